Context: an optimization exercise on an open-source flow, tuned for small area. The choices shown serve that exercise and are no tape-out recipe.
At most, simulation tests tie the RTL to the original design; equivalence was not proved.
Runs are listed by start time; runs that overlapped did not see each other's results, and the first one shown may already differ from the original design.
Not every run is shown, and edits may drop behaviour that the tests do not exercise.
No functional check of the RTL was part of runs 2 to 5, 9, 11 to 13, 15, 19, 20, 23, 24, 26, 28, 29, 31 and 34.
Power figures rest on the tool's default switching activity, not on a simulated workload.

==> flow/design.v <==
module dff(clk, reset, d, q);
input clk;
input reset;
input  [15:0] d;
output [15:0] q; 
reg    [15:0] q_r;
always @(posedge clk)
begin
    if(reset)
        q_r <= 0;
    else
        q_r <= d;
end
assign q = q_r; 
endmodule
module fir(clk, din, reset, dout);
input clk; 
input signed [7:0] din; 
input reset; 
output signed [15:0] dout; 
reg    signed [15:0] dout_reg;
wire  signed [7:0]  h0,h1,h2,h3,h4,h5,h6,h7,h8,h9,h10,h11,h12;
wire  signed [15:0] m0,m1,m2,m3,m4,m5,m6,m7,m8,m9,m10,m11,m12; 
wire  signed [15:0] q1,q2,q3,q4,q5,q6,q7,q8,q9,q10,q11,q12; 
wire  signed [15:0] a1,a2,a3,a4,a5,a6,a7,a8,a9,a10,a11,a12;
assign h0  = -1;
assign h1  = 2;
assign h2  = 2;
assign h3  = -9;
assign h4  = -3;
assign h5  = 38;
assign h6  = 67;
assign h7  = 38;
assign h8  = -3;
assign h9  = -9;
assign h10 = 2;
assign h11 = 2;
assign h12 = -1;
assign m12 = h12 * din; 
assign m11 = h11 * din; 
assign m10 = h10 * din; 
assign m9  = h9  * din; 
assign m8  = h8  * din; 
assign m7  = h7  * din; 
assign m6  = h6  * din; 
assign m5  = h5  * din; 
assign m4  = h4  * din; 
assign m3  = h3  * din; 
assign m2  = h2  * din; 
assign m1  = h1  * din; 
assign m0  = h0  * din; 
assign a1  = q1  + m11;
assign a2  = q2  + m10; 
assign a3  = q3  + m9;
assign a4  = q4  + m8; 
assign a5  = q5  + m7;
assign a6  = q6  + m6; 
assign a7  = q7  + m5;
assign a8  = q8  + m4; 
assign a9  = q9  + m3;
assign a10 = q10 + m2; 
assign a11 = q11 + m1;
assign a12 = q12 + m0; 
dff dff1( .clk(clk), .reset(reset),.d(m12), .q(q1)); 
dff dff2( .clk(clk), .reset(reset),.d(a1),  .q(q2)); 
dff dff3( .clk(clk), .reset(reset),.d(a2),  .q(q3)); 
dff dff4( .clk(clk), .reset(reset),.d(a3),  .q(q4)); 
dff dff5( .clk(clk), .reset(reset),.d(a4),  .q(q5)); 
dff dff6( .clk(clk), .reset(reset),.d(a5),  .q(q6)); 
dff dff7( .clk(clk), .reset(reset),.d(a6),  .q(q7)); 
dff dff8( .clk(clk), .reset(reset),.d(a7),  .q(q8)); 
dff dff9( .clk(clk), .reset(reset),.d(a8),  .q(q9)); 
dff dff10(.clk(clk), .reset(reset),.d(a9),  .q(q10)); 
dff dff11(.clk(clk), .reset(reset),.d(a10), .q(q11)); 
dff dff12(.clk(clk), .reset(reset),.d(a11), .q(q12)); 
always @(posedge clk)
begin
  if(reset)
    dout_reg <= 0;
  else
    dout_reg <= a12;
end
assign dout = dout_reg;
endmodule
==> flow/constraint.sdc <==
create_clock -name core_clock -period 6.5 [get_ports {clk}]
set_input_delay 1.3000 -clock core_clock [delete_from_list [all_inputs] [get_ports {clk}]]
set_output_delay 1.3000 -clock core_clock [all_outputs]
set_load 0.01 [all_outputs]
==> flow/config.mk <==
export PLATFORM = sky130hd
export DESIGN_NAME = fir
export DESIGN_NICKNAME = fir
export VERILOG_FILES = /design/flow/design.v
export SDC_FILE = /design/flow/constraint.sdc
export NUM_CORES = 4
export LEC_CHECK = 0
export CAP_MARGIN = 20
export CORE_MARGIN = 2
export CORE_UTILIZATION = 40
export SLEW_MARGIN = 20
==> flow/run.sh <==
#!/bin/bash
# synth_recipe.tcl (not shown) runs the flow's synth.tcl, then flattens the netlist and writes it again
# the make line also repeats each setting of config.mk as NAME=value (left out here)
make -C /OpenROAD-flow-scripts/flow DESIGN_CONFIG=/design/flow/config.mk WORK_HOME=/design/flow/orfs CLKGATE_MAP_FILE= SYNTH_SCRIPT=/design/flow/synth_recipe.tcl finish
==> results of run 1 <==
routing by layer:
metal | GRT usage (%) | vias to the layer above
met3 | 2.392 | 78
li1 | - | 6412
met5 | 0 | -
met1 | 24.18 | 5787
met4 | 6.315 | 0
met2 | 33.21 | 228
worst register-to-register path: cells and delay by family, from the launching register on:
kind | cells | cell delay [ns]
xor+xnor | 1 | 0.17
buf+inv | 2 | 0.09
simple gates | 1 | 0.05
compound gates | 5 | 1.27
flops | 1 | 0.30
fa+ha+maj | 7 | 2.08
area by class of cell:
class	instances	share of cell area, %
Antenna cell	1	0.01381
Clock inverter	11	1.056
Inverter	129	2.672
Timing Repair Buffer	79	3.598
Multi-Input combinational cell	1411	62.02
Clock buffer	34	4.033
Sequential cell	208	22.98
Tap cell	525	3.625
worst max-delay path by stage:
stage / endpoint / slack, ns / cells after the start
final: dff4.q_r[15] / 0.46 / 23
after global routing: dff10.q_r[15] / 0.13 / 23
after CTS: dff10.q_r[15] / 0.55 / 23
after detailed placement: dff10.q_r[15] / -0.03 / 23
after global placement: dff10.q_r[15] / 0.03 / 23
after floorplan: dff10.q_r[15] / 0.39 / 18
cells in the mapped netlist, drive strengths merged, types with 10 or more instances:
library cell	instances	area share, %
ha	278	22
dfxtp	208	26
nor2	201	4.7
inv	129	3.0
a21oi	104	3.2
xnor2	81	4.4
a21o	69	3.2
xor2	69	3.8
o21ai	68	2.1
nand2	63	1.5
nor2b	61	2.4
nor3	53	1.7
fa	47	5.9
clkbuf	34	0.93
o21a	32	1.5
nand3	22	0.69
a31oi	20	0.78
and2	19	0.74
o21bai	17	0.79
nand2b	16	0.62
a211oi	15	0.70
and3	14	0.55
nand4	13	0.51
or3	11	0.43
a2111oi	10	1.0
mux2	10	0.70
o31a	10	0.54
metrics by stage:
stage | std cells | hold slack [ns]
2_1_floorplan | 1789 | 0.4138
3_3_place_gp | 2352 | 0.4182
3_5_place_dp | 2352 | 0.4220
4_1_cts | 2397 | 0.4351
5_1_grt | 2397 | 0.4496
6_report | 2398 | 0.4331
logic make-up (layout without fill, tap and decap cells):
group / after synthesis / count (layout)
buf+inv: 170 / 253
mux: 13 / 13
fa+ha+maj: 325 / 325
other cells: 0 / 1
simple gates: 512 / 512
xor+xnor: 153 / 153
flops: 208 / 208
compound gates: 408 / 408
report_power, final:
| part | switching (mW) | total, mW | internal, mW |
|---|---|---|---|
| sequential | 0.174 | 1.88 | 1.71 |
| clock | 0.579 | 1.56 | 0.983 |
| combinational | 2.78 | 5.09 | 2.31 |
| total | 3.53 | 8.54 | 5.00 |
==> results.cfg, run 1 <==
[status]
outcome = no timing/DRC/antenna violations

[synth]
synth_top_flop_cell = dfxtp_1
synth-adder-area-share_pct = 27.50
synth_edf_count = 0
synth_cell_type_count = 72
syn_avg_cell_area_um2 = 8.983
synth-async-reset-ratio_pct = 0
yosys_warnings = 2
netlist_area_mm2 = 0.01607
synth-xor-area-share_pct = 8.603
muxShareOfSynthArea_pct = 0.8876
synth_top_family_by_area = adder cells
synth_compound_area_share_pct = 17.31
synth-seq-cells = 208
ys_seq_area_share_pct = 25.91
syn_inst = 1789
synth-simple-area-share_pct = 15.63

[place]
dp_hpwl_mm = 29.93
portBuffers = 25
placed_area_mm2 = 0.01720
globalplace.congestion = 0.8984
dp_slack_ns = -0.02544

[global_route]
grt-ovfl-total = 0
antenna_found_initial = 0
grt_pass1_wl_mm = 63.97
track_usage_pct = 19.02
grt_max_degree = 112
grt_pass1_vias = 12658

[setup_path]
cp_top_family = adder cells
criticalPathCategory = input pin to register
path_buf_inv = 7
cp_data_required_time_ns = 6.98
cpMostUsedCell = inv_1
crit_chain = clkdlybuf4s50_1 -> inv_1 -> fa_1 -> inv_1 -> ha_1 -> inv_1 -> fa_1 -> inv_1 -> buf_4 -> ha_1 -> a21oi_1 -> nor2b_1 -> nor2_1 -> xnor2_1 -> ha_1 -> a2111oi_0 -> o21ai_0 -> a41oi_1 -> buf_4 -> o21ai_0 -> a31oi_1 -> xor3_1 -> nor2_1
worst_setup_path_end_kind = register
rr_worst_depth = 16
worst-path-max-fanout = 3
critPathLaunchType = input pin
worstPathArrival_ns = 6.53
r2r_start = dff6.q_r[1]
cp_slowest_cell = fa_1
worst_path_largest_cell_delay_ns = 0.55
worstSetupStartpoint = din[2]
r2r_end = dff7.q_r[14]
rrSetupSlack_ns = 2.39

[pwr]
p_per_area_mw_per_mm2 = 471.1
power_mw = 8.536
ir_worst_vdd_uv = 305.2
leakage_nw = 8.626

[hold_path]
hold-path-cell-count = 1
min_to = dff3.q_r[0]
hold_class = register to register
min-delay-start = dff2.q_r[0]

[sta]
slew_viol_final = 0
hold_viol = 0
timing.final.ws_setup_ns = 0.4587
fmax_mhz = 165.5
tightest_slew_ns = 0.8588
setup_tns_ns = 0
finClkSkew_ns = 0.01339
min_period_over_period_pct = 92.94
min_period_ns = 6.041
relSlewSlack_pct = 42.74
finalSetupViolations = 0
rsz0062_at_grt = no

[floorplan]
num_rows = 73
num_io_pins = 26
dieArea_mm2 = 0.04180
core_area_mm2 = 0.03973
die_h_um = 204.4
dieWidth_um = 204.4
start_util_pct = 40.45

[finish]
n_fill_cell = 3868
mostFrequentLayoutCell = ha_1
multi_input_area_mm2 = 0.01124
layout_common_cells = ha_1, dfxtp_1, nor2_1
syn_to_final_growth_pct = 12.75
postLayoutCoreUtil_pct = 45.61
design_area_mm2 = 0.01812
layout-drive-gt1-share_pct = 6.784
nNetsFinal = 2190
regArea_mm2 = 0.004164

[drt]
first_pass_iters = 5
vias = 12505
routed.top_layer = met4
drt_iter0_markers = 718
wl_met1_mm = 18.06
wirelength_mm = 38.77
met3_wirelength_mm = 1.201
wl_per_cell_um = 16.17
route.met2.wl_mm = 18.22
final_antenna_net_count = 0
drc = 0
viasPerCell = 5.215

[clock_network]
cts_setup_buffers = 0
ctsResizeCount = 0
numCtsBuffers = 26
cts_buffer_depth = 3
cts.htree.levels = 1
clockRootBuffer = clkbuf_16
clkTransAtPathRegs_ns = 0.06
hold_buffers = 0
tritoncts = done
cts_sinks = 208
clock_latency_ns = 0.56

[flow_run]
drv_cap = 0
==> run 2: changes to the inputs <==
==> flow/design.v (replaced) <==
module dff(clk, reset, d, q);
input clk;
input reset;
input  [15:0] d;
output [15:0] q; 
reg    [15:0] q_r;
always @(posedge clk)
begin
    if(reset)
        q_r <= 0;
    else
        q_r <= d;
end
assign q = q_r; 
endmodule
module fir(clk, din, reset, dout);
input clk;
input signed [7:0] din;
input reset;
output signed [15:0] dout;
reg [7:0] x0;
reg [7:0] x1;
reg [7:0] x2;
reg [7:0] x3;
reg [7:0] x4;
reg [7:0] x5;
reg [7:0] x6;
reg [7:0] x7;
reg [7:0] x8;
reg [7:0] x9;
reg [7:0] x10;
reg [7:0] x11;
reg [7:0] x12;
always @(posedge clk) begin
  x0 <= reset ? 8'hff : ~din;
  x1 <= reset ? 8'h00 : ~x0;
  x2 <= reset ? 8'hff : ~x1;
  x3 <= reset ? 8'h00 : ~x2;
  x4 <= reset ? 8'hff : ~x3;
  x5 <= reset ? 8'h00 : ~x4;
  x6 <= reset ? 8'hff : ~x5;
  x7 <= reset ? 8'h00 : ~x6;
  x8 <= reset ? 8'hff : ~x7;
  x9 <= reset ? 8'h00 : ~x8;
  x10 <= reset ? 8'hff : ~x9;
  x11 <= reset ? 8'h00 : ~x10;
  x12 <= reset ? 8'hff : ~x11;
end
wire s1;
wire c2;
wire n3;
wire s4;
wire c5;
wire s6;
wire c7;
wire s8;
wire c9;
wire s10;
wire c11;
wire s12;
wire c13;
wire s14;
wire c15;
wire n16;
wire s17;
wire c18;
wire s19;
wire c20;
wire n21;
wire s22;
wire c23;
wire s24;
wire c25;
wire s26;
wire c27;
wire s28;
wire c29;
wire s30;
wire c31;
wire s32;
wire c33;
wire n34;
wire s35;
wire c36;
wire s37;
wire c38;
wire n39;
wire s40;
wire c41;
wire s42;
wire c43;
wire s44;
wire c45;
wire s46;
wire c47;
wire s48;
wire c49;
wire s50;
wire c51;
wire n52;
wire s53;
wire c54;
wire s55;
wire c56;
wire n57;
wire s58;
wire c59;
wire s60;
wire c61;
wire s62;
wire c63;
wire n64;
wire s65;
wire c66;
wire s67;
wire c68;
wire n69;
wire s70;
wire c71;
wire n72;
wire s73;
wire c74;
wire s75;
wire c76;
wire n77;
wire s78;
wire c79;
wire s80;
wire c81;
wire n82;
wire s83;
wire c84;
wire s85;
wire c86;
wire n87;
wire s88;
wire c89;
wire n90;
wire s91;
wire c92;
wire n93;
wire s94;
wire c95;
wire n96;
wire s97;
wire c98;
wire s99;
wire c100;
wire s101;
wire c102;
wire s103;
wire c104;
wire s105;
wire c106;
wire n107;
wire s108;
wire c109;
wire s110;
wire c111;
wire s112;
wire c113;
wire n114;
wire s115;
wire c116;
wire n117;
wire s118;
wire c119;
wire n120;
wire s121;
wire c122;
wire n123;
wire s124;
wire c125;
wire s126;
wire c127;
wire s128;
wire c129;
wire n130;
wire s131;
wire c132;
wire s133;
wire c134;
wire s135;
wire c136;
wire n137;
wire s138;
wire c139;
wire s140;
wire c141;
wire n142;
wire s143;
wire c144;
wire s145;
wire c146;
wire n147;
wire s148;
wire c149;
wire n150;
wire s151;
wire c152;
wire n153;
wire s154;
wire c155;
wire s156;
wire c157;
wire s158;
wire c159;
wire n160;
wire s161;
wire c162;
wire s163;
wire c164;
wire s165;
wire c166;
wire s167;
wire c168;
wire n169;
wire s170;
wire c171;
wire n172;
wire s173;
wire c174;
wire n175;
wire s176;
wire c177;
wire s178;
wire c179;
wire n180;
wire s181;
wire c182;
wire n183;
wire s184;
wire c185;
wire s186;
wire c187;
wire n188;
wire s189;
wire c190;
wire n191;
wire s192;
wire c193;
wire s194;
wire c195;
wire n196;
wire s197;
wire c198;
wire n199;
wire s200;
wire c201;
wire s202;
wire c203;
wire s204;
wire c205;
wire n206;
wire s207;
wire c208;
wire s209;
wire c210;
wire n211;
wire s212;
wire c213;
wire s214;
wire c215;
wire s216;
wire c217;
wire n218;
wire s219;
wire c220;
wire n221;
wire s222;
wire c223;
wire n224;
wire s225;
wire c226;
wire n227;
wire s228;
wire c229;
wire s230;
wire c231;
wire s232;
wire c233;
wire s234;
wire c235;
wire n236;
wire s237;
wire c238;
wire s239;
wire c240;
wire s241;
wire c242;
wire n243;
wire s244;
wire c245;
wire s246;
wire c247;
wire n248;
wire s249;
wire c250;
wire n251;
wire s252;
wire c253;
wire n254;
wire s255;
wire c256;
wire n257;
wire s258;
wire c259;
wire n260;
wire s261;
wire c262;
wire n263;
wire s264;
wire c265;
wire n266;
wire s267;
wire c268;
wire n269;
wire s270;
wire c271;
wire s272;
wire c273;
wire n274;
wire s275;
wire c276;
wire s277;
wire c278;
wire n279;
wire s280;
wire c281;
wire s282;
wire c283;
wire s284;
wire c285;
wire n286;
wire s287;
wire c288;
wire n289;
wire s290;
wire c291;
wire n292;
wire s293;
wire c294;
wire n295;
wire s296;
wire c297;
wire s298;
wire c299;
wire n300;
wire s301;
wire c302;
wire n303;
wire s304;
wire c305;
wire n306;
wire s307;
wire c308;
wire s309;
wire c310;
wire n311;
wire s312;
wire c313;
wire s314;
wire c315;
wire s316;
wire c317;
wire s318;
wire c319;
wire s320;
wire c321;
wire n322;
wire s323;
wire c324;
wire s325;
wire c326;
wire s327;
wire c328;
wire s329;
wire c330;
wire n331;
wire s332;
wire c333;
wire s334;
wire c335;
wire s336;
wire c337;
wire n338;
wire s339;
wire c340;
wire s341;
wire c342;
wire s343;
wire c344;
wire s345;
wire c346;
wire s347;
wire c348;
wire s349;
wire c350;
wire n351;
wire s352;
wire c353;
wire n354;
wire s355;
wire c356;
wire n357;
wire s358;
wire c359;
wire s360;
wire c361;
wire s362;
wire c363;
wire n364;
wire s365;
wire c366;
wire s367;
wire c368;
wire n369;
wire s370;
wire c371;
wire s372;
wire c373;
wire n374;
wire s375;
wire c376;
wire n377;
wire s378;
wire c379;
wire n380;
wire s381;
wire c382;
wire s383;
wire c384;
wire s385;
wire c386;
wire n387;
wire s388;
wire c389;
wire s390;
wire c391;
wire n392;
wire s393;
wire c394;
assign s1 = x3[0] ^ x9[0];
assign c2 = ~(x3[0] & x9[0]);
assign n3 = ~c2;
assign s4 = x3[1] ^ x9[1] ^ n3;
assign c5 = (x3[1] & x9[1]) | (x3[1] & n3) | (x9[1] & n3);
assign s6 = x3[2] ^ x9[2] ^ c5;
assign c7 = (x3[2] & x9[2]) | (x3[2] & c5) | (x9[2] & c5);
assign s8 = x3[3] ^ x9[3] ^ c7;
assign c9 = (x3[3] & x9[3]) | (x3[3] & c7) | (x9[3] & c7);
assign s10 = x3[4] ^ x9[4] ^ c9;
assign c11 = (x3[4] & x9[4]) | (x3[4] & c9) | (x9[4] & c9);
assign s12 = x3[5] ^ x9[5] ^ c11;
assign c13 = (x3[5] & x9[5]) | (x3[5] & c11) | (x9[5] & c11);
assign s14 = x3[6] ^ x9[6] ^ c13;
assign c15 = (x3[6] & x9[6]) | (x3[6] & c13) | (x9[6] & c13);
assign n16 = ~c15;
assign s17 = x3[7] ^ x9[7] ^ n16;
assign c18 = (x3[7] & x9[7]) | (x3[7] & n16) | (x9[7] & n16);
assign s19 = x4[0] ^ x8[0];
assign c20 = ~(x4[0] | x8[0]);
assign n21 = ~c20;
assign s22 = x4[1] ^ x8[1] ^ n21;
assign c23 = (x4[1] & x8[1]) | (x4[1] & n21) | (x8[1] & n21);
assign s24 = x4[2] ^ x8[2] ^ c23;
assign c25 = (x4[2] & x8[2]) | (x4[2] & c23) | (x8[2] & c23);
assign s26 = x4[3] ^ x8[3] ^ c25;
assign c27 = (x4[3] & x8[3]) | (x4[3] & c25) | (x8[3] & c25);
assign s28 = x4[4] ^ x8[4] ^ c27;
assign c29 = (x4[4] & x8[4]) | (x4[4] & c27) | (x8[4] & c27);
assign s30 = x4[5] ^ x8[5] ^ c29;
assign c31 = (x4[5] & x8[5]) | (x4[5] & c29) | (x8[5] & c29);
assign s32 = x4[6] ^ x8[6] ^ c31;
assign c33 = (x4[6] & x8[6]) | (x4[6] & c31) | (x8[6] & c31);
assign n34 = ~c33;
assign s35 = x4[7] ^ x8[7] ^ n34;
assign c36 = (x4[7] & x8[7]) | (x4[7] & n34) | (x8[7] & n34);
assign s37 = x5[0] ^ x7[0];
assign c38 = ~(x5[0] & x7[0]);
assign n39 = ~c38;
assign s40 = x5[1] ^ x7[1] ^ n39;
assign c41 = (x5[1] & x7[1]) | (x5[1] & n39) | (x7[1] & n39);
assign s42 = x5[2] ^ x7[2] ^ c41;
assign c43 = (x5[2] & x7[2]) | (x5[2] & c41) | (x7[2] & c41);
assign s44 = x5[3] ^ x7[3] ^ c43;
assign c45 = (x5[3] & x7[3]) | (x5[3] & c43) | (x7[3] & c43);
assign s46 = x5[4] ^ x7[4] ^ c45;
assign c47 = (x5[4] & x7[4]) | (x5[4] & c45) | (x7[4] & c45);
assign s48 = x5[5] ^ x7[5] ^ c47;
assign c49 = (x5[5] & x7[5]) | (x5[5] & c47) | (x7[5] & c47);
assign s50 = x5[6] ^ x7[6] ^ c49;
assign c51 = (x5[6] & x7[6]) | (x5[6] & c49) | (x7[6] & c49);
assign n52 = ~c51;
assign s53 = x5[7] ^ x7[7] ^ n52;
assign c54 = (x5[7] & x7[7]) | (x5[7] & n52) | (x7[7] & n52);
assign s55 = x0[0] ^ x12[0];
assign c56 = ~(x0[0] | x12[0]);
assign n57 = ~s19;
assign s58 = x6[0] ^ s1 ^ n57;
assign c59 = (x6[0] & s1) | (x6[0] & n57) | (s1 & n57);
assign s60 = s55 ^ s58;
assign c61 = ~(s55 | s58);
assign s62 = x0[1] ^ x12[1];
assign c63 = ~(x0[1] | x12[1]);
assign n64 = ~x2[0];
assign s65 = x1[0] ^ x11[0] ^ n64;
assign c66 = (x1[0] & x11[0]) | (x1[0] & n64) | (x11[0] & n64);
assign s67 = x10[0] ^ x6[0] ^ x6[1];
assign c68 = (x10[0] & x6[0]) | (x10[0] & x6[1]) | (x6[0] & x6[1]);
assign n69 = ~s37;
assign s70 = c56 ^ s62 ^ n69;
assign c71 = (c56 & s62) | (c56 & n69) | (s62 & n69);
assign n72 = ~s65;
assign s73 = s67 ^ n72 ^ c59;
assign c74 = (s67 & n72) | (s67 & c59) | (n72 & c59);
assign s75 = s4 ^ s22 ^ s70;
assign c76 = (s4 & s22) | (s4 & s70) | (s22 & s70);
assign n77 = ~c61;
assign s78 = s73 ^ n77 ^ s75;
assign c79 = (s73 & n77) | (s73 & s75) | (n77 & s75);
assign s80 = x0[2] ^ x12[2];
assign c81 = ~(x0[2] | x12[2]);
assign n82 = ~x2[1];
assign s83 = x1[1] ^ x11[1] ^ n82;
assign c84 = (x1[1] & x11[1]) | (x1[1] & n82) | (x11[1] & n82);
assign s85 = x10[1] ^ x6[1] ^ x6[2];
assign c86 = (x10[1] & x6[1]) | (x10[1] & x6[2]) | (x6[1] & x6[2]);
assign n87 = ~s37;
assign s88 = c63 ^ s19 ^ n87;
assign c89 = (c63 & s19) | (c63 & n87) | (s19 & n87);
assign n90 = ~c66;
assign s91 = s80 ^ c68 ^ n90;
assign c92 = (s80 & c68) | (s80 & n90) | (c68 & n90);
assign n93 = ~s83;
assign s94 = s85 ^ n93 ^ c71;
assign c95 = (s85 & n93) | (s85 & c71) | (n93 & c71);
assign n96 = ~s40;
assign s97 = s88 ^ n96 ^ s91;
assign c98 = (s88 & n96) | (s88 & s91) | (n96 & s91);
assign s99 = c74 ^ s6 ^ s24;
assign c100 = (c74 & s6) | (c74 & s24) | (s6 & s24);
assign s101 = s94 ^ c76 ^ s97;
assign c102 = (s94 & c76) | (s94 & s97) | (c76 & s97);
assign s103 = c79 ^ s99 ^ s101;
assign c104 = (c79 & s99) | (c79 & s101) | (s99 & s101);
assign s105 = x0[3] ^ x12[3];
assign c106 = ~(x0[3] | x12[3]);
assign n107 = ~x2[2];
assign s108 = x1[2] ^ x11[2] ^ n107;
assign c109 = (x1[2] & x11[2]) | (x1[2] & n107) | (x11[2] & n107);
assign s110 = x10[2] ^ x6[2] ^ x6[3];
assign c111 = (x10[2] & x6[2]) | (x10[2] & x6[3]) | (x6[2] & x6[3]);
assign s112 = c81 ^ s1 ^ s105;
assign c113 = (c81 & s1) | (c81 & s105) | (s1 & s105);
assign n114 = ~c86;
assign s115 = c84 ^ s108 ^ n114;
assign c116 = (c84 & s108) | (c84 & n114) | (s108 & n114);
assign n117 = ~s22;
assign s118 = s110 ^ c89 ^ n117;
assign c119 = (s110 & c89) | (s110 & n117) | (c89 & n117);
assign n120 = ~s40;
assign s121 = s112 ^ n120 ^ c92;
assign c122 = (s112 & n120) | (s112 & c92) | (n120 & c92);
assign n123 = ~c95;
assign s124 = s115 ^ s42 ^ n123;
assign c125 = (s115 & s42) | (s115 & n123) | (s42 & n123);
assign s126 = s118 ^ c98 ^ s121;
assign c127 = (s118 & c98) | (s118 & s121) | (c98 & s121);
assign s128 = s8 ^ s26 ^ c100;
assign c129 = (s8 & s26) | (s8 & c100) | (s26 & c100);
assign n130 = ~s124;
assign s131 = n130 ^ c102 ^ s126;
assign c132 = (n130 & c102) | (n130 & s126) | (c102 & s126);
assign s133 = s128 ^ c104 ^ s131;
assign c134 = (s128 & c104) | (s128 & s131) | (c104 & s131);
assign s135 = x0[4] ^ x12[4] ^ x1[3];
assign c136 = (x0[4] & x12[4]) | (x0[4] & x1[3]) | (x12[4] & x1[3]);
assign n137 = ~x11[3];
assign s138 = x2[3] ^ x10[3] ^ n137;
assign c139 = (x2[3] & x10[3]) | (x2[3] & n137) | (x10[3] & n137);
assign s140 = x6[3] ^ x6[4] ^ c106;
assign c141 = (x6[3] & x6[4]) | (x6[3] & c106) | (x6[4] & c106);
assign n142 = ~c111;
assign s143 = c109 ^ s135 ^ n142;
assign c144 = (c109 & s135) | (c109 & n142) | (s135 & n142);
assign s145 = s138 ^ s140 ^ c113;
assign c146 = (s138 & s140) | (s138 & c113) | (s140 & c113);
assign n147 = ~s4;
assign s148 = n147 ^ c116 ^ s143;
assign c149 = (n147 & c116) | (n147 & s143) | (c116 & s143);
assign n150 = ~s145;
assign s151 = s24 ^ s42 ^ n150;
assign c152 = (s24 & s42) | (s24 & n150) | (s42 & n150);
assign n153 = ~s148;
assign s154 = c119 ^ c122 ^ n153;
assign c155 = (c119 & c122) | (c119 & n153) | (c122 & n153);
assign s156 = s44 ^ c125 ^ s151;
assign c157 = (s44 & c125) | (s44 & s151) | (c125 & s151);
assign s158 = c127 ^ s10 ^ s28;
assign c159 = (c127 & s10) | (c127 & s28) | (s10 & s28);
assign n160 = ~s156;
assign s161 = s154 ^ c129 ^ n160;
assign c162 = (s154 & c129) | (s154 & n160) | (c129 & n160);
assign s163 = c132 ^ s158 ^ c134;
assign c164 = (c132 & s158) | (c132 & c134) | (s158 & c134);
assign s165 = s161 ^ s163;
assign c166 = ~(s161 | s163);
assign s167 = x0[5] ^ x12[5] ^ x1[4];
assign c168 = (x0[5] & x12[5]) | (x0[5] & x1[4]) | (x12[5] & x1[4]);
assign n169 = ~x11[4];
assign s170 = x2[4] ^ x10[4] ^ n169;
assign c171 = (x2[4] & x10[4]) | (x2[4] & n169) | (x10[4] & n169);
assign n172 = ~s37;
assign s173 = x6[4] ^ x6[5] ^ n172;
assign c174 = (x6[4] & x6[5]) | (x6[4] & n172) | (x6[5] & n172);
assign n175 = ~c139;
assign s176 = c136 ^ s167 ^ n175;
assign c177 = (c136 & s167) | (c136 & n175) | (s167 & n175);
assign s178 = s170 ^ c141 ^ s173;
assign c179 = (s170 & c141) | (s170 & s173) | (c141 & s173);
assign n180 = ~c146;
assign s181 = c144 ^ s176 ^ n180;
assign c182 = (c144 & s176) | (c144 & n180) | (s176 & n180);
assign n183 = ~c149;
assign s184 = s6 ^ s178 ^ n183;
assign c185 = (s6 & s178) | (s6 & n183) | (s178 & n183);
assign s186 = s26 ^ s44 ^ c152;
assign c187 = (s26 & s44) | (s26 & c152) | (s44 & c152);
assign n188 = ~c155;
assign s189 = s181 ^ s46 ^ n188;
assign c190 = (s181 & s46) | (s181 & n188) | (s46 & n188);
assign n191 = ~s184;
assign s192 = n191 ^ s186 ^ c157;
assign c193 = (n191 & s186) | (n191 & c157) | (s186 & c157);
assign s194 = s12 ^ s30 ^ c159;
assign c195 = (s12 & s30) | (s12 & c159) | (s30 & c159);
assign n196 = ~c162;
assign s197 = s189 ^ s192 ^ n196;
assign c198 = (s189 & s192) | (s189 & n196) | (s192 & n196);
assign n199 = ~s197;
assign s200 = s194 ^ c164 ^ n199;
assign c201 = (s194 & c164) | (s194 & n199) | (c164 & n199);
assign s202 = c166 ^ s200;
assign c203 = c166 & ~s200;
assign s204 = x0[6] ^ x12[6] ^ x1[5];
assign c205 = (x0[6] & x12[6]) | (x0[6] & x1[5]) | (x12[6] & x1[5]);
assign n206 = ~x11[5];
assign s207 = x2[5] ^ x10[5] ^ n206;
assign c208 = (x2[5] & x10[5]) | (x2[5] & n206) | (x10[5] & n206);
assign s209 = x6[0] ^ x6[5] ^ x6[6];
assign c210 = (x6[0] & x6[5]) | (x6[0] & x6[6]) | (x6[5] & x6[6]);
assign n211 = ~c171;
assign s212 = c168 ^ s204 ^ n211;
assign c213 = (c168 & s204) | (c168 & n211) | (s204 & n211);
assign s214 = s207 ^ s209 ^ c174;
assign c215 = (s207 & s209) | (s207 & c174) | (s209 & c174);
assign s216 = s40 ^ c177 ^ s212;
assign c217 = (s40 & c177) | (s40 & s212) | (c177 & s212);
assign n218 = ~s216;
assign s219 = c179 ^ s214 ^ n218;
assign c220 = (c179 & s214) | (c179 & n218) | (s214 & n218);
assign n221 = ~c182;
assign s222 = s8 ^ n221 ^ c185;
assign c223 = (s8 & n221) | (s8 & c185) | (n221 & c185);
assign n224 = ~s219;
assign s225 = s28 ^ s46 ^ n224;
assign c226 = (s28 & s46) | (s28 & n224) | (s46 & n224);
assign n227 = ~s222;
assign s228 = c187 ^ s48 ^ n227;
assign c229 = (c187 & s48) | (c187 & n227) | (s48 & n227);
assign s230 = c190 ^ s225 ^ c193;
assign c231 = (c190 & s225) | (c190 & c193) | (s225 & c193);
assign s232 = s14 ^ s32 ^ c195;
assign c233 = (s14 & s32) | (s14 & c195) | (s32 & c195);
assign s234 = s228 ^ s230 ^ c198;
assign c235 = (s228 & s230) | (s228 & c198) | (s230 & c198);
assign n236 = ~s234;
assign s237 = s232 ^ c201 ^ n236;
assign c238 = (s232 & c201) | (s232 & n236) | (c201 & n236);
assign s239 = c203 ^ s237;
assign c240 = c203 & ~s237;
assign s241 = x0[7] ^ x12[7];
assign c242 = ~(x0[7] & x12[7]);
assign n243 = ~x2[6];
assign s244 = x1[6] ^ x11[6] ^ n243;
assign c245 = (x1[6] & x11[6]) | (x1[6] & n243) | (x11[6] & n243);
assign s246 = x10[6] ^ x6[1] ^ x6[6];
assign c247 = (x10[6] & x6[1]) | (x10[6] & x6[6]) | (x6[1] & x6[6]);
assign n248 = ~s241;
assign s249 = x6[7] ^ n248 ^ c205;
assign c250 = (x6[7] & n248) | (x6[7] & c205) | (n248 & c205);
assign n251 = ~s244;
assign s252 = c208 ^ c210 ^ n251;
assign c253 = (c208 & c210) | (c208 & n251) | (c210 & n251);
assign n254 = ~s246;
assign s255 = n254 ^ s249 ^ c213;
assign c256 = (n254 & s249) | (n254 & c213) | (s249 & c213);
assign n257 = ~s42;
assign s258 = s252 ^ c215 ^ n257;
assign c259 = (s252 & c215) | (s252 & n257) | (c215 & n257);
assign n260 = ~s258;
assign s261 = s255 ^ c217 ^ n260;
assign c262 = (s255 & c217) | (s255 & n260) | (c217 & n260);
assign n263 = ~s261;
assign s264 = s10 ^ c220 ^ n263;
assign c265 = (s10 & c220) | (s10 & n263) | (c220 & n263);
assign n266 = ~c223;
assign s267 = s30 ^ s48 ^ n266;
assign c268 = (s30 & s48) | (s30 & n266) | (s48 & n266);
assign n269 = ~s264;
assign s270 = c226 ^ s50 ^ n269;
assign c271 = (c226 & s50) | (c226 & n269) | (s50 & n269);
assign s272 = c229 ^ s267 ^ c231;
assign c273 = (c229 & s267) | (c229 & c231) | (s267 & c231);
assign n274 = ~c233;
assign s275 = s17 ^ s35 ^ n274;
assign c276 = (s17 & s35) | (s17 & n274) | (s35 & n274);
assign s277 = s270 ^ s272 ^ c235;
assign c278 = (s270 & s272) | (s270 & c235) | (s272 & c235);
assign n279 = ~c238;
assign s280 = s275 ^ s277 ^ n279;
assign c281 = (s275 & s277) | (s275 & n279) | (s277 & n279);
assign s282 = c240 ^ s280;
assign c283 = ~(c240 & s280);
assign s284 = x1[7] ^ x11[7];
assign c285 = ~(x1[7] & x11[7]);
assign n286 = ~x6[2];
assign s287 = x2[7] ^ x10[7] ^ n286;
assign c288 = (x2[7] & x10[7]) | (x2[7] & n286) | (x10[7] & n286);
assign n289 = ~s284;
assign s290 = x6[7] ^ c242 ^ n289;
assign c291 = (x6[7] & c242) | (x6[7] & n289) | (c242 & n289);
assign n292 = ~c247;
assign s293 = c245 ^ s287 ^ n292;
assign c294 = (c245 & s287) | (c245 & n292) | (s287 & n292);
assign n295 = ~c253;
assign s296 = s290 ^ c250 ^ n295;
assign c297 = (s290 & c250) | (s290 & n295) | (c250 & n295);
assign s298 = s293 ^ c256 ^ s296;
assign c299 = (s293 & c256) | (s293 & s296) | (c256 & s296);
assign n300 = ~c259;
assign s301 = s44 ^ n300 ^ s298;
assign c302 = (s44 & n300) | (s44 & s298) | (n300 & s298);
assign n303 = ~s12;
assign s304 = c262 ^ s301 ^ n303;
assign c305 = (c262 & s301) | (c262 & n303) | (s301 & n303);
assign n306 = ~c265;
assign s307 = s32 ^ s50 ^ n306;
assign c308 = (s32 & s50) | (s32 & n306) | (s50 & n306);
assign s309 = c268 ^ s304 ^ c18;
assign c310 = (c268 & s304) | (c268 & c18) | (s304 & c18);
assign n311 = ~s53;
assign s312 = c36 ^ c271 ^ n311;
assign c313 = (c36 & c271) | (c36 & n311) | (c271 & n311);
assign s314 = s307 ^ c273 ^ s309;
assign c315 = (s307 & c273) | (s307 & s309) | (c273 & s309);
assign s316 = c276 ^ s312 ^ c278;
assign c317 = (c276 & s312) | (c276 & c278) | (s312 & c278);
assign s318 = s314 ^ s316 ^ c281;
assign c319 = (s314 & s316) | (s314 & c281) | (s316 & c281);
assign s320 = s318 ^ c283;
assign c321 = s318 & ~c283;
assign n322 = ~x6[3];
assign s323 = n322 ^ c285 ^ c288;
assign c324 = (n322 & c285) | (n322 & c288) | (c285 & c288);
assign s325 = c291 ^ s323 ^ c294;
assign c326 = (c291 & s323) | (c291 & c294) | (s323 & c294);
assign s327 = s325 ^ c297 ^ c299;
assign c328 = (s325 & c297) | (s325 & c299) | (c297 & c299);
assign s329 = s46 ^ c302 ^ s327;
assign c330 = (s46 & c302) | (s46 & s327) | (c302 & s327);
assign n331 = ~s14;
assign s332 = n331 ^ c305 ^ s329;
assign c333 = (n331 & c305) | (n331 & s329) | (c305 & s329);
assign s334 = c54 ^ s35 ^ s53;
assign c335 = (c54 & s35) | (c54 & s53) | (s35 & s53);
assign s336 = c308 ^ s332 ^ c310;
assign c337 = (c308 & s332) | (c308 & c310) | (s332 & c310);
assign n338 = ~s334;
assign s339 = c313 ^ n338 ^ c315;
assign c340 = (c313 & n338) | (c313 & c315) | (n338 & c315);
assign s341 = s336 ^ c317 ^ s339;
assign c342 = (s336 & c317) | (s336 & s339) | (c317 & s339);
assign s343 = s341 ^ c319 ^ c321;
assign c344 = (s341 & c319) | (s341 & c321) | (c319 & c321);
assign s345 = c324 ^ x6[4];
assign c346 = c324 | ~x6[4];
assign s347 = s345 ^ c326 ^ c328;
assign c348 = (s345 & c326) | (s345 & c328) | (c326 & c328);
assign s349 = s48 ^ s347 ^ c330;
assign c350 = (s48 & s347) | (s48 & c330) | (s347 & c330);
assign n351 = ~s17;
assign s352 = c36 ^ c54 ^ n351;
assign c353 = (c36 & c54) | (c36 & n351) | (c54 & n351);
assign n354 = ~c335;
assign s355 = s349 ^ c333 ^ n354;
assign c356 = (s349 & c333) | (s349 & n354) | (c333 & n354);
assign n357 = ~s352;
assign s358 = n357 ^ c337 ^ s355;
assign c359 = (n357 & c337) | (n357 & s355) | (c337 & s355);
assign s360 = c340 ^ s358 ^ c342;
assign c361 = (c340 & s358) | (c340 & c342) | (s358 & c342);
assign s362 = s360 ^ c344;
assign c363 = ~(s360 & c344);
assign n364 = ~x6[5];
assign s365 = n364 ^ c346 ^ c348;
assign c366 = (n364 & c346) | (n364 & c348) | (c346 & c348);
assign s367 = s50 ^ s365 ^ c18;
assign c368 = (s50 & s365) | (s50 & c18) | (s365 & c18);
assign n369 = ~c353;
assign s370 = c350 ^ s367 ^ n369;
assign c371 = (c350 & s367) | (c350 & n369) | (s367 & n369);
assign s372 = c356 ^ s370 ^ c359;
assign c373 = (c356 & s370) | (c356 & c359) | (s370 & c359);
assign n374 = ~c363;
assign s375 = s372 ^ c361 ^ n374;
assign c376 = (s372 & c361) | (s372 & n374) | (c361 & n374);
assign n377 = ~c366;
assign s378 = x6[6] ^ n377 ^ s53;
assign c379 = (x6[6] & n377) | (x6[6] & s53) | (n377 & s53);
assign n380 = ~s378;
assign s381 = c368 ^ n380 ^ c371;
assign c382 = (c368 & n380) | (c368 & c371) | (n380 & c371);
assign s383 = s381 ^ c373 ^ c376;
assign c384 = (s381 & c373) | (s381 & c376) | (c373 & c376);
assign s385 = x6[7] ^ c54;
assign c386 = x6[7] | ~c54;
assign n387 = ~c379;
assign s388 = s385 ^ n387 ^ c382;
assign c389 = (s385 & n387) | (s385 & c382) | (n387 & c382);
assign s390 = s388 ^ c384;
assign c391 = ~(s388 & c384);
assign n392 = ~c391;
assign s393 = c386 ^ c389 ^ n392;
assign c394 = (c386 & c389) | (c386 & n392) | (c389 & n392);
assign dout[0] = s60;
assign dout[1] = ~s78;
assign dout[2] = ~s103;
assign dout[3] = ~s133;
assign dout[4] = s165;
assign dout[5] = ~s202;
assign dout[6] = ~s239;
assign dout[7] = s282;
assign dout[8] = ~s320;
assign dout[9] = s343;
assign dout[10] = s362;
assign dout[11] = s375;
assign dout[12] = s383;
assign dout[13] = s390;
assign dout[14] = s393;
assign dout[15] = ~c394;
endmodule
==> run 2 against run 1 <==
Compared with the run above:
- the layout now fails its checks (negative setup slack)
- highest routed layer unchanged
- cell area decreased by 56%
- register-to-register slack improved by 3.3 ns
- critical endpoint is now dout[14]
- clock-buffer cell count decreased by 25
- non-clock buffer count increased by 19
- clock skew decreased by 0.0052 ns
- sequential share of layout area increased by 3.4 points
- routed wire length decreased by 71%
- worst setup slack got worse by 3.1 ns
- critical path type is now register to primary output
- synthesized cell count decreased by 67%
==> results.cfg, run 2 <==
[sta]
slew_viol_final = 0
min_period_over_period_pct = 140.8
tightest_slew_ns = 0.8929
finClkSkew_ns = 0.008180
fmax_mhz = 109.2
holdWs_ns = 0.3978
timing.final.ws_setup_ns = -2.655
rsz0062_at_grt = yes
finalSetupViolations = 9
relSlewSlack_pct = 40.47
hold_viol = 0
min_period_ns = 9.155

[hold_path]
min-delay-start = x3[3]
hold-path-cell-count = 1
min_to = x4[3]
hold_class = register to register

[setup_path]
critPathLaunchType = register
worst_setup_path_end_kind = primary output
criticalPathCategory = register to primary output
worst-path-max-fanout = 1
rr_worst_depth = 2
r2r_start = x6[3]
rrSetupSlack_ns = 5.72
cp_data_required_time_ns = 5.20
r2r_end = x7[3]
worstPathArrival_ns = 7.85

[floorplan]
num_rows = 46
core_area_mm2 = 0.01600
dieArea_mm2 = 0.01751
start_util_pct = 41.17
die_h_um = 132.3
dieWidth_um = 132.3
num_io_pins = 26

[drt]
drc = 0
wl_per_cell_um = 12.54
wirelength_mm = 11.40
viasPerCell = 3.986
first_pass_iters = 4
drt_iter0_markers = 167
final_antenna_net_count = 0
vias = 3623

[synth]
yosys_warnings = 1
syn_inst = 599
synth-seq-cells = 104
synth-async-reset-ratio_pct = 0
yosys.area.top_type = fa_1
ys_seq_area_share_pct = 31.60
syn_avg_cell_area_um2 = 11.00
synth_cell_type_count = 15
synth.most_common_cell = inv_1
synthTopCellsByCount = inv_1, fa_1, dfxtp_1, nand2b_1, nor2_1
synth.area.top_cells = fa_1, dfxtp_1, inv_1, nand2b_1, ha_1
netlist_area_mm2 = 0.006588
synth_edf_count = 0
synth_top_area_share_pct = 41.94
synth_top_flop_cell = dfxtp_1

[global_route]
grt_pass1_vias = 4176
track_usage_pct = 14.63
grt-ovfl-total = 0
grt_max_degree = 105
antenna_found_initial = 0
grt_pass1_wl_mm = 20.04

[status]
outcome = finished with violations
failed_layout_checks = negative setup slack

[finish]
layout.cells.non_filler = 909
insertedDiodeCount = 0
mostFrequentLayoutCell = inv_1
syn_to_final_growth_pct = 20.32
nNetsFinal = 856
layout-drive-gt1-share_pct = 21.07
layout_common_cells = inv_1, fa_1, dfxtp_1

[pwr]
ir_worst_vdd_uv = 343.6
p_per_area_mw_per_mm2 = 332.9
leakage_nw = 3.847

[place]
globalplace.congestion = 0.8266
portBuffers = 25
dp.cells = 891
dp_hpwl_mm = 9.528

[clock_network]
numCtsBuffers = 9
cts_sinks = 104
clock_latency_ns = 0.35
clkTransAtPathRegs_ns = 0.07
clockRootBuffer = clkbuf_16
tritoncts = done
cts_buffer_depth = 2
cts.htree.levels = 3

[flow_run]
drv_cap = 0
## run 2: cell count changes after synthesis, sizes merged, moves of 77 or more
| cell | before | now |
|---|---|---|
| ha | 278 | 20 |
| inv | 129 | 206 |
| a21oi | 104 | 1 |
| nor2 | 201 | 48 |
| dfxtp | 208 | 104 |
| fa | 47 | 138 |
| xnor2 | 81 | 2 |
## run 2: what timing repair did
| item | 4_1_cts | 5_1_grt |
|---|---|---|
| gates cloned | 0 | 0 |
| pin swaps | 9 | 2 |
| setup buffers | 2 | 0 |
| gates resized for setup | 31 | 38 |
| hold buffers | 0 | 0 |
| setup endpoints to repair | 11 | 10 |
## run 2: area by class of cell
class                           instances  area (µm²)
Sequential cell                       104        2090
Fill cell                            1471        8074
Timing Repair Buffer                   98       779.5
Tap cell                              216       270.3
Inverter                              206       773.2
Clock inverter                          7       87.58
Clock buffer                            9       225.2
Multi-Input combinational cell        269        3701
## run 2: worst max-delay path, stage by stage (launching register included)
cell      delay (ns)
dfxtp_2         0.33
fa_1            0.49
fa_1            0.52
inv_2           0.06
fa_1            0.54
inv_2           0.04
fa_1            0.50
fa_1            0.43
fa_1            0.42
fa_1            0.58
fa_1            0.44
fa_2            0.36
fa_1            0.51
ha_2            0.17
inv_2           0.04
fa_2            0.32
inv_2           0.07
ha_4            0.12
inv_2           0.03
fa_2            0.32
fa_2            0.34
inv_2           0.07
ha_4            0.12
inv_1           0.04
fa_1            0.47
inv_1           0.04
clkbuf_2        0.12
## run 2: worst max-delay path by stage
stage	slack (ns)	depth (start not counted)	endpoint	start
floorplan	-2.07	28	dout[14]	x12[6]
global placement	-2.72	28	dout[14]	x0[4]
detailed placement	-2.75	26	dout[14]	x0[4]
CTS	-2.84	26	dout[14]	x12[6]
global route	-2.87	28	dout[14]	x12[6]
finish	-2.65	26	dout[14]	x12[6]
## run 2: cells by family (layout without fill, tap and decap cells)
kind of cell	Yosys count	count (layout)	share of synthesized area, %
xor gates and xnor gates	3	3	0.3989
DFF	104	104	31.60
and+or+nand+nor	105	105	8.148
AOI/OAI and AO/OA	3	3	0.2658
buffers and inverters	226	320	13.85
adders and majority gates	158	158	45.74
## run 2: routing by layer
layer  GRT usage, %  wire [µm]
met5              0          0
met4          4.122        136
met3          2.499        210
met2          23.55       5269
met1          20.55       5786
## run 2: power breakdown
| group | switching (mW) | total, mW | internal (mW) |
|---|---|---|---|
| clock network | 0.255 | 0.562 | 0.307 |
| registers | 0.00493 | 0.650 | 0.645 |
| logic | 0.678 | 1.43 | 0.749 |
## run 2: metrics by stage
| step | power (mW) | utilization [%] | instance area, µm² | setup slack, ns | TNS [ns] |
|---|---|---|---|---|---|
| 2_1_floorplan | 1.703 | - | 6633 | -2.067 | -9.932 |
| 3_3_place_gp | 2.005 | 47.09 | 7535 | -2.720 | -15.41 |
| 3_5_place_dp | 2.002 | 47.09 | 7535 | -2.750 | -15.78 |
| 4_1_cts | 2.499 | 49.27 | 7884 | -2.839 | -16.96 |
| 5_1_grt | 2.884 | 49.54 | 7926 | -2.865 | -16.82 |
| 6_report | 2.639 | 49.54 | 7926 | -2.655 | -14.93 |
==> run 3: changes to the inputs <==
==> flow/design.v (replaced) <==
module dff(clk, reset, d, q);
input clk;
input reset;
input  [15:0] d;
output [15:0] q; 
reg    [15:0] q_r;
always @(posedge clk)
begin
    if(reset)
        q_r <= 0;
    else
        q_r <= d;
end
assign q = q_r; 
endmodule
module fir(clk, din, reset, dout);
input clk;
input signed [7:0] din;
input reset;
output signed [15:0] dout;
reg [7:0] x1;
reg [7:0] x2;
reg [7:0] x3;
reg [7:0] x4;
reg [7:0] x5;
reg [7:0] x6;
reg [7:0] x7;
reg [7:0] x8;
reg [7:0] x9;
reg [7:0] x10;
reg [7:0] x11;
reg [7:0] x12;
always @(posedge clk) begin
  x1 <= reset ? 8'hff : (din ^ 8'hff);
  x2 <= reset ? 8'h00 : (x1 ^ 8'hff);
  x3 <= reset ? 8'hff : (x2 ^ 8'hff);
  x4 <= reset ? 8'h00 : (x3 ^ 8'hff);
  x5 <= reset ? 8'hff : (x4 ^ 8'hff);
  x6 <= reset ? 8'h00 : (x5 ^ 8'hff);
  x7 <= reset ? 8'hff : (x6 ^ 8'hff);
  x8 <= reset ? 8'h00 : (x7 ^ 8'hff);
  x9 <= reset ? 8'hff : (x8 ^ 8'hff);
  x10 <= reset ? 8'h00 : (x9 ^ 8'hff);
  x11 <= reset ? 8'hff : (x10 ^ 8'hff);
  x12 <= reset ? 8'h00 : (x11 ^ 8'hff);
end
wire n1;
wire n2;
wire s3;
wire c4;
wire n5;
wire s6;
wire c7;
wire s8;
wire c9;
wire s10;
wire c11;
wire s12;
wire c13;
wire s14;
wire c15;
wire s16;
wire c17;
wire n18;
wire s19;
wire c20;
wire s21;
wire c22;
wire s23;
wire c24;
wire s25;
wire c26;
wire s27;
wire c28;
wire s29;
wire c30;
wire s31;
wire c32;
wire s33;
wire c34;
wire n35;
wire s36;
wire c37;
wire n38;
wire n39;
wire s40;
wire c41;
wire n42;
wire s43;
wire c44;
wire s45;
wire c46;
wire s47;
wire c48;
wire s49;
wire c50;
wire s51;
wire c52;
wire s53;
wire c54;
wire n55;
wire s56;
wire c57;
wire n58;
wire s59;
wire c60;
wire n61;
wire s62;
wire c63;
wire s64;
wire c65;
wire s66;
wire c67;
wire n68;
wire s69;
wire c70;
wire s71;
wire c72;
wire n73;
wire s74;
wire c75;
wire n76;
wire s77;
wire c78;
wire n79;
wire s80;
wire c81;
wire s82;
wire c83;
wire s84;
wire c85;
wire n86;
wire s87;
wire c88;
wire n89;
wire s90;
wire c91;
wire n92;
wire s93;
wire c94;
wire s95;
wire c96;
wire s97;
wire c98;
wire n99;
wire s100;
wire c101;
wire n102;
wire s103;
wire c104;
wire n105;
wire s106;
wire c107;
wire s108;
wire c109;
wire s110;
wire c111;
wire n112;
wire s113;
wire c114;
wire n115;
wire s116;
wire c117;
wire s118;
wire c119;
wire n120;
wire s121;
wire c122;
wire n123;
wire s124;
wire c125;
wire s126;
wire c127;
wire s128;
wire c129;
wire n130;
wire s131;
wire c132;
wire s133;
wire c134;
wire n135;
wire s136;
wire c137;
wire s138;
wire c139;
wire s140;
wire c141;
wire n142;
wire s143;
wire c144;
wire n145;
wire s146;
wire c147;
wire n148;
wire s149;
wire c150;
wire s151;
wire c152;
wire n153;
wire s154;
wire c155;
wire s156;
wire c157;
wire n158;
wire s159;
wire c160;
wire s161;
wire c162;
wire n163;
wire s164;
wire c165;
wire n166;
wire s167;
wire c168;
wire s169;
wire c170;
wire s171;
wire c172;
wire s173;
wire c174;
wire s175;
wire c176;
wire n177;
wire s178;
wire c179;
wire n180;
wire s181;
wire c182;
wire n183;
wire s184;
wire c185;
wire n186;
wire s187;
wire c188;
wire s189;
wire c190;
wire s191;
wire c192;
wire s193;
wire c194;
wire s195;
wire c196;
wire s197;
wire c198;
wire n199;
wire s200;
wire c201;
wire s202;
wire c203;
wire s204;
wire c205;
wire s206;
wire c207;
wire s208;
wire c209;
wire n210;
wire s211;
wire c212;
wire n213;
wire s214;
wire c215;
wire n216;
wire s217;
wire c218;
wire n219;
wire s220;
wire c221;
wire s222;
wire c223;
wire s224;
wire c225;
wire s226;
wire c227;
wire n228;
wire s229;
wire c230;
wire s231;
wire c232;
wire s233;
wire c234;
wire n235;
wire s236;
wire c237;
wire s238;
wire c239;
wire n240;
wire s241;
wire c242;
wire s243;
wire c244;
wire n245;
wire s246;
wire c247;
wire n248;
wire s249;
wire c250;
wire n251;
wire s252;
wire c253;
wire s254;
wire c255;
wire n256;
wire s257;
wire c258;
wire n259;
wire s260;
wire c261;
wire s262;
wire c263;
wire n264;
wire s265;
wire c266;
wire s267;
wire c268;
wire s269;
wire c270;
wire n271;
wire s272;
wire c273;
wire s274;
wire c275;
wire n276;
wire s277;
wire c278;
wire n279;
wire s280;
wire c281;
wire n282;
wire s283;
wire c284;
wire n285;
wire s286;
wire c287;
wire n288;
wire s289;
wire c290;
wire n291;
wire s292;
wire c293;
wire n294;
wire s295;
wire c296;
wire n297;
wire s298;
wire c299;
wire s300;
wire c301;
wire s302;
wire c303;
wire n304;
wire s305;
wire c306;
wire s307;
wire c308;
wire n309;
wire s310;
wire c311;
wire s312;
wire c313;
wire n314;
wire s315;
wire c316;
wire n317;
wire s318;
wire c319;
wire n320;
wire s321;
wire c322;
wire n323;
wire s324;
wire c325;
wire n326;
wire s327;
wire c328;
wire s329;
wire c330;
wire n331;
wire s332;
wire c333;
wire n334;
wire s335;
wire c336;
wire n337;
wire s338;
wire c339;
wire n340;
wire s341;
wire c342;
wire n343;
wire s344;
wire c345;
wire s346;
wire c347;
wire n348;
wire s349;
wire c350;
wire s351;
wire c352;
wire s353;
wire c354;
wire s355;
wire c356;
wire n357;
wire s358;
wire c359;
wire n360;
wire s361;
wire c362;
wire n363;
wire s364;
wire c365;
wire n366;
wire s367;
wire c368;
wire s369;
wire c370;
wire s371;
wire c372;
wire s373;
wire c374;
wire s375;
wire c376;
wire s377;
wire c378;
wire s379;
wire c380;
wire n381;
wire s382;
wire c383;
wire s384;
wire c385;
wire s386;
wire c387;
assign n1 = ~x3[0];
assign n2 = ~x9[0];
ha u4 (.a(n1), .b(n2), .s(s3), .co(c4));
assign n5 = ~c4;
fa u7 (.a(x3[1]), .b(x9[1]), .ci(n5), .s(s6), .co(c7));
fa u9 (.a(x3[2]), .b(x9[2]), .ci(c7), .s(s8), .co(c9));
fa u11 (.a(x3[3]), .b(x9[3]), .ci(c9), .s(s10), .co(c11));
fa u13 (.a(x3[4]), .b(x9[4]), .ci(c11), .s(s12), .co(c13));
fa u15 (.a(x3[5]), .b(x9[5]), .ci(c13), .s(s14), .co(c15));
fa u17 (.a(x3[6]), .b(x9[6]), .ci(c15), .s(s16), .co(c17));
assign n18 = ~c17;
fa u20 (.a(x3[7]), .b(x9[7]), .ci(n18), .s(s19), .co(c20));
ha u22 (.a(x4[0]), .b(x8[0]), .s(s21), .co(c22));
fa u24 (.a(x4[1]), .b(x8[1]), .ci(c22), .s(s23), .co(c24));
fa u26 (.a(x4[2]), .b(x8[2]), .ci(c24), .s(s25), .co(c26));
fa u28 (.a(x4[3]), .b(x8[3]), .ci(c26), .s(s27), .co(c28));
fa u30 (.a(x4[4]), .b(x8[4]), .ci(c28), .s(s29), .co(c30));
fa u32 (.a(x4[5]), .b(x8[5]), .ci(c30), .s(s31), .co(c32));
fa u34 (.a(x4[6]), .b(x8[6]), .ci(c32), .s(s33), .co(c34));
assign n35 = ~c34;
fa u37 (.a(x4[7]), .b(x8[7]), .ci(n35), .s(s36), .co(c37));
assign n38 = ~x5[0];
assign n39 = ~x7[0];
ha u41 (.a(n38), .b(n39), .s(s40), .co(c41));
assign n42 = ~c41;
fa u44 (.a(x5[1]), .b(x7[1]), .ci(n42), .s(s43), .co(c44));
fa u46 (.a(x5[2]), .b(x7[2]), .ci(c44), .s(s45), .co(c46));
fa u48 (.a(x5[3]), .b(x7[3]), .ci(c46), .s(s47), .co(c48));
fa u50 (.a(x5[4]), .b(x7[4]), .ci(c48), .s(s49), .co(c50));
fa u52 (.a(x5[5]), .b(x7[5]), .ci(c50), .s(s51), .co(c52));
fa u54 (.a(x5[6]), .b(x7[6]), .ci(c52), .s(s53), .co(c54));
assign n55 = ~c54;
fa u57 (.a(x5[7]), .b(x7[7]), .ci(n55), .s(s56), .co(c57));
assign n58 = ~x12[0];
fa u60 (.a(x6[0]), .b(n58), .ci(s21), .s(s59), .co(c60));
assign n61 = ~s59;
fa u63 (.a(s3), .b(n61), .ci(din[0]), .s(s62), .co(c63));
fa u65 (.a(1'b0), .b(x12[1]), .ci(x1[0]), .s(s64), .co(c65));
fa u67 (.a(x2[0]), .b(x10[0]), .ci(x6[0]), .s(s66), .co(c67));
assign n68 = ~x11[0];
fa u70 (.a(x6[1]), .b(n68), .ci(s40), .s(s69), .co(c70));
fa u72 (.a(s66), .b(c60), .ci(s23), .s(s71), .co(c72));
assign n73 = ~s69;
fa u75 (.a(s64), .b(din[1]), .ci(n73), .s(s74), .co(c75));
assign n76 = ~c63;
fa u78 (.a(s6), .b(s71), .ci(n76), .s(s77), .co(c78));
assign n79 = ~s77;
fa u81 (.a(s62), .b(s74), .ci(n79), .s(s80), .co(c81));
fa u83 (.a(1'b0), .b(x12[2]), .ci(x1[1]), .s(s82), .co(c83));
fa u85 (.a(x2[1]), .b(x10[1]), .ci(x6[1]), .s(s84), .co(c85));
assign n86 = ~x6[2];
fa u88 (.a(x11[1]), .b(n86), .ci(s21), .s(s87), .co(c88));
assign n89 = ~c65;
fa u91 (.a(s40), .b(c67), .ci(n89), .s(s90), .co(c91));
assign n92 = ~s82;
fa u94 (.a(s84), .b(n92), .ci(c70), .s(s93), .co(c94));
fa u96 (.a(s87), .b(din[2]), .ci(s43), .s(s95), .co(c96));
fa u98 (.a(s90), .b(c72), .ci(s25), .s(s97), .co(c98));
assign n99 = ~c75;
fa u101 (.a(s93), .b(s8), .ci(n99), .s(s100), .co(c101));
assign n102 = ~s95;
fa u104 (.a(n102), .b(s97), .ci(c78), .s(s103), .co(c104));
assign n105 = ~c81;
fa u107 (.a(s100), .b(s103), .ci(n105), .s(s106), .co(c107));
fa u109 (.a(1'b0), .b(x12[3]), .ci(x1[2]), .s(s108), .co(c109));
fa u111 (.a(x2[2]), .b(x10[2]), .ci(x6[2]), .s(s110), .co(c111));
assign n112 = ~x6[3];
fa u114 (.a(x11[2]), .b(n112), .ci(s3), .s(s113), .co(c114));
assign n115 = ~c85;
fa u117 (.a(c83), .b(n115), .ci(s108), .s(s116), .co(c117));
fa u119 (.a(c88), .b(s23), .ci(s113), .s(s118), .co(c119));
assign n120 = ~s110;
fa u122 (.a(n120), .b(din[3]), .ci(s43), .s(s121), .co(c122));
assign n123 = ~s116;
fa u125 (.a(c91), .b(c94), .ci(n123), .s(s124), .co(c125));
fa u127 (.a(s45), .b(s118), .ci(c96), .s(s126), .co(c127));
fa u129 (.a(s27), .b(c98), .ci(s10), .s(s128), .co(c129));
assign n130 = ~s121;
fa u132 (.a(n130), .b(s124), .ci(c101), .s(s131), .co(c132));
fa u134 (.a(c104), .b(s128), .ci(s131), .s(s133), .co(c134));
assign n135 = ~s126;
fa u137 (.a(n135), .b(s133), .ci(c107), .s(s136), .co(c137));
fa u139 (.a(x12[4]), .b(x1[3]), .ci(x11[3]), .s(s138), .co(c139));
fa u141 (.a(x2[3]), .b(x10[3]), .ci(x6[3]), .s(s140), .co(c141));
assign n142 = ~c109;
fa u144 (.a(x6[4]), .b(c111), .ci(n142), .s(s143), .co(c144));
assign n145 = ~s140;
fa u147 (.a(s138), .b(n145), .ci(c114), .s(s146), .co(c147));
assign n148 = ~s6;
fa u150 (.a(din[4]), .b(n148), .ci(c117), .s(s149), .co(c150));
fa u152 (.a(s25), .b(s146), .ci(c119), .s(s151), .co(c152));
assign n153 = ~s143;
fa u155 (.a(n153), .b(s45), .ci(c122), .s(s154), .co(c155));
fa u157 (.a(s149), .b(s47), .ci(s151), .s(s156), .co(c157));
assign n158 = ~c125;
fa u160 (.a(n158), .b(c127), .ci(s154), .s(s159), .co(c160));
fa u162 (.a(s29), .b(s12), .ci(c129), .s(s161), .co(c162));
assign n163 = ~c132;
fa u165 (.a(n163), .b(s156), .ci(s159), .s(s164), .co(c165));
assign n166 = ~s164;
fa u168 (.a(s161), .b(c134), .ci(n166), .s(s167), .co(c168));
ha u170 (.a(c137), .b(s167), .s(s169), .co(c170));
fa u172 (.a(x12[5]), .b(x1[4]), .ci(x11[4]), .s(s171), .co(c172));
fa u174 (.a(x2[4]), .b(x10[4]), .ci(x6[4]), .s(s173), .co(c174));
fa u176 (.a(x6[5]), .b(s40), .ci(c141), .s(s175), .co(c176));
assign n177 = ~s173;
fa u179 (.a(c139), .b(s171), .ci(n177), .s(s178), .co(c179));
assign n180 = ~din[5];
fa u182 (.a(n180), .b(c144), .ci(s175), .s(s181), .co(c182));
assign n183 = ~s8;
fa u185 (.a(c147), .b(s178), .ci(n183), .s(s184), .co(c185));
assign n186 = ~s181;
fa u188 (.a(c150), .b(s27), .ci(n186), .s(s187), .co(c188));
fa u190 (.a(s47), .b(c152), .ci(c155), .s(s189), .co(c190));
fa u192 (.a(s184), .b(s49), .ci(s187), .s(s191), .co(c192));
fa u194 (.a(c157), .b(s189), .ci(c160), .s(s193), .co(c194));
fa u196 (.a(s31), .b(s14), .ci(c162), .s(s195), .co(c196));
fa u198 (.a(s191), .b(c165), .ci(s193), .s(s197), .co(c198));
assign n199 = ~s197;
fa u201 (.a(s195), .b(c168), .ci(n199), .s(s200), .co(c201));
ha u203 (.a(c170), .b(s200), .s(s202), .co(c203));
fa u205 (.a(x12[6]), .b(x1[5]), .ci(x11[5]), .s(s204), .co(c205));
fa u207 (.a(x2[5]), .b(x10[5]), .ci(x6[0]), .s(s206), .co(c207));
fa u209 (.a(x6[5]), .b(x6[6]), .ci(c174), .s(s208), .co(c209));
assign n210 = ~s206;
fa u212 (.a(c172), .b(s204), .ci(n210), .s(s211), .co(c212));
assign n213 = ~c176;
fa u215 (.a(din[6]), .b(s43), .ci(n213), .s(s214), .co(c215));
assign n216 = ~s208;
fa u218 (.a(n216), .b(c179), .ci(s211), .s(s217), .co(c218));
assign n219 = ~c182;
fa u221 (.a(s214), .b(n219), .ci(s217), .s(s220), .co(c221));
fa u223 (.a(c185), .b(s29), .ci(c188), .s(s222), .co(c223));
fa u225 (.a(s49), .b(s220), .ci(c190), .s(s224), .co(c225));
fa u227 (.a(s51), .b(s222), .ci(c192), .s(s226), .co(c227));
assign n228 = ~s10;
fa u230 (.a(n228), .b(s224), .ci(c194), .s(s229), .co(c230));
fa u232 (.a(s33), .b(s16), .ci(c196), .s(s231), .co(c232));
fa u234 (.a(s226), .b(c198), .ci(s229), .s(s233), .co(c234));
assign n235 = ~s233;
fa u237 (.a(s231), .b(c201), .ci(n235), .s(s236), .co(c237));
ha u239 (.a(c203), .b(s236), .s(s238), .co(c239));
assign n240 = ~x12[7];
fa u242 (.a(x1[6]), .b(x11[6]), .ci(n240), .s(s241), .co(c242));
fa u244 (.a(x2[6]), .b(x10[6]), .ci(x6[1]), .s(s243), .co(c244));
assign n245 = ~x6[6];
fa u247 (.a(x6[7]), .b(n245), .ci(c205), .s(s246), .co(c247));
assign n248 = ~s241;
fa u250 (.a(c207), .b(s243), .ci(n248), .s(s249), .co(c250));
assign n251 = ~s246;
fa u253 (.a(din[7]), .b(c209), .ci(n251), .s(s252), .co(c253));
fa u255 (.a(c212), .b(s45), .ci(c215), .s(s254), .co(c255));
assign n256 = ~c218;
fa u258 (.a(s249), .b(s252), .ci(n256), .s(s257), .co(c258));
assign n259 = ~s12;
fa u261 (.a(s254), .b(c221), .ci(n259), .s(s260), .co(c261));
fa u263 (.a(s31), .b(c223), .ci(s51), .s(s262), .co(c263));
assign n264 = ~s257;
fa u266 (.a(n264), .b(c225), .ci(s260), .s(s265), .co(c266));
fa u268 (.a(s53), .b(s262), .ci(c227), .s(s267), .co(c268));
fa u270 (.a(c230), .b(s265), .ci(s36), .s(s269), .co(c270));
assign n271 = ~c232;
fa u273 (.a(s19), .b(n271), .ci(s267), .s(s272), .co(c273));
fa u275 (.a(c234), .b(s269), .ci(s272), .s(s274), .co(c275));
assign n276 = ~s274;
fa u278 (.a(c237), .b(c239), .ci(n276), .s(s277), .co(c278));
assign n279 = ~x2[7];
fa u281 (.a(x1[7]), .b(x11[7]), .ci(n279), .s(s280), .co(c281));
assign n282 = ~x6[2];
fa u284 (.a(x10[7]), .b(x6[7]), .ci(n282), .s(s283), .co(c284));
assign n285 = ~c242;
fa u287 (.a(c244), .b(n285), .ci(s280), .s(s286), .co(c287));
assign n288 = ~c250;
fa u290 (.a(s283), .b(c247), .ci(n288), .s(s289), .co(c290));
assign n291 = ~s289;
fa u293 (.a(s286), .b(c253), .ci(n291), .s(s292), .co(c293));
assign n294 = ~c258;
fa u296 (.a(s47), .b(c255), .ci(n294), .s(s295), .co(c296));
assign n297 = ~c261;
fa u299 (.a(s292), .b(s14), .ci(n297), .s(s298), .co(c299));
fa u301 (.a(s295), .b(s33), .ci(s53), .s(s300), .co(c301));
fa u303 (.a(c263), .b(c266), .ci(c37), .s(s302), .co(c303));
assign n304 = ~c20;
fa u306 (.a(s298), .b(n304), .ci(s56), .s(s305), .co(c306));
fa u308 (.a(s300), .b(c268), .ci(c270), .s(s307), .co(c308));
assign n309 = ~s305;
fa u311 (.a(s302), .b(n309), .ci(c273), .s(s310), .co(c311));
fa u313 (.a(s307), .b(c275), .ci(s310), .s(s312), .co(c313));
assign n314 = ~s312;
fa u316 (.a(c278), .b(n314), .ci(s277), .s(s315), .co(c316));
assign n317 = ~c284;
fa u319 (.a(x6[3]), .b(c281), .ci(n317), .s(s318), .co(c319));
assign n320 = ~c290;
fa u322 (.a(c287), .b(s318), .ci(n320), .s(s321), .co(c322));
assign n323 = ~s49;
fa u325 (.a(c293), .b(s321), .ci(n323), .s(s324), .co(c325));
assign n326 = ~c296;
fa u328 (.a(n326), .b(s324), .ci(s16), .s(s327), .co(c328));
fa u330 (.a(c299), .b(s36), .ci(c57), .s(s329), .co(c330));
assign n331 = ~c301;
fa u333 (.a(s56), .b(n331), .ci(s327), .s(s332), .co(c333));
assign n334 = ~c303;
fa u336 (.a(n334), .b(s329), .ci(c306), .s(s335), .co(c336));
assign n337 = ~c308;
fa u339 (.a(s332), .b(n337), .ci(s335), .s(s338), .co(c339));
assign n340 = ~s338;
fa u342 (.a(c311), .b(n340), .ci(c313), .s(s341), .co(c342));
assign n343 = ~s341;
fa u345 (.a(n343), .b(c316), .ci(s315), .s(s344), .co(c345));
fa u347 (.a(x6[4]), .b(c319), .ci(c322), .s(s346), .co(c347));
assign n348 = ~s51;
fa u350 (.a(s346), .b(n348), .ci(c325), .s(s349), .co(c350));
fa u352 (.a(s349), .b(c37), .ci(c57), .s(s351), .co(c352));
fa u354 (.a(c328), .b(c330), .ci(s351), .s(s353), .co(c354));
fa u356 (.a(c333), .b(c336), .ci(s353), .s(s355), .co(c356));
assign n357 = ~s19;
fa u359 (.a(n357), .b(c339), .ci(s355), .s(s358), .co(c359));
assign n360 = ~c342;
fa u362 (.a(s358), .b(n360), .ci(c345), .s(s361), .co(c362));
assign n363 = ~s53;
fa u365 (.a(x6[5]), .b(c347), .ci(n363), .s(s364), .co(c365));
assign n366 = ~c20;
fa u368 (.a(c350), .b(n366), .ci(s364), .s(s367), .co(c368));
fa u370 (.a(c352), .b(s367), .ci(c354), .s(s369), .co(c370));
fa u372 (.a(s369), .b(c356), .ci(c359), .s(s371), .co(c372));
fa u374 (.a(s371), .b(c362), .ci(s361), .s(s373), .co(c374));
fa u376 (.a(x6[6]), .b(s56), .ci(c365), .s(s375), .co(c376));
fa u378 (.a(c368), .b(s375), .ci(c370), .s(s377), .co(c378));
fa u380 (.a(s377), .b(c372), .ci(c374), .s(s379), .co(c380));
assign n381 = ~x6[7];
fa u383 (.a(n381), .b(c57), .ci(c376), .s(s382), .co(c383));
fa u385 (.a(s382), .b(c378), .ci(c380), .s(s384), .co(c385));
fa u387 (.a(c383), .b(c385), .ci(s384), .s(s386), .co(c387));
reg [15:0] y;
always @(posedge clk) begin
  y <= reset ? 16'h0000 : {~c387, s386, ~s384, s379, s373, ~s361, s344, ~s315, ~s277, s238, s202, s169, s136, s106, ~s80, s62};
end
assign dout = y;
endmodule
module fa(a, b, ci, s, co);
input a, b, ci;
output s, co;
assign s = a ^ b ^ ci;
assign co = (a & b) | (a & ci) | (b & ci);
endmodule
module ha(a, b, s, co);
input a, b;
output s, co;
assign s = a ^ b;
assign co = a & b;
endmodule
--- a/flow/config.mk
+++ b/flow/config.mk
@@ -9,3 +9,5 @@
 export CORE_MARGIN = 2
 export CORE_UTILIZATION = 40
 export SLEW_MARGIN = 20
+export SYNTH_HIERARCHICAL = 1
+export SYNTH_MINIMUM_KEEP_SIZE = 0
==> run 3 against run 2 <==
Compared with the run above:
- still fails the layout checks on negative setup slack
- critical endpoint is now y[14]
- synthesized cell count decreased by 22%
- clock skew grew 0.0064 ns
- first-iteration DRC count shrank 40%
- critical path type is now register to register
- non-clock buffer count decreased by 19
- clock power increased by 4.4%
- worst setup slack better by 0.93 ns
- total power grew 13%
==> results.cfg, run 3 <==
[finish]
syn_to_final_growth_pct = 20.73
postLayoutCoreUtil_pct = 49.42
design_area_mm2 = 0.007485
layout_common_cells = fa_1, dfxtp_1, inv_1
insertedDiodeCount = 0
layout-drive-gt1-share_pct = 22.06
nNetsFinal = 712
n_fill_cell = 1281
mostFrequentLayoutCell = fa_1
largest_register = y
largest_reg_flops = 16

[floorplan]
start_util_pct = 40.93
num_io_pins = 26
dieWidth_um = 128.5
core_area_mm2 = 0.01515
dieArea_mm2 = 0.01651
die_h_um = 128.5
num_rows = 45

[place]
dp_hpwl_mm = 9.070
globalplace.congestion = 0.8136
portBuffers = 25
dp_slack_ns = -2.541
placed_area_mm2 = 0.007077

[drt]
met3_wirelength_um = 196
wirelength_mm = 11.29
first_pass_iters = 4
wl_met1_mm = 5.432
vias = 3207
drt_iter0_markers = 100
route.met2.wl_mm = 5.501
final_antenna_net_count = 0
viasPerCell = 4.328
drc = 0
routed.top_layer = met4
wl_per_cell_um = 15.23

[sta]
slew_viol_final = 0
relSlewSlack_pct = 34.56
hold_viol = 0
rsz0062_at_grt = yes
min_period_ns = 8.224
finClkSkew_ns = 0.01456
finalSetupViolations = 6
timing.final.ws_setup_ns = -1.724
min_period_over_period_pct = 126.5
fmax_mhz = 121.6
tightest_slew_ns = 0.9816
setup_tns_ns = -6.129

[setup_path]
worstPathArrival_ns = 8.43
r2r_end = y[14]
cp_slowest_cell = fa_1
worst_setup_path_end_kind = register
crit_chain = fa_1 -> inv_2 -> fa_1 -> fa_1 -> fa_1 -> fa_1 -> fa_1 -> fa_1 -> inv_1 -> fa_1 -> ha_2 -> fa_1 -> fa_1 -> fa_2 -> fa_1 -> fa_2 -> fa_2 -> fa_1 -> fa_1 -> nor2b_1
worst_path_largest_cell_delay_ns = 0.55
cpMostUsedCell = fa_1
r2r_start = x2[5]
rrSetupSlack_ns = -1.72
critPathLaunchType = register
rr_worst_depth = 20
cp_data_required_time_ns = 6.71
worst-path-max-fanout = 2
criticalPathCategory = register to register

[synth]
synth_edf_count = 0
synth_cell_type_count = 11
syn_inst = 468
synth-async-reset-ratio_pct = 0
synth.area.top_cells = fa_1, dfxtp_1, nand2b_1, inv_1, nor2_1
yosys.area.top_type = fa_1
synth_top_area_share_pct = 47.79
synthTopCellsByCount = fa_1, dfxtp_1, inv_1, nor2_1, nand2b_1
syn_avg_cell_area_um2 = 13.25
synth_top_flop_cell = dfxtp_1
synth-seq-cells = 112
netlist_area_mm2 = 0.006200
yosys_warnings = 7
synth.most_common_cell = fa_1
ys_seq_area_share_pct = 36.17

[global_route]
grt_max_degree = 113
grt_pass1_wl_mm = 18.85
grt_pass1_vias = 3703
track_usage_pct = 15.31
grt-ovfl-total = 0
antenna_found_initial = 0

[status]
failed_layout_checks = negative setup slack
outcome = finished with violations

[flow_run]
drv_cap = 0

[pwr]
leakage_nw = 3.107
ir_worst_vdd_uv = 366.5
power_mw = 2.971
p_per_area_mw_per_mm2 = 397.0

[clock_network]
clockRootBuffer = clkbuf_16
hold_buffers = 0
clkTransAtPathRegs_ns = 0.08
cts.htree.levels = 3
numCtsBuffers = 9
clock_latency_ns = 0.36
cts_sinks = 112
tritoncts = done
cts_buffer_depth = 2

[hold_path]
min_to = x10[0]
hold-path-cell-count = 1
min-delay-start = x9[0]
hold_class = register to register
run 3: critical path: cells and delay by family, from the launching register on:
kind	cells	cell delay, ns
and+or+nand+nor	1	0.13
buffers and inverters	2	0.09
DFF	1	0.34
adders and majority gates	17	7.50
run 3: stage by stage:
stage	hold slack [ns]	instances
global route	0.4185	741
CTS	0.4060	741
global placement	0.3767	724
floorplan	0.3698	470
detailed placement	0.3877	724
finish	0.4004	741
run 3: cell type report:
cell class	count	area [µm²]	area share (%)
clock inverter	7	85.08	1.137
multi-input combinational	269	3742	50.00
inverter	77	296.5	3.962
timing repair buffer	79	649.4	8.676
tap	188	235.2	3.143
clock buffer	9	225.2	3.009
sequential	112	2251	30.07
run 3: metal layers:
| metal | track usage [%] | up-vias |
|---|---|---|
| li1 | - | 1487 |
| met2 | 24.84 | 22 |
| met4 | 4.604 | 0 |
| met5 | 0 | - |
| met3 | 2.495 | 11 |
| met1 | 21.50 | 1687 |
run 3: power breakdown:
part	switching (mW)	leakage, nW	internal (mW)
logic	0.731	2.04	0.875
clock network	0.279	0.153	0.308
registers	0.0159	0.915	0.763
total	1.03	3.11	1.95
run 3: Yosys stat by module (local to each module, per instance):
module | flops+latches | times used | area (µm²) | cells
fir | 112 | 1 | 3162 | 314
ha | 0 | 6 | 12.51 | 1
fa | 0 | 148 | 20.02 | 1
run 3: worst max-delay path by stage:
| stage | from | to | slack (ns) | depth (start not counted) |
|---|---|---|---|---|
| 3_3_place_gp | din[5] | y[14] | -2.51 | 20 |
| 6_report | x2[5] | y[14] | -1.72 | 20 |
| 5_1_grt | x2[5] | y[14] | -2.01 | 20 |
| 2_1_floorplan | din[5] | y[14] | -1.70 | 19 |
| 4_1_cts | x2[5] | y[14] | -1.76 | 20 |
| 3_5_place_dp | din[5] | y[14] | -2.54 | 20 |
run 3: cell families after synthesis:
kind of cell / count (synthesis) / synth area share (%)
other cells: 1 / 0.06049
buf+inv: 89 / 5.651
flops: 112 / 36.17
fa+ha+maj: 154 / 49.00
simple gates: 112 / 9.122
run 3: what timing repair did:
action                                  4_1_cts  5_1_grt
resized for setup                            37        4
endpoints found under the setup margin        7        6
cloned                                        0        0
endpoints found under the hold margin         0        0
pin swaps                                     9        0
buffers inserted                              1        0
==> run 4: changes to the inputs <==
==> flow/design.v (replaced) <==
module dff(clk, reset, d, q);
input clk;
input reset;
input  [15:0] d;
output [15:0] q; 
reg    [15:0] q_r;
always @(posedge clk)
begin
    if(reset)
        q_r <= 0;
    else
        q_r <= d;
end
assign q = q_r; 
endmodule
module fir(clk, din, reset, dout);
input clk;
input signed [7:0] din;
input reset;
output signed [15:0] dout;
reg [7:0] x1;
reg [7:0] x2;
reg [7:0] x3;
reg [7:0] x4;
reg [7:0] x5;
reg [7:0] x6;
reg [7:0] x7;
reg [7:0] x8;
reg [7:0] x9;
reg [7:0] x10;
reg [7:0] x11;
reg [7:0] x12;
always @(posedge clk) begin
  x1 <= reset ? 8'h00 : din;
  x2 <= reset ? 8'hff : (x1 ^ 8'hff);
  x3 <= reset ? 8'h00 : (x2 ^ 8'hff);
  x4 <= reset ? 8'hff : (x3 ^ 8'hff);
  x5 <= reset ? 8'h00 : (x4 ^ 8'hff);
  x6 <= reset ? 8'hff : (x5 ^ 8'hff);
  x7 <= reset ? 8'h00 : (x6 ^ 8'hff);
  x8 <= reset ? 8'hff : (x7 ^ 8'hff);
  x9 <= reset ? 8'h00 : (x8 ^ 8'hff);
  x10 <= reset ? 8'hff : (x9 ^ 8'hff);
  x11 <= reset ? 8'h00 : (x10 ^ 8'hff);
  x12 <= reset ? 8'hff : (x11 ^ 8'hff);
end
wire s1;
wire c2;
wire s3;
wire c4;
wire s5;
wire c6;
wire s7;
wire c8;
wire s9;
wire c10;
wire s11;
wire c12;
wire s13;
wire c14;
wire n15;
wire s16;
wire c17;
wire n18;
wire n19;
wire s20;
wire c21;
wire n22;
wire s23;
wire c24;
wire s25;
wire c26;
wire s27;
wire c28;
wire s29;
wire c30;
wire s31;
wire c32;
wire s33;
wire c34;
wire n35;
wire s36;
wire c37;
wire s38;
wire c39;
wire s40;
wire c41;
wire s42;
wire c43;
wire s44;
wire c45;
wire s46;
wire c47;
wire s48;
wire c49;
wire s50;
wire c51;
wire n52;
wire s53;
wire c54;
wire n55;
wire s56;
wire c57;
wire n58;
wire s59;
wire c60;
wire s61;
wire c62;
wire s63;
wire c64;
wire n65;
wire s66;
wire c67;
wire s68;
wire c69;
wire n70;
wire s71;
wire c72;
wire s73;
wire c74;
wire n75;
wire s76;
wire c77;
wire s78;
wire c79;
wire s80;
wire c81;
wire n82;
wire s83;
wire c84;
wire n85;
wire s86;
wire c87;
wire s88;
wire c89;
wire n90;
wire s91;
wire c92;
wire s93;
wire c94;
wire n95;
wire s96;
wire c97;
wire s98;
wire c99;
wire n100;
wire s101;
wire c102;
wire s103;
wire c104;
wire s105;
wire c106;
wire n107;
wire s108;
wire c109;
wire n110;
wire s111;
wire c112;
wire n113;
wire s114;
wire c115;
wire n116;
wire s117;
wire c118;
wire s119;
wire c120;
wire s121;
wire c122;
wire s123;
wire c124;
wire s125;
wire c126;
wire s127;
wire c128;
wire n129;
wire s130;
wire c131;
wire s132;
wire c133;
wire s134;
wire c135;
wire n136;
wire s137;
wire c138;
wire s139;
wire c140;
wire n141;
wire s142;
wire c143;
wire s144;
wire c145;
wire s146;
wire c147;
wire s148;
wire c149;
wire s150;
wire c151;
wire n152;
wire s153;
wire c154;
wire n155;
wire s156;
wire c157;
wire n158;
wire s159;
wire c160;
wire n161;
wire n162;
wire s163;
wire c164;
wire s165;
wire c166;
wire s167;
wire c168;
wire n169;
wire s170;
wire c171;
wire n172;
wire s173;
wire c174;
wire n175;
wire s176;
wire c177;
wire s178;
wire c179;
wire s180;
wire c181;
wire s182;
wire c183;
wire s184;
wire c185;
wire s186;
wire c187;
wire n188;
wire s189;
wire c190;
wire n191;
wire s192;
wire c193;
wire n194;
wire s195;
wire c196;
wire n197;
wire s198;
wire c199;
wire s200;
wire c201;
wire s202;
wire c203;
wire s204;
wire c205;
wire n206;
wire s207;
wire c208;
wire n209;
wire s210;
wire c211;
wire n212;
wire s213;
wire c214;
wire n215;
wire s216;
wire c217;
wire n218;
wire s219;
wire c220;
wire n221;
wire s222;
wire c223;
wire n224;
wire s225;
wire c226;
wire s227;
wire c228;
wire s229;
wire c230;
wire s231;
wire c232;
wire n233;
wire s234;
wire c235;
wire n236;
wire s237;
wire c238;
wire s239;
wire c240;
wire n241;
wire s242;
wire c243;
wire n244;
wire s245;
wire c246;
wire n247;
wire s248;
wire c249;
wire s250;
wire c251;
wire n252;
wire s253;
wire c254;
wire n255;
wire s256;
wire c257;
wire s258;
wire c259;
wire s260;
wire c261;
wire s262;
wire c263;
wire n264;
wire s265;
wire c266;
wire s267;
wire c268;
wire n269;
wire s270;
wire c271;
wire n272;
wire s273;
wire c274;
wire s275;
wire c276;
wire s277;
wire c278;
wire n279;
wire s280;
wire c281;
wire n282;
wire s283;
wire c284;
wire s285;
wire c286;
wire n287;
wire s288;
wire c289;
wire s290;
wire c291;
wire n292;
wire s293;
wire c294;
wire s295;
wire c296;
wire n297;
wire s298;
wire c299;
wire n300;
wire s301;
wire c302;
wire s303;
wire c304;
wire s305;
wire c306;
wire n307;
wire s308;
wire c309;
wire n310;
wire s311;
wire c312;
wire n313;
wire s314;
wire c315;
wire s316;
wire c317;
wire n318;
wire s319;
wire c320;
wire n321;
wire s322;
wire c323;
wire s324;
wire c325;
wire s326;
wire c327;
wire s328;
wire c329;
wire n330;
wire s331;
wire c332;
wire s333;
wire c334;
wire n335;
wire s336;
wire c337;
wire n338;
wire s339;
wire c340;
wire n341;
wire s342;
wire c343;
wire n344;
wire s345;
wire c346;
wire n347;
wire s348;
wire c349;
wire s350;
wire c351;
wire s352;
wire c353;
wire n354;
wire s355;
wire c356;
wire n357;
wire s358;
wire c359;
wire s360;
wire c361;
wire s362;
wire c363;
wire n364;
wire s365;
wire c366;
wire n367;
wire s368;
wire c369;
wire n370;
wire s371;
wire c372;
wire n373;
wire s374;
wire c375;
wire n376;
wire s377;
wire c378;
wire s379;
wire c380;
wire s381;
wire c382;
wire s383;
wire c384;
wire g385;
wire p386;
wire p387;
wire g388;
wire p389;
wire g390;
wire g391;
wire g392;
wire p393;
wire g394;
wire p395;
wire g396;
wire g397;
wire g398;
wire g399;
wire g400;
wire g401;
wire s402;
wire s403;
wire s404;
wire s405;
wire s406;
wire s407;
wire s408;
wire s409;
ha u2 (.a(x3[0]), .b(x9[0]), .s(s1), .co(c2));
fa u4 (.a(x3[1]), .b(x9[1]), .ci(c2), .s(s3), .co(c4));
fa u6 (.a(x3[2]), .b(x9[2]), .ci(c4), .s(s5), .co(c6));
fa u8 (.a(x3[3]), .b(x9[3]), .ci(c6), .s(s7), .co(c8));
fa u10 (.a(x3[4]), .b(x9[4]), .ci(c8), .s(s9), .co(c10));
fa u12 (.a(x3[5]), .b(x9[5]), .ci(c10), .s(s11), .co(c12));
fa u14 (.a(x3[6]), .b(x9[6]), .ci(c12), .s(s13), .co(c14));
assign n15 = ~c14;
fa u17 (.a(x3[7]), .b(x9[7]), .ci(n15), .s(s16), .co(c17));
assign n18 = ~x4[0];
assign n19 = ~x8[0];
ha u21 (.a(n18), .b(n19), .s(s20), .co(c21));
assign n22 = ~c21;
fa u24 (.a(x4[1]), .b(x8[1]), .ci(n22), .s(s23), .co(c24));
fa u26 (.a(x4[2]), .b(x8[2]), .ci(c24), .s(s25), .co(c26));
fa u28 (.a(x4[3]), .b(x8[3]), .ci(c26), .s(s27), .co(c28));
fa u30 (.a(x4[4]), .b(x8[4]), .ci(c28), .s(s29), .co(c30));
fa u32 (.a(x4[5]), .b(x8[5]), .ci(c30), .s(s31), .co(c32));
fa u34 (.a(x4[6]), .b(x8[6]), .ci(c32), .s(s33), .co(c34));
assign n35 = ~c34;
fa u37 (.a(x4[7]), .b(x8[7]), .ci(n35), .s(s36), .co(c37));
ha u39 (.a(x5[0]), .b(x7[0]), .s(s38), .co(c39));
fa u41 (.a(x5[1]), .b(x7[1]), .ci(c39), .s(s40), .co(c41));
fa u43 (.a(x5[2]), .b(x7[2]), .ci(c41), .s(s42), .co(c43));
fa u45 (.a(x5[3]), .b(x7[3]), .ci(c43), .s(s44), .co(c45));
fa u47 (.a(x5[4]), .b(x7[4]), .ci(c45), .s(s46), .co(c47));
fa u49 (.a(x5[5]), .b(x7[5]), .ci(c47), .s(s48), .co(c49));
fa u51 (.a(x5[6]), .b(x7[6]), .ci(c49), .s(s50), .co(c51));
assign n52 = ~c51;
fa u54 (.a(x5[7]), .b(x7[7]), .ci(n52), .s(s53), .co(c54));
assign n55 = ~x12[0];
fa u57 (.a(x6[0]), .b(n55), .ci(s1), .s(s56), .co(c57));
assign n58 = ~s20;
fa u60 (.a(n58), .b(s56), .ci(din[0]), .s(s59), .co(c60));
fa u62 (.a(1'b1), .b(x12[1]), .ci(x1[0]), .s(s61), .co(c62));
fa u64 (.a(x2[0]), .b(x10[0]), .ci(x6[0]), .s(s63), .co(c64));
assign n65 = ~x6[1];
fa u67 (.a(x11[0]), .b(n65), .ci(s38), .s(s66), .co(c67));
fa u69 (.a(s63), .b(c57), .ci(s3), .s(s68), .co(c69));
assign n70 = ~din[1];
fa u72 (.a(s61), .b(s66), .ci(n70), .s(s71), .co(c72));
fa u74 (.a(s23), .b(s68), .ci(c60), .s(s73), .co(c74));
assign n75 = ~s71;
fa u77 (.a(s59), .b(n75), .ci(s73), .s(s76), .co(c77));
fa u79 (.a(1'b1), .b(x12[2]), .ci(x1[1]), .s(s78), .co(c79));
fa u81 (.a(x2[1]), .b(x10[1]), .ci(x6[1]), .s(s80), .co(c81));
assign n82 = ~x6[2];
fa u84 (.a(x11[1]), .b(n82), .ci(s38), .s(s83), .co(c84));
assign n85 = ~c62;
fa u87 (.a(s20), .b(c64), .ci(n85), .s(s86), .co(c87));
fa u89 (.a(s78), .b(c67), .ci(s40), .s(s88), .co(c89));
assign n90 = ~s83;
fa u92 (.a(s80), .b(din[2]), .ci(n90), .s(s91), .co(c92));
fa u94 (.a(s86), .b(s5), .ci(c69), .s(s93), .co(c94));
assign n95 = ~s25;
fa u97 (.a(s88), .b(c72), .ci(n95), .s(s96), .co(c97));
fa u99 (.a(s91), .b(s93), .ci(c74), .s(s98), .co(c99));
assign n100 = ~s96;
fa u102 (.a(n100), .b(c77), .ci(s98), .s(s101), .co(c102));
fa u104 (.a(1'b1), .b(x12[3]), .ci(x1[2]), .s(s103), .co(c104));
fa u106 (.a(x2[2]), .b(x10[2]), .ci(x6[2]), .s(s105), .co(c106));
assign n107 = ~x11[2];
fa u109 (.a(x6[3]), .b(n107), .ci(s1), .s(s108), .co(c109));
assign n110 = ~c81;
fa u112 (.a(c79), .b(n110), .ci(s103), .s(s111), .co(c112));
assign n113 = ~s105;
fa u115 (.a(n113), .b(c84), .ci(s40), .s(s114), .co(c115));
assign n116 = ~s23;
fa u118 (.a(s108), .b(din[3]), .ci(n116), .s(s117), .co(c118));
fa u120 (.a(s42), .b(s111), .ci(c89), .s(s119), .co(c120));
fa u122 (.a(c87), .b(c92), .ci(s117), .s(s121), .co(c122));
fa u124 (.a(s7), .b(c94), .ci(s27), .s(s123), .co(c124));
fa u126 (.a(s114), .b(s119), .ci(c97), .s(s125), .co(c126));
fa u128 (.a(s121), .b(c99), .ci(s123), .s(s127), .co(c128));
assign n129 = ~s125;
fa u131 (.a(n129), .b(c102), .ci(s127), .s(s130), .co(c131));
fa u133 (.a(x12[4]), .b(x1[3]), .ci(x11[3]), .s(s132), .co(c133));
fa u135 (.a(x2[3]), .b(x10[3]), .ci(x6[3]), .s(s134), .co(c135));
assign n136 = ~c104;
fa u138 (.a(x6[4]), .b(c106), .ci(n136), .s(s137), .co(c138));
fa u140 (.a(s134), .b(c109), .ci(s3), .s(s139), .co(c140));
assign n141 = ~din[4];
fa u143 (.a(s132), .b(n141), .ci(c112), .s(s142), .co(c143));
fa u145 (.a(s42), .b(c115), .ci(s25), .s(s144), .co(c145));
fa u147 (.a(s137), .b(s139), .ci(c118), .s(s146), .co(c147));
fa u149 (.a(s44), .b(s142), .ci(c120), .s(s148), .co(c149));
fa u151 (.a(c122), .b(s146), .ci(s9), .s(s150), .co(c151));
assign n152 = ~s144;
fa u154 (.a(n152), .b(s29), .ci(c124), .s(s153), .co(c154));
assign n155 = ~s150;
fa u157 (.a(s148), .b(c126), .ci(n155), .s(s156), .co(c157));
assign n158 = ~s156;
fa u160 (.a(s153), .b(c128), .ci(n158), .s(s159), .co(c160));
assign n161 = ~c131;
assign n162 = ~s159;
ha u164 (.a(n161), .b(n162), .s(s163), .co(c164));
fa u166 (.a(x12[5]), .b(x1[4]), .ci(x11[4]), .s(s165), .co(c166));
fa u168 (.a(x2[4]), .b(x10[4]), .ci(x6[4]), .s(s167), .co(c168));
assign n169 = ~x6[5];
fa u171 (.a(n169), .b(s38), .ci(c133), .s(s170), .co(c171));
assign n172 = ~s165;
fa u174 (.a(c135), .b(s167), .ci(n172), .s(s173), .co(c174));
assign n175 = ~s170;
fa u177 (.a(din[5]), .b(c138), .ci(n175), .s(s176), .co(c177));
fa u179 (.a(s5), .b(s173), .ci(c140), .s(s178), .co(c179));
fa u181 (.a(c143), .b(s44), .ci(s27), .s(s180), .co(c181));
fa u183 (.a(s176), .b(s178), .ci(c147), .s(s182), .co(c183));
fa u185 (.a(c145), .b(s46), .ci(c149), .s(s184), .co(c185));
fa u187 (.a(s182), .b(s11), .ci(c151), .s(s186), .co(c187));
assign n188 = ~s31;
fa u190 (.a(s180), .b(n188), .ci(s184), .s(s189), .co(c190));
assign n191 = ~c157;
fa u193 (.a(c154), .b(s186), .ci(n191), .s(s192), .co(c193));
assign n194 = ~s189;
fa u196 (.a(n194), .b(c160), .ci(s192), .s(s195), .co(c196));
assign n197 = ~s195;
ha u199 (.a(c164), .b(n197), .s(s198), .co(c199));
fa u201 (.a(x12[6]), .b(x1[5]), .ci(x11[5]), .s(s200), .co(c201));
fa u203 (.a(x2[5]), .b(x10[5]), .ci(x6[0]), .s(s202), .co(c203));
fa u205 (.a(x6[5]), .b(x6[6]), .ci(c168), .s(s204), .co(c205));
assign n206 = ~s202;
fa u208 (.a(c166), .b(s200), .ci(n206), .s(s207), .co(c208));
assign n209 = ~din[6];
fa u211 (.a(s40), .b(n209), .ci(c171), .s(s210), .co(c211));
assign n212 = ~s207;
fa u214 (.a(s204), .b(c174), .ci(n212), .s(s213), .co(c214));
assign n215 = ~s210;
fa u217 (.a(c177), .b(s7), .ci(n215), .s(s216), .co(c217));
assign n218 = ~s46;
fa u220 (.a(c179), .b(s213), .ci(n218), .s(s219), .co(c220));
assign n221 = ~s216;
fa u223 (.a(s29), .b(c181), .ci(n221), .s(s222), .co(c223));
assign n224 = ~c183;
fa u226 (.a(n224), .b(s48), .ci(c185), .s(s225), .co(c226));
fa u228 (.a(s219), .b(s13), .ci(c187), .s(s227), .co(c228));
fa u230 (.a(s222), .b(s225), .ci(c190), .s(s229), .co(c230));
fa u232 (.a(s33), .b(s227), .ci(c193), .s(s231), .co(c232));
assign n233 = ~s229;
fa u235 (.a(n233), .b(s231), .ci(c196), .s(s234), .co(c235));
assign n236 = ~x12[7];
fa u238 (.a(1'b1), .b(x1[6]), .ci(n236), .s(s237), .co(c238));
fa u240 (.a(x2[6]), .b(x10[6]), .ci(x6[1]), .s(s239), .co(c240));
assign n241 = ~x6[6];
fa u243 (.a(x11[6]), .b(x6[7]), .ci(n241), .s(s242), .co(c243));
assign n244 = ~c203;
fa u246 (.a(c201), .b(n244), .ci(s237), .s(s245), .co(c246));
assign n247 = ~s239;
fa u249 (.a(s242), .b(n247), .ci(din[7]), .s(s248), .co(c249));
fa u251 (.a(c208), .b(s42), .ci(s245), .s(s250), .co(c251));
assign n252 = ~c205;
fa u254 (.a(n252), .b(s248), .ci(c211), .s(s253), .co(c254));
assign n255 = ~c214;
fa u257 (.a(n255), .b(s250), .ci(s253), .s(s256), .co(c257));
fa u259 (.a(s9), .b(c217), .ci(c220), .s(s258), .co(c259));
fa u261 (.a(s48), .b(s256), .ci(s31), .s(s260), .co(c261));
fa u263 (.a(c223), .b(s50), .ci(c226), .s(s262), .co(c263));
assign n264 = ~s258;
fa u266 (.a(n264), .b(s260), .ci(s16), .s(s265), .co(c266));
fa u268 (.a(s36), .b(s262), .ci(c230), .s(s267), .co(c268));
assign n269 = ~s265;
fa u271 (.a(c228), .b(n269), .ci(c232), .s(s270), .co(c271));
assign n272 = ~s267;
fa u274 (.a(n272), .b(s270), .ci(c235), .s(s273), .co(c274));
fa u276 (.a(1'b0), .b(x1[7]), .ci(x11[7]), .s(s275), .co(c276));
fa u278 (.a(x2[7]), .b(x10[7]), .ci(x6[7]), .s(s277), .co(c278));
assign n279 = ~c238;
fa u281 (.a(x6[2]), .b(c240), .ci(n279), .s(s280), .co(c281));
assign n282 = ~s275;
fa u284 (.a(c243), .b(s277), .ci(n282), .s(s283), .co(c284));
fa u286 (.a(c246), .b(s283), .ci(c249), .s(s285), .co(c286));
assign n287 = ~s280;
fa u289 (.a(n287), .b(s44), .ci(c251), .s(s288), .co(c289));
fa u291 (.a(s285), .b(c254), .ci(s288), .s(s290), .co(c291));
assign n292 = ~s11;
fa u294 (.a(c257), .b(n292), .ci(s290), .s(s293), .co(c294));
fa u296 (.a(s50), .b(s33), .ci(c261), .s(s295), .co(c296));
assign n297 = ~c259;
fa u299 (.a(n297), .b(s293), .ci(c17), .s(s298), .co(c299));
assign n300 = ~s53;
fa u302 (.a(c37), .b(c263), .ci(n300), .s(s301), .co(c302));
fa u304 (.a(s295), .b(c266), .ci(s298), .s(s303), .co(c304));
fa u306 (.a(s301), .b(c268), .ci(s303), .s(s305), .co(c306));
assign n307 = ~s305;
fa u309 (.a(c271), .b(n307), .ci(c274), .s(s308), .co(c309));
assign n310 = ~c278;
fa u312 (.a(x6[3]), .b(c276), .ci(n310), .s(s311), .co(c312));
assign n313 = ~c284;
fa u315 (.a(c281), .b(s311), .ci(n313), .s(s314), .co(c315));
fa u317 (.a(c286), .b(s46), .ci(c289), .s(s316), .co(c317));
assign n318 = ~s314;
fa u320 (.a(n318), .b(c291), .ci(s316), .s(s319), .co(c320));
assign n321 = ~s13;
fa u323 (.a(n321), .b(c294), .ci(s319), .s(s322), .co(c323));
fa u325 (.a(c54), .b(s53), .ci(s36), .s(s324), .co(c325));
fa u327 (.a(c296), .b(s322), .ci(c299), .s(s326), .co(c327));
fa u329 (.a(c302), .b(c304), .ci(s326), .s(s328), .co(c329));
assign n330 = ~s324;
fa u332 (.a(n330), .b(c306), .ci(s328), .s(s331), .co(c332));
fa u334 (.a(1'b0), .b(x6[4]), .ci(c312), .s(s333), .co(c334));
assign n335 = ~s48;
fa u337 (.a(s333), .b(c315), .ci(n335), .s(s336), .co(c337));
assign n338 = ~s336;
fa u340 (.a(c317), .b(n338), .ci(c320), .s(s339), .co(c340));
assign n341 = ~s16;
fa u343 (.a(c54), .b(c37), .ci(n341), .s(s342), .co(c343));
assign n344 = ~c325;
fa u346 (.a(c323), .b(s339), .ci(n344), .s(s345), .co(c346));
assign n347 = ~s342;
fa u349 (.a(n347), .b(c327), .ci(s345), .s(s348), .co(c349));
fa u351 (.a(c329), .b(s348), .ci(c332), .s(s350), .co(c351));
fa u353 (.a(x6[5]), .b(c334), .ci(c337), .s(s352), .co(c353));
assign n354 = ~s352;
fa u356 (.a(s50), .b(c17), .ci(n354), .s(s355), .co(c356));
assign n357 = ~c343;
fa u359 (.a(c340), .b(n357), .ci(s355), .s(s358), .co(c359));
fa u361 (.a(c346), .b(s358), .ci(c349), .s(s360), .co(c361));
fa u363 (.a(x6[6]), .b(c353), .ci(s53), .s(s362), .co(c363));
assign n364 = ~s362;
fa u366 (.a(c356), .b(n364), .ci(c359), .s(s365), .co(c366));
assign n367 = ~c54;
fa u369 (.a(1'b1), .b(x6[7]), .ci(n367), .s(s368), .co(c369));
assign n370 = ~c363;
fa u372 (.a(s368), .b(n370), .ci(c366), .s(s371), .co(c372));
assign n373 = ~s234;
ha u375 (.a(c199), .b(n373), .s(s374), .co(c375));
assign n376 = ~c309;
ha u378 (.a(n376), .b(s331), .s(s377), .co(c378));
ha u380 (.a(c351), .b(s360), .s(s379), .co(c380));
ha u382 (.a(c361), .b(s365), .s(s381), .co(c382));
ha u384 (.a(c369), .b(c372), .s(s383), .co(c384));
assign g385 = 1'b0 | (~s273 & c375);
assign p386 = s377 & ~s308;
assign p387 = s379 & s350;
assign g388 = 1'b0 | (s371 & c382);
assign p389 = s371 & s381;
assign g390 = 1'b0 | (~s308 & g385);
assign g391 = c378 | (p386 & g385);
assign g392 = c382 | (s381 & c380);
assign p393 = s381 & p387;
assign g394 = g388 | (p389 & c380);
assign p395 = p389 & p387;
assign g396 = 1'b0 | (s350 & g391);
assign g397 = c380 | (p387 & g391);
assign g398 = g392 | (p393 & g391);
assign g399 = g394 | (p395 & g391);
assign g400 = c384 | (s383 & g399);
assign g401 = c384 | (s383 & g399);
assign s402 = s273 ^ c375;
assign s403 = s308 ^ g385;
assign s404 = s377 ^ g390;
assign s405 = s350 ^ g391;
assign s406 = s379 ^ g396;
assign s407 = s381 ^ g397;
assign s408 = s371 ^ g398;
assign s409 = s383 ^ g399;
reg [15:0] y;
always @(posedge clk) begin
  y <= reset ? 16'h0000 : {~g400, s409, s408, s407, s406, s405, s404, ~s403, ~s402, s374, s198, s163, ~s130, ~s101, ~s76, s59};
end
assign dout = y;
endmodule
module fa(a, b, ci, s, co);
input a, b, ci;
output s, co;
assign s = a ^ b ^ ci;
assign co = (a & b) | (a & ci) | (b & ci);
endmodule
module ha(a, b, s, co);
input a, b;
output s, co;
assign s = a ^ b;
assign co = a & b;
endmodule
==> run 4 against run 3 <==
Compared with the run above:
- still fails the layout checks on negative setup slack
- clock skew decreased by 0.0030 ns
- global-route usage decreased by 0.41 points
- hold slack improved by 0.0052 ns
- synthesized cell count increased by 4.3%
- clock power decreased by 9.0%
- via count increased by 2.1%
- combinational power increased by 9%
- routed wire length decreased by 1.8%
- final cell count increased by 4.6%
- first-iteration DRC count decreased by 1.0%
- clock-buffer cell count increased by 1
==> results.cfg, run 4 <==
[flow_run]
drv_cap = 0

[setup_path]
cp_data_required_time_ns = 6.72
worstPathArrival_ns = 6.75
crit_chain = ha_4 -> fa_2 -> fa_2 -> fa_2 -> fa_2 -> fa_2 -> fa_1 -> fa_2 -> fa_2 -> fa_2 -> fa_2 -> fa_2 -> ha_4 -> a21o_1 -> a21oi_2 -> a21oi_2 -> and2_1 -> ha_1 -> nor2b_1
critPathLaunchType = register
rrSetupSlack_ns = -0.03
cp_slowest_cell = fa_2
r2r_end = y[14]
worst_path_largest_cell_delay_ns = 0.58
criticalPathCategory = register to register
path_buf_inv = 0
worst_setup_path_end_kind = register
cp_top_family = adder cells
rr_worst_depth = 19
r2r_start = x7[0]
cpMostUsedCell = fa_2
worst-path-max-fanout = 2

[sta]
timing.final.ws_setup_ns = -0.02944
hold_viol = 0
finClkSkew_ns = 0.01156
tightest_slew_ns = 0.6709
min_period_ns = 6.529
relSlewSlack_pct = 55.27
finalSetupViolations = 1
holdWs_ns = 0.4056
fmax_mhz = 153.2
min_period_over_period_pct = 100.5
rsz0062_at_grt = yes
setup_tns_ns = -0.02944
slew_viol_final = 0

[finish]
layout_common_cells = fa_1, dfxtp_1, inv_1
insertedDiodeCount = 0
syn_to_final_growth_pct = 18.79
postLayoutCoreUtil_pct = 47.93
design_area_mm2 = 0.007531
layout-drive-gt1-share_pct = 19.14
largest_reg_flops = 16
n_fill_cell = 1403
largest_register = y
nNetsFinal = 722

[synth]
yosys_warnings = 7
synth.area.top_cells = fa_1, dfxtp_1, nand2b_1, inv_1, nor2_1
syn_avg_cell_area_um2 = 12.99
syn_inst = 488
ys_seq_area_share_pct = 35.37
synth_top_area_share_pct = 45.47
netlist_area_mm2 = 0.006340
yosys.area.top_type = fa_1
synth_cell_type_count = 18
synth-async-reset-ratio_pct = 0
synth_top_flop_cell = dfxtp_1
synth_edf_count = 0
synth.most_common_cell = fa_1
synthTopCellsByCount = fa_1, dfxtp_1, inv_1, nor2_1, nand2b_1
synth-seq-cells = 112

[drt]
vias = 3273
wl_per_cell_um = 14.30
first_pass_iters = 4
drt_iter0_markers = 99
wirelength_mm = 11.08
final_antenna_net_count = 0
viasPerCell = 4.223
drc = 0

[floorplan]
num_io_pins = 26
core_area_mm2 = 0.01571
start_util_pct = 40.35
dieArea_mm2 = 0.01687
die_h_um = 129.9
dieWidth_um = 129.9
num_rows = 46

[clock_network]
tritoncts = done
cts_buffer_depth = 2
numCtsBuffers = 9
cts.htree.levels = 3
cts_sinks = 112
clockRootBuffer = clkbuf_16
clock_latency_ns = 0.36
clkTransAtPathRegs_ns = 0.08

[place]
dp_slack_ns = -0.6502
globalplace.congestion = 0.7766
dp_hpwl_mm = 9.402
portBuffers = 25
placed_area_mm2 = 0.007137

[global_route]
track_usage_pct = 14.91
antenna_found_initial = 0
grt_pass1_wl_mm = 18.49
grt_max_degree = 78
grt-ovfl-total = 0
grt_pass1_vias = 3758

[hold_path]
min-delay-start = x8[0]
hold_class = register to register
min_to = x9[0]
hold-path-cell-count = 1

[status]
outcome = finished with violations
failed_layout_checks = negative setup slack

[pwr]
p_per_area_mw_per_mm2 = 405.6
ir_worst_vdd_uv = 396.9
leakage_nw = 3.186
-- run 4: stage by stage --
step	total power, mW	std cells
floorplan	1.959	493
global route	3.378	775
global placement	2.434	757
finish	3.054	775
CTS	3.036	775
detailed placement	2.486	757
-- run 4: what timing repair did --
| item | CTS | global route |
|---|---|---|
| resized for setup | 21 | 18 |
| gates cloned | 0 | 0 |
| endpoints found under the setup margin | 6 | 6 |
| hold buffers | 0 | 0 |
| pin swaps | 22 | 4 |
| setup buffers | 2 | 0 |
-- run 4: worst max-delay path by stage --
stage                     depth (start not counted)    end  startpoint
final                                            19  y[14]       x7[0]
after global routing                             19  y[14]       x7[0]
after CTS                                        19  y[14]       x7[0]
after detailed placement                         17  y[14]      din[7]
after global placement                           17  y[14]      din[7]
after floorplan                                  19  y[14]       x7[0]
-- run 4: final cells by class --
type / count / area [µm²] / area share (%)
Tap cell: 216 / 270.3 / 3.589
Timing Repair Buffer: 62 / 523.0 / 6.945
Multi-Input combinational cell: 291 / 3919 / 52.04
Clock inverter: 6 / 48.80 / 0.6479
Inverter: 78 / 292.8 / 3.888
Sequential cell: 112 / 2248 / 29.86
Clock buffer: 10 / 229.0 / 3.040
-- run 4: routing by layer --
metal	up-vias	routed length (µm)	global-route usage [%]
met5	-	0	0
met4	0	144	4.491
met3	10	249	3.444
met2	30	5755	25.81
met1	1702	4933	18.72
li1	1531	-	-
-- run 4: power by group --
| group | total [mW] | internal, mW | switching (mW) |
|---|---|---|---|
| Clock | 0.534 | 0.266 | 0.268 |
| Sequential | 0.763 | 0.747 | 0.0162 |
| Combinational | 1.76 | 1.01 | 0.743 |
-- run 4: logic make-up (layout without fill, tap and decap cells) --
group | Yosys count | count (layout) | share of synthesized area (%)
xor+xnor | 3 | 3 | 0.4145
buf+inv | 90 | 156 | 5.447
other cells | 2 | 7 | 0.1185
flops | 112 | 112 | 35.37
mux | 1 | 1 | 0.2368
compound gates | 4 | 4 | 0.5724
fa+ha+maj | 158 | 158 | 48.23
simple gates | 118 | 118 | 9.611
-- run 4: Yosys stat by module, one instance, submodules excluded --
module | flops+latches | cells | times used
fa | 0 | 1 | 144
fir | 112 | 334 | 1
ha | 0 | 1 | 10
## Run 5: large edit since run 4, in outline
flow/design.v: 728 -> 734 lines; modules unchanged: 3
  fir: edited, 701 -> 707 lines, shown in part
==> module fir, changes in run 5, first 116 of 1055 lines <==
@@ -46,28 +46,28 @@
 wire n15;
 wire s16;
 wire c17;
-wire n18;
+wire p18;
 wire n19;
-wire s20;
-wire c21;
-wire n22;
-wire s23;
-wire c24;
-wire s25;
-wire c26;
-wire s27;
-wire c28;
-wire s29;
-wire c30;
-wire s31;
-wire c32;
-wire s33;
-wire c34;
-wire n35;
-wire s36;
-wire c37;
-wire s38;
-wire c39;
+wire n20;
+wire s21;
+wire c22;
+wire n23;
+wire s24;
+wire c25;
+wire s26;
+wire c27;
+wire s28;
+wire c29;
+wire s30;
+wire c31;
+wire s32;
+wire c33;
+wire s34;
+wire c35;
+wire n36;
+wire s37;
+wire c38;
+wire p39;
 wire s40;
 wire c41;
 wire s42;
@@ -80,62 +80,62 @@
 wire c49;
 wire s50;
 wire c51;
-wire n52;
-wire s53;
-wire c54;
-wire n55;
-wire s56;
-wire c57;
+wire s52;
+wire c53;
+wire n54;
+wire s55;
+wire c56;
+wire p57;
 wire n58;
 wire s59;
 wire c60;
-wire s61;
-wire c62;
-wire s63;
-wire c64;
-wire n65;
+wire n61;
+wire s62;
+wire c63;
+wire s64;
+wire c65;
 wire s66;
 wire c67;
-wire s68;
-wire c69;
-wire n70;
+wire n68;
+wire s69;
+wire c70;
 wire s71;
 wire c72;
-wire s73;
-wire c74;
-wire n75;
+wire n73;
+wire s74;
+wire c75;
 wire s76;
 wire c77;
-wire s78;
-wire c79;
-wire s80;
-wire c81;
-wire n82;
+wire n78;
+wire s79;
+wire c80;
+wire s81;
+wire c82;
 wire s83;
 wire c84;
 wire n85;
 wire s86;
 wire c87;
-wire s88;
-wire c89;
-wire n90;
+wire n88;
==> run 5 against run 4 <==
Compared with the run above:
- the layout still fails its checks (negative setup slack)
- area after synthesis did not move
- sequential cell count did not move
- largest cell class unchanged
- non-clock buffer count rose by 2
- critical path type is now input pin to register
==> results.cfg, run 5 <==
[hold_path]
min_to = x10[0]
hold_class = register to register
min-delay-start = x9[0]
hold-path-cell-count = 1

[sta]
hold_viol = 0
relSlewSlack_pct = 45.80
rsz0062_at_grt = yes
min_period_ns = 6.510
holdWs_ns = 0.4050
min_period_over_period_pct = 100.1
slew_viol_final = 0
timing.final.ws_setup_ns = -0.009517
fmax_mhz = 153.6
setup_tns_ns = -0.009517
finalSetupViolations = 1
finClkSkew_ns = 0.01236
tightest_slew_ns = 0.8131

[pwr]
ir_worst_vdd_uv = 475.8
p_per_area_mw_per_mm2 = 429.6
leakage_nw = 3.215

[drt]
first_pass_iters = 4
wirelength_mm = 11.55
wl_per_cell_um = 14.87
drc = 0
final_antenna_net_count = 0
viasPerCell = 4.230
drt_iter0_markers = 117
vias = 3287

[clock_network]
cts_buffer_depth = 2
numCtsBuffers = 9
clockRootBuffer = clkbuf_16
clkTransAtPathRegs_ns = 0.08
clock_latency_ns = 0.36
cts_sinks = 112
tritoncts = done
cts.htree.levels = 3

[finish]
layout_common_cells = fa_1, dfxtp_1, inv_1
design_area_mm2 = 0.007579
largest_register = y
postLayoutCoreUtil_pct = 48.23
syn_to_final_growth_pct = 19.54
nNetsFinal = 724
layout-drive-gt1-share_pct = 18.54
insertedDiodeCount = 0
largest_reg_flops = 16
n_fill_cell = 1381

[synth]
synth_top_area_share_pct = 45.47
ys_seq_area_share_pct = 35.37
yosys_warnings = 7
muxShareOfSynthArea_pct = 0.2368
synth-simple-area-share_pct = 9.611
netlist_area_mm2 = 0.006340
syn_inst = 488
synth-adder-area-share_pct = 48.23
synth-async-reset-ratio_pct = 0
synth_compound_area_share_pct = 0.5723
synth_top_family_by_area = adder cells
syn_avg_cell_area_um2 = 12.99
synth-seq-cells = 112
synth.area.top_cells = fa_1, dfxtp_1, nand2b_1, inv_1, nor2_1
synth_top_flop_cell = dfxtp_1
synth_edf_count = 0
synth-xor-area-share_pct = 0.4144
synth_cell_type_count = 18
yosys.area.top_type = fa_1
synthTopCellsByCount = fa_1, dfxtp_1, inv_1, nor2_1, nand2b_1
synth.most_common_cell = fa_1

[floorplan]
num_io_pins = 26
die_h_um = 129.9
start_util_pct = 40.35
core_area_mm2 = 0.01571
num_rows = 46
dieArea_mm2 = 0.01687
dieWidth_um = 129.9

[setup_path]
critPathLaunchType = input pin
criticalPathCategory = input pin to register
worst_setup_path_end_kind = register
worstPathArrival_ns = 6.73
rr_worst_depth = 19
rrSetupSlack_ns = 0
r2r_start = x7[0]
cp_data_required_time_ns = 6.72
worst-path-max-fanout = 2
r2r_end = y[14]

[global_route]
antenna_found_initial = 0
grt_pass1_wl_mm = 19.40
grt-ovfl-total = 0
grt_pass1_vias = 3869
track_usage_pct = 15.58
grt_max_degree = 92

[place]
globalplace.congestion = 0.7912
dp_slack_ns = -0.7152
placed_area_mm2 = 0.007144
portBuffers = 25
dp_hpwl_mm = 9.570

[flow_run]
drv_cap = 0

[status]
failed_layout_checks = negative setup slack
outcome = finished with violations
run 5: cell counts after synthesis:
Identical to the previous run, type by type.
run 5: stage by stage:
| stage | power, mW | std cells |
|---|---|---|
| 2_1_floorplan | 1.959 | 493 |
| 3_3_place_gp | 2.442 | 758 |
| 3_5_place_dp | 2.507 | 758 |
| 4_1_cts | 3.103 | 776 |
| 5_1_grt | 3.584 | 777 |
| 6_report | 3.256 | 777 |
run 5: cells by family after synthesis:
| family | Yosys count |
|---|---|
| adder cells (fa/ha/maj) | 158 |
| AND/OR/NAND/NOR | 118 |
| flip-flops | 112 |
| buffers and inverters | 90 |
| AO/OA/AOI/OAI | 4 |
| XOR/XNOR | 3 |
| other | 2 |
| multiplexers | 1 |
run 5: repair_timing:
item                                    in CTS  in global routing
hold buffers                                 0                  0
hold endpoints to repair                     0                  0
endpoints found under the setup margin       6                  6
pin swaps                                   20                 10
setup buffers                                2                  2
gates resized for setup                     18                 16
run 5: metal layers:
| metal | track usage, % | part of all wire (%) |
|---|---|---|
| met4 | 3.985 | 0.81 |
| met5 | 0 | 0 |
| met2 | 26.82 | 52 |
| met1 | 20.04 | 45 |
| met3 | 3.526 | 2.5 |
run 5: Yosys stat by module, one instance, submodules excluded:
module | copies in the design | area [µm²] | cells
fir | 1 | 3332 | 334
fa | 144 | 20.02 | 1
ha | 10 | 12.51 | 1
run 5: final cells by class:
cell class	count	area [µm²]	share of cell area, %
Inverter	78	292.8	3.863
Clock buffer	10	229.0	3.021
Tap cell	216	270.3	3.566
Sequential cell	112	2245	29.62
Multi-Input combinational cell	291	3924	51.77
Clock inverter	6	82.58	1.090
Timing Repair Buffer	64	535.5	7.066
run 5: worst max-delay path, cell delays in order:
cell             delay, ns
clkdlybuf4s50_1       0.45
inv_1                 0.08
fa_2                  0.36
fa_2                  0.56
fa_2                  0.44
fa_2                  0.36
fa_2                  0.38
fa_1                  0.57
fa_1                  0.44
fa_2                  0.35
fa_2                  0.36
ha_4                  0.28
a21o_1                0.13
a21oi_2               0.06
a21oi_2               0.13
and2_4                0.16
ha_4                  0.18
nor2b_1               0.12
run 5: how the worst max path moves through the flow:
stage               cells after the start     to  startpoint
global route                           19  y[14]       x7[0]
global placement                       17  y[14]      din[7]
finish                                 18  y[14]      din[6]
detailed placement                     17  y[14]      din[7]
CTS                                    19  y[14]       x7[0]
floorplan                              19  y[14]       x7[0]
run 5: power breakdown:
| part | internal, mW | total, mW | switching [mW] | leakage, nW |
|---|---|---|---|---|
| Clock | 0.311 | 0.586 | 0.276 | 0.151 |
| Combinational | 1.10 | 1.91 | 0.802 | 2.15 |
| Sequential | 0.747 | 0.763 | 0.0158 | 0.914 |
## Run 6: large edit since run 5, in outline
flow/design.v: 734 -> 741 lines; modules unchanged: 3
  fir: edited, 707 -> 714 lines, shown in part
==> module fir, changes in run 6, first 116 of 1072 lines <==
@@ -46,28 +46,28 @@
 wire n15;
 wire s16;
 wire c17;
-wire p18;
+wire n18;
 wire n19;
-wire n20;
-wire s21;
-wire c22;
-wire n23;
-wire s24;
-wire c25;
-wire s26;
-wire c27;
-wire s28;
-wire c29;
-wire s30;
-wire c31;
-wire s32;
-wire c33;
-wire s34;
-wire c35;
-wire n36;
-wire s37;
-wire c38;
-wire p39;
+wire s20;
+wire c21;
+wire n22;
+wire s23;
+wire c24;
+wire s25;
+wire c26;
+wire s27;
+wire c28;
+wire s29;
+wire c30;
+wire s31;
+wire c32;
+wire s33;
+wire c34;
+wire n35;
+wire s36;
+wire c37;
+wire s38;
+wire c39;
 wire s40;
 wire c41;
 wire s42;
@@ -80,62 +80,62 @@
 wire c49;
 wire s50;
 wire c51;
-wire s52;
-wire c53;
-wire n54;
-wire s55;
-wire c56;
-wire p57;
+wire n52;
+wire s53;
+wire c54;
+wire n55;
+wire s56;
+wire c57;
 wire n58;
 wire s59;
 wire c60;
-wire n61;
-wire s62;
-wire c63;
-wire s64;
-wire c65;
+wire s61;
+wire c62;
+wire s63;
+wire c64;
+wire n65;
 wire s66;
 wire c67;
-wire n68;
-wire s69;
-wire c70;
+wire s68;
+wire c69;
+wire n70;
 wire s71;
 wire c72;
-wire n73;
-wire s74;
-wire c75;
+wire s73;
+wire c74;
+wire n75;
 wire s76;
 wire c77;
-wire n78;
-wire s79;
-wire c80;
-wire s81;
-wire c82;
+wire s78;
+wire c79;
+wire s80;
+wire c81;
+wire n82;
 wire s83;
 wire c84;
 wire n85;
 wire s86;
 wire c87;
-wire n88;
-wire s89;
-wire c90;
+wire s88;
==> run 6 against run 5 <==
Compared with the run above:
- now clean on timing, DRC and antenna
- critical path depth decreased by 2
- sequential power is essentially flat
- sequential cell count did not move
- register-to-register slack better by 0.11 ns
- die area increased by 0.80%
- worst setup slack better by 0.090 ns
- critical path type unchanged
- largest power group unchanged
==> results.cfg, run 6 <==
[pwr]
leakage_nw = 3.234
p_sw_share_pct = 34.53
seq_power_share_pct = 22.1
clkPwrFrac_pct = 15.8
p_per_area_mw_per_mm2 = 455.4
p_switching_mw = 1.192
p_int_mw = 2.260
pwr-share-comb_pct = 62.1
ir_worst_vdd_uv = 485.3

[global_route]
track_usage_pct = 14.97
grt_pass1_vias = 3780
antenna_found_initial = 0
grt_pass1_wl_mm = 18.79
grt_max_degree = 116
grt-ovfl-total = 0

[clock_network]
cts_buffer_depth = 2
clock_latency_ns = 0.35
cts.htree.levels = 3
tritoncts = done
clockRootBuffer = clkbuf_16
numCtsBuffers = 9
clkTransAtPathRegs_ns = 0.08
hold_buffers = 0
cts_sinks = 112

[sta]
timing.final.ws_setup_ns = 0.08086
tightest_slew_ns = 1.021
finalSetupViolations = 0
slew_viol_final = 0
finClkSkew_ns = 0.01235
holdWs_ns = 0.4039
relSlewSlack_pct = 31.95
min_period_over_period_pct = 98.76
rsz0062_at_grt = yes
fmax_mhz = 155.8
min_period_ns = 6.419
hold_viol = 0

[setup_path]
cp_slowest_cell = fa_2
criticalPathCategory = input pin to register
critPathLaunchType = input pin
worst_path_largest_cell_delay_ns = 0.57
worstPathArrival_ns = 6.64
worst-path-max-fanout = 2
worst_setup_path_end_kind = register
cpMostUsedCell = fa_2
path_buf_inv = 2
cp_top_family = adder cells
cp_data_required_time_ns = 6.72
crit_chain = clkdlybuf4s50_1 -> inv_1 -> fa_2 -> fa_1 -> fa_2 -> fa_2 -> fa_2 -> fa_2 -> fa_2 -> fa_1 -> ha_4 -> o211ai_2 -> o21a_1 -> o21ai_1 -> ha_1 -> nor2b_4

[finish]
insertedDiodeCount = 0
layout-drive-gt1-share_pct = 16.67
mostFrequentLayoutCell = fa_1
layout_common_cells = fa_1, dfxtp_1, inv_1
largest_reg_flops = 16
syn_to_final_growth_pct = 18.59
nNetsFinal = 730
largest_register = y

[synth]
syn_avg_cell_area_um2 = 12.89
synth_edf_count = 0
syn_inst = 496
synth_cell_type_count = 25
ys_seq_area_share_pct = 35.08
synth_top_area_share_pct = 44.16
yosys.area.top_type = fa_1
synth.area.top_cells = fa_1, dfxtp_1, nand2b_1, inv_1, ha_1
synth-seq-cells = 112
synth_top_flop_cell = dfxtp_1
yosys_warnings = 7
synth-async-reset-ratio_pct = 0
synth.most_common_cell = fa_1
netlist_area_mm2 = 0.006392
synthTopCellsByCount = fa_1, dfxtp_1, inv_1, nor2_1, nand2b_1

[drt]
drc = 0
viasPerCell = 4.287
first_pass_iters = 4
final_antenna_net_count = 0
wirelength_mm = 11.30
drt_iter0_markers = 121
vias = 3344
wl_per_cell_um = 14.48

[floorplan]
start_util_pct = 40.53
die_h_um = 130.4
core_area_mm2 = 0.01577
dieWidth_um = 130.4
dieArea_mm2 = 0.01701
num_rows = 46
num_io_pins = 26

[place]
dp_slack_ns = -0.4810
dp_hpwl_mm = 9.393
globalplace.congestion = 0.8101
portBuffers = 25

[status]
outcome = no timing/DRC/antenna violations

[hold_path]
hold_class = register to register

[flow_run]
drv_cap = 0
run 6: changes by cell type in the layout (fill, tap and decap cells not counted), sizes merged, moves of 2 or more:
cell / before / now
o211ai: 0 / 2
xor2: 0 / 2
xnor2: 3 / 0
fa: 144 / 141
nor3b: 0 / 2
ha: 14 / 20
buf: 40 / 35
run 6: cell type report:
type	instances	area (µm²)
fill	1467	8189
multi-input combinational	300	3983
sequential	112	2245
timing repair buffer	59	505.5
inverter	77	289.0
tap	216	270.3
clock buffer	11	242.7
clock inverter	5	46.29
run 6: layer usage:
| layer | share of wire, % | GRT usage [%] | wire (µm) |
|---|---|---|---|
| met1 | 46 | 19.94 | 5190 |
| met4 | 0.91 | 3.191 | 103 |
| met3 | 3.1 | 3.664 | 348 |
| met2 | 50 | 25.22 | 5653 |
| met5 | 0 | 0 | 0 |
run 6: cell families after synthesis:
group | count (synthesis) | share of synthesized area, %
AO/OA/AOI/OAI | 10 | 1.272
XOR/XNOR | 2 | 0.2741
adder cells (fa/ha/maj) | 161 | 48.07
buffers and inverters | 89 | 5.363
flip-flops | 112 | 35.08
multiplexers | 1 | 0.1566
other | 2 | 0.1175
AND/OR/NAND/NOR | 119 | 9.669
run 6: power groups by stage:
stage          logic, mW  registers [mW]  clock network (mW)
5_1_grt             2.43           0.770               0.595
3_3_place_gp        1.72           0.780                   0
6_report            2.14           0.764               0.544
2_1_floorplan       1.07           0.799                   0
4_1_cts             1.92           0.766               0.562
3_5_place_dp        1.77           0.781                   0
run 6: repair_timing:
| item | in CTS | in global routing |
|---|---|---|
| endpoints found under the setup margin | 4 | 5 |
| pin swaps | 4 | 19 |
| resized for setup | 16 | 30 |
| buffers inserted | 2 | 2 |
run 6: per-module statistics from Yosys (local to each module, per instance):
module  cells  cell area [µm²]  flip-flops and latches  copies in the design
ha          1            12.51                       0                    16
fir       339             3369                     112                     1
fa          1            20.02                       0                   141
run 6: worst register-to-register path: stages (launching register included):
cell      delay [ns]
dfxtp_2         0.34
ha_4            0.15
fa_2            0.35
fa_2            0.40
fa_2            0.58
fa_1            0.44
fa_2            0.55
fa_2            0.44
fa_2            0.57
fa_2            0.46
fa_2            0.39
fa_1            0.49
ha_4            0.30
o211ai_2        0.08
o21a_1          0.22
o21ai_1         0.13
ha_1            0.24
nor2b_4         0.12
run 6: stage by stage:
step	utilization (%)	power, mW	cell area [µm²]	std cells	TNS (ns)
after floorplan	-	1.871	6411	501	0
after global placement	45.01	2.504	7098	760	-1.505
after detailed placement	45.01	2.548	7098	760	-1.901
after CTS	47.24	3.251	7450	778	0
after global routing	48.07	3.794	7581	780	-0.08865
final	48.07	3.452	7581	780	0
run 6: path summary, 6_finish.rpt:
path / to / slack, ns / startpoint / cells past startpoint
worst max-delay path: y[14] / 0.08 / din[6] / 16
worst min-delay path: x10[0] / 0.40 / x9[0] / 1
worst max register to register: y[14] / 0.11 / x5[0] / 17
worst min register to register: x10[0] / 0.40 / x9[0] / 1
==> run 7: changes to the inputs <==
--- a/flow/config.mk
+++ b/flow/config.mk
@@ -5,9 +5,11 @@
 export SDC_FILE = /design/flow/constraint.sdc
 export NUM_CORES = 4
 export LEC_CHECK = 0
+export ABC_AREA = 1
 export CAP_MARGIN = 20
 export CORE_MARGIN = 2
 export CORE_UTILIZATION = 40
+export CTS_BUF_LIST = sky130_fd_sc_hd__clkbuf_4 sky130_fd_sc_hd__clkbuf_8
 export SLEW_MARGIN = 20
 export SYNTH_HIERARCHICAL = 1
 export SYNTH_MINIMUM_KEEP_SIZE = 0
==> run 7 against run 6 <==
Compared with the run above:
- first-iteration DRC count down 16%
- die area down 1.2%
- cell area down 3.7%
- combinational power is 14% lower
==> results.cfg, run 7 <==
[status]
outcome = no timing/DRC/antenna violations

[synth]
syn_inst = 515
yosys.area.top_type = fa_1
synth_top_flop_cell = dfxtp_1
ys_seq_area_share_pct = 35.52
yosys_warnings = 7
synth-seq-cells = 112
synthTopCellsByCount = fa_1, dfxtp_1, inv_1, nor2_1, nand2_1
synth.most_common_cell = fa_1
synth_edf_count = 0
synth_cell_type_count = 23
synth-async-reset-ratio_pct = 0
syn_avg_cell_area_um2 = 12.26
netlist_area_mm2 = 0.006312
synth_top_area_share_pct = 44.72
synth.area.top_cells = fa_1, dfxtp_1, inv_1, ha_1, nor2_1

[sta]
tightest_slew_ns = 0.8839
finClkSkew_ns = 0.009469
finalSetupViolations = 0
slew_viol_final = 0
relSlewSlack_pct = 41.07
hold_viol = 0
min_period_over_period_pct = 97.48
fmax_mhz = 157.8
min_period_ns = 6.337
timing.final.ws_setup_ns = 0.1635
setup_tns_ns = 0
rsz0062_at_grt = yes

[floorplan]
start_util_pct = 41.22
core_area_mm2 = 0.01531
dieArea_mm2 = 0.01680
num_io_pins = 26
dieWidth_um = 129.6
num_rows = 45
die_h_um = 129.6

[drt]
wl_per_cell_um = 14.40
first_pass_iters = 4
drt_iter0_markers = 102
wirelength_mm = 11.37
final_antenna_net_count = 0
vias = 3417
viasPerCell = 4.325
drc = 0

[setup_path]
worst-path-max-fanout = 3
worst_setup_path_end_kind = register
rrSetupSlack_ns = 0.17
criticalPathCategory = input pin to register
worstSetupStartpoint = din[6]
cp_data_required_time_ns = 6.83
worstPathArrival_ns = 6.66
cp-endpoint = y[14]
critPathLaunchType = input pin
r2r_start = x5[0]
r2r_end = y[14]
rr_worst_depth = 20

[global_route]
grt_pass1_vias = 3907
grt_max_degree = 65
track_usage_pct = 15.66
grt-ovfl-total = 0
antenna_found_initial = 0
grt_pass1_wl_mm = 19.47

[pwr]
ir_worst_vdd_uv = 375.3
power_mw = 3.015
leakage_nw = 3.245
p_per_area_mw_per_mm2 = 413.2

[clock_network]
cts.htree.levels = 3
hold_buffers = 0
tritoncts = done
clkTransAtPathRegs_ns = 0.11
numCtsBuffers = 9
cts_buffer_depth = 2
cts_sinks = 112
clockRootBuffer = clkbuf_8
clock_latency_ns = 0.39

[place]
globalplace.congestion = 0.8077
dp.cells = 773
dp_slack_ns = -0.4135
dp_hpwl_mm = 9.569
portBuffers = 25

[finish]
insertedDiodeCount = 0
layout.cells.non_filler = 790
largest_reg_flops = 16
regArea_mm2 = 0.002246
postLayoutCoreUtil_pct = 47.65
largest_register = y
syn_to_final_growth_pct = 15.60
layout-drive-gt1-share_pct = 15.54
layout_common_cells = fa_1, dfxtp_1, inv_1
multi_input_area_mm2 = 0.003771
nNetsFinal = 745
mostFrequentLayoutCell = fa_1
n_fill_cell = 1427

[flow_run]
drv_cap = 0

[hold_path]
hold_class = register to register
[run 7: cell types whose count changed after synthesis, sizes merged, moves of 2 or more]
cell	before	now
nand2	1	56
nand2b	49	0
inv	77	95
nor2b	13	0
nor2	51	61
buf	7	12
clkbuf	5	0
a21oi	2	6
nand3	0	2
nor3	1	3
o211ai	2	0
xor2	2	0
[run 7: kinds of logic after synthesis]
group / after synthesis / share of synthesized area [%]
buf+inv: 107 / 6.898
flops: 112 / 35.52
other cells: 2 / 0.1190
compound gates: 9 / 0.8723
fa+ha+maj: 161 / 48.68
simple gates: 124 / 7.909
[run 7: per-layer routing]
| layer | track usage [%] | vias up | wire length [µm] |
|---|---|---|---|
| met2 | 27.07 | 35 | 6163 |
| met3 | 3.179 | 17 | 364 |
| met1 | 19.31 | 1766 | 4568 |
| met4 | 6.199 | 0 | 277 |
| li1 | - | 1599 | - |
| met5 | 0 | - | 0 |
[run 7: through the flow]
stage / hold slack (ns) / cell area [µm²]
after global placement: 0.3760 / 6979
after detailed placement: 0.3840 / 6979
final: 0.4079 / 7297
after global routing: 0.4237 / 7297
after floorplan: 0.3660 / 6331
after CTS: 0.4105 / 7196
[run 7: report_power, final]
group | leakage, nW | internal, mW | total [mW] | switching (mW)
combinational | 2.23 | 0.989 | 1.85 | 0.860
sequential | 0.914 | 0.746 | 0.762 | 0.0160
clock | 0.0985 | 0.156 | 0.404 | 0.247
[run 7: worst max-delay path: stages]
cell	delay, ns
clkdlybuf4s50_1	0.46
inv_1	0.08
fa_1	0.42
fa_1	0.53
fa_2	0.45
fa_1	0.42
fa_2	0.36
fa_1	0.57
fa_1	0.44
fa_1	0.57
ha_4	0.22
a21oi_2	0.13
nand2_2	0.09
nand2_4	0.06
nand2_2	0.04
a21o_1	0.17
ha_4	0.26
inv_1	0.03
nor2_1	0.07
[run 7: Yosys stat by module, one instance, submodules excluded]
module	cells	flip-flops and latches	area (µm²)
fa	1	0	20.02
ha	1	0	12.51
fir	358	112	3289
[run 7: worst min-delay path by stage]
stage	cells past startpoint	endpoint	from	slack (ns)
floorplan	1	x12[2]	x11[2]	0.37
global placement	1	x10[0]	x9[0]	0.38
detailed placement	1	x12[2]	x11[2]	0.38
CTS	1	x12[2]	x11[2]	0.41
global route	1	x12[5]	x11[5]	0.42
finish	1	x12[2]	x11[2]	0.41
[run 7: repair_timing]
action | CTS | global route
buffers inserted | 1 | 0
endpoints found under the setup margin | 4 | 4
pin swaps | 3 | 18
gates resized for setup | 9 | 28
[run 7: area by class of cell]
| type | count | area share [%] |
|---|---|---|
| clock buffer | 10 | 1.886 |
| clock inverter | 6 | 0.6687 |
| inverter | 95 | 4.887 |
| multi-input combinational | 301 | 51.68 |
| sequential | 112 | 30.78 |
| tap | 211 | 3.618 |
| timing repair buffer | 55 | 6.481 |
==> run 8: changes to the inputs <==
--- a/flow/config.mk
+++ b/flow/config.mk
@@ -8,8 +8,11 @@
 export ABC_AREA = 1
 export CAP_MARGIN = 20
 export CORE_MARGIN = 2
-export CORE_UTILIZATION = 40
+export CORE_UTILIZATION = 70
 export CTS_BUF_LIST = sky130_fd_sc_hd__clkbuf_4 sky130_fd_sc_hd__clkbuf_8
+export GPL_ROUTABILITY_DRIVEN = 0
+export GPL_TIMING_DRIVEN = 0
+export PLACE_DENSITY = 0.8
 export SLEW_MARGIN = 20
 export SYNTH_HIERARCHICAL = 1
 export SYNTH_MINIMUM_KEEP_SIZE = 0
==> run 8 against run 7 <==
Compared with the run above:
- still clean
- synthesized cell count stayed put
- via count is 4.5% higher
- clock skew fell by 0.0026 ns
- hold slack lost 0.0016 ns
- area after synthesis unchanged
- routed wire length up 9.9%
- cell area down 2.9%
- worst setup slack worse by 0.052 ns
- non-clock buffer count fell by 13
- combinational power is 12% lower
- critical path depth unchanged
- critical endpoint unchanged
- largest power group unchanged
==> results.cfg, run 8 <==
[synth]
synth_top_area_share_pct = 44.72
synth-seq-cells = 112
syn_avg_cell_area_um2 = 12.26
yosys.area.top_type = fa_1
synth_edf_count = 0
synthTopCellsByCount = fa_1, dfxtp_1, inv_1, nor2_1, nand2_1
synth_cell_type_count = 23
synth-async-reset-ratio_pct = 0
syn_inst = 515
synth_top_flop_cell = dfxtp_1
netlist_area_mm2 = 0.006312
synth.most_common_cell = fa_1
ys_seq_area_share_pct = 35.52
synth.area.top_cells = fa_1, dfxtp_1, inv_1, ha_1, nor2_1
yosys_warnings = 7

[clock_network]
cts_sinks = 112
cts_buffer_depth = 2
hold_buffers = 0
clockRootBuffer = clkbuf_8
numCtsBuffers = 9
tritoncts = done
clock_latency_ns = 0.37
clkTransAtPathRegs_ns = 0.11
cts.htree.levels = 3

[finish]
layout_common_cells = dfxtp_1, fa_1, inv_1
largest_register = y
nNetsFinal = 732
layout-drive-gt1-share_pct = 14.66
layout.cells.non_filler = 674
syn_to_final_growth_pct = 12.21
design_area_mm2 = 0.007083
mostFrequentLayoutCell = dfxtp_1
postLayoutCoreUtil_pct = 81.22
insertedDiodeCount = 0
largest_reg_flops = 16

[pwr]
p_per_area_mw_per_mm2 = 400.6
leakage_nw = 3.170
power_mw = 2.838
ir_worst_vdd_uv = 439.8

[drt]
drc = 0
viasPerCell = 5.297
first_pass_iters = 4
final_antenna_net_count = 0
wirelength_mm = 12.50
vias = 3570
drt_iter0_markers = 149
wl_per_cell_um = 18.55

[setup_path]
crit_chain = clkdlybuf4s50_1 -> inv_1 -> fa_2 -> fa_2 -> fa_1 -> fa_2 -> fa_1 -> fa_1 -> fa_1 -> fa_1 -> ha_4 -> a21oi_2 -> nand2_2 -> nand2_4 -> nand2_1 -> a21o_1 -> ha_1 -> inv_1 -> nor2_1
cp_data_required_time_ns = 6.77
worst-path-max-fanout = 4
cp_slowest_cell = fa_1
criticalPathCategory = input pin to register
cp.depth = 19
cp_top_family = adder cells
path_buf_inv = 3
rrSetupSlack_ns = 0.12
cpMostUsedCell = fa_1
rr_worst_depth = 20
worst_path_largest_cell_delay_ns = 0.56
worstPathArrival_ns = 6.66
critPathLaunchType = input pin
worst_setup_path_end_kind = register

[global_route]
antenna_found_initial = 0
grt_max_degree = 21
grt_pass1_wl_mm = 19.95
track_usage_pct = 28.14
grt_pass1_vias = 4114
grt-ovfl-total = 0

[sta]
finClkSkew_ns = 0.006845
rsz0062_at_grt = yes
slew_viol_final = 0
finalSetupViolations = 0
fmax_mhz = 156.5
hold_viol = 0
min_period_over_period_pct = 98.29
min_period_ns = 6.389

[floorplan]
die_h_um = 98.96
num_io_pins = 26
start_util_pct = 72.38
num_rows = 34
dieWidth_um = 98.96
dieArea_mm2 = 0.009793
core_area_mm2 = 0.008721

[place]
dp.cells = 652
portBuffers = 24
dp_hpwl_mm = 10.23
placed_area_mm2 = 0.006706

[flow_run]
drv_cap = 0

[status]
outcome = no timing/DRC/antenna violations

[hold_path]
hold_class = register to register
hold-path-cell-count = 1
run 8: cell counts after synthesis:
Identical to the previous run, type by type.
run 8: cells by family after synthesis:
family                   synth area share [%]
AO/OA/AOI/OAI                          0.8723
buffers and inverters                   6.898
other                                  0.1190
AND/OR/NAND/NOR                         7.909
adder cells (fa/ha/maj)                 48.68
flip-flops                              35.52
run 8: worst reg2reg max path: cells and delay by family (launching register included):
kind                       cells  cell delay, ns
AOI/OAI and AO/OA              2            0.30
adders and majority gates     13            5.33
buffers and inverters          1            0.05
DFF                            1            0.33
and+or+nand+nor                4            0.27
run 8: metrics by stage:
step                setup TNS [ns]  hold slack [ns]  worst slack (ns)
global placement           -0.9869           0.3723           -0.3757
detailed placement          -1.255           0.3813           -0.4429
CTS                              0           0.4067          0.004301
floorplan                        0           0.3660            0.2054
finish                           0           0.4064            0.1111
global route              -0.04050           0.4324          -0.04050
run 8: worst paths after layout:
kind	startpoint	to
worst min-delay path	x7[0]	x8[0]
worst max register to register	x5[0]	y[14]
worst min register to register	x7[0]	x8[0]
worst max-delay path	din[6]	y[14]
run 8: timing repair:
action | in CTS | in global routing
cloned | 0 | 0
endpoints found under the setup margin | 3 | 3
buffers inserted | 2 | 4
gates resized for setup | 19 | 22
pin swaps | 5 | 16
run 8: report_power, final:
group	internal [mW]	switching, mW
sequential	0.746	0.0179
combinational	0.775	0.860
clock	0.187	0.252
run 8: per-module statistics from Yosys (local to each module, per instance):
module  cells inside  flops+latches
fir              358            112
ha                 1              0
fa                 1              0
run 8: metal layers:
metal	vias to the layer above	GRT usage [%]	routed length [µm]
met3	39	6.241	657
li1	1576	-	-
met5	-	0	0
met2	112	48.75	6718
met4	0	13.80	531
met1	1843	33.38	4593
run 8: final cells by class:
cell class,count,area [µm²]
repair buffers,30,287.8
multi-input cells,301,3766
plain buffers,12,78.83
fillers,472,1638
well taps,108,135.1
clock buffers,9,123.9
clock inverters,7,90.09
inverters,95,356.6
flip-flops and latches,112,2245
==> run 9: changes to the inputs <==
==> flow/design.v (replaced) <==
module dff(clk, reset, d, q);
input clk;
input reset;
input  [15:0] d;
output [15:0] q; 
reg    [15:0] q_r;
always @(posedge clk)
begin
    if(reset)
        q_r <= 0;
    else
        q_r <= d;
end
assign q = q_r; 
endmodule
module fir(clk, din, reset, dout);
input clk;
input signed [7:0] din;
input reset;
output signed [15:0] dout;
reg [7:0] x1;
reg [7:0] x2;
reg [7:0] x3;
reg [7:0] x4;
reg [7:0] x5;
reg [7:0] x6;
reg [7:0] x7;
reg [7:0] x8;
reg [7:0] x9;
reg [7:0] x10;
reg [7:0] x11;
reg [7:0] x12;
always @(posedge clk) begin
  x1 <= reset ? 8'h85 : (din ^ 8'h85);
  x2 <= reset ? 8'hfa : (x1 ^ 8'h7f);
  x3 <= reset ? 8'h01 : (x2 ^ 8'hfb);
  x4 <= reset ? 8'hfe : (x3 ^ 8'hff);
  x5 <= reset ? 8'h00 : (x4 ^ 8'hfe);
  x6 <= reset ? 8'heb : (x5 ^ 8'heb);
  x7 <= reset ? 8'h80 : (x6 ^ 8'h6b);
  x8 <= reset ? 8'h7e : (x7 ^ 8'hfe);
  x9 <= reset ? 8'h01 : (x8 ^ 8'h7f);
  x10 <= reset ? 8'hfe : (x9 ^ 8'hff);
  x11 <= reset ? 8'h80 : (x10 ^ 8'h7e);
  x12 <= reset ? 8'h7f : (x11 ^ 8'hff);
end
wire n1;
wire n2;
wire s3;
wire c4;
wire s5;
wire c6;
wire s7;
wire c8;
wire s9;
wire c10;
wire s11;
wire c12;
wire s13;
wire c14;
wire s15;
wire c16;
wire n17;
wire s18;
wire c19;
wire s20;
wire c21;
wire n22;
wire s23;
wire c24;
wire s25;
wire c26;
wire s27;
wire c28;
wire s29;
wire c30;
wire s31;
wire c32;
wire s33;
wire c34;
wire n35;
wire s36;
wire c37;
wire s38;
wire c39;
wire s40;
wire c41;
wire s42;
wire c43;
wire s44;
wire c45;
wire s46;
wire c47;
wire s48;
wire c49;
wire s50;
wire c51;
wire n52;
wire s53;
wire c54;
wire n55;
wire s56;
wire c57;
wire n58;
wire s59;
wire c60;
wire n61;
wire s62;
wire c63;
wire s64;
wire c65;
wire n66;
wire s67;
wire c68;
wire s69;
wire c70;
wire s71;
wire c72;
wire s73;
wire c74;
wire n75;
wire s76;
wire c77;
wire s78;
wire c79;
wire s80;
wire c81;
wire s82;
wire c83;
wire s84;
wire c85;
wire s86;
wire c87;
wire n88;
wire s89;
wire c90;
wire n91;
wire s92;
wire c93;
wire s94;
wire c95;
wire n96;
wire s97;
wire c98;
wire n99;
wire s100;
wire c101;
wire n102;
wire s103;
wire c104;
wire s105;
wire c106;
wire s107;
wire c108;
wire s109;
wire c110;
wire s111;
wire c112;
wire s113;
wire c114;
wire s115;
wire c116;
wire n117;
wire s118;
wire c119;
wire s120;
wire c121;
wire n122;
wire s123;
wire c124;
wire s125;
wire c126;
wire n127;
wire s128;
wire c129;
wire s130;
wire c131;
wire s132;
wire c133;
wire s134;
wire c135;
wire s136;
wire c137;
wire s138;
wire c139;
wire s140;
wire c141;
wire s142;
wire c143;
wire s144;
wire c145;
wire n146;
wire s147;
wire c148;
wire s149;
wire c150;
wire s151;
wire c152;
wire n153;
wire s154;
wire c155;
wire n156;
wire s157;
wire c158;
wire s159;
wire c160;
wire s161;
wire c162;
wire s163;
wire c164;
wire n165;
wire s166;
wire c167;
wire n168;
wire s169;
wire c170;
wire s171;
wire c172;
wire s173;
wire c174;
wire n175;
wire s176;
wire c177;
wire s178;
wire c179;
wire n180;
wire s181;
wire c182;
wire s183;
wire c184;
wire s185;
wire c186;
wire n187;
wire s188;
wire c189;
wire s190;
wire c191;
wire s192;
wire c193;
wire s194;
wire c195;
wire s196;
wire c197;
wire n198;
wire s199;
wire c200;
wire n201;
wire s202;
wire c203;
wire n204;
wire s205;
wire c206;
wire n207;
wire s208;
wire c209;
wire n210;
wire s211;
wire c212;
wire s213;
wire c214;
wire s215;
wire c216;
wire n217;
wire s218;
wire c219;
wire s220;
wire c221;
wire s222;
wire c223;
wire n224;
wire s225;
wire c226;
wire s227;
wire c228;
wire s229;
wire c230;
wire n231;
wire s232;
wire c233;
wire n234;
wire s235;
wire c236;
wire n237;
wire s238;
wire c239;
wire s240;
wire c241;
wire n242;
wire s243;
wire c244;
wire n245;
wire s246;
wire c247;
wire n248;
wire s249;
wire c250;
wire n251;
wire s252;
wire c253;
wire s254;
wire c255;
wire s256;
wire c257;
wire n258;
wire s259;
wire c260;
wire s261;
wire c262;
wire n263;
wire s264;
wire c265;
wire s266;
wire c267;
wire s268;
wire c269;
wire s270;
wire c271;
wire n272;
wire s273;
wire c274;
wire s275;
wire c276;
wire s277;
wire c278;
wire s279;
wire c280;
wire n281;
wire s282;
wire c283;
wire s284;
wire c285;
wire s286;
wire c287;
wire s288;
wire c289;
wire n290;
wire s291;
wire c292;
wire s293;
wire c294;
wire n295;
wire s296;
wire c297;
wire n298;
wire s299;
wire c300;
wire s301;
wire c302;
wire s303;
wire c304;
wire s305;
wire c306;
wire s307;
wire c308;
wire s309;
wire c310;
wire n311;
wire s312;
wire c313;
wire s314;
wire c315;
wire s316;
wire c317;
wire s318;
wire c319;
wire s320;
wire c321;
wire s322;
wire c323;
wire s324;
wire c325;
wire s326;
wire c327;
wire s328;
wire c329;
wire s330;
wire c331;
wire s332;
wire c333;
wire s334;
wire c335;
wire n336;
wire s337;
wire c338;
wire s339;
wire c340;
wire n341;
wire s342;
wire c343;
wire s344;
wire c345;
wire s346;
wire c347;
wire s348;
wire c349;
wire s350;
wire c351;
wire s352;
wire c353;
wire s354;
wire c355;
wire s356;
wire c357;
wire s358;
wire c359;
wire s360;
wire c361;
wire s362;
wire c363;
wire g364;
wire p365;
wire g366;
wire p367;
wire g368;
wire p369;
wire g370;
wire g371;
wire g372;
wire p373;
wire g374;
wire p375;
wire g376;
wire g377;
wire g378;
wire g379;
wire g380;
wire g381;
wire s382;
wire s383;
wire s384;
wire s385;
wire s386;
wire s387;
wire s388;
wire s389;
assign n1 = ~x3[0];
assign n2 = ~x9[0];
ha u4 (.a(n1), .b(n2), .s(s3), .co(c4));
fa u6 (.a(x3[1]), .b(x9[1]), .ci(c4), .s(s5), .co(c6));
fa u8 (.a(x3[2]), .b(x9[2]), .ci(c6), .s(s7), .co(c8));
fa u10 (.a(x3[3]), .b(x9[3]), .ci(c8), .s(s9), .co(c10));
fa u12 (.a(x3[4]), .b(x9[4]), .ci(c10), .s(s11), .co(c12));
fa u14 (.a(x3[5]), .b(x9[5]), .ci(c12), .s(s13), .co(c14));
fa u16 (.a(x3[6]), .b(x9[6]), .ci(c14), .s(s15), .co(c16));
assign n17 = ~c16;
fa u19 (.a(x3[7]), .b(x9[7]), .ci(n17), .s(s18), .co(c19));
ha u21 (.a(x4[0]), .b(x8[0]), .s(s20), .co(c21));
assign n22 = ~c21;
fa u24 (.a(x4[1]), .b(x8[1]), .ci(n22), .s(s23), .co(c24));
fa u26 (.a(x4[2]), .b(x8[2]), .ci(c24), .s(s25), .co(c26));
fa u28 (.a(x4[3]), .b(x8[3]), .ci(c26), .s(s27), .co(c28));
fa u30 (.a(x4[4]), .b(x8[4]), .ci(c28), .s(s29), .co(c30));
fa u32 (.a(x4[5]), .b(x8[5]), .ci(c30), .s(s31), .co(c32));
fa u34 (.a(x4[6]), .b(x8[6]), .ci(c32), .s(s33), .co(c34));
assign n35 = ~x4[7];
fa u37 (.a(x8[7]), .b(n35), .ci(c34), .s(s36), .co(c37));
ha u39 (.a(x5[0]), .b(x7[0]), .s(s38), .co(c39));
fa u41 (.a(x5[1]), .b(x7[1]), .ci(c39), .s(s40), .co(c41));
fa u43 (.a(x5[2]), .b(x7[2]), .ci(c41), .s(s42), .co(c43));
fa u45 (.a(x5[3]), .b(x7[3]), .ci(c43), .s(s44), .co(c45));
fa u47 (.a(x5[4]), .b(x7[4]), .ci(c45), .s(s46), .co(c47));
fa u49 (.a(x5[5]), .b(x7[5]), .ci(c47), .s(s48), .co(c49));
fa u51 (.a(x5[6]), .b(x7[6]), .ci(c49), .s(s50), .co(c51));
assign n52 = ~x5[7];
fa u54 (.a(x7[7]), .b(n52), .ci(c51), .s(s53), .co(c54));
assign n55 = ~x6[0];
fa u57 (.a(x12[0]), .b(n55), .ci(s20), .s(s56), .co(c57));
assign n58 = ~s56;
fa u60 (.a(s3), .b(din[0]), .ci(n58), .s(s59), .co(c60));
assign n61 = ~x1[0];
fa u63 (.a(1'b1), .b(x12[1]), .ci(n61), .s(s62), .co(c63));
fa u65 (.a(x11[0]), .b(x2[0]), .ci(x10[0]), .s(s64), .co(c65));
assign n66 = ~s38;
fa u68 (.a(x6[0]), .b(x6[1]), .ci(n66), .s(s67), .co(c68));
fa u70 (.a(s62), .b(s64), .ci(c57), .s(s69), .co(c70));
fa u72 (.a(s5), .b(s23), .ci(din[1]), .s(s71), .co(c72));
fa u74 (.a(s67), .b(c60), .ci(s71), .s(s73), .co(c74));
assign n75 = ~s69;
fa u77 (.a(n75), .b(s59), .ci(s73), .s(s76), .co(c77));
fa u79 (.a(1'b1), .b(x12[2]), .ci(x1[1]), .s(s78), .co(c79));
fa u81 (.a(x2[1]), .b(x10[1]), .ci(x6[1]), .s(s80), .co(c81));
fa u83 (.a(x11[1]), .b(x6[2]), .ci(s38), .s(s82), .co(c83));
fa u85 (.a(c63), .b(c65), .ci(s78), .s(s84), .co(c85));
fa u87 (.a(s20), .b(s80), .ci(c68), .s(s86), .co(c87));
assign n88 = ~din[2];
fa u90 (.a(s40), .b(s82), .ci(n88), .s(s89), .co(c90));
assign n91 = ~s7;
fa u93 (.a(s84), .b(c70), .ci(n91), .s(s92), .co(c93));
fa u95 (.a(s25), .b(c72), .ci(s86), .s(s94), .co(c95));
assign n96 = ~c74;
fa u98 (.a(s89), .b(s92), .ci(n96), .s(s97), .co(c98));
assign n99 = ~s97;
fa u101 (.a(s94), .b(c77), .ci(n99), .s(s100), .co(c101));
assign n102 = ~x1[2];
fa u104 (.a(1'b1), .b(x12[3]), .ci(n102), .s(s103), .co(c104));
fa u106 (.a(x11[2]), .b(x2[2]), .ci(x6[2]), .s(s105), .co(c106));
fa u108 (.a(x10[2]), .b(x6[3]), .ci(s3), .s(s107), .co(c108));
fa u110 (.a(c79), .b(s103), .ci(s105), .s(s109), .co(c110));
fa u112 (.a(c83), .b(s40), .ci(s23), .s(s111), .co(c112));
fa u114 (.a(c81), .b(din[3]), .ci(s107), .s(s113), .co(c114));
fa u116 (.a(c85), .b(s42), .ci(s109), .s(s115), .co(c116));
assign n117 = ~c87;
fa u119 (.a(n117), .b(s111), .ci(c90), .s(s118), .co(c119));
fa u121 (.a(s113), .b(s9), .ci(s27), .s(s120), .co(c121));
assign n122 = ~c95;
fa u124 (.a(c93), .b(s115), .ci(n122), .s(s123), .co(c124));
fa u126 (.a(s118), .b(c98), .ci(s123), .s(s125), .co(c126));
assign n127 = ~s125;
fa u129 (.a(s120), .b(c101), .ci(n127), .s(s128), .co(c129));
fa u131 (.a(x12[4]), .b(x1[3]), .ci(x11[3]), .s(s130), .co(c131));
fa u133 (.a(x2[3]), .b(x10[3]), .ci(x6[3]), .s(s132), .co(c133));
fa u135 (.a(x6[4]), .b(c104), .ci(c106), .s(s134), .co(c135));
fa u137 (.a(s132), .b(c108), .ci(s5), .s(s136), .co(c137));
fa u139 (.a(s130), .b(c110), .ci(s134), .s(s138), .co(c139));
fa u141 (.a(s42), .b(s25), .ci(c112), .s(s140), .co(c141));
fa u143 (.a(din[4]), .b(c114), .ci(s136), .s(s142), .co(c143));
fa u145 (.a(s44), .b(c116), .ci(s138), .s(s144), .co(c145));
assign n146 = ~s142;
fa u148 (.a(s140), .b(c119), .ci(n146), .s(s147), .co(c148));
fa u150 (.a(s11), .b(s29), .ci(c121), .s(s149), .co(c150));
fa u152 (.a(s144), .b(c124), .ci(s147), .s(s151), .co(c152));
assign n153 = ~s149;
fa u155 (.a(n153), .b(c126), .ci(s151), .s(s154), .co(c155));
assign n156 = ~c129;
ha u158 (.a(n156), .b(s154), .s(s157), .co(c158));
fa u160 (.a(x12[5]), .b(x1[4]), .ci(x11[4]), .s(s159), .co(c160));
fa u162 (.a(x2[4]), .b(x10[4]), .ci(x6[5]), .s(s161), .co(c162));
fa u164 (.a(x6[4]), .b(s38), .ci(c131), .s(s163), .co(c164));
assign n165 = ~s159;
fa u167 (.a(c133), .b(s161), .ci(n165), .s(s166), .co(c167));
assign n168 = ~din[5];
fa u170 (.a(n168), .b(c135), .ci(s163), .s(s169), .co(c170));
fa u172 (.a(s166), .b(s7), .ci(c137), .s(s171), .co(c172));
fa u174 (.a(s44), .b(c139), .ci(s169), .s(s173), .co(c174));
assign n175 = ~s171;
fa u177 (.a(s27), .b(c141), .ci(n175), .s(s176), .co(c177));
fa u179 (.a(s46), .b(c145), .ci(s173), .s(s178), .co(c179));
assign n180 = ~c143;
fa u182 (.a(n180), .b(s176), .ci(c148), .s(s181), .co(c182));
fa u184 (.a(s13), .b(s31), .ci(c150), .s(s183), .co(c184));
fa u186 (.a(s178), .b(c152), .ci(s181), .s(s185), .co(c186));
assign n187 = ~s183;
fa u189 (.a(n187), .b(c155), .ci(s185), .s(s188), .co(c189));
ha u191 (.a(c158), .b(s188), .s(s190), .co(c191));
fa u193 (.a(x12[6]), .b(x1[5]), .ci(x11[5]), .s(s192), .co(c193));
fa u195 (.a(x2[5]), .b(x10[5]), .ci(x6[0]), .s(s194), .co(c195));
fa u197 (.a(x6[5]), .b(x6[6]), .ci(c162), .s(s196), .co(c197));
assign n198 = ~s194;
fa u200 (.a(c160), .b(s192), .ci(n198), .s(s199), .co(c200));
assign n201 = ~din[6];
fa u203 (.a(s40), .b(n201), .ci(c164), .s(s202), .co(c203));
assign n204 = ~s199;
fa u206 (.a(s196), .b(c167), .ci(n204), .s(s205), .co(c206));
assign n207 = ~s9;
fa u209 (.a(c170), .b(s202), .ci(n207), .s(s208), .co(c209));
assign n210 = ~s46;
fa u212 (.a(c172), .b(s205), .ci(n210), .s(s211), .co(c212));
fa u214 (.a(s29), .b(c174), .ci(s208), .s(s213), .co(c214));
fa u216 (.a(c177), .b(s48), .ci(c179), .s(s215), .co(c216));
assign n217 = ~s211;
fa u219 (.a(n217), .b(s213), .ci(c182), .s(s218), .co(c219));
fa u221 (.a(s15), .b(s33), .ci(c184), .s(s220), .co(c221));
fa u223 (.a(s215), .b(s218), .ci(c186), .s(s222), .co(c223));
assign n224 = ~s220;
fa u226 (.a(n224), .b(c189), .ci(s222), .s(s225), .co(c226));
fa u228 (.a(1'b1), .b(x12[7]), .ci(x1[6]), .s(s227), .co(c228));
fa u230 (.a(x2[6]), .b(x10[6]), .ci(x6[1]), .s(s229), .co(c230));
assign n231 = ~x6[6];
fa u233 (.a(x11[6]), .b(x6[7]), .ci(n231), .s(s232), .co(c233));
assign n234 = ~c195;
fa u236 (.a(c193), .b(n234), .ci(s227), .s(s235), .co(c236));
assign n237 = ~s229;
fa u239 (.a(s232), .b(n237), .ci(din[7]), .s(s238), .co(c239));
fa u241 (.a(c200), .b(s42), .ci(s235), .s(s240), .co(c241));
assign n242 = ~c197;
fa u244 (.a(n242), .b(s238), .ci(c203), .s(s243), .co(c244));
assign n245 = ~c206;
fa u247 (.a(n245), .b(s240), .ci(s243), .s(s246), .co(c247));
assign n248 = ~s11;
fa u250 (.a(n248), .b(c209), .ci(s48), .s(s249), .co(c250));
assign n251 = ~c212;
fa u253 (.a(s31), .b(s246), .ci(n251), .s(s252), .co(c253));
fa u255 (.a(c214), .b(s50), .ci(s249), .s(s254), .co(c255));
fa u257 (.a(c216), .b(s252), .ci(c219), .s(s256), .co(c257));
assign n258 = ~s18;
fa u260 (.a(s36), .b(c221), .ci(n258), .s(s259), .co(c260));
fa u262 (.a(s254), .b(s256), .ci(c223), .s(s261), .co(c262));
assign n263 = ~s259;
fa u265 (.a(n263), .b(s261), .ci(c226), .s(s264), .co(c265));
fa u267 (.a(1'b1), .b(x1[7]), .ci(x11[7]), .s(s266), .co(c267));
fa u269 (.a(x2[7]), .b(x10[7]), .ci(x6[2]), .s(s268), .co(c269));
fa u271 (.a(x6[7]), .b(c228), .ci(c233), .s(s270), .co(c271));
assign n272 = ~c230;
fa u274 (.a(n272), .b(s266), .ci(s268), .s(s273), .co(c274));
fa u276 (.a(c236), .b(s270), .ci(s273), .s(s275), .co(c276));
fa u278 (.a(c239), .b(s44), .ci(c241), .s(s277), .co(c278));
fa u280 (.a(s275), .b(c244), .ci(s277), .s(s279), .co(c280));
assign n281 = ~s13;
fa u283 (.a(c247), .b(n281), .ci(s279), .s(s282), .co(c283));
fa u285 (.a(s50), .b(c250), .ci(s33), .s(s284), .co(c285));
fa u287 (.a(c253), .b(s282), .ci(s53), .s(s286), .co(c287));
fa u289 (.a(c19), .b(c255), .ci(s284), .s(s288), .co(c289));
assign n290 = ~c37;
fa u292 (.a(n290), .b(c257), .ci(s286), .s(s291), .co(c292));
fa u294 (.a(s288), .b(s291), .ci(c262), .s(s293), .co(c294));
assign n295 = ~c260;
fa u297 (.a(n295), .b(s293), .ci(c265), .s(s296), .co(c297));
assign n298 = ~x6[3];
fa u300 (.a(n298), .b(c267), .ci(c269), .s(s299), .co(c300));
fa u302 (.a(c271), .b(c274), .ci(s299), .s(s301), .co(c302));
fa u304 (.a(c276), .b(s301), .ci(s46), .s(s303), .co(c304));
fa u306 (.a(c278), .b(s303), .ci(c280), .s(s305), .co(c306));
fa u308 (.a(c283), .b(s305), .ci(c54), .s(s307), .co(c308));
fa u310 (.a(s53), .b(s36), .ci(c285), .s(s309), .co(c310));
assign n311 = ~s15;
fa u313 (.a(n311), .b(s307), .ci(c287), .s(s312), .co(c313));
fa u315 (.a(c289), .b(s309), .ci(c292), .s(s314), .co(c315));
fa u317 (.a(s312), .b(s314), .ci(c294), .s(s316), .co(c317));
fa u319 (.a(1'b1), .b(x6[4]), .ci(c300), .s(s318), .co(c319));
fa u321 (.a(s318), .b(c302), .ci(s48), .s(s320), .co(c321));
fa u323 (.a(c304), .b(s320), .ci(c306), .s(s322), .co(c323));
fa u325 (.a(c54), .b(c37), .ci(s18), .s(s324), .co(c325));
fa u327 (.a(s322), .b(c308), .ci(c310), .s(s326), .co(c327));
fa u329 (.a(s324), .b(c313), .ci(s326), .s(s328), .co(c329));
ha u331 (.a(c315), .b(s328), .s(s330), .co(c331));
fa u333 (.a(c319), .b(s50), .ci(c321), .s(s332), .co(c333));
fa u335 (.a(c19), .b(s332), .ci(c323), .s(s334), .co(c335));
assign n336 = ~x6[5];
fa u338 (.a(n336), .b(c325), .ci(s334), .s(s337), .co(c338));
fa u340 (.a(c327), .b(s337), .ci(c329), .s(s339), .co(c340));
assign n341 = ~x6[6];
fa u343 (.a(n341), .b(s53), .ci(c333), .s(s342), .co(c343));
fa u345 (.a(s342), .b(c335), .ci(c338), .s(s344), .co(c345));
fa u347 (.a(1'b1), .b(x6[7]), .ci(c54), .s(s346), .co(c347));
ha u349 (.a(s346), .b(c343), .s(s348), .co(c349));
ha u351 (.a(c191), .b(s225), .s(s350), .co(c351));
ha u353 (.a(c297), .b(s316), .s(s352), .co(c353));
ha u355 (.a(s330), .b(c317), .s(s354), .co(c355));
ha u357 (.a(c331), .b(s339), .s(s356), .co(c357));
ha u359 (.a(c340), .b(s344), .s(s358), .co(c359));
ha u361 (.a(s348), .b(c345), .s(s360), .co(c361));
ha u363 (.a(c347), .b(c349), .s(s362), .co(c363));
assign g364 = 1'b0 | (s264 & c351);
assign p365 = s352 & s296;
assign g366 = c357 | (s356 & c355);
assign p367 = s356 & s354;
assign g368 = c361 | (s360 & c359);
assign p369 = s360 & s358;
assign g370 = 1'b0 | (s296 & g364);
assign g371 = c353 | (p365 & g364);
assign g372 = c359 | (s358 & g366);
assign p373 = s358 & p367;
assign g374 = g368 | (p369 & g366);
assign p375 = p369 & p367;
assign g376 = c355 | (s354 & g371);
assign g377 = g366 | (p367 & g371);
assign g378 = g372 | (p373 & g371);
assign g379 = g374 | (p375 & g371);
assign g380 = c363 | (s362 & g379);
assign g381 = c363 | (s362 & g379);
assign s382 = s264 ^ c351;
assign s383 = s296 ^ g364;
assign s384 = s352 ^ g370;
assign s385 = s354 ^ g371;
assign s386 = s356 ^ g376;
assign s387 = s358 ^ g377;
assign s388 = s360 ^ g378;
assign s389 = s362 ^ g379;
reg [15:0] y;
always @(posedge clk) begin
  y <= reset ? 16'h0000 : {~g380, s389, s388, s387, s386, s385, s384, s383, s382, s350, s190, s157, ~s128, ~s100, ~s76, s59};
end
assign dout = y;
endmodule
module fa(a, b, ci, s, co);
input a, b, ci;
output s, co;
assign s = a ^ b ^ ci;
assign co = (a & b) | (a & ci) | (b & ci);
endmodule
module ha(a, b, s, co);
input a, b;
output s, co;
assign s = a ^ b;
assign co = a & b;
endmodule
==> run 9 against run 8 <==
Compared with the run above:
- die area decreased by 0.69%
- cell area increased by 0.18%
- sequential cell count unchanged
- critical path depth increased by 2
- core utilization increased by 0.14 points
- still clean on timing, DRC and antenna
- global-route usage increased by 0.29 points
- fmax decreased by 0.27%
- area after synthesis decreased by 0.71%
- critical path type is now register to register
- total power increased by 15%
- final cell count decreased by 2.5%
- highest routed layer unchanged
- hold slack improved by 0.0036 ns
- sequential power about the same
==> results.cfg, run 9 <==
[status]
outcome = no timing/DRC/antenna violations

[synth]
synth-seq-cells = 112
yosys_warnings = 7
syn_avg_cell_area_um2 = 12.69
ys_seq_area_share_pct = 35.78
syn_inst = 494
netlist_area_mm2 = 0.006267
synthTopCellsByCount = fa_1, dfxtp_1, inv_1, nor2_1, nand2_1
synth.area.top_cells = fa_1, dfxtp_1, inv_1, ha_1, nor2_1
synth_edf_count = 0
synth.most_common_cell = fa_1
yosys.area.top_type = fa_1
synth_top_area_share_pct = 45.36
synth_top_flop_cell = dfxtp_1
synth_cell_type_count = 24
synth-async-reset-ratio_pct = 0

[finish]
mostFrequentLayoutCell = fa_1
largest_register = y
insertedDiodeCount = 0
multi_input_area_mm2 = 0.003819
regArea_mm2 = 0.002247
layout.cells.non_filler = 657
design_area_mm2 = 0.007096
postLayoutCoreUtil_pct = 81.36
largest_reg_flops = 16
layout-drive-gt1-share_pct = 17.49
syn_to_final_growth_pct = 13.22
layout_common_cells = fa_1, dfxtp_1, inv_1
n_fill_cell = 479
nNetsFinal = 714

[global_route]
grt-ovfl-total = 0
grt_pass1_wl_mm = 20.04
grt_pass1_vias = 3913
track_usage_pct = 28.43
grt_max_degree = 21
antenna_found_initial = 0

[floorplan]
num_io_pins = 26
num_rows = 34
die_h_um = 98.62
core_area_mm2 = 0.008721
start_util_pct = 71.87
dieWidth_um = 98.62
dieArea_mm2 = 0.009726

[sta]
fmax_mhz = 156.1
setup_tns_ns = 0
slew_viol_final = 0
hold_viol = 0
min_period_ns = 6.406
finalSetupViolations = 0
finClkSkew_ns = 0.01363
timing.final.ws_setup_ns = 0.09413
min_period_over_period_pct = 98.55
rsz0062_at_grt = yes

[place]
dp_hpwl_mm = 10.15
portBuffers = 24
placed_area_mm2 = 0.006665
dp.cells = 632
dp_slack_ns = -0.5375

[clock_network]
cts_buffer_depth = 2
numCtsBuffers = 9
clock_latency_ns = 0.39
clockRootBuffer = clkbuf_8
cts_sinks = 112
cts.htree.levels = 3
tritoncts = done
clkTransAtPathRegs_ns = 0.11

[flow_run]
drv_cap = 0

[drt]
viasPerCell = 5.374
drt_iter0_markers = 142
final_antenna_net_count = 0
wl_per_cell_um = 20.64
vias = 3531
wirelength_mm = 13.56
first_pass_iters = 4
drc = 0

[hold_path]
hold_class = register to register

[pwr]
pwr-share-comb_pct = 62.8
leakage_nw = 3.050
p_per_area_mw_per_mm2 = 461.5
p_sw_share_pct = 40.79
clkPwrFrac_pct = 13.8
p_int_mw = 1.939
seq_power_share_pct = 23.4
ir_worst_vdd_uv = 713.3
p_switching_mw = 1.336

[setup_path]
critPathLaunchType = register
cp_data_required_time_ns = 6.78
worst_setup_path_end_kind = register
criticalPathCategory = register to register
worstPathArrival_ns = 6.68
worst-path-max-fanout = 3
==> run 9: cell types whose count changed after synthesis, sizes merged, moves of 2 or more <==
cell | before | now
inv | 95 | 76
nand2 | 56 | 53
or2 | 0 | 3
a21oi | 6 | 3
nor2 | 61 | 64
ha | 20 | 18
==> run 9: metrics by stage <==
step / hold WS [ns] / power (mW)
CTS: 0.4151 / 3.008
detailed placement: 0.3905 / 2.476
floorplan: 0.3660 / 2.087
global placement: 0.3749 / 2.388
global route: 0.4342 / 3.551
finish: 0.4100 / 3.274
==> run 9: worst max-delay path, cell delays in order, from the launching register on <==
cell,delay (ns)
dfxtp_2,0.36
ha_4,0.16
fa_2,0.36
fa_2,0.39
fa_2,0.37
fa_2,0.41
fa_2,0.38
fa_2,0.40
fa_2,0.61
fa_1,0.43
fa_2,0.55
fa_2,0.45
fa_2,0.37
ha_4,0.27
nand3_4,0.08
nand2_4,0.07
nand2_4,0.06
nand2_1,0.05
a21o_1,0.16
ha_1,0.26
inv_1,0.06
nor2_1,0.03
==> run 9: path summary, 6_finish.rpt <==
kind	depth (start not counted)	startpoint	end	slack, ns
setup / recovery	21	x5[0]	y[14]	0.09
hold / removal	1	x5[7]	x6[7]	0.41
setup reg to reg	21	x5[0]	y[14]	0.09
hold reg to reg	1	x5[7]	x6[7]	0.41
==> run 9: timing repair <==
item,CTS,global route
endpoints found under the setup margin,3,3
pin swaps,5,18
hold buffers,0,0
buffers inserted,2,7
endpoints found under the hold margin,0,0
gates resized for setup,19,24
==> run 9: logic make-up after synthesis <==
group / after synthesis / synth area share [%]
xor gates and xnor gates: 1 / 0.1398
adders and majority gates: 160 / 48.95
other: 1 / 0.05983
and+or+nand+nor: 126 / 8.625
AOI/OAI and AO/OA: 5 / 0.5589
DFF: 112 / 35.78
buffers and inverters: 89 / 5.889
==> run 9: power groups by stage <==
stage / combinational (mW) / sequential [mW] / clock, mW
5_1_grt: 2.31 / 0.771 / 0.475
3_5_place_dp: 1.69 / 0.782 / 0
4_1_cts: 1.79 / 0.767 / 0.454
2_1_floorplan: 1.29 / 0.801 / 0
3_3_place_gp: 1.61 / 0.779 / 0
6_report: 2.06 / 0.766 / 0.453
==> run 9: metal layers <==
layer  up-vias  share of wire [%]  track usage, %
li1       1534                  -               -
met1      1831                 37           36.26
met2       123                 54           50.55
met3        43                5.4           4.468
met4         0                3.6           9.273
met5         -                  0               0
==> run 9: layout make-up <==
cell class                      instances  share of cell area (%)
Inverter                               77                   4.091
Tap cell                              108                   1.904
Clock buffer                           10                   1.940
Clock inverter                          6                   1.146
Sequential cell                       112                   31.67
Timing Repair Buffer                   33                   4.320
Multi-Input combinational cell        299                   53.82
Buffer                                 12                   1.111
==> run 9: per-module statistics from Yosys (local to each module, per instance) <==
module  flops+latches  cell area, µm²  times used
ha                  0           12.51          14
fir               112            3249           1
fa                  0           20.02         142
==> run 10: changes to the inputs <==
==> flow/design.v: back to that of run 6 <==
==> flow/flow/run.sh (new file) <==
#!/bin/bash
# Layout flow: the standard flow (standard.sh, unchanged synthesis), with
# the ports buffered by the smallest buffer and no dummy loads on the clock tree.
set -euo pipefail
bash standard.sh \
  BUFFER_PORTS_ARGS="-buffer_cell sky130_fd_sc_hd__buf_1" \
  CTS_ARGS="-sink_clustering_enable -repair_clock_nets -buf_list {sky130_fd_sc_hd__clkbuf_4 sky130_fd_sc_hd__clkbuf_8} -dont_use_dummy_load" \
  finish > flow.log 2>&1
==> flow/standard.sh (new file) <==
#!/bin/bash
# synth_recipe.tcl (not shown) runs the flow's synth.tcl, then flattens the netlist and writes it again
# the make line also repeats each setting of config.mk as NAME=value (left out here)
make -C /OpenROAD-flow-scripts/flow DESIGN_CONFIG=/design/flow/config.mk WORK_HOME=/design/flow/orfs CLKGATE_MAP_FILE= SYNTH_SCRIPT=/design/flow/synth_recipe.tcl "${@:-finish}"
removed: flow/run.sh
==> run 10 against run 9 <==
Compared with the run above:
- cell area fell by 3.1%
- core utilization fell by 2.5 points
- final cell count rose by 1.8%
- die area rose by 0.69%
- routed wire length fell by 7.2%
- largest power group unchanged
- global-route usage rose by 0.58 points
- sequential share of layout area rose by 0.99 points
- fmax rose by 0.12%
- combinational power fell by 17%
- first-iteration DRC count fell by 1.4%
- highest routed layer unchanged
==> results.cfg, run 10 <==
[status]
outcome = no timing/DRC/antenna violations

[place]
portBuffers = 24
placed_area_mm2 = 0.006556
dp.cells = 652
dp_slack_ns = -0.1968
dp_hpwl_mm = 9.958

[floorplan]
die_h_um = 98.96
dieWidth_um = 98.96
num_rows = 34
num_io_pins = 26
start_util_pct = 72.38
core_area_mm2 = 0.008721
dieArea_mm2 = 0.009793

[setup_path]
criticalPathCategory = register to register
cp_top_family = adder cells
worst_path_largest_cell_delay_ns = 0.62
cp-endpoint = y[14]
worst-path-max-fanout = 4
path_buf_inv = 1
cpMostUsedCell = fa_2
worstSetupStartpoint = x5[0]
critPathLaunchType = register
worst_setup_path_end_kind = register
worstPathArrival_ns = 6.70
cp_data_required_time_ns = 6.81
r2r_end = y[14]
r2r_start = x5[0]
crit_chain = ha_4 -> fa_2 -> fa_2 -> fa_2 -> fa_1 -> fa_2 -> fa_2 -> fa_2 -> fa_1 -> fa_1 -> fa_1 -> ha_4 -> a21oi_4 -> nand2_4 -> nand2_4 -> nand2_2 -> a21o_1 -> ha_4 -> inv_2 -> nor2_1
cp.depth = 20
rrSetupSlack_ns = 0.10
rr_worst_depth = 20
cp_slowest_cell = fa_2

[global_route]
grt_max_degree = 22
grt-ovfl-total = 0
grt_pass1_vias = 4126
antenna_found_initial = 0
track_usage_pct = 29.02
grt_pass1_wl_mm = 20.62

[synth]
synth-async-reset-ratio_pct = 0
synth_top_flop_cell = dfxtp_1
ys_seq_area_share_pct = 35.52
syn_avg_cell_area_um2 = 12.26
syn_inst = 515
yosys_warnings = 7
synth_edf_count = 0
synth-seq-cells = 112
synthTopCellsByCount = fa_1, dfxtp_1, inv_1, nor2_1, nand2_1
synth.area.top_cells = fa_1, dfxtp_1, inv_1, ha_1, nor2_1
synth_cell_type_count = 23
synth_top_area_share_pct = 44.72
netlist_area_mm2 = 0.006312
synth.most_common_cell = fa_1
yosys.area.top_type = fa_1

[hold_path]
hold_class = register to register

[finish]
layout-drive-gt1-share_pct = 12.83
design_area_mm2 = 0.006877
nNetsFinal = 734
postLayoutCoreUtil_pct = 78.85
largest_reg_flops = 16
layout.cells.non_filler = 669
syn_to_final_growth_pct = 8.940
largest_register = y
layout_common_cells = fa_1, dfxtp_1, inv_1
mostFrequentLayoutCell = fa_1
insertedDiodeCount = 0

[sta]
rsz0062_at_grt = yes
timing.final.ws_setup_ns = 0.1019
min_period_over_period_pct = 98.43
finalSetupViolations = 0
slew_viol_final = 0
setup_tns_ns = 0
holdWs_ns = 0.3936
hold_viol = 0
finClkSkew_ns = 0.03114
fmax_mhz = 156.3
min_period_ns = 6.398

[drt]
wirelength_mm = 12.59
viasPerCell = 5.312
wl_per_cell_um = 18.82
drc = 0
final_antenna_net_count = 0
drt_iter0_markers = 140
vias = 3554
first_pass_iters = 4

[pwr]
ir_worst_vdd_uv = 501.3
power_mw = 2.792
leakage_nw = 3.087
p_per_area_mw_per_mm2 = 406.0

[clock_network]
clock_latency_ns = 0.39
tritoncts = done
cts_sinks = 112
numCtsBuffers = 9
clkTransAtPathRegs_ns = 0.11
cts_buffer_depth = 2
clockRootBuffer = clkbuf_8
cts.htree.levels = 3

[flow_run]
drv_cap = 0
-- run 10: cell type report --
cell class | instances | area (µm²)
plain buffers | 12 | 78.83
multi-input cells | 301 | 3786
flip-flops and latches | 112 | 2246
inverters | 95 | 356.6
fillers | 522 | 1844
well taps | 108 | 135.1
clock buffers | 9 | 123.9
repair buffers | 32 | 150.1
-- run 10: how the worst min path moves through the flow --
| stage | start | to | slack, ns | depth (start not counted) |
|---|---|---|---|---|
| floorplan | x11[2] | x12[2] | 0.37 | 1 |
| global placement | x11[2] | x12[2] | 0.37 | 1 |
| detailed placement | x9[0] | x10[0] | 0.38 | 1 |
| CTS | x1[0] | x2[0] | 0.40 | 1 |
| global route | x1[0] | x2[0] | 0.41 | 1 |
| finish | x1[0] | x2[0] | 0.39 | 1 |
-- run 10: worst reg2reg max path, stage by stage (launching register included) --
cell and delay [ns]:
dfxtp_2 0.36, ha_4 0.16, fa_2 0.33, fa_2 0.36, fa_2 0.62, fa_1 0.45, fa_2 0.54, fa_2 0.44
fa_2 0.37, fa_1 0.53, fa_1 0.45, fa_1 0.56, ha_4 0.23, a21oi_4 0.17, nand2_4 0.08, nand2_4 0.08
nand2_2 0.04, a21o_1 0.17, ha_4 0.26, inv_2 0.02, nor2_1 0.07
-- run 10: cell families after synthesis --
logic type               after synthesis  synth area share, %
AO/OA/AOI/OAI                          9               0.8723
adder cells (fa/ha/maj)              161                48.68
other                                  2               0.1190
AND/OR/NAND/NOR                      124                7.909
buffers and inverters                107                6.898
flip-flops                           112                35.52
-- run 10: repair_timing --
action	in CTS	in global routing
hold buffers	0	0
endpoints found under the setup margin	3	3
gates resized for setup	20	18
setup buffers	5	3
pin swaps	12	6
-- run 10: power by group --
part	leakage (nW)	total, mW	internal (mW)	switching [mW]
logic	2.11	1.70	0.779	0.920
clock network	0.0647	0.331	0.125	0.206
registers	0.914	0.762	0.746	0.0161
total	3.09	2.79	1.65	1.14
-- run 10: routing by layer --
| metal | routed length (µm) | global-route usage, % | up-vias |
|---|---|---|---|
| li1 | - | - | 1572 |
| met1 | 4791 | 36.61 | 1849 |
| met2 | 6611 | 47.66 | 86 |
| met3 | 460 | 4.965 | 47 |
| met4 | 724 | 17.28 | 0 |
| met5 | 0 | 0 | - |
-- run 10: per-module statistics from Yosys (local to each module, per instance) --
| module | flip-flops and latches | cell area (µm²) | copies in the design |
|---|---|---|---|
| fir | 112 | 3289 | 1 |
| fa | 0 | 20.02 | 141 |
| ha | 0 | 12.51 | 16 |
==> run 11: too many edits to list; what changed since run 10 <==
flow/design.v: 741 -> 704 lines; modules unchanged: 3
  fir: edited, 714 -> 662 lines, not shown
  xr: new, 5 lines
  nr: new, 5 lines
  nd: new, 5 lines
==> module xr as of run 11 <==
module xr(a, b, y);
input a, b;
output y;
assign y = a ^ b;
endmodule
==> module nr as of run 11 <==
module nr(a, b, y);
input a, b;
output y;
assign y = ~(a | b);
endmodule
==> module nd as of run 11 <==
module nd(a, b, y);
input a, b;
output y;
assign y = ~(a & b);
endmodule
==> flow/config.mk (replaced) <==
export PLATFORM = sky130hd
export DESIGN_NAME = fir
export DESIGN_NICKNAME = fir
export VERILOG_FILES = /design/flow/design.v
export SDC_FILE = /design/flow/constraint.sdc
export NUM_CORES = 4
export LEC_CHECK = 0
export ABC_AREA = 1
export CAP_MARGIN = 5
export CORE_MARGIN = 2
export CORE_UTILIZATION = 80
export CTS_BUF_LIST = sky130_fd_sc_hd__clkbuf_4 sky130_fd_sc_hd__clkbuf_8
export GPL_ROUTABILITY_DRIVEN = 0
export GPL_TIMING_DRIVEN = 0
export PLACE_DENSITY = 0.85
export SLEW_MARGIN = 5
export SYNTH_HIERARCHICAL = 1
export SYNTH_MINIMUM_KEEP_SIZE = 0
==> run 11 against run 10 <==
Compared with the run above:
- the layout now fails its checks (negative setup slack)
- cell area decreased by 0.84%
- sequential share of layout area increased by 0.48 points
- clock skew decreased by 0.0043 ns
- clock power increased by 2%
- sequential power about the same
- final cell count increased by 3.0%
- worst setup slack got worse by 0.20 ns
- combinational power about the same
- highest routed layer unchanged
- first-iteration DRC count increased by 79%
==> results.cfg, run 11 <==
[floorplan]
die_h_um = 92.43
num_rows = 32
dieWidth_um = 92.43
num_io_pins = 26
core_area_mm2 = 0.007647
dieArea_mm2 = 0.008543
start_util_pct = 81.81

[hold_path]
min-delay-start = x9[4]
hold_class = register to register

[finish]
layout.cells.non_filler = 689
mostFrequentLayoutCell = fa_1
largest_reg_flops = 16
syn_to_final_growth_pct = 9.000
largest_register = y
layout-drive-gt1-share_pct = 15.67
layout_common_cells = fa_1, dfxtp_1, inv_1, nand2_1, nor2_1
postLayoutCoreUtil_pct = 89.17
nNetsFinal = 746
insertedDiodeCount = 0

[flow_run]
drv_cap = 0

[drt]
first_pass_iters = 5
drc = 0
viasPerCell = 5.884
wirelength_mm = 16.03
drt_iter0_markers = 250
final_antenna_net_count = 0
vias = 4054
wl_per_cell_um = 23.26

[sta]
min_period_ns = 6.601
slew_viol_final = 0
fmax_mhz = 151.5
relSlewSlack_pct = 75.70
holdWs_ns = 0.4037
setup_tns_ns = -0.1011
hold_viol = 0
tightest_slew_ns = 0.3640
finClkSkew_ns = 0.02687
timing.final.ws_setup_ns = -0.1011
rsz0062_at_grt = yes
finalSetupViolations = 1
min_period_over_period_pct = 101.6

[global_route]
antenna_found_initial = 0
grt_pass1_wl_mm = 23.40
grt_pass1_vias = 4632
grt-ovfl-total = 0
grt_max_degree = 20
track_usage_pct = 39.37

[synth]
ys_seq_area_share_pct = 35.84
syn_inst = 548
synthTopCellsByCount = fa_1, dfxtp_1, inv_1, nand2_1, nor2_1
synth.area.top_cells = fa_1, dfxtp_1, inv_1, nand2_1, nor2_1
syn_avg_cell_area_um2 = 11.42
synth_edf_count = 0
synth.most_common_cell = fa_1
yosys_warnings = 7
synth-seq-cells = 112
synth_top_flop_cell = dfxtp_1
yosys.area.top_type = fa_1
synth_top_area_share_pct = 43.20
synth_cell_type_count = 20
netlist_area_mm2 = 0.006256
synth-async-reset-ratio_pct = 0

[setup_path]
r2r_start = x5[0]
cp_data_required_time_ns = 6.75
worstPathArrival_ns = 6.85
critPathLaunchType = register
criticalPathCategory = register to register
worstSetupStartpoint = x5[0]
worst_setup_path_end_kind = register
worst-path-max-fanout = 4

[clock_network]
tritoncts = done
clockRootBuffer = clkbuf_8
cts_sinks = 112
cts_buffer_depth = 2
clkTransAtPathRegs_ns = 0.11
numCtsBuffers = 9
hold_buffers = 0
clock_latency_ns = 0.38
cts.htree.levels = 3

[pwr]
p_per_area_mw_per_mm2 = 409.5
ir_worst_vdd_uv = 468.0
leakage_nw = 2.876

[place]
dp_hpwl_mm = 11.14
portBuffers = 24
dp.cells = 674

[status]
failed_layout_checks = negative setup slack
outcome = finished with violations
run 11: cell count changes after synthesis, sizes merged, moves of 2 or more:
| cell | previous run | this run |
|---|---|---|
| fa | 141 | 135 |
| nand2 | 56 | 92 |
| ha | 20 | 12 |
| nor2 | 61 | 73 |
| or2 | 0 | 5 |
| conb | 2 | 0 |
run 11: area by class of cell:
cell class / count / area [µm²]
fill: 301 / 828.3
timing repair buffer: 30 / 135.1
sequential: 112 / 2260
buffer: 12 / 72.57
clock buffer: 9 / 123.9
multi-input combinational: 330 / 3747
tap: 102 / 127.6
inverter: 94 / 352.8
run 11: kinds of logic after synthesis:
family / count (synthesis) / synth area share [%]
adder cells (fa/ha/maj): 147 / 45.60
AO/OA/AOI/OAI: 7 / 0.6600
XOR/XNOR: 1 / 0.1400
buffers and inverters: 106 / 6.800
AND/OR/NAND/NOR: 175 / 10.96
flip-flops: 112 / 35.84
run 11: metrics by stage:
step                      area, µm²  worst slack (ns)  total power, mW
after floorplan                6256            0.1495            1.802
after global placement         6474           -0.2402            2.006
after detailed placement       6474           -0.4406            2.153
after CTS                      6728          -0.04547            2.590
after global routing           6819           -0.2286            2.974
final                          6819           -0.1011            2.793
run 11: path summary, 6_finish.rpt:
kind | to | slack [ns] | cells past startpoint
min | x10[4] | 0.40 | 1
max | y[14] | -0.10 | 23
min reg2reg | x10[4] | 0.40 | 1
max reg2reg | y[14] | -0.10 | 23
run 11: what timing repair did:
item                                    in CTS  in global routing
pin swaps                                   16                 12
setup buffers                                5                  1
resized for setup                           33                 30
endpoints found under the setup margin       4                  3
run 11: report_power, final:
group,internal [mW],total [mW],switching [mW]
clock network,0.125,0.337,0.211
registers,0.742,0.759,0.0176
logic,0.700,1.70,0.996
total,1.57,2.79,1.23
run 11: routing by layer:
metal / wire length [µm] / track usage [%] / part of all wire (%) / vias up
met5: 0 / 0 / 0 / -
met4: 1136 / 24.75 / 7.1 / 0
met3: 1165 / 10.98 / 7.3 / 99
met2: 8491 / 68.43 / 53 / 256
met1: 5235 / 42.40 / 33 / 2044
li1: - / - / - / 1655
run 11: Yosys stat by module (local to each module, per instance):
module,cells inside,flip-flops and latches,area [µm²]
nd,1,0,3.754
fa,1,0,20.02
fir,327,112,3161
ha,1,0,12.51
nr,1,0,3.754
xr,5,0,18.77
run 11: critical path: stages (launching register included):
cell and delay (ns):
dfxtp_4 0.38, ha_4 0.16, fa_2 0.37, fa_2 0.36, fa_2 0.38, fa_2 0.38, fa_2 0.36, fa_1 0.38
inv_2 0.08, fa_2 0.48, fa_2 0.40, fa_1 0.48, fa_2 0.38, fa_1 0.53, inv_2 0.06, ha_4 0.29
nand2_1 0.09, nor2_2 0.17, nand2_4 0.09, nand2_1 0.10, a21o_1 0.20, ha_4 0.23, inv_2 0.07, nor2_1 0.04
==> run 12: changes to the inputs <==
==> flow/config.mk (replaced) <==
export PLATFORM = sky130hd
export DESIGN_NAME = fir
export DESIGN_NICKNAME = fir
export VERILOG_FILES = /design/flow/design.v
export SDC_FILE = /design/flow/constraint.sdc
export NUM_CORES = 4
export LEC_CHECK = 0
export ABC_AREA = 1
export CAP_MARGIN = 20
export CORE_MARGIN = 2
export CORE_UTILIZATION = 70
export CTS_BUF_LIST = sky130_fd_sc_hd__clkbuf_4 sky130_fd_sc_hd__clkbuf_8
export GPL_ROUTABILITY_DRIVEN = 0
export GPL_TIMING_DRIVEN = 0
export PLACE_DENSITY = 0.8
export SLEW_MARGIN = 20
export SYNTH_HIERARCHICAL = 1
export SYNTH_MINIMUM_KEEP_SIZE = 0
==> run 12 against run 11 <==
Compared with the run above:
- the run now finishes clean
- first-iteration DRC count decreased by 21%
- core utilization decreased by 11 points
- sequential share of layout area about the same
- die area grew 14%
- largest power group unchanged
- routed wire length down 19%
- non-clock buffer count down 1
- combinational power is 12% lower
- register-to-register slack improved by 0.21 ns
- fmax rose by 3.4%
- synthesized cell count is the same
- total power is 7.4% lower
- clock skew is 0.0019 ns higher
- critical endpoint unchanged
==> results.cfg, run 12 <==
[synth]
ys_seq_area_share_pct = 35.84
synth.most_common_cell = fa_1
synth_top_flop_cell = dfxtp_1
synth-async-reset-ratio_pct = 0
synth_edf_count = 0
yosys.area.top_type = fa_1
netlist_area_mm2 = 0.006256
yosys_warnings = 7
syn_inst = 548
synth-seq-cells = 112
syn_avg_cell_area_um2 = 11.42
synth.area.top_cells = fa_1, dfxtp_1, inv_1, nand2_1, nor2_1
synthTopCellsByCount = fa_1, dfxtp_1, inv_1, nand2_1, nor2_1
synth_top_area_share_pct = 43.20
synth_cell_type_count = 20

[finish]
regArea_mm2 = 0.002256
syn_to_final_growth_pct = 8.760
multi_input_area_mm2 = 0.003736
layout.cells.non_filler = 694
largest_register = y
postLayoutCoreUtil_pct = 78.40
largest_reg_flops = 16
layout_common_cells = dfxtp_1, fa_1, inv_1
layout-drive-gt1-share_pct = 14.51
mostFrequentLayoutCell = dfxtp_1
insertedDiodeCount = 0
nNetsFinal = 745
n_fill_cell = 535

[clock_network]
cts.htree.levels = 3
numCtsBuffers = 9
clockRootBuffer = clkbuf_8
cts_sinks = 112
clkTransAtPathRegs_ns = 0.11
cts_buffer_depth = 2
tritoncts = done
clock_latency_ns = 0.36

[setup_path]
worstSetupStartpoint = x3[0]
critPathLaunchType = register
r2r_start = x3[0]
crit_chain = ha_1 -> fa_2 -> fa_2 -> fa_2 -> fa_1 -> fa_2 -> fa_2 -> fa_2 -> fa_1 -> fa_1 -> fa_1 -> fa_2 -> inv_1 -> nand3_2 -> nand2_4 -> nand2_4 -> nand2_1 -> a21o_1 -> ha_4 -> inv_2 -> nor2_1
worst_setup_path_end_kind = register
cp_slowest_cell = fa_2
cp_data_required_time_ns = 6.79
worst-path-max-fanout = 4
criticalPathCategory = register to register
cpMostUsedCell = fa_2
worst_path_largest_cell_delay_ns = 0.58
cp_top_family = adder cells
worstPathArrival_ns = 6.67
path_buf_inv = 2

[drt]
viasPerCell = 5.340
drc = 0
first_pass_iters = 5
wl_per_cell_um = 18.70
wirelength_mm = 12.98
drt_iter0_markers = 197
vias = 3706
final_antenna_net_count = 0

[global_route]
grt_pass1_vias = 4119
grt_max_degree = 20
antenna_found_initial = 1
grt_pass1_wl_mm = 20.79
track_usage_pct = 29.38
grt-ovfl-total = 0

[floorplan]
dieWidth_um = 98.54
num_io_pins = 26
num_rows = 34
start_util_pct = 72.09
core_area_mm2 = 0.008678
dieArea_mm2 = 0.009709
die_h_um = 98.54

[place]
portBuffers = 24
dp.cells = 680
dp_hpwl_mm = 10.39

[hold_path]
min-delay-start = x11[1]
hold_class = register to register

[sta]
fmax_mhz = 156.6
min_period_over_period_pct = 98.25
rsz0062_at_grt = yes
finalSetupViolations = 0
slew_viol_final = 0
tightest_slew_ns = 0.3427
relSlewSlack_pct = 77.16
min_period_ns = 6.387
hold_viol = 0
finClkSkew_ns = 0.02879

[pwr]
p_per_area_mw_per_mm2 = 379.9
leakage_nw = 2.881
ir_worst_vdd_uv = 379.0

[flow_run]
drv_cap = 0

[status]
outcome = no timing/DRC/antenna violations
[run 12: per-module statistics from Yosys, one instance, submodules excluded]
module  flip-flops and latches  times used  cell area, µm²
fa                           0         135           20.02
nr                           0          11           3.754
ha                           0           8           12.51
xr                           0          13           18.77
fir                        112           1            3161
nd                           0           2           3.754
[run 12: area by class of cell]
type	count	area share [%]
flip-flops and latches	112	33.16
clock buffers	9	1.821
repair buffers	29	1.876
plain buffers	12	1.067
multi-input cells	330	54.91
well taps	108	1.986
inverters	94	5.186
[run 12: per-layer routing]
| metal | global-route usage [%] | wire, µm | vias to the layer above |
|---|---|---|---|
| met2 | 50.92 | 6854 | 122 |
| met5 | 0 | 0 | - |
| met1 | 36.67 | 4985 | 1906 |
| li1 | - | - | 1644 |
| met4 | 11.06 | 407 | 0 |
| met3 | 6.383 | 730 | 34 |
[run 12: metrics by stage]
step / hold WS [ns] / setup TNS [ns] / cell area (µm²) / setup slack, ns / total power, mW
2_1_floorplan: 0.3660 / 0 / 6256 / 0.1495 / 1.802
3_3_place_gp: 0.3725 / -0.3193 / 6481 / -0.2240 / 2.009
3_5_place_dp: 0.3781 / -0.7091 / 6481 / -0.3840 / 2.103
4_1_cts: 0.4030 / 0 / 6729 / 0.002285 / 2.496
5_1_grt: 0.4131 / -0.08775 / 6804 / -0.08775 / 2.851
6_report: 0.4046 / 0 / 6804 / 0.1134 / 2.585
[run 12: final timing paths]
kind                            endpoint  slack (ns)  cells after the start
worst max-delay path               y[14]        0.11                     21
worst min-delay path              x12[1]        0.40                      1
worst max register to register     y[14]        0.11                     21
worst min register to register    x12[1]        0.40                      1
[run 12: power by group]
part / leakage, nW / total [mW] / internal [mW] / switching (mW)
Clock: 0.0647 / 0.332 / 0.125 / 0.206
Combinational: 1.91 / 1.49 / 0.652 / 0.843
Sequential: 0.912 / 0.759 / 0.742 / 0.0167
[run 12: logic make-up (layout without fill, tap and decap cells)]
family | after synthesis | in the layout | synth area share [%]
buffers and inverters | 106 | 144 | 6.800
adder cells (fa/ha/maj) | 147 | 147 | 45.60
AND/OR/NAND/NOR | 175 | 175 | 10.96
AO/OA/AOI/OAI | 7 | 7 | 0.6600
flip-flops | 112 | 112 | 35.84
XOR/XNOR | 1 | 1 | 0.1400
[run 12: what timing repair did]
item / CTS / global route
hold buffers: 0 / 0
buffers inserted: 5 / 0
resized for setup: 34 / 20
endpoints found under the setup margin: 3 / 3
pin swaps: 12 / 11
==> run 13: changes to the inputs <==
--- a/flow/design.v
+++ b/flow/design.v
@@ -30,19 +30,128 @@
 reg [7:0] x10;
 reg [7:0] x11;
 reg [7:0] x12;
+wire rst_n = ~reset;
+wire [7:0] d1;
+an r1 (.a(rst_n), .b(din[0]), .y(d1[0]));
+an r2 (.a(rst_n), .b(din[1]), .y(d1[1]));
+an r3 (.a(rst_n), .b(din[2]), .y(d1[2]));
+an r4 (.a(rst_n), .b(din[3]), .y(d1[3]));
+nd r5 (.a(rst_n), .b(din[4]), .y(d1[4]));
+an r6 (.a(rst_n), .b(din[5]), .y(d1[5]));
+an r7 (.a(rst_n), .b(din[6]), .y(d1[6]));
+nd r8 (.a(rst_n), .b(din[7]), .y(d1[7]));
+wire [7:0] d2;
+nd r9 (.a(rst_n), .b(x1[0]), .y(d2[0]));
+nd r10 (.a(rst_n), .b(x1[1]), .y(d2[1]));
+nd r11 (.a(rst_n), .b(x1[2]), .y(d2[2]));
+nd r12 (.a(rst_n), .b(x1[3]), .y(d2[3]));
+og r13 (.a(reset), .b(x1[4]), .y(d2[4]));
+nd r14 (.a(rst_n), .b(x1[5]), .y(d2[5]));
+nd r15 (.a(rst_n), .b(x1[6]), .y(d2[6]));
+nr r16 (.a(reset), .b(x1[7]), .y(d2[7]));
+wire [7:0] d3;
+nr r17 (.a(reset), .b(x2[0]), .y(d3[0]));
+nr r18 (.a(reset), .b(x2[1]), .y(d3[1]));
+nr r19 (.a(reset), .b(x2[2]), .y(d3[2]));
+nr r20 (.a(reset), .b(x2[3]), .y(d3[3]));
+nr r21 (.a(reset), .b(x2[4]), .y(d3[4]));
+nr r22 (.a(reset), .b(x2[5]), .y(d3[5]));
+nr r23 (.a(reset), .b(x2[6]), .y(d3[6]));
+nd r24 (.a(rst_n), .b(x2[7]), .y(d3[7]));
+wire [7:0] d4;
+nd r25 (.a(rst_n), .b(x3[0]), .y(d4[0]));
+nd r26 (.a(rst_n), .b(x3[1]), .y(d4[1]));
+nd r27 (.a(rst_n), .b(x3[2]), .y(d4[2]));
+nd r28 (.a(rst_n), .b(x3[3]), .y(d4[3]));
+nd r29 (.a(rst_n), .b(x3[4]), .y(d4[4]));
+nd r30 (.a(rst_n), .b(x3[5]), .y(d4[5]));
+nd r31 (.a(rst_n), .b(x3[6]), .y(d4[6]));
+og r32 (.a(reset), .b(x3[7]), .y(d4[7]));
+wire [7:0] d5;
+nr r33 (.a(reset), .b(x4[0]), .y(d5[0]));
+nr r34 (.a(reset), .b(x4[1]), .y(d5[1]));
+nr r35 (.a(reset), .b(x4[2]), .y(d5[2]));
+nr r36 (.a(reset), .b(x4[3]), .y(d5[3]));
+nr r37 (.a(reset), .b(x4[4]), .y(d5[4]));
+nr r38 (.a(reset), .b(x4[5]), .y(d5[5]));
+nr r39 (.a(reset), .b(x4[6]), .y(d5[6]));
+nr r40 (.a(reset), .b(x4[7]), .y(d5[7]));
+wire [7:0] d6;
+nd r41 (.a(rst_n), .b(x5[0]), .y(d6[0]));
+nd r42 (.a(rst_n), .b(x5[1]), .y(d6[1]));
+nd r43 (.a(rst_n), .b(x5[2]), .y(d6[2]));
+nd r44 (.a(rst_n), .b(x5[3]), .y(d6[3]));
+nd r45 (.a(rst_n), .b(x5[4]), .y(d6[4]));
+nd r46 (.a(rst_n), .b(x5[5]), .y(d6[5]));
+nd r47 (.a(rst_n), .b(x5[6]), .y(d6[6]));
+an r48 (.a(rst_n), .b(x5[7]), .y(d6[7]));
+wire [7:0] d7;
+nr r49 (.a(reset), .b(x6[0]), .y(d7[0]));
+nr r50 (.a(reset), .b(x6[1]), .y(d7[1]));
+nr r51 (.a(reset), .b(x6[2]), .y(d7[2]));
+nr r52 (.a(reset), .b(x6[3]), .y(d7[3]));
+nr r53 (.a(reset), .b(x6[4]), .y(d7[4]));
+nr r54 (.a(reset), .b(x6[5]), .y(d7[5]));
+nr r55 (.a(reset), .b(x6[6]), .y(d7[6]));
+an r56 (.a(rst_n), .b(x6[7]), .y(d7[7]));
+wire [7:0] d8;
+nd r57 (.a(rst_n), .b(x7[0]), .y(d8[0]));
+nd r58 (.a(rst_n), .b(x7[1]), .y(d8[1]));
+nd r59 (.a(rst_n), .b(x7[2]), .y(d8[2]));
+nd r60 (.a(rst_n), .b(x7[3]), .y(d8[3]));
+nd r61 (.a(rst_n), .b(x7[4]), .y(d8[4]));
+nd r62 (.a(rst_n), .b(x7[5]), .y(d8[5]));
+nd r63 (.a(rst_n), .b(x7[6]), .y(d8[6]));
+nd r64 (.a(rst_n), .b(x7[7]), .y(d8[7]));
+wire [7:0] d9;
+nr r65 (.a(reset), .b(x8[0]), .y(d9[0]));
+nr r66 (.a(reset), .b(x8[1]), .y(d9[1]));
+nr r67 (.a(reset), .b(x8[2]), .y(d9[2]));
+nr r68 (.a(reset), .b(x8[3]), .y(d9[3]));
+nr r69 (.a(reset), .b(x8[4]), .y(d9[4]));
+nr r70 (.a(reset), .b(x8[5]), .y(d9[5]));
+nr r71 (.a(reset), .b(x8[6]), .y(d9[6]));
+og r72 (.a(reset), .b(x8[7]), .y(d9[7]));
+wire [7:0] d10;
+nd r73 (.a(rst_n), .b(x9[0]), .y(d10[0]));
+nd r74 (.a(rst_n), .b(x9[1]), .y(d10[1]));
+nd r75 (.a(rst_n), .b(x9[2]), .y(d10[2]));
+nd r76 (.a(rst_n), .b(x9[3]), .y(d10[3]));
+nd r77 (.a(rst_n), .b(x9[4]), .y(d10[4]));
+nd r78 (.a(rst_n), .b(x9[5]), .y(d10[5]));
+nd r79 (.a(rst_n), .b(x9[6]), .y(d10[6]));
+nr r80 (.a(reset), .b(x9[7]), .y(d10[7]));
+wire [7:0] d11;
+og r81 (.a(reset), .b(x10[0]), .y(d11[0]));
+nr r82 (.a(reset), .b(x10[1]), .y(d11[1]));
+og r83 (.a(reset), .b(x10[2]), .y(d11[2]));
+nr r84 (.a(reset), .b(x10[3]), .y(d11[3]));
+nr r85 (.a(reset), .b(x10[4]), .y(d11[4]));
+nr r86 (.a(reset), .b(x10[5]), .y(d11[5]));
+nr r87 (.a(reset), .b(x10[6]), .y(d11[6]));
+nd r88 (.a(rst_n), .b(x10[7]), .y(d11[7]));
+wire [7:0] d12;
+nr r89 (.a(reset), .b(x11[0]), .y(d12[0]));
+nd r90 (.a(rst_n), .b(x11[1]), .y(d12[1]));
+nr r91 (.a(reset), .b(x11[2]), .y(d12[2]));
+nd r92 (.a(rst_n), .b(x11[3]), .y(d12[3]));
+nd r93 (.a(rst_n), .b(x11[4]), .y(d12[4]));
+an r94 (.a(rst_n), .b(x11[5]), .y(d12[5]));
+nd r95 (.a(rst_n), .b(x11[6]), .y(d12[6]));
+nr r96 (.a(reset), .b(x11[7]), .y(d12[7]));
 always @(posedge clk) begin
-  x1 <= reset ? 8'h90 : (din ^ 8'h90);
-  x2 <= reset ? 8'h7f : (x1 ^ 8'hef);
-  x3 <= reset ? 8'h80 : (x2 ^ 8'hff);
-  x4 <= reset ? 8'hff : (x3 ^ 8'h7f);
-  x5 <= reset ? 8'h00 : (x4 ^ 8'hff);
-  x6 <= reset ? 8'h7f : (x5 ^ 8'h7f);
-  x7 <= reset ? 8'h00 : (x6 ^ 8'h7f);
-  x8 <= reset ? 8'hff : (x7 ^ 8'hff);
-  x9 <= reset ? 8'h80 : (x8 ^ 8'h7f);
-  x10 <= reset ? 8'h7f : (x9 ^ 8'hff);
-  x11 <= reset ? 8'h85 : (x10 ^ 8'hfa);
-  x12 <= reset ? 8'h5a : (x11 ^ 8'hdf);
+  x1 <= d1;
+  x2 <= d2;
+  x3 <= d3;
+  x4 <= d4;
+  x5 <= d5;
+  x6 <= d6;
+  x7 <= d7;
+  x8 <= d8;
+  x9 <= d9;
+  x10 <= d10;
+  x11 <= d11;
+  x12 <= d12;
 end
 wire s1;
 wire c2;
@@ -661,17 +770,34 @@
 assign g374 = g369 | (p370 & g366);
 assign g375 = c358 | (s357 & g374);
 assign g376 = c358 | (s357 & g374);
-assign s377 = s248 ^ c343;
-assign s378 = s280 ^ g359;
-assign s379 = ~(s344 ^ g365);
-assign s380 = ~(s347 ^ g366);
-assign s381 = ~(s350 ^ g371);
-assign s382 = ~(s352 ^ g372);
-assign s383 = ~(s355 ^ g373);
-assign s384 = ~(s357 ^ g374);
+xr w377 (.a(s248), .b(c343), .y(s377));
+xr w378 (.a(s280), .b(g359), .y(s378));
+xn w379 (.a(s344), .b(g365), .y(s379));
+xn w380 (.a(s347), .b(g366), .y(s380));
+xn w381 (.a(s350), .b(g371), .y(s381));
+xn w382 (.a(s352), .b(g372), .y(s382));
+xn w383 (.a(s355), .b(g373), .y(s383));
+xn w384 (.a(s357), .b(g374), .y(s384));
 reg [15:0] y;
+wire [15:0] dy;
+an r97 (.a(rst_n), .b(s55), .y(dy[0]));
+nr r98 (.a(reset), .b(s70), .y(dy[1]));
+nr r99 (.a(reset), .b(s94), .y(dy[2]));
+nr r100 (.a(reset), .b(s121), .y(dy[3]));
+an r101 (.a(rst_n), .b(s149), .y(dy[4]));
+an r102 (.a(rst_n), .b(s181), .y(dy[5]));
+an r103 (.a(rst_n), .b(s342), .y(dy[6]));
+nr r104 (.a(reset), .b(s377), .y(dy[7]));
+nr r105 (.a(reset), .b(s378), .y(dy[8]));
+nr r106 (.a(reset), .b(s379), .y(dy[9]));
+nr r107 (.a(reset), .b(s380), .y(dy[10]));
+nr r108 (.a(reset), .b(s381), .y(dy[11]));
+nr r109 (.a(reset), .b(s382), .y(dy[12]));
+nr r110 (.a(reset), .b(s383), .y(dy[13]));
+nr r111 (.a(reset), .b(s384), .y(dy[14]));
+nr r112 (.a(reset), .b(g375), .y(dy[15]));
 always @(posedge clk) begin
-  y <= reset ? 16'h0000 : {~g375, ~s384, ~s383, ~s382, ~s381, ~s380, ~s379, ~s378, ~s377, s342, s181, s149, ~s121, ~s94, ~s70, s55};
+  y <= dy;
 end
 assign dout = y;
 endmodule
@@ -686,6 +812,11 @@
 output y;
 assign y = a ^ b;
 endmodule
+module xn(a, b, y);
+input a, b;
+output y;
+assign y = ~(a ^ b);
+endmodule
 module nr(a, b, y);
 input a, b;
 output y;
@@ -696,6 +827,16 @@
 output y;
 assign y = ~(a & b);
 endmodule
+module an(a, b, y);
+input a, b;
+output y;
+assign y = a & b;
+endmodule
+module og(a, b, y);
+input a, b;
+output y;
+assign y = a | b;
+endmodule
 module ha(a, b, s, co);
 input a, b;
 output s, co;
--- a/flow/config.mk
+++ b/flow/config.mk
@@ -5,13 +5,12 @@
 export SDC_FILE = /design/flow/constraint.sdc
 export NUM_CORES = 4
 export LEC_CHECK = 0
-export ABC_AREA = 1
 export CAP_MARGIN = 20
 export CORE_MARGIN = 2
 export CORE_UTILIZATION = 70
 export CTS_BUF_LIST = sky130_fd_sc_hd__clkbuf_4 sky130_fd_sc_hd__clkbuf_8
 export GPL_ROUTABILITY_DRIVEN = 0
-export GPL_TIMING_DRIVEN = 0
+export GPL_TIMING_DRIVEN = 1
 export PLACE_DENSITY = 0.8
 export SLEW_MARGIN = 20
 export SYNTH_HIERARCHICAL = 1
==> run 13 against run 12 <==
Compared with the run above:
- the layout now fails its checks (negative setup slack)
- cell area fell by 1.1%
- sequential share of layout area rose by 0.23 points
- register-to-register slack got worse by 0.13 ns
- fmax fell by 2.1%
- combinational power rose by 28%
- sequential cell count did not move
- clock skew rose by 0.0078 ns
- critical endpoint is now y[14]
==> results.cfg, run 13 <==
[setup_path]
cp_slowest_cell = fa_2
critPathLaunchType = register
criticalPathCategory = register to register
worst_setup_path_end_kind = register
crit_chain = ha_1 -> fa_2 -> fa_2 -> fa_2 -> buf_4 -> fa_1 -> fa_1 -> fa_2 -> fa_1 -> fa_1 -> fa_2 -> fa_1 -> xor2_1 -> and4bb_1 -> or2_4 -> a31o_4 -> xnor2_2 -> nor2_1
worstPathArrival_ns = 6.76
cp_data_required_time_ns = 6.74
worst-path-max-fanout = 4
worst_path_largest_cell_delay_ns = 0.64

[floorplan]
die_h_um = 96.90
start_util_pct = 72.79
core_area_mm2 = 0.008299
dieWidth_um = 96.90
num_rows = 33
dieArea_mm2 = 0.009389
num_io_pins = 26

[sta]
slew_viol_final = 0
min_period_ns = 6.521
fmax_mhz = 153.3
finClkSkew_ns = 0.03658
hold_viol = 0
holdWs_ns = 0.3972
setup_tns_ns = -0.02149
finalSetupViolations = 1
relSlewSlack_pct = 58.71
timing.final.ws_setup_ns = -0.02149
min_period_over_period_pct = 100.3
rsz0062_at_grt = yes
tightest_slew_ns = 0.6193

[status]
failed_layout_checks = negative setup slack
outcome = finished with violations

[synth]
synth_edf_count = 0
synthTopCellsByCount = fa_1, dfxtp_1, nor2_1, inv_1, nand2_1
syn_avg_cell_area_um2 = 12.99
synth_cell_type_count = 23
ys_seq_area_share_pct = 37.12
synth.area.top_cells = fa_1, dfxtp_1, nor2_1, inv_1, nand2_1
netlist_area_mm2 = 0.006041
synth-seq-cells = 112
yosys_warnings = 7
synth.most_common_cell = fa_1
syn_inst = 465
synth_top_flop_cell = dfxtp_1
synth_top_area_share_pct = 44.74
yosys.area.top_type = fa_1
synth-async-reset-ratio_pct = 0

[clock_network]
cts_buffer_depth = 2
tritoncts = done
cts.htree.levels = 3
numCtsBuffers = 9
clkTransAtPathRegs_ns = 0.10
cts_sinks = 112
clockRootBuffer = clkbuf_8
hold_buffers = 0
clock_latency_ns = 0.37

[finish]
largest_reg_flops = 16
syn_to_final_growth_pct = 11.35
insertedDiodeCount = 0
largest_register = y
layout-drive-gt1-share_pct = 14.45
nNetsFinal = 681
mostFrequentLayoutCell = dfxtp_1
layout_common_cells = dfxtp_1, fa_1, nor2_1

[pwr]
power_mw = 2.998
p_int_mw = 1.873
leakage_nw = 2.645
p_switching_mw = 1.125
p_per_area_mw_per_mm2 = 445.7
clkPwrFrac_pct = 11.2
ir_worst_vdd_uv = 606.9
p_sw_share_pct = 37.54
seq_power_share_pct = 25.4
pwr-share-comb_pct = 63.5

[drt]
drt_iter0_markers = 143
vias = 3492
first_pass_iters = 4
wirelength_mm = 12.83
final_antenna_net_count = 0
wl_per_cell_um = 20.34
viasPerCell = 5.534
drc = 0

[global_route]
grt_max_degree = 58
antenna_found_initial = 0
grt-ovfl-total = 0
track_usage_pct = 26.90
grt_pass1_wl_mm = 19.11
grt_pass1_vias = 3906

[flow_run]
drv_cap = 0

[hold_path]
hold_class = register to register

[place]
dp_hpwl_mm = 9.411
portBuffers = 25
==> run 13: cell count changes after synthesis, sizes merged, moves of 4 or more <==
| cell | previous run | this run |
|---|---|---|
| nor2 | 73 | 62 |
| and2 | 0 | 13 |
| nand2 | 92 | 46 |
| xor2 | 0 | 15 |
| inv | 94 | 46 |
| ha | 12 | 8 |
| buf | 12 | 0 |
| xnor2 | 1 | 6 |
==> run 13: path summary, 6_finish.rpt <==
check	start	to	slack, ns	depth (start not counted)
setup / recovery	x3[0]	y[14]	-0.02	18
hold / removal	x11[6]	x12[6]	0.40	1
setup reg to reg	x3[0]	y[14]	-0.02	18
hold reg to reg	x11[6]	x12[6]	0.40	1
==> run 13: timing repair <==
item,in CTS,in global routing
buffers inserted,1,3
cloned,0,0
pin swaps,8,13
setup endpoints to repair,6,6
gates resized for setup,18,21
==> run 13: metrics by stage <==
| step | util (%) | instance area, µm² | instances | setup WS (ns) |
|---|---|---|---|---|
| finish | 81.05 | 6726 | 631 | -0.02149 |
| global route | 81.05 | 6726 | 631 | -0.2369 |
| CTS | 79.71 | 6615 | 628 | 0.01509 |
| detailed placement | 77.60 | 6440 | 618 | -0.1383 |
| global placement | 77.60 | 6440 | 618 | -0.0008664 |
| floorplan | - | 6041 | 465 | 0.1960 |
==> run 13: kinds of logic (layout without fill, tap and decap cells) <==
logic type                 count (synthesis)  count (layout)  share of synthesized area [%]
xor gates and xnor gates                  21              21                          3.045
adders and majority gates                143             143                          46.40
and+or+nand+nor                          133             133                          9.466
DFF                                      112             112                          37.12
AOI/OAI and AO/OA                         10              10                          1.119
buffers and inverters                     46             107                          2.858
==> run 13: power by group through the flow <==
stage | Combinational [mW] | Sequential, mW | Clock (mW)
floorplan | 1.14 | 0.796 | 0
global placement | 1.51 | 0.776 | 0
detailed placement | 1.60 | 0.778 | 0
CTS | 1.62 | 0.762 | 0.335
global route | 2.10 | 0.765 | 0.356
finish | 1.90 | 0.761 | 0.334
==> run 13: Yosys stat by module, one instance, submodules excluded <==
module	cells inside	times used	flip-flops and latches
fir	176	1	112
an	1	13	0
nd	1	45	0
nr	1	62	0
fa	1	135	0
ha	1	8	0
xr	1	15	0
xn	1	6	0
og	1	5	0
==> run 13: layout make-up <==
| cell class | count | area [µm²] |
|---|---|---|
| well taps | 105 | 131.4 |
| flip-flops and latches | 112 | 2246 |
| inverters | 46 | 172.7 |
| fillers | 468 | 1573 |
| multi-input cells | 307 | 3751 |
| repair buffers | 52 | 301.5 |
| clock buffers | 9 | 123.9 |
==> run 13: critical path: cells and delay by family, from the launching register on <==
kind / cells / cell delay [ns]
and+or+nand+nor: 3 / 0.58
AOI/OAI and AO/OA: 1 / 0.24
buffers and inverters: 1 / 0.13
adders and majority gates: 11 / 4.75
xor gates and xnor gates: 2 / 0.34
DFF: 1 / 0.35
==> run 13: per-layer routing <==
layer	part of all wire, %	routed length [µm]	global-route usage [%]	vias up
met1	37	4805	32.73	1840
met3	4.7	597	5.780	37
li1	-	-	-	1505
met4	3.2	409	7.909	0
met5	0	0	0	-
met2	55	7020	48.50	110
==> run 14: too many edits to list; what changed since run 13 <==
flow/design.v: 845 -> 846 lines; modules unchanged: 9
  fir: edited, 788 -> 789 lines, not shown
--- a/flow/config.mk
+++ b/flow/config.mk
@@ -10,7 +10,7 @@
 export CORE_UTILIZATION = 70
 export CTS_BUF_LIST = sky130_fd_sc_hd__clkbuf_4 sky130_fd_sc_hd__clkbuf_8
 export GPL_ROUTABILITY_DRIVEN = 0
-export GPL_TIMING_DRIVEN = 1
+export GPL_TIMING_DRIVEN = 0
 export PLACE_DENSITY = 0.8
 export SLEW_MARGIN = 20
 export SYNTH_HIERARCHICAL = 1
==> run 14 against run 13 <==
Compared with the run above:
- combinational power decreased by 18%
- clock skew decreased by 0.0040 ns
- hold slack worse by 0.0036 ns
- now clean on timing, DRC and antenna
- routed wire length shrank 9.8%
- fmax rose by 1.8%
- final cell count fell by 2.9%
==> results.cfg, run 14 <==
[sta]
relSlewSlack_pct = 66.45
slew_viol_final = 0
hold_viol = 0
tightest_slew_ns = 0.5026
rsz0062_at_grt = yes
finalSetupViolations = 0
holdWs_ns = 0.3936
finClkSkew_ns = 0.03261
fmax_mhz = 156.1
min_period_over_period_pct = 98.55
min_period_ns = 6.406
timing.final.ws_setup_ns = 0.09416

[drt]
final_antenna_net_count = 0
vias = 3331
drt_iter0_markers = 159
drc = 0
viasPerCell = 5.434
first_pass_iters = 4
wl_per_cell_um = 18.87
wirelength_mm = 11.57

[synth]
synth_top_area_share_pct = 44.68
synth_edf_count = 0
synthTopCellsByCount = fa_1, dfxtp_1, nor2_1, inv_1, nand2_1
yosys.area.top_type = fa_1
syn_avg_cell_area_um2 = 13.04
synth-seq-cells = 112
yosys_warnings = 7
synth.area.top_cells = fa_1, dfxtp_1, nor2_1, inv_1, nand2_1
synth_top_flop_cell = dfxtp_1
netlist_area_mm2 = 0.006048
synth_cell_type_count = 23
ys_seq_area_share_pct = 37.07
synth.most_common_cell = fa_1
syn_inst = 464
synth-async-reset-ratio_pct = 0

[setup_path]
rr_worst_depth = 18
crit_chain = nor2_4 -> fa_2 -> fa_2 -> fa_2 -> fa_1 -> inv_1 -> fa_1 -> fa_1 -> fa_1 -> fa_2 -> fa_2 -> fa_1 -> xor2_2 -> and4bb_1 -> or2_4 -> a21o_2 -> xnor2_1 -> nor2_1
path_buf_inv = 1
cp_top_family = adder cells
cp_data_required_time_ns = 6.75
cp.depth = 18
r2r_start = x5[0]
rrSetupSlack_ns = 0.09
worst_setup_path_end_kind = register
worst-path-max-fanout = 4
critPathLaunchType = register
worst_path_largest_cell_delay_ns = 0.61
cp_slowest_cell = fa_2
worstPathArrival_ns = 6.65
r2r_end = y[11]
criticalPathCategory = register to register

[clock_network]
cts.htree.levels = 3
clock_latency_ns = 0.37
tritoncts = done
cts_buffer_depth = 2
numCtsBuffers = 9
clockRootBuffer = clkbuf_8
cts_sinks = 112
clkTransAtPathRegs_ns = 0.10
hold_buffers = 0

[hold_path]
min-delay-start = x3[2]
min_to = x4[2]
hold_class = register to register
hold-path-cell-count = 1

[pwr]
power_mw = 2.642
p_sw_share_pct = 37.31
p_per_area_mw_per_mm2 = 400.0
p_int_mw = 1.656
pwr-share-comb_pct = 58.8
clkPwrFrac_pct = 12.5
seq_power_share_pct = 28.7
leakage_nw = 2.540
ir_worst_vdd_uv = 451.7
p_switching_uw = 985.8

[finish]
layout_common_cells = fa_1, dfxtp_1, nor2_1
nNetsFinal = 662
n_fill_cell = 459
layout.cells.non_filler = 613
largest_register = y
insertedDiodeCount = 0
mostFrequentLayoutCell = fa_1
layout-drive-gt1-share_pct = 10.63
largest_reg_flops = 16
syn_to_final_growth_pct = 9.206

[floorplan]
dieWidth_um = 96.96
num_io_pins = 26
die_h_um = 96.96
dieArea_mm2 = 0.009400
core_area_mm2 = 0.008299
start_util_pct = 72.88
num_rows = 33

[place]
portBuffers = 25
dp_slack_ns = -0.1400
dp.cells = 596
dp_hpwl_mm = 9.155

[global_route]
track_usage_pct = 26.18
grt_pass1_wl_mm = 18.40
grt_max_degree = 45
grt-ovfl-total = 0
antenna_found_initial = 0
grt_pass1_vias = 3684

[flow_run]
drv_cap = 0

[status]
outcome = no timing/DRC/antenna violations
run 14: cell count changes in the layout (fill, tap and decap cells not counted), sizes merged, moves of 2 or more:
cell / change
buf: -16
or2: +5
nor2: -3
inv: -2
nand2: -2
run 14: through the flow:
step / TNS, ns / utilization [%] / instance area (µm²)
after floorplan: 0 / - / 6048
after global placement: -0.3662 / 75.59 / 6274
after detailed placement: -0.4595 / 76.18 / 6322
after CTS: 0 / 78.03 / 6476
after global routing: -0.08920 / 79.59 / 6605
final: 0 / 79.59 / 6605
run 14: timing repair:
item                                   4_1_cts  5_1_grt
setup buffers                                1        7
gates cloned                                 0        0
pin swaps                                    3        8
endpoints found under the hold margin        0        0
resized for setup                            7       24
setup endpoints to repair                    5        5
run 14: kinds of logic after synthesis:
kind of cell | after synthesis | share of synthesized area, %
buffers and inverters | 44 | 2.731
adder cells (fa/ha/maj) | 142 | 46.13
XOR/XNOR | 22 | 3.186
flip-flops | 112 | 37.07
AO/OA/AOI/OAI | 10 | 1.117
AND/OR/NAND/NOR | 134 | 9.764
run 14: how the worst max path moves through the flow:
stage,endpoint,from
global placement,y[14],x3[0]
detailed placement,y[14],x3[0]
finish,y[11],x5[0]
global route,y[11],x7[0]
CTS,y[14],x6[3]
floorplan,y[14],din[3]
run 14: power groups by stage:
stage               sequential, mW  clock [mW]  combinational, mW
finish                       0.760       0.329               1.55
detailed placement           0.776           0               1.32
CTS                          0.760       0.339               1.33
global placement             0.774           0               1.24
global route                 0.764       0.360               1.72
floorplan                    0.795           0               1.03
run 14: modules after synthesis (local to each module, per instance):
module  cell area, µm²  flops+latches  times used  cells inside
an               6.256              0          14             1
xn               8.758              0           6             1
nr               3.754              0          59             1
fir               2532            112           1           174
fa               20.02              0         135             1
nd               3.754              0          43             1
og               6.256              0          10             1
ha               12.51              0           7             1
xr               8.758              0          16             1
run 14: area by class of cell:
cell class | instances | area, µm² | share of cell area, %
multi-input combinational | 308 | 3734 | 56.53
inverter | 44 | 165.2 | 2.500
sequential | 112 | 2248 | 34.04
tap | 105 | 131.4 | 1.989
clock buffer | 9 | 123.9 | 1.875
timing repair buffer | 35 | 202.7 | 3.069
run 14: per-layer routing:
| layer | vias up | wire (µm) | GRT usage [%] |
|---|---|---|---|
| li1 | 1469 | - | - |
| met1 | 1748 | 4461 | 33.51 |
| met2 | 93 | 6398 | 46.47 |
| met3 | 21 | 455 | 4.046 |
| met4 | 0 | 253 | 8.126 |
| met5 | - | 0 | 0 |
==> run 15: too many edits to list; what changed since run 14 <==
flow/design.v: 846 -> 828 lines; modules unchanged: 9
  fir: edited, 789 -> 771 lines, not shown
==> run 15 against run 14 <==
Compared with the run above:
- via count up 1.1%
- sequential share of layout area up 0.060 points
- critical path depth down 2
- register-to-register slack about the same
- clock skew about the same
- still clean
- synthesized cell count down 1.3%
- hold slack worse by 0.020 ns
- global-route usage up 0.92 points
- area after synthesis down 0.41%
- fmax about the same
==> results.cfg, run 15 <==
[status]
outcome = no timing/DRC/antenna violations

[finish]
largest_register = y
layout-drive-gt1-share_pct = 14.68
insertedDiodeCount = 0
largest_reg_flops = 16
layout_common_cells = fa_1, dfxtp_1, nor2_1
nNetsFinal = 658
syn_to_final_growth_pct = 10.07
postLayoutCoreUtil_pct = 79.89
layout.cells.non_filler = 609

[global_route]
grt-ovfl-total = 0
antenna_found_initial = 0
track_usage_pct = 27.10
grt_max_degree = 48
grt_pass1_wl_mm = 19.00
grt_pass1_vias = 3777

[place]
dp_slack_ns = -0.2346
portBuffers = 25
dp.cells = 590
dp_hpwl_mm = 9.233

[drt]
vias = 3369
drt_iter0_markers = 135
wl_met1_mm = 4.479
route.met2.wl_mm = 6.409
wl_per_cell_um = 19.54
routed.top_layer = met4
met3_wirelength_um = 630
wirelength_mm = 11.90
final_antenna_net_count = 0
drc = 0
viasPerCell = 5.532
first_pass_iters = 4

[clock_network]
tritoncts = done
clockRootBuffer = clkbuf_8
clock_latency_ns = 0.38
cts_sinks = 112
cts_buffer_depth = 2
cts.htree.levels = 3
numCtsBuffers = 9
clkTransAtPathRegs_ns = 0.12

[synth]
synth_cell_type_count = 23
netlist_area_mm2 = 0.006023
yosys.area.top_type = fa_1
synth.area.top_cells = fa_1, dfxtp_1, nor2_1, nand2_1, inv_1
synth_top_flop_cell = dfxtp_1
yosys_warnings = 7
synth-seq-cells = 112
synth.most_common_cell = fa_1
synth_top_area_share_pct = 44.87
synth-async-reset-ratio_pct = 0
syn_avg_cell_area_um2 = 13.15
synthTopCellsByCount = fa_1, dfxtp_1, nor2_1, nand2_1, inv_1
ys_seq_area_share_pct = 37.22
synth_edf_count = 0
syn_inst = 458

[hold_path]
hold-path-cell-count = 1
min-delay-start = x11[6]
hold_class = register to register
min_to = x12[6]

[pwr]
p_per_area_mw_per_mm2 = 419.3
p_switching_mw = 1.039
pwr-share-comb_pct = 60.9
leakage_nw = 2.511
p_int_mw = 1.741
clkPwrFrac_pct = 11.8
ir_worst_vdd_uv = 498.5
p_sw_share_pct = 37.37
seq_power_share_pct = 27.3

[floorplan]
start_util_pct = 72.58
num_rows = 33
num_io_pins = 26
die_h_um = 96.76
dieWidth_um = 96.76
dieArea_mm2 = 0.009363
core_area_mm2 = 0.008299

[setup_path]
cp_data_required_time_ns = 6.74
rrSetupSlack_ns = 0.1
rr_worst_depth = 16
criticalPathCategory = register to register
worst-path-max-fanout = 4
worst_path_largest_cell_delay_ns = 0.56
cp_slowest_cell = fa_1
r2r_end = y[14]
worstPathArrival_ns = 6.64
crit_chain = fa_1 -> fa_1 -> fa_1 -> fa_1 -> fa_2 -> fa_1 -> fa_2 -> fa_2 -> fa_2 -> fa_1 -> xor2_1 -> and4bb_1 -> or2_4 -> a31o_4 -> xnor2_2 -> nor2_1
worst_setup_path_end_kind = register
path_buf_inv = 0
critPathLaunchType = register
cpMostUsedCell = fa_1
r2r_start = x2[7]
worstSetupStartpoint = x2[7]
cp_top_family = adder cells

[sta]
hold_viol = 0
tightest_slew_ns = 0.5267
relSlewSlack_pct = 64.76
rsz0062_at_grt = yes
min_period_over_period_pct = 98.50
fmax_mhz = 156.2
min_period_ns = 6.403
finalSetupViolations = 0
timing.final.ws_setup_ns = 0.09733
finClkSkew_ns = 0.03268
slew_viol_final = 0

[flow_run]
drv_cap = 0
## run 15: cell families after synthesis
logic type | Yosys count | synth area share [%]
simple gates | 134 | 9.763
fa+ha+maj | 142 | 46.32
xor+xnor | 22 | 3.199
flops | 112 | 37.22
compound gates | 10 | 1.122
buf+inv | 38 | 2.368
## run 15: power groups by stage
stage               sequential [mW]  combinational [mW]  clock (mW)
floorplan                     0.795                1.07           0
global placement              0.775                1.29           0
detailed placement            0.776                1.37           0
CTS                           0.759                1.44       0.335
global route                  0.763                1.89       0.366
finish                        0.758                1.69       0.328
## run 15: modules after synthesis, one instance, submodules excluded
module | cells inside | times used | cell area (µm²)
og | 1 | 10 | 6.256
an | 1 | 13 | 6.256
fa | 1 | 135 | 20.02
fir | 168 | 1 | 2510
ha | 1 | 7 | 12.51
nr | 1 | 60 | 3.754
nd | 1 | 43 | 3.754
xr | 1 | 16 | 8.758
xn | 1 | 6 | 8.758
## run 15: final cells by class
type                       count  area [µm²]
multi-input combinational    308        3761
sequential                   112        2261
fill                         458        1669
timing repair buffer          37       210.2
inverter                      38       142.6
tap                          105       131.4
clock buffer                   9       123.9
## run 15: layer usage
metal	up-vias	GRT usage, %
li1	1463	-
met5	-	0
met1	1761	34.81
met4	0	7.909
met2	106	47.22
met3	39	5.564
## run 15: through the flow
step           setup TNS (ns)  total power [mW]  hold slack [ns]  cell area (µm²)
3_3_place_gp          -0.4663             2.063           0.3679             6248
3_5_place_dp          -0.6776             2.149           0.3772             6290
5_1_grt               -0.1116             3.019           0.3909             6630
2_1_floorplan               0             1.867           0.3579             6023
6_report                    0             2.780           0.3734             6630
4_1_cts                     0             2.531           0.3712             6482
## run 15: worst max-delay path by stage
stage	endpoint	cells past startpoint
6_report	y[14]	16
5_1_grt	y[11]	16
4_1_cts	y[13]	17
3_5_place_dp	y[13]	18
3_3_place_gp	y[14]	16
2_1_floorplan	y[14]	15
## run 15: worst register-to-register path, stage by stage (launching register included)
cell and delay, ns:
dfxtp_2 0.34, fa_1 0.56, fa_1 0.44, fa_1 0.52, fa_1 0.45, fa_2 0.56, fa_1 0.45, fa_2 0.56
fa_2 0.45, fa_2 0.35, fa_1 0.49, xor2_1 0.19, and4bb_1 0.24, or2_4 0.26, a31o_4 0.24, xnor2_2 0.13
nor2_1 0.06
## run 15: what timing repair did
action	CTS	global route
hold endpoints to repair	0	0
buffers inserted	2	8
endpoints found under the setup margin	6	5
gates resized for setup	24	29
hold buffers	0	0
pin swaps	6	11
==> run 16: changes to the inputs <==
==> flow/design.v: back to that of run 14 <==
==> flow/flow/run.sh (replaced) <==
#!/bin/bash
# Layout flow: the standard flow (standard.sh, unchanged synthesis), with
# the ports buffered by the smallest buffer and no dummy loads on the clock tree.
set -euo pipefail
bash standard.sh \
  BUFFER_PORTS_ARGS="-buffer_cell sky130_fd_sc_hd__buf_1" \
  CTS_ARGS="-sink_clustering_enable -repair_clock_nets -buf_list {sky130_fd_sc_hd__clkbuf_8} -sink_clustering_size 28 -sink_clustering_max_diameter 100 -dont_use_dummy_load" \
  finish > flow.log 2>&1
==> run 16 against run 15 <==
Compared with the run above:
- total power down 5.0%
- clock power about the same
- clock skew about the same
- fmax about the same
- still clean on timing, DRC and antenna
- die area up 0.40%
- register-to-register slack about the same
- hold slack better by 0.020 ns
- global-route usage down 0.92 points
- critical path type unchanged
- final cell count up 0.66%
==> results.cfg, run 16 <==
[status]
outcome = no timing/DRC/antenna violations

[place]
dp_hpwl_mm = 9.155
portBuffers = 25
dp.cells = 596
placed_area_mm2 = 0.006322

[floorplan]
num_rows = 33
start_util_pct = 72.88
core_area_mm2 = 0.008299
num_io_pins = 26
dieWidth_um = 96.96
dieArea_mm2 = 0.009400
die_h_um = 96.96

[finish]
insertedDiodeCount = 0
layout.cells.non_filler = 613
mostFrequentLayoutCell = fa_1
largest_reg_flops = 16
layout-drive-gt1-share_pct = 10.63
nNetsFinal = 662
design_area_mm2 = 0.006605
largest_register = y
layout_common_cells = fa_1, dfxtp_1, nor2_1
syn_to_final_growth_pct = 9.206
postLayoutCoreUtil_pct = 79.59

[sta]
relSlewSlack_pct = 66.45
tightest_slew_ns = 0.5026
slew_viol_final = 0
fmax_mhz = 156.1
finClkSkew_ns = 0.03261
holdWs_ns = 0.3936
min_period_over_period_pct = 98.55
finalSetupViolations = 0
hold_viol = 0
rsz0062_at_grt = yes
min_period_ns = 6.406

[clock_network]
hold_buffers = 0
cts_buffer_depth = 2
numCtsBuffers = 9
cts.htree.levels = 3
cts_sinks = 112
clock_latency_ns = 0.37
clockRootBuffer = clkbuf_8
tritoncts = done
clkTransAtPathRegs_ns = 0.10

[synth]
yosys.area.top_type = fa_1
synth.area.top_cells = fa_1, dfxtp_1, nor2_1, inv_1, nand2_1
synth-async-reset-ratio_pct = 0
syn_avg_cell_area_um2 = 13.04
synth.most_common_cell = fa_1
netlist_area_mm2 = 0.006048
synth_top_flop_cell = dfxtp_1
ys_seq_area_share_pct = 37.07
synth_top_area_share_pct = 44.68
yosys_warnings = 7
synth_edf_count = 0
synth_cell_type_count = 23
synth-seq-cells = 112
synthTopCellsByCount = fa_1, dfxtp_1, nor2_1, inv_1, nand2_1
syn_inst = 464

[setup_path]
cp_data_required_time_ns = 6.75
worst-path-max-fanout = 4
worst_setup_path_end_kind = register
worstPathArrival_ns = 6.65
critPathLaunchType = register
criticalPathCategory = register to register

[drt]
vias = 3331
drc = 0
wirelength_mm = 11.57
wl_per_cell_um = 18.87
first_pass_iters = 4
drt_iter0_markers = 159
final_antenna_net_count = 0
viasPerCell = 5.434

[pwr]
ir_worst_vdd_uv = 451.7
power_mw = 2.642
leakage_nw = 2.540
p_per_area_mw_per_mm2 = 400.0

[global_route]
grt_pass1_wl_mm = 18.40
track_usage_pct = 26.18
antenna_found_initial = 0
grt_max_degree = 45
grt_pass1_vias = 3684
grt-ovfl-total = 0

[flow_run]
drv_cap = 0

[hold_path]
hold_class = register to register
[run 16: cell count changes in the layout (fill, tap and decap cells not counted), sizes merged]
cell,delta
nor2,-1
and2,+1
buf,-2
inv,+6
[run 16: final cells by class]
cell class,count,area (µm²)
inverters,44,165.2
clock buffers,9,123.9
flip-flops and latches,112,2248
fillers,459,1694
repair buffers,35,202.7
well taps,105,131.4
multi-input cells,308,3734
[run 16: metrics by stage]
stage	worst slack, ns	setup TNS, ns
2_1_floorplan	0.2779	0
3_3_place_gp	-0.1388	-0.3662
3_5_place_dp	-0.1400	-0.4595
4_1_cts	0.004904	0
5_1_grt	-0.04576	-0.08920
6_report	0.09416	0
[run 16: final timing paths]
kind,startpoint,endpoint,slack (ns),cells past startpoint
max,x5[0],y[11],0.09,18
min,x3[2],x4[2],0.39,1
max reg2reg,x5[0],y[11],0.09,18
min reg2reg,x3[2],x4[2],0.39,1
[run 16: cells by family (layout without fill, tap and decap cells)]
logic type / count (synthesis) / after routing / share of synthesized area, %
flip-flops: 112 / 112 / 37.07
AND/OR/NAND/NOR: 134 / 134 / 9.764
adder cells (fa/ha/maj): 142 / 142 / 46.13
XOR/XNOR: 22 / 22 / 3.186
buffers and inverters: 44 / 88 / 2.731
AO/OA/AOI/OAI: 10 / 10 / 1.117
[run 16: per-module statistics from Yosys, one instance, submodules excluded]
module / cells inside / flops+latches
nd: 1 / 0
an: 1 / 0
xn: 1 / 0
xr: 1 / 0
nr: 1 / 0
fa: 1 / 0
og: 1 / 0
fir: 174 / 112
ha: 1 / 0
[run 16: report_power, final]
part	switching, mW	internal [mW]
sequential	0.0163	0.743
clock	0.204	0.125
combinational	0.765	0.788
total	0.986	1.66
[run 16: metal layers]
layer	track usage, %	up-vias	wire (µm)
li1	-	1469	-
met1	33.51	1748	4461
met2	46.47	93	6398
met3	4.046	21	455
met4	8.126	0	253
met5	0	-	0
[run 16: worst max-delay path, cell delays in order (launching register included)]
cell	delay (ns)
dfxtp_4	0.39
nor2_4	0.04
fa_2	0.39
fa_2	0.43
fa_2	0.61
fa_1	0.43
inv_1	0.08
fa_1	0.43
fa_1	0.50
fa_1	0.52
fa_2	0.45
fa_2	0.35
fa_1	0.52
xor2_2	0.20
and4bb_1	0.23
or2_4	0.25
a21o_2	0.22
xnor2_1	0.17
nor2_1	0.08
[run 16: what timing repair did]
item	4_1_cts	5_1_grt
buffers inserted	1	7
endpoints found under the setup margin	5	5
gates resized for setup	7	24
pin swaps	3	8
==> run 17: changes to the inputs <==
==> flow/flow/run.sh (replaced) <==
#!/bin/bash
# Layout flow: the standard flow (standard.sh, unchanged synthesis), with
# the ports buffered by the smallest buffer and no dummy loads on the clock tree.
set -euo pipefail
bash standard.sh \
  BUFFER_PORTS_ARGS="-buffer_cell sky130_fd_sc_hd__buf_1" \
  CTS_ARGS="-sink_clustering_enable -repair_clock_nets -buf_list {sky130_fd_sc_hd__clkbuf_4 sky130_fd_sc_hd__clkbuf_8 sky130_fd_sc_hd__clkbuf_16} -sink_clustering_size 40 -sink_clustering_max_diameter 150 -dont_use_dummy_load" \
  finish > flow.log 2>&1
==> run 17 against run 16 <==
Compared with the run above:
- sequential power about the same
- sequential cell count unchanged
- first-iteration DRC count is the same
- register-to-register slack barely moved
- worst setup slack stayed put
- fmax stayed put
- area after synthesis is the same
- total power stayed put
- final cell count unchanged
- via count unchanged
- critical endpoint unchanged
- routed wire length is the same
==> results.cfg, run 17 <==
[synth]
synth_edf_count = 0
yosys_warnings = 7
synth.most_common_cell = fa_1
syn_inst = 464
synth-seq-cells = 112
synth.area.top_cells = fa_1, dfxtp_1, nor2_1, inv_1, nand2_1
synth_top_area_share_pct = 44.68
syn_avg_cell_area_um2 = 13.04
synthTopCellsByCount = fa_1, dfxtp_1, nor2_1, inv_1, nand2_1
netlist_area_mm2 = 0.006048
synth_cell_type_count = 23
synth-async-reset-ratio_pct = 0
synth_top_flop_cell = dfxtp_1
ys_seq_area_share_pct = 37.07
yosys.area.top_type = fa_1

[sta]
tightest_slew_ns = 0.5026
hold_viol = 0
min_period_over_period_pct = 98.55
timing.final.ws_setup_ns = 0.09416
min_period_ns = 6.406
fmax_mhz = 156.1
slew_viol_final = 0
rsz0062_at_grt = yes
finalSetupViolations = 0
setup_tns_ns = 0
relSlewSlack_pct = 66.45
finClkSkew_ns = 0.03261

[setup_path]
cp_top_family = adder cells
r2r_start = x5[0]
criticalPathCategory = register to register
path_buf_inv = 1
cp-endpoint = y[11]
worst-path-max-fanout = 4
critPathLaunchType = register
crit_chain = nor2_4 -> fa_2 -> fa_2 -> fa_2 -> fa_1 -> inv_1 -> fa_1 -> fa_1 -> fa_1 -> fa_2 -> fa_2 -> fa_1 -> xor2_2 -> and4bb_1 -> or2_4 -> a21o_2 -> xnor2_1 -> nor2_1
worstSetupStartpoint = x5[0]
worstPathArrival_ns = 6.65
rr_worst_depth = 18
cp.depth = 18
cp_slowest_cell = fa_2
worst_setup_path_end_kind = register
worst_path_largest_cell_delay_ns = 0.61
rrSetupSlack_ns = 0.09
r2r_end = y[11]
cp_data_required_time_ns = 6.75

[finish]
design_area_mm2 = 0.006605
n_fill_cell = 459
layout-drive-gt1-share_pct = 10.63
layout.cells.non_filler = 613
insertedDiodeCount = 0
largest_register = y
nNetsFinal = 662
layout_common_cells = fa_1, dfxtp_1, nor2_1
largest_reg_flops = 16
mostFrequentLayoutCell = fa_1
syn_to_final_growth_pct = 9.206

[floorplan]
num_io_pins = 26
num_rows = 33
die_h_um = 96.96
start_util_pct = 72.88
dieArea_mm2 = 0.009400
core_area_mm2 = 0.008299
dieWidth_um = 96.96

[pwr]
clkPwrFrac_pct = 12.5
seq_power_share_pct = 28.7
p_per_area_mw_per_mm2 = 400.0
p_sw_share_pct = 37.31
power_mw = 2.642
p_switching_uw = 985.8
p_int_mw = 1.656
pwr-share-comb_pct = 58.8
ir_worst_vdd_uv = 451.7
leakage_nw = 2.540

[drt]
vias = 3331
drt_iter0_markers = 159
final_antenna_net_count = 0
first_pass_iters = 4
drc = 0
wirelength_mm = 11.57
viasPerCell = 5.434
wl_per_cell_um = 18.87

[clock_network]
clockRootBuffer = clkbuf_8
clock_latency_ns = 0.37
clkTransAtPathRegs_ns = 0.10
cts_sinks = 112
tritoncts = done
cts.htree.levels = 3
numCtsBuffers = 9
cts_buffer_depth = 2
hold_buffers = 0

[hold_path]
min-delay-start = x3[2]
hold_class = register to register

[global_route]
track_usage_pct = 26.18
grt_pass1_wl_mm = 18.40
antenna_found_initial = 0
grt_max_degree = 45
grt_pass1_vias = 3684
grt-ovfl-total = 0

[place]
dp_hpwl_mm = 9.155
dp_slack_ns = -0.1400
placed_area_mm2 = 0.006322
portBuffers = 25
dp.cells = 596

[flow_run]
drv_cap = 0

[status]
outcome = no timing/DRC/antenna violations
==> run 17: worst reg2reg max path, cell delays in order, from the launching register on <==
cell,delay [ns]
dfxtp_4,0.39
nor2_4,0.04
fa_2,0.39
fa_2,0.43
fa_2,0.61
fa_1,0.43
inv_1,0.08
fa_1,0.43
fa_1,0.50
fa_1,0.52
fa_2,0.45
fa_2,0.35
fa_1,0.52
xor2_2,0.20
and4bb_1,0.23
or2_4,0.25
a21o_2,0.23
xnor2_1,0.17
nor2_1,0.08
==> run 17: how the worst min path moves through the flow <==
stage	depth (start not counted)	to
after floorplan	1	x12[1]
after global placement	1	x12[1]
after detailed placement	1	x12[1]
after CTS	1	x10[1]
after global routing	1	x10[1]
final	1	x4[2]
==> run 17: power by group through the flow <==
| stage | clock [mW] | sequential (mW) | combinational [mW] |
|---|---|---|---|
| floorplan | 0 | 0.795 | 1.03 |
| global placement | 0 | 0.774 | 1.24 |
| detailed placement | 0 | 0.776 | 1.32 |
| CTS | 0.339 | 0.760 | 1.33 |
| global route | 0.360 | 0.764 | 1.72 |
| finish | 0.329 | 0.760 | 1.55 |
==> run 17: kinds of logic after synthesis <==
group | share of synthesized area [%]
flops | 37.07
compound gates | 1.117
simple gates | 9.764
fa+ha+maj | 46.13
buf+inv | 2.731
xor+xnor | 3.186
==> run 17: routing by layer <==
| metal | vias up | global-route usage (%) | part of all wire (%) |
|---|---|---|---|
| met5 | - | 0 | 0 |
| met4 | 0 | 8.126 | 2.2 |
| met3 | 21 | 4.046 | 3.9 |
| met2 | 93 | 46.47 | 55 |
| met1 | 1748 | 33.51 | 39 |
| li1 | 1469 | - | - |
==> run 17: modules after synthesis, one instance, submodules excluded <==
| module | copies in the design | area, µm² | flops+latches |
|---|---|---|---|
| xn | 6 | 8.758 | 0 |
| nr | 59 | 3.754 | 0 |
| xr | 16 | 8.758 | 0 |
| ha | 7 | 12.51 | 0 |
| nd | 43 | 3.754 | 0 |
| og | 10 | 6.256 | 0 |
| fa | 135 | 20.02 | 0 |
| fir | 1 | 2532 | 112 |
| an | 14 | 6.256 | 0 |
==> run 17: timing repair <==
item | in CTS | in global routing
gates resized for setup | 7 | 24
endpoints found under the setup margin | 5 | 5
pin swaps | 3 | 8
setup buffers | 1 | 7
cloned | 0 | 0
==> run 17: per-stage QoR <==
step	utilization [%]	hold slack (ns)
after floorplan	-	0.3579
after global placement	75.59	0.3660
after detailed placement	76.18	0.3678
after CTS	78.03	0.3918
after global routing	79.59	0.4099
final	79.59	0.3936
==> run 17: cell type report <==
cell class	count	area, µm²	area share, %
multi-input cells	308	3734	56.53
inverters	44	165.2	2.500
clock buffers	9	123.9	1.875
repair buffers	35	202.7	3.069
flip-flops and latches	112	2248	34.04
well taps	105	131.4	1.989
==> run 18: too many edits to list; what changed since run 17 <==
flow/design.v: 846 -> 802 lines; modules unchanged: 9
  fir: edited, 789 -> 745 lines, not shown
==> flow/flow/run.sh (replaced) <==
#!/bin/bash
# Layout flow: the standard flow (standard.sh, unchanged synthesis), with
# the ports buffered by the smallest buffer and no dummy loads on the clock tree.
set -euo pipefail
bash standard.sh \
  BUFFER_PORTS_ARGS="-buffer_cell sky130_fd_sc_hd__buf_1" \
  CTS_ARGS="-sink_clustering_enable -repair_clock_nets -buf_list {sky130_fd_sc_hd__clkbuf_4 sky130_fd_sc_hd__clkbuf_8} -dont_use_dummy_load" \
  finish > flow.log 2>&1
==> run 18 against run 17 <==
Compared with the run above:
- via count decreased by 1.5%
- largest power group unchanged
- clock power increased by 2%
- highest routed layer unchanged
- die area decreased by 2.0%
- register-to-register slack improved by 0.07 ns
- global-route usage increased by 2.1 points
- hold slack got worse by 0.020 ns
- final cell count decreased by 3.4%
- still clean on timing, DRC and antenna
- clock-buffer cell count unchanged
- synthesized cell count decreased by 3.4%
==> results.cfg, run 18 <==
[clock_network]
numCtsBuffers = 9
tritoncts = done
clkTransAtPathRegs_ns = 0.12
cts_buffer_depth = 2
cts_sinks = 112
clock_latency_ns = 0.38
clockRootBuffer = clkbuf_8
cts.htree.levels = 3
hold_buffers = 0

[finish]
postLayoutCoreUtil_pct = 78.68
insertedDiodeCount = 0
n_fill_cell = 467
syn_to_final_growth_pct = 9.101
mostFrequentLayoutCell = dfxtp_1
largest_register = y
nNetsFinal = 639
layout_common_cells = dfxtp_1, fa_1, nor2_1
largest_reg_flops = 16
layout-drive-gt1-share_pct = 11.50
design_area_mm2 = 0.006465

[floorplan]
start_util_pct = 72.12
num_io_pins = 26
die_h_um = 96.01
num_rows = 33
dieWidth_um = 96.01
core_area_mm2 = 0.008217
dieArea_mm2 = 0.009217

[drt]
drc = 0
wirelength_mm = 11.40
first_pass_iters = 4
final_antenna_net_count = 0
vias = 3282
drt_iter0_markers = 164
wl_per_cell_um = 19.26
viasPerCell = 5.544

[setup_path]
worstPathArrival_ns = 6.58
critPathLaunchType = register
rr_worst_depth = 18
r2r_end = y[14]
criticalPathCategory = register to register
r2r_start = x5[0]
rrSetupSlack_ns = 0.16
worst-path-max-fanout = 4
cp_data_required_time_ns = 6.74
worst_setup_path_end_kind = register

[hold_path]
hold-path-cell-count = 1
hold_class = register to register
min-delay-start = x5[6]
min_to = x6[6]

[synth]
synth-async-reset-ratio_pct = 0
muxShareOfSynthArea_pct = 0
synth_top_area_share_pct = 45.27
synthTopCellsByCount = fa_1, dfxtp_1, nor2_1, nand2_1, inv_1
synth-seq-cells = 112
synth_top_family_by_area = adder cells
synth-simple-area-share_pct = 9.396
ys_seq_area_share_pct = 37.84
syn_inst = 448
synth_compound_area_share_pct = 1.267
synth-adder-area-share_pct = 46.54
yosys.area.top_type = fa_1
synth-xor-area-share_pct = 2.808
netlist_area_mm2 = 0.005926
synth.area.top_cells = fa_1, dfxtp_1, nor2_1, nand2_1, inv_1
synth_edf_count = 0
synth.most_common_cell = fa_1
yosys_warnings = 7
synth_top_flop_cell = dfxtp_1
synth_cell_type_count = 25
syn_avg_cell_area_um2 = 13.23

[sta]
fmax_mhz = 157.7
min_period_ns = 6.340
slew_viol_final = 0
finClkSkew_ns = 0.03830
min_period_over_period_pct = 97.53
tightest_slew_ns = 0.5501
setup_tns_ns = 0
hold_viol = 0
relSlewSlack_pct = 63.32
finalSetupViolations = 0

[global_route]
track_usage_pct = 28.23
grt_pass1_vias = 3735
grt-ovfl-total = 0
grt_max_degree = 50
antenna_found_initial = 0
grt_pass1_wl_mm = 18.49

[pwr]
ir_worst_vdd_uv = 369.0
power_mw = 2.620
leakage_nw = 2.491
p_per_area_mw_per_mm2 = 405.3

[place]
portBuffers = 25
dp_hpwl_mm = 8.933
placed_area_mm2 = 0.006200

[flow_run]
drv_cap = 0

[status]
outcome = no timing/DRC/antenna violations
## run 18: cell types whose count changed after synthesis, sizes merged, moves of 2 or more
| cell | previous run | this run |
|---|---|---|
| or2 | 11 | 1 |
| nand2 | 44 | 47 |
| nor2 | 59 | 64 |
| xor2 | 16 | 12 |
| and3 | 2 | 0 |
| inv | 44 | 34 |
## run 18: final cells by class
cell class,instances,area [µm²],area share (%)
multi-input combinational,302,3672,56.80
clock buffer,9,123.9,1.916
tap,105,131.4,2.032
sequential,112,2245,34.72
inverter,34,127.6,1.974
timing repair buffer,30,165.2,2.555
## run 18: routing by layer
metal	GRT usage [%]	wire length [µm]	vias up
met5	0	0	-
met4	6.905	266	0
met3	7.283	539	22
met2	48.90	6001	96
met1	35.94	4595	1739
li1	-	-	1425
## run 18: stage by stage
step / hold slack (ns) / worst slack [ns] / std cells
floorplan: 0.3579 / 0.2677 / 448
global placement: 0.3672 / -0.1471 / 578
detailed placement: 0.3691 / -0.2278 / 580
CTS: 0.3861 / 0.003742 / 590
global route: 0.3971 / -0.02309 / 592
finish: 0.3740 / 0.1603 / 592
## run 18: worst max-delay path, cell delays in order, from the launching register on
cell and delay (ns):
dfxtp_1 0.33, ha_2 0.19, fa_2 0.56, fa_1 0.46
fa_2 0.36, fa_1 0.38, fa_2 0.35, fa_1 0.40
fa_2 0.37, fa_2 0.35, fa_2 0.35, fa_1 0.54
fa_2 0.50, xor2_4 0.19, a21oi_2 0.21, a21oi_2 0.10
or3_1 0.37, xnor2_1 0.16, nor2_1 0.06
## run 18: per-module statistics from Yosys, one instance, submodules excluded, a selection
module  copies in the design  cells
an                        14      1
fir                        1    166
ha                         6      1
fa                       134      1
xr                        12      1
xn                         7      1
## run 18: logic make-up (layout without fill, tap and decap cells)
kind of cell | count (synthesis) | in the layout
buf+inv | 34 | 73
xor+xnor | 19 | 19
compound gates | 10 | 10
simple gates | 133 | 133
flops | 112 | 112
fa+ha+maj | 140 | 140
## run 18: report_power, final
group	total, mW	internal [mW]	switching [mW]
clock	0.335	0.125	0.210
combinational	1.52	0.730	0.793
sequential	0.762	0.746	0.0163
## run 18: how the worst max path moves through the flow
stage | slack, ns | start | to
after floorplan | 0.27 | x5[0] | y[13]
after global placement | -0.15 | x5[0] | y[13]
after detailed placement | -0.23 | x5[0] | y[13]
after CTS | 0.004 | x5[0] | y[14]
after global routing | -0.02 | x1[4] | y[14]
final | 0.16 | x5[0] | y[14]
## run 18: what timing repair did
action | CTS | global route
gates resized for setup | 15 | 22
pin swaps | 7 | 8
setup endpoints to repair | 5 | 5
setup buffers | 1 | 2
## Run 19: large edit since run 18, in outline
flow/design.v: 802 -> 797 lines; modules unchanged: 9
  fir: edited, 745 -> 740 lines, not shown
==> run 19 against run 18 <==
Compared with the run above:
- clock power about the same
- sequential power about the same
- area after synthesis shrank 0.13%
- register-to-register slack about the same
- cell area increased by 0.81%
- largest power group unchanged
- core utilization rose by 0.64 points
- final cell count is 0.68% higher
- critical path depth stayed put
- critical path type unchanged
- first-iteration DRC count shrank 24%
- non-clock buffer count grew 7
- total power increased by 1.0%
- hold slack better by 0.021 ns
==> results.cfg, run 19 <==
[setup_path]
rr_worst_depth = 18
worstPathArrival_ns = 6.57
criticalPathCategory = register to register
worst_setup_path_end_kind = register
critPathLaunchType = register
cp_slowest_cell = fa_2
cpMostUsedCell = fa_1
cp_data_required_time_ns = 6.72
r2r_end = y[14]
r2r_start = x5[0]
crit_chain = ha_2 -> fa_2 -> fa_2 -> buf_4 -> fa_1 -> fa_1 -> fa_1 -> fa_1 -> fa_1 -> fa_1 -> fa_1 -> fa_1 -> xor2_2 -> nand4b_1 -> a21oi_2 -> or3_1 -> xnor2_1 -> nor2_1
worst_path_largest_cell_delay_ns = 0.61
cp-endpoint = y[14]
worst-path-max-fanout = 3
rrSetupSlack_ns = 0.15
worstSetupStartpoint = x5[0]

[clock_network]
cts_sinks = 112
clockRootBuffer = clkbuf_8
numCtsBuffers = 9
clock_latency_ns = 0.37
cts.htree.levels = 3
cts_buffer_depth = 2
clkTransAtPathRegs_ns = 0.10
tritoncts = done
hold_buffers = 0

[finish]
postLayoutCoreUtil_pct = 79.32
largest_register = y
insertedDiodeCount = 0
nNetsFinal = 644
mostFrequentLayoutCell = dfxtp_1
largest_reg_flops = 16
layout_common_cells = dfxtp_1, fa_1, nor2_1
layout-drive-gt1-share_pct = 14.26
syn_to_final_growth_pct = 10.13

[sta]
min_period_ns = 6.349
rsz0062_at_grt = yes
slew_viol_final = 0
tightest_slew_ns = 0.4902
finalSetupViolations = 0
finClkSkew_ns = 0.02889
hold_viol = 0
min_period_over_period_pct = 97.68
relSlewSlack_pct = 67.32
setup_tns_ns = 0
fmax_mhz = 157.5

[floorplan]
dieArea_mm2 = 0.009206
num_io_pins = 26
start_util_pct = 72.03
die_h_um = 95.95
num_rows = 33
core_area_mm2 = 0.008217
dieWidth_um = 95.95

[pwr]
clkPwrFrac_pct = 12.6
p_sw_share_pct = 38.53
p_per_area_mw_per_mm2 = 406.1
p_switching_mw = 1.020
ir_worst_vdd_uv = 424.9
p_int_mw = 1.627
seq_power_share_pct = 28.8
leakage_nw = 2.580
pwr-share-comb_pct = 58.6

[status]
outcome = no timing/DRC/antenna violations

[hold_path]
hold_class = register to register

[synth]
syn_inst = 445
synth.most_common_cell = fa_1
synth_edf_count = 0
synth_top_area_share_pct = 45.33
synth-seq-cells = 112
ys_seq_area_share_pct = 37.89
yosys_warnings = 7
synthTopCellsByCount = fa_1, dfxtp_1, nor2_1, nand2_1, inv_1
synth.area.top_cells = fa_1, dfxtp_1, nor2_1, nand2_1, inv_1
synth_cell_type_count = 25
netlist_area_mm2 = 0.005918
yosys.area.top_type = fa_1
syn_avg_cell_area_um2 = 13.30
synth_top_flop_cell = dfxtp_1
synth-async-reset-ratio_pct = 0

[drt]
wirelength_mm = 12.02
viasPerCell = 5.497
first_pass_iters = 4
vias = 3276
drc = 0
wl_per_cell_um = 20.16
final_antenna_net_count = 0
drt_iter0_markers = 125

[global_route]
grt_pass1_vias = 3650
track_usage_pct = 28.89
grt-ovfl-total = 0
antenna_found_initial = 0
grt_max_degree = 50
grt_pass1_wl_mm = 18.51

[flow_run]
drv_cap = 0

[place]
dp_hpwl_mm = 9.332
portBuffers = 25
-- run 19: worst min-delay path by stage --
stage           start      to  slack [ns]  cells after the start
3_5_place_dp   x11[0]  x12[0]        0.37                      1
5_1_grt         x9[6]  x10[6]        0.41                      1
4_1_cts        x10[7]  x11[7]        0.40                      1
6_report       x10[7]  x11[7]        0.39                      1
3_3_place_gp    x7[0]   x8[0]        0.37                      1
2_1_floorplan  x11[0]  x12[0]        0.36                      1
-- run 19: routing by layer --
metal  share of wire, %  GRT usage [%]  vias to the layer above
li1                   -              -                     1432
met1                 38          35.76                     1745
met2                 56          51.86                       82
met3                3.8          3.994                       17
met4                1.9          11.07                        0
met5                  0              0                        -
-- run 19: what timing repair did --
action                                  CTS  global route
endpoints found under the setup margin    5             5
pin swaps                                 2            14
setup buffers                             2             8
gates cloned                              0             0
resized for setup                        20            24
-- run 19: modules after synthesis, one instance, submodules excluded --
module  copies in the design  flip-flops and latches  area [µm²]  cells inside
fa                       134                       0       20.02             1
nr                        62                       0       3.754             1
ha                         7                       0       12.51             1
xn                         7                       0       8.758             1
an                        14                       0       6.256             1
xr                        11                       0       8.758             1
nd                        46                       0       3.754             1
fir                        1                     112        2497           164
-- run 19: worst max-delay path, delay by kind of cell (launching register included) --
| family | cells | cell delay [ns] |
|---|---|---|
| simple gates | 3 | 0.57 |
| buf+inv | 1 | 0.14 |
| flops | 1 | 0.34 |
| fa+ha+maj | 11 | 4.73 |
| compound gates | 1 | 0.09 |
| xor+xnor | 2 | 0.33 |
-- run 19: cells by family (layout without fill, tap and decap cells) --
| group | after synthesis | count (layout) | synth area share [%] |
|---|---|---|---|
| flops | 112 | 112 | 37.89 |
| xor+xnor | 18 | 18 | 2.664 |
| buf+inv | 32 | 78 | 2.030 |
| fa+ha+maj | 141 | 141 | 46.81 |
| compound gates | 10 | 10 | 1.269 |
| simple gates | 132 | 132 | 9.345 |
-- run 19: per-stage QoR --
step                      setup slack (ns)  area [µm²]  total power, mW  std cells  hold WS [ns]
final                               0.1509        6518            2.647        596        0.3946
after detailed placement           -0.3371        6185            2.162        577        0.3730
after global routing              -0.04367        6518            2.842        596        0.4091
after floorplan                     0.2643        5918            1.898        445        0.3579
after CTS                          0.01239        6391            2.533        588        0.3964
after global placement             -0.2295        6143            2.098        575        0.3668
-- run 19: area by class of cell --
cell class	instances	area [µm²]
inverter	32	120.1
timing repair buffer	37	210.2
sequential	112	2247
multi-input combinational	301	3685
fill	471	1699
tap	105	131.4
clock buffer	9	123.9
-- run 19: power by group through the flow --
stage               Sequential [mW]  Clock (mW)  Combinational, mW
floorplan                     0.797           0               1.10
global placement              0.777           0               1.32
detailed placement            0.779           0               1.38
CTS                           0.763       0.336               1.43
global route                  0.768       0.361               1.71
finish                        0.763       0.333               1.55
## Run 20: large edit since run 19, in outline
flow/design.v: 797 -> 802 lines; modules unchanged: 9
  fir: edited, 740 -> 745 lines, not shown
==> run 20 against run 19 <==
Compared with the run above:
- non-clock buffer count is 4 lower
- die area is 0.20% higher
- final cell count fell by 0.17%
- clock power barely moved
- sequential cell count is the same
- still clean
- clock-buffer cell count stayed put
- clock skew shrank 0.0037 ns
- fmax up 0.24%
- largest cell class unchanged
==> results.cfg, run 20 <==
[setup_path]
worstPathArrival_ns = 6.59
worst_setup_path_end_kind = register
worst-path-max-fanout = 3
critPathLaunchType = register
criticalPathCategory = register to register
cp_data_required_time_ns = 6.76

[drt]
first_pass_iters = 5
drc = 0
wirelength_mm = 12.15
vias = 3272
wl_per_cell_um = 20.43
drt_iter0_markers = 154
final_antenna_net_count = 0
viasPerCell = 5.499

[clock_network]
tritoncts = done
hold_buffers = 0
numCtsBuffers = 9
cts_sinks = 112
clock_latency_ns = 0.37
cts.htree.levels = 3
cts_buffer_depth = 2
clockRootBuffer = clkbuf_8
clkTransAtPathRegs_ns = 0.10

[sta]
timing.final.ws_setup_ns = 0.1660
relSlewSlack_pct = 68.85
min_period_over_period_pct = 97.45
slew_viol_final = 0
hold_viol = 0
fmax_mhz = 157.9
tightest_slew_ns = 0.4656
finClkSkew_ns = 0.02521
finalSetupViolations = 0
holdWs_ns = 0.3847
min_period_ns = 6.334

[finish]
insertedDiodeCount = 0
largest_reg_flops = 16
n_fill_cell = 467
syn_to_final_growth_pct = 9.388
design_area_mm2 = 0.006487
nNetsFinal = 642
layout-drive-gt1-share_pct = 11.02
largest_register = y
mostFrequentLayoutCell = fa_1
layout.cells.non_filler = 595
layout_common_cells = fa_1, dfxtp_1, nor2_1

[synth]
synthTopCellsByCount = fa_1, dfxtp_1, nor2_1, nand2_1, inv_1
synth.most_common_cell = fa_1
synth-async-reset-ratio_pct = 0
syn_avg_cell_area_um2 = 13.24
synth_cell_type_count = 26
yosys_warnings = 7
ys_seq_area_share_pct = 37.81
synth_top_area_share_pct = 45.23
synth_top_flop_cell = dfxtp_1
yosys.area.top_type = fa_1
synth_edf_count = 0
syn_inst = 448
synth.area.top_cells = fa_1, dfxtp_1, nor2_1, nand2_1, inv_1
synth-seq-cells = 112
netlist_area_mm2 = 0.005931

[status]
outcome = no timing/DRC/antenna violations

[floorplan]
core_area_mm2 = 0.008217
die_h_um = 96.05
start_util_pct = 72.18
dieWidth_um = 96.05
num_rows = 33
num_io_pins = 26
dieArea_mm2 = 0.009225

[place]
placed_area_mm2 = 0.006197
dp.cells = 580
dp_hpwl_mm = 8.933
portBuffers = 25
dp_slack_ns = -0.06734

[pwr]
ir_worst_vdd_uv = 338.8
leakage_nw = 2.546
power_mw = 2.758
p_per_area_mw_per_mm2 = 425.1

[global_route]
grt-ovfl-total = 0
grt_pass1_wl_mm = 18.37
antenna_found_initial = 0
track_usage_pct = 28.39
grt_max_degree = 49
grt_pass1_vias = 3720

[flow_run]
drv_cap = 0

[hold_path]
hold_class = register to register
==> run 20: cell types whose count changed after synthesis <==
cell | before | now
nand2_1 | 47 | 46
and2_1 | 14 | 15
ha_1 | 7 | 6
or2_1 | 0 | 1
xor2_1 | 11 | 12
inv_1 | 32 | 34
==> run 20: worst paths after layout <==
kind / start / end / slack [ns] / cells past startpoint
worst max-delay path: x5[0] / y[14] / 0.17 / 18
worst min-delay path: x10[7] / x11[7] / 0.38 / 1
worst max register to register: x5[0] / y[14] / 0.17 / 18
worst min register to register: x10[7] / x11[7] / 0.38 / 1
==> run 20: power breakdown <==
group	total [mW]	switching, mW	internal, mW
clock	0.330	0.205	0.125
sequential	0.763	0.0164	0.747
combinational	1.66	0.881	0.784
total	2.76	1.10	1.66
==> run 20: cell type report <==
type / instances / area, µm² / area share (%)
Clock buffer: 9 / 123.9 / 1.909
Sequential cell: 112 / 2243 / 34.58
Inverter: 34 / 127.6 / 1.967
Tap cell: 105 / 131.4 / 2.025
Timing Repair Buffer: 33 / 192.7 / 2.970
Multi-Input combinational cell: 302 / 3669 / 56.55
==> run 20: Yosys stat by module (local to each module, per instance) <==
module,copies in the design,cells inside,flops+latches,area [µm²]
fir,1,166,112,2505
og,1,1,0,6.256
ha,6,1,0,12.51
nd,45,1,0,3.754
xn,7,1,0,8.758
fa,134,1,0,20.02
an,15,1,0,6.256
nr,62,1,0,3.754
xr,12,1,0,8.758
==> run 20: worst max-delay path, stage by stage (launching register included) <==
cell and delay [ns]:
dfxtp_1 0.33, ha_1 0.23, fa_2 0.36, fa_2 0.50, buf_12 0.16, fa_1 0.46
fa_1 0.42, fa_1 0.48, fa_1 0.42, fa_1 0.47, fa_1 0.42, fa_1 0.41
fa_2 0.59, nor2_1 0.11, a21oi_2 0.18, a21oi_2 0.09, or3_1 0.36, xnor2_1 0.16
nor2_1 0.06
==> run 20: through the flow <==
step                TNS, ns  util [%]
floorplan                 0         -
global placement    -0.2123     74.92
detailed placement  -0.1230     75.42
CTS                       0     77.36
global route        -0.1397     78.96
finish                    0     78.96
==> run 20: repair_timing <==
action | 4_1_cts | 5_1_grt
resized for setup | 7 | 25
pin swaps | 0 | 9
endpoints found under the setup margin | 2 | 5
setup buffers | 0 | 6
==> run 20: kinds of logic after synthesis <==
kind of cell	after synthesis	share of synthesized area (%)
simple gates	133	9.473
fa+ha+maj	140	46.50
buf+inv	34	2.152
xor+xnor	19	2.806
flops	112	37.81
compound gates	10	1.266
==> run 20: layer usage <==
layer / vias up / global-route usage (%) / wire (µm) / part of all wire, %
met4: 0 / 12.62 / 474 / 3.9
met5: - / 0 / 0 / 0
li1: 1431 / - / - / -
met3: 44 / 6.108 / 483 / 4.0
met2: 99 / 50.58 / 6604 / 54
met1: 1698 / 32.98 / 4591 / 38
==> run 21: changes to the inputs <==
==> flow/design.v: back to that of run 18 <==
--- a/flow/config.mk
+++ b/flow/config.mk
@@ -7,11 +7,11 @@
 export LEC_CHECK = 0
 export CAP_MARGIN = 20
 export CORE_MARGIN = 2
-export CORE_UTILIZATION = 70
+export CORE_UTILIZATION = 75
 export CTS_BUF_LIST = sky130_fd_sc_hd__clkbuf_4 sky130_fd_sc_hd__clkbuf_8
 export GPL_ROUTABILITY_DRIVEN = 0
 export GPL_TIMING_DRIVEN = 0
-export PLACE_DENSITY = 0.8
+export PLACE_DENSITY = 0.85
 export SLEW_MARGIN = 20
 export SYNTH_HIERARCHICAL = 1
 export SYNTH_MINIMUM_KEEP_SIZE = 0
==> run 21 against run 20 <==
Compared with the run above:
- the layout now fails its checks (negative setup slack)
- register-to-register slack worse by 0.41 ns
- critical path depth down 1
- clock power about the same
- sequential share of layout area down 0.60 points
- sequential power about the same
- worst setup slack worse by 0.41 ns
- routed wire length up 33%
- core utilization up 7.1 points
- hold slack better by 0.0033 ns
- via count up 15%
- clock skew up 0.016 ns
- area after synthesis about the same
==> results.cfg, run 21 <==
[pwr]
ir_worst_vdd_uv = 373.7
p_per_area_mw_per_mm2 = 460.0
leakage_nw = 2.544

[drt]
first_pass_iters = 5
viasPerCell = 6.295
drc = 0
wirelength_mm = 16.22
wl_per_cell_um = 27.03
drt_iter0_markers = 286
final_antenna_net_count = 0
vias = 3777

[setup_path]
path_buf_inv = 0
worstPathArrival_ns = 6.96
worst_path_largest_cell_delay_ns = 0.61
critPathLaunchType = register
crit_chain = xor2_1 -> fa_1 -> fa_1 -> fa_1 -> fa_1 -> fa_2 -> fa_1 -> fa_1 -> fa_1 -> fa_1 -> fa_2 -> xor2_2 -> nand3b_1 -> a22oi_2 -> a31o_2 -> xnor2_1 -> nor2_1
r2r_start = x8[0]
criticalPathCategory = register to register
cp_top_family = adder cells
cp_data_required_time_ns = 6.72
worstSetupStartpoint = x8[0]
cp_slowest_cell = fa_1
worst-path-max-fanout = 3
cpMostUsedCell = fa_1
worst_setup_path_end_kind = register

[sta]
finClkSkew_ns = 0.04140
rsz0062_at_grt = yes
slew_viol_final = 0
finalSetupViolations = 6
holdWs_ns = 0.3880
timing.final.ws_setup_ns = -0.2411
hold_viol = 0
fmax_mhz = 148.3
min_period_ns = 6.741
tightest_slew_ns = 0.5567
min_period_over_period_pct = 103.7
relSlewSlack_pct = 62.76

[synth]
yosys.area.top_type = fa_1
synth_cell_type_count = 25
synth-async-reset-ratio_pct = 0
yosys_warnings = 7
synth_edf_count = 0
synth-adder-area-share_pct = 46.54
synthTopCellsByCount = fa_1, dfxtp_1, nor2_1, nand2_1, inv_1
syn_inst = 448
muxShareOfSynthArea_pct = 0
synth_compound_area_share_pct = 1.267
synth_top_area_share_pct = 45.27
ys_seq_area_share_pct = 37.84
synth-seq-cells = 112
synth_top_flop_cell = dfxtp_1
netlist_area_mm2 = 0.005926
synth-simple-area-share_pct = 9.396
syn_avg_cell_area_um2 = 13.23
synth.most_common_cell = fa_1
synth_top_family_by_area = adder cells
synth-xor-area-share_pct = 2.808
synth.area.top_cells = fa_1, dfxtp_1, nor2_1, nand2_1, inv_1

[clock_network]
cts.htree.levels = 3
tritoncts = done
cts_buffer_depth = 2
clock_latency_ns = 0.37
clkTransAtPathRegs_ns = 0.12
numCtsBuffers = 9
clockRootBuffer = clkbuf_8
cts_sinks = 112

[finish]
largest_reg_flops = 16
mostFrequentLayoutCell = dfxtp_1
layout-drive-gt1-share_pct = 17.47
syn_to_final_growth_pct = 11.61
insertedDiodeCount = 0
layout_common_cells = dfxtp_1, fa_1, nor2_1
nNetsFinal = 650
largest_register = y
design_area_mm2 = 0.006614

[status]
outcome = finished with violations
failed_layout_checks = negative setup slack

[floorplan]
core_area_mm2 = 0.007687
num_io_pins = 26
num_rows = 32
die_h_um = 92.89
dieWidth_um = 92.89
start_util_pct = 77.08
dieArea_mm2 = 0.008628

[flow_run]
drv_cap = 0

[place]
placed_area_mm2 = 0.006188
dp_hpwl_mm = 10.10
dp_slack_ns = -0.3819
portBuffers = 25

[global_route]
antenna_found_initial = 0
track_usage_pct = 35.73
grt_max_degree = 45
grt_pass1_wl_mm = 21.65
grt_pass1_vias = 4125
grt-ovfl-total = 0

[hold_path]
hold_class = register to register
min-delay-start = x5[6]
[run 21: cell types whose count changed after synthesis, sizes merged]
| cell | before | now |
|---|---|---|
| and2 | 15 | 14 |
| or2 | 2 | 1 |
| nand2 | 46 | 47 |
| nor2 | 63 | 64 |
[run 21: layer usage]
metal	up-vias	part of all wire [%]	track usage (%)
li1	1442	-	-
met4	0	7.8	20.10
met1	1887	33	40.65
met5	-	0	0
met3	122	9.0	7.404
met2	326	50	62.86
[run 21: area by class of cell]
| type | count | area [µm²] |
|---|---|---|
| Sequential cell | 112 | 2247 |
| Multi-Input combinational cell | 302 | 3747 |
| Timing Repair Buffer | 41 | 240.2 |
| Clock buffer | 9 | 123.9 |
| Fill cell | 320 | 1074 |
| Inverter | 34 | 127.6 |
| Tap cell | 102 | 127.6 |
[run 21: per-module statistics from Yosys (local to each module, per instance)]
module  area (µm²)  times used  flops+latches
an           6.256          14              0
fa           20.02         134              0
fir           2505           1            112
ha           12.51           6              0
nd           3.754          46              0
nr           3.754          63              0
xn           8.758           7              0
xr           8.758          12              0
[run 21: cell families (layout without fill, tap and decap cells)]
| logic type | after synthesis | after routing |
|---|---|---|
| flops | 112 | 112 |
| fa+ha+maj | 140 | 140 |
| buf+inv | 34 | 84 |
| xor+xnor | 19 | 19 |
| simple gates | 133 | 133 |
| compound gates | 10 | 10 |
[run 21: report_power, final]
| part | total, mW | switching, mW | internal (mW) | leakage, nW |
|---|---|---|---|---|
| Sequential | 0.763 | 0.0169 | 0.746 | 0.913 |
| Combinational | 1.95 | 1.06 | 0.886 | 1.57 |
| Clock | 0.333 | 0.207 | 0.125 | 0.0647 |
| Total | 3.04 | 1.28 | 1.76 | 2.54 |
[run 21: worst paths after layout]
| check | slack [ns] | cells past startpoint | endpoint |
|---|---|---|---|
| worst max-delay path | -0.24 | 17 | y[13] |
| worst min-delay path | 0.39 | 1 | x6[6] |
| worst max register to register | -0.24 | 17 | y[13] |
| worst min register to register | 0.39 | 1 | x6[6] |
[run 21: per-stage QoR]
| step | power, mW | setup TNS (ns) | std cells | utilization (%) |
|---|---|---|---|---|
| floorplan | 1.832 | 0 | 448 | - |
| global placement | 2.003 | -0.4012 | 575 | 79.96 |
| detailed placement | 2.161 | -1.437 | 577 | 80.50 |
| CTS | 2.644 | 0 | 590 | 83.54 |
| global route | 3.195 | -1.539 | 600 | 86.04 |
| finish | 3.042 | -0.8601 | 600 | 86.04 |
[run 21: worst register-to-register path: stages (launching register included)]
cell	delay, ns
dfxtp_1	0.36
xor2_1	0.23
fa_1	0.42
fa_1	0.48
fa_1	0.61
fa_1	0.53
fa_2	0.42
fa_1	0.50
fa_1	0.43
fa_1	0.45
fa_1	0.42
fa_2	0.59
xor2_2	0.25
nand3b_1	0.16
a22oi_2	0.26
a31o_2	0.24
xnor2_1	0.16
nor2_1	0.08
[run 21: timing repair]
action / 4_1_cts / 5_1_grt
cloned: 0 / 0
pin swaps: 8 / 22
setup endpoints to repair: 6 / 6
hold buffers: 0 / 0
gates resized for setup: 24 / 36
buffers inserted: 4 / 10
==> run 22: changes to the inputs <==
--- a/flow/config.mk
+++ b/flow/config.mk
@@ -7,11 +7,11 @@
 export LEC_CHECK = 0
 export CAP_MARGIN = 20
 export CORE_MARGIN = 2
-export CORE_UTILIZATION = 75
+export CORE_UTILIZATION = 60
 export CTS_BUF_LIST = sky130_fd_sc_hd__clkbuf_4 sky130_fd_sc_hd__clkbuf_8
 export GPL_ROUTABILITY_DRIVEN = 0
 export GPL_TIMING_DRIVEN = 0
-export PLACE_DENSITY = 0.85
+export PLACE_DENSITY = 0.7
 export SLEW_MARGIN = 20
 export SYNTH_HIERARCHICAL = 1
 export SYNTH_MINIMUM_KEEP_SIZE = 0
==> run 22 against run 21 <==
Compared with the run above:
- the run now finishes clean
- clock skew decreased by 0.023 ns
- total power decreased by 18%
- critical endpoint is now y[14]
- highest routed layer unchanged
- sequential cell count unchanged
- fmax increased by 6.7%
- critical path type unchanged
- non-clock buffer count decreased by 9
==> results.cfg, run 22 <==
[clock_network]
cts.htree.levels = 3
clock_latency_ns = 0.38
clockRootBuffer = clkbuf_8
cts_sinks = 112
cts_buffer_depth = 2
numCtsBuffers = 9
tritoncts = done
hold_buffers = 0
clkTransAtPathRegs_ns = 0.09

[finish]
largest_reg_flops = 16
mostFrequentLayoutCell = dfxtp_1
nNetsFinal = 641
largest_register = y
design_area_mm2 = 0.006494
layout_common_cells = dfxtp_1, fa_1, nor2_1
layout-drive-gt1-share_pct = 11.66
insertedDiodeCount = 0
syn_to_final_growth_pct = 9.586

[drt]
wl_met1_mm = 4.201
drt_iter0_markers = 116
wl_per_cell_um = 16.61
route.met2.wl_mm = 5.644
met3_wirelength_um = 242
viasPerCell = 5.003
final_antenna_net_count = 0
drc = 0
first_pass_iters = 4
vias = 3112
wirelength_mm = 10.33
routed.top_layer = met4

[sta]
setup_tns_ns = 0
min_period_ns = 6.316
hold_viol = 0
finalSetupViolations = 0
rsz0062_at_grt = no
relSlewSlack_pct = 67.67
finClkSkew_ns = 0.01792
min_period_over_period_pct = 97.16
fmax_mhz = 158.3
timing.final.ws_setup_ns = 0.1843
tightest_slew_ns = 0.4850
slew_viol_final = 0

[synth]
synth.most_common_cell = fa_1
synthTopCellsByCount = fa_1, dfxtp_1, nor2_1, nand2_1, inv_1
synth_top_flop_cell = dfxtp_1
synth_cell_type_count = 25
synth-adder-area-share_pct = 46.54
synth-xor-area-share_pct = 2.808
muxShareOfSynthArea_pct = 0
ys_seq_area_share_pct = 37.84
synth_top_family_by_area = adder cells
yosys_warnings = 7
netlist_area_mm2 = 0.005926
synth-async-reset-ratio_pct = 0
synth_edf_count = 0
synth.area.top_cells = fa_1, dfxtp_1, nor2_1, nand2_1, inv_1
syn_avg_cell_area_um2 = 13.23
syn_inst = 448
synth-simple-area-share_pct = 9.396
synth-seq-cells = 112
synth_compound_area_share_pct = 1.267
yosys.area.top_type = fa_1
synth_top_area_share_pct = 45.27

[pwr]
p_int_mw = 1.566
p_per_area_mw_per_mm2 = 383.5
p_sw_share_pct = 37.09
clkPwrFrac_pct = 13.2
leakage_nw = 2.500
power_mw = 2.490
pwr-share-comb_pct = 56.3
ir_worst_vdd_uv = 231.2
p_switching_uw = 923.6
seq_power_share_pct = 30.6

[global_route]
grt-ovfl-total = 0
grt_pass1_wl_mm = 17.52
grt_max_degree = 38
antenna_found_initial = 0
track_usage_pct = 23.19
grt_pass1_vias = 3474

[floorplan]
dieWidth_um = 103.4
dieArea_mm2 = 0.01069
num_io_pins = 26
num_rows = 36
core_area_mm2 = 0.009684
die_h_um = 103.4
start_util_pct = 61.19

[setup_path]
criticalPathCategory = register to register
worstPathArrival_ns = 6.58
worst_setup_path_end_kind = register
worst-path-max-fanout = 4
critPathLaunchType = register
cp_data_required_time_ns = 6.76

[place]
placed_area_mm2 = 0.006227
portBuffers = 25
dp_hpwl_mm = 8.770
dp_slack_ns = -0.2195

[flow_run]
drv_cap = 0

[hold_path]
hold_class = register to register

[status]
outcome = no timing/DRC/antenna violations
-- run 22: cell counts after synthesis --
Identical to the previous run, type by type.
-- run 22: power groups by stage --
stage	logic, mW	clock network, mW	registers, mW
after floorplan	1.04	0	0.797
after global placement	1.28	0	0.777
after detailed placement	1.30	0	0.778
after CTS	1.35	0.343	0.762
after global routing	1.62	0.366	0.767
final	1.40	0.328	0.761
-- run 22: cells by family (layout without fill, tap and decap cells) --
logic type / Yosys count / count (layout)
adder cells (fa/ha/maj): 140 / 140
AND/OR/NAND/NOR: 133 / 133
flip-flops: 112 / 112
buffers and inverters: 34 / 75
XOR/XNOR: 19 / 19
AO/OA/AOI/OAI: 10 / 10
-- run 22: per-layer routing --
layer | track usage (%) | vias to the layer above
met3 | 5.040 | 17
met5 | 0 | -
met4 | 8.502 | 0
met1 | 28.99 | 1627
li1 | - | 1433
met2 | 40.05 | 35
-- run 22: area by class of cell --
class                      instances  area [µm²]
clock buffer                       9       123.9
tap                              133       166.4
timing repair buffer              32       172.7
inverter                          34       127.6
fill                             741        3191
multi-input combinational        302        3659
sequential                       112        2245
-- run 22: critical path: stages, from the launching register on --
cell and delay, ns:
dfxtp_1 0.33, ha_2 0.19, fa_2 0.56, fa_1 0.45, fa_2 0.37, fa_2 0.34, fa_2 0.36, fa_1 0.39
fa_2 0.36, fa_1 0.40, fa_2 0.35, fa_1 0.50, fa_1 0.46, xor2_2 0.23, a21oi_2 0.22, a21oi_2 0.10
or3_1 0.36, xnor2_1 0.17, nor2_1 0.06
-- run 22: worst paths after layout --
| check | slack [ns] | startpoint | cells after the start | to |
|---|---|---|---|---|
| max | 0.18 | x5[0] | 18 | y[14] |
| min | 0.38 | x11[5] | 1 | x12[5] |
| max reg2reg | 0.18 | x5[0] | 18 | y[14] |
| min reg2reg | 0.38 | x11[5] | 1 | x12[5] |
-- run 22: what timing repair did --
| item | 4_1_cts | 5_1_grt |
|---|---|---|
| setup endpoints to repair | 5 | 5 |
| resized for setup | 18 | 17 |
| pin swaps | 2 | 5 |
| buffers inserted | 1 | 4 |
-- run 22: per-module statistics from Yosys, one instance, submodules excluded --
module  copies in the design  cells
fir                        1    166
fa                       134      1
ha                         6      1
xn                         7      1
xr                        12      1
an                        14      1
nd                        46      1
nr                        63      1
-- run 22: through the flow --
stage	hold WS [ns]	cells	utilization, %
finish	0.3797	622	67.05
floorplan	0.3579	448	-
global placement	0.3644	606	63.88
detailed placement	0.3795	608	64.30
CTS	0.3840	618	66.20
global route	0.3907	622	67.05
## Run 23: large edit since run 22, in outline
flow/design.v: 802 -> 796 lines; modules unchanged: 9
  fir: edited, 745 -> 739 lines, not shown
==> run 23 against run 22 <==
Compared with the run above:
- combinational power increased by 11%
- routed wire length increased by 0.74%
- sequential power about the same
- register-to-register slack got worse by 0.12 ns
- synthesized cell count decreased by 0.67%
- critical path depth unchanged
- worst setup slack got worse by 0.12 ns
- total power increased by 6.1%
- cell area increased by 0.19%
- final cell count decreased by 0.48%
==> results.cfg, run 23 <==
[finish]
nNetsFinal = 638
postLayoutCoreUtil_pct = 67.18
design_area_mm2 = 0.006506
layout_common_cells = fa_1, dfxtp_1, nor2_1
mostFrequentLayoutCell = fa_1
syn_to_final_growth_pct = 10.05
largest_register = y
layout-drive-gt1-share_pct = 9.671
insertedDiodeCount = 0
largest_reg_flops = 16

[synth]
netlist_area_mm2 = 0.005912
synth-async-reset-ratio_pct = 0
synth_cell_type_count = 26
syn_avg_cell_area_um2 = 13.29
synthTopCellsByCount = fa_1, dfxtp_1, nor2_1, nand2_1, inv_1
synth.most_common_cell = fa_1
yosys_warnings = 7
synth_edf_count = 0
synth.area.top_cells = fa_1, dfxtp_1, nor2_1, nand2_1, inv_1
syn_inst = 445
synth-seq-cells = 112
synth_top_area_share_pct = 45.38
yosys.area.top_type = fa_1
synth_top_flop_cell = dfxtp_1
ys_seq_area_share_pct = 37.93

[setup_path]
cp_data_required_time_ns = 6.76
worst_path_largest_cell_delay_ns = 0.58
crit_chain = ha_4 -> fa_2 -> fa_2 -> fa_1 -> fa_1 -> fa_2 -> fa_2 -> fa_1 -> fa_1 -> inv_2 -> fa_1 -> fa_2 -> xor2_4 -> a21oi_4 -> a21oi_2 -> or3_1 -> xnor2_1 -> nor2_1
worst-path-max-fanout = 4
path_buf_inv = 1
cp_top_family = adder cells
worstPathArrival_ns = 6.70
critPathLaunchType = register
cp_slowest_cell = fa_2
criticalPathCategory = register to register
worst_setup_path_end_kind = register

[sta]
slew_viol_final = 0
fmax_mhz = 155.3
finalSetupViolations = 0
min_period_ns = 6.437
rsz0062_at_grt = yes
min_period_over_period_pct = 99.03
tightest_slew_ns = 0.5348
relSlewSlack_pct = 64.30
timing.final.ws_setup_ns = 0.06276
finClkSkew_ns = 0.02662
holdWs_ns = 0.3859
hold_viol = 0

[global_route]
track_usage_pct = 23.23
grt-ovfl-total = 0
grt_pass1_vias = 3512
antenna_found_initial = 0
grt_pass1_wl_mm = 17.44
grt_max_degree = 41

[clock_network]
clockRootBuffer = clkbuf_8
numCtsBuffers = 9
tritoncts = done
cts_buffer_depth = 2
clkTransAtPathRegs_ns = 0.11
cts_sinks = 112
clock_latency_ns = 0.40
cts.htree.levels = 3

[drt]
viasPerCell = 4.981
wirelength_mm = 10.41
first_pass_iters = 4
wl_per_cell_um = 16.82
drt_iter0_markers = 125
drc = 0
final_antenna_net_count = 0
vias = 3083

[floorplan]
dieWidth_um = 103.3
dieArea_mm2 = 0.01066
num_io_pins = 26
start_util_pct = 61.05
die_h_um = 103.3
core_area_mm2 = 0.009684
num_rows = 36

[pwr]
p_switching_mw = 1.023
ir_worst_vdd_uv = 338.1
p_per_area_mw_per_mm2 = 406.1
p_sw_share_pct = 38.70
pwr-share-comb_pct = 58.7
p_int_mw = 1.620
leakage_nw = 2.512
clkPwrFrac_pct = 12.6
seq_power_share_pct = 28.7

[place]
placed_area_mm2 = 0.006221
portBuffers = 25
dp_hpwl_mm = 8.619
dp_slack_ns = -0.1194

[hold_path]
hold_class = register to register

[status]
outcome = no timing/DRC/antenna violations

[flow_run]
drv_cap = 0
[run 23: stage by stage]
step | TNS [ns] | instances | power (mW)
floorplan | 0 | 445 | 1.837
global placement | -0.4374 | 603 | 2.021
detailed placement | -0.3155 | 605 | 2.070
CTS | 0 | 615 | 2.461
global route | -0.2771 | 619 | 2.888
finish | 0 | 619 | 2.642
[run 23: repair_timing]
item / in CTS / in global routing
pin swaps: 1 / 8
buffers inserted: 1 / 4
hold buffers: 0 / 0
gates resized for setup: 5 / 24
endpoints found under the setup margin: 3 / 5
[run 23: routing by layer]
metal / routed length (µm) / share of wire [%] / track usage [%]
met3: 444 / 4.3 / 5.175
met4: 206 / 2.0 / 6.883
met5: 0 / 0 / 0
met2: 5154 / 50 / 38.91
met1: 4604 / 44 / 30.88
[run 23: worst paths after layout]
path	startpoint	to	slack, ns	cells past startpoint
max reg2reg	x5[0]	y[14]	0.06	18
min reg2reg	x7[2]	x8[2]	0.39	1
min	x7[2]	x8[2]	0.39	1
max	x5[0]	y[14]	0.06	18
[run 23: power by group through the flow]
stage,Combinational (mW),Sequential [mW],Clock (mW)
floorplan,1.04,0.795,0
global placement,1.25,0.776,0
detailed placement,1.29,0.776,0
CTS,1.36,0.760,0.346
global route,1.75,0.768,0.370
finish,1.55,0.760,0.332
[run 23: layout make-up]
type / instances / area (µm²)
fillers: 723 / 3178
multi-input cells: 302 / 3674
well taps: 133 / 166.4
repair buffers: 32 / 180.2
inverters: 31 / 116.4
flip-flops and latches: 112 / 2246
clock buffers: 9 / 123.9
[run 23: kinds of logic (layout without fill, tap and decap cells)]
group / Yosys count / after routing / synth area share [%]
fa+ha+maj: 140 / 140 / 46.65
simple gates: 133 / 133 / 9.376
flops: 112 / 112 / 37.93
buf+inv: 31 / 72 / 1.968
xor+xnor: 19 / 19 / 2.815
compound gates: 10 / 10 / 1.270
[run 23: Yosys stat by module (local to each module, per instance)]
module  cells inside  copies in the design  flops+latches
fa                 1                   134              0
fir              163                     1            112
og                 1                     5              0
ha                 1                     6              0
an                 1                     8              0
xn                 1                     7              0
nr                 1                    64              0
xr                 1                    12              0
nd                 1                    46              0
## Run 24: large edit since run 23, in outline
flow/design.v: 796 -> 795 lines; modules unchanged: 9
  fir: edited, 739 -> 738 lines, not shown
==> run 24 against run 23 <==
Compared with the run above:
- final cell count did not move
- critical path depth did not move
- still clean
- critical endpoint is now y[12]
- sequential share of layout area fell by 0.32 points
- worst setup slack improved by 0.075 ns
- largest power group unchanged
- sequential cell count did not move
==> results.cfg, run 24 <==
[status]
outcome = no timing/DRC/antenna violations

[setup_path]
worst-path-max-fanout = 5
criticalPathCategory = register to register
crit_chain = ha_4 -> fa_1 -> fa_1 -> fa_1 -> fa_2 -> fa_2 -> inv_1 -> fa_2 -> fa_1 -> fa_1 -> ha_2 -> fa_2 -> ha_2 -> a21o_1 -> a221oi_4 -> a21oi_2 -> xnor2_1 -> nor2_1
worstPathArrival_ns = 6.62
cp_data_required_time_ns = 6.76
path_buf_inv = 1
worst_path_largest_cell_delay_ns = 0.54
r2r_start = x3[0]
r2r_end = y[12]
cp_slowest_cell = fa_2
cp_top_family = adder cells
cpMostUsedCell = fa_1
rrSetupSlack_ns = 0.14
rr_worst_depth = 18
worst_setup_path_end_kind = register
critPathLaunchType = register

[pwr]
p_per_area_mw_per_mm2 = 389.1
power_mw = 2.560
leakage_nw = 2.527
p_int_mw = 1.625
pwr-share-comb_pct = 57.4
p_sw_share_pct = 36.51
p_switching_uw = 934.5
seq_power_share_pct = 29.7
clkPwrFrac_pct = 12.9
ir_worst_vdd_uv = 326.9

[place]
dp.cells = 605
dp_slack_ns = -0.2666
dp_hpwl_mm = 8.672
portBuffers = 25

[floorplan]
start_util_pct = 61.29
dieArea_mm2 = 0.01070
num_io_pins = 26
die_h_um = 103.5
num_rows = 36
dieWidth_um = 103.5
core_area_mm2 = 0.009684

[synth]
synth-xor-area-share_pct = 2.213
synth_compound_area_share_pct = 1.602
yosys.area.top_type = fa_1
netlist_area_mm2 = 0.005936
synth-simple-area-share_pct = 9.127
muxShareOfSynthArea_pct = 0
ys_seq_area_share_pct = 37.77
synth_top_area_share_pct = 44.86
synth-async-reset-ratio_pct = 0
synth.most_common_cell = fa_1
synth_cell_type_count = 26
synth_top_family_by_area = adder cells
synthTopCellsByCount = fa_1, dfxtp_1, nor2_1, nand2_1, inv_1
syn_inst = 445
syn_avg_cell_area_um2 = 13.34
synth_top_flop_cell = dfxtp_1
yosys_warnings = 7
synth-adder-area-share_pct = 47.39
synth_edf_count = 0
synth-seq-cells = 112
synth.area.top_cells = fa_1, dfxtp_1, nor2_1, nand2_1, ha_1

[finish]
largest_reg_flops = 16
layout-drive-gt1-share_pct = 12.55
nNetsFinal = 643
largest_register = y
syn_to_final_growth_pct = 10.83
layout.cells.non_filler = 619
layout_common_cells = fa_1, dfxtp_1, nor2_1
insertedDiodeCount = 0

[hold_path]
min-delay-start = x11[2]
min_to = x12[2]
hold-path-cell-count = 1
hold_class = register to register

[sta]
holdWs_ns = 0.4007
timing.final.ws_setup_ns = 0.1381
min_period_ns = 6.362
slew_viol_final = 0
setup_tns_ns = 0
tightest_slew_ns = 0.6697
rsz0062_at_grt = yes
finClkSkew_ns = 0.01981
min_period_over_period_pct = 97.88
finalSetupViolations = 0
hold_viol = 0
relSlewSlack_pct = 55.35
fmax_mhz = 157.2

[global_route]
antenna_found_initial = 0
grt-ovfl-total = 0
grt_pass1_wl_mm = 17.07
grt_max_degree = 33
grt_pass1_vias = 3425
track_usage_pct = 22.59

[clock_network]
cts.htree.levels = 3
clock_latency_ns = 0.38
clockRootBuffer = clkbuf_8
clkTransAtPathRegs_ns = 0.09
numCtsBuffers = 9
cts_sinks = 112
cts_buffer_depth = 2
hold_buffers = 0
tritoncts = done

[drt]
drc = 0
viasPerCell = 5.090
drt_iter0_markers = 60
final_antenna_net_count = 0
first_pass_iters = 4
wl_per_cell_um = 17.22
wirelength_mm = 10.66
vias = 3151

[flow_run]
drv_cap = 0
-- run 24: changes by cell type in the layout (fill, tap and decap cells not counted), moves of 3 or more --
cell / previous run / this run
and2_1: 8 / 12
ha_4: 1 / 4
fa_1: 126 / 108
fa_2: 8 / 25
ha_2: 0 / 3
or2_1: 5 / 1
-- run 24: final cells by class --
cell class	instances	area, µm²
fill	702	3105
sequential	112	2250
inverter	30	112.6
timing repair buffer	32	187.7
clock buffer	9	123.9
tap	133	166.4
multi-input combinational	303	3739
-- run 24: power groups by stage --
stage | clock [mW] | combinational (mW) | sequential, mW
floorplan | 0 | 0.963 | 0.796
global placement | 0 | 1.17 | 0.776
detailed placement | 0 | 1.22 | 0.777
CTS | 0.342 | 1.32 | 0.761
global route | 0.368 | 1.65 | 0.767
finish | 0.331 | 1.47 | 0.760
-- run 24: worst reg2reg max path, stage by stage, from the launching register on --
cell	delay (ns)
dfxtp_2	0.35
ha_4	0.26
fa_1	0.48
fa_1	0.52
fa_1	0.52
fa_2	0.44
fa_2	0.54
inv_1	0.05
fa_2	0.34
fa_1	0.51
fa_1	0.52
ha_2	0.18
fa_2	0.43
ha_2	0.19
a21o_1	0.20
a221oi_4	0.38
a21oi_2	0.10
xnor2_1	0.17
nor2_1	0.06
-- run 24: how the worst max path moves through the flow --
stage	start	depth (start not counted)	slack [ns]	endpoint
floorplan	din[1]	16	0.19	y[14]
global placement	din[1]	17	-0.28	y[13]
detailed placement	din[1]	17	-0.27	y[12]
CTS	x8[0]	19	0.005	y[14]
global route	x3[0]	18	-0.04	y[13]
finish	x3[0]	18	0.14	y[12]
-- run 24: per-layer routing --
metal / wire length, µm / track usage (%) / vias to the layer above / part of all wire [%]
li1: - / - / 1432 / -
met5: 0 / 0 / - / 0
met4: 190 / 6.984 / 0 / 1.8
met1: 4464 / 29.71 / 1635 / 42
met3: 581 / 6.922 / 14 / 5.5
met2: 5422 / 36.58 / 70 / 51
-- run 24: modules after synthesis (local to each module, per instance), excerpt --
module	times used	cells	flops+latches
fir	1	166	112
ha	12	1	0
xr	7	1	0
an	12	1	0
og	1	1	0
nr	59	1	0
-- run 24: timing repair --
item	CTS	global route
endpoints found under the setup margin	6	6
buffers inserted	1	4
pin swaps	4	13
resized for setup	10	34
-- run 24: stage by stage --
step	area, µm²	util, %
after global placement	6196	63.98
after detailed placement	6252	64.56
after global routing	6579	67.93
after floorplan	5936	-
after CTS	6442	66.52
final	6579	67.93
-- run 24: kinds of logic (layout without fill, tap and decap cells) --
group | count (synthesis) | after routing
AND/OR/NAND/NOR | 130 | 130
buffers and inverters | 30 | 71
XOR/XNOR | 15 | 15
flip-flops | 112 | 112
adder cells (fa/ha/maj) | 145 | 145
AO/OA/AOI/OAI | 13 | 13
==> run 25: changes to the inputs <==
==> flow/design.v: back to that of run 18 <==
==> flow/flow/run.sh (replaced) <==
#!/bin/bash
# Layout flow: the standard flow (standard.sh, unchanged synthesis), with
# the ports buffered by the smallest buffer and no dummy loads on the clock tree.
set -euo pipefail
bash standard.sh \
  BUFFER_PORTS_ARGS="-buffer_cell sky130_fd_sc_hd__buf_1" \
  CTS_ARGS="-sink_clustering_enable -sink_clustering_size 30 -sink_clustering_max_diameter 200 -sink_clustering_levels 1 -repair_clock_nets -buf_list {sky130_fd_sc_hd__clkbuf_8} -dont_use_dummy_load" \
  finish > flow.log 2>&1
==> run 25 against run 24 <==
Compared with the run above:
- area after synthesis fell by 0.17%
- largest cell class unchanged
- total power fell by 2.7%
- worst setup slack improved by 0.046 ns
- critical path type unchanged
- clock-buffer cell count did not move
- cell area fell by 1.3%
- clock skew fell by 0.0019 ns
- critical path depth did not move
- combinational power fell by 5%
- largest power group unchanged
- register-to-register slack improved by 0.05 ns
- fmax rose by 0.73%
- via count fell by 1.2%
- hold slack got worse by 0.021 ns
==> results.cfg, run 25 <==
[status]
outcome = no timing/DRC/antenna violations

[setup_path]
crit_chain = ha_2 -> fa_2 -> fa_1 -> fa_2 -> fa_2 -> fa_2 -> fa_1 -> fa_2 -> fa_1 -> fa_2 -> fa_1 -> fa_1 -> xor2_2 -> a21oi_2 -> a21oi_2 -> or3_1 -> xnor2_1 -> nor2_1
worst_setup_path_end_kind = register
cp_slowest_cell = fa_2
cpMostUsedCell = fa_2
worst_path_largest_cell_delay_ns = 0.56
criticalPathCategory = register to register
critPathLaunchType = register
worst-path-max-fanout = 4
worstPathArrival_ns = 6.58
cp_data_required_time_ns = 6.76

[finish]
regArea_mm2 = 0.002245
nNetsFinal = 641
layout_common_cells = dfxtp_1, fa_1, nor2_1
multi_input_area_mm2 = 0.003659
insertedDiodeCount = 0
largest_register = y
n_fill_cell = 741
mostFrequentLayoutCell = dfxtp_1
layout.cells.non_filler = 622
syn_to_final_growth_pct = 9.586
largest_reg_flops = 16
layout-drive-gt1-share_pct = 11.66
postLayoutCoreUtil_pct = 67.05

[sta]
setup_tns_ns = 0
min_period_over_period_pct = 97.16
rsz0062_at_grt = no
fmax_mhz = 158.3
slew_viol_final = 0
min_period_ns = 6.316
tightest_slew_ns = 0.4850
finClkSkew_ns = 0.01792
hold_viol = 0
finalSetupViolations = 0
holdWs_ns = 0.3797
relSlewSlack_pct = 67.67

[place]
portBuffers = 25
dp_hpwl_mm = 8.770
dp.cells = 608

[drt]
drc = 0
drt_iter0_markers = 116
vias = 3112
final_antenna_net_count = 0
viasPerCell = 5.003
first_pass_iters = 4
wl_per_cell_um = 16.61
wirelength_mm = 10.33

[synth]
ys_seq_area_share_pct = 37.84
synthTopCellsByCount = fa_1, dfxtp_1, nor2_1, nand2_1, inv_1
syn_avg_cell_area_um2 = 13.23
synth_top_area_share_pct = 45.27
yosys.area.top_type = fa_1
syn_inst = 448
synth-seq-cells = 112
netlist_area_mm2 = 0.005926
synth.most_common_cell = fa_1
synth_top_flop_cell = dfxtp_1
synth-async-reset-ratio_pct = 0
yosys_warnings = 7
synth_cell_type_count = 25
synth.area.top_cells = fa_1, dfxtp_1, nor2_1, nand2_1, inv_1
synth_edf_count = 0

[floorplan]
start_util_pct = 61.19
core_area_mm2 = 0.009684
die_h_um = 103.4
num_io_pins = 26
num_rows = 36
dieArea_mm2 = 0.01069
dieWidth_um = 103.4

[pwr]
leakage_nw = 2.500
p_per_area_mw_per_mm2 = 383.5
ir_worst_vdd_uv = 231.2

[hold_path]
hold_class = register to register

[global_route]
grt_pass1_vias = 3474
grt-ovfl-total = 0
track_usage_pct = 23.19
grt_max_degree = 38
grt_pass1_wl_mm = 17.52
antenna_found_initial = 0

[clock_network]
cts.htree.levels = 3
numCtsBuffers = 9
clock_latency_ns = 0.38
clockRootBuffer = clkbuf_8
cts_buffer_depth = 2
clkTransAtPathRegs_ns = 0.09
tritoncts = done
cts_sinks = 112

[flow_run]
drv_cap = 0
==> run 25: critical path, delay by kind of cell (launching register included) <==
| kind | cells | cell delay, ns |
|---|---|---|
| AOI/OAI and AO/OA | 2 | 0.32 |
| adders and majority gates | 12 | 4.73 |
| xor gates and xnor gates | 2 | 0.40 |
| DFF | 1 | 0.33 |
| and+or+nand+nor | 2 | 0.42 |
==> run 25: path summary, 6_finish.rpt <==
| kind | start | endpoint | slack (ns) | depth (start not counted) |
|---|---|---|---|---|
| setup / recovery | x5[0] | y[14] | 0.18 | 18 |
| hold / removal | x11[5] | x12[5] | 0.38 | 1 |
| setup reg to reg | x5[0] | y[14] | 0.18 | 18 |
| hold reg to reg | x11[5] | x12[5] | 0.38 | 1 |
==> run 25: logic make-up (layout without fill, tap and decap cells) <==
group                    count (synthesis)  in the layout  synth area share (%)
AND/OR/NAND/NOR                        133            133                 9.396
AO/OA/AOI/OAI                           10             10                 1.267
XOR/XNOR                                19             19                 2.808
buffers and inverters                   34             75                 2.154
flip-flops                             112            112                 37.84
adder cells (fa/ha/maj)                140            140                 46.54
==> run 25: layout make-up <==
cell class | instances | area share (%)
Sequential cell | 112 | 34.57
Clock buffer | 9 | 1.908
Tap cell | 133 | 2.563
Timing Repair Buffer | 32 | 2.659
Inverter | 34 | 1.965
Multi-Input combinational cell | 302 | 56.34
==> run 25: per-module statistics from Yosys (local to each module, per instance), excerpt <==
| module | copies in the design | cells | area (µm²) |
|---|---|---|---|
| an | 14 | 1 | 6.256 |
| nd | 46 | 1 | 3.754 |
| fir | 1 | 166 | 2505 |
| nr | 63 | 1 | 3.754 |
| xn | 7 | 1 | 8.758 |
| xr | 12 | 1 | 8.758 |
| fa | 134 | 1 | 20.02 |
==> run 25: power by group <==
group / total [mW] / leakage (nW) / internal (mW) / switching [mW]
Clock: 0.328 / 0.0647 / 0.125 / 0.203
Sequential: 0.761 / 0.912 / 0.746 / 0.0152
Combinational: 1.40 / 1.52 / 0.696 / 0.705
==> run 25: metrics by stage <==
stage / worst slack [ns] / instance area, µm² / power [mW]
global placement: -0.1902 / 6186 / 2.060
global route: 0.009816 / 6494 / 2.754
CTS: 0.01225 / 6411 / 2.453
detailed placement: -0.2195 / 6227 / 2.078
floorplan: 0.2677 / 5926 / 1.832
finish: 0.1843 / 6494 / 2.490
==> run 25: per-layer routing <==
layer | up-vias | part of all wire [%] | GRT usage, %
li1 | 1433 | - | -
met1 | 1627 | 41 | 28.99
met2 | 35 | 55 | 40.05
met3 | 17 | 2.3 | 5.040
met4 | 0 | 2.4 | 8.502
met5 | - | 0 | 0
==> run 25: timing repair <==
item                                    4_1_cts  5_1_grt
hold endpoints to repair                      0        0
endpoints found under the setup margin        5        5
buffers inserted                              1        4
hold buffers                                  0        0
pin swaps                                     2        5
gates resized for setup                      18       17
==> run 26: changes to the inputs <==
--- a/flow/design.v
+++ b/flow/design.v
@@ -30,115 +30,123 @@
 reg [7:0] x10;
 reg [7:0] x11;
 reg [7:0] x12;
-wire rst_n = ~reset;
+wire [3:0] rn, rp;
+iv ri0 (.a(reset), .y(rn[0]));
+iv rj0 (.a(rn[0]), .y(rp[0]));
+iv ri1 (.a(reset), .y(rn[1]));
+iv rj1 (.a(rn[1]), .y(rp[1]));
+iv ri2 (.a(reset), .y(rn[2]));
+iv rj2 (.a(rn[2]), .y(rp[2]));
+iv ri3 (.a(reset), .y(rn[3]));
+iv rj3 (.a(rn[3]), .y(rp[3]));
 wire [7:0] d1;
-an r1 (.a(rst_n), .b(din[0]), .y(d1[0]));
-an r2 (.a(rst_n), .b(din[1]), .y(d1[1]));
-an r3 (.a(rst_n), .b(din[2]), .y(d1[2]));
-an r4 (.a(rst_n), .b(din[3]), .y(d1[3]));
-an r5 (.a(rst_n), .b(din[4]), .y(d1[4]));
-an r6 (.a(rst_n), .b(din[5]), .y(d1[5]));
-an r7 (.a(rst_n), .b(din[6]), .y(d1[6]));
-an r8 (.a(rst_n), .b(din[7]), .y(d1[7]));
+an r1 (.a(rn[0]), .b(din[0]), .y(d1[0]));
+an r2 (.a(rn[0]), .b(din[1]), .y(d1[1]));
+an r3 (.a(rn[1]), .b(din[2]), .y(d1[2]));
+an r4 (.a(rn[1]), .b(din[3]), .y(d1[3]));
+an r5 (.a(rn[2]), .b(din[4]), .y(d1[4]));
+an r6 (.a(rn[2]), .b(din[5]), .y(d1[5]));
+an r7 (.a(rn[3]), .b(din[6]), .y(d1[6]));
+an r8 (.a(rn[3]), .b(din[7]), .y(d1[7]));
 wire [7:0] d2;
-nd r9 (.a(rst_n), .b(x1[0]), .y(d2[0]));
-nd r10 (.a(rst_n), .b(x1[1]), .y(d2[1]));
-nd r11 (.a(rst_n), .b(x1[2]), .y(d2[2]));
-nd r12 (.a(rst_n), .b(x1[3]), .y(d2[3]));
-nd r13 (.a(rst_n), .b(x1[4]), .y(d2[4]));
-nd r14 (.a(rst_n), .b(x1[5]), .y(d2[5]));
-nd r15 (.a(rst_n), .b(x1[6]), .y(d2[6]));
-an r16 (.a(rst_n), .b(x1[7]), .y(d2[7]));
+nd r9 (.a(rn[0]), .b(x1[0]), .y(d2[0]));
+nd r10 (.a(rn[0]), .b(x1[1]), .y(d2[1]));
+nd r11 (.a(rn[1]), .b(x1[2]), .y(d2[2]));
+nd r12 (.a(rn[1]), .b(x1[3]), .y(d2[3]));
+nd r13 (.a(rn[2]), .b(x1[4]), .y(d2[4]));
+nd r14 (.a(rn[2]), .b(x1[5]), .y(d2[5]));
+nd r15 (.a(rn[3]), .b(x1[6]), .y(d2[6]));
+an r16 (.a(rn[3]), .b(x1[7]), .y(d2[7]));
 wire [7:0] d3;
-nr r17 (.a(reset), .b(x2[0]), .y(d3[0]));
-nr r18 (.a(reset), .b(x2[1]), .y(d3[1]));
-nr r19 (.a(reset), .b(x2[2]), .y(d3[2]));
-nr r20 (.a(reset), .b(x2[3]), .y(d3[3]));
-nr r21 (.a(reset), .b(x2[4]), .y(d3[4]));
-nr r22 (.a(reset), .b(x2[5]), .y(d3[5]));
-nr r23 (.a(reset), .b(x2[6]), .y(d3[6]));
-nd r24 (.a(rst_n), .b(x2[7]), .y(d3[7]));
+nr r17 (.a(rp[0]), .b(x2[0]), .y(d3[0]));
+nr r18 (.a(rp[0]), .b(x2[1]), .y(d3[1]));
+nr r19 (.a(rp[1]), .b(x2[2]), .y(d3[2]));
+nr r20 (.a(rp[1]), .b(x2[3]), .y(d3[3]));
+nr r21 (.a(rp[2]), .b(x2[4]), .y(d3[4]));
+nr r22 (.a(rp[2]), .b(x2[5]), .y(d3[5]));
+nr r23 (.a(rp[3]), .b(x2[6]), .y(d3[6]));
+nd r24 (.a(rn[3]), .b(x2[7]), .y(d3[7]));
 wire [7:0] d4;
-nd r25 (.a(rst_n), .b(x3[0]), .y(d4[0]));
-nd r26 (.a(rst_n), .b(x3[1]), .y(d4[1]));
-nd r27 (.a(rst_n), .b(x3[2]), .y(d4[2]));
-nd r28 (.a(rst_n), .b(x3[3]), .y(d4[3]));
-nd r29 (.a(rst_n), .b(x3[4]), .y(d4[4]));
-nd r30 (.a(rst_n), .b(x3[5]), .y(d4[5]));
-nd r31 (.a(rst_n), .b(x3[6]), .y(d4[6]));
-nr r32 (.a(reset), .b(x3[7]), .y(d4[7]));
+nd r25 (.a(rn[0]), .b(x3[0]), .y(d4[0]));
+nd r26 (.a(rn[0]), .b(x3[1]), .y(d4[1]));
+nd r27 (.a(rn[1]), .b(x3[2]), .y(d4[2]));
+nd r28 (.a(rn[1]), .b(x3[3]), .y(d4[3]));
+nd r29 (.a(rn[2]), .b(x3[4]), .y(d4[4]));
+nd r30 (.a(rn[2]), .b(x3[5]), .y(d4[5]));
+nd r31 (.a(rn[3]), .b(x3[6]), .y(d4[6]));
+nr r32 (.a(rp[3]), .b(x3[7]), .y(d4[7]));
 wire [7:0] d5;
-nr r33 (.a(reset), .b(x4[0]), .y(d5[0]));
-nr r34 (.a(reset), .b(x4[1]), .y(d5[1]));
-nr r35 (.a(reset), .b(x4[2]), .y(d5[2]));
-nr r36 (.a(reset), .b(x4[3]), .y(d5[3]));
-nr r37 (.a(reset), .b(x4[4]), .y(d5[4]));
-nr r38 (.a(reset), .b(x4[5]), .y(d5[5]));
-nr r39 (.a(reset), .b(x4[6]), .y(d5[6]));
-nd r40 (.a(rst_n), .b(x4[7]), .y(d5[7]));
+nr r33 (.a(rp[0]), .b(x4[0]), .y(d5[0]));
+nr r34 (.a(rp[0]), .b(x4[1]), .y(d5[1]));
+nr r35 (.a(rp[1]), .b(x4[2]), .y(d5[2]));
+nr r36 (.a(rp[1]), .b(x4[3]), .y(d5[3]));
+nr r37 (.a(rp[2]), .b(x4[4]), .y(d5[4]));
+nr r38 (.a(rp[2]), .b(x4[5]), .y(d5[5]));
+nr r39 (.a(rp[3]), .b(x4[6]), .y(d5[6]));
+nd r40 (.a(rn[3]), .b(x4[7]), .y(d5[7]));
 wire [7:0] d6;
-nd r41 (.a(rst_n), .b(x5[0]), .y(d6[0]));
-nd r42 (.a(rst_n), .b(x5[1]), .y(d6[1]));
-nd r43 (.a(rst_n), .b(x5[2]), .y(d6[2]));
-nd r44 (.a(rst_n), .b(x5[3]), .y(d6[3]));
-nd r45 (.a(rst_n), .b(x5[4]), .y(d6[4]));
-nd r46 (.a(rst_n), .b(x5[5]), .y(d6[5]));
-nd r47 (.a(rst_n), .b(x5[6]), .y(d6[6]));
-nr r48 (.a(reset), .b(x5[7]), .y(d6[7]));
+nd r41 (.a(rn[0]), .b(x5[0]), .y(d6[0]));
+nd r42 (.a(rn[0]), .b(x5[1]), .y(d6[1]));
+nd r43 (.a(rn[1]), .b(x5[2]), .y(d6[2]));
+nd r44 (.a(rn[1]), .b(x5[3]), .y(d6[3]));
+nd r45 (.a(rn[2]), .b(x5[4]), .y(d6[4]));
+nd r46 (.a(rn[2]), .b(x5[5]), .y(d6[5]));
+nd r47 (.a(rn[3]), .b(x5[6]), .y(d6[6]));
+nr r48 (.a(rp[3]), .b(x5[7]), .y(d6[7]));
 wire [7:0] d7;
-nr r49 (.a(reset), .b(x6[0]), .y(d7[0]));
-nr r50 (.a(reset), .b(x6[1]), .y(d7[1]));
-nr r51 (.a(reset), .b(x6[2]), .y(d7[2]));
-nr r52 (.a(reset), .b(x6[3]), .y(d7[3]));
-nr r53 (.a(reset), .b(x6[4]), .y(d7[4]));
-nr r54 (.a(reset), .b(x6[5]), .y(d7[5]));
-nr r55 (.a(reset), .b(x6[6]), .y(d7[6]));
-nd r56 (.a(rst_n), .b(x6[7]), .y(d7[7]));
+nr r49 (.a(rp[0]), .b(x6[0]), .y(d7[0]));
+nr r50 (.a(rp[0]), .b(x6[1]), .y(d7[1]));
+nr r51 (.a(rp[1]), .b(x6[2]), .y(d7[2]));
+nr r52 (.a(rp[1]), .b(x6[3]), .y(d7[3]));
+nr r53 (.a(rp[2]), .b(x6[4]), .y(d7[4]));
+nr r54 (.a(rp[2]), .b(x6[5]), .y(d7[5]));
+nr r55 (.a(rp[3]), .b(x6[6]), .y(d7[6]));
+nd r56 (.a(rn[3]), .b(x6[7]), .y(d7[7]));
 wire [7:0] d8;
-nd r57 (.a(rst_n), .b(x7[0]), .y(d8[0]));
-nd r58 (.a(rst_n), .b(x7[1]), .y(d8[1]));
-nd r59 (.a(rst_n), .b(x7[2]), .y(d8[2]));
-nd r60 (.a(rst_n), .b(x7[3]), .y(d8[3]));
-nd r61 (.a(rst_n), .b(x7[4]), .y(d8[4]));
-nd r62 (.a(rst_n), .b(x7[5]), .y(d8[5]));
-nd r63 (.a(rst_n), .b(x7[6]), .y(d8[6]));
-nr r64 (.a(reset), .b(x7[7]), .y(d8[7]));
+nd r57 (.a(rn[0]), .b(x7[0]), .y(d8[0]));
+nd r58 (.a(rn[0]), .b(x7[1]), .y(d8[1]));
+nd r59 (.a(rn[1]), .b(x7[2]), .y(d8[2]));
+nd r60 (.a(rn[1]), .b(x7[3]), .y(d8[3]));
+nd r61 (.a(rn[2]), .b(x7[4]), .y(d8[4]));
+nd r62 (.a(rn[2]), .b(x7[5]), .y(d8[5]));
+nd r63 (.a(rn[3]), .b(x7[6]), .y(d8[6]));
+nr r64 (.a(rp[3]), .b(x7[7]), .y(d8[7]));
 wire [7:0] d9;
-nr r65 (.a(reset), .b(x8[0]), .y(d9[0]));
-nr r66 (.a(reset), .b(x8[1]), .y(d9[1]));
-nr r67 (.a(reset), .b(x8[2]), .y(d9[2]));
-nr r68 (.a(reset), .b(x8[3]), .y(d9[3]));
-nr r69 (.a(reset), .b(x8[4]), .y(d9[4]));
-nr r70 (.a(reset), .b(x8[5]), .y(d9[5]));
-nr r71 (.a(reset), .b(x8[6]), .y(d9[6]));
-nd r72 (.a(rst_n), .b(x8[7]), .y(d9[7]));
+nr r65 (.a(rp[0]), .b(x8[0]), .y(d9[0]));
+nr r66 (.a(rp[0]), .b(x8[1]), .y(d9[1]));
+nr r67 (.a(rp[1]), .b(x8[2]), .y(d9[2]));
+nr r68 (.a(rp[1]), .b(x8[3]), .y(d9[3]));
+nr r69 (.a(rp[2]), .b(x8[4]), .y(d9[4]));
+nr r70 (.a(rp[2]), .b(x8[5]), .y(d9[5]));
+nr r71 (.a(rp[3]), .b(x8[6]), .y(d9[6]));
+nd r72 (.a(rn[3]), .b(x8[7]), .y(d9[7]));
 wire [7:0] d10;
-nd r73 (.a(rst_n), .b(x9[0]), .y(d10[0]));
-nd r74 (.a(rst_n), .b(x9[1]), .y(d10[1]));
-nd r75 (.a(rst_n), .b(x9[2]), .y(d10[2]));
-nd r76 (.a(rst_n), .b(x9[3]), .y(d10[3]));
-nd r77 (.a(rst_n), .b(x9[4]), .y(d10[4]));
-nd r78 (.a(rst_n), .b(x9[5]), .y(d10[5]));
-nd r79 (.a(rst_n), .b(x9[6]), .y(d10[6]));
-nr r80 (.a(reset), .b(x9[7]), .y(d10[7]));
+nd r73 (.a(rn[0]), .b(x9[0]), .y(d10[0]));
+nd r74 (.a(rn[0]), .b(x9[1]), .y(d10[1]));
+nd r75 (.a(rn[1]), .b(x9[2]), .y(d10[2]));
+nd r76 (.a(rn[1]), .b(x9[3]), .y(d10[3]));
+nd r77 (.a(rn[2]), .b(x9[4]), .y(d10[4]));
+nd r78 (.a(rn[2]), .b(x9[5]), .y(d10[5]));
+nd r79 (.a(rn[3]), .b(x9[6]), .y(d10[6]));
+nr r80 (.a(rp[3]), .b(x9[7]), .y(d10[7]));
 wire [7:0] d11;
-nr r81 (.a(reset), .b(x10[0]), .y(d11[0]));
-nr r82 (.a(reset), .b(x10[1]), .y(d11[1]));
-nr r83 (.a(reset), .b(x10[2]), .y(d11[2]));
-nr r84 (.a(reset), .b(x10[3]), .y(d11[3]));
-nr r85 (.a(reset), .b(x10[4]), .y(d11[4]));
-nr r86 (.a(reset), .b(x10[5]), .y(d11[5]));
-nr r87 (.a(reset), .b(x10[6]), .y(d11[6]));
-nd r88 (.a(rst_n), .b(x10[7]), .y(d11[7]));
+nr r81 (.a(rp[0]), .b(x10[0]), .y(d11[0]));
+nr r82 (.a(rp[0]), .b(x10[1]), .y(d11[1]));
+nr r83 (.a(rp[1]), .b(x10[2]), .y(d11[2]));
+nr r84 (.a(rp[1]), .b(x10[3]), .y(d11[3]));
+nr r85 (.a(rp[2]), .b(x10[4]), .y(d11[4]));
+nr r86 (.a(rp[2]), .b(x10[5]), .y(d11[5]));
+nr r87 (.a(rp[3]), .b(x10[6]), .y(d11[6]));
+nd r88 (.a(rn[3]), .b(x10[7]), .y(d11[7]));
 wire [7:0] d12;
-nd r89 (.a(rst_n), .b(x11[0]), .y(d12[0]));
-nd r90 (.a(rst_n), .b(x11[1]), .y(d12[1]));
-an r91 (.a(rst_n), .b(x11[2]), .y(d12[2]));
-nd r92 (.a(rst_n), .b(x11[3]), .y(d12[3]));
-nd r93 (.a(rst_n), .b(x11[4]), .y(d12[4]));
-nd r94 (.a(rst_n), .b(x11[5]), .y(d12[5]));
-nd r95 (.a(rst_n), .b(x11[6]), .y(d12[6]));
-nr r96 (.a(reset), .b(x11[7]), .y(d12[7]));
+nd r89 (.a(rn[0]), .b(x11[0]), .y(d12[0]));
+nd r90 (.a(rn[0]), .b(x11[1]), .y(d12[1]));
+an r91 (.a(rn[1]), .b(x11[2]), .y(d12[2]));
+nd r92 (.a(rn[1]), .b(x11[3]), .y(d12[3]));
+nd r93 (.a(rn[2]), .b(x11[4]), .y(d12[4]));
+nd r94 (.a(rn[2]), .b(x11[5]), .y(d12[5]));
+nd r95 (.a(rn[3]), .b(x11[6]), .y(d12[6]));
+nr r96 (.a(rp[3]), .b(x11[7]), .y(d12[7]));
 always @(posedge clk) begin
   x1 <= d1;
   x2 <= d2;
@@ -737,22 +745,22 @@
 xn w361 (.a(s333), .b(g351), .y(s361));
 reg [15:0] y;
 wire [15:0] dy;
-nr r97 (.a(reset), .b(s53), .y(dy[0]));
-nr r98 (.a(reset), .b(s68), .y(dy[1]));
-an r99 (.a(rst_n), .b(s87), .y(dy[2]));
-nr r100 (.a(reset), .b(s113), .y(dy[3]));
-an r101 (.a(rst_n), .b(s139), .y(dy[4]));
-an r102 (.a(rst_n), .b(s169), .y(dy[5]));
-an r103 (.a(rst_n), .b(s317), .y(dy[6]));
-nr r104 (.a(reset), .b(s354), .y(dy[7]));
-nr r105 (.a(reset), .b(s355), .y(dy[8]));
-nr r106 (.a(reset), .b(s356), .y(dy[9]));
-nr r107 (.a(reset), .b(s357), .y(dy[10]));
-nr r108 (.a(reset), .b(s358), .y(dy[11]));
-nr r109 (.a(reset), .b(s359), .y(dy[12]));
-nr r110 (.a(reset), .b(s360), .y(dy[13]));
-nr r111 (.a(reset), .b(s361), .y(dy[14]));
-nr r112 (.a(reset), .b(g352), .y(dy[15]));
+nr r97 (.a(rp[0]), .b(s53), .y(dy[0]));
+nr r98 (.a(rp[0]), .b(s68), .y(dy[1]));
+an r99 (.a(rn[0]), .b(s87), .y(dy[2]));
+nr r100 (.a(rp[0]), .b(s113), .y(dy[3]));
+an r101 (.a(rn[1]), .b(s139), .y(dy[4]));
+an r102 (.a(rn[1]), .b(s169), .y(dy[5]));
+an r103 (.a(rn[1]), .b(s317), .y(dy[6]));
+nr r104 (.a(rp[1]), .b(s354), .y(dy[7]));
+nr r105 (.a(rp[2]), .b(s355), .y(dy[8]));
+nr r106 (.a(rp[2]), .b(s356), .y(dy[9]));
+nr r107 (.a(rp[2]), .b(s357), .y(dy[10]));
+nr r108 (.a(rp[2]), .b(s358), .y(dy[11]));
+nr r109 (.a(rp[3]), .b(s359), .y(dy[12]));
+nr r110 (.a(rp[3]), .b(s360), .y(dy[13]));
+nr r111 (.a(rp[3]), .b(s361), .y(dy[14]));
+nr r112 (.a(rp[3]), .b(g352), .y(dy[15]));
 always @(posedge clk) begin
   y <= dy;
 end
@@ -764,6 +772,11 @@
 assign s = a ^ b ^ ci;
 assign co = (a & b) | (a & ci) | (b & ci);
 endmodule
+module iv(a, y);
+input a;
+output y;
+assign y = ~a;
+endmodule
 module xr(a, b, y);
 input a, b;
 output y;
==> flow/flow/run.sh (replaced) <==
#!/bin/bash
# Layout flow: the standard flow (standard.sh, unchanged synthesis), with
# the ports buffered by the smallest buffer and no dummy loads on the clock tree.
set -euo pipefail
bash standard.sh \
  BUFFER_PORTS_ARGS="-buffer_cell sky130_fd_sc_hd__buf_1" \
  CTS_ARGS="-sink_clustering_enable -repair_clock_nets -buf_list {sky130_fd_sc_hd__clkbuf_4 sky130_fd_sc_hd__clkbuf_8} -dont_use_dummy_load" \
  finish > flow.log 2>&1
==> run 26 against run 25 <==
Compared with the run above:
- critical path type unchanged
- fmax increased by 0.84%
- core utilization decreased by 0.31 points
- still clean on timing, DRC and antenna
- clock-buffer cell count unchanged
- largest cell class unchanged
==> results.cfg, run 26 <==
[synth]
synthTopCellsByCount = fa_1, dfxtp_1, nor2_1, nand2_1, inv_1
synth.area.top_cells = fa_1, dfxtp_1, nor2_1, nand2_1, inv_1
ys_seq_area_share_pct = 37.67
synth_top_flop_cell = dfxtp_1
syn_avg_cell_area_um2 = 13.08
synth-seq-cells = 112
synth_cell_type_count = 25
netlist_area_mm2 = 0.005952
synth-async-reset-ratio_pct = 0
synth_top_area_share_pct = 45.07
yosys_warnings = 7
synth_edf_count = 0
syn_inst = 455
yosys.area.top_type = fa_1
synth.most_common_cell = fa_1

[drt]
final_antenna_net_count = 0
vias = 3122
first_pass_iters = 4
viasPerCell = 4.995
wl_per_cell_um = 16.87
drc = 0
wirelength_mm = 10.54
drt_iter0_markers = 115

[finish]
nNetsFinal = 644
insertedDiodeCount = 0
largest_reg_flops = 16
layout-drive-gt1-share_pct = 9.756
mostFrequentLayoutCell = fa_1
syn_to_final_growth_pct = 8.598
design_area_mm2 = 0.006464
largest_register = y
layout_common_cells = fa_1, dfxtp_1, nor2_1

[place]
dp_hpwl_mm = 9.026
portBuffers = 25
placed_area_mm2 = 0.006212

[pwr]
seq_power_share_pct = 30.4
ir_worst_vdd_uv = 390.4
p_int_mw = 1.564
leakage_nw = 2.523
p_sw_share_pct = 37.55
clkPwrFrac_pct = 13.2
pwr-share-comb_pct = 56.4
p_switching_uw = 940.3
p_per_area_mw_per_mm2 = 387.4

[hold_path]
hold-path-cell-count = 1
min_to = x6[0]
hold_class = register to register
min-delay-start = x5[0]

[setup_path]
worstSetupStartpoint = x3[0]
worst-path-max-fanout = 4
cp_data_required_time_ns = 6.75
rrSetupSlack_ns = 0.24
criticalPathCategory = register to register
r2r_end = y[14]
worst_setup_path_end_kind = register
rr_worst_depth = 18
worstPathArrival_ns = 6.52
critPathLaunchType = register
r2r_start = x3[0]

[clock_network]
hold_buffers = 0
clkTransAtPathRegs_ns = 0.09
cts_buffer_depth = 2
clock_latency_ns = 0.40
cts.htree.levels = 3
clockRootBuffer = clkbuf_8
tritoncts = done
numCtsBuffers = 9
cts_sinks = 112

[sta]
fmax_mhz = 159.7
min_period_over_period_pct = 96.36
finClkSkew_ns = 0.02700
holdWs_ns = 0.3924
min_period_ns = 6.263
tightest_slew_ns = 0.5387
relSlewSlack_pct = 64.05
slew_viol_final = 0
finalSetupViolations = 0
rsz0062_at_grt = no
hold_viol = 0

[floorplan]
num_rows = 36
die_h_um = 103.6
dieWidth_um = 103.6
start_util_pct = 61.46
num_io_pins = 26
dieArea_mm2 = 0.01073
core_area_mm2 = 0.009684

[global_route]
track_usage_pct = 22.26
grt-ovfl-total = 0
grt_pass1_vias = 3549
grt_max_degree = 22
antenna_found_initial = 0
grt_pass1_wl_mm = 17.67

[flow_run]
drv_cap = 0

[status]
outcome = no timing/DRC/antenna violations
[run 26: changes by cell type in the layout (fill, tap and decap cells not counted), moves of 2 or more]
| cell | before | now |
|---|---|---|
| fa_2 | 26 | 22 |
| buf_12 | 2 | 0 |
| inv_1 | 33 | 41 |
| buf_4 | 5 | 3 |
| fa_1 | 108 | 112 |
[run 26: worst max path at each step]
stage                        to  cells past startpoint
after floorplan           y[13]                     18
after global routing      y[13]                     18
after global placement    y[13]                     18
final                     y[14]                     18
after CTS                 y[14]                     19
after detailed placement  y[13]                     18
[run 26: area by class of cell]
| cell class | instances | area, µm² |
|---|---|---|
| Inverter | 41 | 153.9 |
| Sequential cell | 112 | 2245 |
| Fill cell | 725 | 3221 |
| Tap cell | 133 | 166.4 |
| Timing Repair Buffer | 28 | 116.4 |
| Multi-Input combinational cell | 302 | 3659 |
| Clock buffer | 9 | 123.9 |
[run 26: power groups by stage]
stage                     sequential (mW)  combinational, mW  clock (mW)
final                               0.761               1.41       0.331
after floorplan                     0.797               1.04           0
after global placement              0.776               1.25           0
after CTS                           0.762               1.34       0.342
after global routing                0.766               1.61       0.362
after detailed placement            0.778               1.28           0
[run 26: critical path, stage by stage (launching register included)]
cell,delay (ns)
dfxtp_1,0.33
ha_1,0.22
fa_1,0.39
fa_1,0.42
fa_2,0.36
fa_2,0.36
fa_2,0.36
fa_2,0.47
fa_1,0.46
fa_2,0.36
fa_1,0.39
fa_1,0.46
fa_1,0.55
xor2_2,0.26
nand4b_1,0.20
a21oi_2,0.23
or3_4,0.16
xnor2_2,0.09
nor2_1,0.05
[run 26: through the flow]
step | util, % | setup WS [ns] | std cells | TNS, ns | total power, mW
3_5_place_dp | 64.15 | -0.2138 | 613 | -0.6958 | 2.062
2_1_floorplan | - | 0.2573 | 455 | 0 | 1.836
3_3_place_gp | 64.15 | -0.1199 | 613 | -0.2894 | 2.027
6_report | 66.74 | 0.2367 | 625 | 0 | 2.504
5_1_grt | 66.74 | 0.03099 | 625 | 0 | 2.739
4_1_cts | 66.06 | 0.007726 | 623 | 0 | 2.440
[run 26: kinds of logic after synthesis]
family,share of synthesized area [%]
AO/OA/AOI/OAI,1.261
XOR/XNOR,2.796
adder cells (fa/ha/maj),46.33
buffers and inverters,2.586
flip-flops,37.67
AND/OR/NAND/NOR,9.355
[run 26: what timing repair did]
action	4_1_cts	5_1_grt
setup endpoints to repair	5	5
hold endpoints to repair	0	0
pin swaps	4	11
resized for setup	16	17
buffers inserted	1	2
[run 26: per-layer routing]
| layer | vias to the layer above | wire length [µm] | global-route usage, % |
|---|---|---|---|
| met4 | 0 | 146 | 7.143 |
| met5 | - | 0 | 0 |
| met1 | 1619 | 4410 | 28.44 |
| li1 | 1433 | - | - |
| met2 | 59 | 5584 | 37.75 |
| met3 | 11 | 402 | 5.664 |
[run 26: modules after synthesis (local to each module, per instance)]
| module | cell area, µm² | copies in the design | cells | flops+latches |
|---|---|---|---|---|
| an | 6.256 | 14 | 1 | 0 |
| nd | 3.754 | 46 | 1 | 0 |
| fir | 2501 | 1 | 165 | 112 |
| fa | 20.02 | 134 | 1 | 0 |
| iv | 3.754 | 8 | 1 | 0 |
| ha | 12.51 | 6 | 1 | 0 |
| nr | 3.754 | 63 | 1 | 0 |
| xr | 8.758 | 12 | 1 | 0 |
| xn | 8.758 | 7 | 1 | 0 |
==> run 27: changes to the inputs <==
--- a/flow/design.v
+++ b/flow/design.v
@@ -30,123 +30,119 @@
 reg [7:0] x10;
 reg [7:0] x11;
 reg [7:0] x12;
-wire [3:0] rn, rp;
+wire [1:0] rn, rp;
 iv ri0 (.a(reset), .y(rn[0]));
 iv rj0 (.a(rn[0]), .y(rp[0]));
 iv ri1 (.a(reset), .y(rn[1]));
 iv rj1 (.a(rn[1]), .y(rp[1]));
-iv ri2 (.a(reset), .y(rn[2]));
-iv rj2 (.a(rn[2]), .y(rp[2]));
-iv ri3 (.a(reset), .y(rn[3]));
-iv rj3 (.a(rn[3]), .y(rp[3]));
 wire [7:0] d1;
 an r1 (.a(rn[0]), .b(din[0]), .y(d1[0]));
 an r2 (.a(rn[0]), .b(din[1]), .y(d1[1]));
-an r3 (.a(rn[1]), .b(din[2]), .y(d1[2]));
-an r4 (.a(rn[1]), .b(din[3]), .y(d1[3]));
-an r5 (.a(rn[2]), .b(din[4]), .y(d1[4]));
-an r6 (.a(rn[2]), .b(din[5]), .y(d1[5]));
-an r7 (.a(rn[3]), .b(din[6]), .y(d1[6]));
-an r8 (.a(rn[3]), .b(din[7]), .y(d1[7]));
+an r3 (.a(rn[0]), .b(din[2]), .y(d1[2]));
+an r4 (.a(rn[0]), .b(din[3]), .y(d1[3]));
+an r5 (.a(rn[1]), .b(din[4]), .y(d1[4]));
+an r6 (.a(rn[1]), .b(din[5]), .y(d1[5]));
+an r7 (.a(rn[1]), .b(din[6]), .y(d1[6]));
+an r8 (.a(rn[1]), .b(din[7]), .y(d1[7]));
 wire [7:0] d2;
 nd r9 (.a(rn[0]), .b(x1[0]), .y(d2[0]));
 nd r10 (.a(rn[0]), .b(x1[1]), .y(d2[1]));
-nd r11 (.a(rn[1]), .b(x1[2]), .y(d2[2]));
-nd r12 (.a(rn[1]), .b(x1[3]), .y(d2[3]));
-nd r13 (.a(rn[2]), .b(x1[4]), .y(d2[4]));
-nd r14 (.a(rn[2]), .b(x1[5]), .y(d2[5]));
-nd r15 (.a(rn[3]), .b(x1[6]), .y(d2[6]));
-an r16 (.a(rn[3]), .b(x1[7]), .y(d2[7]));
+nd r11 (.a(rn[0]), .b(x1[2]), .y(d2[2]));
+nd r12 (.a(rn[0]), .b(x1[3]), .y(d2[3]));
+nd r13 (.a(rn[1]), .b(x1[4]), .y(d2[4]));
+nd r14 (.a(rn[1]), .b(x1[5]), .y(d2[5]));
+nd r15 (.a(rn[1]), .b(x1[6]), .y(d2[6]));
+an r16 (.a(rn[1]), .b(x1[7]), .y(d2[7]));
 wire [7:0] d3;
 nr r17 (.a(rp[0]), .b(x2[0]), .y(d3[0]));
 nr r18 (.a(rp[0]), .b(x2[1]), .y(d3[1]));
-nr r19 (.a(rp[1]), .b(x2[2]), .y(d3[2]));
-nr r20 (.a(rp[1]), .b(x2[3]), .y(d3[3]));
-nr r21 (.a(rp[2]), .b(x2[4]), .y(d3[4]));
-nr r22 (.a(rp[2]), .b(x2[5]), .y(d3[5]));
-nr r23 (.a(rp[3]), .b(x2[6]), .y(d3[6]));
-nd r24 (.a(rn[3]), .b(x2[7]), .y(d3[7]));
+nr r19 (.a(rp[0]), .b(x2[2]), .y(d3[2]));
+nr r20 (.a(rp[0]), .b(x2[3]), .y(d3[3]));
+nr r21 (.a(rp[1]), .b(x2[4]), .y(d3[4]));
+nr r22 (.a(rp[1]), .b(x2[5]), .y(d3[5]));
+nr r23 (.a(rp[1]), .b(x2[6]), .y(d3[6]));
+nd r24 (.a(rn[1]), .b(x2[7]), .y(d3[7]));
 wire [7:0] d4;
 nd r25 (.a(rn[0]), .b(x3[0]), .y(d4[0]));
 nd r26 (.a(rn[0]), .b(x3[1]), .y(d4[1]));
-nd r27 (.a(rn[1]), .b(x3[2]), .y(d4[2]));
-nd r28 (.a(rn[1]), .b(x3[3]), .y(d4[3]));
-nd r29 (.a(rn[2]), .b(x3[4]), .y(d4[4]));
-nd r30 (.a(rn[2]), .b(x3[5]), .y(d4[5]));
-nd r31 (.a(rn[3]), .b(x3[6]), .y(d4[6]));
-nr r32 (.a(rp[3]), .b(x3[7]), .y(d4[7]));
+nd r27 (.a(rn[0]), .b(x3[2]), .y(d4[2]));
+nd r28 (.a(rn[0]), .b(x3[3]), .y(d4[3]));
+nd r29 (.a(rn[1]), .b(x3[4]), .y(d4[4]));
+nd r30 (.a(rn[1]), .b(x3[5]), .y(d4[5]));
+nd r31 (.a(rn[1]), .b(x3[6]), .y(d4[6]));
+nr r32 (.a(rp[1]), .b(x3[7]), .y(d4[7]));
 wire [7:0] d5;
 nr r33 (.a(rp[0]), .b(x4[0]), .y(d5[0]));
 nr r34 (.a(rp[0]), .b(x4[1]), .y(d5[1]));
-nr r35 (.a(rp[1]), .b(x4[2]), .y(d5[2]));
-nr r36 (.a(rp[1]), .b(x4[3]), .y(d5[3]));
-nr r37 (.a(rp[2]), .b(x4[4]), .y(d5[4]));
-nr r38 (.a(rp[2]), .b(x4[5]), .y(d5[5]));
-nr r39 (.a(rp[3]), .b(x4[6]), .y(d5[6]));
-nd r40 (.a(rn[3]), .b(x4[7]), .y(d5[7]));
+nr r35 (.a(rp[0]), .b(x4[2]), .y(d5[2]));
+nr r36 (.a(rp[0]), .b(x4[3]), .y(d5[3]));
+nr r37 (.a(rp[1]), .b(x4[4]), .y(d5[4]));
+nr r38 (.a(rp[1]), .b(x4[5]), .y(d5[5]));
+nr r39 (.a(rp[1]), .b(x4[6]), .y(d5[6]));
+nd r40 (.a(rn[1]), .b(x4[7]), .y(d5[7]));
 wire [7:0] d6;
 nd r41 (.a(rn[0]), .b(x5[0]), .y(d6[0]));
 nd r42 (.a(rn[0]), .b(x5[1]), .y(d6[1]));
-nd r43 (.a(rn[1]), .b(x5[2]), .y(d6[2]));
-nd r44 (.a(rn[1]), .b(x5[3]), .y(d6[3]));
-nd r45 (.a(rn[2]), .b(x5[4]), .y(d6[4]));
-nd r46 (.a(rn[2]), .b(x5[5]), .y(d6[5]));
-nd r47 (.a(rn[3]), .b(x5[6]), .y(d6[6]));
-nr r48 (.a(rp[3]), .b(x5[7]), .y(d6[7]));
+nd r43 (.a(rn[0]), .b(x5[2]), .y(d6[2]));
+nd r44 (.a(rn[0]), .b(x5[3]), .y(d6[3]));
+nd r45 (.a(rn[1]), .b(x5[4]), .y(d6[4]));
+nd r46 (.a(rn[1]), .b(x5[5]), .y(d6[5]));
+nd r47 (.a(rn[1]), .b(x5[6]), .y(d6[6]));
+nr r48 (.a(rp[1]), .b(x5[7]), .y(d6[7]));
 wire [7:0] d7;
 nr r49 (.a(rp[0]), .b(x6[0]), .y(d7[0]));
 nr r50 (.a(rp[0]), .b(x6[1]), .y(d7[1]));
-nr r51 (.a(rp[1]), .b(x6[2]), .y(d7[2]));
-nr r52 (.a(rp[1]), .b(x6[3]), .y(d7[3]));
-nr r53 (.a(rp[2]), .b(x6[4]), .y(d7[4]));
-nr r54 (.a(rp[2]), .b(x6[5]), .y(d7[5]));
-nr r55 (.a(rp[3]), .b(x6[6]), .y(d7[6]));
-nd r56 (.a(rn[3]), .b(x6[7]), .y(d7[7]));
+nr r51 (.a(rp[0]), .b(x6[2]), .y(d7[2]));
+nr r52 (.a(rp[0]), .b(x6[3]), .y(d7[3]));
+nr r53 (.a(rp[1]), .b(x6[4]), .y(d7[4]));
+nr r54 (.a(rp[1]), .b(x6[5]), .y(d7[5]));
+nr r55 (.a(rp[1]), .b(x6[6]), .y(d7[6]));
+nd r56 (.a(rn[1]), .b(x6[7]), .y(d7[7]));
 wire [7:0] d8;
 nd r57 (.a(rn[0]), .b(x7[0]), .y(d8[0]));
 nd r58 (.a(rn[0]), .b(x7[1]), .y(d8[1]));
-nd r59 (.a(rn[1]), .b(x7[2]), .y(d8[2]));
-nd r60 (.a(rn[1]), .b(x7[3]), .y(d8[3]));
-nd r61 (.a(rn[2]), .b(x7[4]), .y(d8[4]));
-nd r62 (.a(rn[2]), .b(x7[5]), .y(d8[5]));
-nd r63 (.a(rn[3]), .b(x7[6]), .y(d8[6]));
-nr r64 (.a(rp[3]), .b(x7[7]), .y(d8[7]));
+nd r59 (.a(rn[0]), .b(x7[2]), .y(d8[2]));
+nd r60 (.a(rn[0]), .b(x7[3]), .y(d8[3]));
+nd r61 (.a(rn[1]), .b(x7[4]), .y(d8[4]));
+nd r62 (.a(rn[1]), .b(x7[5]), .y(d8[5]));
+nd r63 (.a(rn[1]), .b(x7[6]), .y(d8[6]));
+nr r64 (.a(rp[1]), .b(x7[7]), .y(d8[7]));
 wire [7:0] d9;
 nr r65 (.a(rp[0]), .b(x8[0]), .y(d9[0]));
 nr r66 (.a(rp[0]), .b(x8[1]), .y(d9[1]));
-nr r67 (.a(rp[1]), .b(x8[2]), .y(d9[2]));
-nr r68 (.a(rp[1]), .b(x8[3]), .y(d9[3]));
-nr r69 (.a(rp[2]), .b(x8[4]), .y(d9[4]));
-nr r70 (.a(rp[2]), .b(x8[5]), .y(d9[5]));
-nr r71 (.a(rp[3]), .b(x8[6]), .y(d9[6]));
-nd r72 (.a(rn[3]), .b(x8[7]), .y(d9[7]));
+nr r67 (.a(rp[0]), .b(x8[2]), .y(d9[2]));
+nr r68 (.a(rp[0]), .b(x8[3]), .y(d9[3]));
+nr r69 (.a(rp[1]), .b(x8[4]), .y(d9[4]));
+nr r70 (.a(rp[1]), .b(x8[5]), .y(d9[5]));
+nr r71 (.a(rp[1]), .b(x8[6]), .y(d9[6]));
+nd r72 (.a(rn[1]), .b(x8[7]), .y(d9[7]));
 wire [7:0] d10;
 nd r73 (.a(rn[0]), .b(x9[0]), .y(d10[0]));
 nd r74 (.a(rn[0]), .b(x9[1]), .y(d10[1]));
-nd r75 (.a(rn[1]), .b(x9[2]), .y(d10[2]));
-nd r76 (.a(rn[1]), .b(x9[3]), .y(d10[3]));
-nd r77 (.a(rn[2]), .b(x9[4]), .y(d10[4]));
-nd r78 (.a(rn[2]), .b(x9[5]), .y(d10[5]));
-nd r79 (.a(rn[3]), .b(x9[6]), .y(d10[6]));
-nr r80 (.a(rp[3]), .b(x9[7]), .y(d10[7]));
+nd r75 (.a(rn[0]), .b(x9[2]), .y(d10[2]));
+nd r76 (.a(rn[0]), .b(x9[3]), .y(d10[3]));
+nd r77 (.a(rn[1]), .b(x9[4]), .y(d10[4]));
+nd r78 (.a(rn[1]), .b(x9[5]), .y(d10[5]));
+nd r79 (.a(rn[1]), .b(x9[6]), .y(d10[6]));
+nr r80 (.a(rp[1]), .b(x9[7]), .y(d10[7]));
 wire [7:0] d11;
 nr r81 (.a(rp[0]), .b(x10[0]), .y(d11[0]));
 nr r82 (.a(rp[0]), .b(x10[1]), .y(d11[1]));
-nr r83 (.a(rp[1]), .b(x10[2]), .y(d11[2]));
-nr r84 (.a(rp[1]), .b(x10[3]), .y(d11[3]));
-nr r85 (.a(rp[2]), .b(x10[4]), .y(d11[4]));
-nr r86 (.a(rp[2]), .b(x10[5]), .y(d11[5]));
-nr r87 (.a(rp[3]), .b(x10[6]), .y(d11[6]));
-nd r88 (.a(rn[3]), .b(x10[7]), .y(d11[7]));
+nr r83 (.a(rp[0]), .b(x10[2]), .y(d11[2]));
+nr r84 (.a(rp[0]), .b(x10[3]), .y(d11[3]));
+nr r85 (.a(rp[1]), .b(x10[4]), .y(d11[4]));
+nr r86 (.a(rp[1]), .b(x10[5]), .y(d11[5]));
+nr r87 (.a(rp[1]), .b(x10[6]), .y(d11[6]));
+nd r88 (.a(rn[1]), .b(x10[7]), .y(d11[7]));
 wire [7:0] d12;
 nd r89 (.a(rn[0]), .b(x11[0]), .y(d12[0]));
 nd r90 (.a(rn[0]), .b(x11[1]), .y(d12[1]));
-an r91 (.a(rn[1]), .b(x11[2]), .y(d12[2]));
-nd r92 (.a(rn[1]), .b(x11[3]), .y(d12[3]));
-nd r93 (.a(rn[2]), .b(x11[4]), .y(d12[4]));
-nd r94 (.a(rn[2]), .b(x11[5]), .y(d12[5]));
-nd r95 (.a(rn[3]), .b(x11[6]), .y(d12[6]));
-nr r96 (.a(rp[3]), .b(x11[7]), .y(d12[7]));
+an r91 (.a(rn[0]), .b(x11[2]), .y(d12[2]));
+nd r92 (.a(rn[0]), .b(x11[3]), .y(d12[3]));
+nd r93 (.a(rn[1]), .b(x11[4]), .y(d12[4]));
+nd r94 (.a(rn[1]), .b(x11[5]), .y(d12[5]));
+nd r95 (.a(rn[1]), .b(x11[6]), .y(d12[6]));
+nr r96 (.a(rp[1]), .b(x11[7]), .y(d12[7]));
 always @(posedge clk) begin
   x1 <= d1;
   x2 <= d2;
@@ -749,18 +745,18 @@
 nr r98 (.a(rp[0]), .b(s68), .y(dy[1]));
 an r99 (.a(rn[0]), .b(s87), .y(dy[2]));
 nr r100 (.a(rp[0]), .b(s113), .y(dy[3]));
-an r101 (.a(rn[1]), .b(s139), .y(dy[4]));
-an r102 (.a(rn[1]), .b(s169), .y(dy[5]));
-an r103 (.a(rn[1]), .b(s317), .y(dy[6]));
-nr r104 (.a(rp[1]), .b(s354), .y(dy[7]));
-nr r105 (.a(rp[2]), .b(s355), .y(dy[8]));
-nr r106 (.a(rp[2]), .b(s356), .y(dy[9]));
-nr r107 (.a(rp[2]), .b(s357), .y(dy[10]));
-nr r108 (.a(rp[2]), .b(s358), .y(dy[11]));
-nr r109 (.a(rp[3]), .b(s359), .y(dy[12]));
-nr r110 (.a(rp[3]), .b(s360), .y(dy[13]));
-nr r111 (.a(rp[3]), .b(s361), .y(dy[14]));
-nr r112 (.a(rp[3]), .b(g352), .y(dy[15]));
+an r101 (.a(rn[0]), .b(s139), .y(dy[4]));
+an r102 (.a(rn[0]), .b(s169), .y(dy[5]));
+an r103 (.a(rn[0]), .b(s317), .y(dy[6]));
+nr r104 (.a(rp[0]), .b(s354), .y(dy[7]));
+nr r105 (.a(rp[1]), .b(s355), .y(dy[8]));
+nr r106 (.a(rp[1]), .b(s356), .y(dy[9]));
+nr r107 (.a(rp[1]), .b(s357), .y(dy[10]));
+nr r108 (.a(rp[1]), .b(s358), .y(dy[11]));
+nr r109 (.a(rp[1]), .b(s359), .y(dy[12]));
+nr r110 (.a(rp[1]), .b(s360), .y(dy[13]));
+nr r111 (.a(rp[1]), .b(s361), .y(dy[14]));
+nr r112 (.a(rp[1]), .b(g352), .y(dy[15]));
 always @(posedge clk) begin
   y <= dy;
 end
==> run 27 against run 26 <==
Compared with the run above:
- still clean
- clock skew up 0.0033 ns
- clock-buffer cell count stayed put
- global-route usage decreased by 1.0 points
==> results.cfg, run 27 <==
[finish]
insertedDiodeCount = 0
nNetsFinal = 639
layout_common_cells = fa_1, dfxtp_1, nor2_1
syn_to_final_growth_pct = 8.114
regArea_mm2 = 0.002245
n_fill_cell = 745
design_area_mm2 = 0.006419
layout-drive-gt1-share_pct = 8.830
postLayoutCoreUtil_pct = 66.28
largest_reg_flops = 16
mostFrequentLayoutCell = fa_1
largest_register = y
multi_input_area_mm2 = 0.003636

[synth]
synthTopCellsByCount = fa_1, dfxtp_1, nor2_1, nand2_1, inv_1
ys_seq_area_share_pct = 37.77
netlist_area_mm2 = 0.005937
yosys_warnings = 7
synth_cell_type_count = 25
synth.most_common_cell = fa_1
synth-seq-cells = 112
synth.area.top_cells = fa_1, dfxtp_1, nor2_1, nand2_1, inv_1
synth_edf_count = 0
yosys.area.top_type = fa_1
syn_inst = 451
synth_top_flop_cell = dfxtp_1
synth-async-reset-ratio_pct = 0
syn_avg_cell_area_um2 = 13.16
synth_top_area_share_pct = 45.18

[clock_network]
clkTransAtPathRegs_ns = 0.11
tritoncts = done
numCtsBuffers = 9
clock_latency_ns = 0.38
hold_buffers = 0
cts_sinks = 112
cts_buffer_depth = 2
clockRootBuffer = clkbuf_8
cts.htree.levels = 3

[sta]
relSlewSlack_pct = 35.57
fmax_mhz = 159.1
setup_tns_ns = 0
finalSetupViolations = 0
timing.final.ws_setup_ns = 0.2140
min_period_over_period_pct = 96.71
slew_viol_final = 0
finClkSkew_ns = 0.03029
tightest_slew_ns = 0.9654
hold_viol = 0
min_period_ns = 6.286
rsz0062_at_grt = yes

[pwr]
p_per_area_mw_per_mm2 = 373.4
ir_worst_vdd_uv = 329.2
leakage_nw = 2.489

[global_route]
grtUsageMet1_pct = 30.18
use_met3_pct = 4.570
grt_pass1_wl_mm = 16.09
grt_pass1_vias = 3245
track_usage_pct = 21.24
met2_usage_pct = 33.45
antenna_found_initial = 0
busiest_layer = met2
grt-ovfl-total = 0
grt_max_degree = 34

[setup_path]
r2r_end = y[14]
cp_data_required_time_ns = 6.72
cp-endpoint = y[14]
rr_worst_depth = 17
worst_setup_path_end_kind = register
r2r_start = x3[0]
worstPathArrival_ns = 6.50
rrSetupSlack_ns = 0.21
criticalPathCategory = register to register
worst-path-max-fanout = 4
worstSetupStartpoint = x3[0]
critPathLaunchType = register

[drt]
first_pass_iters = 4
drt_iter0_markers = 97
final_antenna_net_count = 0
viasPerCell = 4.963
wirelength_mm = 10.02
wl_per_cell_um = 16.17
drc = 0
vias = 3077

[place]
portBuffers = 25
placed_area_mm2 = 0.006197
dp_slack_ns = -0.2296
dp_hpwl_mm = 8.603

[floorplan]
num_rows = 36
start_util_pct = 61.30
dieWidth_um = 103.5
num_io_pins = 26
core_area_mm2 = 0.009684
die_h_um = 103.5
dieArea_mm2 = 0.01071

[status]
outcome = no timing/DRC/antenna violations

[flow_run]
drv_cap = 0

[hold_path]
hold_class = register to register
-- run 27: cell count changes after synthesis, sizes merged --
cell / delta
inv: -4
-- run 27: layout make-up --
class / count / area share, %
multi-input combinational: 302 / 56.65
sequential: 112 / 34.97
tap: 133 / 2.593
inverter: 37 / 2.164
clock buffer: 9 / 1.930
timing repair buffer: 27 / 1.696
-- run 27: power breakdown --
group / total, mW / internal (mW) / switching, mW
Sequential: 0.761 / 0.746 / 0.0152
Clock: 0.322 / 0.125 / 0.197
Combinational: 1.31 / 0.638 / 0.676
-- run 27: cell families (layout without fill, tap and decap cells) --
| group | after synthesis | count (layout) | share of synthesized area [%] |
|---|---|---|---|
| AOI/OAI and AO/OA | 10 | 10 | 1.265 |
| xor gates and xnor gates | 19 | 19 | 2.803 |
| adders and majority gates | 140 | 140 | 46.45 |
| buffers and inverters | 37 | 73 | 2.339 |
| DFF | 112 | 112 | 37.77 |
| and+or+nand+nor | 133 | 133 | 9.379 |
-- run 27: repair_timing --
action	4_1_cts	5_1_grt
pin swaps	3	5
resized for setup	14	14
buffers inserted	1	1
setup endpoints to repair	5	5
-- run 27: worst min path at each step --
stage / end / cells after the start / slack [ns] / from
detailed placement: x12[0] / 1 / 0.37 / x11[0]
global placement: x8[0] / 1 / 0.37 / x7[0]
floorplan: x12[0] / 1 / 0.36 / x11[0]
finish: x2[3] / 1 / 0.38 / x1[3]
global route: x2[3] / 1 / 0.40 / x1[3]
CTS: x2[3] / 1 / 0.38 / x1[3]
-- run 27: metrics by stage --
stage | power [mW] | hold slack, ns | instances
2_1_floorplan | 1.836 | 0.3579 | 451
3_3_place_gp | 2.019 | 0.3670 | 609
3_5_place_dp | 2.037 | 0.3663 | 609
4_1_cts | 2.412 | 0.3824 | 619
5_1_grt | 2.644 | 0.3999 | 620
6_report | 2.396 | 0.3765 | 620
-- run 27: metal layers --
layer / vias up / part of all wire, %
li1: 1429 / -
met1: 1586 / 45
met2: 51 / 50
met3: 11 / 3.8
met4: 0 / 1.6
met5: - / 0
-- run 27: modules after synthesis (local to each module, per instance) --
module / copies in the design / cell area, µm² / flip-flops and latches
iv: 4 / 3.754 / 0
fir: 1 / 2501 / 112
fa: 134 / 20.02 / 0
nd: 46 / 3.754 / 0
xr: 12 / 8.758 / 0
ha: 6 / 12.51 / 0
xn: 7 / 8.758 / 0
an: 14 / 6.256 / 0
nr: 63 / 3.754 / 0
-- run 27: worst max-delay path, stage by stage, from the launching register on --
cell and delay, ns:
dfxtp_1 0.33, ha_1 0.22, fa_1 0.39, fa_1 0.40
fa_1 0.43, fa_2 0.39, fa_2 0.35, fa_2 0.61
fa_1 0.45, fa_1 0.49, fa_1 0.57, fa_1 0.46
xor2_2 0.23, a21oi_2 0.18, a21oi_2 0.10, or3_1 0.37
xnor2_1 0.14, nor2_1 0.06
==> run 28: changes to the inputs <==
--- a/flow/design.v
+++ b/flow/design.v
@@ -30,119 +30,117 @@
 reg [7:0] x10;
 reg [7:0] x11;
 reg [7:0] x12;
-wire [1:0] rn, rp;
+wire [0:0] rn, rp;
 iv ri0 (.a(reset), .y(rn[0]));
 iv rj0 (.a(rn[0]), .y(rp[0]));
-iv ri1 (.a(reset), .y(rn[1]));
-iv rj1 (.a(rn[1]), .y(rp[1]));
 wire [7:0] d1;
 an r1 (.a(rn[0]), .b(din[0]), .y(d1[0]));
 an r2 (.a(rn[0]), .b(din[1]), .y(d1[1]));
 an r3 (.a(rn[0]), .b(din[2]), .y(d1[2]));
 an r4 (.a(rn[0]), .b(din[3]), .y(d1[3]));
-an r5 (.a(rn[1]), .b(din[4]), .y(d1[4]));
-an r6 (.a(rn[1]), .b(din[5]), .y(d1[5]));
-an r7 (.a(rn[1]), .b(din[6]), .y(d1[6]));
-an r8 (.a(rn[1]), .b(din[7]), .y(d1[7]));
+an r5 (.a(rn[0]), .b(din[4]), .y(d1[4]));
+an r6 (.a(rn[0]), .b(din[5]), .y(d1[5]));
+an r7 (.a(rn[0]), .b(din[6]), .y(d1[6]));
+an r8 (.a(rn[0]), .b(din[7]), .y(d1[7]));
 wire [7:0] d2;
 nd r9 (.a(rn[0]), .b(x1[0]), .y(d2[0]));
 nd r10 (.a(rn[0]), .b(x1[1]), .y(d2[1]));
 nd r11 (.a(rn[0]), .b(x1[2]), .y(d2[2]));
 nd r12 (.a(rn[0]), .b(x1[3]), .y(d2[3]));
-nd r13 (.a(rn[1]), .b(x1[4]), .y(d2[4]));
-nd r14 (.a(rn[1]), .b(x1[5]), .y(d2[5]));
-nd r15 (.a(rn[1]), .b(x1[6]), .y(d2[6]));
-an r16 (.a(rn[1]), .b(x1[7]), .y(d2[7]));
+nd r13 (.a(rn[0]), .b(x1[4]), .y(d2[4]));
+nd r14 (.a(rn[0]), .b(x1[5]), .y(d2[5]));
+nd r15 (.a(rn[0]), .b(x1[6]), .y(d2[6]));
+an r16 (.a(rn[0]), .b(x1[7]), .y(d2[7]));
 wire [7:0] d3;
 nr r17 (.a(rp[0]), .b(x2[0]), .y(d3[0]));
 nr r18 (.a(rp[0]), .b(x2[1]), .y(d3[1]));
 nr r19 (.a(rp[0]), .b(x2[2]), .y(d3[2]));
 nr r20 (.a(rp[0]), .b(x2[3]), .y(d3[3]));
-nr r21 (.a(rp[1]), .b(x2[4]), .y(d3[4]));
-nr r22 (.a(rp[1]), .b(x2[5]), .y(d3[5]));
-nr r23 (.a(rp[1]), .b(x2[6]), .y(d3[6]));
-nd r24 (.a(rn[1]), .b(x2[7]), .y(d3[7]));
+nr r21 (.a(rp[0]), .b(x2[4]), .y(d3[4]));
+nr r22 (.a(rp[0]), .b(x2[5]), .y(d3[5]));
+nr r23 (.a(rp[0]), .b(x2[6]), .y(d3[6]));
+nd r24 (.a(rn[0]), .b(x2[7]), .y(d3[7]));
 wire [7:0] d4;
 nd r25 (.a(rn[0]), .b(x3[0]), .y(d4[0]));
 nd r26 (.a(rn[0]), .b(x3[1]), .y(d4[1]));
 nd r27 (.a(rn[0]), .b(x3[2]), .y(d4[2]));
 nd r28 (.a(rn[0]), .b(x3[3]), .y(d4[3]));
-nd r29 (.a(rn[1]), .b(x3[4]), .y(d4[4]));
-nd r30 (.a(rn[1]), .b(x3[5]), .y(d4[5]));
-nd r31 (.a(rn[1]), .b(x3[6]), .y(d4[6]));
-nr r32 (.a(rp[1]), .b(x3[7]), .y(d4[7]));
+nd r29 (.a(rn[0]), .b(x3[4]), .y(d4[4]));
+nd r30 (.a(rn[0]), .b(x3[5]), .y(d4[5]));
+nd r31 (.a(rn[0]), .b(x3[6]), .y(d4[6]));
+nr r32 (.a(rp[0]), .b(x3[7]), .y(d4[7]));
 wire [7:0] d5;
 nr r33 (.a(rp[0]), .b(x4[0]), .y(d5[0]));
 nr r34 (.a(rp[0]), .b(x4[1]), .y(d5[1]));
 nr r35 (.a(rp[0]), .b(x4[2]), .y(d5[2]));
 nr r36 (.a(rp[0]), .b(x4[3]), .y(d5[3]));
-nr r37 (.a(rp[1]), .b(x4[4]), .y(d5[4]));
-nr r38 (.a(rp[1]), .b(x4[5]), .y(d5[5]));
-nr r39 (.a(rp[1]), .b(x4[6]), .y(d5[6]));
-nd r40 (.a(rn[1]), .b(x4[7]), .y(d5[7]));
+nr r37 (.a(rp[0]), .b(x4[4]), .y(d5[4]));
+nr r38 (.a(rp[0]), .b(x4[5]), .y(d5[5]));
+nr r39 (.a(rp[0]), .b(x4[6]), .y(d5[6]));
+nd r40 (.a(rn[0]), .b(x4[7]), .y(d5[7]));
 wire [7:0] d6;
 nd r41 (.a(rn[0]), .b(x5[0]), .y(d6[0]));
 nd r42 (.a(rn[0]), .b(x5[1]), .y(d6[1]));
 nd r43 (.a(rn[0]), .b(x5[2]), .y(d6[2]));
 nd r44 (.a(rn[0]), .b(x5[3]), .y(d6[3]));
-nd r45 (.a(rn[1]), .b(x5[4]), .y(d6[4]));
-nd r46 (.a(rn[1]), .b(x5[5]), .y(d6[5]));
-nd r47 (.a(rn[1]), .b(x5[6]), .y(d6[6]));
-nr r48 (.a(rp[1]), .b(x5[7]), .y(d6[7]));
+nd r45 (.a(rn[0]), .b(x5[4]), .y(d6[4]));
+nd r46 (.a(rn[0]), .b(x5[5]), .y(d6[5]));
+nd r47 (.a(rn[0]), .b(x5[6]), .y(d6[6]));
+nr r48 (.a(rp[0]), .b(x5[7]), .y(d6[7]));
 wire [7:0] d7;
 nr r49 (.a(rp[0]), .b(x6[0]), .y(d7[0]));
 nr r50 (.a(rp[0]), .b(x6[1]), .y(d7[1]));
 nr r51 (.a(rp[0]), .b(x6[2]), .y(d7[2]));
 nr r52 (.a(rp[0]), .b(x6[3]), .y(d7[3]));
-nr r53 (.a(rp[1]), .b(x6[4]), .y(d7[4]));
-nr r54 (.a(rp[1]), .b(x6[5]), .y(d7[5]));
-nr r55 (.a(rp[1]), .b(x6[6]), .y(d7[6]));
-nd r56 (.a(rn[1]), .b(x6[7]), .y(d7[7]));
+nr r53 (.a(rp[0]), .b(x6[4]), .y(d7[4]));
+nr r54 (.a(rp[0]), .b(x6[5]), .y(d7[5]));
+nr r55 (.a(rp[0]), .b(x6[6]), .y(d7[6]));
+nd r56 (.a(rn[0]), .b(x6[7]), .y(d7[7]));
 wire [7:0] d8;
 nd r57 (.a(rn[0]), .b(x7[0]), .y(d8[0]));
 nd r58 (.a(rn[0]), .b(x7[1]), .y(d8[1]));
 nd r59 (.a(rn[0]), .b(x7[2]), .y(d8[2]));
 nd r60 (.a(rn[0]), .b(x7[3]), .y(d8[3]));
-nd r61 (.a(rn[1]), .b(x7[4]), .y(d8[4]));
-nd r62 (.a(rn[1]), .b(x7[5]), .y(d8[5]));
-nd r63 (.a(rn[1]), .b(x7[6]), .y(d8[6]));
-nr r64 (.a(rp[1]), .b(x7[7]), .y(d8[7]));
+nd r61 (.a(rn[0]), .b(x7[4]), .y(d8[4]));
+nd r62 (.a(rn[0]), .b(x7[5]), .y(d8[5]));
+nd r63 (.a(rn[0]), .b(x7[6]), .y(d8[6]));
+nr r64 (.a(rp[0]), .b(x7[7]), .y(d8[7]));
 wire [7:0] d9;
 nr r65 (.a(rp[0]), .b(x8[0]), .y(d9[0]));
 nr r66 (.a(rp[0]), .b(x8[1]), .y(d9[1]));
 nr r67 (.a(rp[0]), .b(x8[2]), .y(d9[2]));
 nr r68 (.a(rp[0]), .b(x8[3]), .y(d9[3]));
-nr r69 (.a(rp[1]), .b(x8[4]), .y(d9[4]));
-nr r70 (.a(rp[1]), .b(x8[5]), .y(d9[5]));
-nr r71 (.a(rp[1]), .b(x8[6]), .y(d9[6]));
-nd r72 (.a(rn[1]), .b(x8[7]), .y(d9[7]));
+nr r69 (.a(rp[0]), .b(x8[4]), .y(d9[4]));
+nr r70 (.a(rp[0]), .b(x8[5]), .y(d9[5]));
+nr r71 (.a(rp[0]), .b(x8[6]), .y(d9[6]));
+nd r72 (.a(rn[0]), .b(x8[7]), .y(d9[7]));
 wire [7:0] d10;
 nd r73 (.a(rn[0]), .b(x9[0]), .y(d10[0]));
 nd r74 (.a(rn[0]), .b(x9[1]), .y(d10[1]));
 nd r75 (.a(rn[0]), .b(x9[2]), .y(d10[2]));
 nd r76 (.a(rn[0]), .b(x9[3]), .y(d10[3]));
-nd r77 (.a(rn[1]), .b(x9[4]), .y(d10[4]));
-nd r78 (.a(rn[1]), .b(x9[5]), .y(d10[5]));
-nd r79 (.a(rn[1]), .b(x9[6]), .y(d10[6]));
-nr r80 (.a(rp[1]), .b(x9[7]), .y(d10[7]));
+nd r77 (.a(rn[0]), .b(x9[4]), .y(d10[4]));
+nd r78 (.a(rn[0]), .b(x9[5]), .y(d10[5]));
+nd r79 (.a(rn[0]), .b(x9[6]), .y(d10[6]));
+nr r80 (.a(rp[0]), .b(x9[7]), .y(d10[7]));
 wire [7:0] d11;
 nr r81 (.a(rp[0]), .b(x10[0]), .y(d11[0]));
 nr r82 (.a(rp[0]), .b(x10[1]), .y(d11[1]));
 nr r83 (.a(rp[0]), .b(x10[2]), .y(d11[2]));
 nr r84 (.a(rp[0]), .b(x10[3]), .y(d11[3]));
-nr r85 (.a(rp[1]), .b(x10[4]), .y(d11[4]));
-nr r86 (.a(rp[1]), .b(x10[5]), .y(d11[5]));
-nr r87 (.a(rp[1]), .b(x10[6]), .y(d11[6]));
-nd r88 (.a(rn[1]), .b(x10[7]), .y(d11[7]));
+nr r85 (.a(rp[0]), .b(x10[4]), .y(d11[4]));
+nr r86 (.a(rp[0]), .b(x10[5]), .y(d11[5]));
+nr r87 (.a(rp[0]), .b(x10[6]), .y(d11[6]));
+nd r88 (.a(rn[0]), .b(x10[7]), .y(d11[7]));
 wire [7:0] d12;
 nd r89 (.a(rn[0]), .b(x11[0]), .y(d12[0]));
 nd r90 (.a(rn[0]), .b(x11[1]), .y(d12[1]));
 an r91 (.a(rn[0]), .b(x11[2]), .y(d12[2]));
 nd r92 (.a(rn[0]), .b(x11[3]), .y(d12[3]));
-nd r93 (.a(rn[1]), .b(x11[4]), .y(d12[4]));
-nd r94 (.a(rn[1]), .b(x11[5]), .y(d12[5]));
-nd r95 (.a(rn[1]), .b(x11[6]), .y(d12[6]));
-nr r96 (.a(rp[1]), .b(x11[7]), .y(d12[7]));
+nd r93 (.a(rn[0]), .b(x11[4]), .y(d12[4]));
+nd r94 (.a(rn[0]), .b(x11[5]), .y(d12[5]));
+nd r95 (.a(rn[0]), .b(x11[6]), .y(d12[6]));
+nr r96 (.a(rp[0]), .b(x11[7]), .y(d12[7]));
 always @(posedge clk) begin
   x1 <= d1;
   x2 <= d2;
@@ -749,14 +747,14 @@
 an r102 (.a(rn[0]), .b(s169), .y(dy[5]));
 an r103 (.a(rn[0]), .b(s317), .y(dy[6]));
 nr r104 (.a(rp[0]), .b(s354), .y(dy[7]));
-nr r105 (.a(rp[1]), .b(s355), .y(dy[8]));
-nr r106 (.a(rp[1]), .b(s356), .y(dy[9]));
-nr r107 (.a(rp[1]), .b(s357), .y(dy[10]));
-nr r108 (.a(rp[1]), .b(s358), .y(dy[11]));
-nr r109 (.a(rp[1]), .b(s359), .y(dy[12]));
-nr r110 (.a(rp[1]), .b(s360), .y(dy[13]));
-nr r111 (.a(rp[1]), .b(s361), .y(dy[14]));
-nr r112 (.a(rp[1]), .b(g352), .y(dy[15]));
+nr r105 (.a(rp[0]), .b(s355), .y(dy[8]));
+nr r106 (.a(rp[0]), .b(s356), .y(dy[9]));
+nr r107 (.a(rp[0]), .b(s357), .y(dy[10]));
+nr r108 (.a(rp[0]), .b(s358), .y(dy[11]));
+nr r109 (.a(rp[0]), .b(s359), .y(dy[12]));
+nr r110 (.a(rp[0]), .b(s360), .y(dy[13]));
+nr r111 (.a(rp[0]), .b(s361), .y(dy[14]));
+nr r112 (.a(rp[0]), .b(g352), .y(dy[15]));
 always @(posedge clk) begin
   y <= dy;
 end
==> run 28 against run 27 <==
Compared with the run above:
- still clean
- non-clock buffer count up 7
- hold slack better by 0.0023 ns
- clock skew down 0.0091 ns
- core utilization up 0.85 points
- total power up 2.9%
- sequential power about the same
- critical path type unchanged
==> results.cfg, run 28 <==
[synth]
synth.area.top_cells = fa_1, dfxtp_1, nor2_1, nand2_1, inv_1
netlist_area_mm2 = 0.005929
synth-xor-area-share_pct = 2.806
synth.most_common_cell = fa_1
ys_seq_area_share_pct = 37.81
synth_top_family_by_area = adder cells
synth_compound_area_share_pct = 1.266
synth-adder-area-share_pct = 46.51
synth-async-reset-ratio_pct = 0
synth_cell_type_count = 25
synth_top_area_share_pct = 45.24
synth-seq-cells = 112
synthTopCellsByCount = fa_1, dfxtp_1, nor2_1, nand2_1, inv_1
syn_inst = 449
muxShareOfSynthArea_pct = 0
synth_edf_count = 0
synth_top_flop_cell = dfxtp_1
synth-simple-area-share_pct = 9.390
yosys.area.top_type = fa_1
yosys_warnings = 7
syn_avg_cell_area_um2 = 13.21

[pwr]
ir_worst_vdd_uv = 249.9
p_sw_share_pct = 37.02
seq_power_share_pct = 30.9
pwr-share-comb_pct = 55.8
p_per_area_mw_per_mm2 = 379.3
p_switching_uw = 912.9
clkPwrFrac_pct = 13.3
power_mw = 2.466
leakage_nw = 2.518
p_int_mw = 1.553

[hold_path]
hold-path-cell-count = 1
min_to = x12[5]
hold_class = register to register
min-delay-start = x11[5]

[sta]
finClkSkew_ns = 0.02116
slew_viol_final = 0
holdWs_ns = 0.3788
timing.final.ws_setup_ns = 0.1948
fmax_mhz = 158.6
tightest_slew_ns = 0.4405
relSlewSlack_pct = 70.59
min_period_over_period_pct = 97.00
finalSetupViolations = 0
min_period_ns = 6.305
hold_viol = 0

[global_route]
grt_max_degree = 44
track_usage_pct = 23.61
grt-ovfl-total = 0
grt_pass1_vias = 3515
antenna_found_initial = 0
grt_pass1_wl_mm = 17.66

[clock_network]
cts_sinks = 112
cts_buffer_depth = 2
hold_buffers = 0
cts.htree.levels = 3
tritoncts = done
clock_latency_ns = 0.39
clockRootBuffer = clkbuf_8
clkTransAtPathRegs_ns = 0.09
numCtsBuffers = 9

[setup_path]
r2r_start = x3[0]
rr_worst_depth = 18
rrSetupSlack_ns = 0.19
worst-path-max-fanout = 4
critPathLaunchType = register
cp_data_required_time_ns = 6.76
r2r_end = y[14]
worst_setup_path_end_kind = register
worstPathArrival_ns = 6.57
criticalPathCategory = register to register

[finish]
layout-drive-gt1-share_pct = 11.18
mostFrequentLayoutCell = fa_1
nNetsFinal = 644
design_area_mm2 = 0.006501
syn_to_final_growth_pct = 9.643
largest_reg_flops = 16
layout_common_cells = fa_1, dfxtp_1, nor2_1
postLayoutCoreUtil_pct = 67.13
largest_register = y
insertedDiodeCount = 0

[status]
outcome = no timing/DRC/antenna violations

[drt]
final_antenna_net_count = 0
vias = 3109
first_pass_iters = 4
viasPerCell = 4.974
wl_per_cell_um = 16.76
drt_iter0_markers = 64
wirelength_mm = 10.48
drc = 0

[floorplan]
num_rows = 36
core_area_mm2 = 0.009684
start_util_pct = 61.23
die_h_um = 103.4
num_io_pins = 26
dieWidth_um = 103.4
dieArea_mm2 = 0.01069

[place]
portBuffers = 25
dp_slack_ns = -0.2608
placed_area_mm2 = 0.006230
dp_hpwl_mm = 8.782

[flow_run]
drv_cap = 0
## run 28: cell count changes after synthesis
cell / previous run / this run
inv_1: 37 / 35
## run 28: power groups by stage
stage,Sequential (mW),Clock [mW],Combinational [mW]
after floorplan,0.797,0,1.04
after global placement,0.776,0,1.26
after detailed placement,0.778,0,1.28
after CTS,0.762,0.338,1.36
after global routing,0.767,0.362,1.59
final,0.761,0.329,1.38
## run 28: worst max path at each step
stage                from     to  slack [ns]  depth (start not counted)
floorplan           x5[0]  y[13]        0.22                         18
global placement    x3[0]  y[13]       -0.18                         18
detailed placement  x3[0]  y[13]       -0.26                         18
CTS                 x5[0]  y[14]       0.007                         18
global route        x3[0]  y[14]      -0.001                         18
finish              x3[0]  y[14]        0.19                         18
## run 28: cells by family (layout without fill, tap and decap cells)
kind of cell	after synthesis	after routing
compound gates	10	10
fa+ha+maj	140	140
flops	112	112
simple gates	133	133
buf+inv	35	78
xor+xnor	19	19
## run 28: worst max-delay path: stages, from the launching register on
cell     delay [ns]
dfxtp_1        0.33
ha_1           0.25
fa_1           0.42
fa_2           0.36
fa_1           0.40
fa_2           0.38
fa_2           0.35
fa_2           0.47
fa_2           0.41
fa_1           0.38
fa_1           0.38
fa_1           0.51
fa_2           0.47
xor2_2         0.22
a21oi_2        0.19
a21oi_2        0.09
or3_1          0.36
xnor2_1        0.16
nor2_1         0.06
## run 28: per-stage QoR
stage	cells	setup TNS (ns)
after floorplan	449	0
after global placement	607	-0.4888
after detailed placement	609	-0.7843
after CTS	620	0
after global routing	625	-0.001362
final	625	0
## run 28: timing repair
item,4_1_cts,5_1_grt
endpoints found under the hold margin,0,0
pin swaps,4,7
setup endpoints to repair,5,5
resized for setup,12,20
buffers inserted,2,5
## run 28: final cells by class
cell class / count / area [µm²]
fillers: 719 / 3183
inverters: 35 / 131.4
multi-input cells: 302 / 3649
clock buffers: 9 / 123.9
repair buffers: 34 / 186.4
well taps: 133 / 166.4
flip-flops and latches: 112 / 2245
## run 28: Yosys stat by module, one instance, submodules excluded
module	area, µm²	cells inside	flip-flops and latches	copies in the design
nr	3.754	1	0	63
iv	3.754	1	0	2
an	6.256	1	0	14
xn	8.758	1	0	7
fir	2501	165	112	1
nd	3.754	1	0	46
fa	20.02	1	0	134
ha	12.51	1	0	6
xr	8.758	1	0	12
## run 28: routing by layer
layer	track usage (%)	vias to the layer above	routed length, µm
met4	9.211	0	298
li1	-	1434	-
met3	6.183	22	377
met1	28.33	1608	4134
met2	40.99	45	5666
met5	0	-	0
## Run 29: large edit since run 28, in outline
flow/design.v: 809 -> 805 lines; modules unchanged: 10
  fir: edited, 747 -> 743 lines, not shown
==> run 29 against run 28 <==
Compared with the run above:
- sequential power about the same
- area after synthesis decreased by 0.11%
- die area decreased by 0.11%
- clock-buffer cell count unchanged
- combinational power increased by 8%
- global-route usage decreased by 1.9 points
- routed wire length decreased by 1.0%
- clock skew decreased by 0.0013 ns
- critical path type unchanged
- total power increased by 4.7%
- non-clock buffer count decreased by 4
- sequential share of layout area increased by 0.24 points
- sequential cell count unchanged
==> results.cfg, run 29 <==
[floorplan]
num_io_pins = 26
core_area_mm2 = 0.009684
die_h_um = 103.4
dieWidth_um = 103.4
num_rows = 36
start_util_pct = 61.16
dieArea_mm2 = 0.01068

[global_route]
track_usage_pct = 21.71
antenna_found_initial = 0
use_met3_pct = 4.435
grt_pass1_vias = 3296
grt-ovfl-total = 0
busiest_layer = met2
grtUsageMet1_pct = 30.11
met2_usage_pct = 34.99
grt_max_degree = 32
grt_pass1_wl_mm = 16.62

[synth]
syn_inst = 448
synth_edf_count = 0
ys_seq_area_share_pct = 37.85
syn_avg_cell_area_um2 = 13.22
synthTopCellsByCount = fa_1, dfxtp_1, nor2_1, nand2_1, inv_1
yosys.area.top_type = fa_1
synth.area.top_cells = fa_1, dfxtp_1, nor2_1, nand2_1, inv_1
synth_top_flop_cell = dfxtp_1
netlist_area_mm2 = 0.005923
synth_top_area_share_pct = 45.29
yosys_warnings = 7
synth_cell_type_count = 26
synth-async-reset-ratio_pct = 0
synth.most_common_cell = fa_1
synth-seq-cells = 112

[finish]
largest_register = y
postLayoutCoreUtil_pct = 66.67
largest_reg_flops = 16
nNetsFinal = 639
design_area_mm2 = 0.006456
layout_common_cells = fa_1, dfxtp_1, nor2_1
layout-drive-gt1-share_pct = 8.624
insertedDiodeCount = 0
mostFrequentLayoutCell = fa_1
n_fill_cell = 725
syn_to_final_growth_pct = 8.999

[drt]
wl_per_cell_um = 16.73
first_pass_iters = 4
final_antenna_net_count = 0
drc = 0
wirelength_mm = 10.37
viasPerCell = 4.989
vias = 3093
drt_iter0_markers = 128

[sta]
finalSetupViolations = 0
hold_viol = 0
tightest_slew_ns = 0.9612
setup_tns_ns = 0
fmax_mhz = 156.0
finClkSkew_ns = 0.01985
slew_viol_final = 0
relSlewSlack_pct = 35.85
min_period_ns = 6.409
rsz0062_at_grt = yes
min_period_over_period_pct = 98.60

[clock_network]
cts_sinks = 112
clock_latency_ns = 0.38
cts.htree.levels = 3
numCtsBuffers = 9
clkTransAtPathRegs_ns = 0.09
clockRootBuffer = clkbuf_8
cts_buffer_depth = 2
tritoncts = done
hold_buffers = 0

[pwr]
ir_worst_vdd_uv = 292.8
p_per_area_mw_per_mm2 = 399.7
power_mw = 2.581
leakage_nw = 2.501

[setup_path]
critPathLaunchType = register
r2r_start = x5[0]
cp_top_family = adder cells
worstPathArrival_ns = 6.62
cpMostUsedCell = fa_2
path_buf_inv = 1
rr_worst_depth = 18
cp_slowest_cell = fa_2
worstSetupStartpoint = x5[0]
worst-path-max-fanout = 4
rrSetupSlack_ns = 0.09
criticalPathCategory = register to register
worst_setup_path_end_kind = register
cp_data_required_time_ns = 6.72
worst_path_largest_cell_delay_ns = 0.60
crit_chain = ha_4 -> fa_2 -> fa_2 -> fa_1 -> fa_1 -> fa_2 -> fa_2 -> fa_2 -> fa_1 -> inv_2 -> fa_1 -> fa_2 -> xor2_4 -> a21oi_2 -> a21oi_2 -> or3_4 -> xnor2_2 -> nor2_1
r2r_end = y[14]

[hold_path]
hold_class = register to register
min-delay-start = x9[4]
min_to = x10[4]
hold-path-cell-count = 1

[place]
placed_area_mm2 = 0.006183
dp_hpwl_mm = 8.761
portBuffers = 25

[flow_run]
drv_cap = 0

[status]
outcome = no timing/DRC/antenna violations
run 29: how the worst max path moves through the flow:
stage,to,slack (ns),cells after the start
after detailed placement,y[13],-0.14,18
after CTS,y[13],0.03,18
after floorplan,y[13],0.28,18
after global placement,y[13],-0.08,18
final,y[14],0.09,18
after global routing,y[13],-0.17,19
run 29: layout make-up:
cell class / instances / area [µm²] / share of cell area (%)
tap: 133 / 166.4 / 2.578
sequential: 112 / 2245 / 34.77
timing repair buffer: 30 / 131.4 / 2.035
clock buffer: 9 / 123.9 / 1.919
inverter: 34 / 127.6 / 1.977
multi-input combinational: 302 / 3662 / 56.72
run 29: per-module statistics from Yosys (local to each module, per instance), excerpt:
module,area [µm²],flip-flops and latches,cells inside
fir,2490,112,162
fa,20.02,0,1
xr,8.758,0,1
xn,8.758,0,1
og,6.256,0,1
an,6.256,0,1
nr,3.754,0,1
nd,3.754,0,1
iv,3.754,0,1
run 29: per-stage QoR:
| step | setup WS, ns | hold WS [ns] | cells |
|---|---|---|---|
| 6_report | 0.09084 | 0.3908 | 620 |
| 3_3_place_gp | -0.08127 | 0.3641 | 606 |
| 5_1_grt | -0.1659 | 0.4117 | 620 |
| 3_5_place_dp | -0.1426 | 0.3746 | 606 |
| 4_1_cts | 0.03201 | 0.3958 | 615 |
| 2_1_floorplan | 0.2840 | 0.3579 | 448 |
run 29: cell families (layout without fill, tap and decap cells):
kind of cell / after synthesis / in the layout / share of synthesized area [%]
AOI/OAI and AO/OA: 10 / 10 / 1.268
xor gates and xnor gates: 19 / 19 / 2.809
adders and majority gates: 140 / 140 / 46.56
buffers and inverters: 34 / 73 / 2.155
DFF: 112 / 112 / 37.85
and+or+nand+nor: 133 / 133 / 9.358
run 29: power by group:
| part | leakage (nW) | internal (mW) | switching, mW | total [mW] |
|---|---|---|---|---|
| sequential | 0.914 | 0.745 | 0.0160 | 0.761 |
| clock | 0.0647 | 0.125 | 0.200 | 0.325 |
| combinational | 1.52 | 0.734 | 0.761 | 1.49 |
run 29: layer usage:
| metal | wire length, µm | up-vias |
|---|---|---|
| met5 | 0 | - |
| met4 | 178 | 0 |
| met2 | 5319 | 39 |
| met1 | 4576 | 1610 |
| met3 | 295 | 16 |
| li1 | - | 1428 |
run 29: repair_timing:
item / CTS / global route
endpoints found under the setup margin: 4 / 5
gates resized for setup: 5 / 22
cloned: 0 / 0
buffers inserted: 0 / 5
pin swaps: 0 / 14
==> run 30: changes to the inputs <==
==> flow/design.v: back to that of run 27 <==
--- a/flow/config.mk
+++ b/flow/config.mk
@@ -7,11 +7,11 @@
 export LEC_CHECK = 0
 export CAP_MARGIN = 20
 export CORE_MARGIN = 2
-export CORE_UTILIZATION = 60
+export CORE_UTILIZATION = 50
 export CTS_BUF_LIST = sky130_fd_sc_hd__clkbuf_4 sky130_fd_sc_hd__clkbuf_8
 export GPL_ROUTABILITY_DRIVEN = 0
 export GPL_TIMING_DRIVEN = 0
-export PLACE_DENSITY = 0.7
+export PLACE_DENSITY = 0.6
 export SLEW_MARGIN = 20
 export SYNTH_HIERARCHICAL = 1
 export SYNTH_MINIMUM_KEEP_SIZE = 0
==> run 30 against run 29 <==
Compared with the run above:
- critical path type unchanged
- critical endpoint unchanged
- worst setup slack improved by 0.14 ns
- synthesized cell count increased by 0.67%
- non-clock buffer count unchanged
==> results.cfg, run 30 <==
[floorplan]
dieArea_mm2 = 0.01276
num_io_pins = 26
num_rows = 39
dieWidth_um = 113.0
core_area_mm2 = 0.01152
start_util_pct = 51.55
die_h_um = 113.0

[setup_path]
criticalPathCategory = register to register
crit_chain = nor2_1 -> inv_1 -> fa_1 -> fa_1 -> fa_2 -> fa_2 -> fa_2 -> fa_2 -> fa_2 -> fa_1 -> fa_1 -> fa_1 -> inv_1 -> fa_1 -> xor2_2 -> a211oi_2 -> nor2_1 -> or3_1 -> xnor2_1 -> nor2_1
worst_setup_path_end_kind = register
cp_top_family = adder cells
r2r_start = x8[0]
cpMostUsedCell = fa_1
worst_path_largest_cell_delay_ns = 0.50
cp_slowest_cell = fa_1
cp_data_required_time_ns = 6.74
path_buf_inv = 2
worstSetupStartpoint = x8[0]
critPathLaunchType = register
worstPathArrival_ns = 6.51
worst-path-max-fanout = 5

[synth]
synth_top_area_share_pct = 45.18
synth-adder-area-share_pct = 46.45
synth_top_flop_cell = dfxtp_1
synth_top_family_by_area = adder cells
synth_edf_count = 0
synth_cell_type_count = 25
synth-simple-area-share_pct = 9.378
synth-async-reset-ratio_pct = 0
synth.area.top_cells = fa_1, dfxtp_1, nor2_1, nand2_1, inv_1
synth-seq-cells = 112
synth-xor-area-share_pct = 2.803
syn_inst = 451
syn_avg_cell_area_um2 = 13.16
yosys.area.top_type = fa_1
ys_seq_area_share_pct = 37.77
yosys_warnings = 7
netlist_area_mm2 = 0.005937
synth.most_common_cell = fa_1
synthTopCellsByCount = fa_1, dfxtp_1, nor2_1, nand2_1, inv_1
synth_compound_area_share_pct = 1.264
muxShareOfSynthArea_pct = 0

[flow_run]
drv_cap = 0

[finish]
syn_to_final_growth_pct = 8.978
largest_reg_flops = 16
nNetsFinal = 642
layout_common_cells = dfxtp_1, fa_1, nor2_1
postLayoutCoreUtil_pct = 56.18
mostFrequentLayoutCell = dfxtp_1
largest_register = y
layout-drive-gt1-share_pct = 10.41
insertedDiodeCount = 0

[global_route]
grt_max_degree = 34
grt_pass1_vias = 3671
track_usage_pct = 19.51
grt-ovfl-total = 0
grt_pass1_wl_mm = 18.31
antenna_found_initial = 0

[hold_path]
hold_class = register to register
min-delay-start = x11[5]

[clock_network]
numCtsBuffers = 9
tritoncts = done
clockRootBuffer = clkbuf_8
cts_sinks = 112
clock_latency_ns = 0.39
cts.htree.levels = 3
cts_buffer_depth = 2
clkTransAtPathRegs_ns = 0.10

[pwr]
p_switching_uw = 919.7
p_int_mw = 1.585
power_mw = 2.505
seq_power_share_pct = 30.4
leakage_nw = 2.498
p_per_area_mw_per_mm2 = 387.2
p_sw_share_pct = 36.72
ir_worst_vdd_uv = 278.6
pwr-share-comb_pct = 56.6
clkPwrFrac_pct = 13.0

[drt]
routed.top_layer = met4
drc = 0
vias = 3142
wirelength_mm = 10.57
first_pass_iters = 15
met3_wirelength_um = 350
wl_met1_mm = 4.282
wl_per_cell_um = 16.70
final_antenna_net_count = 0
viasPerCell = 4.964
drt_iter0_markers = 152
route.met2.wl_mm = 5.728

[sta]
setup_tns_ns = 0
finalSetupViolations = 0
tightest_slew_ns = 0.9703
min_period_over_period_pct = 96.51
rsz0062_at_grt = no
relSlewSlack_pct = 35.24
finClkSkew_ns = 0.01841
min_period_ns = 6.273
hold_viol = 0
fmax_mhz = 159.4
slew_viol_final = 0

[place]
dp_hpwl_mm = 8.923
portBuffers = 25

[status]
outcome = no timing/DRC/antenna violations
-- run 30: per-layer routing --
| metal | vias to the layer above | track usage [%] |
|---|---|---|
| met4 | 0 | 7.398 |
| met1 | 1658 | 23.34 |
| li1 | 1430 | - |
| met3 | 17 | 5.731 |
| met2 | 37 | 33.65 |
| met5 | - | 0 |
-- run 30: timing repair --
item,in CTS,in global routing
setup endpoints to repair,5,5
buffers inserted,2,3
pin swaps,4,5
hold buffers,0,0
gates resized for setup,18,15
-- run 30: final timing paths --
path              endpoint  slack, ns  depth (start not counted)
hold / removal      x12[5]       0.38                          1
setup reg to reg     y[14]       0.23                         20
setup / recovery     y[14]       0.23                         20
hold reg to reg     x12[5]       0.38                          1
-- run 30: Yosys stat by module (local to each module, per instance) --
module | cells inside | area, µm²
an | 1 | 6.256
ha | 1 | 12.51
xn | 1 | 8.758
iv | 1 | 3.754
fa | 1 | 20.02
nr | 1 | 3.754
fir | 165 | 2501
nd | 1 | 3.754
xr | 1 | 8.758
-- run 30: final cells by class --
cell class,instances,area (µm²)
flip-flops and latches,112,2245
fillers,981,5046
well taps,143,178.9
inverters,37,138.9
repair buffers,30,131.4
clock buffers,9,123.9
multi-input cells,302,3652
-- run 30: per-stage QoR --
stage | instances | area [µm²] | setup WS [ns] | hold slack (ns)
floorplan | 451 | 5937 | 0.2437 | 0.3579
global placement | 619 | 6210 | -0.1693 | 0.3651
detailed placement | 619 | 6210 | -0.2549 | 0.3738
CTS | 630 | 6406 | 0.02219 | 0.3883
global route | 633 | 6470 | 0.007747 | 0.3957
finish | 633 | 6470 | 0.2270 | 0.3790
-- run 30: cells by family (layout without fill, tap and decap cells) --
logic type               after synthesis  count (layout)
AND/OR/NAND/NOR                      133             133
AO/OA/AOI/OAI                         10              10
adder cells (fa/ha/maj)              140             140
XOR/XNOR                              19              19
flip-flops                           112             112
buffers and inverters                 37              76
-- run 30: worst reg2reg max path, stage by stage, from the launching register on --
cell,delay (ns)
dfxtp_1,0.34
nor2_1,0.10
inv_1,0.06
fa_1,0.41
fa_1,0.40
fa_2,0.37
fa_2,0.37
fa_2,0.35
fa_2,0.35
fa_2,0.39
fa_1,0.47
fa_1,0.39
fa_1,0.49
inv_1,0.05
fa_1,0.50
xor2_2,0.24
a211oi_2,0.23
nor2_1,0.08
or3_1,0.33
xnor2_1,0.16
nor2_1,0.06
-- run 30: power groups by stage --
stage | logic, mW | registers [mW] | clock network (mW)
floorplan | 1.04 | 0.797 | 0
detailed placement | 1.31 | 0.778 | 0
finish | 1.42 | 0.761 | 0.326
CTS | 1.36 | 0.762 | 0.344
global route | 1.64 | 0.766 | 0.366
global placement | 1.30 | 0.776 | 0
==> run 31: too many edits to list; what changed since run 30 <==
flow/design.v: 811 -> 806 lines; modules unchanged: 10
  fir: edited, 749 -> 744 lines, not shown
--- a/flow/config.mk
+++ b/flow/config.mk
@@ -7,11 +7,11 @@
 export LEC_CHECK = 0
 export CAP_MARGIN = 20
 export CORE_MARGIN = 2
-export CORE_UTILIZATION = 50
+export CORE_UTILIZATION = 60
 export CTS_BUF_LIST = sky130_fd_sc_hd__clkbuf_4 sky130_fd_sc_hd__clkbuf_8
 export GPL_ROUTABILITY_DRIVEN = 0
 export GPL_TIMING_DRIVEN = 0
-export PLACE_DENSITY = 0.6
+export PLACE_DENSITY = 0.7
 export SLEW_MARGIN = 20
 export SYNTH_HIERARCHICAL = 1
 export SYNTH_MINIMUM_KEEP_SIZE = 0
==> run 31 against run 30 <==
Compared with the run above:
- critical path depth unchanged
- routed wire length increased by 1.9%
- synthesized cell count decreased by 0.67%
- critical path type unchanged
- total power increased by 3.6%
- largest cell class unchanged
==> results.cfg, run 31 <==
[clock_network]
clockRootBuffer = clkbuf_8
clock_latency_ns = 0.39
tritoncts = done
cts.htree.levels = 3
numCtsBuffers = 9
clkTransAtPathRegs_ns = 0.11
cts_buffer_depth = 2
cts_sinks = 112

[synth]
synth-async-reset-ratio_pct = 0
synth.most_common_cell = fa_1
synth_edf_count = 0
synthTopCellsByCount = fa_1, dfxtp_1, nor2_1, nand2_1, inv_1
ys_seq_area_share_pct = 37.81
synth_top_flop_cell = dfxtp_1
syn_inst = 448
synth-seq-cells = 112
synth.area.top_cells = fa_1, dfxtp_1, nor2_1, nand2_1, inv_1
netlist_area_mm2 = 0.005929
synth_cell_type_count = 25
syn_avg_cell_area_um2 = 13.24
yosys_warnings = 7
yosys.area.top_type = fa_1
synth_top_area_share_pct = 45.24

[sta]
rsz0062_at_grt = yes
finClkSkew_ns = 0.03013
timing.final.ws_setup_ns = 0.1559
min_period_over_period_pct = 97.60
tightest_slew_ns = 0.9553
finalSetupViolations = 0
min_period_ns = 6.344
holdWs_ns = 0.3879
fmax_mhz = 157.6
slew_viol_final = 0
hold_viol = 0
relSlewSlack_pct = 36.25

[global_route]
use_met3_pct = 6.384
grtUsageMet1_pct = 28.12
grt_pass1_wl_mm = 17.17
track_usage_pct = 22.77
grt_pass1_vias = 3525
busiest_layer = met2
met2_usage_pct = 38.91
grt-ovfl-total = 0
antenna_found_initial = 0
grt_max_degree = 34

[place]
dp_hpwl_mm = 8.848
portBuffers = 25
dp_slack_ns = -0.3148
dp.cells = 606
placed_area_mm2 = 0.006190

[drt]
drc = 0
wl_per_cell_um = 17.26
vias = 3147
final_antenna_net_count = 0
drt_iter0_markers = 100
first_pass_iters = 4
viasPerCell = 5.043
wirelength_mm = 10.77

[finish]
layout.cells.non_filler = 624
layout-drive-gt1-share_pct = 13.24
mostFrequentLayoutCell = dfxtp_1
largest_register = y
design_area_mm2 = 0.006523
syn_to_final_growth_pct = 10.00
largest_reg_flops = 16
layout_common_cells = dfxtp_1, fa_1, nor2_1
nNetsFinal = 644
insertedDiodeCount = 0

[setup_path]
worst_setup_path_end_kind = register
worst-path-max-fanout = 3
rrSetupSlack_ns = 0.16
worstPathArrival_ns = 6.57
criticalPathCategory = register to register
cp_data_required_time_ns = 6.73
rr_worst_depth = 20
critPathLaunchType = register

[hold_path]
hold_class = register to register
hold-path-cell-count = 1

[floorplan]
start_util_pct = 61.23
dieArea_mm2 = 0.01069
num_rows = 36
dieWidth_um = 103.4
die_h_um = 103.4
num_io_pins = 26
core_area_mm2 = 0.009684

[pwr]
p_per_area_mw_per_mm2 = 397.9
leakage_nw = 2.571
ir_worst_vdd_uv = 342.5
power_mw = 2.595

[status]
outcome = no timing/DRC/antenna violations

[flow_run]
drv_cap = 0
==> run 31: changes by cell type in the layout (fill, tap and decap cells not counted), sizes merged <==
cell  delta
buf      +4
inv      -2
ha       +1
nor2     -1
xor2     -1
==> run 31: worst max-delay path, cell delays in order (launching register included) <==
cell and delay (ns):
dfxtp_1 0.33, ha_1 0.22, fa_2 0.36, fa_2 0.42, fa_2 0.38, fa_2 0.41
fa_2 0.35, fa_2 0.36, fa_2 0.43, inv_1 0.09, fa_1 0.43, fa_2 0.35
fa_1 0.48, inv_1 0.05, fa_2 0.57, xor2_2 0.21, o21ai_1 0.12, a22oi_2 0.24
a31o_2 0.20, xnor2_1 0.12, nor2_1 0.06
==> run 31: layer usage <==
layer	wire (µm)	vias to the layer above
met4	290	0
met2	5720	55
met5	0	-
met1	4339	1641
li1	-	1431
met3	419	20
==> run 31: logic make-up after synthesis <==
kind of cell	after synthesis	synth area share, %
adder cells (fa/ha/maj)	141	46.72
buffers and inverters	35	2.216
AND/OR/NAND/NOR	132	9.327
AO/OA/AOI/OAI	10	1.266
XOR/XNOR	18	2.659
flip-flops	112	37.81
==> run 31: timing repair <==
action,4_1_cts,5_1_grt
setup buffers,1,8
gates cloned,0,0
resized for setup,16,29
hold endpoints to repair,0,0
setup endpoints to repair,5,5
pin swaps,3,11
hold buffers,0,0
==> run 31: Yosys stat by module, one instance, submodules excluded <==
module | flops+latches | cells | times used
fir | 112 | 163 | 1
fa | 0 | 1 | 134
ha | 0 | 1 | 7
xn | 0 | 1 | 7
xr | 0 | 1 | 11
an | 0 | 1 | 14
iv | 0 | 1 | 4
nd | 0 | 1 | 46
nr | 0 | 1 | 62
==> run 31: worst paths after layout <==
path                            startpoint     end
worst max-delay path                 x5[0]   y[13]
worst min register to register      x11[4]  x12[4]
worst max register to register       x5[0]   y[13]
worst min-delay path                x11[4]  x12[4]
==> run 31: through the flow <==
stage | TNS, ns | util [%]
floorplan | 0 | -
global placement | -0.5415 | 63.91
detailed placement | -0.9899 | 63.91
CTS | 0 | 65.97
global route | -0.06321 | 67.35
finish | 0 | 67.35
==> run 31: where the power goes <==
part           switching, mW  internal (mW)
registers             0.0166          0.747
clock network          0.201          0.125
logic                  0.762          0.744
==> run 31: cell type report <==
| type | instances | area (µm²) |
|---|---|---|
| fillers | 731 | 3162 |
| flip-flops and latches | 112 | 2245 |
| repair buffers | 34 | 161.4 |
| clock buffers | 9 | 123.9 |
| multi-input cells | 301 | 3695 |
| well taps | 133 | 166.4 |
| inverters | 35 | 131.4 |
==> run 32: changes to the inputs <==
==> flow/design.v: back to that of run 27 <==
--- a/flow/config.mk
+++ b/flow/config.mk
@@ -12,6 +12,7 @@
 export GPL_ROUTABILITY_DRIVEN = 0
 export GPL_TIMING_DRIVEN = 0
 export PLACE_DENSITY = 0.7
+export SETUP_SLACK_MARGIN = -0.3
 export SLEW_MARGIN = 20
 export SYNTH_HIERARCHICAL = 1
 export SYNTH_MINIMUM_KEEP_SIZE = 0
==> run 32 against run 31 <==
Compared with the run above:
- the layout now fails its checks (negative setup slack)
- via count shrank 2.2%
- total power shrank 8.3%
- critical path depth down 2
- area after synthesis grew 0.13%
- cell area is 2.5% lower
- worst setup slack lost 0.19 ns
- combinational power down 14%
- synthesized cell count is 0.67% higher
- fmax shrank 2.9%
- register-to-register slack got worse by 0.19 ns
- critical endpoint is now y[14]
- largest power group unchanged
==> results.cfg, run 32 <==
[status]
outcome = finished with violations
failed_layout_checks = negative setup slack

[sta]
min_period_ns = 6.534
setup_tns_ns = -0.04790
min_period_over_period_pct = 100.5
tightest_slew_ns = 0.9720
finalSetupViolations = 2
timing.final.ws_setup_ns = -0.03377
hold_viol = 0
relSlewSlack_pct = 35.13
finClkSkew_ns = 0.03122
fmax_mhz = 153.1
slew_viol_final = 0

[synth]
synth_compound_area_share_pct = 1.264
netlist_area_mm2 = 0.005937
synth-adder-area-share_pct = 46.45
syn_avg_cell_area_um2 = 13.16
synth_top_family_by_area = adder cells
yosys_warnings = 7
synth.area.top_cells = fa_1, dfxtp_1, nor2_1, nand2_1, inv_1
synth_edf_count = 0
synth-xor-area-share_pct = 2.803
synth.most_common_cell = fa_1
synth_top_flop_cell = dfxtp_1
yosys.area.top_type = fa_1
synth_cell_type_count = 25
syn_inst = 451
ys_seq_area_share_pct = 37.77
synth_top_area_share_pct = 45.18
muxShareOfSynthArea_pct = 0
synth-async-reset-ratio_pct = 0
synth-simple-area-share_pct = 9.378
synth-seq-cells = 112
synthTopCellsByCount = fa_1, dfxtp_1, nor2_1, nand2_1, inv_1

[flow_run]
drv_cap = 0

[pwr]
leakage_nw = 2.499
power_mw = 2.381
p_per_area_mw_per_mm2 = 374.3
ir_worst_vdd_uv = 320.7

[clock_network]
clkTransAtPathRegs_ns = 0.11
cts_sinks = 112
hold_buffers = 0
tritoncts = done
clockRootBuffer = clkbuf_8
numCtsBuffers = 9
cts_buffer_depth = 2
clock_latency_ns = 0.38
cts.htree.levels = 3

[place]
dp.cells = 609
dp_slack_ns = -0.2296
dp_hpwl_mm = 8.603
placed_area_mm2 = 0.006197
portBuffers = 25

[setup_path]
worst-path-max-fanout = 4
worst_path_largest_cell_delay_ns = 0.51
rrSetupSlack_ns = -0.03
r2r_end = y[14]
cp-endpoint = y[14]
cp_data_required_time_ns = 6.72
worst_setup_path_end_kind = register
worstPathArrival_ns = 6.75
cpMostUsedCell = fa_1
critPathLaunchType = register
criticalPathCategory = register to register
cp_slowest_cell = fa_1
rr_worst_depth = 18
worstSetupStartpoint = x3[0]
r2r_start = x3[0]
crit_chain = ha_1 -> fa_1 -> fa_1 -> fa_1 -> fa_1 -> fa_2 -> fa_1 -> fa_1 -> fa_1 -> fa_1 -> fa_1 -> fa_1 -> xor2_2 -> a21oi_2 -> a21oi_1 -> or3_1 -> xnor2_1 -> nor2_1

[finish]
layout.cells.non_filler = 619
nNetsFinal = 638
design_area_mm2 = 0.006360
layout-drive-gt1-share_pct = 4.321
largest_register = y
mostFrequentLayoutCell = fa_1
syn_to_final_growth_pct = 7.123
layout_common_cells = fa_1, dfxtp_1, nor2_1
largest_reg_flops = 16
insertedDiodeCount = 0

[drt]
viasPerCell = 4.974
drt_iter0_markers = 112
wirelength_mm = 9.960
vias = 3079
wl_per_cell_um = 16.09
final_antenna_net_count = 0
drc = 0
first_pass_iters = 4

[floorplan]
core_area_mm2 = 0.009684
num_io_pins = 26
die_h_um = 103.5
dieWidth_um = 103.5
dieArea_mm2 = 0.01071
num_rows = 36
start_util_pct = 61.30

[hold_path]
hold_class = register to register
min-delay-start = x1[3]

[global_route]
antenna_found_initial = 0
track_usage_pct = 21.11
grt_pass1_wl_mm = 15.98
grt_max_degree = 34
grt_pass1_vias = 3214
grt-ovfl-total = 0
==> run 32: through the flow <==
| step | util [%] | hold WS (ns) |
|---|---|---|
| global placement | 63.99 | 0.3670 |
| finish | 65.67 | 0.3770 |
| floorplan | - | 0.3579 |
| detailed placement | 63.99 | 0.3663 |
| global route | 65.67 | 0.3999 |
| CTS | 65.27 | 0.3824 |
==> run 32: final cells by class <==
cell class,count,area (µm²)
multi-input cells,302,3587
inverters,37,138.9
fillers,744,3324
clock buffers,9,123.9
repair buffers,26,101.3
flip-flops and latches,112,2242
well taps,133,166.4
==> run 32: how the worst min path moves through the flow <==
stage / slack (ns) / to / depth (start not counted)
3_3_place_gp: 0.37 / x8[0] / 1
6_report: 0.38 / x2[3] / 1
3_5_place_dp: 0.37 / x12[0] / 1
2_1_floorplan: 0.36 / x12[0] / 1
5_1_grt: 0.40 / x2[3] / 1
4_1_cts: 0.38 / x2[3] / 1
==> run 32: repair_timing <==
item	in CTS	in global routing
setup endpoints to repair	0	4
resized for setup	0	7
setup buffers	0	1
==> run 32: metal layers <==
| layer | global-route usage [%] | vias to the layer above | wire length, µm |
|---|---|---|---|
| li1 | - | 1427 | - |
| met1 | 30.03 | 1590 | 4525 |
| met2 | 33.15 | 49 | 4969 |
| met5 | 0 | - | 0 |
| met3 | 4.570 | 13 | 294 |
| met4 | 6.579 | 0 | 171 |
==> run 32: power by group <==
group          internal, mW  switching [mW]  total [mW]  leakage [nW]
clock network         0.125           0.196       0.321        0.0647
logic                 0.634           0.665        1.30          1.52
registers             0.746          0.0152       0.761         0.913
total                  1.50           0.876        2.38          2.50
==> run 32: worst max-delay path, delay by kind of cell, from the launching register on <==
kind            cells  cell delay [ns]
fa+ha+maj          12             4.97
flops               1             0.33
xor+xnor            2             0.39
simple gates        2             0.44
compound gates      2             0.27
==> run 32: logic make-up (layout without fill, tap and decap cells) <==
kind of cell,count (synthesis),after routing
AOI/OAI and AO/OA,10,10
xor gates and xnor gates,19,19
buffers and inverters,37,72
DFF,112,112
adders and majority gates,140,140
and+or+nand+nor,133,133
==> run 32: Yosys stat by module (local to each module, per instance) <==
| module | cell area, µm² | flip-flops and latches | copies in the design | cells inside |
|---|---|---|---|---|
| iv | 3.754 | 0 | 4 | 1 |
| fa | 20.02 | 0 | 134 | 1 |
| fir | 2501 | 112 | 1 | 165 |
| nr | 3.754 | 0 | 63 | 1 |
| nd | 3.754 | 0 | 46 | 1 |
| ha | 12.51 | 0 | 6 | 1 |
| an | 6.256 | 0 | 14 | 1 |
| xn | 8.758 | 0 | 7 | 1 |
| xr | 8.758 | 0 | 12 | 1 |
==> run 33: changes to the inputs <==
--- a/flow/config.mk
+++ b/flow/config.mk
@@ -12,7 +12,7 @@
 export GPL_ROUTABILITY_DRIVEN = 0
 export GPL_TIMING_DRIVEN = 0
 export PLACE_DENSITY = 0.7
-export SETUP_SLACK_MARGIN = -0.3
+export SETUP_SLACK_MARGIN = -0.15
 export SLEW_MARGIN = 20
 export SYNTH_HIERARCHICAL = 1
 export SYNTH_MINIMUM_KEEP_SIZE = 0
==> run 33 against run 32 <==
Compared with the run above:
- the run now finishes clean
- total power rose by 0.41%
- hold slack hardly changed
- register-to-register slack gained 0.12 ns
- clock skew shrank 0.0016 ns
- worst setup slack gained 0.12 ns
- via count unchanged
- global-route usage is 0.073 points higher
- routed wire length rose by 0.16%
- critical path type unchanged
==> results.cfg, run 33 <==
[status]
outcome = no timing/DRC/antenna violations

[finish]
nNetsFinal = 638
insertedDiodeCount = 0
n_fill_cell = 745
regArea_mm2 = 0.002243
syn_to_final_growth_pct = 7.503
largest_register = y
design_area_mm2 = 0.006382
multi_input_area_mm2 = 0.003608
largest_reg_flops = 16
layout.cells.non_filler = 619
layout-drive-gt1-share_pct = 6.173
mostFrequentLayoutCell = fa_1
layout_common_cells = fa_1, dfxtp_1, nor2_1

[drt]
wirelength_mm = 9.976
final_antenna_net_count = 0
viasPerCell = 4.974
drt_iter0_markers = 100
wl_per_cell_um = 16.12
vias = 3079
drc = 0
first_pass_iters = 5

[clock_network]
clkTransAtPathRegs_ns = 0.11
cts_buffer_depth = 2
tritoncts = done
cts_sinks = 112
clockRootBuffer = clkbuf_8
hold_buffers = 0
cts.htree.levels = 3
clock_latency_ns = 0.38
numCtsBuffers = 9

[synth]
synthTopCellsByCount = fa_1, dfxtp_1, nor2_1, nand2_1, inv_1
synth_top_family_by_area = adder cells
syn_avg_cell_area_um2 = 13.16
synth_top_flop_cell = dfxtp_1
ys_seq_area_share_pct = 37.77
synth_cell_type_count = 25
synth-simple-area-share_pct = 9.378
synth-xor-area-share_pct = 2.803
synth.most_common_cell = fa_1
synth_edf_count = 0
yosys_warnings = 7
syn_inst = 451
muxShareOfSynthArea_pct = 0
synth-seq-cells = 112
netlist_area_mm2 = 0.005937
synth_compound_area_share_pct = 1.264
synth-adder-area-share_pct = 46.45
synth-async-reset-ratio_pct = 0
synth_top_area_share_pct = 45.18
yosys.area.top_type = fa_1
synth.area.top_cells = fa_1, dfxtp_1, nor2_1, nand2_1, inv_1

[sta]
finClkSkew_ns = 0.02963
tightest_slew_ns = 0.9726
finalSetupViolations = 0
timing.final.ws_setup_ns = 0.08534
slew_viol_final = 0
fmax_mhz = 155.9
min_period_over_period_pct = 98.69
hold_viol = 0
relSlewSlack_pct = 35.09
min_period_ns = 6.415

[floorplan]
dieWidth_um = 103.5
core_area_mm2 = 0.009684
die_h_um = 103.5
num_io_pins = 26
num_rows = 36
start_util_pct = 61.30
dieArea_mm2 = 0.01071

[setup_path]
critPathLaunchType = register
worst-path-max-fanout = 4
cp_data_required_time_ns = 6.72
worst_setup_path_end_kind = register
worstPathArrival_ns = 6.63
criticalPathCategory = register to register

[global_route]
track_usage_pct = 21.18
grt-ovfl-total = 0
grt_max_degree = 34
antenna_found_initial = 0
grt_pass1_vias = 3228
grt_pass1_wl_mm = 16.04

[pwr]
p_int_mw = 1.507
p_sw_share_pct = 36.95
seq_power_share_pct = 31.8
clkPwrFrac_pct = 13.4
pwr-share-comb_pct = 54.7
p_per_area_mw_per_mm2 = 374.5
ir_worst_vdd_uv = 326.3
leakage_nw = 2.491
p_switching_uw = 883.2

[place]
placed_area_mm2 = 0.006197
dp.cells = 609
dp_slack_ns = -0.2296
portBuffers = 25
dp_hpwl_mm = 8.603

[hold_path]
hold_class = register to register

[flow_run]
drv_cap = 0
## run 33: cell counts after synthesis
Identical to the previous run, type by type.
## run 33: final cells by class
type                    count  share of cell area [%]
multi-input cells         302                   56.54
clock buffers               9                   1.941
repair buffers             26                   1.588
well taps                 133                   2.607
flip-flops and latches    112                   35.15
inverters                  37                   2.176
## run 33: path summary, 6_finish.rpt
path / from / to / slack, ns / cells after the start
worst min register to register: x1[3] / x2[3] / 0.38 / 1
worst min-delay path: x1[3] / x2[3] / 0.38 / 1
worst max register to register: x5[0] / y[14] / 0.09 / 18
worst max-delay path: x5[0] / y[14] / 0.09 / 18
## run 33: cell families after synthesis
family	Yosys count
fa+ha+maj	140
compound gates	10
buf+inv	37
flops	112
simple gates	133
xor+xnor	19
## run 33: repair_timing
action	CTS	global route
gates cloned	0	0
buffers inserted	0	1
pin swaps	0	4
endpoints found under the setup margin	3	5
resized for setup	4	12
endpoints found under the hold margin	0	0
## run 33: power by group through the flow
stage	Clock [mW]	Sequential, mW	Combinational, mW
6_report	0.321	0.761	1.31
5_1_grt	0.358	0.767	1.51
4_1_cts	0.334	0.762	1.29
3_5_place_dp	0	0.778	1.26
3_3_place_gp	0	0.776	1.24
2_1_floorplan	0	0.797	1.04
## run 33: per-stage QoR
stage | setup TNS, ns | hold slack, ns | utilization (%) | total power, mW
floorplan | 0 | 0.3579 | - | 1.836
global placement | -0.3007 | 0.3670 | 63.99 | 2.019
detailed placement | -0.7019 | 0.3663 | 63.99 | 2.037
CTS | -0.3355 | 0.3824 | 65.40 | 2.381
global route | -0.4500 | 0.3999 | 65.90 | 2.639
finish | 0 | 0.3770 | 65.90 | 2.390
## run 33: worst max-delay path, stage by stage (launching register included)
cell and delay (ns):
dfxtp_1 0.32, ha_1 0.23, fa_2 0.58, fa_1 0.45
fa_1 0.39, fa_1 0.39, fa_1 0.39, fa_1 0.40
fa_2 0.35, fa_1 0.38, fa_2 0.35, fa_1 0.46
fa_1 0.53, xor2_2 0.23, a21oi_2 0.17, a21oi_2 0.10
or3_1 0.37, xnor2_1 0.14, nor2_1 0.06
## run 33: Yosys stat by module, one instance, submodules excluded
module,copies in the design,flops+latches,cell area [µm²]
nd,46,0,3.754
fir,1,112,2501
xn,7,0,8.758
ha,6,0,12.51
an,14,0,6.256
fa,134,0,20.02
xr,12,0,8.758
iv,4,0,3.754
nr,63,0,3.754
## run 33: metal layers
| metal | GRT usage, % | wire (µm) | vias up |
|---|---|---|---|
| met2 | 33.30 | 4962 | 46 |
| met5 | 0 | 0 | - |
| met3 | 4.570 | 372 | 15 |
| met4 | 6.579 | 176 | 0 |
| met1 | 30.13 | 4464 | 1592 |
| li1 | - | - | 1426 |
==> run 34: changes to the inputs <==
--- a/flow/design.v
+++ b/flow/design.v
@@ -121,7 +121,7 @@
 nd r74 (.a(rn[0]), .b(x9[1]), .y(d10[1]));
 nd r75 (.a(rn[0]), .b(x9[2]), .y(d10[2]));
 nd r76 (.a(rn[0]), .b(x9[3]), .y(d10[3]));
-nd r77 (.a(rn[1]), .b(x9[4]), .y(d10[4]));
+an r77 (.a(rn[1]), .b(x9[4]), .y(d10[4]));
 nd r78 (.a(rn[1]), .b(x9[5]), .y(d10[5]));
 nd r79 (.a(rn[1]), .b(x9[6]), .y(d10[6]));
 nr r80 (.a(rp[1]), .b(x9[7]), .y(d10[7]));
@@ -130,7 +130,7 @@
 nr r82 (.a(rp[0]), .b(x10[1]), .y(d11[1]));
 nr r83 (.a(rp[0]), .b(x10[2]), .y(d11[2]));
 nr r84 (.a(rp[0]), .b(x10[3]), .y(d11[3]));
-nr r85 (.a(rp[1]), .b(x10[4]), .y(d11[4]));
+nd r85 (.a(rn[1]), .b(x10[4]), .y(d11[4]));
 nr r86 (.a(rp[1]), .b(x10[5]), .y(d11[5]));
 nr r87 (.a(rp[1]), .b(x10[6]), .y(d11[6]));
 nd r88 (.a(rn[1]), .b(x10[7]), .y(d11[7]));
@@ -139,7 +139,7 @@
 nd r90 (.a(rn[0]), .b(x11[1]), .y(d12[1]));
 an r91 (.a(rn[0]), .b(x11[2]), .y(d12[2]));
 nd r92 (.a(rn[0]), .b(x11[3]), .y(d12[3]));
-nd r93 (.a(rn[1]), .b(x11[4]), .y(d12[4]));
+og r93 (.a(rp[1]), .b(x11[4]), .y(d12[4]));
 nd r94 (.a(rn[1]), .b(x11[5]), .y(d12[5]));
 nd r95 (.a(rn[1]), .b(x11[6]), .y(d12[6]));
 nr r96 (.a(rp[1]), .b(x11[7]), .y(d12[7]));
@@ -221,9 +221,9 @@
 wire c62;
 wire s63;
 wire c64;
-wire n65;
-wire s66;
-wire c67;
+wire s65;
+wire c66;
+wire n67;
 wire s68;
 wire c69;
 wire s70;
@@ -250,11 +250,11 @@
 wire n91;
 wire s92;
 wire c93;
-wire n94;
-wire s95;
-wire c96;
-wire s97;
-wire c98;
+wire s94;
+wire c95;
+wire s96;
+wire c97;
+wire n98;
 wire s99;
 wire c100;
 wire s101;
@@ -286,11 +286,11 @@
 wire c127;
 wire s128;
 wire c129;
-wire n130;
-wire s131;
-wire c132;
-wire s133;
-wire c134;
+wire s130;
+wire c131;
+wire s132;
+wire c133;
+wire n134;
 wire s135;
 wire c136;
 wire s137;
@@ -307,13 +307,13 @@
 wire c148;
 wire s149;
 wire c150;
-wire n151;
-wire s152;
-wire c153;
-wire s154;
-wire c155;
-wire s156;
-wire c157;
+wire s151;
+wire c152;
+wire s153;
+wire c154;
+wire s155;
+wire c156;
+wire n157;
 wire s158;
 wire c159;
 wire s160;
@@ -367,9 +367,9 @@
 wire c208;
 wire s209;
 wire c210;
-wire n211;
-wire s212;
-wire c213;
+wire s211;
+wire c212;
+wire n213;
 wire s214;
 wire c215;
 wire s216;
@@ -552,127 +552,127 @@
 assign n57 = ~x6[1];
 fa u59 (.a(x2[0]), .b(x10[0]), .ci(n57), .s(s58), .co(c59));
 assign n60 = ~x11[0];
-fa u62 (.a(n60), .b(s55), .ci(s34), .s(s61), .co(c62));
-fa u64 (.a(s3), .b(s20), .ci(s61), .s(s63), .co(c64));
-assign n65 = ~c51;
-fa u67 (.a(s58), .b(n65), .ci(din[1]), .s(s66), .co(c67));
-fa u69 (.a(c54), .b(s63), .ci(s66), .s(s68), .co(c69));
+fa u62 (.a(n60), .b(s34), .ci(s58), .s(s61), .co(c62));
+fa u64 (.a(s55), .b(s20), .ci(din[1]), .s(s63), .co(c64));
+fa u66 (.a(s3), .b(c54), .ci(s63), .s(s65), .co(c66));
+assign n67 = ~c51;
+fa u69 (.a(n67), .b(s61), .ci(s65), .s(s68), .co(c69));
 fa u71 (.a(x12[2]), .b(x2[1]), .ci(x10[1]), .s(s70), .co(c71));
 fa u73 (.a(x1[1]), .b(x11[1]), .ci(x6[2]), .s(s72), .co(c73));
 fa u75 (.a(x6[0]), .b(c56), .ci(s17), .s(s74), .co(c75));
-fa u77 (.a(c59), .b(s70), .ci(s36), .s(s76), .co(c77));
+fa u77 (.a(s70), .b(s36), .ci(s74), .s(s76), .co(c77));
 assign n78 = ~s72;
-fa u80 (.a(n78), .b(c62), .ci(din[2]), .s(s79), .co(c80));
-fa u82 (.a(s74), .b(s5), .ci(s76), .s(s81), .co(c82));
-fa u84 (.a(s22), .b(c67), .ci(s79), .s(s83), .co(c84));
-fa u86 (.a(c64), .b(s81), .ci(c69), .s(s85), .co(c86));
-xr u88 (.a(s83), .b(s85), .y(s87));
-nr v88 (.a(s83), .b(s85), .y(c88));
+fa u80 (.a(c59), .b(n78), .ci(din[2]), .s(s79), .co(c80));
+fa u82 (.a(c62), .b(s5), .ci(c64), .s(s81), .co(c82));
+fa u84 (.a(s22), .b(s76), .ci(s79), .s(s83), .co(c84));
+fa u86 (.a(s81), .b(c66), .ci(s83), .s(s85), .co(c86));
+xr u88 (.a(c69), .b(s85), .y(s87));
+nr v88 (.a(c69), .b(s85), .y(c88));
 fa u90 (.a(x12[3]), .b(x1[2]), .ci(x11[2]), .s(s89), .co(c90));
 assign n91 = ~x6[3];
-fa u93 (.a(x2[2]), .b(x10[2]), .ci(n91), .s(s92), .co(c93));
-assign n94 = ~c73;
-fa u96 (.a(x6[1]), .b(s1), .ci(n94), .s(s95), .co(c96));
-fa u98 (.a(c71), .b(s92), .ci(c75), .s(s97), .co(c98));
-fa u100 (.a(s34), .b(s89), .ci(s20), .s(s99), .co(c100));
-fa u102 (.a(s95), .b(c77), .ci(s38), .s(s101), .co(c102));
-assign n103 = ~s99;
-fa u105 (.a(din[3]), .b(c80), .ci(n103), .s(s104), .co(c105));
-fa u107 (.a(s97), .b(s24), .ci(c82), .s(s106), .co(c107));
-fa u109 (.a(s7), .b(s101), .ci(c84), .s(s108), .co(c109));
-fa u111 (.a(s104), .b(s106), .ci(s108), .s(s110), .co(c111));
+fa u93 (.a(x2[2]), .b(x6[1]), .ci(n91), .s(s92), .co(c93));
+fa u95 (.a(x10[2]), .b(s1), .ci(c71), .s(s94), .co(c95));
+fa u97 (.a(s34), .b(c73), .ci(s89), .s(s96), .co(c97));
+assign n98 = ~s20;
+fa u100 (.a(s92), .b(c75), .ci(n98), .s(s99), .co(c100));
+fa u102 (.a(din[3]), .b(s94), .ci(c77), .s(s101), .co(c102));
+assign n103 = ~s96;
+fa u105 (.a(s38), .b(n103), .ci(c80), .s(s104), .co(c105));
+fa u107 (.a(s99), .b(s7), .ci(s24), .s(s106), .co(c107));
+fa u109 (.a(s101), .b(s104), .ci(c84), .s(s108), .co(c109));
+fa u111 (.a(c82), .b(c86), .ci(s108), .s(s110), .co(c111));
 assign n112 = ~c88;
-fa u114 (.a(c86), .b(n112), .ci(s110), .s(s113), .co(c114));
+fa u114 (.a(s106), .b(n112), .ci(s110), .s(s113), .co(c114));
 fa u116 (.a(x12[4]), .b(x1[3]), .ci(x11[3]), .s(s115), .co(c116));
 fa u118 (.a(x2[3]), .b(x10[3]), .ci(x6[2]), .s(s117), .co(c118));
 fa u120 (.a(x6[4]), .b(c90), .ci(s115), .s(s119), .co(c120));
-fa u122 (.a(c93), .b(s117), .ci(din[4]), .s(s121), .co(c122));
+fa u122 (.a(c93), .b(s3), .ci(din[4]), .s(s121), .co(c122));
 assign n123 = ~s36;
-fa u125 (.a(s3), .b(n123), .ci(c98), .s(s124), .co(c125));
-fa u127 (.a(s119), .b(c100), .ci(s22), .s(s126), .co(c127));
-fa u129 (.a(s121), .b(s40), .ci(s124), .s(s128), .co(c129));
-assign n130 = ~s126;
-fa u132 (.a(c96), .b(c102), .ci(n130), .s(s131), .co(c132));
-fa u134 (.a(c105), .b(s26), .ci(c107), .s(s133), .co(c134));
-fa u136 (.a(s9), .b(s128), .ci(c109), .s(s135), .co(c136));
-fa u138 (.a(s131), .b(s133), .ci(c111), .s(s137), .co(c138));
-fa u140 (.a(s135), .b(c114), .ci(s137), .s(s139), .co(c140));
-fa u142 (.a(x12[5]), .b(x1[4]), .ci(x11[4]), .s(s141), .co(c142));
-fa u144 (.a(x2[4]), .b(x10[4]), .ci(x6[3]), .s(s143), .co(c144));
-fa u146 (.a(s34), .b(c116), .ci(s141), .s(s145), .co(c146));
+fa u125 (.a(s117), .b(n123), .ci(c95), .s(s124), .co(c125));
+fa u127 (.a(c97), .b(s119), .ci(s22), .s(s126), .co(c127));
+fa u129 (.a(s121), .b(s124), .ci(s40), .s(s128), .co(c129));
+fa u131 (.a(c100), .b(c102), .ci(c105), .s(s130), .co(c131));
+fa u133 (.a(s9), .b(s26), .ci(s128), .s(s132), .co(c133));
+assign n134 = ~s126;
+fa u136 (.a(n134), .b(c107), .ci(c109), .s(s135), .co(c136));
+fa u138 (.a(s132), .b(s135), .ci(c111), .s(s137), .co(c138));
+fa u140 (.a(s130), .b(c114), .ci(s137), .s(s139), .co(c140));
+fa u142 (.a(x12[5]), .b(x1[4]), .ci(x10[4]), .s(s141), .co(c142));
+fa u144 (.a(x11[4]), .b(x2[4]), .ci(x6[3]), .s(s143), .co(c144));
+fa u146 (.a(x6[5]), .b(s34), .ci(s141), .s(s145), .co(c146));
 fa u148 (.a(c118), .b(s143), .ci(din[5]), .s(s147), .co(c148));
-fa u150 (.a(x6[5]), .b(c120), .ci(s145), .s(s149), .co(c150));
-assign n151 = ~s38;
-fa u153 (.a(s5), .b(n151), .ci(c122), .s(s152), .co(c153));
-fa u155 (.a(s24), .b(s149), .ci(c127), .s(s154), .co(c155));
-fa u157 (.a(s147), .b(s152), .ci(s42), .s(s156), .co(c157));
-fa u159 (.a(c125), .b(c129), .ci(c132), .s(s158), .co(c159));
-fa u161 (.a(s11), .b(s28), .ci(c134), .s(s160), .co(c161));
-fa u163 (.a(s156), .b(c136), .ci(s158), .s(s162), .co(c163));
-fa u165 (.a(s160), .b(c138), .ci(s162), .s(s164), .co(c165));
+fa u150 (.a(c116), .b(s145), .ci(s38), .s(s149), .co(c150));
+fa u152 (.a(c122), .b(c125), .ci(s147), .s(s151), .co(c152));
+fa u154 (.a(c120), .b(c127), .ci(s149), .s(s153), .co(c154));
+fa u156 (.a(s5), .b(s151), .ci(c129), .s(s155), .co(c156));
+assign n157 = ~s24;
+fa u159 (.a(n157), .b(s42), .ci(c131), .s(s158), .co(c159));
+fa u161 (.a(s28), .b(c133), .ci(s155), .s(s160), .co(c161));
+fa u163 (.a(s11), .b(s158), .ci(c136), .s(s162), .co(c163));
+fa u165 (.a(s160), .b(s162), .ci(c138), .s(s164), .co(c165));
 fa u167 (.a(c140), .b(s164), .ci(s139), .s(s166), .co(c167));
 assign n168 = ~s166;
-ha u170 (.a(s154), .b(n168), .s(s169), .co(c170));
+ha u170 (.a(s153), .b(n168), .s(s169), .co(c170));
 fa u172 (.a(x12[6]), .b(x1[5]), .ci(x11[5]), .s(s171), .co(c172));
-fa u174 (.a(x2[5]), .b(x6[0]), .ci(x6[4]), .s(s173), .co(c174));
+fa u174 (.a(x2[5]), .b(x10[5]), .ci(x6[0]), .s(s173), .co(c174));
 fa u176 (.a(x6[6]), .b(c142), .ci(s171), .s(s175), .co(c176));
-fa u178 (.a(x10[5]), .b(c144), .ci(din[6]), .s(s177), .co(c178));
+fa u178 (.a(x6[4]), .b(c144), .ci(din[6]), .s(s177), .co(c178));
 fa u180 (.a(s36), .b(c146), .ci(s175), .s(s179), .co(c180));
 fa u182 (.a(s173), .b(c148), .ci(s177), .s(s181), .co(c182));
-fa u184 (.a(c150), .b(s40), .ci(s179), .s(s183), .co(c184));
-fa u186 (.a(s7), .b(c153), .ci(s181), .s(s185), .co(c186));
-fa u188 (.a(s26), .b(c155), .ci(s183), .s(s187), .co(c188));
-fa u190 (.a(s44), .b(c157), .ci(c159), .s(s189), .co(c190));
+fa u184 (.a(s40), .b(c150), .ci(s179), .s(s183), .co(c184));
+fa u186 (.a(s7), .b(c152), .ci(s181), .s(s185), .co(c186));
+fa u188 (.a(s26), .b(c154), .ci(s183), .s(s187), .co(c188));
+fa u190 (.a(s44), .b(c156), .ci(c159), .s(s189), .co(c190));
 fa u192 (.a(s13), .b(s30), .ci(c161), .s(s191), .co(c192));
 assign n193 = ~s187;
-fa u195 (.a(s185), .b(n193), .ci(c163), .s(s194), .co(c195));
-fa u197 (.a(s191), .b(c165), .ci(s194), .s(s196), .co(c197));
-fa u199 (.a(s189), .b(s196), .ci(c167), .s(s198), .co(c199));
+fa u195 (.a(n193), .b(s189), .ci(c163), .s(s194), .co(c195));
+fa u197 (.a(s191), .b(s194), .ci(c165), .s(s196), .co(c197));
+fa u199 (.a(s185), .b(s196), .ci(c167), .s(s198), .co(c199));
 xr u201 (.a(x12[7]), .b(x1[6]), .y(s200));
 nr v201 (.a(x12[7]), .b(x1[6]), .y(c201));
 fa u203 (.a(x2[6]), .b(x10[6]), .ci(x6[5]), .s(s202), .co(c203));
 assign n204 = ~s200;
 fa u206 (.a(x11[6]), .b(x6[7]), .ci(n204), .s(s205), .co(c206));
 fa u208 (.a(x6[1]), .b(c174), .ci(s202), .s(s207), .co(c208));
-fa u210 (.a(c172), .b(din[7]), .ci(c176), .s(s209), .co(c210));
-assign n211 = ~s205;
-fa u213 (.a(n211), .b(s207), .ci(c178), .s(s212), .co(c213));
-fa u215 (.a(s38), .b(c180), .ci(s209), .s(s214), .co(c215));
-fa u217 (.a(c182), .b(s212), .ci(s9), .s(s216), .co(c217));
-fa u219 (.a(s42), .b(c184), .ci(s214), .s(s218), .co(c219));
-fa u221 (.a(s28), .b(c188), .ci(s218), .s(s220), .co(c221));
-fa u223 (.a(c186), .b(s46), .ci(c190), .s(s222), .co(c223));
+fa u210 (.a(c172), .b(s205), .ci(din[7]), .s(s209), .co(c210));
+fa u212 (.a(c176), .b(s38), .ci(s209), .s(s211), .co(c212));
+assign n213 = ~c180;
+fa u215 (.a(s207), .b(n213), .ci(c182), .s(s214), .co(c215));
+fa u217 (.a(s211), .b(s42), .ci(c184), .s(s216), .co(c217));
+fa u219 (.a(c178), .b(s9), .ci(s214), .s(s218), .co(c219));
+fa u221 (.a(s28), .b(c188), .ci(s216), .s(s220), .co(c221));
+fa u223 (.a(c186), .b(s218), .ci(c190), .s(s222), .co(c223));
 fa u225 (.a(s15), .b(s32), .ci(c192), .s(s224), .co(c225));
 assign n226 = ~s220;
-fa u228 (.a(s216), .b(n226), .ci(c195), .s(s227), .co(c228));
-fa u230 (.a(s222), .b(s227), .ci(c197), .s(s229), .co(c230));
-fa u232 (.a(s224), .b(s229), .ci(c199), .s(s231), .co(c232));
+fa u228 (.a(s46), .b(n226), .ci(s222), .s(s227), .co(c228));
+fa u230 (.a(c195), .b(s224), .ci(c197), .s(s229), .co(c230));
+fa u232 (.a(s227), .b(s229), .ci(c199), .s(s231), .co(c232));
 fa u234 (.a(x1[7]), .b(x2[7]), .ci(x10[7]), .s(s233), .co(c234));
 fa u236 (.a(x6[2]), .b(x6[6]), .ci(c201), .s(s235), .co(c236));
 fa u238 (.a(c203), .b(s233), .ci(s235), .s(s237), .co(c238));
-assign n239 = ~c208;
+assign n239 = ~s237;
 fa u241 (.a(x11[7]), .b(c206), .ci(n239), .s(s240), .co(c241));
 fa u243 (.a(c210), .b(s40), .ci(s240), .s(s242), .co(c243));
-assign n244 = ~c215;
-fa u246 (.a(s237), .b(c213), .ci(n244), .s(s245), .co(c246));
-fa u248 (.a(s242), .b(s44), .ci(c219), .s(s247), .co(c248));
-fa u250 (.a(s11), .b(c217), .ci(s245), .s(s249), .co(c250));
+assign n244 = ~s242;
+fa u246 (.a(c208), .b(c215), .ci(n244), .s(s245), .co(c246));
+fa u248 (.a(c212), .b(s44), .ci(c217), .s(s247), .co(c248));
+fa u250 (.a(s11), .b(c219), .ci(s245), .s(s249), .co(c250));
 fa u252 (.a(s30), .b(s247), .ci(c221), .s(s251), .co(c252));
-fa u254 (.a(s249), .b(c33), .ci(s48), .s(s253), .co(c254));
-fa u256 (.a(c16), .b(c223), .ci(c225), .s(s255), .co(c256));
+fa u254 (.a(c16), .b(c33), .ci(s48), .s(s253), .co(c254));
+fa u256 (.a(s249), .b(c223), .ci(c225), .s(s255), .co(c256));
 assign n257 = ~s251;
 fa u259 (.a(n257), .b(s253), .ci(c228), .s(s258), .co(c259));
 fa u261 (.a(s255), .b(s258), .ci(c230), .s(s260), .co(c261));
-fa u263 (.a(x6[3]), .b(x6[7]), .ci(c236), .s(s262), .co(c263));
-fa u265 (.a(c234), .b(s262), .ci(c238), .s(s264), .co(c265));
+fa u263 (.a(x6[3]), .b(x6[7]), .ci(c234), .s(s262), .co(c263));
+fa u265 (.a(c236), .b(s262), .ci(c238), .s(s264), .co(c265));
 fa u267 (.a(c241), .b(s42), .ci(c243), .s(s266), .co(c267));
 fa u269 (.a(s264), .b(c246), .ci(s13), .s(s268), .co(c269));
 fa u271 (.a(s266), .b(s46), .ci(c248), .s(s270), .co(c271));
-fa u273 (.a(c250), .b(c49), .ci(s268), .s(s272), .co(c273));
+fa u273 (.a(c49), .b(c250), .ci(s268), .s(s272), .co(c273));
 fa u275 (.a(s32), .b(s270), .ci(c252), .s(s274), .co(c275));
 assign n276 = ~s274;
-fa u278 (.a(s272), .b(n276), .ci(c256), .s(s277), .co(c278));
-fa u280 (.a(c254), .b(c259), .ci(s277), .s(s279), .co(c280));
+fa u278 (.a(c254), .b(s272), .ci(n276), .s(s277), .co(c278));
+fa u280 (.a(c256), .b(c259), .ci(s277), .s(s279), .co(c280));
 fa u282 (.a(x6[4]), .b(c263), .ci(c265), .s(s281), .co(c282));
 fa u284 (.a(s44), .b(c267), .ci(c33), .s(s283), .co(c284));
 fa u286 (.a(s281), .b(s15), .ci(c269), .s(s285), .co(c286));
@@ -680,7 +680,7 @@
 assign n289 = ~c275;
 fa u291 (.a(c273), .b(s285), .ci(n289), .s(s290), .co(c291));
 assign n292 = ~s287;
-fa u294 (.a(n292), .b(s290), .ci(c278), .s(s293), .co(c294));
+fa u294 (.a(n292), .b(c278), .ci(s290), .s(s293), .co(c294));
 assign n295 = ~s46;
 fa u297 (.a(x6[5]), .b(c282), .ci(n295), .s(s296), .co(c297));
 fa u299 (.a(c16), .b(s296), .ci(c286), .s(s298), .co(c299));
==> run 34 against run 33 <==
Compared with the run above:
- still clean
- first-iteration DRC count grew 15%
- via count grew 0.78%
- clock power grew 2%
- sequential cell count is the same
- sequential share of layout area shrank 0.22 points
- worst setup slack lost 0.019 ns
- critical path type unchanged
==> results.cfg, run 34 <==
[setup_path]
critPathLaunchType = register
crit_chain = nor2_1 -> inv_1 -> fa_1 -> fa_1 -> fa_1 -> fa_2 -> fa_1 -> fa_1 -> fa_2 -> fa_1 -> fa_1 -> fa_1 -> inv_1 -> fa_1 -> xor2_2 -> a211oi_2 -> nor2_1 -> or3_1 -> xnor2_2 -> nor2_1
worst-path-max-fanout = 5
worst_setup_path_end_kind = register
worstPathArrival_ns = 6.64
criticalPathCategory = register to register
rr_worst_depth = 20
r2r_end = y[14]
r2r_start = x4[0]
cp_data_required_time_ns = 6.71
worst_path_largest_cell_delay_ns = 0.49
cp_slowest_cell = fa_1
cpMostUsedCell = fa_1
rrSetupSlack_ns = 0.07

[synth]
synth-adder-area-share_pct = 46.41
synth_top_area_share_pct = 45.15
synth-simple-area-share_pct = 9.455
synthTopCellsByCount = fa_1, dfxtp_1, nor2_1, nand2_1, inv_1
synth_top_flop_cell = dfxtp_1
synth-xor-area-share_pct = 2.801
synth_cell_type_count = 26
synth-seq-cells = 112
syn_inst = 451
syn_avg_cell_area_um2 = 13.18
synth_edf_count = 0
muxShareOfSynthArea_pct = 0
synth-async-reset-ratio_pct = 0
synth.most_common_cell = fa_1
yosys_warnings = 7
synth.area.top_cells = fa_1, dfxtp_1, nor2_1, nand2_1, inv_1
netlist_area_mm2 = 0.005942
yosys.area.top_type = fa_1
synth_top_family_by_area = adder cells
synth_compound_area_share_pct = 1.263
ys_seq_area_share_pct = 37.73

[finish]
insertedDiodeCount = 0
n_fill_cell = 706
postLayoutCoreUtil_pct = 66.32
mostFrequentLayoutCell = fa_1
layout-drive-gt1-share_pct = 6.557
multi_input_area_mm2 = 0.003633
largest_register = y
layout_common_cells = fa_1, dfxtp_1, nor2_1
syn_to_final_growth_pct = 8.086
nNetsFinal = 640
regArea_mm2 = 0.002243
layout.cells.non_filler = 621
largest_reg_flops = 16

[global_route]
track_usage_pct = 21.12
antenna_found_initial = 0
grt-ovfl-total = 0
busiest_layer = met2
grt_pass1_vias = 3401
use_met3_pct = 3.902
grtUsageMet1_pct = 28.41
grt_pass1_wl_mm = 16.97
met2_usage_pct = 35.24
grt_max_degree = 34

[clock_network]
cts_buffer_depth = 2
tritoncts = done
cts_sinks = 112
hold_buffers = 0
clkTransAtPathRegs_ns = 0.10
numCtsBuffers = 9
clockRootBuffer = clkbuf_8
clock_latency_ns = 0.38
cts.htree.levels = 3

[place]
dp.cells = 609
dp_slack_ns = -0.1257
dp_hpwl_mm = 8.621
portBuffers = 25

[pwr]
p_per_area_mw_per_mm2 = 393.4
leakage_nw = 2.541
power_mw = 2.526
ir_worst_vdd_uv = 360.6

[drt]
first_pass_iters = 4
vias = 3103
final_antenna_net_count = 0
wirelength_mm = 10.13
drc = 0
viasPerCell = 4.997
wl_per_cell_um = 16.31
drt_iter0_markers = 115

[hold_path]
min_to = x3[7]
hold-path-cell-count = 1
min-delay-start = x2[7]
hold_class = register to register

[sta]
fmax_mhz = 155.4
holdWs_ns = 0.3884
min_period_ns = 6.434
relSlewSlack_pct = 35.43
slew_viol_final = 0
min_period_over_period_pct = 98.98
tightest_slew_ns = 0.9675
timing.final.ws_setup_ns = 0.06606
finClkSkew_ns = 0.03020
finalSetupViolations = 0
hold_viol = 0

[status]
outcome = no timing/DRC/antenna violations

[floorplan]
dieArea_mm2 = 0.01072
start_util_pct = 61.36
die_h_um = 103.5
core_area_mm2 = 0.009684
dieWidth_um = 103.5
num_io_pins = 26
num_rows = 36

[flow_run]
drv_cap = 0
-- run 34: cell types whose count changed in the layout (fill, tap and decap cells not counted), sizes merged --
cell and delta:
nand2 -1, and2 +1, or2 +1, buf +2
nor2 -1
-- run 34: how the worst max path moves through the flow --
stage / startpoint / endpoint / slack [ns]
3_3_place_gp: din[2] / y[13] / -0.07
3_5_place_dp: din[2] / y[13] / -0.13
2_1_floorplan: din[2] / y[13] / 0.29
6_report: x4[0] / y[14] / 0.07
5_1_grt: x5[0] / y[12] / -0.15
4_1_cts: x5[0] / y[13] / -0.13
-- run 34: area by class of cell --
cell class,count,area share [%]
inverters,37,2.162
multi-input cells,302,56.58
repair buffers,28,1.812
clock buffers,9,1.929
well taps,133,2.591
flip-flops and latches,112,34.93
-- run 34: metal layers --
layer  share of wire [%]  wire length, µm
met5                   0                0
met4                 1.6              161
met1                  43             4360
met2                  52             5262
met3                 3.4              343
-- run 34: cell families (layout without fill, tap and decap cells) --
family | Yosys count | in the layout
adders and majority gates | 140 | 140
and+or+nand+nor | 133 | 133
AOI/OAI and AO/OA | 10 | 10
DFF | 112 | 112
buffers and inverters | 37 | 74
xor gates and xnor gates | 19 | 19
-- run 34: through the flow --
step / instance area [µm²] / setup TNS, ns
finish: 6422 / 0
global route: 6422 / -0.4004
CTS: 6326 / -0.3141
detailed placement: 6202 / -0.2580
global placement: 6202 / -0.1197
floorplan: 5942 / 0
-- run 34: report_power, final --
part           leakage [nW]  internal [mW]  switching, mW
sequential            0.913          0.747         0.0153
clock                0.0647          0.125          0.203
combinational          1.56          0.697          0.739
total                  2.54           1.57          0.957
-- run 34: per-module statistics from Yosys, one instance, submodules excluded --
| module | cells inside | area (µm²) | flops+latches | copies in the design |
|---|---|---|---|---|
| nd | 1 | 3.754 | 0 | 45 |
| xn | 1 | 8.758 | 0 | 7 |
| og | 1 | 6.256 | 0 | 1 |
| xr | 1 | 8.758 | 0 | 12 |
| ha | 1 | 12.51 | 0 | 6 |
| fir | 165 | 2501 | 112 | 1 |
| fa | 1 | 20.02 | 0 | 134 |
| nr | 1 | 3.754 | 0 | 62 |
| an | 1 | 6.256 | 0 | 15 |
| iv | 1 | 3.754 | 0 | 4 |
-- run 34: critical path, delay by kind of cell (launching register included) --
| family | cells | cell delay (ns) |
|---|---|---|
| AO/OA/AOI/OAI | 1 | 0.22 |
| flip-flops | 1 | 0.36 |
| XOR/XNOR | 2 | 0.38 |
| buffers and inverters | 2 | 0.11 |
| adder cells (fa/ha/maj) | 11 | 4.58 |
| AND/OR/NAND/NOR | 4 | 0.59 |
-- run 34: timing repair --
action                     CTS  global route
resized for setup            0            16
setup endpoints to repair    0             5
setup buffers                0             3
==> run 35: changes to the inputs <==
==> flow/design.v: back to that of run 27 <==
--- a/flow/config.mk
+++ b/flow/config.mk
@@ -12,7 +12,7 @@
 export GPL_ROUTABILITY_DRIVEN = 0
 export GPL_TIMING_DRIVEN = 0
 export PLACE_DENSITY = 0.7
-export SETUP_SLACK_MARGIN = -0.15
+export SETUP_SLACK_MARGIN = -0.1
 export SLEW_MARGIN = 20
 export SYNTH_HIERARCHICAL = 1
 export SYNTH_MINIMUM_KEEP_SIZE = 0
==> run 35 against run 34 <==
Compared with the run above:
- still clean on timing, DRC and antenna
- routed wire length is 1.2% lower
- sequential power about the same
- non-clock buffer count is 1 lower
- worst setup slack better by 0.043 ns
- sequential cell count stayed put
- via count fell by 0.84%
- critical path type unchanged
==> results.cfg, run 35 <==
[synth]
synth.most_common_cell = fa_1
yosys.area.top_type = fa_1
syn_inst = 451
muxShareOfSynthArea_pct = 0
synth_cell_type_count = 25
synth_top_family_by_area = adder cells
synth-async-reset-ratio_pct = 0
ys_seq_area_share_pct = 37.77
netlist_area_mm2 = 0.005937
synth_edf_count = 0
synth_top_flop_cell = dfxtp_1
yosys_warnings = 7
syn_avg_cell_area_um2 = 13.16
synth_top_area_share_pct = 45.18
synth.area.top_cells = fa_1, dfxtp_1, nor2_1, nand2_1, inv_1
synth-seq-cells = 112
synth_compound_area_share_pct = 1.264
synth-adder-area-share_pct = 46.45
synth-simple-area-share_pct = 9.378
synth-xor-area-share_pct = 2.803
synthTopCellsByCount = fa_1, dfxtp_1, nor2_1, nand2_1, inv_1

[setup_path]
worstPathArrival_ns = 6.61
critPathLaunchType = register
criticalPathCategory = register to register
worst-path-max-fanout = 4
worst_setup_path_end_kind = register
cp_data_required_time_ns = 6.72

[drt]
drt_iter0_markers = 106
first_pass_iters = 5
wirelength_mm = 10.01
final_antenna_net_count = 0
drc = 0
wl_per_cell_um = 16.15
vias = 3077
viasPerCell = 4.963

[global_route]
grt-ovfl-total = 0
antenna_found_initial = 0
grt_pass1_vias = 3243
grt_max_degree = 34
grt_pass1_wl_mm = 16.08
track_usage_pct = 21.22

[pwr]
ir_worst_vdd_uv = 329.7
leakage_nw = 2.497
p_int_mw = 1.507
p_sw_share_pct = 37.05
clkPwrFrac_pct = 13.4
power_mw = 2.394
p_per_area_mw_per_mm2 = 374.6
seq_power_share_pct = 31.8
pwr-share-comb_pct = 54.8
p_switching_uw = 887.0

[sta]
relSlewSlack_pct = 33.89
finalSetupViolations = 0
min_period_over_period_pct = 98.33
holdWs_ns = 0.3775
rsz0062_at_grt = yes
slew_viol_final = 0
finClkSkew_ns = 0.03066
tightest_slew_ns = 0.9905
fmax_mhz = 156.5
hold_viol = 0
min_period_ns = 6.391

[finish]
layout_common_cells = fa_1, dfxtp_1, nor2_1
insertedDiodeCount = 0
syn_to_final_growth_pct = 7.671
largest_register = y
mostFrequentLayoutCell = fa_1
multi_input_area_mm2 = 0.003611
nNetsFinal = 639
largest_reg_flops = 16
n_fill_cell = 741
layout-drive-gt1-share_pct = 6.571
regArea_mm2 = 0.002243

[clock_network]
clock_latency_ns = 0.38
clkTransAtPathRegs_ns = 0.11
clockRootBuffer = clkbuf_8
cts_sinks = 112
cts_buffer_depth = 2
numCtsBuffers = 9
hold_buffers = 0
cts.htree.levels = 3
tritoncts = done

[status]
outcome = no timing/DRC/antenna violations

[flow_run]
drv_cap = 0

[hold_path]
hold_class = register to register

[floorplan]
core_area_mm2 = 0.009684
num_rows = 36
dieWidth_um = 103.5
dieArea_mm2 = 0.01071
num_io_pins = 26
die_h_um = 103.5
start_util_pct = 61.30

[place]
dp_hpwl_mm = 8.603
portBuffers = 25
run 35: cell types whose count changed after synthesis, sizes merged:
| cell | before | now |
|---|---|---|
| and2 | 15 | 14 |
| nand2 | 46 | 47 |
| nor2 | 63 | 64 |
| or2 | 2 | 1 |
run 35: timing repair:
item / 4_1_cts / 5_1_grt
buffers inserted: 1 / 1
pin swaps: 1 / 4
cloned: 0 / 0
endpoints found under the setup margin: 3 / 5
resized for setup: 6 / 11
hold endpoints to repair: 0 / 0
run 35: cells by family after synthesis:
logic type | count (synthesis)
fa+ha+maj | 140
simple gates | 133
flops | 112
buf+inv | 37
xor+xnor | 19
compound gates | 10
run 35: cell type report:
class                   count  area share, %
multi-input cells         302          56.49
flip-flops and latches    112          35.09
well taps                 133          2.603
inverters                  37          2.173
clock buffers               9          1.938
repair buffers             27          1.703
run 35: path summary, 6_finish.rpt:
path | startpoint | end | slack [ns] | cells after the start
worst max register to register | x5[0] | y[14] | 0.11 | 18
worst min register to register | x1[3] | x2[3] | 0.38 | 1
worst max-delay path | x5[0] | y[14] | 0.11 | 18
worst min-delay path | x1[3] | x2[3] | 0.38 | 1
run 35: layer usage:
layer  up-vias  routed length, µm  global-route usage (%)
li1       1430                  -                       -
met1      1590               4607                   30.15
met2        42               4951                   33.40
met3        15                275                   4.570
met4         0                178                   6.579
met5         -                  0                       0
run 35: through the flow:
stage	util (%)	worst slack, ns	cells	instance area, µm²	setup TNS, ns
after CTS	65.58	-0.09881	619	6351	-0.1394
after global routing	66.01	-0.1490	620	6392	-0.3801
after global placement	63.99	-0.1220	609	6197	-0.3007
final	66.01	0.1088	620	6392	0
after floorplan	-	0.2437	451	5937	0
after detailed placement	63.99	-0.2296	609	6197	-0.7019
run 35: power groups by stage:
stage	clock, mW	sequential, mW	combinational [mW]
floorplan	0	0.797	1.04
global placement	0	0.776	1.24
detailed placement	0	0.778	1.26
CTS	0.334	0.762	1.30
global route	0.358	0.767	1.52
finish	0.321	0.761	1.31
run 35: per-module statistics from Yosys, one instance, submodules excluded:
module | area (µm²) | copies in the design
an | 6.256 | 14
xr | 8.758 | 12
ha | 12.51 | 6
xn | 8.758 | 7
fir | 2501 | 1
nd | 3.754 | 46
fa | 20.02 | 134
iv | 3.754 | 4
nr | 3.754 | 63
run 35: critical path, stage by stage, from the launching register on:
cell     delay, ns
dfxtp_1       0.32
ha_1          0.21
fa_2          0.56
fa_1          0.44
fa_1          0.39
fa_1          0.39
fa_1          0.39
fa_1          0.40
fa_2          0.35
fa_1          0.38
fa_2          0.35
fa_1          0.46
fa_1          0.53
xor2_2        0.23
a21oi_2       0.18
a21oi_2       0.10
or3_1         0.37
xnor2_1       0.14
nor2_1        0.06

static timing again, ports no longer ideal:
The results above use ideal ports. As a check the final layouts listed here were re-extracted and re-timed, cells and wires unchanged. Step 1 assumes that a clkbuf_16 drives the clock port and a buf_2 every other input. Step 2, shift: input delay + t, output delay - t, t = (earliest + latest rising clock arrival at the registers) / 2. This alone moves slack from input paths to output paths. Slacks: ideal ports / drivers / drivers and shift; pairs: ideal ports / drivers.
run | shift t [ns] | setup slack, ns | latest minus earliest clock arrival (ns) | worst slew at a driven data input, ns
run 1 | 0.603 | 0.459 / 0.491 / -0.112 | 0.014 / 0.014 | 0.05
run 2 | 0.386 | -2.655 / -2.693 / -2.307 | 0.012 / 0.012 | 0.04
run 3 | 0.391 | -1.724 / -1.724 / -2.072 | 0.015 / 0.015 | 0.04
run 4 | 0.391 | -0.029 / -0.029 / -0.373 | 0.013 / 0.013 | 0.03
run 5 | 0.386 | -0.010 / -0.002 / -0.383 | 0.014 / 0.014 | 0.04
run 6 | 0.385 | 0.081 / 0.092 / -0.293 | 0.013 / 0.013 | 0.04
run 7 | 0.422 | 0.163 / 0.170 / -0.246 | 0.010 / 0.010 | 0.03
run 8 | 0.403 | 0.111 / 0.120 / -0.281 | 0.007 / 0.007 | 0.04
run 9 | 0.409 | 0.094 / 0.094 / -0.260 | 0.014 / 0.013 | 0.04
run 10 | 0.404 | 0.102 / 0.102 / -0.016 | 0.033 / 0.032 | 0.04
run 11 | 0.398 | -0.101 / -0.101 / -0.237 | 0.027 / 0.027 | 0.04
run 12 | 0.386 | 0.113 / 0.113 / -0.004 | 0.031 / 0.031 | 0.04
run 13 | 0.387 | -0.021 / -0.021 / -0.138 | 0.037 / 0.037 | 0.03
run 14 | 0.391 | 0.094 / 0.094 / -0.070 | 0.032 / 0.032 | 0.03
run 15 | 0.398 | 0.097 / 0.097 / -0.081 | 0.034 / 0.034 | 0.03
run 16 | 0.391 | 0.094 / 0.094 / -0.070 | 0.032 / 0.032 | 0.03
run 17 | 0.391 | 0.094 / 0.094 / -0.070 | 0.032 / 0.032 | 0.03
run 18 | 0.390 | 0.160 / 0.160 / -0.037 | 0.039 / 0.038 | 0.03
run 19 | 0.391 | 0.151 / 0.151 / -0.045 | 0.030 / 0.029 | 0.03
run 20 | 0.385 | 0.166 / 0.166 / -0.063 | 0.026 / 0.026 | 0.03
run 21 | 0.382 | -0.241 / -0.241 / -0.325 | 0.042 / 0.042 | 0.03
run 22 | 0.409 | 0.184 / 0.184 / -0.047 | 0.018 / 0.018 | 0.03
run 23 | 0.411 | 0.063 / 0.063 / -0.037 | 0.031 / 0.031 | 0.03
run 24 | 0.403 | 0.138 / 0.138 / -0.051 | 0.020 / 0.020 | 0.03
run 25 | 0.409 | 0.184 / 0.184 / -0.047 | 0.018 / 0.018 | 0.03
run 26 | 0.414 | 0.237 / 0.237 / 0.015 | 0.035 / 0.036 | 0.03
run 27 | 0.393 | 0.214 / 0.214 / -0.015 | 0.034 / 0.034 | 0.03
run 28 | 0.414 | 0.195 / 0.195 / 0.045 | 0.023 / 0.022 | 0.03
run 29 | 0.395 | 0.091 / 0.091 / -0.034 | 0.023 / 0.023 | 0.03
run 30 | 0.409 | 0.227 / 0.227 / -0.003 | 0.022 / 0.023 | 0.03
run 31 | 0.413 | 0.156 / 0.156 / -0.009 | 0.030 / 0.030 | 0.03
run 32 | 0.394 | -0.034 / -0.034 / -0.034 | 0.035 / 0.035 | 0.03
run 33 | 0.394 | 0.085 / 0.085 / -0.021 | 0.033 / 0.033 | 0.03
run 34 | 0.389 | 0.066 / 0.066 / -0.041 | 0.035 / 0.035 | 0.03
run 35 | 0.394 | 0.109 / 0.109 / -0.022 | 0.034 / 0.034 | 0.03
With both steps, setup timing fails in 25 of these runs, where it was met with ideal ports. For run 1, which loses most, drivers alone change the setup slack by +0.032 ns; drivers and shift together by -0.571 ns.
